What follows belongs to an exercise in optimizing a design on an open flow for small area and a short achievable clock period; a production flow would make more cautious choices.
Where RTL was checked, it was by simulation tests only, not by an equivalence proof against the original.
Order is by start time. A run may have started before the one above it ended, and the first run may already hold edits.
Some runs may be left out. An edit can pass the tests and still lose a function that they never use.
No functional check of the RTL was part of runs 5 to 8, 16, 19, 21 and 25.

==> flow/design.v <==
module Chevychev_highpass (
    data_in, data_out, clk, rst
);
  output[17:0] data_out;
    input[7:0] data_in;
    input clk, rst;
    parameter b0 = 8'b10000001;
    parameter b1 = 8'b01110110;
    parameter b2 = 8'b10100100;
    parameter b3 = 8'b00101011;
    parameter b4 = 8'b11111111;
    parameter b5 = 8'b00000000;
    parameter b6 = 8'b11010100;
    parameter b7 = 8'b01011011;
    parameter b8 = 8'b10001001;
    parameter b9 = 8'b01111110;
    parameter a1 = 8'b00000000;
    parameter a2 = 8'b11111111;
    parameter a3 = 8'b00010010;
    parameter a4 = 8'b10111110;
    parameter a5 = 8'b01011101;
    parameter a6 = 8'b01110011;
    parameter a7 = 8'b01100100;
    parameter a8 = 8'b01010101;
    parameter a9 = 8'b01010101;
    wire[17:0] data_feedforward;
    wire[17:0] data_feedback;
    reg[17:0] ff_data[1:9];
    reg[17:0] fb_data[1:9];
    assign data_feedforward = b0*data_in+b1*ff_data[1]+b2*ff_data[2]+b3*ff_data[3]+b4*ff_data[4]+b5*ff_data[5]+b6*ff_data[6]+b7*ff_data[7]+b8*ff_data[8]+b9*ff_data[9];
    assign data_feedback = a1*fb_data[1]+a2*fb_data[2]+a3*fb_data[3]+a4*fb_data[4]+a5*fb_data[5]+a6*fb_data[6]+a7*fb_data[7]+a8*fb_data[8]+a9*fb_data[9];
    assign data_out = (data_feedforward - data_feedback);
    integer k;
    always @ (posedge clk)
        if (rst==1)
        begin
            for (k=1;k<=9;k=k+1)
            begin
                ff_data[k]<=0;
                fb_data[k]<=0;
            end
        end
        else
        begin
            ff_data[1]<=data_in;
            fb_data[1]<=data_out;
            for (k=2;k<=9;k=k+1)
            begin
                ff_data[k]<=ff_data[k-1];
                fb_data[k]<=fb_data[k-1];
            end
        end
endmodule
==> flow/run.sh <==
#!/bin/bash
# synth_recipe.tcl (not shown) runs the flow's synth.tcl, then flattens the netlist and writes it again
# the make line also repeats each setting of config.mk as NAME=value (left out here)
make -C /OpenROAD-flow-scripts/flow DESIGN_CONFIG=/design/flow/config.mk WORK_HOME=/design/flow/orfs CLKGATE_MAP_FILE= SYNTH_SCRIPT=/design/flow/synth_recipe.tcl finish
==> flow/config.mk <==
export PLATFORM = sky130hd
export DESIGN_NAME = Chevychev_highpass
export DESIGN_NICKNAME = Chevychev_highpass
export VERILOG_FILES = /design/flow/design.v
export SDC_FILE = /design/flow/constraint.sdc
export NUM_CORES = 4
export LEC_CHECK = 0
export CAP_MARGIN = 20
export CORE_MARGIN = 2
export CORE_UTILIZATION = 40
export SLEW_MARGIN = 20
==> flow/constraint.sdc <==
create_clock -name core_clock -period 16.0 [get_ports {clk}]
set_input_delay 3.2000 -clock core_clock [delete_from_list [all_inputs] [get_ports {clk}]]
set_output_delay 3.2000 -clock core_clock [all_outputs]
set_load 0.01 [all_outputs]
==> results.sh, run 1 <==
export IMPL_status="complete, no violations"
export IMPL_fp_row_count=104
export IMPL_ios=28
export IMPL_end_kind="output port"
export IMPL_cp_arrival_ps=12180
export IMPL_die_width_microns=289
export IMPL_fp_coreArea_sq_um=80500
export IMPL_slew_viol_final=0
export IMPL_grt_pass1_wl_microns=120000
export IMPL_synth_top_area_share=0.410
export IMPL_dp_hpwl_microns=64400
export IMPL_first_pass_iters=5
export IMPL_slowest_delay_ps=550
export IMPL_cp_slowest_cell="fa_1"
export IMPL_finClkSkew_ps=37.3
export IMPL_cts_buffers=34
export IMPL_fin_crit_ps=15380
export IMPL_crit_top_cell="fa_1"
export IMPL_rsz0062_at_grt="no"
export IMPL_cts_root_buffer="clkbuf_16"
export IMPL_post_route_drc_count=0
export IMPL_min_period_over_period=0.962
export IMPL_grt_max_degree=94
export IMPL_use_met3=0.0206
export IMPL_start_util=0.404
export IMPL_n_fill_cell=7705
export IMPL_antenna_found_initial=7
export IMPL_seqCellArea_sq_um=4690
export IMPL_synth_edf_count=0
export IMPL_overflow=0
export IMPL_grt_use_met2=0.311
export IMPL_h_tree_depth=2
export IMPL_ys_flop_type="dfxtp_1"
export IMPL_placed_cell_area_sq_um=34100
export IMPL_cap_violations=0
export IMPL_dr_first_iter_drc_count=956
export IMPL_design_area_sq_um=35400
export IMPL_critPathKind="flop to output port"
export IMPL_postRouteAntennaNets=0
export IMPL_synth_cell_types=38
export IMPL_hp_class="flop to flop"
export IMPL_yosys_warnings=3
export IMPL_cts_buffer_depth=3
export IMPL_routedWlPerCell_microns=17.4
export IMPL_via_per_inst=4.46
export IMPL_gp_congestion=0.878
export IMPL_use_met1=0.274
export IMPL_crit_fanout=4
export IMPL_path_clk_slew_ps=50
export IMPL_fin_util=0.439
export IMPL_cts_num_sinks=234
export IMPL_setup_viol_count_final=0
export IMPL_grt_pass1_vias=20994
export IMPL_area_growth_pct=8.68
export IMPL_grt_most_used_layer="met2"
export IMPL_synthCells=3057
export IMPL_max_slew_margin=0.370
export IMPL_fmax_mhz=65.0
export IMPL_seq_area_frac_synth=0.144
export IMPL_num_antenna_cells=0
export IMPL_grt_total_usage=0.192
export IMPL_io_buffer_count=27
export IMPL_holdWs_ps=431
export IMPL_cts_tree="yes"
export IMPL_dieArea_sq_um=83600
export IMPL_tightest_slew_ps=939
export IMPL_dieHeight_microns=289
export IMPL_postCtsSetupBuffers=0
export IMPL_synth_area_sq_um=32500
export IMPL_required_ps=12800
export IMPL_syn_avg_cell_area_sq_um=10.6
export IMPL_holdBufCountCts=0
export IMPL_final_layout_size_suffix_gt1_frac=0.0237
export IMPL_yosys_area_top_type="fa_1"
export IMPL_vias=18673
export IMPL_totalWireLength_microns=72900
export IMPL_ys_ff_latch=234
export IMPL_async_flop_share=0
export IMPL_clk_latency_ps=570
export IMPL_multiInputGateArea_sq_um=24100
export IMPL_critPathLaunchType="flop"
export IMPL_finalHoldViolCount=0
export IMPL_synth_most_common_cell="inv_1"
export IMPL_yosys_top_cells_area="fa_1 (41%), ha_1 (21%), dfxtp_1 (14%), inv_1 (11%), xnor2_1 (3.5%)"
export IMPL_setup_tns_ps=0
export IMPL_final_nets=4316
export IMPL_synth_commonest_cells="inv_1 (981), fa_1 (667), ha_1 (542)"
sequential cells by signal, summed over array words and instances, names as in the netlist:
| name | cells |
|---|---|
| fb_data | 162 |
| ff_data | 72 |
critical path: cells and delay by family (launching register included):
family	cells	cell delay, ps
fa+ha+maj	15	6700
xor+xnor	11	2170
compound gates	7	1200
buf+inv	7	720
simple gates	1	450
flops	1	420
placed cells by master (no fill, tap or decap), drive strengths merged, types with 2 or more instances in the layout:
cell / n
clkinvlp: 3
o21a: 6
o41a: 2
inv: 983
nor2b: 175
clkdlybuf4s50: 25
dfxtp: 234
nor2: 88
a21oi: 59
xor2: 30
o21bai: 24
o2111ai: 2
bufinv: 8
a21boi: 2
ha: 542
a21o: 13
nand2b: 10
fa: 667
xnor2: 130
buf: 4
nand2: 17
nand3: 5
nor3: 5
clkbuf: 41
or2: 2
clkinv: 9
o21ai: 24
path summary, 6_finish.rpt:
path	to	depth (start not counted)	slack [ps]	startpoint
setup / recovery	data_out[17]	41	620	fb_data[4][2]
hold / removal	fb_data[2][9]	1	430	fb_data[1][9]
setup reg to reg	fb_data[1][17]	41	4350	fb_data[4][2]
hold reg to reg	fb_data[2][9]	1	430	fb_data[1][9]
per-stage QoR:
step / instances / worst slack (ps)
after CTS: 4183 / 57.4
after global placement: 4121 / 697
after floorplan: 3057 / 2080
after global routing: 4183 / 30.9
after detailed placement: 4121 / 570
final: 4183 / 615
final cells by class:
cell class,instances,area share
Sequential cell,234,0.133
Inverter,981,0.104
Tap cell,1060,0.0375
Timing Repair Buffer,31,0.00867
Clock buffer,40,0.0258
Multi-Input combinational cell,1815,0.681
Clock inverter,22,0.0105
cells by family (layout without fill, tap and decap cells):
logic type      Yosys count  count (layout)  synth area share
fa+ha+maj              1209            1209             0.619
buf+inv                1008            1074             0.116
simple gates            305             305            0.0502
flops                   234             234             0.144
xor+xnor                161             161            0.0440
compound gates          140             140            0.0265
layer usage:
metal,routed length [microns],up-vias
met5,0,-
met4,2140,0
met3,2040,74
met2,33800,214
met1,34900,9356
li1,-,9029
timing repair:
action,4_1_cts,5_1_grt
gates resized for setup,3,2
endpoints found under the hold margin,0,0
endpoints found under the setup margin,1,1
Power of run 1 is not shown: default switching activity piles up to over one toggle a cycle in this logic, so the estimate is an artifact.
==> inputs of run 2 (changes only) <==
==> flow/design.v (replaced) <==
module Chevychev_highpass (
    data_in, data_out, clk, rst
);
    output [17:0] data_out;
    input  [7:0]  data_in;
    input         clk, rst;
    reg  [7:0]  X;
    reg  [17:0] Y;
    reg  [17:0] w1, w2, w3, w4, w5, w6, w7, w8;
    wire [17:0] x18 = {10'd0, data_in};
    wire [17:0] X18 = {10'd0, X};
    assign data_out = 18'd129 * x18 + 18'd118 * X18 + w1;
    always @(posedge clk) begin
        if (rst) begin
            X <= 0; Y <= 0;
            w1 <= 0; w2 <= 0; w3 <= 0; w4 <= 0;
            w5 <= 0; w6 <= 0; w7 <= 0; w8 <= 0;
        end else begin
            X  <= data_in;
            Y  <= data_out;
            w1 <= 18'd164 * X18 - 18'd255 * Y + w2;
            w2 <= 18'd43  * X18 - 18'd18  * Y + w3;
            w3 <= 18'd255 * X18 - 18'd190 * Y + w4;
            w4 <=                 - 18'd93  * Y + w5;
            w5 <= 18'd212 * X18 - 18'd115 * Y + w6;
            w6 <= 18'd91  * X18 - 18'd100 * Y + w7;
            w7 <= 18'd137 * X18 - 18'd85  * Y + w8;
            w8 <= 18'd126 * X18 - 18'd85  * Y;
        end
    end
endmodule
==> results.sh, run 2 <==
export IMPL_fmax_mhz=86.2
export IMPL_synth_top_area_share=0.298
export IMPL_vias=21717
export IMPL_critPathKind="input port to output port"
export IMPL_start_util=0.402
export IMPL_crit_fanout=3
export IMPL_gp_congestion=0.925
export IMPL_synthCells=3289
export IMPL_syn_avg_cell_area_sq_um=9.42
export IMPL_cts_buffers=17
export IMPL_status="complete, no violations"
export IMPL_use_met3=0.0334
export IMPL_synth_cell_types=71
export IMPL_grt_max_degree=107
export IMPL_ctsResizeCount=0
export IMPL_setup_tns_ps=0
export IMPL_dieArea_sq_um=79700
export IMPL_critPathLaunchType="input port"
export IMPL_synth_simple_area_share=0.0848
export IMPL_seq_area_frac_synth=0.110
export IMPL_totalWireLength_microns=84500
export IMPL_dp_hpwl_microns=70700
export IMPL_max_slew_margin=0.233
export IMPL_tightest_slew_ps=1140
export IMPL_cts_num_sinks=170
export IMPL_yosys_mux_area_fraction=0.00343
export IMPL_end_kind="output port"
export IMPL_use_met1=0.306
export IMPL_postRouteAntennaNets=0
export IMPL_postCtsSetupBuffers=0
export IMPL_mostFrequentLayoutCells="inv_1 (856), ha_1 (618), fa_1 (461)"
export IMPL_post_route_drc_count=0
export IMPL_cts_root_buffer="clkbuf_16"
export IMPL_antenna_found_initial=1
export IMPL_dr_first_iter_drc_count=1209
export IMPL_synth_top_family_by_area="adder cells"
export IMPL_dieHeight_microns=282
export IMPL_seqCellArea_sq_um=3400
export IMPL_overflow=0
export IMPL_synth_xor_area_frac=0.0666
export IMPL_clk_latency_ps=510
export IMPL_synth_edf_count=0
export IMPL_cap_violations=0
export IMPL_fp_row_count=102
export IMPL_yosys_warnings=1
export IMPL_grt_most_used_layer="met2"
export IMPL_synth_compound_area_frac=0.0818
export IMPL_finClkSkew_ps=15.5
export IMPL_required_ps=12800
export IMPL_h_tree_depth=4
export IMPL_holdBufCountCts=0
export IMPL_pre_cts_slack_ps=4360
export IMPL_hp_class="flop to flop"
export IMPL_yosys_area_top_type="fa_1"
export IMPL_final_nets=4438
export IMPL_grt_use_met2=0.368
export IMPL_first_pass_iters=5
export IMPL_ys_flop_type="dfxtp_1"
export IMPL_min_period_over_period=0.725
export IMPL_layout_setup_ws_ps=4400
export IMPL_ios=28
export IMPL_synth_commonest_cells="inv_1 (856), ha_1 (618), fa_1 (461)"
export IMPL_area_growth_pct=7.56
export IMPL_finalHoldViolCount=0
export IMPL_holdWs_ps=538
export IMPL_cts_tree="yes"
export IMPL_final_layout_size_suffix_gt1_frac=0.0259
export IMPL_n_fill_cell=7691
export IMPL_io_buffer_count=27
export IMPL_slew_viol_final=0
export IMPL_yosys_top_cells_area="fa_1 (30%), ha_1 (25%), dfxtp_1 (11%), inv_1 (10%), xnor2_1 (4.1%)"
export IMPL_fin_crit_ps=11600
export IMPL_setup_viol_count_final=0
export IMPL_layout_commonest_cell="inv_1"
export IMPL_rsz0062_at_grt="no"
export IMPL_cts_buffer_depth=2
export IMPL_via_per_inst=4.93
export IMPL_routedWlPerCell_microns=19.2
export IMPL_synth_adder_area_share=0.547
export IMPL_grt_pass1_wl_microns=132000
export IMPL_grt_total_usage=0.224
export IMPL_multiInputGateArea_sq_um=24300
export IMPL_die_width_microns=282
export IMPL_ys_ff_latch=170
export IMPL_path_clk_slew_ps=80
export IMPL_grt_pass1_vias=22535
export IMPL_synth_most_common_cell="inv_1"
export IMPL_fp_coreArea_sq_um=77100
export IMPL_synth_area_sq_um=31000
export IMPL_async_flop_share=0
export IMPL_cp_arrival_ps=8400
run 2: cell types whose count changed after synthesis, moves of 51 or more:
cell,change
dfxtp_1,-64
nor2_1,+100
xor2_1,+52
a21oi_1,+51
fa_1,-206
inv_1,-125
nor2b_1,-121
o21ai_0,+56
nor3_1,+55
ha_1,+76
nand2_1,+55
run 2: cell families (layout without fill, tap and decap cells):
group,after synthesis,in the layout
fa+ha+maj,1079,1079
buf+inv,875,947
simple gates,537,537
compound gates,387,387
xor+xnor,231,231
flops,170,170
mux,10,10
other cells,0,1
run 2: path summary, 6_finish.rpt:
| check | startpoint | endpoint | slack [ps] | cells past startpoint |
|---|---|---|---|---|
| max | data_in[1] | data_out[16] | 4400 | 17 |
| min | w6[0] | w5[0] | 540 | 3 |
| max reg2reg | Y[1] | w3[16] | 7020 | 27 |
| min reg2reg | w6[0] | w5[0] | 540 | 3 |
run 2: metrics by stage:
stage / std cells / util / area, sq um
final: 4402 / 0.432 / 33300
after global routing: 4401 / 0.432 / 33300
after CTS: 4401 / 0.432 / 33300
after detailed placement: 4370 / 0.425 / 32700
after global placement: 4370 / 0.425 / 32700
after floorplan: 3289 / - / 31000
run 2: cell type report:
class	instances	share of cell area
diodes	1	0.0000751
clock buffers	17	0.0128
clock inverters	14	0.00458
inverters	856	0.0964
multi-input cells	2244	0.729
flip-flops and latches	170	0.102
well taps	1040	0.0390
repair buffers	60	0.0160
run 2: per-layer routing:
metal / vias up / wire, microns
met2: 444 / 39700
met4: 0 / 2170
met1: 10698 / 38100
li1: 10499 / -
met5: - / 0
met3: 76 / 4490
run 2: worst max-delay path: stages:
cell and delay, ps:
clkdlybuf4s50_1 480, ha_1 220, ha_1 290, ha_1 170, inv_1 70, fa_1 430, fa_1 490, inv_1 60
fa_1 400, a21o_1 200, a21oi_1 290, o21a_1 190, o31ai_1 120, o41ai_1 490, o21ai_1 170, xor2_1 480
clkdlybuf4s50_1 640
Power of run 2 is left out for the same reason.
==> inputs of run 3 (changes only) <==
==> flow/design.v (replaced) <==
module Chevychev_highpass (
    data_in, data_out, clk, rst
);
    output [17:0] data_out;
    input  [7:0]  data_in;
    input         clk, rst;
    reg [7:0]  X;
    reg [17:0] Y;
    reg [17:0] w1, w2, w3, w4, w5, w6, w7, w8;
    wire n_1 = ~Y[0];
    wire n_2 = ~Y[1];
    wire n_3 = ~Y[2];
    wire n_4 = ~Y[3];
    wire n_5 = ~Y[4];
    wire n_6 = ~Y[5];
    wire n_7 = ~Y[6];
    wire n_8 = ~Y[7];
    wire n_9 = ~Y[8];
    wire n_10 = ~Y[9];
    wire n_11 = ~Y[10];
    wire n_12 = ~Y[11];
    wire n_13 = ~Y[12];
    wire n_14 = ~Y[13];
    wire n_15 = ~Y[14];
    wire n_16 = ~Y[15];
    wire n_17 = ~Y[16];
    wire n_18 = ~Y[17];
    wire s_19, c_20;
    iir_ha us_19 (.a(n_3), .b(n_1), .s(s_19), .co(c_20));
    wire s_21, c_22;
    iir_fa us_21 (.a(n_4), .b(n_2), .c(c_20), .s(s_21), .co(c_22));
    wire s_23, c_24;
    iir_fa us_23 (.a(n_5), .b(n_3), .c(c_22), .s(s_23), .co(c_24));
    wire s_25, c_26;
    iir_fa us_25 (.a(n_6), .b(n_4), .c(c_24), .s(s_25), .co(c_26));
    wire s_27, c_28;
    iir_fa us_27 (.a(n_7), .b(n_5), .c(c_26), .s(s_27), .co(c_28));
    wire s_29, c_30;
    iir_fa us_29 (.a(n_8), .b(n_6), .c(c_28), .s(s_29), .co(c_30));
    wire s_31, c_32;
    iir_fa us_31 (.a(n_9), .b(n_7), .c(c_30), .s(s_31), .co(c_32));
    wire s_33, c_34;
    iir_fa us_33 (.a(n_10), .b(n_8), .c(c_32), .s(s_33), .co(c_34));
    wire s_35, c_36;
    iir_fa us_35 (.a(n_11), .b(n_9), .c(c_34), .s(s_35), .co(c_36));
    wire s_37, c_38;
    iir_fa us_37 (.a(n_12), .b(n_10), .c(c_36), .s(s_37), .co(c_38));
    wire s_39, c_40;
    iir_fa us_39 (.a(n_13), .b(n_11), .c(c_38), .s(s_39), .co(c_40));
    wire s_41, c_42;
    iir_fa us_41 (.a(n_14), .b(n_12), .c(c_40), .s(s_41), .co(c_42));
    wire s_43, c_44;
    iir_fa us_43 (.a(n_15), .b(n_13), .c(c_42), .s(s_43), .co(c_44));
    wire s_45, c_46;
    iir_fa us_45 (.a(n_16), .b(n_14), .c(c_44), .s(s_45), .co(c_46));
    wire s_47, c_48;
    iir_fa us_47 (.a(n_17), .b(n_15), .c(c_46), .s(s_47), .co(c_48));
    wire s_49 = n_18 ^ n_16;
    wire s_50 = s_49 ^ c_48;
    wire s_51, c_52;
    iir_ha us_51 (.a(n_1), .b(s_23), .s(s_51), .co(c_52));
    wire s_53, c_54;
    iir_fa us_53 (.a(n_2), .b(c_52), .c(s_25), .s(s_53), .co(c_54));
    wire s_55, c_56;
    iir_fa us_55 (.a(s_19), .b(s_27), .c(c_54), .s(s_55), .co(c_56));
    wire s_57, c_58;
    iir_fa us_57 (.a(s_21), .b(s_29), .c(c_56), .s(s_57), .co(c_58));
    wire s_59, c_60;
    iir_fa us_59 (.a(s_23), .b(s_31), .c(c_58), .s(s_59), .co(c_60));
    wire s_61, c_62;
    iir_fa us_61 (.a(s_25), .b(s_33), .c(c_60), .s(s_61), .co(c_62));
    wire s_63, c_64;
    iir_fa us_63 (.a(s_27), .b(s_35), .c(c_62), .s(s_63), .co(c_64));
    wire s_65, c_66;
    iir_fa us_65 (.a(s_29), .b(s_37), .c(c_64), .s(s_65), .co(c_66));
    wire s_67, c_68;
    iir_fa us_67 (.a(s_31), .b(s_39), .c(c_66), .s(s_67), .co(c_68));
    wire s_69, c_70;
    iir_fa us_69 (.a(s_33), .b(c_68), .c(s_41), .s(s_69), .co(c_70));
    wire s_71, c_72;
    iir_fa us_71 (.a(s_35), .b(s_43), .c(c_70), .s(s_71), .co(c_72));
    wire s_73, c_74;
    iir_fa us_73 (.a(s_37), .b(s_45), .c(c_72), .s(s_73), .co(c_74));
    wire s_75, c_76;
    iir_fa us_75 (.a(s_39), .b(s_47), .c(c_74), .s(s_75), .co(c_76));
    wire s_77 = s_41 ^ s_50;
    wire s_78 = c_76 ^ s_77;
    wire s_79, c_80;
    iir_ha us_79 (.a(X[1]), .b(X[0]), .s(s_79), .co(c_80));
    wire s_81, c_82;
    iir_fa us_81 (.a(X[2]), .b(X[1]), .c(c_80), .s(s_81), .co(c_82));
    wire s_83, c_84;
    iir_fa us_83 (.a(X[3]), .b(X[2]), .c(c_82), .s(s_83), .co(c_84));
    wire s_85, c_86;
    iir_fa us_85 (.a(X[4]), .b(X[3]), .c(c_84), .s(s_85), .co(c_86));
    wire s_87, c_88;
    iir_fa us_87 (.a(X[5]), .b(X[4]), .c(c_86), .s(s_87), .co(c_88));
    wire s_89, c_90;
    iir_fa us_89 (.a(X[6]), .b(X[5]), .c(c_88), .s(s_89), .co(c_90));
    wire s_91, c_92;
    iir_fa us_91 (.a(X[7]), .b(X[6]), .c(c_90), .s(s_91), .co(c_92));
    wire s_93, c_94;
    iir_ha us_93 (.a(X[7]), .b(c_92), .s(s_93), .co(c_94));
    wire s_95, c_96;
    iir_ha us_95 (.a(X[2]), .b(X[0]), .s(s_95), .co(c_96));
    wire s_97, c_98;
    iir_fa us_97 (.a(X[3]), .b(X[1]), .c(c_96), .s(s_97), .co(c_98));
    wire s_99, c_100;
    iir_fa us_99 (.a(X[4]), .b(X[2]), .c(c_98), .s(s_99), .co(c_100));
    wire s_101, c_102;
    iir_fa us_101 (.a(X[5]), .b(X[3]), .c(c_100), .s(s_101), .co(c_102));
    wire s_103, c_104;
    iir_fa us_103 (.a(X[6]), .b(X[4]), .c(c_102), .s(s_103), .co(c_104));
    wire s_105, c_106;
    iir_fa us_105 (.a(X[7]), .b(X[5]), .c(c_104), .s(s_105), .co(c_106));
    wire s_107, c_108;
    iir_ha us_107 (.a(X[6]), .b(c_106), .s(s_107), .co(c_108));
    wire s_109, c_110;
    iir_ha us_109 (.a(X[7]), .b(c_108), .s(s_109), .co(c_110));
    wire n_111 = ~X[0];
    wire n_112 = ~X[1];
    wire n_113 = ~X[2];
    wire n_114 = ~X[3];
    wire n_115 = ~X[4];
    wire n_116 = ~X[5];
    wire n_117 = ~X[6];
    wire n_118 = ~X[7];
    wire s_119, c_120;
    iir_ha us_119 (.a(n_111), .b(n_2), .s(s_119), .co(c_120));
    wire s_121, c_122;
    iir_fa us_121 (.a(n_112), .b(c_120), .c(s_19), .s(s_121), .co(c_122));
    wire s_123, c_124;
    iir_fa us_123 (.a(n_113), .b(c_122), .c(s_21), .s(s_123), .co(c_124));
    wire s_125, c_126;
    iir_fa us_125 (.a(n_114), .b(c_124), .c(s_51), .s(s_125), .co(c_126));
    wire s_127, c_128;
    iir_fa us_127 (.a(n_115), .b(c_126), .c(s_53), .s(s_127), .co(c_128));
    wire s_129, c_130;
    iir_fa us_129 (.a(n_116), .b(s_55), .c(c_128), .s(s_129), .co(c_130));
    wire s_131, c_132;
    iir_fa us_131 (.a(X[0]), .b(n_117), .c(s_57), .s(s_131), .co(c_132));
    wire s_133, c_134;
    iir_ha us_133 (.a(c_130), .b(s_131), .s(s_133), .co(c_134));
    wire s_135, c_136;
    iir_fa us_135 (.a(X[1]), .b(n_118), .c(s_59), .s(s_135), .co(c_136));
    wire s_137, c_138;
    iir_fa us_137 (.a(c_132), .b(c_134), .c(s_135), .s(s_137), .co(c_138));
    wire s_139, c_140;
    iir_fa us_139 (.a(X[2]), .b(s_61), .c(c_136), .s(s_139), .co(c_140));
    wire s_141, c_142;
    iir_ha us_141 (.a(c_138), .b(s_139), .s(s_141), .co(c_142));
    wire s_143, c_144;
    iir_fa us_143 (.a(X[3]), .b(s_63), .c(c_140), .s(s_143), .co(c_144));
    wire s_145, c_146;
    iir_ha us_145 (.a(c_142), .b(s_143), .s(s_145), .co(c_146));
    wire s_147, c_148;
    iir_fa us_147 (.a(X[4]), .b(s_65), .c(c_144), .s(s_147), .co(c_148));
    wire s_149, c_150;
    iir_ha us_149 (.a(c_146), .b(s_147), .s(s_149), .co(c_150));
    wire s_151, c_152;
    iir_fa us_151 (.a(X[5]), .b(c_148), .c(s_67), .s(s_151), .co(c_152));
    wire s_153, c_154;
    iir_ha us_153 (.a(c_150), .b(s_151), .s(s_153), .co(c_154));
    wire s_155, c_156;
    iir_fa us_155 (.a(X[6]), .b(c_152), .c(s_69), .s(s_155), .co(c_156));
    wire s_157, c_158;
    iir_ha us_157 (.a(c_154), .b(s_155), .s(s_157), .co(c_158));
    wire s_159, c_160;
    iir_fa us_159 (.a(X[7]), .b(s_71), .c(c_156), .s(s_159), .co(c_160));
    wire s_161, c_162;
    iir_ha us_161 (.a(c_158), .b(s_159), .s(s_161), .co(c_162));
    wire s_163, c_164;
    iir_fa us_163 (.a(s_73), .b(c_160), .c(c_162), .s(s_163), .co(c_164));
    wire s_165, c_166;
    iir_ha us_165 (.a(s_75), .b(c_164), .s(s_165), .co(c_166));
    wire s_167 = s_78 ^ c_166;
    wire [17:0] wn8 = {s_167,s_165,s_163,s_161,s_157,s_153,s_149,s_145,s_141,s_137,s_133,s_129,s_127,s_125,s_123,s_121,s_119,n_1};
    wire s_168, c_169;
    iir_fa us_168 (.a(X[0]), .b(w8[0]), .c(n_1), .s(s_168), .co(c_169));
    wire s_170, c_171;
    iir_fa us_170 (.a(X[1]), .b(w8[1]), .c(n_2), .s(s_170), .co(c_171));
    wire s_172, c_173;
    iir_ha us_172 (.a(c_169), .b(s_170), .s(s_172), .co(c_173));
    wire s_174, c_175;
    iir_fa us_174 (.a(X[2]), .b(w8[2]), .c(s_19), .s(s_174), .co(c_175));
    wire s_176, c_177;
    iir_fa us_176 (.a(c_171), .b(c_173), .c(s_174), .s(s_176), .co(c_177));
    wire s_178, c_179;
    iir_fa us_178 (.a(X[0]), .b(X[3]), .c(w8[3]), .s(s_178), .co(c_179));
    wire s_180, c_181;
    iir_fa us_180 (.a(s_178), .b(c_175), .c(s_21), .s(s_180), .co(c_181));
    wire s_182, c_183;
    iir_ha us_182 (.a(c_177), .b(s_180), .s(s_182), .co(c_183));
    wire s_184, c_185;
    iir_fa us_184 (.a(X[1]), .b(X[4]), .c(w8[4]), .s(s_184), .co(c_185));
    wire s_186, c_187;
    iir_fa us_186 (.a(c_179), .b(s_184), .c(c_181), .s(s_186), .co(c_187));
    wire s_188, c_189;
    iir_fa us_188 (.a(c_183), .b(s_51), .c(s_186), .s(s_188), .co(c_189));
    wire s_190, c_191;
    iir_fa us_190 (.a(X[2]), .b(X[5]), .c(w8[5]), .s(s_190), .co(c_191));
    wire s_192, c_193;
    iir_fa us_192 (.a(c_185), .b(s_190), .c(c_187), .s(s_192), .co(c_193));
    wire s_194, c_195;
    iir_fa us_194 (.a(s_53), .b(c_189), .c(s_192), .s(s_194), .co(c_195));
    wire s_196, c_197;
    iir_fa us_196 (.a(X[3]), .b(X[6]), .c(w8[6]), .s(s_196), .co(c_197));
    wire s_198, c_199;
    iir_fa us_198 (.a(c_191), .b(s_196), .c(c_193), .s(s_198), .co(c_199));
    wire s_200, c_201;
    iir_fa us_200 (.a(s_55), .b(c_195), .c(s_198), .s(s_200), .co(c_201));
    wire s_202, c_203;
    iir_fa us_202 (.a(X[0]), .b(X[4]), .c(X[7]), .s(s_202), .co(c_203));
    wire s_204, c_205;
    iir_fa us_204 (.a(w8[7]), .b(c_197), .c(s_202), .s(s_204), .co(c_205));
    wire s_206, c_207;
    iir_fa us_206 (.a(s_204), .b(c_199), .c(s_57), .s(s_206), .co(c_207));
    wire s_208, c_209;
    iir_ha us_208 (.a(c_201), .b(s_206), .s(s_208), .co(c_209));
    wire s_210, c_211;
    iir_fa us_210 (.a(X[1]), .b(X[5]), .c(w8[8]), .s(s_210), .co(c_211));
    wire s_212, c_213;
    iir_fa us_212 (.a(c_203), .b(s_210), .c(c_205), .s(s_212), .co(c_213));
    wire s_214, c_215;
    iir_fa us_214 (.a(s_212), .b(s_59), .c(c_207), .s(s_214), .co(c_215));
    wire s_216, c_217;
    iir_ha us_216 (.a(c_209), .b(s_214), .s(s_216), .co(c_217));
    wire s_218, c_219;
    iir_fa us_218 (.a(X[2]), .b(X[6]), .c(w8[9]), .s(s_218), .co(c_219));
    wire s_220, c_221;
    iir_fa us_220 (.a(c_211), .b(s_218), .c(c_213), .s(s_220), .co(c_221));
    wire s_222, c_223;
    iir_fa us_222 (.a(s_220), .b(s_61), .c(c_215), .s(s_222), .co(c_223));
    wire s_224, c_225;
    iir_ha us_224 (.a(c_217), .b(s_222), .s(s_224), .co(c_225));
    wire s_226, c_227;
    iir_fa us_226 (.a(X[3]), .b(X[7]), .c(w8[10]), .s(s_226), .co(c_227));
    wire s_228, c_229;
    iir_fa us_228 (.a(c_219), .b(s_226), .c(c_221), .s(s_228), .co(c_229));
    wire s_230, c_231;
    iir_fa us_230 (.a(s_228), .b(s_63), .c(c_223), .s(s_230), .co(c_231));
    wire s_232, c_233;
    iir_ha us_232 (.a(c_225), .b(s_230), .s(s_232), .co(c_233));
    wire s_234, c_235;
    iir_fa us_234 (.a(X[4]), .b(w8[11]), .c(c_227), .s(s_234), .co(c_235));
    wire s_236, c_237;
    iir_fa us_236 (.a(s_234), .b(c_229), .c(s_65), .s(s_236), .co(c_237));
    wire s_238, c_239;
    iir_fa us_238 (.a(c_231), .b(c_233), .c(s_236), .s(s_238), .co(c_239));
    wire s_240, c_241;
    iir_fa us_240 (.a(X[5]), .b(w8[12]), .c(c_235), .s(s_240), .co(c_241));
    wire s_242, c_243;
    iir_fa us_242 (.a(s_240), .b(c_237), .c(s_67), .s(s_242), .co(c_243));
    wire s_244, c_245;
    iir_ha us_244 (.a(c_239), .b(s_242), .s(s_244), .co(c_245));
    wire s_246, c_247;
    iir_fa us_246 (.a(X[6]), .b(w8[13]), .c(c_241), .s(s_246), .co(c_247));
    wire s_248, c_249;
    iir_fa us_248 (.a(s_246), .b(c_243), .c(s_69), .s(s_248), .co(c_249));
    wire s_250, c_251;
    iir_ha us_250 (.a(c_245), .b(s_248), .s(s_250), .co(c_251));
    wire s_252, c_253;
    iir_fa us_252 (.a(X[7]), .b(w8[14]), .c(c_247), .s(s_252), .co(c_253));
    wire s_254, c_255;
    iir_fa us_254 (.a(s_252), .b(s_71), .c(c_249), .s(s_254), .co(c_255));
    wire s_256, c_257;
    iir_ha us_256 (.a(c_251), .b(s_254), .s(s_256), .co(c_257));
    wire s_258, c_259;
    iir_fa us_258 (.a(w8[15]), .b(c_253), .c(s_73), .s(s_258), .co(c_259));
    wire s_260, c_261;
    iir_fa us_260 (.a(c_255), .b(c_257), .c(s_258), .s(s_260), .co(c_261));
    wire s_262, c_263;
    iir_fa us_262 (.a(w8[16]), .b(s_75), .c(c_259), .s(s_262), .co(c_263));
    wire s_264, c_265;
    iir_ha us_264 (.a(c_261), .b(s_262), .s(s_264), .co(c_265));
    wire s_266 = w8[17] ^ s_78;
    wire s_267 = c_263 ^ s_266;
    wire s_268 = c_265 ^ s_267;
    wire [17:0] wn7 = {s_268,s_264,s_260,s_256,s_250,s_244,s_238,s_232,s_224,s_216,s_208,s_200,s_194,s_188,s_182,s_176,s_172,s_168};
    wire n_269 = ~X[0];
    wire n_270 = ~X[1];
    wire n_271 = ~s_95;
    wire n_272 = ~s_97;
    wire n_273 = ~s_99;
    wire n_274 = ~s_101;
    wire n_275 = ~s_103;
    wire n_276 = ~s_105;
    wire n_277 = ~s_107;
    wire n_278 = ~s_109;
    wire n_279 = ~c_110;
    wire s_280, c_281;
    iir_ha us_280 (.a(w7[0]), .b(n_269), .s(s_280), .co(c_281));
    wire s_282, c_283;
    iir_fa us_282 (.a(w7[1]), .b(n_270), .c(c_281), .s(s_282), .co(c_283));
    wire s_284, c_285;
    iir_fa us_284 (.a(w7[2]), .b(n_1), .c(n_271), .s(s_284), .co(c_285));
    wire s_286, c_287;
    iir_ha us_286 (.a(c_283), .b(s_284), .s(s_286), .co(c_287));
    wire s_288, c_289;
    iir_fa us_288 (.a(w7[3]), .b(n_2), .c(n_272), .s(s_288), .co(c_289));
    wire s_290, c_291;
    iir_fa us_290 (.a(c_285), .b(c_287), .c(s_288), .s(s_290), .co(c_291));
    wire s_292, c_293;
    iir_fa us_292 (.a(w7[4]), .b(n_1), .c(s_19), .s(s_292), .co(c_293));
    wire s_294, c_295;
    iir_fa us_294 (.a(s_292), .b(n_273), .c(c_289), .s(s_294), .co(c_295));
    wire s_296, c_297;
    iir_ha us_296 (.a(c_291), .b(s_294), .s(s_296), .co(c_297));
    wire s_298, c_299;
    iir_fa us_298 (.a(X[0]), .b(w7[5]), .c(n_2), .s(s_298), .co(c_299));
    wire s_300, c_301;
    iir_fa us_300 (.a(s_298), .b(c_293), .c(s_21), .s(s_300), .co(c_301));
    wire s_302, c_303;
    iir_fa us_302 (.a(s_300), .b(n_274), .c(c_295), .s(s_302), .co(c_303));
    wire s_304, c_305;
    iir_ha us_304 (.a(c_297), .b(s_302), .s(s_304), .co(c_305));
    wire s_306, c_307;
    iir_fa us_306 (.a(w7[6]), .b(s_79), .c(s_19), .s(s_306), .co(c_307));
    wire s_308, c_309;
    iir_fa us_308 (.a(c_299), .b(s_306), .c(s_23), .s(s_308), .co(c_309));
    wire s_310, c_311;
    iir_fa us_310 (.a(c_301), .b(s_308), .c(n_275), .s(s_310), .co(c_311));
    wire s_312, c_313;
    iir_fa us_312 (.a(c_303), .b(c_305), .c(s_310), .s(s_312), .co(c_313));
    wire s_314, c_315;
    iir_fa us_314 (.a(w7[7]), .b(s_81), .c(c_307), .s(s_314), .co(c_315));
    wire s_316, c_317;
    iir_fa us_316 (.a(s_21), .b(s_314), .c(s_25), .s(s_316), .co(c_317));
    wire s_318, c_319;
    iir_fa us_318 (.a(c_309), .b(s_316), .c(n_276), .s(s_318), .co(c_319));
    wire s_320, c_321;
    iir_fa us_320 (.a(c_311), .b(c_313), .c(s_318), .s(s_320), .co(c_321));
    wire s_322, c_323;
    iir_fa us_322 (.a(w7[8]), .b(s_83), .c(c_315), .s(s_322), .co(c_323));
    wire s_324, c_325;
    iir_fa us_324 (.a(s_23), .b(s_322), .c(s_27), .s(s_324), .co(c_325));
    wire s_326, c_327;
    iir_fa us_326 (.a(c_317), .b(s_324), .c(n_277), .s(s_326), .co(c_327));
    wire s_328, c_329;
    iir_fa us_328 (.a(c_319), .b(s_326), .c(c_321), .s(s_328), .co(c_329));
    wire s_330, c_331;
    iir_fa us_330 (.a(w7[9]), .b(s_85), .c(s_25), .s(s_330), .co(c_331));
    wire s_332, c_333;
    iir_fa us_332 (.a(c_323), .b(s_330), .c(s_29), .s(s_332), .co(c_333));
    wire s_334, c_335;
    iir_fa us_334 (.a(c_325), .b(s_332), .c(n_278), .s(s_334), .co(c_335));
    wire s_336, c_337;
    iir_fa us_336 (.a(c_327), .b(s_334), .c(c_329), .s(s_336), .co(c_337));
    wire s_338, c_339;
    iir_fa us_338 (.a(w7[10]), .b(s_87), .c(s_27), .s(s_338), .co(c_339));
    wire s_340, c_341;
    iir_fa us_340 (.a(c_331), .b(s_338), .c(s_31), .s(s_340), .co(c_341));
    wire s_342, c_343;
    iir_fa us_342 (.a(c_333), .b(n_279), .c(s_340), .s(s_342), .co(c_343));
    wire s_344, c_345;
    iir_fa us_344 (.a(c_335), .b(s_342), .c(c_337), .s(s_344), .co(c_345));
    wire s_346, c_347;
    iir_fa us_346 (.a(w7[11]), .b(s_89), .c(s_29), .s(s_346), .co(c_347));
    wire s_348, c_349;
    iir_fa us_348 (.a(c_339), .b(s_346), .c(s_33), .s(s_348), .co(c_349));
    wire s_350, c_351;
    iir_fa us_350 (.a(c_341), .b(c_343), .c(s_348), .s(s_350), .co(c_351));
    wire s_352, c_353;
    iir_ha us_352 (.a(s_350), .b(c_345), .s(s_352), .co(c_353));
    wire s_354, c_355;
    iir_fa us_354 (.a(w7[12]), .b(s_91), .c(s_31), .s(s_354), .co(c_355));
    wire s_356, c_357;
    iir_fa us_356 (.a(c_347), .b(s_354), .c(s_35), .s(s_356), .co(c_357));
    wire s_358, c_359;
    iir_fa us_358 (.a(c_349), .b(c_351), .c(s_356), .s(s_358), .co(c_359));
    wire s_360, c_361;
    iir_ha us_360 (.a(s_358), .b(c_353), .s(s_360), .co(c_361));
    wire s_362, c_363;
    iir_fa us_362 (.a(w7[13]), .b(s_93), .c(s_33), .s(s_362), .co(c_363));
    wire s_364, c_365;
    iir_fa us_364 (.a(c_355), .b(s_362), .c(s_37), .s(s_364), .co(c_365));
    wire s_366, c_367;
    iir_fa us_366 (.a(c_357), .b(c_359), .c(s_364), .s(s_366), .co(c_367));
    wire s_368, c_369;
    iir_ha us_368 (.a(c_361), .b(s_366), .s(s_368), .co(c_369));
    wire s_370, c_371;
    iir_fa us_370 (.a(w7[14]), .b(c_94), .c(s_35), .s(s_370), .co(c_371));
    wire s_372, c_373;
    iir_fa us_372 (.a(c_363), .b(s_370), .c(s_39), .s(s_372), .co(c_373));
    wire s_374, c_375;
    iir_fa us_374 (.a(c_365), .b(c_367), .c(s_372), .s(s_374), .co(c_375));
    wire s_376, c_377;
    iir_ha us_376 (.a(c_369), .b(s_374), .s(s_376), .co(c_377));
    wire s_378, c_379;
    iir_fa us_378 (.a(w7[15]), .b(s_37), .c(c_371), .s(s_378), .co(c_379));
    wire s_380, c_381;
    iir_fa us_380 (.a(s_378), .b(c_373), .c(s_41), .s(s_380), .co(c_381));
    wire s_382, c_383;
    iir_fa us_382 (.a(c_375), .b(s_380), .c(c_377), .s(s_382), .co(c_383));
    wire s_384, c_385;
    iir_fa us_384 (.a(w7[16]), .b(s_39), .c(c_379), .s(s_384), .co(c_385));
    wire s_386, c_387;
    iir_fa us_386 (.a(s_384), .b(s_43), .c(c_381), .s(s_386), .co(c_387));
    wire s_388, c_389;
    iir_ha us_388 (.a(s_386), .b(c_383), .s(s_388), .co(c_389));
    wire s_390 = w7[17] ^ c_385;
    wire s_391 = s_41 ^ s_390;
    wire s_392 = s_391 ^ s_45;
    wire s_393 = c_387 ^ s_392;
    wire s_394 = s_393 ^ c_389;
    wire [17:0] wn6 = {s_394,s_388,s_382,s_376,s_368,s_360,s_352,s_344,s_336,s_328,s_320,s_312,s_304,s_296,s_290,s_286,s_282,s_280};
    wire n_395 = ~n_1;
    wire n_396 = ~n_2;
    wire n_397 = ~s_19;
    wire n_398 = ~s_21;
    wire n_399 = ~s_23;
    wire n_400 = ~s_25;
    wire n_401 = ~s_27;
    wire n_402 = ~s_29;
    wire n_403 = ~s_31;
    wire n_404 = ~s_33;
    wire n_405 = ~s_35;
    wire n_406 = ~s_37;
    wire n_407 = ~s_39;
    wire n_408 = ~s_41;
    wire n_409 = ~s_43;
    wire n_410 = ~s_45;
    wire n_411 = ~s_47;
    wire n_412 = ~s_50;
    wire s_413, c_414;
    iir_ha us_413 (.a(w6[0]), .b(n_395), .s(s_413), .co(c_414));
    wire s_415, c_416;
    iir_fa us_415 (.a(w6[1]), .b(n_396), .c(c_414), .s(s_415), .co(c_416));
    wire s_417, c_418;
    iir_fa us_417 (.a(X[0]), .b(w6[2]), .c(n_397), .s(s_417), .co(c_418));
    wire s_419, c_420;
    iir_ha us_419 (.a(c_416), .b(s_417), .s(s_419), .co(c_420));
    wire s_421, c_422;
    iir_fa us_421 (.a(X[1]), .b(Y[0]), .c(w6[3]), .s(s_421), .co(c_422));
    wire s_423, c_424;
    iir_fa us_423 (.a(s_421), .b(c_418), .c(n_398), .s(s_423), .co(c_424));
    wire s_425, c_426;
    iir_ha us_425 (.a(c_420), .b(s_423), .s(s_425), .co(c_426));
    wire s_427, c_428;
    iir_fa us_427 (.a(Y[1]), .b(w6[4]), .c(s_95), .s(s_427), .co(c_428));
    wire s_429, c_430;
    iir_fa us_429 (.a(c_422), .b(s_427), .c(c_424), .s(s_429), .co(c_430));
    wire s_431, c_432;
    iir_fa us_431 (.a(n_399), .b(c_426), .c(s_429), .s(s_431), .co(c_432));
    wire s_433, c_434;
    iir_fa us_433 (.a(Y[2]), .b(w6[5]), .c(c_428), .s(s_433), .co(c_434));
    wire s_435, c_436;
    iir_fa us_435 (.a(s_97), .b(s_433), .c(n_400), .s(s_435), .co(c_436));
    wire s_437, c_438;
    iir_fa us_437 (.a(c_430), .b(c_432), .c(s_435), .s(s_437), .co(c_438));
    wire s_439, c_440;
    iir_fa us_439 (.a(X[0]), .b(Y[3]), .c(w6[6]), .s(s_439), .co(c_440));
    wire s_441, c_442;
    iir_fa us_441 (.a(s_439), .b(c_434), .c(s_99), .s(s_441), .co(c_442));
    wire s_443, c_444;
    iir_fa us_443 (.a(s_441), .b(n_401), .c(c_436), .s(s_443), .co(c_444));
    wire s_445, c_446;
    iir_ha us_445 (.a(s_443), .b(c_438), .s(s_445), .co(c_446));
    wire s_447, c_448;
    iir_fa us_447 (.a(Y[4]), .b(w6[7]), .c(n_1), .s(s_447), .co(c_448));
    wire s_449, c_450;
    iir_fa us_449 (.a(s_79), .b(c_440), .c(s_447), .s(s_449), .co(c_450));
    wire s_451, c_452;
    iir_fa us_451 (.a(s_449), .b(s_101), .c(c_442), .s(s_451), .co(c_452));
    wire s_453, c_454;
    iir_fa us_453 (.a(s_451), .b(n_402), .c(c_444), .s(s_453), .co(c_454));
    wire s_455, c_456;
    iir_ha us_455 (.a(c_446), .b(s_453), .s(s_455), .co(c_456));
    wire s_457, c_458;
    iir_fa us_457 (.a(Y[5]), .b(w6[8]), .c(n_2), .s(s_457), .co(c_458));
    wire s_459, c_460;
    iir_fa us_459 (.a(c_448), .b(s_457), .c(s_81), .s(s_459), .co(c_460));
    wire s_461, c_462;
    iir_fa us_461 (.a(c_450), .b(s_459), .c(s_103), .s(s_461), .co(c_462));
    wire s_463, c_464;
    iir_fa us_463 (.a(c_452), .b(s_461), .c(n_403), .s(s_463), .co(c_464));
    wire s_465, c_466;
    iir_fa us_465 (.a(c_454), .b(c_456), .c(s_463), .s(s_465), .co(c_466));
    wire s_467, c_468;
    iir_fa us_467 (.a(Y[6]), .b(w6[9]), .c(n_3), .s(s_467), .co(c_468));
    wire s_469, c_470;
    iir_fa us_469 (.a(c_458), .b(s_467), .c(s_83), .s(s_469), .co(c_470));
    wire s_471, c_472;
    iir_fa us_471 (.a(c_460), .b(s_469), .c(s_105), .s(s_471), .co(c_472));
    wire s_473, c_474;
    iir_fa us_473 (.a(c_462), .b(s_471), .c(n_404), .s(s_473), .co(c_474));
    wire s_475, c_476;
    iir_fa us_475 (.a(c_464), .b(c_466), .c(s_473), .s(s_475), .co(c_476));
    wire s_477, c_478;
    iir_fa us_477 (.a(Y[7]), .b(w6[10]), .c(n_4), .s(s_477), .co(c_478));
    wire s_479, c_480;
    iir_fa us_479 (.a(c_468), .b(s_477), .c(s_85), .s(s_479), .co(c_480));
    wire s_481, c_482;
    iir_fa us_481 (.a(c_470), .b(s_479), .c(s_107), .s(s_481), .co(c_482));
    wire s_483, c_484;
    iir_fa us_483 (.a(c_472), .b(s_481), .c(n_405), .s(s_483), .co(c_484));
    wire s_485, c_486;
    iir_fa us_485 (.a(c_474), .b(c_476), .c(s_483), .s(s_485), .co(c_486));
    wire s_487, c_488;
    iir_fa us_487 (.a(Y[8]), .b(w6[11]), .c(n_5), .s(s_487), .co(c_488));
    wire s_489, c_490;
    iir_fa us_489 (.a(c_478), .b(s_487), .c(s_87), .s(s_489), .co(c_490));
    wire s_491, c_492;
    iir_fa us_491 (.a(c_480), .b(s_489), .c(s_109), .s(s_491), .co(c_492));
    wire s_493, c_494;
    iir_fa us_493 (.a(c_482), .b(s_491), .c(n_406), .s(s_493), .co(c_494));
    wire s_495, c_496;
    iir_fa us_495 (.a(c_484), .b(c_486), .c(s_493), .s(s_495), .co(c_496));
    wire s_497, c_498;
    iir_fa us_497 (.a(Y[9]), .b(w6[12]), .c(n_6), .s(s_497), .co(c_498));
    wire s_499, c_500;
    iir_fa us_499 (.a(c_488), .b(s_497), .c(s_89), .s(s_499), .co(c_500));
    wire s_501, c_502;
    iir_fa us_501 (.a(c_490), .b(c_110), .c(s_499), .s(s_501), .co(c_502));
    wire s_503, c_504;
    iir_fa us_503 (.a(c_492), .b(s_501), .c(n_407), .s(s_503), .co(c_504));
    wire s_505, c_506;
    iir_fa us_505 (.a(c_494), .b(c_496), .c(s_503), .s(s_505), .co(c_506));
    wire s_507, c_508;
    iir_fa us_507 (.a(Y[10]), .b(w6[13]), .c(n_7), .s(s_507), .co(c_508));
    wire s_509, c_510;
    iir_fa us_509 (.a(c_498), .b(s_507), .c(s_91), .s(s_509), .co(c_510));
    wire s_511, c_512;
    iir_fa us_511 (.a(c_500), .b(c_502), .c(s_509), .s(s_511), .co(c_512));
    wire s_513, c_514;
    iir_fa us_513 (.a(s_511), .b(c_504), .c(n_408), .s(s_513), .co(c_514));
    wire s_515, c_516;
    iir_ha us_515 (.a(c_506), .b(s_513), .s(s_515), .co(c_516));
    wire s_517, c_518;
    iir_fa us_517 (.a(Y[11]), .b(w6[14]), .c(n_8), .s(s_517), .co(c_518));
    wire s_519, c_520;
    iir_fa us_519 (.a(c_508), .b(s_517), .c(s_93), .s(s_519), .co(c_520));
    wire s_521, c_522;
    iir_fa us_521 (.a(c_510), .b(s_519), .c(c_512), .s(s_521), .co(c_522));
    wire s_523, c_524;
    iir_fa us_523 (.a(s_521), .b(n_409), .c(c_514), .s(s_523), .co(c_524));
    wire s_525, c_526;
    iir_ha us_525 (.a(c_516), .b(s_523), .s(s_525), .co(c_526));
    wire s_527, c_528;
    iir_fa us_527 (.a(Y[12]), .b(w6[15]), .c(n_9), .s(s_527), .co(c_528));
    wire s_529, c_530;
    iir_fa us_529 (.a(c_518), .b(s_527), .c(c_94), .s(s_529), .co(c_530));
    wire s_531, c_532;
    iir_fa us_531 (.a(c_520), .b(s_529), .c(c_522), .s(s_531), .co(c_532));
    wire s_533, c_534;
    iir_fa us_533 (.a(s_531), .b(n_410), .c(c_524), .s(s_533), .co(c_534));
    wire s_535, c_536;
    iir_ha us_535 (.a(c_526), .b(s_533), .s(s_535), .co(c_536));
    wire s_537, c_538;
    iir_fa us_537 (.a(Y[13]), .b(w6[16]), .c(n_10), .s(s_537), .co(c_538));
    wire s_539, c_540;
    iir_fa us_539 (.a(c_528), .b(s_537), .c(c_530), .s(s_539), .co(c_540));
    wire s_541, c_542;
    iir_fa us_541 (.a(s_539), .b(c_532), .c(n_411), .s(s_541), .co(c_542));
    wire s_543, c_544;
    iir_fa us_543 (.a(c_534), .b(c_536), .c(s_541), .s(s_543), .co(c_544));
    wire s_545 = Y[14] ^ w6[17];
    wire s_546 = n_11 ^ s_545;
    wire s_547 = c_538 ^ s_546;
    wire s_548 = s_547 ^ c_540;
    wire s_549 = s_548 ^ n_412;
    wire s_550 = c_542 ^ s_549;
    wire s_551 = s_550 ^ c_544;
    wire [17:0] wn5 = {s_551,s_543,s_535,s_525,s_515,s_505,s_495,s_485,s_475,s_465,s_455,s_445,s_437,s_431,s_425,s_419,s_415,s_413};
    wire s_552, c_553;
    iir_ha us_552 (.a(w5[0]), .b(n_1), .s(s_552), .co(c_553));
    wire s_554, c_555;
    iir_fa us_554 (.a(w5[1]), .b(n_2), .c(c_553), .s(s_554), .co(c_555));
    wire s_556, c_557;
    iir_fa us_556 (.a(w5[2]), .b(s_19), .c(c_555), .s(s_556), .co(c_557));
    wire s_558, c_559;
    iir_fa us_558 (.a(w5[3]), .b(n_1), .c(s_21), .s(s_558), .co(c_559));
    wire s_560, c_561;
    iir_ha us_560 (.a(c_557), .b(s_558), .s(s_560), .co(c_561));
    wire s_562, c_563;
    iir_fa us_562 (.a(w5[4]), .b(n_2), .c(c_559), .s(s_562), .co(c_563));
    wire s_564, c_565;
    iir_fa us_564 (.a(c_561), .b(s_51), .c(s_562), .s(s_564), .co(c_565));
    wire s_566, c_567;
    iir_fa us_566 (.a(w5[5]), .b(n_3), .c(c_563), .s(s_566), .co(c_567));
    wire s_568, c_569;
    iir_fa us_568 (.a(s_53), .b(c_565), .c(s_566), .s(s_568), .co(c_569));
    wire s_570, c_571;
    iir_fa us_570 (.a(w5[6]), .b(n_4), .c(c_567), .s(s_570), .co(c_571));
    wire s_572, c_573;
    iir_fa us_572 (.a(s_55), .b(c_569), .c(s_570), .s(s_572), .co(c_573));
    wire s_574, c_575;
    iir_fa us_574 (.a(w5[7]), .b(n_5), .c(c_571), .s(s_574), .co(c_575));
    wire s_576, c_577;
    iir_fa us_576 (.a(s_57), .b(c_573), .c(s_574), .s(s_576), .co(c_577));
    wire s_578, c_579;
    iir_fa us_578 (.a(w5[8]), .b(n_6), .c(c_575), .s(s_578), .co(c_579));
    wire s_580, c_581;
    iir_fa us_580 (.a(s_59), .b(c_577), .c(s_578), .s(s_580), .co(c_581));
    wire s_582, c_583;
    iir_fa us_582 (.a(w5[9]), .b(n_7), .c(c_579), .s(s_582), .co(c_583));
    wire s_584, c_585;
    iir_fa us_584 (.a(s_61), .b(c_581), .c(s_582), .s(s_584), .co(c_585));
    wire s_586, c_587;
    iir_fa us_586 (.a(w5[10]), .b(n_8), .c(c_583), .s(s_586), .co(c_587));
    wire s_588, c_589;
    iir_fa us_588 (.a(s_63), .b(c_585), .c(s_586), .s(s_588), .co(c_589));
    wire s_590, c_591;
    iir_fa us_590 (.a(w5[11]), .b(n_9), .c(c_587), .s(s_590), .co(c_591));
    wire s_592, c_593;
    iir_fa us_592 (.a(s_65), .b(c_589), .c(s_590), .s(s_592), .co(c_593));
    wire s_594, c_595;
    iir_fa us_594 (.a(w5[12]), .b(n_10), .c(c_591), .s(s_594), .co(c_595));
    wire s_596, c_597;
    iir_fa us_596 (.a(s_67), .b(c_593), .c(s_594), .s(s_596), .co(c_597));
    wire s_598, c_599;
    iir_fa us_598 (.a(w5[13]), .b(n_11), .c(c_595), .s(s_598), .co(c_599));
    wire s_600, c_601;
    iir_fa us_600 (.a(c_597), .b(s_598), .c(s_69), .s(s_600), .co(c_601));
    wire s_602, c_603;
    iir_fa us_602 (.a(w5[14]), .b(n_12), .c(c_599), .s(s_602), .co(c_603));
    wire s_604, c_605;
    iir_fa us_604 (.a(s_602), .b(s_71), .c(c_601), .s(s_604), .co(c_605));
    wire s_606, c_607;
    iir_fa us_606 (.a(w5[15]), .b(n_13), .c(c_603), .s(s_606), .co(c_607));
    wire s_608, c_609;
    iir_fa us_608 (.a(s_606), .b(s_73), .c(c_605), .s(s_608), .co(c_609));
    wire s_610, c_611;
    iir_fa us_610 (.a(w5[16]), .b(n_14), .c(c_607), .s(s_610), .co(c_611));
    wire s_612, c_613;
    iir_fa us_612 (.a(s_610), .b(s_75), .c(c_609), .s(s_612), .co(c_613));
    wire s_614 = w5[17] ^ n_15;
    wire s_615 = s_614 ^ c_611;
    wire s_616 = s_615 ^ s_78;
    wire s_617 = c_613 ^ s_616;
    wire [17:0] wn4 = {s_617,s_612,s_608,s_604,s_600,s_596,s_592,s_588,s_584,s_580,s_576,s_572,s_568,s_564,s_560,s_556,s_554,s_552};
    wire s_618, c_619;
    iir_ha us_618 (.a(w4[0]), .b(n_111), .s(s_618), .co(c_619));
    wire s_620, c_621;
    iir_fa us_620 (.a(w4[1]), .b(n_112), .c(n_1), .s(s_620), .co(c_621));
    wire s_622, c_623;
    iir_ha us_622 (.a(c_619), .b(s_620), .s(s_622), .co(c_623));
    wire s_624, c_625;
    iir_fa us_624 (.a(w4[2]), .b(n_113), .c(n_2), .s(s_624), .co(c_625));
    wire s_626, c_627;
    iir_fa us_626 (.a(n_1), .b(c_621), .c(s_624), .s(s_626), .co(c_627));
    wire s_628, c_629;
    iir_ha us_628 (.a(c_623), .b(s_626), .s(s_628), .co(c_629));
    wire s_630, c_631;
    iir_fa us_630 (.a(w4[3]), .b(n_114), .c(n_2), .s(s_630), .co(c_631));
    wire s_632, c_633;
    iir_fa us_632 (.a(s_19), .b(c_625), .c(s_630), .s(s_632), .co(c_633));
    wire s_634, c_635;
    iir_fa us_634 (.a(c_627), .b(s_632), .c(c_629), .s(s_634), .co(c_635));
    wire s_636, c_637;
    iir_fa us_636 (.a(w4[4]), .b(n_115), .c(s_19), .s(s_636), .co(c_637));
    wire s_638, c_639;
    iir_fa us_638 (.a(c_631), .b(s_21), .c(s_636), .s(s_638), .co(c_639));
    wire s_640, c_641;
    iir_fa us_640 (.a(c_633), .b(s_638), .c(c_635), .s(s_640), .co(c_641));
    wire s_642, c_643;
    iir_fa us_642 (.a(w4[5]), .b(n_116), .c(c_637), .s(s_642), .co(c_643));
    wire s_644, c_645;
    iir_fa us_644 (.a(s_21), .b(c_639), .c(s_642), .s(s_644), .co(c_645));
    wire s_646, c_647;
    iir_fa us_646 (.a(s_51), .b(s_644), .c(c_641), .s(s_646), .co(c_647));
    wire s_648, c_649;
    iir_fa us_648 (.a(w4[6]), .b(n_117), .c(c_643), .s(s_648), .co(c_649));
    wire s_650, c_651;
    iir_fa us_650 (.a(s_23), .b(c_645), .c(s_648), .s(s_650), .co(c_651));
    wire s_652, c_653;
    iir_fa us_652 (.a(s_53), .b(s_650), .c(c_647), .s(s_652), .co(c_653));
    wire s_654, c_655;
    iir_fa us_654 (.a(w4[7]), .b(n_118), .c(s_25), .s(s_654), .co(c_655));
    wire s_656, c_657;
    iir_fa us_656 (.a(c_649), .b(s_654), .c(c_651), .s(s_656), .co(c_657));
    wire s_658, c_659;
    iir_fa us_658 (.a(s_55), .b(s_656), .c(c_653), .s(s_658), .co(c_659));
    wire s_660, c_661;
    iir_fa us_660 (.a(X[0]), .b(w4[8]), .c(s_27), .s(s_660), .co(c_661));
    wire s_662, c_663;
    iir_fa us_662 (.a(c_655), .b(s_660), .c(c_657), .s(s_662), .co(c_663));
    wire s_664, c_665;
    iir_fa us_664 (.a(s_57), .b(s_662), .c(c_659), .s(s_664), .co(c_665));
    wire s_666, c_667;
    iir_fa us_666 (.a(X[1]), .b(w4[9]), .c(s_29), .s(s_666), .co(c_667));
    wire s_668, c_669;
    iir_fa us_668 (.a(c_661), .b(s_666), .c(c_663), .s(s_668), .co(c_669));
    wire s_670, c_671;
    iir_fa us_670 (.a(s_59), .b(s_668), .c(c_665), .s(s_670), .co(c_671));
    wire s_672, c_673;
    iir_fa us_672 (.a(X[2]), .b(w4[10]), .c(s_31), .s(s_672), .co(c_673));
    wire s_674, c_675;
    iir_fa us_674 (.a(c_667), .b(s_672), .c(c_669), .s(s_674), .co(c_675));
    wire s_676, c_677;
    iir_fa us_676 (.a(s_61), .b(s_674), .c(c_671), .s(s_676), .co(c_677));
    wire s_678, c_679;
    iir_fa us_678 (.a(X[3]), .b(w4[11]), .c(s_33), .s(s_678), .co(c_679));
    wire s_680, c_681;
    iir_fa us_680 (.a(c_673), .b(s_678), .c(c_675), .s(s_680), .co(c_681));
    wire s_682, c_683;
    iir_fa us_682 (.a(s_63), .b(s_680), .c(c_677), .s(s_682), .co(c_683));
    wire s_684, c_685;
    iir_fa us_684 (.a(X[4]), .b(w4[12]), .c(s_35), .s(s_684), .co(c_685));
    wire s_686, c_687;
    iir_fa us_686 (.a(c_679), .b(s_684), .c(c_681), .s(s_686), .co(c_687));
    wire s_688, c_689;
    iir_fa us_688 (.a(s_65), .b(s_686), .c(c_683), .s(s_688), .co(c_689));
    wire s_690, c_691;
    iir_fa us_690 (.a(X[5]), .b(w4[13]), .c(s_37), .s(s_690), .co(c_691));
    wire s_692, c_693;
    iir_fa us_692 (.a(c_685), .b(c_687), .c(s_690), .s(s_692), .co(c_693));
    wire s_694, c_695;
    iir_fa us_694 (.a(s_67), .b(s_692), .c(c_689), .s(s_694), .co(c_695));
    wire s_696, c_697;
    iir_fa us_696 (.a(X[6]), .b(w4[14]), .c(s_39), .s(s_696), .co(c_697));
    wire s_698, c_699;
    iir_fa us_698 (.a(c_691), .b(c_693), .c(s_696), .s(s_698), .co(c_699));
    wire s_700, c_701;
    iir_fa us_700 (.a(s_69), .b(s_698), .c(c_695), .s(s_700), .co(c_701));
    wire s_702, c_703;
    iir_fa us_702 (.a(X[7]), .b(w4[15]), .c(c_697), .s(s_702), .co(c_703));
    wire s_704, c_705;
    iir_fa us_704 (.a(s_41), .b(c_699), .c(s_702), .s(s_704), .co(c_705));
    wire s_706, c_707;
    iir_fa us_706 (.a(s_71), .b(s_704), .c(c_701), .s(s_706), .co(c_707));
    wire s_708, c_709;
    iir_fa us_708 (.a(w4[16]), .b(c_703), .c(s_43), .s(s_708), .co(c_709));
    wire s_710, c_711;
    iir_fa us_710 (.a(c_705), .b(s_708), .c(s_73), .s(s_710), .co(c_711));
    wire s_712, c_713;
    iir_ha us_712 (.a(c_707), .b(s_710), .s(s_712), .co(c_713));
    wire s_714 = w4[17] ^ s_45;
    wire s_715 = c_709 ^ s_714;
    wire s_716 = s_715 ^ s_75;
    wire s_717 = c_711 ^ s_716;
    wire s_718 = c_713 ^ s_717;
    wire [17:0] wn3 = {s_718,s_712,s_706,s_700,s_694,s_688,s_682,s_676,s_670,s_664,s_658,s_652,s_646,s_640,s_634,s_628,s_622,s_618};
    wire s_719, c_720;
    iir_ha us_719 (.a(X[0]), .b(w3[0]), .s(s_719), .co(c_720));
    wire s_721, c_722;
    iir_fa us_721 (.a(w3[1]), .b(n_1), .c(c_720), .s(s_721), .co(c_722));
    wire s_723, c_724;
    iir_ha us_723 (.a(s_79), .b(s_721), .s(s_723), .co(c_724));
    wire s_725, c_726;
    iir_fa us_725 (.a(w3[2]), .b(n_2), .c(c_722), .s(s_725), .co(c_726));
    wire s_727, c_728;
    iir_fa us_727 (.a(s_81), .b(c_724), .c(s_725), .s(s_727), .co(c_728));
    wire s_729, c_730;
    iir_fa us_729 (.a(X[0]), .b(w3[3]), .c(n_3), .s(s_729), .co(c_730));
    wire s_731, c_732;
    iir_fa us_731 (.a(s_729), .b(c_726), .c(s_83), .s(s_731), .co(c_732));
    wire s_733, c_734;
    iir_ha us_733 (.a(c_728), .b(s_731), .s(s_733), .co(c_734));
    wire s_735, c_736;
    iir_fa us_735 (.a(X[1]), .b(w3[4]), .c(n_1), .s(s_735), .co(c_736));
    wire s_737, c_738;
    iir_fa us_737 (.a(n_4), .b(c_730), .c(s_735), .s(s_737), .co(c_738));
    wire s_739, c_740;
    iir_fa us_739 (.a(s_737), .b(s_85), .c(c_732), .s(s_739), .co(c_740));
    wire s_741, c_742;
    iir_ha us_741 (.a(c_734), .b(s_739), .s(s_741), .co(c_742));
    wire s_743, c_744;
    iir_fa us_743 (.a(w3[5]), .b(n_2), .c(n_5), .s(s_743), .co(c_744));
    wire s_745, c_746;
    iir_fa us_745 (.a(s_95), .b(c_736), .c(s_743), .s(s_745), .co(c_746));
    wire s_747, c_748;
    iir_fa us_747 (.a(c_738), .b(s_745), .c(s_87), .s(s_747), .co(c_748));
    wire s_749, c_750;
    iir_fa us_749 (.a(c_740), .b(c_742), .c(s_747), .s(s_749), .co(c_750));
    wire s_751, c_752;
    iir_fa us_751 (.a(w3[6]), .b(n_3), .c(n_6), .s(s_751), .co(c_752));
    wire s_753, c_754;
    iir_fa us_753 (.a(c_744), .b(s_751), .c(s_97), .s(s_753), .co(c_754));
    wire s_755, c_756;
    iir_fa us_755 (.a(c_746), .b(s_753), .c(s_89), .s(s_755), .co(c_756));
    wire s_757, c_758;
    iir_fa us_757 (.a(c_748), .b(c_750), .c(s_755), .s(s_757), .co(c_758));
    wire s_759, c_760;
    iir_fa us_759 (.a(w3[7]), .b(n_4), .c(n_7), .s(s_759), .co(c_760));
    wire s_761, c_762;
    iir_fa us_761 (.a(c_752), .b(s_759), .c(s_99), .s(s_761), .co(c_762));
    wire s_763, c_764;
    iir_fa us_763 (.a(c_754), .b(s_761), .c(s_91), .s(s_763), .co(c_764));
    wire s_765, c_766;
    iir_fa us_765 (.a(c_756), .b(c_758), .c(s_763), .s(s_765), .co(c_766));
    wire s_767, c_768;
    iir_fa us_767 (.a(w3[8]), .b(n_5), .c(n_8), .s(s_767), .co(c_768));
    wire s_769, c_770;
    iir_fa us_769 (.a(c_760), .b(s_767), .c(s_101), .s(s_769), .co(c_770));
    wire s_771, c_772;
    iir_fa us_771 (.a(c_762), .b(s_769), .c(s_93), .s(s_771), .co(c_772));
    wire s_773, c_774;
    iir_fa us_773 (.a(c_764), .b(s_771), .c(c_766), .s(s_773), .co(c_774));
    wire s_775, c_776;
    iir_fa us_775 (.a(w3[9]), .b(n_6), .c(n_9), .s(s_775), .co(c_776));
    wire s_777, c_778;
    iir_fa us_777 (.a(c_768), .b(s_775), .c(s_103), .s(s_777), .co(c_778));
    wire s_779, c_780;
    iir_fa us_779 (.a(c_770), .b(s_777), .c(c_94), .s(s_779), .co(c_780));
    wire s_781, c_782;
    iir_fa us_781 (.a(c_772), .b(s_779), .c(c_774), .s(s_781), .co(c_782));
    wire s_783, c_784;
    iir_fa us_783 (.a(w3[10]), .b(n_7), .c(n_10), .s(s_783), .co(c_784));
    wire s_785, c_786;
    iir_fa us_785 (.a(c_776), .b(s_783), .c(s_105), .s(s_785), .co(c_786));
    wire s_787, c_788;
    iir_fa us_787 (.a(c_778), .b(s_785), .c(c_780), .s(s_787), .co(c_788));
    wire s_789, c_790;
    iir_ha us_789 (.a(s_787), .b(c_782), .s(s_789), .co(c_790));
    wire s_791, c_792;
    iir_fa us_791 (.a(w3[11]), .b(n_8), .c(n_11), .s(s_791), .co(c_792));
    wire s_793, c_794;
    iir_fa us_793 (.a(c_784), .b(s_791), .c(s_107), .s(s_793), .co(c_794));
    wire s_795, c_796;
    iir_fa us_795 (.a(c_786), .b(s_793), .c(c_788), .s(s_795), .co(c_796));
    wire s_797, c_798;
    iir_ha us_797 (.a(s_795), .b(c_790), .s(s_797), .co(c_798));
    wire s_799, c_800;
    iir_fa us_799 (.a(w3[12]), .b(n_9), .c(n_12), .s(s_799), .co(c_800));
    wire s_801, c_802;
    iir_fa us_801 (.a(c_792), .b(s_799), .c(s_109), .s(s_801), .co(c_802));
    wire s_803, c_804;
    iir_fa us_803 (.a(c_794), .b(s_801), .c(c_796), .s(s_803), .co(c_804));
    wire s_805, c_806;
    iir_ha us_805 (.a(s_803), .b(c_798), .s(s_805), .co(c_806));
    wire s_807, c_808;
    iir_fa us_807 (.a(w3[13]), .b(n_10), .c(n_13), .s(s_807), .co(c_808));
    wire s_809, c_810;
    iir_fa us_809 (.a(c_800), .b(s_807), .c(c_110), .s(s_809), .co(c_810));
    wire s_811, c_812;
    iir_fa us_811 (.a(c_802), .b(s_809), .c(c_804), .s(s_811), .co(c_812));
    wire s_813, c_814;
    iir_ha us_813 (.a(s_811), .b(c_806), .s(s_813), .co(c_814));
    wire s_815, c_816;
    iir_fa us_815 (.a(w3[14]), .b(n_11), .c(n_14), .s(s_815), .co(c_816));
    wire s_817, c_818;
    iir_fa us_817 (.a(c_808), .b(s_815), .c(c_810), .s(s_817), .co(c_818));
    wire s_819, c_820;
    iir_fa us_819 (.a(s_817), .b(c_812), .c(c_814), .s(s_819), .co(c_820));
    wire s_821, c_822;
    iir_fa us_821 (.a(w3[15]), .b(n_12), .c(n_15), .s(s_821), .co(c_822));
    wire s_823, c_824;
    iir_fa us_823 (.a(c_816), .b(s_821), .c(c_818), .s(s_823), .co(c_824));
    wire s_825, c_826;
    iir_ha us_825 (.a(s_823), .b(c_820), .s(s_825), .co(c_826));
    wire s_827, c_828;
    iir_fa us_827 (.a(w3[16]), .b(n_13), .c(n_16), .s(s_827), .co(c_828));
    wire s_829, c_830;
    iir_fa us_829 (.a(c_822), .b(s_827), .c(c_824), .s(s_829), .co(c_830));
    wire s_831, c_832;
    iir_ha us_831 (.a(s_829), .b(c_826), .s(s_831), .co(c_832));
    wire s_833 = w3[17] ^ n_14;
    wire s_834 = n_17 ^ s_833;
    wire s_835 = c_828 ^ s_834;
    wire s_836 = s_835 ^ c_830;
    wire s_837 = s_836 ^ c_832;
    wire [17:0] wn2 = {s_837,s_831,s_825,s_819,s_813,s_805,s_797,s_789,s_781,s_773,s_765,s_757,s_749,s_741,s_733,s_727,s_723,s_719};
    wire s_838, c_839;
    iir_ha us_838 (.a(Y[0]), .b(w2[0]), .s(s_838), .co(c_839));
    wire s_840, c_841;
    iir_fa us_840 (.a(Y[1]), .b(w2[1]), .c(c_839), .s(s_840), .co(c_841));
    wire s_842, c_843;
    iir_fa us_842 (.a(X[0]), .b(Y[2]), .c(w2[2]), .s(s_842), .co(c_843));
    wire s_844, c_845;
    iir_ha us_844 (.a(s_842), .b(c_841), .s(s_844), .co(c_845));
    wire s_846, c_847;
    iir_fa us_846 (.a(X[1]), .b(Y[3]), .c(w2[3]), .s(s_846), .co(c_847));
    wire s_848, c_849;
    iir_fa us_848 (.a(c_843), .b(s_846), .c(c_845), .s(s_848), .co(c_849));
    wire s_850, c_851;
    iir_fa us_850 (.a(X[2]), .b(Y[4]), .c(w2[4]), .s(s_850), .co(c_851));
    wire s_852, c_853;
    iir_fa us_852 (.a(c_847), .b(s_850), .c(c_849), .s(s_852), .co(c_853));
    wire s_854, c_855;
    iir_fa us_854 (.a(X[0]), .b(X[3]), .c(Y[5]), .s(s_854), .co(c_855));
    wire s_856, c_857;
    iir_fa us_856 (.a(w2[5]), .b(c_851), .c(s_854), .s(s_856), .co(c_857));
    wire s_858, c_859;
    iir_ha us_858 (.a(s_856), .b(c_853), .s(s_858), .co(c_859));
    wire s_860, c_861;
    iir_fa us_860 (.a(X[1]), .b(X[4]), .c(Y[6]), .s(s_860), .co(c_861));
    wire s_862, c_863;
    iir_fa us_862 (.a(w2[6]), .b(c_855), .c(s_860), .s(s_862), .co(c_863));
    wire s_864, c_865;
    iir_fa us_864 (.a(c_857), .b(s_862), .c(c_859), .s(s_864), .co(c_865));
    wire s_866, c_867;
    iir_fa us_866 (.a(X[5]), .b(Y[7]), .c(w2[7]), .s(s_866), .co(c_867));
    wire s_868, c_869;
    iir_fa us_868 (.a(s_95), .b(c_861), .c(s_866), .s(s_868), .co(c_869));
    wire s_870, c_871;
    iir_fa us_870 (.a(c_863), .b(s_868), .c(c_865), .s(s_870), .co(c_871));
    wire s_872, c_873;
    iir_fa us_872 (.a(X[6]), .b(Y[8]), .c(w2[8]), .s(s_872), .co(c_873));
    wire s_874, c_875;
    iir_fa us_874 (.a(n_1), .b(c_867), .c(s_872), .s(s_874), .co(c_875));
    wire s_876, c_877;
    iir_fa us_876 (.a(s_97), .b(c_869), .c(s_874), .s(s_876), .co(c_877));
    wire s_878, c_879;
    iir_ha us_878 (.a(s_876), .b(c_871), .s(s_878), .co(c_879));
    wire s_880, c_881;
    iir_fa us_880 (.a(X[7]), .b(Y[9]), .c(w2[9]), .s(s_880), .co(c_881));
    wire s_882, c_883;
    iir_fa us_882 (.a(n_2), .b(c_873), .c(s_880), .s(s_882), .co(c_883));
    wire s_884, c_885;
    iir_fa us_884 (.a(c_875), .b(s_882), .c(s_99), .s(s_884), .co(c_885));
    wire s_886, c_887;
    iir_fa us_886 (.a(c_877), .b(s_884), .c(c_879), .s(s_886), .co(c_887));
    wire s_888, c_889;
    iir_fa us_888 (.a(Y[10]), .b(w2[10]), .c(n_3), .s(s_888), .co(c_889));
    wire s_890, c_891;
    iir_fa us_890 (.a(c_881), .b(s_888), .c(c_883), .s(s_890), .co(c_891));
    wire s_892, c_893;
    iir_fa us_892 (.a(s_890), .b(s_101), .c(c_885), .s(s_892), .co(c_893));
    wire s_894, c_895;
    iir_ha us_894 (.a(s_892), .b(c_887), .s(s_894), .co(c_895));
    wire s_896, c_897;
    iir_fa us_896 (.a(Y[11]), .b(w2[11]), .c(n_4), .s(s_896), .co(c_897));
    wire s_898, c_899;
    iir_fa us_898 (.a(c_889), .b(s_896), .c(c_891), .s(s_898), .co(c_899));
    wire s_900, c_901;
    iir_fa us_900 (.a(s_898), .b(s_103), .c(c_893), .s(s_900), .co(c_901));
    wire s_902, c_903;
    iir_ha us_902 (.a(s_900), .b(c_895), .s(s_902), .co(c_903));
    wire s_904, c_905;
    iir_fa us_904 (.a(Y[12]), .b(w2[12]), .c(n_5), .s(s_904), .co(c_905));
    wire s_906, c_907;
    iir_fa us_906 (.a(c_897), .b(s_904), .c(c_899), .s(s_906), .co(c_907));
    wire s_908, c_909;
    iir_fa us_908 (.a(s_906), .b(s_105), .c(c_901), .s(s_908), .co(c_909));
    wire s_910, c_911;
    iir_ha us_910 (.a(s_908), .b(c_903), .s(s_910), .co(c_911));
    wire s_912, c_913;
    iir_fa us_912 (.a(Y[13]), .b(w2[13]), .c(n_6), .s(s_912), .co(c_913));
    wire s_914, c_915;
    iir_fa us_914 (.a(c_905), .b(s_912), .c(c_907), .s(s_914), .co(c_915));
    wire s_916, c_917;
    iir_fa us_916 (.a(s_107), .b(s_914), .c(c_909), .s(s_916), .co(c_917));
    wire s_918, c_919;
    iir_ha us_918 (.a(s_916), .b(c_911), .s(s_918), .co(c_919));
    wire s_920, c_921;
    iir_fa us_920 (.a(Y[14]), .b(w2[14]), .c(n_7), .s(s_920), .co(c_921));
    wire s_922, c_923;
    iir_fa us_922 (.a(c_913), .b(s_920), .c(c_915), .s(s_922), .co(c_923));
    wire s_924, c_925;
    iir_fa us_924 (.a(s_109), .b(s_922), .c(c_917), .s(s_924), .co(c_925));
    wire s_926, c_927;
    iir_ha us_926 (.a(s_924), .b(c_919), .s(s_926), .co(c_927));
    wire s_928, c_929;
    iir_fa us_928 (.a(Y[15]), .b(w2[15]), .c(n_8), .s(s_928), .co(c_929));
    wire s_930, c_931;
    iir_fa us_930 (.a(c_921), .b(s_928), .c(c_110), .s(s_930), .co(c_931));
    wire s_932, c_933;
    iir_fa us_932 (.a(c_923), .b(s_930), .c(c_925), .s(s_932), .co(c_933));
    wire s_934, c_935;
    iir_ha us_934 (.a(s_932), .b(c_927), .s(s_934), .co(c_935));
    wire s_936, c_937;
    iir_fa us_936 (.a(Y[16]), .b(w2[16]), .c(n_9), .s(s_936), .co(c_937));
    wire s_938, c_939;
    iir_fa us_938 (.a(c_929), .b(s_936), .c(c_931), .s(s_938), .co(c_939));
    wire s_940, c_941;
    iir_fa us_940 (.a(s_938), .b(c_933), .c(c_935), .s(s_940), .co(c_941));
    wire s_942 = Y[17] ^ w2[17];
    wire s_943 = n_10 ^ s_942;
    wire s_944 = c_937 ^ s_943;
    wire s_945 = s_944 ^ c_939;
    wire s_946 = s_945 ^ c_941;
    wire [17:0] wn1 = {s_946,s_940,s_934,s_926,s_918,s_910,s_902,s_894,s_886,s_878,s_870,s_864,s_858,s_852,s_848,s_844,s_840,s_838};
    wire s_947, c_948;
    iir_fa us_947 (.a(1'b1), .b(w1[0]), .c(data_in[0]), .s(s_947), .co(c_948));
    wire s_949, c_950;
    iir_fa us_949 (.a(w1[1]), .b(n_111), .c(data_in[1]), .s(s_949), .co(c_950));
    wire s_951, c_952;
    iir_fa us_951 (.a(1'b1), .b(w1[2]), .c(n_112), .s(s_951), .co(c_952));
    wire s_953, c_954;
    iir_fa us_953 (.a(s_951), .b(data_in[2]), .c(c_950), .s(s_953), .co(c_954));
    wire s_955, c_956;
    iir_fa us_955 (.a(w1[3]), .b(n_111), .c(n_113), .s(s_955), .co(c_956));
    wire s_957, c_958;
    iir_fa us_957 (.a(c_952), .b(s_955), .c(data_in[3]), .s(s_957), .co(c_958));
    wire s_959, c_960;
    iir_fa us_959 (.a(w1[4]), .b(n_112), .c(n_114), .s(s_959), .co(c_960));
    wire s_961, c_962;
    iir_fa us_961 (.a(c_956), .b(s_959), .c(data_in[4]), .s(s_961), .co(c_962));
    wire s_963, c_964;
    iir_fa us_963 (.a(w1[5]), .b(n_113), .c(n_115), .s(s_963), .co(c_964));
    wire s_965, c_966;
    iir_fa us_965 (.a(c_960), .b(s_963), .c(data_in[5]), .s(s_965), .co(c_966));
    wire s_967, c_968;
    iir_fa us_967 (.a(1'b1), .b(w1[6]), .c(n_114), .s(s_967), .co(c_968));
    wire s_969, c_970;
    iir_fa us_969 (.a(n_116), .b(c_964), .c(s_967), .s(s_969), .co(c_970));
    wire s_971, c_972;
    iir_fa us_971 (.a(s_969), .b(data_in[6]), .c(c_966), .s(s_971), .co(c_972));
    wire s_973, c_974;
    iir_fa us_973 (.a(1'b1), .b(X[0]), .c(w1[7]), .s(s_973), .co(c_974));
    wire s_975, c_976;
    iir_fa us_975 (.a(n_115), .b(n_117), .c(c_968), .s(s_975), .co(c_976));
    wire s_977, c_978;
    iir_fa us_977 (.a(s_973), .b(c_970), .c(s_975), .s(s_977), .co(c_978));
    wire s_979, c_980;
    iir_fa us_979 (.a(s_977), .b(data_in[7]), .c(data_in[0]), .s(s_979), .co(c_980));
    wire s_981, c_982;
    iir_fa us_981 (.a(X[1]), .b(w1[8]), .c(n_116), .s(s_981), .co(c_982));
    wire s_983, c_984;
    iir_fa us_983 (.a(n_118), .b(c_974), .c(s_981), .s(s_983), .co(c_984));
    wire s_985, c_986;
    iir_fa us_985 (.a(c_976), .b(s_983), .c(c_978), .s(s_985), .co(c_986));
    wire s_987, c_988;
    iir_fa us_987 (.a(s_985), .b(data_in[1]), .c(c_980), .s(s_987), .co(c_988));
    wire s_989, c_990;
    iir_fa us_989 (.a(1'b1), .b(X[2]), .c(w1[9]), .s(s_989), .co(c_990));
    wire s_991, c_992;
    iir_fa us_991 (.a(n_117), .b(c_982), .c(s_989), .s(s_991), .co(c_992));
    wire s_993, c_994;
    iir_fa us_993 (.a(c_984), .b(s_991), .c(c_986), .s(s_993), .co(c_994));
    wire s_995, c_996;
    iir_fa us_995 (.a(s_993), .b(data_in[2]), .c(c_988), .s(s_995), .co(c_996));
    wire s_997, c_998;
    iir_fa us_997 (.a(1'b1), .b(X[3]), .c(w1[10]), .s(s_997), .co(c_998));
    wire s_999, c_1000;
    iir_fa us_999 (.a(n_118), .b(c_990), .c(s_997), .s(s_999), .co(c_1000));
    wire s_1001, c_1002;
    iir_fa us_1001 (.a(c_992), .b(s_999), .c(c_994), .s(s_1001), .co(c_1002));
    wire s_1003, c_1004;
    iir_fa us_1003 (.a(s_1001), .b(data_in[3]), .c(c_996), .s(s_1003), .co(c_1004));
    wire s_1005, c_1006;
    iir_fa us_1005 (.a(1'b1), .b(X[4]), .c(w1[11]), .s(s_1005), .co(c_1006));
    wire s_1007, c_1008;
    iir_fa us_1007 (.a(c_998), .b(s_1005), .c(c_1000), .s(s_1007), .co(c_1008));
    wire s_1009, c_1010;
    iir_fa us_1009 (.a(s_1007), .b(c_1002), .c(data_in[4]), .s(s_1009), .co(c_1010));
    wire s_1011, c_1012;
    iir_fa us_1011 (.a(X[5]), .b(w1[12]), .c(c_1006), .s(s_1011), .co(c_1012));
    wire s_1013, c_1014;
    iir_fa us_1013 (.a(s_1011), .b(c_1008), .c(data_in[5]), .s(s_1013), .co(c_1014));
    wire s_1015, c_1016;
    iir_fa us_1015 (.a(1'b1), .b(X[6]), .c(w1[13]), .s(s_1015), .co(c_1016));
    wire s_1017, c_1018;
    iir_fa us_1017 (.a(s_1015), .b(c_1012), .c(data_in[6]), .s(s_1017), .co(c_1018));
    wire s_1019, c_1020;
    iir_fa us_1019 (.a(1'b1), .b(X[7]), .c(w1[14]), .s(s_1019), .co(c_1020));
    wire s_1021, c_1022;
    iir_fa us_1021 (.a(c_1016), .b(s_1019), .c(data_in[7]), .s(s_1021), .co(c_1022));
    wire s_1023, c_1024;
    iir_fa us_1023 (.a(1'b1), .b(w1[15]), .c(c_1020), .s(s_1023), .co(c_1024));
    wire s_1025, c_1026;
    iir_fa us_1025 (.a(1'b1), .b(w1[16]), .c(c_1024), .s(s_1025), .co(c_1026));
    wire s_1027 = 1'b1 ^ w1[17];
    assign data_out = {s_1027,s_1025,s_1023,c_1018,c_1014,c_1010,s_1009,s_1003,s_995,s_987,s_979,s_971,c_962,c_958,s_957,s_953,c_948,s_947} + {c_1026,1'b0,c_1022,s_1021,s_1017,s_1013,c_1004,1'b0,1'b0,1'b0,c_972,1'b0,s_965,s_961,c_954,1'b0,s_949,1'b0};
    always @(posedge clk) begin
        if (rst) begin
            X <= 8'd0;
            Y <= 18'd0;
            w1 <= 18'd1861;
            w2 <= 18'd2117;
            w3 <= 18'd2135;
            w4 <= 18'd2070;
            w5 <= 18'd2163;
            w6 <= 18'd2287;
            w7 <= 18'd340;
            w8 <= 18'd425;
        end else begin
            X <= data_in;
            Y <= data_out;
            w1 <= wn1;
            w2 <= wn2;
            w3 <= wn3;
            w4 <= wn4;
            w5 <= wn5;
            w6 <= wn6;
            w7 <= wn7;
            w8 <= wn8;
        end
    end
endmodule
module iir_fa (input a, input b, input c, output s, output co);
    assign s  = a ^ b ^ c;
    assign co = (a & b) | (a & c) | (b & c);
endmodule
module iir_ha (input a, input b, output s, output co);
    assign s  = a ^ b;
    assign co = a & b;
endmodule
--- a/flow/config.mk
+++ b/flow/config.mk
@@ -9,3 +9,5 @@
 export CORE_MARGIN = 2
 export CORE_UTILIZATION = 40
 export SLEW_MARGIN = 20
+export SYNTH_HIERARCHICAL = 1
+export SYNTH_MINIMUM_KEEP_SIZE = 0
==> results.sh, run 3 <==
export IMPL_status="complete, no violations"
export IMPL_cts_buffers=17
export IMPL_min_period_over_period=0.648
export IMPL_crit_top_cell="fa_1"
export IMPL_r2r_end="w4[17]"
export IMPL_antenna_found_initial=0
export IMPL_rr_worst_depth=22
export IMPL_synthCells=1004
export IMPL_finClkSkew_ps=10.6
export IMPL_slowest_delay_ps=550
export IMPL_grt_pass1_wl_microns=50800
export IMPL_final_nets=1538
export IMPL_min_to="w1[0]"
export IMPL_r2r_setup_slack_ps=6890
export IMPL_cap_violations=0
export IMPL_via_per_inst=4.72
export IMPL_yosys_top_cells_area="fa_1 (54%), dfxtp_1 (23%), ha_1 (6.9%), nor2b_1 (5.0%), xnor2_1 (2.8%)"
export IMPL_seq_area_frac_synth=0.233
export IMPL_grt_pass1_vias=8488
export IMPL_finalHoldViolCount=0
export IMPL_slew_viol_final=0
export IMPL_ys_ff_latch=170
export IMPL_die_width_microns=195
export IMPL_hp_class="flop to flop"
export IMPL_async_flop_share=0
export IMPL_setup_viol_count_final=0
export IMPL_ctsResizeCount=0
export IMPL_syn_avg_cell_area_sq_um=14.5
export IMPL_hold_path_startpoint="w2[0]"
export IMPL_cts_root_buffer="clkbuf_16"
export IMPL_crit_fanout=4
export IMPL_holdBufCountCts=0
export IMPL_path_delay_family="adder cells"
export IMPL_holdWs_ps=534
export IMPL_critPathLaunchType="input port"
export IMPL_crit_buf_inv=2
export IMPL_dp_hpwl_microns=24100
export IMPL_post_route_drc_count=0
export IMPL_final_layout_size_suffix_gt1_frac=0.0930
export IMPL_path_cells="clkdlybuf4s50_1, fa_1, fa_1, fa_1, fa_1, ha_1, and4_1, nand3_1, o21ai_2, o21ai_1, xnor2_1, clkdlybuf4s50_1"
export IMPL_overflow=0
export IMPL_synth_top_area_share=0.544
export IMPL_dr_first_iter_drc_count=320
export IMPL_gp_congestion=0.794
export IMPL_cts_tree="yes"
export IMPL_totalWireLength_microns=29900
export IMPL_fin_crit_ps=10370
export IMPL_end_kind="output port"
export IMPL_grt_total_usage=0.180
export IMPL_synth_edf_count=0
export IMPL_fmax_mhz=96.4
export IMPL_synth_commonest_cells="fa_1 (397), dfxtp_1 (170), nor2b_1 (117)"
export IMPL_postRouteAntennaNets=0
export IMPL_holdPathStages=2
export IMPL_grt_max_degree=91
export IMPL_cp_arrival_ps=7170
export IMPL_tightest_slew_ps=972
export IMPL_routedWlPerCell_microns=19.6
export IMPL_yosys_area_top_type="fa_1"
export IMPL_rsz0062_at_grt="no"
export IMPL_critPathKind="input port to output port"
export IMPL_vias=7203
export IMPL_area_growth_pct=10.1
export IMPL_ys_flop_type="dfxtp_1"
export IMPL_cts_num_sinks=170
export IMPL_clk_latency_ps=440
export IMPL_h_tree_depth=4
export IMPL_r2r_start="Y[2]"
export IMPL_dieArea_sq_um=38100
export IMPL_start_util=0.409
export IMPL_setup_tns_ps=0
export IMPL_io_buffer_count=27
export IMPL_yosys_warnings=7
export IMPL_num_antenna_cells=0
export IMPL_layout_commonest_cell="fa_1"
export IMPL_ios=28
export IMPL_mostFrequentLayoutCells="fa_1 (397), dfxtp_1 (170), nor2b_1 (117)"
export IMPL_path_clk_slew_ps=60
export IMPL_dieHeight_microns=195
export IMPL_synth_most_common_cell="fa_1"
export IMPL_max_slew_margin=0.352
export IMPL_synth_area_sq_um=14600
export IMPL_postCtsSetupBuffers=0
export IMPL_cts_buffer_depth=2
export IMPL_first_pass_iters=4
export IMPL_cp_slowest_cell="clkdlybuf4s50_1"
export IMPL_synth_cell_types=39
export IMPL_fp_row_count=69
export IMPL_fp_coreArea_sq_um=35700
export IMPL_required_ps=12800
run 3: layer usage:
metal,GRT usage,routed length (microns),part of all wire,up-vias
met5,0,0,0,-
met4,0.0280,179,0.0060,0
met3,0.0307,876,0.029,8
met2,0.294,15300,0.51,69
met1,0.257,13500,0.45,3932
li1,-,-,-,3194
run 3: layout make-up:
type | count | area, sq um
inverter | 50 | 188
sequential | 170 | 3400
clock inverter | 9 | 114
multi-input combinational | 774 | 11000
tap | 461 | 577
timing repair buffer | 38 | 350
fill | 3228 | 19700
clock buffer | 23 | 478
run 3: worst register-to-register path, cell delays in order (launching register included):
cell and delay (ps):
dfxtp_1 430, inv_1 290, ha_1 320, fa_1 370, fa_1 400, fa_1 780
fa_1 630, fa_1 510, fa_1 450, fa_1 430, fa_1 430, fa_1 440
fa_1 430, fa_1 430, fa_1 430, fa_1 460, fa_1 400, fa_1 390
fa_1 380, xnor2_1 210, xnor2_1 160, xnor2_1 140, nor2_1 50
run 3: cells by family (layout without fill, tap and decap cells):
kind of cell | count (synthesis) | after routing | share of synthesized area
fa+ha+maj | 477 | 477 | 0.613
simple gates | 200 | 200 | 0.0814
flops | 170 | 170 | 0.233
buf+inv | 70 | 120 | 0.0182
xor+xnor | 54 | 54 | 0.0324
compound gates | 26 | 26 | 0.0170
mux | 6 | 6 | 0.00488
other cells | 1 | 11 | 0.000257
run 3: stage by stage:
stage               instances  setup slack, ps  utilization  area (sq um)
floorplan                1014             6860            -         14600
global placement         1493             5690        0.433         15500
detailed placement       1493             5630        0.433         15500
CTS                      1525             5630        0.450         16100
global route             1525             5440        0.450         16100
finish                   1525             5630        0.450         16100
run 3: Yosys stat by module (local to each module, per instance):
module              area [sq um]  times used
iir_ha                      12.5          69
Chevychev_highpass          5790           1
iir_fa                      20.0         397
run 3: how the worst max path moves through the flow:
stage / startpoint / end / depth (start not counted)
finish: data_in[7] / data_out[17] / 12
global placement: data_in[7] / data_out[14] / 11
floorplan: data_in[7] / data_out[14] / 9
detailed placement: data_in[7] / data_out[14] / 11
CTS: data_in[7] / data_out[14] / 11
global route: data_in[7] / data_out[17] / 12
Power of run 3 is left out for the same reason.
==> inputs of run 4 (changes only) <==
==> flow/design.v (replaced) <==
module Chevychev_highpass (
    data_in, data_out, clk, rst
);
    output [17:0] data_out;
    input  [7:0]  data_in;
    input         clk, rst;
    reg [7:0]  XN;    
    reg [17:0] YN;    
    reg [17:0] RS;
    reg [17:0] R3;
    reg [0:0] R3c;    
    reg [17:0] R4;
    reg [0:0] R4c;    
    reg [17:0] R5;
    reg [0:0] R5c;    
    reg [17:0] R6;
    reg [0:0] R6c;    
    reg [17:0] R7;
    reg [0:0] R7c;    
    reg [17:0] R8;
    reg [0:0] R8c;    
    reg [17:0] R9;
    reg [0:0] R9c;    
    wire n_1 = ~XN[0];
    wire n_2 = ~XN[1];
    wire n_3 = ~XN[2];
    wire n_4 = ~XN[3];
    wire n_5 = ~XN[4];
    wire n_6 = ~XN[5];
    wire n_7 = ~XN[6];
    wire n_8 = ~XN[7];
    wire n_9 = ~YN[0];
    wire n_10 = ~YN[1];
    wire n_11 = ~YN[2];
    wire n_12 = ~YN[3];
    wire n_13 = ~YN[4];
    wire n_14 = ~YN[5];
    wire n_15 = ~YN[6];
    wire n_16 = ~YN[7];
    wire n_17 = ~YN[8];
    wire n_18 = ~YN[9];
    wire n_19 = ~YN[10];
    wire n_20 = ~YN[11];
    wire n_21 = ~YN[12];
    wire n_22 = ~YN[13];
    wire n_23 = ~YN[14];
    wire n_24 = ~YN[15];
    wire n_25 = ~YN[16];
    wire n_26 = ~YN[17];
    wire s_27, c_28;
    iir_ha us_27 (.a(n_3), .b(n_1), .s(s_27), .co(c_28));
    wire s_29, c_30;
    iir_fa us_29 (.a(n_4), .b(n_2), .c(c_28), .s(s_29), .co(c_30));
    wire s_31, c_32;
    iir_fa us_31 (.a(n_5), .b(n_3), .c(c_30), .s(s_31), .co(c_32));
    wire s_33, c_34;
    iir_fa us_33 (.a(n_6), .b(n_4), .c(c_32), .s(s_33), .co(c_34));
    wire s_35, c_36;
    iir_fa us_35 (.a(n_7), .b(n_5), .c(c_34), .s(s_35), .co(c_36));
    wire s_37, c_38;
    iir_fa us_37 (.a(n_8), .b(n_6), .c(c_36), .s(s_37), .co(c_38));
    wire s_39, c_40;
    iir_ha us_39 (.a(n_7), .b(c_38), .s(s_39), .co(c_40));
    wire s_41, c_42;
    iir_ha us_41 (.a(n_8), .b(c_40), .s(s_41), .co(c_42));
    wire n_43 = ~data_in[0];
    wire n_44 = ~data_in[1];
    wire n_45 = ~data_in[2];
    wire n_46 = ~data_in[3];
    wire n_47 = ~data_in[4];
    wire n_48 = ~data_in[5];
    wire n_49 = ~data_in[6];
    wire n_50 = ~data_in[7];
    wire n_51 = ~n_1;
    wire n_52 = ~n_2;
    wire n_53 = ~s_27;
    wire n_54 = ~s_29;
    wire n_55 = ~s_31;
    wire n_56 = ~s_33;
    wire n_57 = ~s_35;
    wire n_58 = ~s_37;
    wire n_59 = ~s_39;
    wire n_60 = ~s_41;
    wire n_61 = ~c_42;
    wire s_62, c_63;
    iir_fa us_62 (.a(YN[1]), .b(R3[1]), .c(data_in[0]), .s(s_62), .co(c_63));
    wire s_64, c_65;
    iir_fa us_64 (.a(XN[0]), .b(YN[2]), .c(R3[2]), .s(s_64), .co(c_65));
    wire s_66, c_67;
    iir_fa us_66 (.a(s_64), .b(data_in[1]), .c(c_63), .s(s_66), .co(c_67));
    wire s_68, c_69;
    iir_fa us_68 (.a(XN[1]), .b(YN[3]), .c(R3[3]), .s(s_68), .co(c_69));
    wire s_70, c_71;
    iir_fa us_70 (.a(c_65), .b(s_68), .c(data_in[0]), .s(s_70), .co(c_71));
    wire s_72, c_73;
    iir_fa us_72 (.a(data_in[2]), .b(s_70), .c(c_67), .s(s_72), .co(c_73));
    wire s_74, c_75;
    iir_fa us_74 (.a(XN[2]), .b(YN[4]), .c(R3[4]), .s(s_74), .co(c_75));
    wire s_76, c_77;
    iir_fa us_76 (.a(c_69), .b(s_74), .c(data_in[1]), .s(s_76), .co(c_77));
    wire s_78, c_79;
    iir_fa us_78 (.a(data_in[3]), .b(c_71), .c(s_76), .s(s_78), .co(c_79));
    wire s_80, c_81;
    iir_fa us_80 (.a(XN[3]), .b(YN[5]), .c(R3[5]), .s(s_80), .co(c_81));
    wire s_82, c_83;
    iir_fa us_82 (.a(c_75), .b(n_51), .c(s_80), .s(s_82), .co(c_83));
    wire s_84, c_85;
    iir_fa us_84 (.a(s_82), .b(data_in[2]), .c(data_in[4]), .s(s_84), .co(c_85));
    wire s_86, c_87;
    iir_fa us_86 (.a(c_77), .b(s_84), .c(c_79), .s(s_86), .co(c_87));
    wire s_88, c_89;
    iir_fa us_88 (.a(XN[4]), .b(YN[6]), .c(R3[6]), .s(s_88), .co(c_89));
    wire s_90, c_91;
    iir_fa us_90 (.a(c_81), .b(n_52), .c(s_88), .s(s_90), .co(c_91));
    wire s_92, c_93;
    iir_fa us_92 (.a(c_83), .b(s_90), .c(data_in[3]), .s(s_92), .co(c_93));
    wire s_94, c_95;
    iir_fa us_94 (.a(data_in[5]), .b(c_85), .c(s_92), .s(s_94), .co(c_95));
    wire s_96, c_97;
    iir_fa us_96 (.a(XN[5]), .b(YN[7]), .c(R3[7]), .s(s_96), .co(c_97));
    wire s_98, c_99;
    iir_fa us_98 (.a(c_89), .b(s_96), .c(n_53), .s(s_98), .co(c_99));
    wire s_100, c_101;
    iir_fa us_100 (.a(c_91), .b(s_98), .c(data_in[4]), .s(s_100), .co(c_101));
    wire s_102, c_103;
    iir_fa us_102 (.a(data_in[6]), .b(n_43), .c(c_93), .s(s_102), .co(c_103));
    wire s_104, c_105;
    iir_fa us_104 (.a(s_100), .b(s_102), .c(c_95), .s(s_104), .co(c_105));
    wire s_106, c_107;
    iir_fa us_106 (.a(XN[6]), .b(YN[8]), .c(R3[8]), .s(s_106), .co(c_107));
    wire s_108, c_109;
    iir_fa us_108 (.a(n_9), .b(c_97), .c(s_106), .s(s_108), .co(c_109));
    wire s_110, c_111;
    iir_fa us_110 (.a(s_108), .b(c_99), .c(n_54), .s(s_110), .co(c_111));
    wire s_112, c_113;
    iir_fa us_112 (.a(s_110), .b(data_in[5]), .c(data_in[7]), .s(s_112), .co(c_113));
    wire s_114, c_115;
    iir_fa us_114 (.a(n_44), .b(c_101), .c(s_112), .s(s_114), .co(c_115));
    wire s_116, c_117;
    iir_fa us_116 (.a(c_103), .b(s_114), .c(c_105), .s(s_116), .co(c_117));
    wire s_118, c_119;
    iir_fa us_118 (.a(XN[7]), .b(YN[9]), .c(R3[9]), .s(s_118), .co(c_119));
    wire s_120, c_121;
    iir_fa us_120 (.a(R3c[0]), .b(n_10), .c(c_107), .s(s_120), .co(c_121));
    wire s_122, c_123;
    iir_fa us_122 (.a(s_118), .b(s_120), .c(c_109), .s(s_122), .co(c_123));
    wire s_124, c_125;
    iir_fa us_124 (.a(s_122), .b(n_55), .c(c_111), .s(s_124), .co(c_125));
    wire s_126, c_127;
    iir_fa us_126 (.a(s_124), .b(data_in[6]), .c(n_45), .s(s_126), .co(c_127));
    wire s_128, c_129;
    iir_fa us_128 (.a(c_113), .b(s_126), .c(c_115), .s(s_128), .co(c_129));
    wire s_130, c_131;
    iir_fa us_130 (.a(YN[10]), .b(R3[10]), .c(n_11), .s(s_130), .co(c_131));
    wire s_132, c_133;
    iir_fa us_132 (.a(c_119), .b(c_121), .c(s_130), .s(s_132), .co(c_133));
    wire s_134, c_135;
    iir_fa us_134 (.a(c_123), .b(s_132), .c(c_125), .s(s_134), .co(c_135));
    wire s_136, c_137;
    iir_fa us_136 (.a(n_56), .b(s_134), .c(data_in[7]), .s(s_136), .co(c_137));
    wire s_138, c_139;
    iir_fa us_138 (.a(n_46), .b(s_136), .c(c_127), .s(s_138), .co(c_139));
    wire s_140, c_141;
    iir_fa us_140 (.a(YN[11]), .b(R3[11]), .c(n_12), .s(s_140), .co(c_141));
    wire s_142, c_143;
    iir_fa us_142 (.a(c_131), .b(s_140), .c(c_133), .s(s_142), .co(c_143));
    wire s_144, c_145;
    iir_fa us_144 (.a(s_142), .b(n_57), .c(c_135), .s(s_144), .co(c_145));
    wire s_146, c_147;
    iir_fa us_146 (.a(s_144), .b(n_47), .c(c_137), .s(s_146), .co(c_147));
    wire s_148, c_149;
    iir_fa us_148 (.a(YN[12]), .b(R3[12]), .c(n_13), .s(s_148), .co(c_149));
    wire s_150, c_151;
    iir_fa us_150 (.a(c_141), .b(s_148), .c(c_143), .s(s_150), .co(c_151));
    wire s_152, c_153;
    iir_fa us_152 (.a(s_150), .b(c_145), .c(n_58), .s(s_152), .co(c_153));
    wire s_154, c_155;
    iir_fa us_154 (.a(n_48), .b(s_152), .c(c_147), .s(s_154), .co(c_155));
    wire s_156, c_157;
    iir_fa us_156 (.a(YN[13]), .b(R3[13]), .c(n_14), .s(s_156), .co(c_157));
    wire s_158, c_159;
    iir_fa us_158 (.a(c_149), .b(s_156), .c(c_151), .s(s_158), .co(c_159));
    wire s_160, c_161;
    iir_fa us_160 (.a(s_158), .b(n_59), .c(c_153), .s(s_160), .co(c_161));
    wire s_162, c_163;
    iir_fa us_162 (.a(n_49), .b(s_160), .c(c_155), .s(s_162), .co(c_163));
    wire s_164, c_165;
    iir_fa us_164 (.a(YN[14]), .b(R3[14]), .c(n_15), .s(s_164), .co(c_165));
    wire s_166, c_167;
    iir_fa us_166 (.a(c_157), .b(s_164), .c(c_159), .s(s_166), .co(c_167));
    wire s_168, c_169;
    iir_fa us_168 (.a(s_166), .b(n_60), .c(n_50), .s(s_168), .co(c_169));
    wire s_170, c_171;
    iir_fa us_170 (.a(c_161), .b(s_168), .c(c_163), .s(s_170), .co(c_171));
    wire s_172, c_173;
    iir_fa us_172 (.a(YN[15]), .b(R3[15]), .c(n_16), .s(s_172), .co(c_173));
    wire s_174, c_175;
    iir_fa us_174 (.a(c_165), .b(s_172), .c(c_167), .s(s_174), .co(c_175));
    wire s_176, c_177;
    iir_fa us_176 (.a(n_61), .b(s_174), .c(c_169), .s(s_176), .co(c_177));
    wire s_178, c_179;
    iir_fa us_178 (.a(YN[16]), .b(R3[16]), .c(n_17), .s(s_178), .co(c_179));
    wire s_180, c_181;
    iir_fa us_180 (.a(c_173), .b(s_178), .c(c_175), .s(s_180), .co(c_181));
    wire s_182 = YN[17] ^ R3[17];
    wire s_183 = n_18 ^ s_182;
    wire s_184 = s_183 ^ c_179;
    wire [17:0] VS = {s_184,s_180,s_176,s_170,s_162,s_154,s_146,s_138,s_128,s_116,s_104,s_94,s_86,s_78,s_72,s_66,s_62,YN[0]} + {c_181,c_177,c_171,1'b0,1'b0,1'b0,c_139,c_129,c_117,1'b0,1'b0,c_87,1'b0,c_73,1'b0,1'b0,1'b0,R3[0]};
    wire s_185, c_186;
    iir_ha us_185 (.a(n_2), .b(n_1), .s(s_185), .co(c_186));
    wire s_187, c_188;
    iir_fa us_187 (.a(n_3), .b(n_2), .c(c_186), .s(s_187), .co(c_188));
    wire s_189, c_190;
    iir_fa us_189 (.a(n_4), .b(n_3), .c(c_188), .s(s_189), .co(c_190));
    wire s_191, c_192;
    iir_fa us_191 (.a(n_5), .b(n_4), .c(c_190), .s(s_191), .co(c_192));
    wire s_193, c_194;
    iir_fa us_193 (.a(n_6), .b(n_5), .c(c_192), .s(s_193), .co(c_194));
    wire s_195, c_196;
    iir_fa us_195 (.a(n_7), .b(n_6), .c(c_194), .s(s_195), .co(c_196));
    wire s_197, c_198;
    iir_fa us_197 (.a(n_8), .b(n_7), .c(c_196), .s(s_197), .co(c_198));
    wire s_199, c_200;
    iir_ha us_199 (.a(n_8), .b(c_198), .s(s_199), .co(c_200));
    wire s_201, c_202;
    iir_ha us_201 (.a(R4[0]), .b(n_1), .s(s_201), .co(c_202));
    wire s_203, c_204;
    iir_fa us_203 (.a(YN[0]), .b(R4[1]), .c(c_202), .s(s_203), .co(c_204));
    wire s_205, c_206;
    iir_ha us_205 (.a(s_185), .b(s_203), .s(s_205), .co(c_206));
    wire s_207, c_208;
    iir_fa us_207 (.a(YN[1]), .b(R4[2]), .c(c_204), .s(s_207), .co(c_208));
    wire s_209, c_210;
    iir_fa us_209 (.a(s_187), .b(c_206), .c(s_207), .s(s_209), .co(c_210));
    wire s_211, c_212;
    iir_fa us_211 (.a(YN[2]), .b(R4[3]), .c(n_1), .s(s_211), .co(c_212));
    wire s_213, c_214;
    iir_fa us_213 (.a(s_211), .b(c_208), .c(s_189), .s(s_213), .co(c_214));
    wire s_215, c_216;
    iir_ha us_215 (.a(c_210), .b(s_213), .s(s_215), .co(c_216));
    wire s_217, c_218;
    iir_fa us_217 (.a(YN[0]), .b(YN[3]), .c(R4[4]), .s(s_217), .co(c_218));
    wire s_219, c_220;
    iir_fa us_219 (.a(n_2), .b(s_217), .c(c_212), .s(s_219), .co(c_220));
    wire s_221, c_222;
    iir_fa us_221 (.a(s_219), .b(c_214), .c(s_191), .s(s_221), .co(c_222));
    wire s_223, c_224;
    iir_ha us_223 (.a(c_216), .b(s_221), .s(s_223), .co(c_224));
    wire s_225, c_226;
    iir_fa us_225 (.a(YN[1]), .b(YN[4]), .c(R4[5]), .s(s_225), .co(c_226));
    wire s_227, c_228;
    iir_fa us_227 (.a(c_218), .b(s_27), .c(s_225), .s(s_227), .co(c_228));
    wire s_229, c_230;
    iir_fa us_229 (.a(c_220), .b(s_227), .c(s_193), .s(s_229), .co(c_230));
    wire s_231, c_232;
    iir_fa us_231 (.a(c_222), .b(c_224), .c(s_229), .s(s_231), .co(c_232));
    wire s_233, c_234;
    iir_fa us_233 (.a(YN[2]), .b(YN[5]), .c(R4[6]), .s(s_233), .co(c_234));
    wire s_235, c_236;
    iir_fa us_235 (.a(c_226), .b(s_233), .c(c_228), .s(s_235), .co(c_236));
    wire s_237, c_238;
    iir_fa us_237 (.a(s_29), .b(s_235), .c(c_230), .s(s_237), .co(c_238));
    wire s_239, c_240;
    iir_fa us_239 (.a(s_195), .b(c_232), .c(s_237), .s(s_239), .co(c_240));
    wire s_241, c_242;
    iir_fa us_241 (.a(YN[3]), .b(YN[6]), .c(R4[7]), .s(s_241), .co(c_242));
    wire s_243, c_244;
    iir_fa us_243 (.a(c_234), .b(s_241), .c(c_236), .s(s_243), .co(c_244));
    wire s_245, c_246;
    iir_fa us_245 (.a(s_31), .b(s_243), .c(s_197), .s(s_245), .co(c_246));
    wire s_247, c_248;
    iir_fa us_247 (.a(c_238), .b(s_245), .c(c_240), .s(s_247), .co(c_248));
    wire s_249, c_250;
    iir_fa us_249 (.a(YN[4]), .b(YN[7]), .c(R4[8]), .s(s_249), .co(c_250));
    wire s_251, c_252;
    iir_fa us_251 (.a(c_242), .b(s_249), .c(c_244), .s(s_251), .co(c_252));
    wire s_253, c_254;
    iir_fa us_253 (.a(s_33), .b(s_251), .c(s_199), .s(s_253), .co(c_254));
    wire s_255, c_256;
    iir_fa us_255 (.a(c_246), .b(s_253), .c(c_248), .s(s_255), .co(c_256));
    wire s_257, c_258;
    iir_fa us_257 (.a(YN[5]), .b(YN[8]), .c(R4[9]), .s(s_257), .co(c_258));
    wire s_259, c_260;
    iir_fa us_259 (.a(R4c[0]), .b(c_250), .c(s_257), .s(s_259), .co(c_260));
    wire s_261, c_262;
    iir_fa us_261 (.a(s_259), .b(c_252), .c(s_35), .s(s_261), .co(c_262));
    wire s_263, c_264;
    iir_fa us_263 (.a(s_261), .b(c_200), .c(c_254), .s(s_263), .co(c_264));
    wire s_265, c_266;
    iir_fa us_265 (.a(YN[6]), .b(YN[9]), .c(R4[10]), .s(s_265), .co(c_266));
    wire s_267, c_268;
    iir_fa us_267 (.a(c_258), .b(s_265), .c(c_260), .s(s_267), .co(c_268));
    wire s_269, c_270;
    iir_fa us_269 (.a(s_267), .b(c_262), .c(s_37), .s(s_269), .co(c_270));
    wire s_271, c_272;
    iir_ha us_271 (.a(s_269), .b(c_264), .s(s_271), .co(c_272));
    wire s_273, c_274;
    iir_fa us_273 (.a(YN[7]), .b(YN[10]), .c(R4[11]), .s(s_273), .co(c_274));
    wire s_275, c_276;
    iir_fa us_275 (.a(c_266), .b(s_273), .c(c_268), .s(s_275), .co(c_276));
    wire s_277, c_278;
    iir_fa us_277 (.a(s_275), .b(s_39), .c(c_270), .s(s_277), .co(c_278));
    wire s_279, c_280;
    iir_ha us_279 (.a(s_277), .b(c_272), .s(s_279), .co(c_280));
    wire s_281, c_282;
    iir_fa us_281 (.a(YN[8]), .b(YN[11]), .c(R4[12]), .s(s_281), .co(c_282));
    wire s_283, c_284;
    iir_fa us_283 (.a(c_274), .b(s_281), .c(c_276), .s(s_283), .co(c_284));
    wire s_285, c_286;
    iir_fa us_285 (.a(s_283), .b(s_41), .c(c_278), .s(s_285), .co(c_286));
    wire s_287, c_288;
    iir_ha us_287 (.a(s_285), .b(c_280), .s(s_287), .co(c_288));
    wire s_289, c_290;
    iir_fa us_289 (.a(YN[9]), .b(YN[12]), .c(R4[13]), .s(s_289), .co(c_290));
    wire s_291, c_292;
    iir_fa us_291 (.a(c_282), .b(s_289), .c(c_284), .s(s_291), .co(c_292));
    wire s_293, c_294;
    iir_fa us_293 (.a(s_291), .b(c_42), .c(c_286), .s(s_293), .co(c_294));
    wire s_295, c_296;
    iir_ha us_295 (.a(s_293), .b(c_288), .s(s_295), .co(c_296));
    wire s_297, c_298;
    iir_fa us_297 (.a(YN[10]), .b(YN[13]), .c(R4[14]), .s(s_297), .co(c_298));
    wire s_299, c_300;
    iir_fa us_299 (.a(c_290), .b(s_297), .c(c_292), .s(s_299), .co(c_300));
    wire s_301, c_302;
    iir_fa us_301 (.a(s_299), .b(c_294), .c(c_296), .s(s_301), .co(c_302));
    wire s_303, c_304;
    iir_fa us_303 (.a(YN[11]), .b(YN[14]), .c(R4[15]), .s(s_303), .co(c_304));
    wire s_305, c_306;
    iir_fa us_305 (.a(c_298), .b(s_303), .c(c_300), .s(s_305), .co(c_306));
    wire s_307, c_308;
    iir_ha us_307 (.a(s_305), .b(c_302), .s(s_307), .co(c_308));
    wire s_309, c_310;
    iir_fa us_309 (.a(YN[12]), .b(YN[15]), .c(R4[16]), .s(s_309), .co(c_310));
    wire s_311, c_312;
    iir_fa us_311 (.a(c_304), .b(s_309), .c(c_306), .s(s_311), .co(c_312));
    wire s_313, c_314;
    iir_ha us_313 (.a(s_311), .b(c_308), .s(s_313), .co(c_314));
    wire s_315 = YN[13] ^ YN[16];
    wire s_316 = R4[17] ^ s_315;
    wire s_317 = c_310 ^ s_316;
    wire s_318 = s_317 ^ c_312;
    wire s_319 = s_318 ^ c_314;
    wire [17:0] V3 = {s_319,s_313,s_307,s_301,s_295,s_287,s_279,s_271,s_263,s_255,s_247,s_239,s_231,s_223,s_215,s_209,s_205,s_201};
    wire [0:0] V3c = {c_256};
    wire s_320, c_321;
    iir_ha us_320 (.a(n_11), .b(n_9), .s(s_320), .co(c_321));
    wire s_322, c_323;
    iir_fa us_322 (.a(n_12), .b(n_10), .c(c_321), .s(s_322), .co(c_323));
    wire s_324, c_325;
    iir_fa us_324 (.a(n_13), .b(n_11), .c(c_323), .s(s_324), .co(c_325));
    wire s_326, c_327;
    iir_fa us_326 (.a(n_14), .b(n_12), .c(c_325), .s(s_326), .co(c_327));
    wire s_328, c_329;
    iir_fa us_328 (.a(n_15), .b(n_13), .c(c_327), .s(s_328), .co(c_329));
    wire s_330, c_331;
    iir_fa us_330 (.a(n_16), .b(n_14), .c(c_329), .s(s_330), .co(c_331));
    wire s_332, c_333;
    iir_fa us_332 (.a(n_17), .b(n_15), .c(c_331), .s(s_332), .co(c_333));
    wire s_334, c_335;
    iir_ha us_334 (.a(n_18), .b(n_16), .s(s_334), .co(c_335));
    wire s_336, c_337;
    iir_fa us_336 (.a(n_19), .b(n_17), .c(c_335), .s(s_336), .co(c_337));
    wire s_338, c_339;
    iir_fa us_338 (.a(n_20), .b(n_18), .c(c_337), .s(s_338), .co(c_339));
    wire s_340, c_341;
    iir_fa us_340 (.a(n_21), .b(n_19), .c(c_339), .s(s_340), .co(c_341));
    wire s_342, c_343;
    iir_fa us_342 (.a(n_22), .b(n_20), .c(c_341), .s(s_342), .co(c_343));
    wire s_344, c_345;
    iir_fa us_344 (.a(n_23), .b(n_21), .c(c_343), .s(s_344), .co(c_345));
    wire s_346, c_347;
    iir_fa us_346 (.a(n_24), .b(n_22), .c(c_345), .s(s_346), .co(c_347));
    wire s_348, c_349;
    iir_fa us_348 (.a(n_25), .b(n_23), .c(c_347), .s(s_348), .co(c_349));
    wire s_350 = n_26 ^ n_24;
    wire s_351 = s_350 ^ c_349;
    wire s_352, c_353;
    iir_ha us_352 (.a(n_9), .b(s_324), .s(s_352), .co(c_353));
    wire s_354, c_355;
    iir_fa us_354 (.a(n_10), .b(c_353), .c(s_326), .s(s_354), .co(c_355));
    wire s_356, c_357;
    iir_fa us_356 (.a(s_320), .b(s_328), .c(c_355), .s(s_356), .co(c_357));
    wire s_358, c_359;
    iir_fa us_358 (.a(s_322), .b(s_330), .c(c_357), .s(s_358), .co(c_359));
    wire s_360, c_361;
    iir_fa us_360 (.a(s_324), .b(s_332), .c(c_359), .s(s_360), .co(c_361));
    wire s_362, c_363;
    iir_fa us_362 (.a(s_334), .b(s_326), .c(c_333), .s(s_362), .co(c_363));
    wire s_364, c_365;
    iir_fa us_364 (.a(s_336), .b(s_328), .c(c_363), .s(s_364), .co(c_365));
    wire s_366, c_367;
    iir_fa us_366 (.a(s_338), .b(s_330), .c(c_365), .s(s_366), .co(c_367));
    wire s_368, c_369;
    iir_fa us_368 (.a(s_340), .b(s_332), .c(c_367), .s(s_368), .co(c_369));
    wire s_370, c_371;
    iir_fa us_370 (.a(s_334), .b(s_342), .c(c_333), .s(s_370), .co(c_371));
    wire s_372, c_373;
    iir_ha us_372 (.a(s_370), .b(c_369), .s(s_372), .co(c_373));
    wire s_374, c_375;
    iir_fa us_374 (.a(s_336), .b(s_344), .c(c_371), .s(s_374), .co(c_375));
    wire s_376, c_377;
    iir_ha us_376 (.a(s_374), .b(c_373), .s(s_376), .co(c_377));
    wire s_378, c_379;
    iir_fa us_378 (.a(s_338), .b(s_346), .c(c_375), .s(s_378), .co(c_379));
    wire s_380, c_381;
    iir_ha us_380 (.a(s_378), .b(c_377), .s(s_380), .co(c_381));
    wire s_382, c_383;
    iir_fa us_382 (.a(s_340), .b(s_348), .c(c_379), .s(s_382), .co(c_383));
    wire s_384, c_385;
    iir_ha us_384 (.a(s_382), .b(c_381), .s(s_384), .co(c_385));
    wire s_386 = s_342 ^ s_351;
    wire s_387 = s_386 ^ c_383;
    wire s_388 = s_387 ^ c_385;
    wire s_389, c_390;
    iir_ha us_389 (.a(R5[0]), .b(n_1), .s(s_389), .co(c_390));
    wire s_391, c_392;
    iir_fa us_391 (.a(R5[1]), .b(n_2), .c(n_9), .s(s_391), .co(c_392));
    wire s_393, c_394;
    iir_ha us_393 (.a(c_390), .b(s_391), .s(s_393), .co(c_394));
    wire s_395, c_396;
    iir_fa us_395 (.a(R5[2]), .b(n_3), .c(n_10), .s(s_395), .co(c_396));
    wire s_397, c_398;
    iir_fa us_397 (.a(n_9), .b(c_392), .c(s_395), .s(s_397), .co(c_398));
    wire s_399, c_400;
    iir_ha us_399 (.a(c_394), .b(s_397), .s(s_399), .co(c_400));
    wire s_401, c_402;
    iir_fa us_401 (.a(R5[3]), .b(n_4), .c(n_10), .s(s_401), .co(c_402));
    wire s_403, c_404;
    iir_fa us_403 (.a(s_320), .b(c_396), .c(s_401), .s(s_403), .co(c_404));
    wire s_405, c_406;
    iir_fa us_405 (.a(c_398), .b(s_403), .c(c_400), .s(s_405), .co(c_406));
    wire s_407, c_408;
    iir_fa us_407 (.a(R5[4]), .b(n_5), .c(s_320), .s(s_407), .co(c_408));
    wire s_409, c_410;
    iir_fa us_409 (.a(c_402), .b(s_322), .c(s_407), .s(s_409), .co(c_410));
    wire s_411, c_412;
    iir_fa us_411 (.a(c_404), .b(s_409), .c(c_406), .s(s_411), .co(c_412));
    wire s_413, c_414;
    iir_fa us_413 (.a(R5[5]), .b(n_6), .c(c_408), .s(s_413), .co(c_414));
    wire s_415, c_416;
    iir_fa us_415 (.a(s_322), .b(c_410), .c(s_413), .s(s_415), .co(c_416));
    wire s_417, c_418;
    iir_fa us_417 (.a(s_352), .b(s_415), .c(c_412), .s(s_417), .co(c_418));
    wire s_419, c_420;
    iir_fa us_419 (.a(R5[6]), .b(n_7), .c(c_414), .s(s_419), .co(c_420));
    wire s_421, c_422;
    iir_fa us_421 (.a(s_324), .b(c_416), .c(s_419), .s(s_421), .co(c_422));
    wire s_423, c_424;
    iir_fa us_423 (.a(s_354), .b(s_421), .c(c_418), .s(s_423), .co(c_424));
    wire s_425, c_426;
    iir_fa us_425 (.a(R5[7]), .b(n_8), .c(c_420), .s(s_425), .co(c_426));
    wire s_427, c_428;
    iir_fa us_427 (.a(s_326), .b(s_425), .c(c_422), .s(s_427), .co(c_428));
    wire s_429, c_430;
    iir_fa us_429 (.a(s_356), .b(s_427), .c(c_424), .s(s_429), .co(c_430));
    wire s_431, c_432;
    iir_fa us_431 (.a(XN[0]), .b(R5[8]), .c(c_426), .s(s_431), .co(c_432));
    wire s_433, c_434;
    iir_fa us_433 (.a(s_328), .b(c_428), .c(s_431), .s(s_433), .co(c_434));
    wire s_435, c_436;
    iir_fa us_435 (.a(s_358), .b(s_433), .c(c_430), .s(s_435), .co(c_436));
    wire s_437, c_438;
    iir_fa us_437 (.a(XN[1]), .b(R5[9]), .c(R5c[0]), .s(s_437), .co(c_438));
    wire s_439, c_440;
    iir_fa us_439 (.a(s_437), .b(c_432), .c(s_330), .s(s_439), .co(c_440));
    wire s_441, c_442;
    iir_fa us_441 (.a(c_434), .b(s_439), .c(s_360), .s(s_441), .co(c_442));
    wire s_443, c_444;
    iir_fa us_443 (.a(XN[2]), .b(R5[10]), .c(c_438), .s(s_443), .co(c_444));
    wire s_445, c_446;
    iir_fa us_445 (.a(s_443), .b(s_332), .c(c_440), .s(s_445), .co(c_446));
    wire s_447, c_448;
    iir_fa us_447 (.a(s_362), .b(c_361), .c(s_445), .s(s_447), .co(c_448));
    wire s_449, c_450;
    iir_ha us_449 (.a(c_442), .b(s_447), .s(s_449), .co(c_450));
    wire s_451, c_452;
    iir_fa us_451 (.a(XN[3]), .b(R5[11]), .c(s_334), .s(s_451), .co(c_452));
    wire s_453, c_454;
    iir_fa us_453 (.a(c_444), .b(s_451), .c(c_333), .s(s_453), .co(c_454));
    wire s_455, c_456;
    iir_fa us_455 (.a(c_446), .b(s_453), .c(s_364), .s(s_455), .co(c_456));
    wire s_457, c_458;
    iir_fa us_457 (.a(c_448), .b(c_450), .c(s_455), .s(s_457), .co(c_458));
    wire s_459, c_460;
    iir_fa us_459 (.a(XN[4]), .b(R5[12]), .c(c_452), .s(s_459), .co(c_460));
    wire s_461, c_462;
    iir_fa us_461 (.a(s_336), .b(s_459), .c(c_454), .s(s_461), .co(c_462));
    wire s_463, c_464;
    iir_fa us_463 (.a(s_461), .b(s_366), .c(c_456), .s(s_463), .co(c_464));
    wire s_465, c_466;
    iir_ha us_465 (.a(c_458), .b(s_463), .s(s_465), .co(c_466));
    wire s_467, c_468;
    iir_fa us_467 (.a(XN[5]), .b(R5[13]), .c(c_460), .s(s_467), .co(c_468));
    wire s_469, c_470;
    iir_fa us_469 (.a(s_338), .b(s_467), .c(c_462), .s(s_469), .co(c_470));
    wire s_471, c_472;
    iir_fa us_471 (.a(s_469), .b(s_368), .c(c_464), .s(s_471), .co(c_472));
    wire s_473, c_474;
    iir_ha us_473 (.a(c_466), .b(s_471), .s(s_473), .co(c_474));
    wire s_475, c_476;
    iir_fa us_475 (.a(XN[6]), .b(R5[14]), .c(c_468), .s(s_475), .co(c_476));
    wire s_477, c_478;
    iir_fa us_477 (.a(s_340), .b(s_475), .c(c_470), .s(s_477), .co(c_478));
    wire s_479, c_480;
    iir_fa us_479 (.a(s_477), .b(s_372), .c(c_472), .s(s_479), .co(c_480));
    wire s_481, c_482;
    iir_ha us_481 (.a(c_474), .b(s_479), .s(s_481), .co(c_482));
    wire s_483, c_484;
    iir_fa us_483 (.a(XN[7]), .b(R5[15]), .c(c_476), .s(s_483), .co(c_484));
    wire s_485, c_486;
    iir_fa us_485 (.a(s_342), .b(s_483), .c(c_478), .s(s_485), .co(c_486));
    wire s_487, c_488;
    iir_fa us_487 (.a(s_376), .b(s_485), .c(c_480), .s(s_487), .co(c_488));
    wire s_489, c_490;
    iir_ha us_489 (.a(c_482), .b(s_487), .s(s_489), .co(c_490));
    wire s_491, c_492;
    iir_fa us_491 (.a(R5[16]), .b(c_484), .c(s_344), .s(s_491), .co(c_492));
    wire s_493, c_494;
    iir_fa us_493 (.a(s_491), .b(c_486), .c(s_380), .s(s_493), .co(c_494));
    wire s_495, c_496;
    iir_fa us_495 (.a(s_493), .b(c_488), .c(c_490), .s(s_495), .co(c_496));
    wire s_497 = R5[17] ^ s_346;
    wire s_498 = c_492 ^ s_497;
    wire s_499 = s_498 ^ s_384;
    wire s_500 = c_494 ^ s_499;
    wire s_501 = s_500 ^ c_496;
    wire [17:0] V4 = {s_501,s_495,s_489,s_481,s_473,s_465,s_457,s_449,s_441,s_435,s_429,s_423,s_417,s_411,s_405,s_399,s_393,s_389};
    wire [0:0] V4c = {c_436};
    wire s_502, c_503;
    iir_ha us_502 (.a(YN[2]), .b(YN[0]), .s(s_502), .co(c_503));
    wire s_504, c_505;
    iir_fa us_504 (.a(YN[3]), .b(YN[1]), .c(c_503), .s(s_504), .co(c_505));
    wire s_506, c_507;
    iir_fa us_506 (.a(YN[4]), .b(YN[2]), .c(c_505), .s(s_506), .co(c_507));
    wire s_508, c_509;
    iir_fa us_508 (.a(YN[5]), .b(YN[3]), .c(c_507), .s(s_508), .co(c_509));
    wire s_510, c_511;
    iir_fa us_510 (.a(YN[6]), .b(YN[4]), .c(c_509), .s(s_510), .co(c_511));
    wire s_512, c_513;
    iir_fa us_512 (.a(YN[7]), .b(YN[5]), .c(c_511), .s(s_512), .co(c_513));
    wire s_514, c_515;
    iir_fa us_514 (.a(YN[8]), .b(YN[6]), .c(c_513), .s(s_514), .co(c_515));
    wire s_516, c_517;
    iir_ha us_516 (.a(YN[9]), .b(YN[7]), .s(s_516), .co(c_517));
    wire s_518, c_519;
    iir_fa us_518 (.a(YN[10]), .b(YN[8]), .c(c_517), .s(s_518), .co(c_519));
    wire s_520, c_521;
    iir_fa us_520 (.a(YN[11]), .b(YN[9]), .c(c_519), .s(s_520), .co(c_521));
    wire s_522, c_523;
    iir_fa us_522 (.a(YN[12]), .b(YN[10]), .c(c_521), .s(s_522), .co(c_523));
    wire s_524, c_525;
    iir_fa us_524 (.a(YN[13]), .b(YN[11]), .c(c_523), .s(s_524), .co(c_525));
    wire s_526, c_527;
    iir_fa us_526 (.a(YN[14]), .b(YN[12]), .c(c_525), .s(s_526), .co(c_527));
    wire s_528, c_529;
    iir_fa us_528 (.a(YN[15]), .b(YN[13]), .c(c_527), .s(s_528), .co(c_529));
    wire s_530, c_531;
    iir_fa us_530 (.a(YN[16]), .b(YN[14]), .c(c_529), .s(s_530), .co(c_531));
    wire s_532 = YN[17] ^ YN[15];
    wire s_533 = s_532 ^ c_531;
    wire s_534, c_535;
    iir_ha us_534 (.a(YN[0]), .b(s_506), .s(s_534), .co(c_535));
    wire s_536, c_537;
    iir_fa us_536 (.a(YN[1]), .b(c_535), .c(s_508), .s(s_536), .co(c_537));
    wire s_538, c_539;
    iir_fa us_538 (.a(s_502), .b(s_510), .c(c_537), .s(s_538), .co(c_539));
    wire s_540, c_541;
    iir_fa us_540 (.a(s_504), .b(s_512), .c(c_539), .s(s_540), .co(c_541));
    wire s_542, c_543;
    iir_fa us_542 (.a(s_506), .b(s_514), .c(c_541), .s(s_542), .co(c_543));
    wire s_544, c_545;
    iir_fa us_544 (.a(s_516), .b(s_508), .c(c_515), .s(s_544), .co(c_545));
    wire s_546, c_547;
    iir_fa us_546 (.a(s_518), .b(s_510), .c(c_545), .s(s_546), .co(c_547));
    wire s_548, c_549;
    iir_fa us_548 (.a(s_520), .b(s_512), .c(c_547), .s(s_548), .co(c_549));
    wire s_550, c_551;
    iir_fa us_550 (.a(s_522), .b(s_514), .c(c_549), .s(s_550), .co(c_551));
    wire s_552, c_553;
    iir_fa us_552 (.a(s_516), .b(s_524), .c(c_515), .s(s_552), .co(c_553));
    wire s_554, c_555;
    iir_ha us_554 (.a(s_552), .b(c_551), .s(s_554), .co(c_555));
    wire s_556, c_557;
    iir_fa us_556 (.a(s_518), .b(s_526), .c(c_553), .s(s_556), .co(c_557));
    wire s_558, c_559;
    iir_ha us_558 (.a(s_556), .b(c_555), .s(s_558), .co(c_559));
    wire s_560, c_561;
    iir_fa us_560 (.a(s_520), .b(s_528), .c(c_557), .s(s_560), .co(c_561));
    wire s_562, c_563;
    iir_ha us_562 (.a(s_560), .b(c_559), .s(s_562), .co(c_563));
    wire s_564, c_565;
    iir_fa us_564 (.a(s_522), .b(s_530), .c(c_561), .s(s_564), .co(c_565));
    wire s_566, c_567;
    iir_ha us_566 (.a(s_564), .b(c_563), .s(s_566), .co(c_567));
    wire s_568 = s_524 ^ s_533;
    wire s_569 = s_568 ^ c_565;
    wire s_570 = s_569 ^ c_567;
    wire s_571, c_572;
    iir_ha us_571 (.a(YN[0]), .b(R6[0]), .s(s_571), .co(c_572));
    wire s_573, c_574;
    iir_fa us_573 (.a(YN[1]), .b(R6[1]), .c(c_572), .s(s_573), .co(c_574));
    wire s_575, c_576;
    iir_fa us_575 (.a(R6[2]), .b(s_502), .c(c_574), .s(s_575), .co(c_576));
    wire s_577, c_578;
    iir_fa us_577 (.a(YN[0]), .b(R6[3]), .c(s_504), .s(s_577), .co(c_578));
    wire s_579, c_580;
    iir_ha us_579 (.a(c_576), .b(s_577), .s(s_579), .co(c_580));
    wire s_581, c_582;
    iir_fa us_581 (.a(YN[1]), .b(R6[4]), .c(c_578), .s(s_581), .co(c_582));
    wire s_583, c_584;
    iir_fa us_583 (.a(s_534), .b(c_580), .c(s_581), .s(s_583), .co(c_584));
    wire s_585, c_586;
    iir_fa us_585 (.a(YN[2]), .b(R6[5]), .c(c_582), .s(s_585), .co(c_586));
    wire s_587, c_588;
    iir_fa us_587 (.a(c_584), .b(s_536), .c(s_585), .s(s_587), .co(c_588));
    wire s_589, c_590;
    iir_fa us_589 (.a(YN[3]), .b(R6[6]), .c(c_586), .s(s_589), .co(c_590));
    wire s_591, c_592;
    iir_fa us_591 (.a(s_589), .b(c_588), .c(s_538), .s(s_591), .co(c_592));
    wire s_593, c_594;
    iir_fa us_593 (.a(YN[4]), .b(R6[7]), .c(c_590), .s(s_593), .co(c_594));
    wire s_595, c_596;
    iir_fa us_595 (.a(s_540), .b(s_593), .c(c_592), .s(s_595), .co(c_596));
    wire s_597, c_598;
    iir_fa us_597 (.a(YN[5]), .b(R6[8]), .c(c_594), .s(s_597), .co(c_598));
    wire s_599, c_600;
    iir_fa us_599 (.a(s_597), .b(s_542), .c(c_596), .s(s_599), .co(c_600));
    wire s_601, c_602;
    iir_fa us_601 (.a(YN[6]), .b(R6[9]), .c(R6c[0]), .s(s_601), .co(c_602));
    wire s_603, c_604;
    iir_fa us_603 (.a(s_601), .b(c_598), .c(s_544), .s(s_603), .co(c_604));
    wire s_605, c_606;
    iir_ha us_605 (.a(c_543), .b(s_603), .s(s_605), .co(c_606));
    wire s_607, c_608;
    iir_fa us_607 (.a(YN[7]), .b(R6[10]), .c(c_602), .s(s_607), .co(c_608));
    wire s_609, c_610;
    iir_fa us_609 (.a(s_607), .b(s_546), .c(c_604), .s(s_609), .co(c_610));
    wire s_611, c_612;
    iir_ha us_611 (.a(c_606), .b(s_609), .s(s_611), .co(c_612));
    wire s_613, c_614;
    iir_fa us_613 (.a(YN[8]), .b(R6[11]), .c(c_608), .s(s_613), .co(c_614));
    wire s_615, c_616;
    iir_fa us_615 (.a(s_613), .b(s_548), .c(c_610), .s(s_615), .co(c_616));
    wire s_617, c_618;
    iir_ha us_617 (.a(c_612), .b(s_615), .s(s_617), .co(c_618));
    wire s_619, c_620;
    iir_fa us_619 (.a(YN[9]), .b(R6[12]), .c(c_614), .s(s_619), .co(c_620));
    wire s_621, c_622;
    iir_fa us_621 (.a(s_619), .b(s_550), .c(c_616), .s(s_621), .co(c_622));
    wire s_623, c_624;
    iir_ha us_623 (.a(c_618), .b(s_621), .s(s_623), .co(c_624));
    wire s_625, c_626;
    iir_fa us_625 (.a(YN[10]), .b(R6[13]), .c(c_620), .s(s_625), .co(c_626));
    wire s_627, c_628;
    iir_fa us_627 (.a(s_625), .b(s_554), .c(c_622), .s(s_627), .co(c_628));
    wire s_629, c_630;
    iir_ha us_629 (.a(c_624), .b(s_627), .s(s_629), .co(c_630));
    wire s_631, c_632;
    iir_fa us_631 (.a(YN[11]), .b(R6[14]), .c(c_626), .s(s_631), .co(c_632));
    wire s_633, c_634;
    iir_fa us_633 (.a(s_631), .b(s_558), .c(c_628), .s(s_633), .co(c_634));
    wire s_635, c_636;
    iir_ha us_635 (.a(c_630), .b(s_633), .s(s_635), .co(c_636));
    wire s_637, c_638;
    iir_fa us_637 (.a(YN[12]), .b(R6[15]), .c(c_632), .s(s_637), .co(c_638));
    wire s_639, c_640;
    iir_fa us_639 (.a(s_637), .b(s_562), .c(c_634), .s(s_639), .co(c_640));
    wire s_641, c_642;
    iir_ha us_641 (.a(c_636), .b(s_639), .s(s_641), .co(c_642));
    wire s_643, c_644;
    iir_fa us_643 (.a(YN[13]), .b(R6[16]), .c(c_638), .s(s_643), .co(c_644));
    wire s_645, c_646;
    iir_fa us_645 (.a(s_643), .b(s_566), .c(c_640), .s(s_645), .co(c_646));
    wire s_647, c_648;
    iir_ha us_647 (.a(c_642), .b(s_645), .s(s_647), .co(c_648));
    wire s_649 = YN[14] ^ R6[17];
    wire s_650 = s_649 ^ c_644;
    wire s_651 = s_650 ^ s_570;
    wire s_652 = s_651 ^ c_646;
    wire s_653 = s_652 ^ c_648;
    wire [17:0] V5 = {s_653,s_647,s_641,s_635,s_629,s_623,s_617,s_611,s_605,s_599,s_595,s_591,s_587,s_583,s_579,s_575,s_573,s_571};
    wire [0:0] V5c = {c_600};
    wire n_654 = ~n_1;
    wire n_655 = ~s_185;
    wire n_656 = ~s_187;
    wire n_657 = ~s_189;
    wire n_658 = ~s_191;
    wire n_659 = ~s_193;
    wire n_660 = ~s_195;
    wire n_661 = ~s_197;
    wire n_662 = ~s_199;
    wire n_663 = ~c_200;
    wire s_664, c_665;
    iir_ha us_664 (.a(YN[0]), .b(R7[0]), .s(s_664), .co(c_665));
    wire s_666, c_667;
    iir_fa us_666 (.a(YN[1]), .b(R7[1]), .c(c_665), .s(s_666), .co(c_667));
    wire s_668, c_669;
    iir_fa us_668 (.a(R7[2]), .b(s_502), .c(n_51), .s(s_668), .co(c_669));
    wire s_670, c_671;
    iir_ha us_670 (.a(c_667), .b(s_668), .s(s_670), .co(c_671));
    wire s_672, c_673;
    iir_fa us_672 (.a(YN[0]), .b(R7[3]), .c(n_52), .s(s_672), .co(c_673));
    wire s_674, c_675;
    iir_fa us_674 (.a(s_504), .b(c_669), .c(s_672), .s(s_674), .co(c_675));
    wire s_676, c_677;
    iir_ha us_676 (.a(c_671), .b(s_674), .s(s_676), .co(c_677));
    wire s_678, c_679;
    iir_fa us_678 (.a(YN[1]), .b(R7[4]), .c(n_53), .s(s_678), .co(c_679));
    wire s_680, c_681;
    iir_fa us_680 (.a(c_673), .b(s_506), .c(s_678), .s(s_680), .co(c_681));
    wire s_682, c_683;
    iir_fa us_682 (.a(c_675), .b(c_677), .c(s_680), .s(s_682), .co(c_683));
    wire s_684, c_685;
    iir_fa us_684 (.a(YN[2]), .b(R7[5]), .c(c_679), .s(s_684), .co(c_685));
    wire s_686, c_687;
    iir_fa us_686 (.a(n_54), .b(s_508), .c(c_681), .s(s_686), .co(c_687));
    wire s_688, c_689;
    iir_fa us_688 (.a(s_684), .b(s_686), .c(c_683), .s(s_688), .co(c_689));
    wire s_690, c_691;
    iir_fa us_690 (.a(YN[3]), .b(R7[6]), .c(n_654), .s(s_690), .co(c_691));
    wire s_692, c_693;
    iir_fa us_692 (.a(s_690), .b(c_685), .c(n_55), .s(s_692), .co(c_693));
    wire s_694, c_695;
    iir_fa us_694 (.a(s_510), .b(c_687), .c(s_692), .s(s_694), .co(c_695));
    wire s_696, c_697;
    iir_ha us_696 (.a(c_689), .b(s_694), .s(s_696), .co(c_697));
    wire s_698, c_699;
    iir_fa us_698 (.a(YN[4]), .b(R7[7]), .c(n_9), .s(s_698), .co(c_699));
    wire s_700, c_701;
    iir_fa us_700 (.a(n_655), .b(s_698), .c(c_691), .s(s_700), .co(c_701));
    wire s_702, c_703;
    iir_fa us_702 (.a(s_700), .b(c_693), .c(n_56), .s(s_702), .co(c_703));
    wire s_704, c_705;
    iir_fa us_704 (.a(s_512), .b(c_695), .c(s_702), .s(s_704), .co(c_705));
    wire s_706, c_707;
    iir_ha us_706 (.a(c_697), .b(s_704), .s(s_706), .co(c_707));
    wire s_708, c_709;
    iir_fa us_708 (.a(YN[5]), .b(R7[8]), .c(n_10), .s(s_708), .co(c_709));
    wire s_710, c_711;
    iir_fa us_710 (.a(c_699), .b(s_708), .c(n_656), .s(s_710), .co(c_711));
    wire s_712, c_713;
    iir_fa us_712 (.a(c_701), .b(s_710), .c(n_57), .s(s_712), .co(c_713));
    wire s_714, c_715;
    iir_fa us_714 (.a(c_703), .b(s_514), .c(s_712), .s(s_714), .co(c_715));
    wire s_716, c_717;
    iir_fa us_716 (.a(c_705), .b(c_707), .c(s_714), .s(s_716), .co(c_717));
    wire s_718, c_719;
    iir_fa us_718 (.a(YN[6]), .b(R7[9]), .c(R7c[0]), .s(s_718), .co(c_719));
    wire s_720, c_721;
    iir_fa us_720 (.a(n_11), .b(s_516), .c(s_718), .s(s_720), .co(c_721));
    wire s_722, c_723;
    iir_fa us_722 (.a(c_709), .b(s_720), .c(n_657), .s(s_722), .co(c_723));
    wire s_724, c_725;
    iir_fa us_724 (.a(c_711), .b(s_722), .c(c_515), .s(s_724), .co(c_725));
    wire s_726, c_727;
    iir_fa us_726 (.a(c_713), .b(n_58), .c(s_724), .s(s_726), .co(c_727));
    wire s_728, c_729;
    iir_ha us_728 (.a(c_715), .b(s_726), .s(s_728), .co(c_729));
    wire s_730, c_731;
    iir_fa us_730 (.a(YN[7]), .b(R7[10]), .c(n_12), .s(s_730), .co(c_731));
    wire s_732, c_733;
    iir_fa us_732 (.a(c_719), .b(s_518), .c(s_730), .s(s_732), .co(c_733));
    wire s_734, c_735;
    iir_fa us_734 (.a(c_721), .b(s_732), .c(c_723), .s(s_734), .co(c_735));
    wire s_736, c_737;
    iir_fa us_736 (.a(n_658), .b(s_734), .c(n_59), .s(s_736), .co(c_737));
    wire s_738, c_739;
    iir_fa us_738 (.a(c_725), .b(s_736), .c(c_727), .s(s_738), .co(c_739));
    wire s_740, c_741;
    iir_ha us_740 (.a(c_729), .b(s_738), .s(s_740), .co(c_741));
    wire s_742, c_743;
    iir_fa us_742 (.a(YN[8]), .b(R7[11]), .c(n_13), .s(s_742), .co(c_743));
    wire s_744, c_745;
    iir_fa us_744 (.a(c_731), .b(s_742), .c(s_520), .s(s_744), .co(c_745));
    wire s_746, c_747;
    iir_fa us_746 (.a(c_733), .b(s_744), .c(n_659), .s(s_746), .co(c_747));
    wire s_748, c_749;
    iir_fa us_748 (.a(c_735), .b(s_746), .c(n_60), .s(s_748), .co(c_749));
    wire s_750, c_751;
    iir_fa us_750 (.a(c_737), .b(s_748), .c(c_739), .s(s_750), .co(c_751));
    wire s_752, c_753;
    iir_ha us_752 (.a(c_741), .b(s_750), .s(s_752), .co(c_753));
    wire s_754, c_755;
    iir_fa us_754 (.a(YN[9]), .b(R7[12]), .c(n_14), .s(s_754), .co(c_755));
    wire s_756, c_757;
    iir_fa us_756 (.a(c_743), .b(s_754), .c(s_522), .s(s_756), .co(c_757));
    wire s_758, c_759;
    iir_fa us_758 (.a(c_745), .b(s_756), .c(c_747), .s(s_758), .co(c_759));
    wire s_760, c_761;
    iir_fa us_760 (.a(n_660), .b(n_61), .c(s_758), .s(s_760), .co(c_761));
    wire s_762, c_763;
    iir_fa us_762 (.a(c_749), .b(s_760), .c(c_751), .s(s_762), .co(c_763));
    wire s_764, c_765;
    iir_ha us_764 (.a(c_753), .b(s_762), .s(s_764), .co(c_765));
    wire s_766, c_767;
    iir_fa us_766 (.a(YN[10]), .b(R7[13]), .c(n_15), .s(s_766), .co(c_767));
    wire s_768, c_769;
    iir_fa us_768 (.a(c_755), .b(s_766), .c(s_524), .s(s_768), .co(c_769));
    wire s_770, c_771;
    iir_fa us_770 (.a(c_757), .b(s_768), .c(n_661), .s(s_770), .co(c_771));
    wire s_772, c_773;
    iir_fa us_772 (.a(c_759), .b(s_770), .c(c_761), .s(s_772), .co(c_773));
    wire s_774, c_775;
    iir_fa us_774 (.a(s_772), .b(c_763), .c(c_765), .s(s_774), .co(c_775));
    wire s_776, c_777;
    iir_fa us_776 (.a(YN[11]), .b(R7[14]), .c(n_16), .s(s_776), .co(c_777));
    wire s_778, c_779;
    iir_fa us_778 (.a(c_767), .b(s_776), .c(c_769), .s(s_778), .co(c_779));
    wire s_780, c_781;
    iir_fa us_780 (.a(s_526), .b(s_778), .c(n_662), .s(s_780), .co(c_781));
    wire s_782, c_783;
    iir_fa us_782 (.a(c_771), .b(s_780), .c(c_773), .s(s_782), .co(c_783));
    wire s_784, c_785;
    iir_ha us_784 (.a(s_782), .b(c_775), .s(s_784), .co(c_785));
    wire s_786, c_787;
    iir_fa us_786 (.a(YN[12]), .b(R7[15]), .c(n_17), .s(s_786), .co(c_787));
    wire s_788, c_789;
    iir_fa us_788 (.a(c_777), .b(s_786), .c(s_528), .s(s_788), .co(c_789));
    wire s_790, c_791;
    iir_fa us_790 (.a(c_779), .b(s_788), .c(n_663), .s(s_790), .co(c_791));
    wire s_792, c_793;
    iir_fa us_792 (.a(c_781), .b(s_790), .c(c_783), .s(s_792), .co(c_793));
    wire s_794, c_795;
    iir_ha us_794 (.a(s_792), .b(c_785), .s(s_794), .co(c_795));
    wire s_796, c_797;
    iir_fa us_796 (.a(YN[13]), .b(R7[16]), .c(n_18), .s(s_796), .co(c_797));
    wire s_798, c_799;
    iir_fa us_798 (.a(c_787), .b(s_796), .c(c_789), .s(s_798), .co(c_799));
    wire s_800, c_801;
    iir_fa us_800 (.a(s_530), .b(s_798), .c(c_791), .s(s_800), .co(c_801));
    wire s_802, c_803;
    iir_fa us_802 (.a(s_800), .b(c_793), .c(c_795), .s(s_802), .co(c_803));
    wire s_804 = YN[14] ^ R7[17];
    wire s_805 = n_19 ^ s_804;
    wire s_806 = s_805 ^ c_797;
    wire s_807 = s_806 ^ s_533;
    wire s_808 = c_799 ^ s_807;
    wire s_809 = s_808 ^ c_801;
    wire s_810 = s_809 ^ c_803;
    wire [17:0] V6 = {s_810,s_802,s_794,s_784,s_774,s_764,s_752,s_740,s_728,s_716,s_706,s_696,s_688,s_682,s_676,s_670,s_666,s_664};
    wire [0:0] V6c = {c_717};
    wire s_811, c_812;
    iir_ha us_811 (.a(R8[0]), .b(n_51), .s(s_811), .co(c_812));
    wire s_813, c_814;
    iir_fa us_813 (.a(R8[1]), .b(n_52), .c(c_812), .s(s_813), .co(c_814));
    wire s_815, c_816;
    iir_fa us_815 (.a(YN[0]), .b(R8[2]), .c(n_53), .s(s_815), .co(c_816));
    wire s_817, c_818;
    iir_ha us_817 (.a(c_814), .b(s_815), .s(s_817), .co(c_818));
    wire s_819, c_820;
    iir_fa us_819 (.a(YN[1]), .b(R8[3]), .c(c_816), .s(s_819), .co(c_820));
    wire s_821, c_822;
    iir_fa us_821 (.a(n_54), .b(c_818), .c(s_819), .s(s_821), .co(c_822));
    wire s_823, c_824;
    iir_fa us_823 (.a(YN[0]), .b(R8[4]), .c(s_502), .s(s_823), .co(c_824));
    wire s_825, c_826;
    iir_fa us_825 (.a(s_823), .b(c_820), .c(n_55), .s(s_825), .co(c_826));
    wire s_827, c_828;
    iir_ha us_827 (.a(c_822), .b(s_825), .s(s_827), .co(c_828));
    wire s_829, c_830;
    iir_fa us_829 (.a(YN[1]), .b(R8[5]), .c(n_1), .s(s_829), .co(c_830));
    wire s_831, c_832;
    iir_fa us_831 (.a(c_824), .b(s_504), .c(s_829), .s(s_831), .co(c_832));
    wire s_833, c_834;
    iir_fa us_833 (.a(s_831), .b(c_826), .c(n_56), .s(s_833), .co(c_834));
    wire s_835, c_836;
    iir_ha us_835 (.a(c_828), .b(s_833), .s(s_835), .co(c_836));
    wire s_837, c_838;
    iir_fa us_837 (.a(R8[6]), .b(s_502), .c(s_185), .s(s_837), .co(c_838));
    wire s_839, c_840;
    iir_fa us_839 (.a(c_830), .b(s_837), .c(s_506), .s(s_839), .co(c_840));
    wire s_841, c_842;
    iir_fa us_841 (.a(c_832), .b(s_839), .c(n_57), .s(s_841), .co(c_842));
    wire s_843, c_844;
    iir_fa us_843 (.a(c_834), .b(c_836), .c(s_841), .s(s_843), .co(c_844));
    wire s_845, c_846;
    iir_fa us_845 (.a(R8[7]), .b(s_504), .c(c_838), .s(s_845), .co(c_846));
    wire s_847, c_848;
    iir_fa us_847 (.a(s_187), .b(s_845), .c(s_508), .s(s_847), .co(c_848));
    wire s_849, c_850;
    iir_fa us_849 (.a(c_840), .b(s_847), .c(c_842), .s(s_849), .co(c_850));
    wire s_851, c_852;
    iir_fa us_851 (.a(n_58), .b(c_844), .c(s_849), .s(s_851), .co(c_852));
    wire s_853, c_854;
    iir_fa us_853 (.a(R8[8]), .b(s_506), .c(c_846), .s(s_853), .co(c_854));
    wire s_855, c_856;
    iir_fa us_855 (.a(s_189), .b(s_853), .c(s_510), .s(s_855), .co(c_856));
    wire s_857, c_858;
    iir_fa us_857 (.a(c_848), .b(s_855), .c(n_59), .s(s_857), .co(c_858));
    wire s_859, c_860;
    iir_fa us_859 (.a(c_850), .b(s_857), .c(c_852), .s(s_859), .co(c_860));
    wire s_861, c_862;
    iir_fa us_861 (.a(R8[9]), .b(R8c[0]), .c(s_508), .s(s_861), .co(c_862));
    wire s_863, c_864;
    iir_fa us_863 (.a(c_854), .b(s_191), .c(s_861), .s(s_863), .co(c_864));
    wire s_865, c_866;
    iir_fa us_865 (.a(c_856), .b(s_512), .c(s_863), .s(s_865), .co(c_866));
    wire s_867, c_868;
    iir_fa us_867 (.a(s_865), .b(n_60), .c(c_858), .s(s_867), .co(c_868));
    wire s_869, c_870;
    iir_fa us_869 (.a(R8[10]), .b(s_510), .c(c_862), .s(s_869), .co(c_870));
    wire s_871, c_872;
    iir_fa us_871 (.a(s_193), .b(c_864), .c(s_869), .s(s_871), .co(c_872));
    wire s_873, c_874;
    iir_fa us_873 (.a(s_514), .b(c_866), .c(s_871), .s(s_873), .co(c_874));
    wire s_875, c_876;
    iir_fa us_875 (.a(n_61), .b(s_873), .c(c_868), .s(s_875), .co(c_876));
    wire s_877, c_878;
    iir_fa us_877 (.a(R8[11]), .b(s_516), .c(s_512), .s(s_877), .co(c_878));
    wire s_879, c_880;
    iir_fa us_879 (.a(c_870), .b(c_515), .c(s_195), .s(s_879), .co(c_880));
    wire s_881, c_882;
    iir_fa us_881 (.a(s_877), .b(c_872), .c(s_879), .s(s_881), .co(c_882));
    wire s_883, c_884;
    iir_fa us_883 (.a(c_874), .b(s_881), .c(c_876), .s(s_883), .co(c_884));
    wire s_885, c_886;
    iir_fa us_885 (.a(R8[12]), .b(s_518), .c(s_514), .s(s_885), .co(c_886));
    wire s_887, c_888;
    iir_fa us_887 (.a(c_878), .b(s_197), .c(c_880), .s(s_887), .co(c_888));
    wire s_889, c_890;
    iir_fa us_889 (.a(s_885), .b(c_882), .c(s_887), .s(s_889), .co(c_890));
    wire s_891, c_892;
    iir_ha us_891 (.a(s_889), .b(c_884), .s(s_891), .co(c_892));
    wire s_893, c_894;
    iir_fa us_893 (.a(R8[13]), .b(s_516), .c(s_520), .s(s_893), .co(c_894));
    wire s_895, c_896;
    iir_fa us_895 (.a(s_893), .b(c_515), .c(s_199), .s(s_895), .co(c_896));
    wire s_897, c_898;
    iir_fa us_897 (.a(c_886), .b(c_888), .c(s_895), .s(s_897), .co(c_898));
    wire s_899, c_900;
    iir_fa us_899 (.a(c_890), .b(s_897), .c(c_892), .s(s_899), .co(c_900));
    wire s_901, c_902;
    iir_fa us_901 (.a(R8[14]), .b(s_518), .c(s_522), .s(s_901), .co(c_902));
    wire s_903, c_904;
    iir_fa us_903 (.a(c_894), .b(s_901), .c(c_200), .s(s_903), .co(c_904));
    wire s_905, c_906;
    iir_fa us_905 (.a(c_896), .b(s_903), .c(c_898), .s(s_905), .co(c_906));
    wire s_907, c_908;
    iir_ha us_907 (.a(s_905), .b(c_900), .s(s_907), .co(c_908));
    wire s_909, c_910;
    iir_fa us_909 (.a(R8[15]), .b(s_520), .c(s_524), .s(s_909), .co(c_910));
    wire s_911, c_912;
    iir_fa us_911 (.a(c_902), .b(s_909), .c(c_904), .s(s_911), .co(c_912));
    wire s_913, c_914;
    iir_fa us_913 (.a(s_911), .b(c_906), .c(c_908), .s(s_913), .co(c_914));
    wire s_915, c_916;
    iir_fa us_915 (.a(R8[16]), .b(s_522), .c(c_910), .s(s_915), .co(c_916));
    wire s_917, c_918;
    iir_fa us_917 (.a(s_526), .b(s_915), .c(c_912), .s(s_917), .co(c_918));
    wire s_919, c_920;
    iir_ha us_919 (.a(s_917), .b(c_914), .s(s_919), .co(c_920));
    wire s_921 = R8[17] ^ s_524;
    wire s_922 = s_921 ^ s_528;
    wire s_923 = c_916 ^ s_922;
    wire s_924 = s_923 ^ c_918;
    wire s_925 = s_924 ^ c_920;
    wire [17:0] V7 = {s_925,s_919,s_913,s_907,s_899,s_891,s_883,s_875,s_867,s_859,s_851,s_843,s_835,s_827,s_821,s_817,s_813,s_811};
    wire [0:0] V7c = {c_860};
    wire s_926, c_927;
    iir_fa us_926 (.a(XN[0]), .b(R9[0]), .c(n_9), .s(s_926), .co(c_927));
    wire s_928, c_929;
    iir_fa us_928 (.a(XN[1]), .b(R9[1]), .c(n_10), .s(s_928), .co(c_929));
    wire s_930, c_931;
    iir_ha us_930 (.a(c_927), .b(s_928), .s(s_930), .co(c_931));
    wire s_932, c_933;
    iir_fa us_932 (.a(XN[2]), .b(R9[2]), .c(s_320), .s(s_932), .co(c_933));
    wire s_934, c_935;
    iir_fa us_934 (.a(c_929), .b(c_931), .c(s_932), .s(s_934), .co(c_935));
    wire s_936, c_937;
    iir_fa us_936 (.a(XN[0]), .b(XN[3]), .c(R9[3]), .s(s_936), .co(c_937));
    wire s_938, c_939;
    iir_fa us_938 (.a(s_936), .b(c_933), .c(s_322), .s(s_938), .co(c_939));
    wire s_940, c_941;
    iir_ha us_940 (.a(c_935), .b(s_938), .s(s_940), .co(c_941));
    wire s_942, c_943;
    iir_fa us_942 (.a(XN[1]), .b(XN[4]), .c(R9[4]), .s(s_942), .co(c_943));
    wire s_944, c_945;
    iir_fa us_944 (.a(c_937), .b(s_942), .c(c_939), .s(s_944), .co(c_945));
    wire s_946, c_947;
    iir_fa us_946 (.a(s_352), .b(c_941), .c(s_944), .s(s_946), .co(c_947));
    wire s_948, c_949;
    iir_fa us_948 (.a(XN[2]), .b(XN[5]), .c(R9[5]), .s(s_948), .co(c_949));
    wire s_950, c_951;
    iir_fa us_950 (.a(c_943), .b(s_948), .c(c_945), .s(s_950), .co(c_951));
    wire s_952, c_953;
    iir_fa us_952 (.a(c_947), .b(s_354), .c(s_950), .s(s_952), .co(c_953));
    wire s_954, c_955;
    iir_fa us_954 (.a(XN[3]), .b(XN[6]), .c(R9[6]), .s(s_954), .co(c_955));
    wire s_956, c_957;
    iir_fa us_956 (.a(c_949), .b(s_954), .c(c_951), .s(s_956), .co(c_957));
    wire s_958, c_959;
    iir_fa us_958 (.a(s_956), .b(c_953), .c(s_356), .s(s_958), .co(c_959));
    wire s_960, c_961;
    iir_fa us_960 (.a(XN[0]), .b(XN[4]), .c(XN[7]), .s(s_960), .co(c_961));
    wire s_962, c_963;
    iir_fa us_962 (.a(R9[7]), .b(c_955), .c(s_960), .s(s_962), .co(c_963));
    wire s_964, c_965;
    iir_fa us_964 (.a(s_962), .b(c_957), .c(s_358), .s(s_964), .co(c_965));
    wire s_966, c_967;
    iir_ha us_966 (.a(c_959), .b(s_964), .s(s_966), .co(c_967));
    wire s_968, c_969;
    iir_fa us_968 (.a(XN[1]), .b(XN[5]), .c(R9[8]), .s(s_968), .co(c_969));
    wire s_970, c_971;
    iir_fa us_970 (.a(c_961), .b(s_968), .c(c_963), .s(s_970), .co(c_971));
    wire s_972, c_973;
    iir_fa us_972 (.a(s_970), .b(s_360), .c(c_965), .s(s_972), .co(c_973));
    wire s_974, c_975;
    iir_ha us_974 (.a(c_967), .b(s_972), .s(s_974), .co(c_975));
    wire s_976, c_977;
    iir_fa us_976 (.a(XN[2]), .b(XN[6]), .c(R9[9]), .s(s_976), .co(c_977));
    wire s_978, c_979;
    iir_fa us_978 (.a(R9c[0]), .b(c_969), .c(s_976), .s(s_978), .co(c_979));
    wire s_980, c_981;
    iir_fa us_980 (.a(s_978), .b(c_971), .c(s_362), .s(s_980), .co(c_981));
    wire s_982, c_983;
    iir_fa us_982 (.a(c_361), .b(s_980), .c(c_973), .s(s_982), .co(c_983));
    wire s_984, c_985;
    iir_fa us_984 (.a(XN[3]), .b(XN[7]), .c(R9[10]), .s(s_984), .co(c_985));
    wire s_986, c_987;
    iir_fa us_986 (.a(c_977), .b(s_984), .c(c_979), .s(s_986), .co(c_987));
    wire s_988, c_989;
    iir_fa us_988 (.a(s_986), .b(s_364), .c(c_981), .s(s_988), .co(c_989));
    wire s_990, c_991;
    iir_ha us_990 (.a(s_988), .b(c_983), .s(s_990), .co(c_991));
    wire s_992, c_993;
    iir_fa us_992 (.a(XN[4]), .b(R9[11]), .c(c_985), .s(s_992), .co(c_993));
    wire s_994, c_995;
    iir_fa us_994 (.a(s_992), .b(c_987), .c(s_366), .s(s_994), .co(c_995));
    wire s_996, c_997;
    iir_fa us_996 (.a(c_989), .b(c_991), .c(s_994), .s(s_996), .co(c_997));
    wire s_998, c_999;
    iir_fa us_998 (.a(XN[5]), .b(R9[12]), .c(c_993), .s(s_998), .co(c_999));
    wire s_1000, c_1001;
    iir_fa us_1000 (.a(s_998), .b(s_368), .c(c_995), .s(s_1000), .co(c_1001));
    wire s_1002, c_1003;
    iir_ha us_1002 (.a(c_997), .b(s_1000), .s(s_1002), .co(c_1003));
    wire s_1004, c_1005;
    iir_fa us_1004 (.a(XN[6]), .b(R9[13]), .c(c_999), .s(s_1004), .co(c_1005));
    wire s_1006, c_1007;
    iir_fa us_1006 (.a(s_1004), .b(s_372), .c(c_1001), .s(s_1006), .co(c_1007));
    wire s_1008, c_1009;
    iir_ha us_1008 (.a(c_1003), .b(s_1006), .s(s_1008), .co(c_1009));
    wire s_1010, c_1011;
    iir_fa us_1010 (.a(XN[7]), .b(R9[14]), .c(c_1005), .s(s_1010), .co(c_1011));
    wire s_1012, c_1013;
    iir_fa us_1012 (.a(s_1010), .b(s_376), .c(c_1007), .s(s_1012), .co(c_1013));
    wire s_1014, c_1015;
    iir_ha us_1014 (.a(c_1009), .b(s_1012), .s(s_1014), .co(c_1015));
    wire s_1016, c_1017;
    iir_fa us_1016 (.a(R9[15]), .b(c_1011), .c(s_380), .s(s_1016), .co(c_1017));
    wire s_1018, c_1019;
    iir_fa us_1018 (.a(s_1016), .b(c_1013), .c(c_1015), .s(s_1018), .co(c_1019));
    wire s_1020, c_1021;
    iir_fa us_1020 (.a(R9[16]), .b(s_384), .c(c_1017), .s(s_1020), .co(c_1021));
    wire s_1022, c_1023;
    iir_ha us_1022 (.a(s_1020), .b(c_1019), .s(s_1022), .co(c_1023));
    wire s_1024 = R9[17] ^ s_388;
    wire s_1025 = s_1024 ^ c_1021;
    wire s_1026 = s_1025 ^ c_1023;
    wire [17:0] V8 = {s_1026,s_1022,s_1018,s_1014,s_1008,s_1002,s_996,s_990,s_982,s_974,s_966,s_958,s_952,s_946,s_940,s_934,s_930,s_926};
    wire [0:0] V8c = {c_975};
    wire s_1027, c_1028;
    iir_ha us_1027 (.a(XN[0]), .b(YN[1]), .s(s_1027), .co(c_1028));
    wire s_1029, c_1030;
    iir_fa us_1029 (.a(1'b1), .b(XN[1]), .c(c_1028), .s(s_1029), .co(c_1030));
    wire s_1031, c_1032;
    iir_ha us_1031 (.a(s_502), .b(s_1029), .s(s_1031), .co(c_1032));
    wire s_1033, c_1034;
    iir_fa us_1033 (.a(1'b1), .b(XN[2]), .c(c_1030), .s(s_1033), .co(c_1034));
    wire s_1035, c_1036;
    iir_fa us_1035 (.a(s_504), .b(c_1032), .c(s_1033), .s(s_1035), .co(c_1036));
    wire s_1037, c_1038;
    iir_fa us_1037 (.a(XN[3]), .b(c_1034), .c(s_534), .s(s_1037), .co(c_1038));
    wire s_1039, c_1040;
    iir_ha us_1039 (.a(c_1036), .b(s_1037), .s(s_1039), .co(c_1040));
    wire s_1041, c_1042;
    iir_fa us_1041 (.a(1'b1), .b(XN[4]), .c(c_1038), .s(s_1041), .co(c_1042));
    wire s_1043, c_1044;
    iir_fa us_1043 (.a(s_536), .b(c_1040), .c(s_1041), .s(s_1043), .co(c_1044));
    wire s_1045, c_1046;
    iir_fa us_1045 (.a(XN[5]), .b(c_1042), .c(s_538), .s(s_1045), .co(c_1046));
    wire s_1047, c_1048;
    iir_ha us_1047 (.a(c_1044), .b(s_1045), .s(s_1047), .co(c_1048));
    wire s_1049, c_1050;
    iir_fa us_1049 (.a(1'b1), .b(XN[6]), .c(n_1), .s(s_1049), .co(c_1050));
    wire s_1051, c_1052;
    iir_fa us_1051 (.a(s_1049), .b(s_540), .c(c_1046), .s(s_1051), .co(c_1052));
    wire s_1053, c_1054;
    iir_ha us_1053 (.a(c_1048), .b(s_1051), .s(s_1053), .co(c_1054));
    wire s_1055, c_1056;
    iir_fa us_1055 (.a(1'b1), .b(XN[7]), .c(n_2), .s(s_1055), .co(c_1056));
    wire s_1057, c_1058;
    iir_fa us_1057 (.a(c_1050), .b(s_1055), .c(s_542), .s(s_1057), .co(c_1058));
    wire s_1059, c_1060;
    iir_fa us_1059 (.a(c_1052), .b(c_1054), .c(s_1057), .s(s_1059), .co(c_1060));
    wire s_1061, c_1062;
    iir_fa us_1061 (.a(1'b1), .b(n_3), .c(c_1056), .s(s_1061), .co(c_1062));
    wire s_1063, c_1064;
    iir_fa us_1063 (.a(s_1061), .b(s_544), .c(c_543), .s(s_1063), .co(c_1064));
    wire s_1065, c_1066;
    iir_ha us_1065 (.a(s_1063), .b(c_1058), .s(s_1065), .co(c_1066));
    wire s_1067, c_1068;
    iir_fa us_1067 (.a(n_4), .b(c_1062), .c(s_546), .s(s_1067), .co(c_1068));
    wire s_1069, c_1070;
    iir_fa us_1069 (.a(c_1064), .b(c_1066), .c(s_1067), .s(s_1069), .co(c_1070));
    wire s_1071, c_1072;
    iir_fa us_1071 (.a(n_5), .b(s_548), .c(c_1068), .s(s_1071), .co(c_1072));
    wire s_1073, c_1074;
    iir_ha us_1073 (.a(c_1070), .b(s_1071), .s(s_1073), .co(c_1074));
    wire s_1075, c_1076;
    iir_fa us_1075 (.a(n_6), .b(s_550), .c(c_1072), .s(s_1075), .co(c_1076));
    wire s_1077, c_1078;
    iir_ha us_1077 (.a(c_1074), .b(s_1075), .s(s_1077), .co(c_1078));
    wire s_1079, c_1080;
    iir_fa us_1079 (.a(1'b1), .b(n_7), .c(s_554), .s(s_1079), .co(c_1080));
    wire s_1081, c_1082;
    iir_fa us_1081 (.a(c_1076), .b(s_1079), .c(c_1078), .s(s_1081), .co(c_1082));
    wire s_1083, c_1084;
    iir_fa us_1083 (.a(n_8), .b(s_558), .c(c_1080), .s(s_1083), .co(c_1084));
    wire s_1085, c_1086;
    iir_ha us_1085 (.a(s_1083), .b(c_1082), .s(s_1085), .co(c_1086));
    wire s_1087, c_1088;
    iir_fa us_1087 (.a(s_562), .b(c_1084), .c(c_1086), .s(s_1087), .co(c_1088));
    wire s_1089, c_1090;
    iir_ha us_1089 (.a(s_566), .b(c_1088), .s(s_1089), .co(c_1090));
    wire s_1091 = s_570 ^ c_1090;
    wire [17:0] V9 = {s_1091,s_1089,s_1087,s_1085,s_1081,s_1077,s_1073,s_1069,s_1065,s_1059,s_1053,s_1047,s_1043,s_1039,s_1035,s_1031,s_1027,YN[0]};
    wire [0:0] V9c = {c_1060};
    assign data_out = RS + {3'b000, data_in, 7'b0000000} + {10'd0, data_in};
    always @(posedge clk) begin
        if (rst) begin
            XN <= 8'hff;
            YN <= 18'h3ffff;
            RS <= 18'd0;
            R3 <= 18'd162980;
            R3c <= 1'd0;
            R4 <= 18'd99693;
            R4c <= 1'd0;
            R5 <= 18'd97682;
            R5c <= 1'd0;
            R6 <= 18'd165066;
            R6c <= 1'd0;
            R7 <= 18'd23942;
            R7c <= 1'd0;
            R8 <= 18'd236766;
            R8c <= 1'd0;
            R9 <= 18'd253098;
            R9c <= 1'd0;
        end else begin
            XN <= ~data_in;
            YN <= ~data_out;
            RS <= ~VS;
            R3 <= ~V3;
            R3c <= ~V3c;
            R4 <= ~V4;
            R4c <= ~V4c;
            R5 <= ~V5;
            R5c <= ~V5c;
            R6 <= ~V6;
            R6c <= ~V6c;
            R7 <= ~V7;
            R7c <= ~V7c;
            R8 <= ~V8;
            R8c <= ~V8c;
            R9 <= ~V9;
            R9c <= ~V9c;
        end
    end
endmodule
module iir_fa (input a, input b, input c, output s, output co);
    assign s  = a ^ b ^ c;
    assign co = (a & b) | (a & c) | (b & c);
endmodule
module iir_ha (input a, input b, output s, output co);
    assign s  = a ^ b;
    assign co = a & b;
endmodule
==> results.sh, run 4 <==
export IMPL_synth_commonest_cells="fa_1 (414), dfxtp_1 (177), ha_1 (122)"
export IMPL_clk_latency_ps=460
export IMPL_synth_cell_types=47
export IMPL_yosys_warnings=7
export IMPL_cap_violations=0
export IMPL_grt_total_usage=0.190
export IMPL_fp_coreArea_sq_um=38600
export IMPL_area_growth_pct=9.72
export IMPL_critPathKind="input port to output port"
export IMPL_postCtsSetupBuffers=0
export IMPL_min_period_over_period=0.617
export IMPL_antenna_found_initial=0
export IMPL_via_per_inst=4.90
export IMPL_vias=8489
export IMPL_h_tree_depth=4
export IMPL_ios=28
export IMPL_seq_area_frac_synth=0.226
export IMPL_cts_tree="yes"
export IMPL_die_width_microns=202
export IMPL_io_buffer_count=27
export IMPL_cts_buffers=17
export IMPL_setup_tns_ps=0
export IMPL_ctsResizeCount=0
export IMPL_syn_avg_cell_area_sq_um=13.6
export IMPL_final_nets=1747
export IMPL_rsz0062_at_grt="no"
export IMPL_fp_row_count=72
export IMPL_max_slew_margin=0.349
export IMPL_num_antenna_cells=0
export IMPL_end_kind="output port"
export IMPL_dieArea_sq_um=40800
export IMPL_tightest_slew_ps=977
export IMPL_fmax_mhz=101
export IMPL_yosys_top_cells_area="fa_1 (53%), dfxtp_1 (23%), ha_1 (9.7%), xnor2_1 (2.9%), nand2_1 (2.3%)"
export IMPL_cts_buffer_depth=2
export IMPL_synth_top_area_share=0.529
export IMPL_start_util=0.405
export IMPL_status="complete, no violations"
export IMPL_dieHeight_microns=202
export IMPL_slew_viol_final=0
export IMPL_ys_ff_latch=177
export IMPL_async_flop_share=0
export IMPL_layout_commonest_cell="fa_1"
export IMPL_overflow=0
export IMPL_fin_crit_ps=9880
export IMPL_critPathLaunch="data_in[1]"
export IMPL_crit_fanout=6
export IMPL_dr_first_iter_drc_count=426
export IMPL_post_route_drc_count=0
export IMPL_holdBufCountCts=0
export IMPL_mostFrequentLayoutCells="fa_1 (414), dfxtp_1 (177), ha_1 (122)"
export IMPL_finClkSkew_ps=13.3
export IMPL_final_layout_size_suffix_gt1_frac=0.0453
export IMPL_cts_num_sinks=177
export IMPL_finalHoldViolCount=0
export IMPL_first_pass_iters=4
export IMPL_postRouteAntennaNets=0
export IMPL_gp_congestion=0.849
export IMPL_hold_path_startpoint="R6[0]"
export IMPL_ys_flop_type="dfxtp_1"
export IMPL_grt_pass1_wl_microns=56700
export IMPL_dp_hpwl_microns=28500
export IMPL_grt_pass1_vias=9463
export IMPL_required_ps=12800
export IMPL_cp_arrival_ps=6680
export IMPL_holdWs_ps=510
export IMPL_synth_edf_count=0
export IMPL_r2r_start="YN[2]"
export IMPL_setup_viol_count_final=0
export IMPL_critPathLaunchType="input port"
export IMPL_yosys_area_top_type="fa_1"
export IMPL_routedWlPerCell_microns=20.1
export IMPL_cts_root_buffer="clkbuf_16"
export IMPL_grt_max_degree=77
export IMPL_synth_most_common_cell="fa_1"
export IMPL_synth_area_sq_um=15700
export IMPL_synthCells=1156
export IMPL_totalWireLength_microns=34900
export IMPL_path_clk_slew_ps=70
export IMPL_hp_class="flop to flop"
==> run 4: logic make-up (layout without fill, tap and decap cells) <==
logic type	count (synthesis)	after routing	share of synthesized area
compound gates	63	63	0.0281
xor+xnor	64	64	0.0358
fa+ha+maj	536	536	0.626
buf+inv	85	137	0.0208
flops	177	177	0.226
mux	3	3	0.00192
other cells	1	7	0.000239
simple gates	227	227	0.0605
==> run 4: routing by layer <==
metal | global-route usage | vias to the layer above | part of all wire | wire (microns)
met5 | 0 | - | 0 | 0
met4 | 0.0436 | 0 | 0.017 | 587
met3 | 0.0431 | 24 | 0.052 | 1810
met2 | 0.296 | 198 | 0.48 | 16800
met1 | 0.271 | 4507 | 0.45 | 15600
li1 | - | 3760 | - | -
==> run 4: modules after synthesis (local to each module, per instance) <==
module              flip-flops and latches  cells
Chevychev_highpass                     177    660
iir_fa                                   0      1
iir_ha                                   0      1
==> run 4: worst paths after layout <==
| kind | end | depth (start not counted) | slack (ps) |
|---|---|---|---|
| max | data_out[17] | 12 | 6120 |
| min | R5[0] | 2 | 510 |
| max reg2reg | R8[17] | 23 | 7280 |
| min reg2reg | R5[0] | 2 | 510 |
==> run 4: cell type report <==
type	count	area, sq um
clock buffer	19	443
clock inverter	13	126
fill	3530	21500
inverter	65	244
multi-input combinational	900	11800
sequential	177	3540
tap	518	648
timing repair buffer	40	365
==> run 4: through the flow <==
step	cell area, sq um	setup WS [ps]	utilization	cells
floorplan	15700	7500	-	1162
global placement	16600	6160	0.430	1700
detailed placement	16600	6130	0.430	1700
CTS	17200	6120	0.445	1732
global route	17200	5890	0.445	1732
finish	17200	6120	0.445	1732
==> run 4: worst max-delay path, cell delays in order <==
cell and delay [ps]:
clkdlybuf4s50_1 610, ha_1 410, ha_1 180, inv_1 60, fa_1 390, nand2b_1 190
a21oi_1 240, o21ba_4 230, a41oi_2 190, a31oi_2 270, xor2_1 160, clkdlybuf4s50_1 550
Power of run 4 is left out for the same reason.
--- run 5: outline of the changes from run 4 ---
flow/design.v: 1178 -> 1403 lines; modules unchanged: 2
  Chevychev_highpass: edited, 1170 -> 1395 lines, shown in part
==> module Chevychev_highpass, changes in run 5, first 34 of 2192 lines <==
@@ -83,1051 +83,1276 @@
     wire n_60 = ~s_41;
     wire n_61 = ~c_42;
     wire s_62, c_63;
-    iir_fa us_62 (.a(YN[1]), .b(R3[1]), .c(data_in[0]), .s(s_62), .co(c_63));
+    iir_ha us_62 (.a(XN[5]), .b(YN[7]), .s(s_62), .co(c_63));
     wire s_64, c_65;
-    iir_fa us_64 (.a(XN[0]), .b(YN[2]), .c(R3[2]), .s(s_64), .co(c_65));
+    iir_fa us_64 (.a(XN[6]), .b(YN[8]), .c(R3[8]), .s(s_64), .co(c_65));
     wire s_66, c_67;
-    iir_fa us_66 (.a(s_64), .b(data_in[1]), .c(c_63), .s(s_66), .co(c_67));
+    iir_ha us_66 (.a(n_9), .b(n_54), .s(s_66), .co(c_67));
     wire s_68, c_69;
-    iir_fa us_68 (.a(XN[1]), .b(YN[3]), .c(R3[3]), .s(s_68), .co(c_69));
+    iir_fa us_68 (.a(XN[7]), .b(YN[9]), .c(R3[9]), .s(s_68), .co(c_69));
     wire s_70, c_71;
-    iir_fa us_70 (.a(c_65), .b(s_68), .c(data_in[0]), .s(s_70), .co(c_71));
+    iir_fa us_70 (.a(R3c[0]), .b(n_10), .c(n_55), .s(s_70), .co(c_71));
     wire s_72, c_73;
-    iir_fa us_72 (.a(data_in[2]), .b(s_70), .c(c_67), .s(s_72), .co(c_73));
+    iir_fa us_72 (.a(YN[10]), .b(R3[10]), .c(n_11), .s(s_72), .co(c_73));
     wire s_74, c_75;
-    iir_fa us_74 (.a(XN[2]), .b(YN[4]), .c(R3[4]), .s(s_74), .co(c_75));
+    iir_ha us_74 (.a(XN[1]), .b(YN[3]), .s(s_74), .co(c_75));
     wire s_76, c_77;
-    iir_fa us_76 (.a(c_69), .b(s_74), .c(data_in[1]), .s(s_76), .co(c_77));
+    iir_fa us_76 (.a(XN[2]), .b(YN[4]), .c(R3[4]), .s(s_76), .co(c_77));
     wire s_78, c_79;
-    iir_fa us_78 (.a(data_in[3]), .b(c_71), .c(s_76), .s(s_78), .co(c_79));
+    iir_fa us_78 (.a(XN[3]), .b(YN[5]), .c(R3[5]), .s(s_78), .co(c_79));
     wire s_80, c_81;
-    iir_fa us_80 (.a(XN[3]), .b(YN[5]), .c(R3[5]), .s(s_80), .co(c_81));
+    iir_ha us_80 (.a(n_51), .b(data_in[2]), .s(s_80), .co(c_81));
     wire s_82, c_83;
removed: flow/run.sh
==> flow/flow/run.sh (new file) <==
#!/bin/bash
# Standard layout, with stronger port buffers and timing repair aimed past the clock period.
set -euo pipefail
bash standard.sh "BUFFER_PORTS_ARGS=-buffer_cell sky130_fd_sc_hd__buf_4" SETUP_SLACK_MARGIN=7 finish > standard_sh.log 2>&1
==> flow/standard.sh (new file) <==
#!/bin/bash
# synth_recipe.tcl (not shown) runs the flow's synth.tcl, then flattens the netlist and writes it again
# the make line also repeats each setting of config.mk as NAME=value (left out here)
make -C /OpenROAD-flow-scripts/flow DESIGN_CONFIG=/design/flow/config.mk WORK_HOME=/design/flow/orfs CLKGATE_MAP_FILE= SYNTH_SCRIPT=/design/flow/synth_recipe.tcl "${@:-finish}"
==> results.sh, run 5 <==
export IMPL_status="complete, no violations"
export IMPL_end_kind="output port"
export IMPL_io_buffer_count=27
export IMPL_synth_area_sq_um=15800
export IMPL_postRouteAntennaNets=0
export IMPL_min_period_over_period=0.550
export IMPL_fp_coreArea_sq_um=38700
export IMPL_grt_pass1_vias=9486
export IMPL_via_per_inst=4.76
export IMPL_mostFrequentLayoutCells="fa_1 (403), dfxtp_1 (176), ha_1 (151)"
export IMPL_start_util=0.407
export IMPL_routedWlPerCell_microns=19.9
export IMPL_gp_congestion=0.861
export IMPL_yosys_area_top_type="fa_1"
export IMPL_clk_latency_ps=460
export IMPL_critPathKind="input port to output port"
export IMPL_setup_tns_ps=0
export IMPL_finalHoldViolCount=0
export IMPL_ys_flop_type="dfxtp_1"
export IMPL_synth_edf_count=0
export IMPL_post_route_drc_count=0
export IMPL_hp_class="flop to flop"
export IMPL_required_ps=12800
export IMPL_synth_top_area_share=0.512
export IMPL_area_growth_pct=8.54
export IMPL_fin_crit_ps=8800
export IMPL_overflow=0
export IMPL_n_fill_cell=3585
export IMPL_die_width_microns=202
export IMPL_postCtsSetupBuffers=0
export IMPL_totalWireLength_microns=33600
export IMPL_slew_viol_final=0
export IMPL_cp_arrival_ps=5600
export IMPL_cap_violations=0
export IMPL_layout_commonest_cell="fa_1"
export IMPL_synthCells=1131
export IMPL_path_delay_family="adder cells"
export IMPL_ys_ff_latch=177
export IMPL_finClkSkew_ps=10.1
export IMPL_antenna_found_initial=0
export IMPL_vias=8036
export IMPL_seq_area_frac_synth=0.225
export IMPL_max_slew_margin=0.357
export IMPL_synth_xor_area_frac=0.0309
export IMPL_crit_buf_inv=2
export IMPL_dp_hpwl_microns=27900
export IMPL_dieArea_sq_um=41000
export IMPL_dieHeight_microns=202
export IMPL_grt_total_usage=0.187
export IMPL_crit_fanout=6
export IMPL_h_tree_depth=4
export IMPL_grt_max_degree=92
export IMPL_cp_slowest_cell="or2_2"
export IMPL_cts_buffer_depth=2
export IMPL_cts_buffers=17
export IMPL_synth_commonest_cells="fa_1 (403), dfxtp_1 (177), ha_1 (152)"
export IMPL_synth_adder_area_share=0.633
export IMPL_final_layout_size_suffix_gt1_frac=0.0684
export IMPL_seqCellArea_sq_um=3540
export IMPL_async_flop_share=0
export IMPL_multiInputGateArea_sq_um=11900
export IMPL_num_antenna_cells=0
export IMPL_synth_top_family_by_area="adder cells"
export IMPL_first_pass_iters=5
export IMPL_synth_cell_types=31
export IMPL_cts_num_sinks=177
export IMPL_cts_root_buffer="clkbuf_16"
export IMPL_synth_most_common_cell="fa_1"
export IMPL_tightest_slew_ps=964
export IMPL_path_clk_slew_ps=60
export IMPL_rsz0062_at_grt="no"
export IMPL_ios=28
export IMPL_setup_viol_count_final=0
export IMPL_path_cells="buf_4, ha_1, ha_2, a21oi_1, nand3_1, or2_2, a31oi_4, o41ai_2, ha_1, xor2_1, buf_4"
export IMPL_syn_avg_cell_area_sq_um=13.9
export IMPL_dr_first_iter_drc_count=323
export IMPL_fmax_mhz=114
export IMPL_synth_compound_area_frac=0.0194
export IMPL_slowest_delay_ps=340
export IMPL_yosys_top_cells_area="fa_1 (51%), dfxtp_1 (22%), ha_1 (12%), nand2b_1 (3.7%), xnor2_1 (2.3%)"
export IMPL_fp_row_count=72
export IMPL_yosys_warnings=7
export IMPL_yosys_mux_area_fraction=0
export IMPL_grt_pass1_wl_microns=56500
export IMPL_critPathLaunchType="input port"
export IMPL_cts_tree="yes"
export IMPL_synth_simple_area_share=0.0662
export IMPL_final_nets=1721
==> run 5: cell type report <==
class,count,share of cell area
Timing Repair Buffer,37,0.0162
Clock buffer,19,0.0259
Inverter,53,0.0116
Multi-Input combinational cell,870,0.693
Tap cell,518,0.0379
Sequential cell,177,0.207
Clock inverter,13,0.00797
==> run 5: cells by family (layout without fill, tap and decap cells) <==
| logic type | Yosys count | in the layout |
|---|---|---|
| buf+inv | 90 | 122 |
| compound gates | 49 | 49 |
| flops | 177 | 177 |
| xor+xnor | 53 | 53 |
| simple gates | 206 | 206 |
| other cells | 1 | 7 |
| fa+ha+maj | 555 | 555 |
==> run 5: routing by layer <==
layer,share of wire,wire length (microns),up-vias,track usage
li1,-,-,3605,-
met1,0.46,15300,4311,0.266
met2,0.51,17100,99,0.304
met3,0.026,859,21,0.0303
met4,0.011,361,0,0.0388
met5,0,0,-,0
==> run 5: modules after synthesis, one instance, submodules excluded <==
module	cell area (sq um)	times used
iir_ha	12.5	134
iir_fa	20.0	403
Chevychev_highpass	6010	1
==> run 5: path summary, 6_finish.rpt <==
check	start	end	slack, ps	cells past startpoint
max	data_in[0]	data_out[17]	7200	11
min	R7[0]	R6[0]	500	2
max reg2reg	YN[2]	R8[17]	7510	23
min reg2reg	R7[0]	R6[0]	500	2
==> run 5: what timing repair did <==
| item | 4_1_cts | 5_1_grt |
|---|---|---|
| pin swaps | 0 | 1 |
| gates resized for setup | 1 | 4 |
| hold buffers | 0 | 0 |
| setup endpoints to repair | 2 | 4 |
| hold endpoints to repair | 0 | 0 |
==> run 5: worst reg2reg max path: stages (launching register included) <==
cell	delay (ps)
dfxtp_1	740
inv_1	370
ha_1	320
fa_1	380
fa_1	390
fa_1	400
fa_1	400
fa_1	390
fa_1	460
fa_1	410
fa_1	410
fa_1	400
fa_1	510
fa_1	440
fa_1	390
fa_1	450
ha_1	210
fa_1	400
ha_1	210
xnor2_1	170
xnor2_1	150
xnor2_1	160
xnor2_1	140
nand2b_1	70
==> run 5: through the flow <==
| stage | cells | hold WS (ps) | util | setup slack [ps] | area, sq um |
|---|---|---|---|---|---|
| finish | 1687 | 495 | 0.442 | 7200 | 17100 |
| detailed placement | 1655 | 493 | 0.426 | 6930 | 16500 |
| floorplan | 1137 | 454 | - | 7570 | 15800 |
| global route | 1687 | 520 | 0.442 | 7040 | 17100 |
| global placement | 1655 | 489 | 0.426 | 6960 | 16500 |
| CTS | 1687 | 502 | 0.441 | 7010 | 17100 |
Power of run 5 is left out for the same reason.
==> inputs of run 6 (changes only) <==
==> flow/flow/run.sh (replaced) <==
#!/bin/bash
# Standard layout, with stronger port buffers and timing repair aimed past the clock period.
set -euo pipefail
bash standard.sh "BUFFER_PORTS_ARGS=-buffer_cell sky130_fd_sc_hd__buf_4" finish > standard_sh.log 2>&1
==> results.sh, run 6 <==
export IMPL_status="complete, no violations"
export IMPL_postCtsSetupBuffers=0
export IMPL_dr_first_iter_drc_count=346
export IMPL_yosys_warnings=7
export IMPL_fin_crit_ps=9060
export IMPL_io_buffer_count=27
export IMPL_ys_flop_type="dfxtp_1"
export IMPL_routedWlPerCell_microns=19.9
export IMPL_start_util=0.407
export IMPL_ys_ff_latch=177
export IMPL_crit_buf_inv=2
export IMPL_r2r_start="YN[0]"
export IMPL_fp_row_count=72
export IMPL_grt_max_degree=92
export IMPL_synth_cell_types=31
export IMPL_crit_top_cell="ha_1"
export IMPL_grt_total_usage=0.186
export IMPL_cp_slowest_cell="a31oi_1"
export IMPL_gp_congestion=0.861
export IMPL_synth_top_area_share=0.512
export IMPL_post_route_drc_count=0
export IMPL_cp_arrival_ps=5860
export IMPL_rsz0062_at_grt="no"
export IMPL_via_per_inst=4.79
export IMPL_hold_path_startpoint="R7[0]"
export IMPL_cts_root_buffer="clkbuf_16"
export IMPL_ios=28
export IMPL_setup_viol_count_final=0
export IMPL_postRouteAntennaNets=0
export IMPL_critPathLaunchType="input port"
export IMPL_cts_tree="yes"
export IMPL_synth_commonest_cells="fa_1 (403), dfxtp_1 (177), ha_1 (152)"
export IMPL_final_nets=1721
export IMPL_yosys_top_cells_area="fa_1 (51%), dfxtp_1 (22%), ha_1 (12%), nand2b_1 (3.7%), xnor2_1 (2.3%)"
export IMPL_tightest_slew_ps=964
export IMPL_slew_viol_final=0
export IMPL_hp_class="flop to flop"
export IMPL_synthCells=1131
export IMPL_ctsResizeCount=0
export IMPL_n_fill_cell=3587
export IMPL_layout_commonest_cell="fa_1"
export IMPL_setup_tns_ps=0
export IMPL_path_delay_family="adder cells"
export IMPL_vias=8085
export IMPL_cts_num_sinks=177
export IMPL_synth_most_common_cell="fa_1"
export IMPL_grt_pass1_vias=9472
export IMPL_totalWireLength_microns=33600
export IMPL_min_period_over_period=0.567
export IMPL_holdBufCountCts=0
export IMPL_critPathKind="input port to output port"
export IMPL_slowest_delay_ps=420
export IMPL_required_ps=12800
export IMPL_mostFrequentLayoutCells="fa_1 (403), dfxtp_1 (177), ha_1 (152)"
export IMPL_async_flop_share=0
export IMPL_max_slew_margin=0.357
export IMPL_clk_latency_ps=460
export IMPL_fin_util=0.441
export IMPL_path_cells="buf_4, ha_1, ha_1, a21oi_1, nand3_1, or2_2, a31oi_1, o41ai_1, ha_1, xor2_1, buf_4"
export IMPL_h_tree_depth=4
export IMPL_critPathLaunch="data_in[0]"
export IMPL_synth_edf_count=0
export IMPL_grt_pass1_wl_microns=56400
export IMPL_syn_avg_cell_area_sq_um=13.9
export IMPL_antenna_found_initial=0
export IMPL_fp_coreArea_sq_um=38700
export IMPL_cts_buffer_depth=2
export IMPL_num_antenna_cells=0
export IMPL_overflow=0
export IMPL_fmax_mhz=110
export IMPL_seq_area_frac_synth=0.225
export IMPL_cts_buffers=17
export IMPL_cap_violations=0
export IMPL_dieHeight_microns=202
export IMPL_dp_hpwl_microns=27900
export IMPL_final_layout_size_suffix_gt1_frac=0.0650
export IMPL_yosys_area_top_type="fa_1"
export IMPL_crit_fanout=6
export IMPL_die_width_microns=202
export IMPL_first_pass_iters=4
export IMPL_synth_area_sq_um=15800
export IMPL_path_clk_slew_ps=70
export IMPL_finClkSkew_ps=9.63
export IMPL_finalHoldViolCount=0
export IMPL_end_kind="output port"
export IMPL_area_growth_pct=8.38
export IMPL_dieArea_sq_um=41000
[run 6: cell types whose count changed in the layout (fill, tap and decap cells not counted)]
| cell | previous run | this run |
|---|---|---|
| a31oi_4 | 1 | 0 |
| ha_1 | 151 | 152 |
| ha_2 | 1 | 0 |
| a31oi_1 | 0 | 1 |
| o41ai_1 | 0 | 1 |
| o41ai_2 | 1 | 0 |
| dfxtp_2 | 1 | 0 |
| dfxtp_1 | 176 | 177 |
[run 6: worst register-to-register path, stage by stage (launching register included)]
cell      delay [ps]
dfxtp_1          830
inv_1            480
ha_1             350
fa_1             380
fa_1             390
fa_1             400
fa_1             400
fa_1             390
fa_1             460
fa_1             410
fa_1             410
fa_1             400
fa_1             510
fa_1             440
fa_1             390
fa_1             450
ha_1             210
fa_1             400
ha_1             210
xnor2_1          170
xnor2_1          150
xnor2_1          160
xnor2_1          140
nand2b_1          70
[run 6: Yosys stat by module (local to each module, per instance)]
module	cells	flops+latches
Chevychev_highpass	594	177
iir_fa	1	0
iir_ha	1	0
[run 6: logic make-up (layout without fill, tap and decap cells)]
family,Yosys count,after routing,synth area share
AOI/OAI and AO/OA,49,49,0.0194
xor gates and xnor gates,53,53,0.0309
adders and majority gates,555,555,0.633
buffers and inverters,90,122,0.0258
DFF,177,177,0.225
other,1,7,0.000238
and+or+nand+nor,206,206,0.0662
[run 6: final cells by class]
cell class	instances	area [sq um]	area share
Clock buffer	19	443	0.0259
Clock inverter	13	136	0.00799
Inverter	53	199	0.0116
Multi-Input combinational cell	870	11800	0.693
Sequential cell	177	3540	0.207
Tap cell	518	648	0.0379
Timing Repair Buffer	37	278	0.0163
[run 6: final timing paths]
path	to	slack, ps	cells past startpoint
max	data_out[17]	6940	11
min	R6[0]	500	2
max reg2reg	R8[17]	7290	23
min reg2reg	R6[0]	500	2
[run 6: through the flow]
step	cells	hold WS (ps)	area [sq um]	worst slack, ps
after floorplan	1137	454	15800	7570
after global placement	1655	489	16500	6960
after detailed placement	1655	493	16500	6930
after CTS	1687	502	17100	6890
after global routing	1687	520	17100	6730
final	1687	495	17100	6940
[run 6: routing by layer]
layer | wire length (microns) | track usage | part of all wire
met1 | 15200 | 0.265 | 0.45
met5 | 0 | 0 | 0
met4 | 361 | 0.0388 | 0.011
met3 | 987 | 0.0303 | 0.029
met2 | 17100 | 0.304 | 0.51
Power of run 6 is left out for the same reason.
==> inputs of run 7 (changes only) <==
==> flow/flow/run.sh (replaced) <==
#!/bin/bash
# Standard layout, with stronger port buffers and timing repair aimed past the clock period.
set -euo pipefail
bash standard.sh "BUFFER_PORTS_ARGS=-buffer_cell sky130_fd_sc_hd__buf_4" SETUP_SLACK_MARGIN=7 finish > standard_sh.log 2>&1
--- a/flow/config.mk
+++ b/flow/config.mk
@@ -8,6 +8,9 @@
 export CAP_MARGIN = 20
 export CORE_MARGIN = 2
 export CORE_UTILIZATION = 40
+export CTS_BUF_LIST = sky130_fd_sc_hd__clkbuf_8
+export CTS_CLUSTER_DIAMETER = 60
+export CTS_CLUSTER_SIZE = 20
 export SLEW_MARGIN = 20
 export SYNTH_HIERARCHICAL = 1
 export SYNTH_MINIMUM_KEEP_SIZE = 0
==> results.sh, run 7 <==
export IMPL_status="complete, no violations"
export IMPL_path_clk_slew_ps=90
export IMPL_vias=8029
export IMPL_grt_use_met2=0.303
export IMPL_setup_viol_count_final=0
export IMPL_use_met1=0.264
export IMPL_first_pass_iters=4
export IMPL_num_antenna_cells=0
export IMPL_start_util=0.407
export IMPL_hp_class="flop to flop"
export IMPL_yosys_warnings=7
export IMPL_h_tree_depth=4
export IMPL_via_per_inst=4.76
export IMPL_mostFrequentLayoutCells="fa_1 (403), dfxtp_1 (176), ha_1 (151)"
export IMPL_fp_coreArea_sq_um=38700
export IMPL_slew_viol_final=0
export IMPL_post_route_drc_count=0
export IMPL_final_nets=1721
export IMPL_io_buffer_count=27
export IMPL_cp_arrival_ps=5600
export IMPL_cts_buffers=17
export IMPL_setup_tns_ps=0
export IMPL_synth_area_sq_um=15800
export IMPL_cts_tree="yes"
export IMPL_grt_total_usage=0.186
export IMPL_synthCells=1131
export IMPL_cts_num_sinks=177
export IMPL_use_met3=0.0310
export IMPL_ys_ff_latch=177
export IMPL_synth_top_area_share=0.512
export IMPL_die_width_microns=202
export IMPL_max_slew_margin=0.374
export IMPL_tightest_slew_ps=939
export IMPL_min_period_over_period=0.550
export IMPL_cts_buffer_depth=2
export IMPL_layout_commonest_cell="fa_1"
export IMPL_finalHoldViolCount=0
export IMPL_yosys_top_cells_area="fa_1 (51%), dfxtp_1 (22%), ha_1 (12%), nand2b_1 (3.7%), xnor2_1 (2.3%)"
export IMPL_rsz0062_at_grt="no"
export IMPL_routedWlPerCell_microns=19.8
export IMPL_synth_commonest_cells="fa_1 (403), dfxtp_1 (177), ha_1 (152)"
export IMPL_postCtsSetupBuffers=0
export IMPL_dieHeight_microns=202
export IMPL_syn_avg_cell_area_sq_um=13.9
export IMPL_fin_crit_ps=8800
export IMPL_critPathLaunchType="input port"
export IMPL_overflow=0
export IMPL_grt_pass1_wl_microns=56400
export IMPL_async_flop_share=0
export IMPL_postRouteAntennaNets=0
export IMPL_grt_pass1_vias=9484
export IMPL_end_kind="output port"
export IMPL_ios=28
export IMPL_dr_first_iter_drc_count=324
export IMPL_grt_most_used_layer="met2"
export IMPL_critPathKind="input port to output port"
export IMPL_synth_cell_types=31
export IMPL_cts_root_buffer="clkbuf_8"
export IMPL_dp_hpwl_microns=27900
export IMPL_area_growth_pct=7.33
export IMPL_seq_area_frac_synth=0.225
export IMPL_antenna_found_initial=0
export IMPL_holdBufCountCts=0
export IMPL_ys_flop_type="dfxtp_1"
export IMPL_totalWireLength_microns=33400
export IMPL_cap_violations=0
export IMPL_fp_row_count=72
export IMPL_grt_max_degree=92
export IMPL_finClkSkew_ps=15.6
export IMPL_crit_fanout=6
export IMPL_dieArea_sq_um=41000
export IMPL_yosys_area_top_type="fa_1"
export IMPL_synth_edf_count=0
export IMPL_fmax_mhz=114
export IMPL_gp_congestion=0.861
export IMPL_required_ps=12800
export IMPL_synth_most_common_cell="fa_1"
export IMPL_clk_latency_ps=510
export IMPL_final_layout_size_suffix_gt1_frac=0.0684
## run 7: cell counts after synthesis
No cell type changed its count.
## run 7: worst max-delay path, cell delays in order
cell and delay (ps):
buf_4 150, ha_1 290, ha_2 370, nand4_1 80, a21oi_1 120, or2_2 190, a31oi_4 140, o41ai_2 380
ha_1 260, xor2_1 240, buf_4 170
## run 7: final cells by class
cell class	instances	area, sq um
Multi-Input combinational cell	870	11900
Fill cell	3610	21800
Tap cell	518	648
Timing Repair Buffer	37	278
Sequential cell	177	3540
Clock buffer	18	248
Inverter	53	199
Clock inverter	14	140
## run 7: through the flow
stage          hold WS [ps]  std cells  utilization  area, sq um  worst slack [ps]
3_5_place_dp            493       1655        0.426        16500              6930
4_1_cts                 506       1687        0.436        16900              7010
6_report                499       1687        0.437        16900              7200
3_3_place_gp            489       1655        0.426        16500              6960
5_1_grt                 524       1687        0.437        16900              7040
2_1_floorplan           454       1137            -        15800              7570
## run 7: per-module statistics from Yosys, one instance, submodules excluded
module	flip-flops and latches	copies in the design	area, sq um
Chevychev_highpass	177	1	6010
iir_ha	0	134	12.5
iir_fa	0	403	20.0
## run 7: cells by family (layout without fill, tap and decap cells)
kind of cell    Yosys count  count (layout)  share of synthesized area
xor+xnor                 53              53                     0.0309
flops                   177             177                      0.225
buf+inv                  90             122                     0.0258
simple gates            206             206                     0.0662
other cells               1               7                   0.000238
fa+ha+maj               555             555                      0.633
compound gates           49              49                     0.0194
## run 7: path summary, 6_finish.rpt
path	from	slack [ps]	endpoint	cells past startpoint
setup / recovery	data_in[0]	7200	data_out[17]	11
hold / removal	R7[0]	500	R6[0]	2
setup reg to reg	YN[2]	7510	R8[17]	23
hold reg to reg	R7[0]	500	R6[0]	2
## run 7: metal layers
layer / routed length, microns / vias up
li1: - / 3606
met2: 17100 / 95
met4: 361 / 0
met5: 0 / -
met1: 15000 / 4307
met3: 975 / 21
## run 7: timing repair
| action | CTS | global route |
|---|---|---|
| gates resized for setup | 1 | 4 |
| pin swaps | 0 | 1 |
| setup endpoints to repair | 2 | 4 |
| gates cloned | 0 | 0 |
Power of run 7 is left out for the same reason.
==> inputs of run 8 (changes only) <==
==> flow/flow/run.sh (replaced) <==
#!/bin/bash
# Standard layout, with stronger port buffers and timing repair aimed past the clock period.
set -euo pipefail
bash standard.sh "BUFFER_PORTS_ARGS=-buffer_cell sky130_fd_sc_hd__buf_4" SETUP_SLACK_MARGIN=8.5 finish > standard_sh.log 2>&1
--- a/flow/config.mk
+++ b/flow/config.mk
@@ -8,9 +8,6 @@
 export CAP_MARGIN = 20
 export CORE_MARGIN = 2
 export CORE_UTILIZATION = 40
-export CTS_BUF_LIST = sky130_fd_sc_hd__clkbuf_8
-export CTS_CLUSTER_DIAMETER = 60
-export CTS_CLUSTER_SIZE = 20
 export SLEW_MARGIN = 20
 export SYNTH_HIERARCHICAL = 1
 export SYNTH_MINIMUM_KEEP_SIZE = 0
==> results.sh, run 8 <==
export IMPL_status="complete, no violations"
export IMPL_layout_commonest_cell="fa_1"
export IMPL_dieArea_sq_um=41000
export IMPL_antenna_found_initial=0
export IMPL_tightest_slew_ps=793
export IMPL_fin_util=0.469
export IMPL_end_kind="output port"
export IMPL_num_antenna_cells=0
export IMPL_via_per_inst=4.76
export IMPL_dp_hpwl_microns=28500
export IMPL_area_growth_pct=15.3
export IMPL_dr_first_iter_drc_count=302
export IMPL_final_layout_size_suffix_gt1_frac=0.184
export IMPL_postRouteAntennaNets=0
export IMPL_synth_top_area_share=0.512
export IMPL_seq_area_frac_synth=0.225
export IMPL_grt_pass1_wl_microns=57900
export IMPL_grt_pass1_vias=9786
export IMPL_start_util=0.407
export IMPL_max_slew_margin=0.471
export IMPL_routedWlPerCell_microns=20.2
export IMPL_fmax_mhz=117
export IMPL_cp_arrival_ps=5320
export IMPL_cts_buffers=17
export IMPL_holdBufCountCts=0
export IMPL_finClkSkew_ps=11.5
export IMPL_fp_row_count=72
export IMPL_gp_congestion=0.847
export IMPL_cts_buffer_depth=2
export IMPL_hp_class="flop to flop"
export IMPL_critPathLaunchType="input port"
export IMPL_ys_ff_latch=177
export IMPL_yosys_warnings=7
export IMPL_h_tree_depth=4
export IMPL_totalWireLength_microns=35300
export IMPL_post_route_drc_count=0
export IMPL_synth_area_sq_um=15800
export IMPL_cap_violations=0
export IMPL_overflow=0
export IMPL_synth_edf_count=0
export IMPL_dieHeight_microns=202
export IMPL_ys_flop_type="dfxtp_1"
export IMPL_fp_coreArea_sq_um=38700
export IMPL_cts_root_buffer="clkbuf_16"
export IMPL_grt_max_degree=66
export IMPL_slew_viol_final=0
export IMPL_path_clk_slew_ps=60
export IMPL_synth_cell_types=31
export IMPL_syn_avg_cell_area_sq_um=13.9
export IMPL_min_period_over_period=0.532
export IMPL_synth_most_common_cell="fa_1"
export IMPL_grt_total_usage=0.193
export IMPL_mostFrequentLayoutCells="fa_1 (370), dfxtp_1 (171), ha_1 (132)"
export IMPL_async_flop_share=0
export IMPL_vias=8305
export IMPL_finalHoldViolCount=0
export IMPL_required_ps=12800
export IMPL_final_nets=1777
export IMPL_setup_viol_count_final=0
export IMPL_rsz0062_at_grt="yes"
export IMPL_cts_num_sinks=177
export IMPL_setup_tns_ps=0
export IMPL_die_width_microns=202
export IMPL_synth_commonest_cells="fa_1 (403), dfxtp_1 (177), ha_1 (152)"
export IMPL_cts_tree="yes"
export IMPL_first_pass_iters=5
export IMPL_synthCells=1131
export IMPL_io_buffer_count=27
export IMPL_fin_crit_ps=8520
export IMPL_ios=28
export IMPL_crit_fanout=2
export IMPL_clk_latency_ps=460
export IMPL_critPathKind="input port to output port"
export IMPL_yosys_area_top_type="fa_1"
export IMPL_yosys_top_cells_area="fa_1 (51%), dfxtp_1 (22%), ha_1 (12%), nand2b_1 (3.7%), xnor2_1 (2.3%)"
==> run 8: worst max-delay path: stages <==
cell      delay (ps)
buf_12           100
ha_4             230
ha_4             150
o211ai_1         260
a21oi_1          120
or2_4            270
buf_6            120
a21o_1           150
a21o_1           180
ha_4             160
nor2_4            90
xnor2_2          120
buf_4            150
==> run 8: layout make-up <==
class	count	area, sq um
sequential	177	3560
fill	3532	20600
tap	518	648
clock buffer	20	437
multi-input combinational	870	12400
clock inverter	12	159
timing repair buffer	93	781
inverter	53	229
==> run 8: final timing paths <==
check	endpoint	from	cells past startpoint	slack (ps)
worst max-delay path	data_out[11]	data_in[1]	13	7480
worst min-delay path	R6[0]	R7[0]	2	500
worst max register to register	R8[17]	YN[2]	24	8660
worst min register to register	R6[0]	R7[0]	2	500
==> run 8: logic make-up after synthesis <==
logic type	count (synthesis)	share of synthesized area
adders and majority gates	555	0.633
xor gates and xnor gates	53	0.0309
DFF	177	0.225
other	1	0.000238
AOI/OAI and AO/OA	49	0.0194
and+or+nand+nor	206	0.0662
buffers and inverters	90	0.0258
==> run 8: what timing repair did <==
| action | CTS | global route |
|---|---|---|
| endpoints found under the setup margin | 24 | 20 |
| endpoints found under the hold margin | 0 | 0 |
| pin swaps | 36 | 39 |
| resized for setup | 54 | 48 |
| buffers inserted | 33 | 22 |
==> run 8: per-module statistics from Yosys (local to each module, per instance) <==
module              flip-flops and latches  cells  cell area [sq um]
Chevychev_highpass                     177    594               6010
iir_fa                                   0      1               20.0
iir_ha                                   0      1               12.5
==> run 8: metrics by stage <==
step	std cells	setup slack (ps)	hold WS, ps	area (sq um)
after floorplan	1137	7870	454	16000
after global placement	1656	7460	491	16700
after detailed placement	1656	7430	491	16700
after CTS	1721	7460	501	17800
after global routing	1743	7400	518	18200
final	1743	7480	498	18200
==> run 8: layer usage <==
metal | up-vias | track usage | wire length (microns)
met5 | - | 0 | 0
met4 | 0 | 0.0519 | 575
met3 | 31 | 0.0403 | 1430
met2 | 146 | 0.313 | 17800
met1 | 4405 | 0.264 | 15400
li1 | 3723 | - | -
Power of run 8 is left out for the same reason.
## Run 9: large edit since run 8, in outline
flow/design.v: 1403 -> 1370 lines; modules unchanged: 2
  Chevychev_highpass: edited, 1395 -> 1362 lines, shown in part
==> module Chevychev_highpass, changes in run 9, first 31 of 1613 lines <==
@@ -450,41 +450,41 @@
     wire [17:0] V3 = {s_425,s_419,s_413,s_407,s_401,s_393,s_385,s_377,s_369,s_361,s_353,s_345,s_337,s_329,s_321,s_315,s_311,s_307};
     wire [0:0] V3c = {c_362};
     wire s_426, c_427;
-    iir_ha us_426 (.a(n_11), .b(n_9), .s(s_426), .co(c_427));
+    iir_ha us_426 (.a(YN[2]), .b(YN[0]), .s(s_426), .co(c_427));
     wire s_428, c_429;
-    iir_fa us_428 (.a(n_12), .b(n_10), .c(c_427), .s(s_428), .co(c_429));
+    iir_fa us_428 (.a(YN[3]), .b(YN[1]), .c(c_427), .s(s_428), .co(c_429));
     wire s_430, c_431;
-    iir_fa us_430 (.a(n_13), .b(n_11), .c(c_429), .s(s_430), .co(c_431));
+    iir_fa us_430 (.a(YN[4]), .b(YN[2]), .c(c_429), .s(s_430), .co(c_431));
     wire s_432, c_433;
-    iir_fa us_432 (.a(n_14), .b(n_12), .c(c_431), .s(s_432), .co(c_433));
+    iir_fa us_432 (.a(YN[5]), .b(YN[3]), .c(c_431), .s(s_432), .co(c_433));
     wire s_434, c_435;
-    iir_fa us_434 (.a(n_15), .b(n_13), .c(c_433), .s(s_434), .co(c_435));
+    iir_fa us_434 (.a(YN[6]), .b(YN[4]), .c(c_433), .s(s_434), .co(c_435));
     wire s_436, c_437;
-    iir_fa us_436 (.a(n_16), .b(n_14), .c(c_435), .s(s_436), .co(c_437));
+    iir_fa us_436 (.a(YN[7]), .b(YN[5]), .c(c_435), .s(s_436), .co(c_437));
     wire s_438, c_439;
-    iir_fa us_438 (.a(n_17), .b(n_15), .c(c_437), .s(s_438), .co(c_439));
+    iir_fa us_438 (.a(YN[8]), .b(YN[6]), .c(c_437), .s(s_438), .co(c_439));
     wire s_440, c_441;
-    iir_ha us_440 (.a(n_18), .b(n_16), .s(s_440), .co(c_441));
+    iir_ha us_440 (.a(YN[9]), .b(YN[7]), .s(s_440), .co(c_441));
     wire s_442, c_443;
-    iir_fa us_442 (.a(n_19), .b(n_17), .c(c_441), .s(s_442), .co(c_443));
+    iir_fa us_442 (.a(YN[10]), .b(YN[8]), .c(c_441), .s(s_442), .co(c_443));
     wire s_444, c_445;
==> flow/flow/run.sh (replaced) <==
#!/bin/bash
# The standard layout (standard.sh), with three changes to how it is made:
#  - port buffers are buf_4 instead of the default (a slow delay buffer),
#  - timing repair aims for 7 ns of setup slack (the design runs well below
#    the 16 ns clock, so the default repair would never act),
#  - clock tree: clkbuf_8 buffers, sinks clustered by 20 within 60 um, no
#    dummy loads.
# The full make output goes to standard_sh.log; ORFS keeps per-step logs in orfs/logs.
set -euo pipefail
bash standard.sh \
  "BUFFER_PORTS_ARGS=-buffer_cell sky130_fd_sc_hd__buf_4" \
  SETUP_SLACK_MARGIN=7 \
  "CTS_ARGS=-sink_clustering_enable -repair_clock_nets -dont_use_dummy_load -sink_clustering_size 20 -sink_clustering_max_diameter 60 -buf_list sky130_fd_sc_hd__clkbuf_8" \
  finish > standard_sh.log 2>&1
==> results.sh, run 9 <==
export IMPL_start_util=0.405
export IMPL_synth_xor_area_frac=0.0292
export IMPL_required_ps=12800
export IMPL_via_per_inst=4.72
export IMPL_grt_pass1_wl_microns=52000
export IMPL_routedWlPerCell_microns=18.5
export IMPL_postCtsSetupBuffers=0
export IMPL_synth_simple_area_share=0.0681
export IMPL_yosys_area_top_type="fa_1"
export IMPL_ys_flop_type="dfxtp_1"
export IMPL_hp_class="flop to flop"
export IMPL_antenna_found_initial=0
export IMPL_pre_cts_slack_ps=6990
export IMPL_syn_avg_cell_area_sq_um=13.6
export IMPL_die_width_microns=199
export IMPL_seq_area_frac_synth=0.233
export IMPL_final_nets=1676
export IMPL_cp_arrival_ps=5630
export IMPL_critPathLaunchType="input port"
export IMPL_fp_coreArea_sq_um=37600
export IMPL_layout_commonest_cell="fa_1"
export IMPL_first_pass_iters=6
export IMPL_yosys_top_cells_area="fa_1 (50%), dfxtp_1 (23%), ha_1 (12%), nand2b_1 (3.6%), nor2_1 (2.3%)"
export IMPL_grt_pass1_vias=9199
export IMPL_layout_setup_ws_ps=7170
export IMPL_yosys_warnings=7
export IMPL_overflow=0
export IMPL_cts_root_buffer="clkbuf_8"
export IMPL_postRouteAntennaNets=0
export IMPL_multiInputGateArea_sq_um=11200
export IMPL_synth_compound_area_frac=0.0211
export IMPL_finalHoldViolCount=0
export IMPL_io_buffer_count=27
export IMPL_finClkSkew_ps=16.8
export IMPL_totalWireLength_microns=30600
export IMPL_vias=7795
export IMPL_dieHeight_microns=199
export IMPL_cts_buffer_depth=2
export IMPL_ios=28
export IMPL_h_tree_depth=4
export IMPL_synth_most_common_cell="fa_1"
export IMPL_fin_crit_ps=8830
export IMPL_crit_fanout=6
export IMPL_dp_hpwl_microns=25600
export IMPL_cap_violations=0
export IMPL_dieArea_sq_um=39600
export IMPL_ys_ff_latch=177
export IMPL_clk_latency_ps=490
export IMPL_setup_tns_ps=0
export IMPL_cts_num_sinks=177
export IMPL_max_slew_margin=0.315
export IMPL_slew_viol_final=0
export IMPL_area_growth_pct=6.65
export IMPL_synth_area_sq_um=15200
export IMPL_holdPathStages=2
export IMPL_cts_buffers=17
export IMPL_r2r_setup_slack_ps=7660
export IMPL_post_route_drc_count=0
export IMPL_critPathKind="input port to output port"
export IMPL_grt_max_degree=102
export IMPL_dr_first_iter_drc_count=272
export IMPL_synth_cell_types=32
export IMPL_synthCells=1115
export IMPL_synth_top_area_share=0.498
export IMPL_mostFrequentLayoutCells="fa_1 (378), dfxtp_1 (177), ha_1 (144)"
export IMPL_synth_adder_area_share=0.616
export IMPL_cts_tree="yes"
export IMPL_num_antenna_cells=0
export IMPL_rr_worst_depth=22
export IMPL_fp_row_count=71
export IMPL_setup_viol_count_final=0
export IMPL_min_period_over_period=0.552
export IMPL_n_fill_cell=3558
export IMPL_seqCellArea_sq_um=3540
export IMPL_holdBufCountCts=0
export IMPL_synth_edf_count=0
export IMPL_status="complete, no violations"
export IMPL_end_kind="output port"
export IMPL_async_flop_share=0
export IMPL_gp_congestion=0.848
export IMPL_fmax_mhz=113
export IMPL_grt_total_usage=0.179
export IMPL_ctsResizeCount=1
export IMPL_synth_top_family_by_area="adder cells"
export IMPL_final_layout_size_suffix_gt1_frac=0.0595
export IMPL_rsz0062_at_grt="no"
export IMPL_synth_commonest_cells="fa_1 (378), dfxtp_1 (177), ha_1 (144)"
export IMPL_path_clk_slew_ps=80
export IMPL_tightest_slew_ps=1030
export IMPL_yosys_mux_area_fraction=0
==> run 9: cell count changes in the layout (fill, tap and decap cells not counted), sizes merged <==
cell,previous run,this run
buf,93,41
xnor2,44,39
bufinv,3,0
inv,47,74
nor2,89,93
fa,403,378
clkbuf,20,17
ha,152,144
clkinvlp,13,0
nand2b,92,88
clkinv,2,0
xor2,9,10
==> run 9: path summary, 6_finish.rpt <==
kind,to,startpoint
worst min register to register,R6[0],R7[0]
worst min-delay path,R6[0],R7[0]
worst max-delay path,data_out[17],data_in[0]
worst max register to register,R5[17],YN[2]
==> run 9: logic make-up (layout without fill, tap and decap cells) <==
group / after synthesis / after routing
other: 1 / 7
flip-flops: 177 / 177
AND/OR/NAND/NOR: 206 / 206
AO/OA/AOI/OAI: 49 / 49
XOR/XNOR: 49 / 49
adder cells (fa/ha/maj): 522 / 522
buffers and inverters: 111 / 132
==> run 9: Yosys stat by module, one instance, submodules excluded <==
module / times used / flip-flops and latches / cell area (sq um)
iir_ha: 126 / 0 / 12.5
Chevychev_highpass: 1 / 177 / 6060
iir_fa: 378 / 0 / 20.0
==> run 9: critical path, stage by stage <==
cell,delay [ps]
buf_4,150
ha_1,280
ha_1,380
nand4_1,110
a21oi_1,140
or2_4,170
a31oi_4,120
o41ai_2,420
ha_1,270
xor2_2,220
buf_4,160
==> run 9: layout make-up <==
cell class                      instances  area share
Tap cell                              511      0.0394
Sequential cell                       177       0.219
Clock buffer                           17      0.0144
Multi-Input combinational cell        833       0.691
Timing Repair Buffer                   41      0.0190
Inverter                               74      0.0171
==> run 9: per-stage QoR <==
stage	cell area, sq um	util	hold slack [ps]	std cells
2_1_floorplan	15200	-	454	1121
3_3_place_gp	16000	0.425	492	1636
3_5_place_dp	16000	0.425	497	1636
4_1_cts	16200	0.431	506	1653
5_1_grt	16200	0.431	523	1653
6_report	16200	0.431	503	1653
==> run 9: layer usage <==
metal,vias up,part of all wire,GRT usage
li1,3521,-,-
met1,4161,0.45,0.249
met2,92,0.50,0.294
met3,21,0.038,0.0353
met4,0,0.012,0.0379
met5,-,0,0
Power of run 9 is left out for the same reason.
==> inputs of run 10 (changes only) <==
--- a/flow/flow/run.sh
+++ b/flow/flow/run.sh
@@ -9,6 +9,6 @@
 set -euo pipefail
 bash standard.sh \
   "BUFFER_PORTS_ARGS=-buffer_cell sky130_fd_sc_hd__buf_4" \
-  SETUP_SLACK_MARGIN=7 \
+  SETUP_SLACK_MARGIN=7.5 \
   "CTS_ARGS=-sink_clustering_enable -repair_clock_nets -dont_use_dummy_load -sink_clustering_size 20 -sink_clustering_max_diameter 60 -buf_list sky130_fd_sc_hd__clkbuf_8" \
   finish > standard_sh.log 2>&1
==> results.sh, run 10 <==
export IMPL_status="complete, no violations"
export IMPL_cap_violations=0
export IMPL_via_per_inst=4.72
export IMPL_end_kind="output port"
export IMPL_mostFrequentLayoutCells="fa_1 (378), dfxtp_1 (176), ha_1 (134)"
export IMPL_max_slew_margin=0.312
export IMPL_dieArea_sq_um=39600
export IMPL_io_buffer_count=27
export IMPL_first_pass_iters=4
export IMPL_routedWlPerCell_microns=18.7
export IMPL_yosys_area_top_type="fa_1"
export IMPL_hp_class="flop to flop"
export IMPL_critPathKind="input port to output port"
export IMPL_cp_arrival_ps=5250
export IMPL_yosys_warnings=7
export IMPL_grt_pass1_wl_microns=52100
export IMPL_rr_worst_depth=23
export IMPL_synth_edf_count=0
export IMPL_slew_viol_final=0
export IMPL_n_fill_cell=3546
export IMPL_synth_commonest_cells="fa_1 (378), dfxtp_1 (177), ha_1 (144)"
export IMPL_r2r_setup_slack_ps=7750
export IMPL_grt_pass1_vias=9228
export IMPL_start_util=0.405
export IMPL_cp_slowest_cell="or2_4"
export IMPL_required_ps=12800
export IMPL_yosys_top_cells_area="fa_1 (50%), dfxtp_1 (23%), ha_1 (12%), nand2b_1 (3.6%), nor2_1 (2.3%)"
export IMPL_cp_depth=12
export IMPL_path_cells="buf_6, ha_4, ha_4, o211ai_1, a21oi_2, or2_4, a31oi_4, o31ai_2, ha_2, nor2_4, xnor2_2, buf_4"
export IMPL_fin_crit_ps=8450
export IMPL_ys_ff_latch=177
export IMPL_min_period_over_period=0.528
export IMPL_fp_coreArea_sq_um=37600
export IMPL_crit_top_cell="ha_4"
export IMPL_dieHeight_microns=199
export IMPL_cts_root_buffer="clkbuf_8"
export IMPL_gp_congestion=0.848
export IMPL_h_tree_depth=4
export IMPL_holdPathStages=2
export IMPL_cts_buffers=17
export IMPL_overflow=0
export IMPL_num_antenna_cells=0
export IMPL_ys_flop_type="dfxtp_1"
export IMPL_cts_tree="yes"
export IMPL_clk_latency_ps=490
export IMPL_totalWireLength_microns=30900
export IMPL_finalHoldViolCount=0
export IMPL_final_nets=1678
export IMPL_synth_most_common_cell="fa_1"
export IMPL_critPathLaunch="data_in[1]"
export IMPL_setup_tns_ps=0
export IMPL_vias=7817
export IMPL_seq_area_frac_synth=0.233
export IMPL_r2r_start="YN[0]"
export IMPL_finalNonFillerCells=1655
export IMPL_hold_path_startpoint="R7[0]"
export IMPL_synthCells=1115
export IMPL_rsz0062_at_grt="yes"
export IMPL_setup_viol_count_final=0
export IMPL_finClkSkew_ps=17.1
export IMPL_critPathLaunchType="input port"
export IMPL_design_area_sq_um=16400
export IMPL_layout_commonest_cell="fa_1"
export IMPL_cts_num_sinks=177
export IMPL_placed_cell_area_sq_um=16000
export IMPL_path_delay_family="compound AO/OA/AOI/OAI gates"
export IMPL_crit_buf_inv=2
export IMPL_path_clk_slew_ps=80
export IMPL_dp_cells=1636
export IMPL_synth_cell_types=32
export IMPL_synth_top_area_share=0.498
export IMPL_dp_hpwl_microns=25600
export IMPL_multiInputGateArea_sq_um=11400
export IMPL_syn_avg_cell_area_sq_um=13.6
export IMPL_seqCellArea_sq_um=3540
export IMPL_synth_area_sq_um=15200
export IMPL_final_layout_size_suffix_gt1_frac=0.0822
export IMPL_tightest_slew_ps=1030
export IMPL_fp_row_count=71
export IMPL_post_route_drc_count=0
export IMPL_cts_buffer_depth=2
export IMPL_fmax_mhz=118
export IMPL_ios=28
export IMPL_dr_first_iter_drc_count=273
export IMPL_async_flop_share=0
export IMPL_holdWs_ps=502
export IMPL_slowest_delay_ps=280
export IMPL_antenna_found_initial=0
export IMPL_grt_total_usage=0.180
export IMPL_grt_max_degree=102
export IMPL_crit_fanout=6
export IMPL_postRouteAntennaNets=0
export IMPL_area_growth_pct=8.01
export IMPL_die_width_microns=199
[run 10: changes by cell type in the layout (fill, tap and decap cells not counted), moves of 4 or more]
cell     delta
ha_4        +5
ha_2        +5
ha_1       -10
nor2_1      -4
a21oi_1     -4
a21oi_2     +4
[run 10: timing repair]
item                                    4_1_cts  5_1_grt
gates resized for setup                      17       21
hold buffers                                  0        0
endpoints found under the setup margin        7        5
pin swaps                                    11       13
buffers inserted                              1        1
[run 10: worst paths after layout]
path                                      to
worst max-delay path            data_out[15]
worst min-delay path                   R6[0]
worst max register to register        R5[17]
worst min register to register         R6[0]
[run 10: logic make-up after synthesis]
logic type,after synthesis,synth area share
adder cells (fa/ha/maj),522,0.616
AND/OR/NAND/NOR,206,0.0681
flip-flops,177,0.233
buffers and inverters,111,0.0319
AO/OA/AOI/OAI,49,0.0211
XOR/XNOR,49,0.0292
other,1,0.000247
[run 10: routing by layer]
| metal | routed length (microns) | track usage | vias up |
|---|---|---|---|
| li1 | - | - | 3524 |
| met1 | 13900 | 0.249 | 4197 |
| met2 | 15600 | 0.295 | 75 |
| met3 | 1070 | 0.0353 | 21 |
| met4 | 353 | 0.0376 | 0 |
| met5 | 0 | 0 | - |
[run 10: per-stage QoR]
step | setup slack, ps | util
4_1_cts | 7510 | 0.434
3_5_place_dp | 6990 | 0.425
6_report | 7550 | 0.437
2_1_floorplan | 7630 | -
5_1_grt | 7440 | 0.437
3_3_place_gp | 7050 | 0.425
[run 10: tightest hold or removal path: cells and delay by family, from the launching register on]
kind                     cells  cell delay [ps]
adder cells (fa/ha/maj)      1              110
AND/OR/NAND/NOR              1               40
flip-flops                   1              320
[run 10: layout make-up]
type,count,share of cell area
timing repair buffer,43,0.0209
sequential,177,0.216
inverter,74,0.0169
tap,511,0.0389
multi-input combinational,833,0.693
clock buffer,17,0.0142
[run 10: Yosys stat by module, one instance, submodules excluded]
| module | cell area, sq um | cells inside | times used |
|---|---|---|---|
| Chevychev_highpass | 6060 | 611 | 1 |
| iir_fa | 20.0 | 1 | 378 |
| iir_ha | 12.5 | 1 | 126 |
Power of run 10 is left out for the same reason.
==> inputs of run 11 (changes only) <==
--- a/flow/flow/run.sh
+++ b/flow/flow/run.sh
@@ -9,6 +9,6 @@
 set -euo pipefail
 bash standard.sh \
   "BUFFER_PORTS_ARGS=-buffer_cell sky130_fd_sc_hd__buf_4" \
-  SETUP_SLACK_MARGIN=7.5 \
+  SETUP_SLACK_MARGIN=8 \
   "CTS_ARGS=-sink_clustering_enable -repair_clock_nets -dont_use_dummy_load -sink_clustering_size 20 -sink_clustering_max_diameter 60 -buf_list sky130_fd_sc_hd__clkbuf_8" \
   finish > standard_sh.log 2>&1
==> results.sh, run 11 <==
export IMPL_status="complete, no violations"
export IMPL_h_tree_depth=4
export IMPL_max_slew_margin=0.277
export IMPL_slew_viol_final=0
export IMPL_totalWireLength_microns=31200
export IMPL_grt_pass1_vias=9214
export IMPL_synth_top_area_share=0.498
export IMPL_synth_area_sq_um=15200
export IMPL_first_pass_iters=4
export IMPL_synth_edf_count=0
export IMPL_finClkSkew_ps=22.3
export IMPL_cts_buffers=17
export IMPL_design_area_sq_um=16900
export IMPL_routedWlPerCell_microns=18.6
export IMPL_end_kind="output port"
export IMPL_hold_path_startpoint="R6[0]"
export IMPL_area_growth_pct=10.9
export IMPL_critPathKind="input port to output port"
export IMPL_setup_tns_ps=0
export IMPL_placed_cell_area_sq_um=16100
export IMPL_min_period_over_period=0.531
export IMPL_ys_ff_latch=177
export IMPL_cts_root_buffer="clkbuf_8"
export IMPL_crit_fanout=2
export IMPL_post_route_drc_count=0
export IMPL_final_nets=1703
export IMPL_grt_max_degree=107
export IMPL_overflow=0
export IMPL_cp_arrival_ps=5300
export IMPL_setup_viol_count_final=0
export IMPL_clk_latency_ps=490
export IMPL_cts_tree="yes"
export IMPL_antenna_found_initial=0
export IMPL_min_to="R5[0]"
export IMPL_yosys_warnings=7
export IMPL_dieArea_sq_um=39600
export IMPL_io_buffer_count=27
export IMPL_cts_num_sinks=177
export IMPL_yosys_top_cells_area="fa_1 (50%), dfxtp_1 (23%), ha_1 (12%), nand2b_1 (3.6%), nor2_1 (2.3%)"
export IMPL_postRouteAntennaNets=0
export IMPL_holdBufCountCts=0
export IMPL_fin_crit_ps=8500
export IMPL_ys_flop_type="dfxtp_1"
export IMPL_grt_pass1_wl_microns=52500
export IMPL_fp_coreArea_sq_um=37600
export IMPL_pre_cts_slack_ps=7380
export IMPL_die_width_microns=199
export IMPL_via_per_inst=4.67
export IMPL_synth_most_common_cell="fa_1"
export IMPL_layout_setup_ws_ps=7500
export IMPL_fmax_mhz=118
export IMPL_async_flop_share=0
export IMPL_r2r_end="R5[17]"
export IMPL_tightest_slew_ps=1080
export IMPL_dp_hpwl_microns=25500
export IMPL_mostFrequentLayoutCells="fa_1 (374), dfxtp_1 (174), ha_1 (126)"
export IMPL_syn_avg_cell_area_sq_um=13.6
export IMPL_final_layout_size_suffix_gt1_frac=0.120
export IMPL_path_clk_slew_ps=80
export IMPL_dr_first_iter_drc_count=243
export IMPL_r2r_start="YN[2]"
export IMPL_r2r_setup_slack_ps=8290
export IMPL_yosys_area_top_type="fa_1"
export IMPL_rr_worst_depth=22
export IMPL_synth_cell_types=32
export IMPL_num_antenna_cells=0
export IMPL_vias=7846
export IMPL_fp_row_count=71
export IMPL_finalHoldViolCount=0
export IMPL_synthCells=1115
export IMPL_rsz0062_at_grt="yes"
export IMPL_ios=28
export IMPL_grt_total_usage=0.181
export IMPL_layout_commonest_cell="fa_1"
export IMPL_cts_buffer_depth=2
export IMPL_required_ps=12800
export IMPL_cap_violations=0
export IMPL_hp_class="flop to flop"
export IMPL_critPathLaunchType="input port"
export IMPL_gp_congestion=0.819
export IMPL_start_util=0.405
export IMPL_holdPathStages=2
export IMPL_dieHeight_microns=199
export IMPL_seq_area_frac_synth=0.233
export IMPL_synth_commonest_cells="fa_1 (378), dfxtp_1 (177), ha_1 (144)"
-- run 11: cell types whose count changed in the layout (fill, tap and decap cells not counted), sizes merged --
cell,before,now
clkinvlp,0,1
buf,43,68
inv,74,73
-- run 11: Yosys stat by module (local to each module, per instance) --
module              times used  flops+latches  area [sq um]  cells
iir_ha                     126              0          12.5      1
Chevychev_highpass           1            177          6060    611
iir_fa                     378              0          20.0      1
-- run 11: metal layers --
metal / up-vias / global-route usage / part of all wire
met5: - / 0 / 0
li1: 3569 / - / -
met1: 4178 / 0.251 / 0.45
met4: 0 / 0.0282 / 0.0093
met2: 83 / 0.296 / 0.50
met3: 16 / 0.0400 / 0.037
-- run 11: worst max-delay path by stage --
stage	from	endpoint	slack [ps]	depth (start not counted)
finish	data_in[1]	data_out[11]	7500	13
global route	data_in[1]	data_out[15]	7420	12
CTS	data_in[1]	data_out[11]	7490	13
detailed placement	data_in[0]	data_out[17]	7380	11
global placement	data_in[0]	data_out[17]	7400	11
floorplan	data_in[0]	data_out[11]	7870	11
-- run 11: cell type report --
type	instances	area, sq um
sequential	177	3550
tap	511	639
inverter	74	282
fill	3451	20700
multi-input combinational	833	11600
clock buffer	17	234
timing repair buffer	68	573
-- run 11: what timing repair did --
item | CTS | global route
setup endpoints to repair | 17 | 16
setup buffers | 10 | 16
resized for setup | 42 | 25
pin swaps | 24 | 22
-- run 11: through the flow --
stage | hold WS (ps) | instances | utilization
final | 505 | 1680 | 0.449
after global routing | 544 | 1680 | 0.449
after CTS | 507 | 1664 | 0.442
after detailed placement | 495 | 1637 | 0.427
after global placement | 498 | 1637 | 0.427
after floorplan | 454 | 1121 | -
-- run 11: cell families after synthesis --
family                     Yosys count  synth area share
DFF                                177             0.233
buffers and inverters              111            0.0319
and+or+nand+nor                    206            0.0681
xor gates and xnor gates            49            0.0292
adders and majority gates          522             0.616
other                                1          0.000247
AOI/OAI and AO/OA                   49            0.0211
-- run 11: critical path, stage by stage --
cell,delay [ps]
buf_12,100
ha_4,230
ha_4,150
o211ai_1,260
a21oi_1,110
or2_4,260
buf_6,120
a21o_1,140
a21o_1,180
ha_4,170
nor2_4,90
xnor2_2,130
buf_4,150
Power of run 11 is left out for the same reason.
==> inputs of run 12 (changes only) <==
--- a/flow/flow/run.sh
+++ b/flow/flow/run.sh
@@ -9,6 +9,6 @@
 set -euo pipefail
 bash standard.sh \
   "BUFFER_PORTS_ARGS=-buffer_cell sky130_fd_sc_hd__buf_4" \
-  SETUP_SLACK_MARGIN=8 \
+  SETUP_SLACK_MARGIN=7.5 \
   "CTS_ARGS=-sink_clustering_enable -repair_clock_nets -dont_use_dummy_load -sink_clustering_size 20 -sink_clustering_max_diameter 60 -buf_list sky130_fd_sc_hd__clkbuf_8" \
   finish > standard_sh.log 2>&1
--- a/flow/config.mk
+++ b/flow/config.mk
@@ -7,7 +7,7 @@
 export LEC_CHECK = 0
 export CAP_MARGIN = 20
 export CORE_MARGIN = 2
-export CORE_UTILIZATION = 40
+export CORE_UTILIZATION = 60
 export SLEW_MARGIN = 20
 export SYNTH_HIERARCHICAL = 1
 export SYNTH_MINIMUM_KEEP_SIZE = 0
==> results.sh, run 12 <==
export IMPL_status="complete, no violations"
export IMPL_n_fill_cell=1943
export IMPL_setup_viol_count_final=0
export IMPL_holdWs_ps=497
export IMPL_synth_top_family_by_area="adder cells"
export IMPL_crit_fanout=4
export IMPL_path_delay_family="compound AO/OA/AOI/OAI gates"
export IMPL_grt_total_usage=0.269
export IMPL_post_route_drc_count=0
export IMPL_min_period_over_period=0.529
export IMPL_totalWireLength_microns=30800
export IMPL_rr_worst_depth=23
export IMPL_critPathLaunch="data_in[1]"
export IMPL_synth_compound_area_frac=0.0211
export IMPL_cts_num_sinks=177
export IMPL_ios=28
export IMPL_layout_commonest_cell="fa_1"
export IMPL_start_util=0.607
export IMPL_cp_arrival_ps=5260
export IMPL_grt_pass1_vias=9235
export IMPL_r2r_setup_slack_ps=7750
export IMPL_tightest_slew_ps=978
export IMPL_synth_edf_count=0
export IMPL_layout_setup_ws_ps=7540
export IMPL_synth_adder_area_share=0.616
export IMPL_yosys_mux_area_fraction=0
export IMPL_final_layout_size_suffix_gt1_frac=0.0836
export IMPL_fp_row_count=58
export IMPL_num_antenna_cells=0
export IMPL_crit_buf_inv=2
export IMPL_area_growth_pct=6.58
export IMPL_dieArea_sq_um=26600
export IMPL_path_cells="buf_12, ha_4, ha_4, o211ai_1, a21oi_2, or2_4, a31oi_4, o31ai_2, ha_2, nor2_4, xnor2_2, buf_4"
export IMPL_routedWlPerCell_microns=20.9
export IMPL_vias=7824
export IMPL_cts_buffers=17
export IMPL_critical_path_endpoint="data_out[15]"
export IMPL_yosys_area_top_type="fa_1"
export IMPL_cts_buffer_depth=2
export IMPL_slew_viol_final=0
export IMPL_finClkSkew_ps=43.4
export IMPL_max_slew_margin=0.348
export IMPL_cp_depth=12
export IMPL_synth_most_common_cell="fa_1"
export IMPL_gp_congestion=0.807
export IMPL_async_flop_share=0
export IMPL_die_width_microns=163
export IMPL_cts_tree="yes"
export IMPL_yosys_warnings=7
export IMPL_synth_area_sq_um=15200
export IMPL_clk_latency_ps=470
export IMPL_slowest_delay_ps=290
export IMPL_end_kind="output port"
export IMPL_path_clk_slew_ps=110
export IMPL_synth_top_area_share=0.498
export IMPL_grt_max_degree=100
export IMPL_ys_ff_latch=177
export IMPL_yosys_top_cells_area="fa_1 (50%), dfxtp_1 (23%), ha_1 (12%), nand2b_1 (3.6%), nor2_1 (2.3%)"
export IMPL_setup_tns_ps=0
export IMPL_synth_commonest_cells="fa_1 (378), dfxtp_1 (177), ha_1 (144)"
export IMPL_seq_area_frac_synth=0.233
export IMPL_hp_class="flop to flop"
export IMPL_dp_hpwl_microns=25200
export IMPL_synth_simple_area_share=0.0681
export IMPL_crit_top_cell="ha_4"
export IMPL_postRouteAntennaNets=0
export IMPL_cp_slowest_cell="or2_4"
export IMPL_holdBufCountCts=0
export IMPL_required_ps=12800
export IMPL_synthCells=1115
export IMPL_antenna_found_initial=0
export IMPL_finalHoldViolCount=0
export IMPL_rsz0062_at_grt="yes"
export IMPL_first_pass_iters=4
export IMPL_h_tree_depth=4
export IMPL_synth_cell_types=32
export IMPL_r2r_end="R5[17]"
export IMPL_mostFrequentLayoutCells="fa_1 (378), dfxtp_1 (176), ha_1 (134)"
export IMPL_final_nets=1683
export IMPL_syn_avg_cell_area_sq_um=13.6
export IMPL_dr_first_iter_drc_count=383
export IMPL_via_per_inst=5.29
export IMPL_cap_violations=0
export IMPL_overflow=0
export IMPL_grt_pass1_wl_microns=51900
export IMPL_critPathKind="input port to output port"
export IMPL_dieHeight_microns=163
export IMPL_fp_coreArea_sq_um=25000
export IMPL_critPathLaunchType="input port"
export IMPL_io_buffer_count=27
export IMPL_ys_flop_type="dfxtp_1"
export IMPL_r2r_start="YN[0]"
export IMPL_pre_cts_slack_ps=7250
export IMPL_synth_xor_area_frac=0.0292
export IMPL_fin_crit_ps=8460
export IMPL_fmax_mhz=118
export IMPL_cts_root_buffer="clkbuf_8"
[run 12: cell counts after synthesis]
No cell type changed its count.
[run 12: cells by family (layout without fill, tap and decap cells)]
logic type      count (synthesis)  count (layout)
fa+ha+maj                     522             522
flops                         177             177
other cells                     1               7
xor+xnor                       49              49
simple gates                  206             206
compound gates                 49              49
buf+inv                       111             139
[run 12: worst min-delay path by stage]
stage | startpoint | to | slack [ps] | cells after the start
finish | R5[0] | R4[0] | 500 | 2
global route | R5[0] | R4[0] | 520 | 2
CTS | R5[0] | R4[0] | 500 | 2
detailed placement | RS[17] | YN[17] | 480 | 2
global placement | RS[17] | YN[17] | 490 | 2
floorplan | RS[17] | YN[17] | 450 | 2
[run 12: routing by layer]
metal | track usage | share of wire
met5 | 0 | 0
met4 | 0.0623 | 0.020
met3 | 0.0455 | 0.035
met2 | 0.451 | 0.52
met1 | 0.373 | 0.42
[run 12: stage by stage]
step	std cells	util	area, sq um
after CTS	1477	0.643	16100
after floorplan	1121	-	15200
after global routing	1479	0.647	16200
after global placement	1455	0.629	15700
final	1479	0.647	16200
after detailed placement	1455	0.629	15700
[run 12: worst min-delay path: cells and delay by family, from the launching register on]
family	cells	cell delay, ps
AND/OR/NAND/NOR	1	50
adder cells (fa/ha/maj)	1	130
flip-flops	1	320
[run 12: what timing repair did]
action,CTS,global route
endpoints found under the setup margin,6,5
pin swaps,8,18
gates resized for setup,11,21
setup buffers,5,2
[run 12: cell type report]
| class | count | area (sq um) | share of cell area |
|---|---|---|---|
| repair buffers | 48 | 377 | 0.0232 |
| multi-input cells | 833 | 11400 | 0.701 |
| inverters | 74 | 278 | 0.0171 |
| well taps | 330 | 413 | 0.0255 |
| clock buffers | 17 | 234 | 0.0144 |
| flip-flops and latches | 177 | 3540 | 0.219 |
[run 12: Yosys stat by module, one instance, submodules excluded]
module              flops+latches  cell area (sq um)  cells  copies in the design
Chevychev_highpass            177               6060    611                     1
iir_ha                          0               12.5      1                   126
iir_fa                          0               20.0      1                   378
Power of run 12 is left out for the same reason.
==> inputs of run 13 (changes only) <==
--- a/flow/config.mk
+++ b/flow/config.mk
@@ -7,7 +7,8 @@
 export LEC_CHECK = 0
 export CAP_MARGIN = 20
 export CORE_MARGIN = 2
-export CORE_UTILIZATION = 60
+export CORE_UTILIZATION = 70
+export PLACE_DENSITY = 0.75
 export SLEW_MARGIN = 20
 export SYNTH_HIERARCHICAL = 1
 export SYNTH_MINIMUM_KEEP_SIZE = 0
==> results.sh, run 13 <==
export IMPL_mostFrequentLayoutCells="fa_1 (378), dfxtp_1 (176), ha_1 (134)"
export IMPL_cts_buffer_depth=2
export IMPL_status="complete, no violations"
export IMPL_cts_root_buffer="clkbuf_8"
export IMPL_holdPathStages=2
export IMPL_yosys_warnings=7
export IMPL_hp_class="flop to flop"
export IMPL_synth_commonest_cells="fa_1 (378), dfxtp_1 (177), ha_1 (144)"
export IMPL_grt_total_usage=0.302
export IMPL_ys_ff_latch=177
export IMPL_yosys_area_top_type="fa_1"
export IMPL_via_per_inst=5.60
export IMPL_fp_row_count=53
export IMPL_cts_tree="yes"
export IMPL_ios=28
export IMPL_dieArea_sq_um=22900
export IMPL_synth_edf_count=0
export IMPL_fin_crit_ps=8480
export IMPL_dp_hpwl_microns=24300
export IMPL_setup_viol_count_final=0
export IMPL_rsz0062_at_grt="yes"
export IMPL_routedWlPerCell_microns=21.0
export IMPL_cts_buffers=17
export IMPL_layout_commonest_cell="fa_1"
export IMPL_vias=7983
export IMPL_finClkSkew_ps=36.0
export IMPL_grt_pass1_wl_microns=49700
export IMPL_area_growth_pct=6.19
export IMPL_gp_congestion=0.865
export IMPL_holdBufCountCts=0
export IMPL_cp_arrival_ps=5280
export IMPL_clk_latency_ps=490
export IMPL_syn_avg_cell_area_sq_um=13.6
export IMPL_fmax_mhz=118
export IMPL_first_pass_iters=6
export IMPL_synthCells=1115
export IMPL_grt_max_degree=106
export IMPL_num_antenna_cells=0
export IMPL_max_slew_margin=0.328
export IMPL_end_kind="output port"
export IMPL_cts_num_sinks=177
export IMPL_synth_top_area_share=0.498
export IMPL_fp_coreArea_sq_um=21200
export IMPL_antenna_found_initial=0
export IMPL_overflow=0
export IMPL_start_util=0.719
export IMPL_dr_first_iter_drc_count=240
export IMPL_cap_violations=0
export IMPL_dieHeight_microns=151
export IMPL_crit_fanout=5
export IMPL_finalHoldViolCount=0
export IMPL_slew_viol_final=0
export IMPL_yosys_top_cells_area="fa_1 (50%), dfxtp_1 (23%), ha_1 (12%), nand2b_1 (3.6%), nor2_1 (2.3%)"
export IMPL_critPathLaunchType="input port"
export IMPL_tightest_slew_ps=1010
export IMPL_critPathKind="input port to output port"
export IMPL_die_width_microns=151
export IMPL_setup_tns_ps=0
export IMPL_ys_flop_type="dfxtp_1"
export IMPL_totalWireLength_microns=29900
export IMPL_synth_cell_types=32
export IMPL_postRouteAntennaNets=0
export IMPL_post_route_drc_count=0
export IMPL_h_tree_depth=4
export IMPL_required_ps=12800
export IMPL_io_buffer_count=27
export IMPL_path_clk_slew_ps=110
export IMPL_final_nets=1685
export IMPL_final_layout_size_suffix_gt1_frac=0.0851
export IMPL_rr_worst_depth=23
export IMPL_seq_area_frac_synth=0.233
export IMPL_min_period_over_period=0.530
export IMPL_async_flop_share=0
export IMPL_synth_area_sq_um=15200
export IMPL_grt_pass1_vias=9311
export IMPL_synth_most_common_cell="fa_1"
-- run 13: cells by family (layout without fill, tap and decap cells) --
| logic type | count (synthesis) | in the layout | synth area share |
|---|---|---|---|
| AOI/OAI and AO/OA | 49 | 49 | 0.0211 |
| xor gates and xnor gates | 49 | 49 | 0.0292 |
| adders and majority gates | 522 | 522 | 0.616 |
| buffers and inverters | 111 | 141 | 0.0319 |
| DFF | 177 | 177 | 0.233 |
| other | 1 | 7 | 0.000247 |
| and+or+nand+nor | 206 | 206 | 0.0681 |
-- run 13: timing repair --
item                                    in CTS  in global routing
pin swaps                                   13                 16
hold endpoints to repair                     0                  0
buffers inserted                             6                  4
endpoints found under the setup margin       6                  5
gates resized for setup                     11                 21
-- run 13: metrics by stage --
step,hold slack (ps),cells,cell area (sq um),setup WS (ps),util
detailed placement,481,1399,15700,7240,0.740
finish,497,1426,16100,7520,0.763
global route,521,1426,16100,7410,0.763
floorplan,454,1121,15200,7630,-
CTS,499,1422,16000,7500,0.757
global placement,479,1399,15700,7280,0.740
-- run 13: modules after synthesis (local to each module, per instance) --
| module | area (sq um) | copies in the design | cells | flops+latches |
|---|---|---|---|---|
| Chevychev_highpass | 6060 | 1 | 611 | 177 |
| iir_ha | 12.5 | 126 | 1 | 0 |
| iir_fa | 20.0 | 378 | 1 | 0 |
-- run 13: path summary, 6_finish.rpt --
path,end,slack [ps],startpoint
max reg2reg,R5[17],7860,YN[0]
min reg2reg,RS[0],500,R3[0]
min,RS[0],500,R3[0]
max,data_out[13],7520,data_in[1]
-- run 13: critical path, cell delays in order --
cell      delay (ps)
buf_12           110
ha_4             210
ha_4             150
o211ai_1         260
a21oi_2           90
or2_4            280
a31oi_4          240
nor2_1            80
ha_2             190
nor2_2           120
xnor2_1          160
buf_4            160
-- run 13: cell type report --
| class | instances | area [sq um] |
|---|---|---|
| repair buffers | 50 | 400 |
| inverters | 74 | 278 |
| multi-input cells | 833 | 11300 |
| clock buffers | 17 | 234 |
| well taps | 275 | 344 |
| fillers | 1353 | 5010 |
| flip-flops and latches | 177 | 3540 |
-- run 13: routing by layer --
layer  track usage  vias to the layer above  part of all wire
met5             0                        -                 0
met4        0.0991                        0             0.034
met3        0.0524                       49             0.031
met2         0.509                      124              0.52
met1         0.404                     4272              0.41
li1              -                     3538                 -
Power of run 13 is left out for the same reason.
==> inputs of run 14 (changes only) <==
--- a/flow/flow/run.sh
+++ b/flow/flow/run.sh
@@ -10,5 +10,5 @@
 bash standard.sh \
   "BUFFER_PORTS_ARGS=-buffer_cell sky130_fd_sc_hd__buf_4" \
   SETUP_SLACK_MARGIN=7.5 \
-  "CTS_ARGS=-sink_clustering_enable -repair_clock_nets -dont_use_dummy_load -sink_clustering_size 20 -sink_clustering_max_diameter 60 -buf_list sky130_fd_sc_hd__clkbuf_8" \
+  "CTS_ARGS=-sink_clustering_enable -repair_clock_nets -dont_use_dummy_load -sink_clustering_size 30 -sink_clustering_max_diameter 100 -buf_list sky130_fd_sc_hd__clkbuf_8" \
   finish > standard_sh.log 2>&1
--- a/flow/config.mk
+++ b/flow/config.mk
@@ -7,8 +7,7 @@
 export LEC_CHECK = 0
 export CAP_MARGIN = 20
 export CORE_MARGIN = 2
-export CORE_UTILIZATION = 70
-export PLACE_DENSITY = 0.75
+export CORE_UTILIZATION = 40
 export SLEW_MARGIN = 20
 export SYNTH_HIERARCHICAL = 1
 export SYNTH_MINIMUM_KEEP_SIZE = 0
==> results.sh, run 14 <==
export IMPL_fmax_mhz=118
export IMPL_crit_fanout=6
export IMPL_ios=28
export IMPL_cts_buffer_depth=2
export IMPL_n_fill_cell=3546
export IMPL_crit_buf_inv=2
export IMPL_via_per_inst=4.72
export IMPL_seq_area_frac_synth=0.233
export IMPL_slowest_delay_ps=280
export IMPL_cts_root_buffer="clkbuf_8"
export IMPL_yosys_warnings=7
export IMPL_critPathKind="input port to output port"
export IMPL_syn_avg_cell_area_sq_um=13.6
export IMPL_r2r_setup_slack_ps=7750
export IMPL_r2r_start="YN[0]"
export IMPL_seqCellArea_sq_um=3540
export IMPL_die_width_microns=199
export IMPL_yosys_area_top_type="fa_1"
export IMPL_start_util=0.405
export IMPL_crit_top_cell="ha_4"
export IMPL_hp_class="flop to flop"
export IMPL_vias=7817
export IMPL_grt_use_met2=0.295
export IMPL_holdBufCountCts=0
export IMPL_grt_total_usage=0.180
export IMPL_postRouteAntennaNets=0
export IMPL_tightest_slew_ps=1030
export IMPL_clk_latency_ps=490
export IMPL_grt_max_degree=102
export IMPL_ys_ff_latch=177
export IMPL_area_growth_pct=8.01
export IMPL_ys_flop_type="dfxtp_1"
export IMPL_synth_top_area_share=0.498
export IMPL_overflow=0
export IMPL_cts_tree="yes"
export IMPL_synthCells=1115
export IMPL_layout_commonest_cell="fa_1"
export IMPL_slew_viol_final=0
export IMPL_cap_violations=0
export IMPL_min_period_over_period=0.528
export IMPL_async_flop_share=0
export IMPL_antenna_found_initial=0
export IMPL_multiInputGateArea_sq_um=11400
export IMPL_critPathLaunch="data_in[1]"
export IMPL_dieHeight_microns=199
export IMPL_grt_pass1_wl_microns=52100
export IMPL_rsz0062_at_grt="yes"
export IMPL_setup_tns_ps=0
export IMPL_fin_crit_ps=8450
export IMPL_synth_area_sq_um=15200
export IMPL_max_slew_margin=0.312
export IMPL_fp_row_count=71
export IMPL_io_buffer_count=27
export IMPL_first_pass_iters=4
export IMPL_status="complete, no violations"
export IMPL_cts_buffers=17
export IMPL_rr_worst_depth=23
export IMPL_critPathLaunchType="input port"
export IMPL_mostFrequentLayoutCells="fa_1 (378), dfxtp_1 (176), ha_1 (134)"
export IMPL_final_layout_size_suffix_gt1_frac=0.0822
export IMPL_cp_arrival_ps=5250
export IMPL_gp_congestion=0.848
export IMPL_end_kind="output port"
export IMPL_synth_cell_types=32
export IMPL_use_met1=0.249
export IMPL_path_clk_slew_ps=80
export IMPL_post_route_drc_count=0
export IMPL_synth_edf_count=0
export IMPL_dr_first_iter_drc_count=273
export IMPL_required_ps=12800
export IMPL_r2r_end="R5[17]"
export IMPL_synth_most_common_cell="fa_1"
export IMPL_final_nets=1678
export IMPL_synth_commonest_cells="fa_1 (378), dfxtp_1 (177), ha_1 (144)"
export IMPL_grt_pass1_vias=9228
export IMPL_cp_slowest_cell="or2_4"
export IMPL_fp_coreArea_sq_um=37600
export IMPL_h_tree_depth=4
export IMPL_cp_depth=12
export IMPL_cts_num_sinks=177
export IMPL_yosys_top_cells_area="fa_1 (50%), dfxtp_1 (23%), ha_1 (12%), nand2b_1 (3.6%), nor2_1 (2.3%)"
export IMPL_dieArea_sq_um=39600
export IMPL_path_delay_family="compound AO/OA/AOI/OAI gates"
export IMPL_use_met3=0.0353
export IMPL_path_cells="buf_6, ha_4, ha_4, o211ai_1, a21oi_2, or2_4, a31oi_4, o31ai_2, ha_2, nor2_4, xnor2_2, buf_4"
export IMPL_critical_path_endpoint="data_out[15]"
export IMPL_routedWlPerCell_microns=18.7
export IMPL_finalHoldViolCount=0
export IMPL_setup_viol_count_final=0
export IMPL_dp_hpwl_microns=25600
export IMPL_totalWireLength_microns=30900
export IMPL_num_antenna_cells=0
export IMPL_finClkSkew_ps=17.1
export IMPL_grt_most_used_layer="met2"
export IMPL_hold_path_startpoint="R7[0]"
-- run 14: cell count changes in the layout (fill, tap and decap cells not counted), sizes merged --
cell  change
buf       -7
-- run 14: what timing repair did --
item,CTS,global route
buffers inserted,1,1
resized for setup,17,21
endpoints found under the setup margin,7,5
pin swaps,11,13
-- run 14: layout make-up --
type / instances / area share
repair buffers: 43 / 0.0209
well taps: 511 / 0.0389
flip-flops and latches: 177 / 0.216
inverters: 74 / 0.0169
multi-input cells: 833 / 0.693
clock buffers: 17 / 0.0142
-- run 14: through the flow --
| step | hold slack [ps] | instances | util | area [sq um] | worst slack, ps |
|---|---|---|---|---|---|
| after floorplan | 454 | 1121 | - | 15200 | 7630 |
| after global placement | 492 | 1636 | 0.425 | 16000 | 7050 |
| after detailed placement | 497 | 1636 | 0.425 | 16000 | 6990 |
| after CTS | 506 | 1654 | 0.434 | 16300 | 7510 |
| after global routing | 523 | 1655 | 0.437 | 16400 | 7440 |
| final | 502 | 1655 | 0.437 | 16400 | 7550 |
-- run 14: modules after synthesis, one instance, submodules excluded --
module | copies in the design | cells | flops+latches | cell area (sq um)
Chevychev_highpass | 1 | 611 | 177 | 6060
iir_fa | 378 | 1 | 0 | 20.0
iir_ha | 126 | 1 | 0 | 12.5
-- run 14: per-layer routing --
metal | vias to the layer above | share of wire
met5 | - | 0
met4 | 0 | 0.011
met3 | 21 | 0.035
met2 | 75 | 0.50
met1 | 4197 | 0.45
li1 | 3524 | -
-- run 14: how the worst min path moves through the flow --
stage,end,slack (ps),cells after the start
global placement,R6[0],490,2
global route,R6[0],520,2
floorplan,YN[17],450,2
detailed placement,R6[0],500,2
finish,R6[0],500,2
CTS,R6[0],510,2
-- run 14: worst min-delay path, cell delays in order, from the launching register on --
cell	delay [ps]
dfxtp_1	320
ha_1	110
nor2_1	40
-- run 14: cells by family after synthesis --
kind of cell,count (synthesis),share of synthesized area
flip-flops,177,0.233
buffers and inverters,111,0.0319
XOR/XNOR,49,0.0292
adder cells (fa/ha/maj),522,0.616
AO/OA/AOI/OAI,49,0.0211
AND/OR/NAND/NOR,206,0.0681
other,1,0.000247
Power of run 14 is left out for the same reason.
--- run 15: outline of the changes from run 14 ---
flow/design.v: 1370 -> 1320 lines; modules unchanged: 2
  Chevychev_highpass: edited, 1362 -> 1312 lines, shown in part
==> module Chevychev_highpass, changes in run 15, first 34 of 1519 lines <==
@@ -464,7 +464,7 @@
     wire s_438, c_439;
     iir_fa us_438 (.a(YN[8]), .b(YN[6]), .c(c_437), .s(s_438), .co(c_439));
     wire s_440, c_441;
-    iir_ha us_440 (.a(YN[9]), .b(YN[7]), .s(s_440), .co(c_441));
+    iir_fa us_440 (.a(YN[9]), .b(YN[7]), .c(c_439), .s(s_440), .co(c_441));
     wire s_442, c_443;
     iir_fa us_442 (.a(YN[10]), .b(YN[8]), .c(c_441), .s(s_442), .co(c_443));
     wire s_444, c_445;
@@ -492,834 +492,784 @@
     wire s_466, c_467;
     iir_fa us_466 (.a(s_430), .b(s_438), .c(c_465), .s(s_466), .co(c_467));
     wire s_468, c_469;
-    iir_fa us_468 (.a(s_440), .b(s_432), .c(c_439), .s(s_468), .co(c_469));
+    iir_fa us_468 (.a(s_432), .b(s_440), .c(c_467), .s(s_468), .co(c_469));
     wire s_470, c_471;
-    iir_fa us_470 (.a(s_442), .b(s_434), .c(c_469), .s(s_470), .co(c_471));
+    iir_fa us_470 (.a(s_434), .b(s_442), .c(c_469), .s(s_470), .co(c_471));
     wire s_472, c_473;
-    iir_fa us_472 (.a(s_444), .b(s_436), .c(c_471), .s(s_472), .co(c_473));
+    iir_fa us_472 (.a(s_436), .b(s_444), .c(c_471), .s(s_472), .co(c_473));
     wire s_474, c_475;
-    iir_fa us_474 (.a(s_446), .b(s_438), .c(c_473), .s(s_474), .co(c_475));
+    iir_fa us_474 (.a(s_438), .b(s_446), .c(c_473), .s(s_474), .co(c_475));
     wire s_476, c_477;
-    iir_fa us_476 (.a(s_440), .b(s_448), .c(c_439), .s(s_476), .co(c_477));
+    iir_fa us_476 (.a(s_440), .b(s_448), .c(c_475), .s(s_476), .co(c_477));
     wire s_478, c_479;
-    iir_ha us_478 (.a(s_476), .b(c_475), .s(s_478), .co(c_479));
+    iir_fa us_478 (.a(s_442), .b(s_450), .c(c_477), .s(s_478), .co(c_479));
     wire s_480, c_481;
-    iir_fa us_480 (.a(s_442), .b(s_450), .c(c_477), .s(s_480), .co(c_481));
+    iir_fa us_480 (.a(s_444), .b(s_452), .c(c_479), .s(s_480), .co(c_481));
     wire s_482, c_483;
--- a/flow/flow/run.sh
+++ b/flow/flow/run.sh
@@ -10,5 +10,5 @@
 bash standard.sh \
   "BUFFER_PORTS_ARGS=-buffer_cell sky130_fd_sc_hd__buf_4" \
   SETUP_SLACK_MARGIN=7.5 \
-  "CTS_ARGS=-sink_clustering_enable -repair_clock_nets -dont_use_dummy_load -sink_clustering_size 30 -sink_clustering_max_diameter 100 -buf_list sky130_fd_sc_hd__clkbuf_8" \
+  "CTS_ARGS=-sink_clustering_enable -repair_clock_nets -dont_use_dummy_load -sink_clustering_size 20 -sink_clustering_max_diameter 60 -buf_list sky130_fd_sc_hd__clkbuf_8" \
   finish > standard_sh.log 2>&1
==> results.sh, run 15 <==
export IMPL_dieHeight_microns=197
export IMPL_placed_cell_area_sq_um=15500
export IMPL_cap_violations=0
export IMPL_cts_num_sinks=177
export IMPL_mostFrequentLayoutCells="fa_1 (364), dfxtp_1 (174), ha_1 (109)"
export IMPL_holdBufCountCts=0
export IMPL_fp_row_count=70
export IMPL_gp_congestion=0.848
export IMPL_yosys_warnings=7
export IMPL_fp_coreArea_sq_um=36600
export IMPL_postRouteAntennaNets=0
export IMPL_grt_max_degree=70
export IMPL_min_period_over_period=0.528
export IMPL_final_layout_size_suffix_gt1_frac=0.0994
export IMPL_start_util=0.406
export IMPL_fmax_mhz=118
export IMPL_antenna_found_initial=0
export IMPL_hp_class="flop to flop"
export IMPL_critPathLaunch="data_in[1]"
export IMPL_yosys_area_top_type="fa_1"
export IMPL_fin_util=0.442
export IMPL_grt_pass1_vias=8821
export IMPL_via_per_inst=4.79
export IMPL_status="complete, no violations"
export IMPL_h_tree_depth=4
export IMPL_routedWlPerCell_microns=18.9
export IMPL_seq_area_frac_synth=0.239
export IMPL_seqCellArea_sq_um=3550
export IMPL_vias=7585
export IMPL_finalHoldViolCount=0
export IMPL_synth_area_sq_um=14800
export IMPL_yosys_top_cells_area="fa_1 (50%), dfxtp_1 (24%), ha_1 (11%), nand2b_1 (4.0%), nor2_1 (2.2%)"
export IMPL_area_growth_pct=8.97
export IMPL_slew_viol_final=0
export IMPL_fin_crit_ps=8450
export IMPL_io_buffer_count=27
export IMPL_cp_arrival_ps=5250
export IMPL_critPathKind="input port to output port"
export IMPL_cts_tree="yes"
export IMPL_grt_total_usage=0.175
export IMPL_ys_flop_type="dfxtp_1"
export IMPL_ys_ff_latch=177
export IMPL_dp_hpwl_microns=25000
export IMPL_tightest_slew_ps=806
export IMPL_dr_first_iter_drc_count=304
export IMPL_design_area_sq_um=16200
export IMPL_ios=28
export IMPL_finClkSkew_ps=37.0
export IMPL_syn_avg_cell_area_sq_um=13.6
export IMPL_dieArea_sq_um=38700
export IMPL_path_clk_slew_ps=80
export IMPL_setup_viol_count_final=0
export IMPL_n_fill_cell=3332
export IMPL_overflow=0
export IMPL_synth_commonest_cells="fa_1 (371), dfxtp_1 (177), ha_1 (128)"
export IMPL_synth_cell_types=30
export IMPL_end_kind="output port"
export IMPL_critPathLaunchType="input port"
export IMPL_max_slew_margin=0.462
export IMPL_num_antenna_cells=0
export IMPL_grt_pass1_wl_microns=50200
export IMPL_synth_most_common_cell="fa_1"
export IMPL_async_flop_share=0
export IMPL_die_width_microns=197
export IMPL_crit_fanout=6
export IMPL_hold_path_startpoint="R4[0]"
export IMPL_first_pass_iters=6
export IMPL_synthCells=1090
export IMPL_r2r_start="YN[2]"
export IMPL_final_nets=1628
export IMPL_totalWireLength_microns=29900
export IMPL_setup_tns_ps=0
export IMPL_cts_root_buffer="clkbuf_8"
export IMPL_synth_edf_count=0
export IMPL_rsz0062_at_grt="yes"
export IMPL_clk_latency_ps=490
export IMPL_multiInputGateArea_sq_um=11200
export IMPL_post_route_drc_count=0
export IMPL_synth_top_area_share=0.500
export IMPL_cts_buffer_depth=2
export IMPL_layout_commonest_cell="fa_1"
export IMPL_cts_buffers=17
export IMPL_required_ps=12800
-- run 15: changes by cell type in the layout (fill, tap and decap cells not counted), sizes merged, moves of 3 or more --
cell / before / now
nand3: 4 / 0
nor3: 0 / 5
inv: 74 / 70
nor2: 93 / 88
ha: 144 / 128
fa: 378 / 371
nand4: 4 / 1
a31o: 2 / 6
nand2b: 88 / 95
o21ai: 9 / 12
-- run 15: per-layer routing --
metal | wire length, microns | up-vias | part of all wire | global-route usage
li1 | - | 3430 | - | -
met1 | 13600 | 4063 | 0.45 | 0.249
met2 | 15000 | 76 | 0.50 | 0.284
met3 | 994 | 16 | 0.033 | 0.0346
met4 | 310 | 0 | 0.010 | 0.0331
met5 | 0 | - | 0 | 0
-- run 15: kinds of logic (layout without fill, tap and decap cells) --
group           Yosys count  after routing  synth area share
fa+ha+maj               499            499             0.608
other cells               1              6          0.000253
xor+xnor                 47             47            0.0282
buf+inv                 107            129            0.0319
simple gates            208            208            0.0710
compound gates           51             51            0.0219
flops                   177            177             0.239
-- run 15: worst paths after layout --
check	slack [ps]	cells past startpoint	end
setup / recovery	7550	11	data_out[17]
hold / removal	500	2	R3[0]
setup reg to reg	7670	23	R8[17]
hold reg to reg	500	2	R3[0]
-- run 15: final cells by class --
type | count | area share
sequential | 177 | 0.219
tap | 468 | 0.0362
multi-input combinational | 811 | 0.693
clock buffer | 17 | 0.0145
timing repair buffer | 42 | 0.0209
inverter | 70 | 0.0162
-- run 15: stage by stage --
step           setup slack (ps)  hold WS (ps)  cells
2_1_floorplan              7650           454   1095
3_3_place_gp               7170           489   1564
3_5_place_dp               7150           489   1564
4_1_cts                    7430           501   1584
5_1_grt                    7370           519   1585
6_report                   7550           495   1585
-- run 15: what timing repair did --
| action | in CTS | in global routing |
|---|---|---|
| pin swaps | 9 | 16 |
| setup buffers | 3 | 1 |
| resized for setup | 27 | 37 |
| setup endpoints to repair | 8 | 7 |
-- run 15: critical path, stage by stage --
cell	delay, ps
buf_8	120
ha_1	280
ha_1	310
nand2_2	100
o21ai_2	90
o21a_1	180
a31o_4	220
a31o_1	230
ha_4	190
xor2_4	190
buf_6	130
-- run 15: modules after synthesis, one instance, submodules excluded --
| module | copies in the design | cells inside |
|---|---|---|
| Chevychev_highpass | 1 | 609 |
| iir_ha | 110 | 1 |
| iir_fa | 371 | 1 |
Power of run 15 is left out for the same reason.
==> run 16: too many edits to list; what changed since run 15 <==
flow/design.v: 1320 -> 1344 lines; modules unchanged: 2
  Chevychev_highpass: edited, 1312 -> 1336 lines, shown in part
==> module Chevychev_highpass as of run 16, first 64 of 1336 lines <==
module Chevychev_highpass (
    data_in, data_out, clk, rst
);
    output [17:0] data_out;
    input  [7:0]  data_in;
    input         clk, rst;
    reg [7:0]  XN;    
    reg [17:0] YN;    
    reg [17:0] RS;
    reg [17:0] R3;
    reg [0:0] R3c;    
    reg [17:0] R4;
    reg [0:0] R4c;    
    reg [17:0] R5;
    reg [0:0] R5c;    
    reg [17:0] R6;
    reg [0:0] R6c;    
    reg [17:0] R7;
    reg [0:0] R7c;    
    reg [17:0] R8;
    reg [0:0] R8c;    
    reg [17:0] R9;
    reg [0:0] R9c;    
    wire n_1 = ~XN[0];
    wire n_2 = ~XN[1];
    wire n_3 = ~XN[2];
    wire n_4 = ~XN[3];
    wire n_5 = ~XN[4];
    wire n_6 = ~XN[5];
    wire n_7 = ~XN[6];
    wire n_8 = ~XN[7];
    wire n_9 = ~YN[0];
    wire n_10 = ~YN[1];
    wire n_11 = ~YN[2];
    wire n_12 = ~YN[3];
    wire n_13 = ~YN[4];
    wire n_14 = ~YN[5];
    wire n_15 = ~YN[6];
    wire n_16 = ~YN[7];
    wire n_17 = ~YN[8];
    wire n_18 = ~YN[9];
    wire n_19 = ~YN[10];
    wire n_20 = ~YN[11];
    wire n_21 = ~YN[12];
    wire n_22 = ~YN[13];
    wire n_23 = ~YN[14];
    wire n_24 = ~YN[15];
    wire n_25 = ~YN[16];
    wire n_26 = ~YN[17];
    wire s_27, c_28;
    iir_ha us_27 (.a(n_3), .b(n_1), .s(s_27), .co(c_28));
    wire s_29, c_30;
    iir_fa us_29 (.a(n_4), .b(n_2), .c(c_28), .s(s_29), .co(c_30));
    wire s_31, c_32;
    iir_fa us_31 (.a(n_5), .b(n_3), .c(c_30), .s(s_31), .co(c_32));
    wire s_33, c_34;
    iir_fa us_33 (.a(n_6), .b(n_4), .c(c_32), .s(s_33), .co(c_34));
    wire s_35, c_36;
    iir_fa us_35 (.a(n_7), .b(n_5), .c(c_34), .s(s_35), .co(c_36));
    wire s_37, c_38;
    iir_fa us_37 (.a(n_8), .b(n_6), .c(c_36), .s(s_37), .co(c_38));
    wire s_39, c_40;
    iir_ha us_39 (.a(n_7), .b(c_38), .s(s_39), .co(c_40));
    wire s_41, c_42;
==> results.sh, run 16 <==
export IMPL_status="complete, no violations"
export IMPL_dp_cells=1583
export IMPL_required_ps=12800
export IMPL_vias=7849
export IMPL_hold_path_startpoint="R4[0]"
export IMPL_finalNonFillerCells=1642
export IMPL_clk_latency_ps=480
export IMPL_yosys_area_top_type="fa_1"
export IMPL_grt_max_degree=73
export IMPL_io_buffer_count=27
export IMPL_routedWlPerCell_microns=19.0
export IMPL_synth_edf_count=0
export IMPL_num_antenna_cells=0
export IMPL_syn_avg_cell_area_sq_um=13.3
export IMPL_die_width_microns=196
export IMPL_synth_simple_area_share=0.0601
export IMPL_dieHeight_microns=196
export IMPL_cp_arrival_ps=5350
export IMPL_dr_first_iter_drc_count=267
export IMPL_overflow=0
export IMPL_finClkSkew_ps=31.5
export IMPL_cts_buffers=17
export IMPL_cts_root_buffer="clkbuf_8"
export IMPL_synth_most_common_cell="fa_1"
export IMPL_cap_violations=0
export IMPL_dieArea_sq_um=38300
export IMPL_synth_cell_types=48
export IMPL_grt_pass1_wl_microns=52200
export IMPL_via_per_inst=4.78
export IMPL_ys_flop_type="dfxtp_1"
export IMPL_holdWs_ps=507
export IMPL_holdPathStages=2
export IMPL_rsz0062_at_grt="yes"
export IMPL_max_slew_margin=0.406
export IMPL_synth_area_sq_um=14700
export IMPL_critPathLaunchType="input port"
export IMPL_grt_total_usage=0.182
export IMPL_antenna_found_initial=0
export IMPL_yosys_top_cells_area="fa_1 (50%), dfxtp_1 (24%), ha_1 (10%), nand2_1 (2.5%), nor2_1 (2.2%)"
export IMPL_min_period_over_period=0.534
export IMPL_ys_ff_latch=177
export IMPL_r2r_setup_slack_ps=7680
export IMPL_setup_tns_ps=0
export IMPL_hp_class="flop to flop"
export IMPL_area_growth_pct=10.2
export IMPL_path_clk_slew_ps=100
export IMPL_seq_area_frac_synth=0.241
export IMPL_fin_crit_ps=8550
export IMPL_yosys_mux_area_fraction=0.00366
export IMPL_yosys_warnings=7
export IMPL_fp_coreArea_sq_um=36400
export IMPL_finalHoldViolCount=0
export IMPL_synth_top_area_share=0.505
export IMPL_first_pass_iters=4
export IMPL_cts_num_sinks=177
export IMPL_path_cells="buf_4, ha_4, ha_4, a21oi_2, nor2_1, a21oi_2, nand3b_1, a41o_1, a21o_1, ha_4, xor2_2, buf_4"
export IMPL_slew_viol_final=0
export IMPL_post_route_drc_count=0
export IMPL_r2r_end="R8[17]"
export IMPL_fmax_mhz=117
export IMPL_mostFrequentLayoutCells="fa_1 (356), dfxtp_1 (175), ha_1 (109)"
export IMPL_fp_row_count=70
export IMPL_synth_compound_area_frac=0.0231
export IMPL_gp_congestion=0.838
export IMPL_ios=28
export IMPL_holdBufCountCts=0
export IMPL_start_util=0.404
export IMPL_synth_commonest_cells="fa_1 (371), dfxtp_1 (177), ha_1 (120)"
export IMPL_h_tree_depth=4
export IMPL_crit_fanout=6
export IMPL_rr_worst_depth=23
export IMPL_totalWireLength_microns=31100
export IMPL_slowest_delay_ps=280
export IMPL_grt_pass1_vias=9141
export IMPL_synth_adder_area_share=0.607
export IMPL_end_kind="output port"
export IMPL_final_nets=1677
export IMPL_crit_top_cell="ha_4"
export IMPL_critPathKind="input port to output port"
export IMPL_cts_tree="yes"
export IMPL_synth_top_family_by_area="adder cells"
export IMPL_min_to="R3[0]"
export IMPL_setup_viol_count_final=0
export IMPL_layout_commonest_cell="fa_1"
export IMPL_r2r_start="YN[2]"
export IMPL_final_layout_size_suffix_gt1_frac=0.127
export IMPL_dp_hpwl_microns=25200
export IMPL_postRouteAntennaNets=0
export IMPL_tightest_slew_ps=892
export IMPL_fin_util=0.445
export IMPL_cp_slowest_cell="ha_4"
export IMPL_async_flop_share=0
export IMPL_synthCells=1106
export IMPL_cts_buffer_depth=2
export IMPL_synth_xor_area_frac=0.0309
export IMPL_n_fill_cell=3350
[run 16: worst max path at each step]
| stage | from | end | slack (ps) | depth (start not counted) |
|---|---|---|---|---|
| floorplan | data_in[2] | data_out[17] | 7520 | 11 |
| global placement | data_in[0] | data_out[17] | 7090 | 12 |
| detailed placement | data_in[0] | data_out[17] | 7060 | 12 |
| CTS | data_in[1] | data_out[17] | 7500 | 12 |
| global route | YN[2] | R8[17] | 7350 | 23 |
| finish | data_in[2] | data_out[17] | 7450 | 12 |
[run 16: logic make-up (layout without fill, tap and decap cells)]
| family | after synthesis | in the layout |
|---|---|---|
| multiplexers | 5 | 5 |
| other | 1 | 6 |
| XOR/XNOR | 52 | 52 |
| flip-flops | 177 | 177 |
| adder cells (fa/ha/maj) | 491 | 491 |
| AO/OA/AOI/OAI | 51 | 51 |
| buffers and inverters | 113 | 176 |
| AND/OR/NAND/NOR | 216 | 216 |
[run 16: per-module statistics from Yosys, one instance, submodules excluded]
| module | copies in the design | cells inside | flops+latches |
|---|---|---|---|
| Chevychev_highpass | 1 | 625 | 177 |
| iir_fa | 371 | 1 | 0 |
| iir_ha | 110 | 1 | 0 |
[run 16: layout make-up]
cell class | instances | area, sq um | area share
Clock buffer | 17 | 234 | 0.0144
Inverter | 75 | 283 | 0.0174
Multi-Input combinational cell | 821 | 10900 | 0.673
Sequential cell | 177 | 3550 | 0.219
Tap cell | 468 | 586 | 0.0361
Timing Repair Buffer | 84 | 658 | 0.0406
[run 16: worst max-delay path, delay by kind of cell]
kind	cells	cell delay [ps]
simple gates	2	230
fa+ha+maj	3	660
buf+inv	2	300
compound gates	4	790
xor+xnor	1	170
[run 16: what timing repair did]
| item | in CTS | in global routing |
|---|---|---|
| endpoints found under the setup margin | 4 | 9 |
| cloned | 0 | 0 |
| pin swaps | 18 | 17 |
| resized for setup | 24 | 28 |
| endpoints found under the hold margin | 0 | 0 |
| buffers inserted | 22 | 20 |
[run 16: per-layer routing]
layer / vias to the layer above / track usage / wire, microns
met3: 17 / 0.0254 / 1210
met1: 4167 / 0.257 / 13700
met5: - / 0 / 0
met2: 95 / 0.304 / 15900
met4: 0 / 0.0365 / 345
li1: 3570 / - / -
[run 16: per-stage QoR]
stage / instance area (sq um) / setup slack, ps
floorplan: 14700 / 7520
global placement: 15400 / 7090
detailed placement: 15400 / 7060
CTS: 15900 / 7500
global route: 16200 / 7350
finish: 16200 / 7450
Power of run 16 is left out for the same reason.
==> inputs of run 17 (changes only) <==
==> flow/design.v: back to that of run 15 <==
==> flow/flow/run.sh (replaced) <==
#!/bin/bash
# The standard layout (standard.sh), with three changes to how it is made:
#  - port buffers are buf_2 instead of the default (a slow delay buffer),
#  - timing repair aims for 7 ns of setup slack (the design runs well below
#    the 16 ns clock, so the default repair would never act),
#  - clock tree: clkbuf_8 buffers, sinks clustered by 20 within 60 um, no
#    dummy loads.
# The full make output goes to standard_sh.log; ORFS keeps per-step logs in orfs/logs.
set -euo pipefail
bash standard.sh \
  "BUFFER_PORTS_ARGS=-buffer_cell sky130_fd_sc_hd__buf_2" \
  SETUP_SLACK_MARGIN=7.5 \
  "CTS_ARGS=-sink_clustering_enable -repair_clock_nets -dont_use_dummy_load -sink_clustering_size 20 -sink_clustering_max_diameter 60 -buf_list sky130_fd_sc_hd__clkbuf_8" \
  finish > standard_sh.log 2>&1
==> results.sh, run 17 <==
export IMPL_status="complete, no violations"
export IMPL_ys_ff_latch=177
export IMPL_dieHeight_microns=197
export IMPL_gp_congestion=0.837
export IMPL_area_growth_pct=10.2
export IMPL_synth_area_sq_um=14800
export IMPL_dieArea_sq_um=38700
export IMPL_n_fill_cell=3363
export IMPL_crit_top_cell="ha_4"
export IMPL_ys_flop_type="dfxtp_1"
export IMPL_synth_edf_count=0
export IMPL_clk_latency_ps=500
export IMPL_routedWlPerCell_microns=18.8
export IMPL_cap_violations=0
export IMPL_dr_first_iter_drc_count=275
export IMPL_post_route_drc_count=0
export IMPL_yosys_warnings=7
export IMPL_rsz0062_at_grt="yes"
export IMPL_start_util=0.406
export IMPL_dp_hpwl_microns=25200
export IMPL_antenna_found_initial=0
export IMPL_fmax_mhz=118
export IMPL_cts_root_buffer="clkbuf_8"
export IMPL_r2r_setup_slack_ps=7640
export IMPL_die_width_microns=197
export IMPL_ios=28
export IMPL_max_slew_margin=0.355
export IMPL_mostFrequentLayoutCells="fa_1 (357), dfxtp_1 (174), ha_1 (110)"
export IMPL_async_flop_share=0
export IMPL_path_delay_family="compound AO/OA/AOI/OAI gates"
export IMPL_overflow=0
export IMPL_grt_pass1_vias=8998
export IMPL_r2r_end="R8[17]"
export IMPL_cts_buffers=17
export IMPL_layout_commonest_cell="fa_1"
export IMPL_finalHoldViolCount=0
export IMPL_min_period_over_period=0.531
export IMPL_io_buffer_count=27
export IMPL_path_cells="buf_12, ha_4, ha_4, o211ai_1, nand2_1, a31o_4, a21o_2, a31o_2, ha_1, nor2_2, xnor2_2, buf_2"
export IMPL_crit_buf_inv=2
export IMPL_setup_tns_ps=0
export IMPL_pre_cts_slack_ps=7140
export IMPL_cts_buffer_depth=2
export IMPL_setup_viol_count_final=0
export IMPL_synth_commonest_cells="fa_1 (371), dfxtp_1 (177), ha_1 (128)"
export IMPL_num_antenna_cells=0
export IMPL_path_clk_slew_ps=80
export IMPL_final_nets=1658
export IMPL_required_ps=12800
export IMPL_first_pass_iters=4
export IMPL_holdBufCountCts=0
export IMPL_fp_coreArea_sq_um=36600
export IMPL_crit_fanout=4
export IMPL_grt_pass1_wl_microns=50800
export IMPL_final_layout_size_suffix_gt1_frac=0.128
export IMPL_syn_avg_cell_area_sq_um=13.6
export IMPL_fin_crit_ps=8500
export IMPL_tightest_slew_ps=968
export IMPL_vias=7667
export IMPL_h_tree_depth=4
export IMPL_finClkSkew_ps=35.3
export IMPL_layout_setup_ws_ps=7500
export IMPL_hold_path_startpoint="R7[0]"
export IMPL_yosys_top_cells_area="fa_1 (50%), dfxtp_1 (24%), ha_1 (11%), nand2b_1 (4.0%), nor2_1 (2.2%)"
export IMPL_slowest_delay_ps=270
export IMPL_critPathKind="input port to output port"
export IMPL_synthCells=1090
export IMPL_cp_slowest_cell="a31o_4"
export IMPL_synth_cell_types=30
export IMPL_slew_viol_final=0
export IMPL_cts_num_sinks=177
export IMPL_hp_class="flop to flop"
export IMPL_min_to="R6[0]"
export IMPL_rr_worst_depth=23
export IMPL_via_per_inst=4.75
export IMPL_grt_max_degree=96
export IMPL_cp_arrival_ps=5300
export IMPL_end_kind="output port"
export IMPL_critPathLaunchType="input port"
export IMPL_holdPathStages=2
export IMPL_yosys_area_top_type="fa_1"
export IMPL_seq_area_frac_synth=0.239
export IMPL_postRouteAntennaNets=0
export IMPL_cts_tree="yes"
export IMPL_grt_total_usage=0.178
export IMPL_synth_top_area_share=0.500
export IMPL_fp_row_count=70
export IMPL_r2r_start="YN[0]"
export IMPL_totalWireLength_microns=30400
export IMPL_synth_most_common_cell="fa_1"
## run 17: area by class of cell
| type | count | area [sq um] | share of cell area |
|---|---|---|---|
| Sequential cell | 177 | 3550 | 0.217 |
| Inverter | 70 | 263 | 0.0161 |
| Clock buffer | 17 | 234 | 0.0143 |
| Multi-Input combinational cell | 811 | 11200 | 0.685 |
| Tap cell | 468 | 586 | 0.0358 |
| Timing Repair Buffer | 72 | 523 | 0.0320 |
## run 17: modules after synthesis (local to each module, per instance)
| module | cells inside | cell area, sq um | flip-flops and latches |
|---|---|---|---|
| iir_ha | 1 | 12.5 | 0 |
| iir_fa | 1 | 20.0 | 0 |
| Chevychev_highpass | 609 | 6040 | 177 |
## run 17: worst max-delay path by stage
stage,startpoint,end,cells past startpoint
after CTS,data_in[2],data_out[17],11
after global routing,YN[0],R8[17],23
final,data_in[1],data_out[13],12
after detailed placement,data_in[0],data_out[17],11
after global placement,data_in[0],data_out[17],11
after floorplan,data_in[6],data_out[17],10
## run 17: cell families after synthesis
kind of cell | Yosys count | share of synthesized area
XOR/XNOR | 47 | 0.0282
other | 1 | 0.000253
flip-flops | 177 | 0.239
adder cells (fa/ha/maj) | 499 | 0.608
AND/OR/NAND/NOR | 208 | 0.0710
AO/OA/AOI/OAI | 51 | 0.0219
buffers and inverters | 107 | 0.0319
## run 17: repair_timing
item,CTS,global route
resized for setup,38,40
pin swaps,11,29
setup endpoints to repair,10,7
setup buffers,6,28
## run 17: metrics by stage
| step | hold WS, ps | instance area (sq um) | util | cells |
|---|---|---|---|---|
| 5_1_grt | 505 | 16400 | 0.447 | 1615 |
| 2_1_floorplan | 454 | 14900 | - | 1095 |
| 3_5_place_dp | 487 | 15500 | 0.422 | 1564 |
| 3_3_place_gp | 490 | 15500 | 0.422 | 1564 |
| 6_report | 470 | 16400 | 0.447 | 1615 |
| 4_1_cts | 475 | 16000 | 0.436 | 1587 |
## run 17: worst reg2reg max path: stages, from the launching register on
cell,delay [ps]
dfxtp_4,430
ha_1,220
fa_1,380
fa_2,380
fa_2,410
fa_2,380
fa_2,380
fa_2,410
fa_2,410
fa_2,400
fa_2,390
fa_2,420
fa_2,530
fa_1,420
fa_1,410
fa_2,620
inv_1,80
fa_1,450
fa_1,390
ha_1,220
xor2_1,170
xnor2_1,150
xnor2_1,140
nand2b_1,60
## run 17: routing by layer
metal	global-route usage	vias to the layer above	part of all wire
met2	0.294	83	0.50
met4	0.0398	0	0.016
met5	0	-	0
met3	0.0371	21	0.032
met1	0.243	4065	0.45
li1	-	3498	-
Power of run 17 is left out for the same reason.
==> inputs of run 18 (changes only) <==
==> flow/flow/run.sh (replaced) <==
#!/bin/bash
# The standard layout (standard.sh), with three changes to how it is made:
#  - port buffers are buf_4 instead of the default (a slow delay buffer),
#  - timing repair aims for 7 ns of setup slack (the design runs well below
#    the 16 ns clock, so the default repair would never act),
#  - clock tree: clkbuf_8 buffers, sinks clustered by 20 within 60 um, no
#    dummy loads.
# The full make output goes to standard_sh.log; ORFS keeps per-step logs in orfs/logs.
set -euo pipefail
bash standard.sh \
  "BUFFER_PORTS_ARGS=-buffer_cell sky130_fd_sc_hd__buf_4" \
  SETUP_SLACK_MARGIN=7.75 \
  "CTS_ARGS=-sink_clustering_enable -repair_clock_nets -dont_use_dummy_load -sink_clustering_size 20 -sink_clustering_max_diameter 60 -buf_list sky130_fd_sc_hd__clkbuf_8" \
  finish > standard_sh.log 2>&1
==> results.sh, run 18 <==
export IMPL_h_tree_depth=4
export IMPL_num_antenna_cells=0
export IMPL_gp_congestion=0.847
export IMPL_grt_pass1_wl_microns=51300
export IMPL_yosys_warnings=7
export IMPL_status="complete, no violations"
export IMPL_critPathLaunchType="input port"
export IMPL_cts_buffers=17
export IMPL_synth_cell_types=30
export IMPL_dieHeight_microns=197
export IMPL_setup_viol_count_final=0
export IMPL_cap_violations=0
export IMPL_r2r_setup_slack_ps=7980
export IMPL_cts_tree="yes"
export IMPL_syn_avg_cell_area_sq_um=13.6
export IMPL_fp_coreArea_sq_um=36600
export IMPL_hold_path_startpoint="R4[0]"
export IMPL_finalNonFillerCells=1616
export IMPL_finClkSkew_ps=28.9
export IMPL_grt_pass1_vias=8983
export IMPL_grt_total_usage=0.181
export IMPL_max_slew_margin=0.484
export IMPL_critPathKind="input port to output port"
export IMPL_holdPathStages=2
export IMPL_slew_viol_final=0
export IMPL_ys_ff_latch=177
export IMPL_cts_buffer_depth=2
export IMPL_final_layout_size_suffix_gt1_frac=0.147
export IMPL_synth_top_area_share=0.500
export IMPL_ys_flop_type="dfxtp_1"
export IMPL_finalHoldViolCount=0
export IMPL_clk_latency_ps=510
export IMPL_mostFrequentLayoutCells="fa_1 (347), dfxtp_1 (174), ha_1 (107)"
export IMPL_fp_row_count=70
export IMPL_setup_tns_ps=0
export IMPL_end_kind="output port"
export IMPL_cts_num_sinks=177
export IMPL_via_per_inst=4.82
export IMPL_synthCells=1090
export IMPL_final_nets=1659
export IMPL_seq_area_frac_synth=0.239
export IMPL_min_to="R3[0]"
export IMPL_dp_hpwl_microns=25200
export IMPL_synth_commonest_cells="fa_1 (371), dfxtp_1 (177), ha_1 (128)"
export IMPL_area_growth_pct=11.6
export IMPL_layout_commonest_cell="fa_1"
export IMPL_ios=28
export IMPL_start_util=0.406
export IMPL_dieArea_sq_um=38700
export IMPL_io_buffer_count=27
export IMPL_path_clk_slew_ps=90
export IMPL_r2r_start="YN[2]"
export IMPL_rr_worst_depth=23
export IMPL_antenna_found_initial=0
export IMPL_dr_first_iter_drc_count=321
export IMPL_crit_fanout=6
export IMPL_fin_crit_ps=8440
export IMPL_first_pass_iters=4
export IMPL_synth_area_sq_um=14800
export IMPL_totalWireLength_microns=30900
export IMPL_rsz0062_at_grt="yes"
export IMPL_hp_class="flop to flop"
export IMPL_overflow=0
export IMPL_async_flop_share=0
export IMPL_dp_cells=1568
export IMPL_tightest_slew_ps=773
export IMPL_yosys_area_top_type="fa_1"
export IMPL_routedWlPerCell_microns=19.1
export IMPL_layout_setup_ws_ps=7560
export IMPL_required_ps=12800
export IMPL_fmax_mhz=119
export IMPL_synth_edf_count=0
export IMPL_post_route_drc_count=0
export IMPL_cp_arrival_ps=5240
export IMPL_vias=7790
export IMPL_holdWs_ps=499
export IMPL_cts_root_buffer="clkbuf_8"
export IMPL_pre_cts_slack_ps=7220
export IMPL_postRouteAntennaNets=0
export IMPL_grt_max_degree=66
export IMPL_die_width_microns=197
export IMPL_synth_most_common_cell="fa_1"
export IMPL_min_period_over_period=0.527
export IMPL_r2r_end="R8[17]"
export IMPL_yosys_top_cells_area="fa_1 (50%), dfxtp_1 (24%), ha_1 (11%), nand2b_1 (4.0%), nor2_1 (2.2%)"
export IMPL_holdBufCountCts=0
[run 18: cell types whose count changed in the layout (fill, tap and decap cells not counted), moves of 4 or more]
cell,change
buf_2,-18
ha_4,+5
buf_4,+14
fa_2,+10
buf_6,+4
fa_1,-10
[run 18: stage by stage]
step	util	cell area, sq um
2_1_floorplan	-	14900
3_3_place_gp	0.427	15600
3_5_place_dp	0.427	15600
4_1_cts	0.447	16400
5_1_grt	0.453	16600
6_report	0.453	16600
[run 18: Yosys stat by module (local to each module, per instance)]
module	copies in the design	cells	flops+latches
iir_ha	110	1	0
iir_fa	371	1	0
Chevychev_highpass	1	609	177
[run 18: worst max-delay path, cell delays in order]
cell	delay, ps
buf_4	180
ha_4	230
ha_4	290
o21ai_2	60
a211oi_2	260
buf_4	160
a31o_4	170
a31o_1	190
ha_4	170
xor2_4	180
buf_6	120
[run 18: worst max-delay path by stage]
stage | start | cells after the start | end
floorplan | data_in[2] | 10 | data_out[17]
global placement | data_in[2] | 11 | data_out[17]
detailed placement | data_in[2] | 11 | data_out[17]
CTS | data_in[1] | 11 | data_out[17]
global route | data_in[3] | 11 | data_out[17]
finish | data_in[3] | 11 | data_out[17]
[run 18: area by class of cell]
type | count | area (sq um)
Fill cell | 3318 | 20000
Sequential cell | 177 | 3550
Multi-Input combinational cell | 811 | 11300
Tap cell | 468 | 586
Inverter | 70 | 267
Timing Repair Buffer | 73 | 598
Clock buffer | 17 | 234
[run 18: repair_timing]
action                                  4_1_cts  5_1_grt
resized for setup                            66       26
setup buffers                                20       11
pin swaps                                    37       25
endpoints found under the setup margin       15       13
[run 18: kinds of logic (layout without fill, tap and decap cells)]
logic type | Yosys count | in the layout | share of synthesized area
fa+ha+maj | 499 | 499 | 0.608
simple gates | 208 | 208 | 0.0710
flops | 177 | 177 | 0.239
buf+inv | 107 | 160 | 0.0319
compound gates | 51 | 51 | 0.0219
xor+xnor | 47 | 47 | 0.0282
other cells | 1 | 6 | 0.000253
[run 18: per-layer routing]
| metal | GRT usage | vias up | wire [microns] | part of all wire |
|---|---|---|---|---|
| met2 | 0.292 | 85 | 15400 | 0.50 |
| met5 | 0 | - | 0 | 0 |
| met3 | 0.0260 | 34 | 846 | 0.027 |
| met1 | 0.253 | 4173 | 14000 | 0.45 |
| met4 | 0.0576 | 0 | 713 | 0.023 |
| li1 | - | 3498 | - | - |
Power of run 18 is left out for the same reason.
==> inputs of run 19 (changes only) <==
--- a/flow/design.v
+++ b/flow/design.v
@@ -8,19 +8,12 @@
     reg [17:0] YN;    
     reg [17:0] RS;
     reg [17:0] R3;
-    reg [0:0] R3c;    
     reg [17:0] R4;
-    reg [0:0] R4c;    
     reg [17:0] R5;
-    reg [0:0] R5c;    
     reg [17:0] R6;
-    reg [0:0] R6c;    
     reg [17:0] R7;
-    reg [0:0] R7c;    
     reg [17:0] R8;
-    reg [0:0] R8c;    
     reg [17:0] R9;
-    reg [0:0] R9c;    
     wire n_1 = ~XN[0];
     wire n_2 = ~XN[1];
     wire n_3 = ~XN[2];
@@ -91,7 +84,7 @@
     wire s_68, c_69;
     iir_fa us_68 (.a(XN[7]), .b(YN[9]), .c(R3[9]), .s(s_68), .co(c_69));
     wire s_70, c_71;
-    iir_fa us_70 (.a(R3c[0]), .b(n_10), .c(n_55), .s(s_70), .co(c_71));
+    iir_ha us_70 (.a(n_10), .b(n_55), .s(s_70), .co(c_71));
     wire s_72, c_73;
     iir_fa us_72 (.a(YN[10]), .b(R3[10]), .c(n_11), .s(s_72), .co(c_73));
     wire s_74, c_75;
@@ -387,41 +380,41 @@
     wire s_363, c_364;
     iir_fa us_363 (.a(YN[5]), .b(YN[8]), .c(R4[9]), .s(s_363), .co(c_364));
     wire s_365, c_366;
-    iir_fa us_365 (.a(R4c[0]), .b(c_356), .c(s_363), .s(s_365), .co(c_366));
+    iir_fa us_365 (.a(c_356), .b(s_363), .c(c_358), .s(s_365), .co(c_366));
     wire s_367, c_368;
-    iir_fa us_367 (.a(s_365), .b(c_358), .c(s_35), .s(s_367), .co(c_368));
+    iir_fa us_367 (.a(s_35), .b(s_365), .c(c_306), .s(s_367), .co(c_368));
     wire s_369, c_370;
-    iir_fa us_369 (.a(s_367), .b(c_306), .c(c_360), .s(s_369), .co(c_370));
+    iir_fa us_369 (.a(c_360), .b(s_367), .c(c_362), .s(s_369), .co(c_370));
     wire s_371, c_372;
     iir_fa us_371 (.a(YN[6]), .b(YN[9]), .c(R4[10]), .s(s_371), .co(c_372));
     wire s_373, c_374;
     iir_fa us_373 (.a(c_364), .b(s_371), .c(c_366), .s(s_373), .co(c_374));
     wire s_375, c_376;
-    iir_fa us_375 (.a(s_373), .b(c_368), .c(s_37), .s(s_375), .co(c_376));
+    iir_fa us_375 (.a(s_37), .b(s_373), .c(c_368), .s(s_375), .co(c_376));
     wire s_377, c_378;
     iir_ha us_377 (.a(s_375), .b(c_370), .s(s_377), .co(c_378));
     wire s_379, c_380;
     iir_fa us_379 (.a(YN[7]), .b(YN[10]), .c(R4[11]), .s(s_379), .co(c_380));
     wire s_381, c_382;
-    iir_fa us_381 (.a(c_372), .b(s_379), .c(c_374), .s(s_381), .co(c_382));
+    iir_fa us_381 (.a(c_372), .b(s_379), .c(s_39), .s(s_381), .co(c_382));
     wire s_383, c_384;
-    iir_fa us_383 (.a(s_381), .b(s_39), .c(c_376), .s(s_383), .co(c_384));
+    iir_fa us_383 (.a(c_374), .b(s_381), .c(c_376), .s(s_383), .co(c_384));
     wire s_385, c_386;
     iir_ha us_385 (.a(s_383), .b(c_378), .s(s_385), .co(c_386));
     wire s_387, c_388;
     iir_fa us_387 (.a(YN[8]), .b(YN[11]), .c(R4[12]), .s(s_387), .co(c_388));
     wire s_389, c_390;
-    iir_fa us_389 (.a(c_380), .b(s_387), .c(c_382), .s(s_389), .co(c_390));
+    iir_fa us_389 (.a(c_380), .b(s_387), .c(s_41), .s(s_389), .co(c_390));
     wire s_391, c_392;
-    iir_fa us_391 (.a(s_389), .b(s_41), .c(c_384), .s(s_391), .co(c_392));
+    iir_fa us_391 (.a(c_382), .b(s_389), .c(c_384), .s(s_391), .co(c_392));
     wire s_393, c_394;
     iir_ha us_393 (.a(s_391), .b(c_386), .s(s_393), .co(c_394));
     wire s_395, c_396;
     iir_fa us_395 (.a(YN[9]), .b(YN[12]), .c(R4[13]), .s(s_395), .co(c_396));
     wire s_397, c_398;
-    iir_fa us_397 (.a(c_388), .b(s_395), .c(c_390), .s(s_397), .co(c_398));
+    iir_fa us_397 (.a(c_388), .b(s_395), .c(c_42), .s(s_397), .co(c_398));
     wire s_399, c_400;
-    iir_fa us_399 (.a(s_397), .b(c_42), .c(c_392), .s(s_399), .co(c_400));
+    iir_fa us_399 (.a(c_390), .b(s_397), .c(c_392), .s(s_399), .co(c_400));
     wire s_401, c_402;
     iir_ha us_401 (.a(s_399), .b(c_394), .s(s_401), .co(c_402));
     wire s_403, c_404;
@@ -448,7 +441,6 @@
     wire s_424 = s_423 ^ c_418;
     wire s_425 = s_424 ^ c_420;
     wire [17:0] V3 = {s_425,s_419,s_413,s_407,s_401,s_393,s_385,s_377,s_369,s_361,s_353,s_345,s_337,s_329,s_321,s_315,s_311,s_307};
-    wire [0:0] V3c = {c_362};
     wire s_426, c_427;
     iir_ha us_426 (.a(YN[2]), .b(YN[0]), .s(s_426), .co(c_427));
     wire s_428, c_429;
@@ -594,47 +586,47 @@
     wire s_568, c_569;
     iir_fa us_568 (.a(n_493), .b(s_566), .c(c_563), .s(s_568), .co(c_569));
     wire s_570, c_571;
-    iir_fa us_570 (.a(XN[1]), .b(R5[9]), .c(R5c[0]), .s(s_570), .co(c_571));
+    iir_fa us_570 (.a(XN[1]), .b(R5[9]), .c(c_565), .s(s_570), .co(c_571));
     wire s_572, c_573;
-    iir_fa us_572 (.a(s_570), .b(c_565), .c(n_511), .s(s_572), .co(c_573));
+    iir_fa us_572 (.a(n_511), .b(s_570), .c(c_567), .s(s_572), .co(c_573));
     wire s_574, c_575;
-    iir_fa us_574 (.a(c_567), .b(s_572), .c(n_494), .s(s_574), .co(c_575));
+    iir_fa us_574 (.a(n_494), .b(s_572), .c(c_569), .s(s_574), .co(c_575));
     wire s_576, c_577;
     iir_fa us_576 (.a(XN[2]), .b(R5[10]), .c(c_571), .s(s_576), .co(c_577));
     wire s_578, c_579;
-    iir_fa us_578 (.a(s_576), .b(n_512), .c(c_573), .s(s_578), .co(c_579));
+    iir_fa us_578 (.a(n_512), .b(c_573), .c(s_576), .s(s_578), .co(c_579));
     wire s_580, c_581;
-    iir_fa us_580 (.a(s_578), .b(n_495), .c(c_575), .s(s_580), .co(c_581));
+    iir_fa us_580 (.a(n_495), .b(s_578), .c(c_575), .s(s_580), .co(c_581));
     wire s_582, c_583;
     iir_fa us_582 (.a(XN[3]), .b(R5[11]), .c(c_577), .s(s_582), .co(c_583));
     wire s_584, c_585;
-    iir_fa us_584 (.a(s_582), .b(n_513), .c(c_579), .s(s_584), .co(c_585));
+    iir_fa us_584 (.a(n_513), .b(s_582), .c(c_579), .s(s_584), .co(c_585));
     wire s_586, c_587;
-    iir_fa us_586 (.a(s_584), .b(n_496), .c(c_581), .s(s_586), .co(c_587));
+    iir_fa us_586 (.a(n_496), .b(s_584), .c(c_581), .s(s_586), .co(c_587));
     wire s_588, c_589;
     iir_fa us_588 (.a(XN[4]), .b(R5[12]), .c(c_583), .s(s_588), .co(c_589));
     wire s_590, c_591;
-    iir_fa us_590 (.a(s_588), .b(n_514), .c(c_585), .s(s_590), .co(c_591));
+    iir_fa us_590 (.a(n_514), .b(s_588), .c(c_585), .s(s_590), .co(c_591));
     wire s_592, c_593;
-    iir_fa us_592 (.a(s_590), .b(n_497), .c(c_587), .s(s_592), .co(c_593));
+    iir_fa us_592 (.a(n_497), .b(s_590), .c(c_587), .s(s_592), .co(c_593));
     wire s_594, c_595;
     iir_fa us_594 (.a(XN[5]), .b(R5[13]), .c(c_589), .s(s_594), .co(c_595));
     wire s_596, c_597;
-    iir_fa us_596 (.a(s_594), .b(n_515), .c(c_591), .s(s_596), .co(c_597));
+    iir_fa us_596 (.a(n_515), .b(s_594), .c(c_591), .s(s_596), .co(c_597));
     wire s_598, c_599;
-    iir_fa us_598 (.a(s_596), .b(n_498), .c(c_593), .s(s_598), .co(c_599));
+    iir_fa us_598 (.a(n_498), .b(s_596), .c(c_593), .s(s_598), .co(c_599));
     wire s_600, c_601;
     iir_fa us_600 (.a(XN[6]), .b(R5[14]), .c(c_595), .s(s_600), .co(c_601));
     wire s_602, c_603;
-    iir_fa us_602 (.a(s_600), .b(n_516), .c(c_597), .s(s_602), .co(c_603));
+    iir_fa us_602 (.a(n_516), .b(s_600), .c(c_597), .s(s_602), .co(c_603));
     wire s_604, c_605;
-    iir_fa us_604 (.a(s_602), .b(n_499), .c(c_599), .s(s_604), .co(c_605));
+    iir_fa us_604 (.a(n_499), .b(s_602), .c(c_599), .s(s_604), .co(c_605));
     wire s_606, c_607;
     iir_fa us_606 (.a(XN[7]), .b(R5[15]), .c(c_601), .s(s_606), .co(c_607));
     wire s_608, c_609;
-    iir_fa us_608 (.a(s_606), .b(n_517), .c(c_603), .s(s_608), .co(c_609));
+    iir_fa us_608 (.a(n_517), .b(s_606), .c(c_603), .s(s_608), .co(c_609));
     wire s_610, c_611;
-    iir_fa us_610 (.a(s_608), .b(n_500), .c(c_605), .s(s_610), .co(c_611));
+    iir_fa us_610 (.a(n_500), .b(s_608), .c(c_605), .s(s_610), .co(c_611));
     wire s_612, c_613;
     iir_fa us_612 (.a(R5[16]), .b(c_607), .c(n_518), .s(s_612), .co(c_613));
     wire s_614, c_615;
@@ -647,7 +639,6 @@
     wire s_621 = c_615 ^ s_620;
     wire s_622 = c_617 ^ s_621;
     wire [17:0] V4 = {s_622,s_616,s_610,s_604,s_598,s_592,s_586,s_580,s_574,s_568,s_562,s_556,s_550,s_544,s_538,s_532,s_526,s_522};
-    wire [0:0] V4c = {c_569};
     wire s_623, c_624;
     iir_ha us_623 (.a(YN[0]), .b(R6[0]), .s(s_623), .co(c_624));
     wire s_625, c_626;
@@ -679,9 +670,9 @@
     wire s_651, c_652;
     iir_fa us_651 (.a(s_649), .b(s_466), .c(c_648), .s(s_651), .co(c_652));
     wire s_653, c_654;
-    iir_fa us_653 (.a(YN[6]), .b(R6[9]), .c(R6c[0]), .s(s_653), .co(c_654));
+    iir_fa us_653 (.a(YN[6]), .b(R6[9]), .c(c_650), .s(s_653), .co(c_654));
     wire s_655, c_656;
-    iir_fa us_655 (.a(s_653), .b(c_650), .c(s_468), .s(s_655), .co(c_656));
+    iir_fa us_655 (.a(s_468), .b(s_653), .c(c_652), .s(s_655), .co(c_656));
     wire s_657, c_658;
     iir_fa us_657 (.a(YN[7]), .b(R6[10]), .c(c_654), .s(s_657), .co(c_658));
     wire s_659, c_660;
@@ -715,7 +706,6 @@
     wire s_687 = s_686 ^ s_485;
     wire s_688 = c_684 ^ s_687;
     wire [17:0] V5 = {s_688,s_683,s_679,s_675,s_671,s_667,s_663,s_659,s_655,s_651,s_647,s_643,s_639,s_635,s_631,s_627,s_625,s_623};
-    wire [0:0] V5c = {c_652};
     wire n_689 = ~n_1;
     wire n_690 = ~s_291;
     wire n_691 = ~s_293;
@@ -781,71 +771,71 @@
     wire s_751, c_752;
     iir_fa us_751 (.a(c_740), .b(c_742), .c(s_749), .s(s_751), .co(c_752));
     wire s_753, c_754;
-    iir_fa us_753 (.a(YN[6]), .b(R7[9]), .c(R7c[0]), .s(s_753), .co(c_754));
+    iir_fa us_753 (.a(YN[6]), .b(R7[9]), .c(n_11), .s(s_753), .co(c_754));
     wire s_755, c_756;
-    iir_fa us_755 (.a(n_11), .b(s_753), .c(c_744), .s(s_755), .co(c_756));
+    iir_fa us_755 (.a(c_744), .b(s_753), .c(n_692), .s(s_755), .co(c_756));
     wire s_757, c_758;
-    iir_fa us_757 (.a(s_755), .b(n_692), .c(c_746), .s(s_757), .co(c_758));
+    iir_fa us_757 (.a(c_746), .b(s_755), .c(c_748), .s(s_757), .co(c_758));
     wire s_759, c_760;
-    iir_fa us_759 (.a(s_757), .b(c_748), .c(n_58), .s(s_759), .co(c_760));
+    iir_fa us_759 (.a(n_58), .b(s_440), .c(c_750), .s(s_759), .co(c_760));
     wire s_761, c_762;
-    iir_fa us_761 (.a(s_440), .b(c_750), .c(s_759), .s(s_761), .co(c_762));
+    iir_fa us_761 (.a(s_757), .b(c_752), .c(s_759), .s(s_761), .co(c_762));
     wire s_763, c_764;
     iir_fa us_763 (.a(YN[7]), .b(R7[10]), .c(n_12), .s(s_763), .co(c_764));
     wire s_765, c_766;
     iir_fa us_765 (.a(c_754), .b(s_763), .c(c_756), .s(s_765), .co(c_766));
     wire s_767, c_768;
-    iir_fa us_767 (.a(s_765), .b(c_758), .c(n_693), .s(s_767), .co(c_768));
+    iir_fa us_767 (.a(n_693), .b(s_765), .c(n_59), .s(s_767), .co(c_768));
     wire s_769, c_770;
-    iir_fa us_769 (.a(s_767), .b(n_59), .c(c_760), .s(s_769), .co(c_770));
+    iir_fa us_769 (.a(c_758), .b(s_442), .c(s_767), .s(s_769), .co(c_770));
     wire s_771, c_772;
-    iir_fa us_771 (.a(s_442), .b(c_762), .c(s_769), .s(s_771), .co(c_772));
+    iir_fa us_771 (.a(c_760), .b(s_769), .c(c_762), .s(s_771), .co(c_772));
     wire s_773, c_774;
     iir_fa us_773 (.a(YN[8]), .b(R7[11]), .c(n_13), .s(s_773), .co(c_774));
     wire s_775, c_776;
-    iir_fa us_775 (.a(c_764), .b(s_773), .c(c_766), .s(s_775), .co(c_776));
+    iir_fa us_775 (.a(c_764), .b(s_773), .c(n_694), .s(s_775), .co(c_776));
     wire s_777, c_778;
-    iir_fa us_777 (.a(s_775), .b(n_694), .c(c_768), .s(s_777), .co(c_778));
+    iir_fa us_777 (.a(c_766), .b(s_775), .c(n_60), .s(s_777), .co(c_778));
     wire s_779, c_780;
-    iir_fa us_779 (.a(s_777), .b(n_60), .c(c_770), .s(s_779), .co(c_780));
+    iir_fa us_779 (.a(c_768), .b(s_777), .c(s_444), .s(s_779), .co(c_780));
     wire s_781, c_782;
-    iir_fa us_781 (.a(s_444), .b(c_772), .c(s_779), .s(s_781), .co(c_782));
+    iir_fa us_781 (.a(c_770), .b(s_779), .c(c_772), .s(s_781), .co(c_782));
     wire s_783, c_784;
     iir_fa us_783 (.a(YN[9]), .b(R7[12]), .c(n_14), .s(s_783), .co(c_784));
     wire s_785, c_786;
     iir_fa us_785 (.a(c_774), .b(s_783), .c(c_776), .s(s_785), .co(c_786));
     wire s_787, c_788;
-    iir_fa us_787 (.a(s_785), .b(n_695), .c(c_778), .s(s_787), .co(c_788));
+    iir_fa us_787 (.a(n_695), .b(n_61), .c(s_785), .s(s_787), .co(c_788));
     wire s_789, c_790;
-    iir_fa us_789 (.a(n_61), .b(s_787), .c(c_780), .s(s_789), .co(c_790));
+    iir_fa us_789 (.a(c_778), .b(s_787), .c(s_446), .s(s_789), .co(c_790));
     wire s_791, c_792;
-    iir_fa us_791 (.a(s_446), .b(c_782), .c(s_789), .s(s_791), .co(c_792));
+    iir_fa us_791 (.a(c_780), .b(s_789), .c(c_782), .s(s_791), .co(c_792));
     wire s_793, c_794;
     iir_fa us_793 (.a(YN[10]), .b(R7[13]), .c(n_15), .s(s_793), .co(c_794));
     wire s_795, c_796;
-    iir_fa us_795 (.a(c_784), .b(s_793), .c(c_786), .s(s_795), .co(c_796));
+    iir_fa us_795 (.a(c_784), .b(s_793), .c(n_696), .s(s_795), .co(c_796));
     wire s_797, c_798;
-    iir_fa us_797 (.a(s_795), .b(n_696), .c(c_788), .s(s_797), .co(c_798));
+    iir_fa us_797 (.a(c_786), .b(s_795), .c(c_788), .s(s_797), .co(c_798));
     wire s_799, c_800;
-    iir_fa us_799 (.a(s_797), .b(c_790), .c(s_448), .s(s_799), .co(c_800));
+    iir_fa us_799 (.a(s_797), .b(s_448), .c(c_790), .s(s_799), .co(c_800));
     wire s_801, c_802;
-    iir_ha us_801 (.a(c_792), .b(s_799), .s(s_801), .co(c_802));
+    iir_ha us_801 (.a(s_799), .b(c_792), .s(s_801), .co(c_802));
     wire s_803, c_804;
     iir_fa us_803 (.a(YN[11]), .b(R7[14]), .c(n_16), .s(s_803), .co(c_804));
     wire s_805, c_806;
-    iir_fa us_805 (.a(c_794), .b(s_803), .c(c_796), .s(s_805), .co(c_806));
+    iir_fa us_805 (.a(c_794), .b(s_803), .c(n_697), .s(s_805), .co(c_806));
     wire s_807, c_808;
-    iir_fa us_807 (.a(s_805), .b(n_697), .c(c_798), .s(s_807), .co(c_808));
+    iir_fa us_807 (.a(c_796), .b(s_805), .c(c_798), .s(s_807), .co(c_808));
     wire s_809, c_810;
     iir_fa us_809 (.a(s_807), .b(s_450), .c(c_800), .s(s_809), .co(c_810));
     wire s_811, c_812;
-    iir_ha us_811 (.a(c_802), .b(s_809), .s(s_811), .co(c_812));
+    iir_ha us_811 (.a(s_809), .b(c_802), .s(s_811), .co(c_812));
     wire s_813, c_814;
     iir_fa us_813 (.a(YN[12]), .b(R7[15]), .c(n_17), .s(s_813), .co(c_814));
     wire s_815, c_816;
-    iir_fa us_815 (.a(c_804), .b(s_813), .c(c_806), .s(s_815), .co(c_816));
+    iir_fa us_815 (.a(c_804), .b(s_813), .c(n_698), .s(s_815), .co(c_816));
     wire s_817, c_818;
-    iir_fa us_817 (.a(n_698), .b(s_815), .c(c_808), .s(s_817), .co(c_818));
+    iir_fa us_817 (.a(c_806), .b(s_815), .c(c_808), .s(s_817), .co(c_818));
     wire s_819, c_820;
     iir_fa us_819 (.a(s_817), .b(s_452), .c(c_810), .s(s_819), .co(c_820));
     wire s_821, c_822;
@@ -866,7 +856,6 @@
     wire s_836 = c_828 ^ s_835;
     wire s_837 = s_836 ^ c_830;
     wire [17:0] V6 = {s_837,s_829,s_821,s_811,s_801,s_791,s_781,s_771,s_761,s_751,s_741,s_731,s_723,s_717,s_711,s_705,s_701,s_699};
-    wire [0:0] V6c = {c_752};
     wire s_838, c_839;
     iir_ha us_838 (.a(R8[0]), .b(n_51), .s(s_838), .co(c_839));
     wire s_840, c_841;
@@ -918,21 +907,21 @@
     wire s_886, c_887;
     iir_fa us_886 (.a(c_877), .b(s_884), .c(c_879), .s(s_886), .co(c_887));
     wire s_888, c_889;
-    iir_fa us_888 (.a(R8[9]), .b(R8c[0]), .c(s_432), .s(s_888), .co(c_889));
+    iir_fa us_888 (.a(R8[9]), .b(s_432), .c(c_881), .s(s_888), .co(c_889));
     wire s_890, c_891;
-    iir_fa us_890 (.a(c_881), .b(s_297), .c(s_888), .s(s_890), .co(c_891));
+    iir_fa us_890 (.a(s_297), .b(s_888), .c(c_883), .s(s_890), .co(c_891));
     wire s_892, c_893;
-    iir_fa us_892 (.a(c_883), .b(s_436), .c(s_890), .s(s_892), .co(c_893));
+    iir_fa us_892 (.a(s_436), .b(s_890), .c(n_60), .s(s_892), .co(c_893));
     wire s_894, c_895;
-    iir_fa us_894 (.a(s_892), .b(n_60), .c(c_885), .s(s_894), .co(c_895));
+    iir_fa us_894 (.a(c_885), .b(s_892), .c(c_887), .s(s_894), .co(c_895));
     wire s_896, c_897;
     iir_fa us_896 (.a(R8[10]), .b(s_434), .c(c_889), .s(s_896), .co(c_897));
     wire s_898, c_899;
-    iir_fa us_898 (.a(s_299), .b(c_891), .c(s_896), .s(s_898), .co(c_899));
+    iir_fa us_898 (.a(s_299), .b(s_896), .c(s_438), .s(s_898), .co(c_899));
     wire s_900, c_901;
-    iir_fa us_900 (.a(s_438), .b(c_893), .c(s_898), .s(s_900), .co(c_901));
+    iir_fa us_900 (.a(c_891), .b(n_61), .c(s_898), .s(s_900), .co(c_901));
     wire s_902, c_903;
-    iir_fa us_902 (.a(n_61), .b(s_900), .c(c_895), .s(s_902), .co(c_903));
+    iir_fa us_902 (.a(c_893), .b(s_900), .c(c_895), .s(s_902), .co(c_903));
     wire s_904, c_905;
     iir_fa us_904 (.a(R8[11]), .b(s_436), .c(c_897), .s(s_904), .co(c_905));
     wire s_906, c_907;
@@ -944,33 +933,33 @@
     wire s_912, c_913;
     iir_fa us_912 (.a(R8[12]), .b(s_438), .c(c_905), .s(s_912), .co(c_913));
     wire s_914, c_915;
-    iir_fa us_914 (.a(s_303), .b(c_907), .c(s_912), .s(s_914), .co(c_915));
+    iir_fa us_914 (.a(s_303), .b(s_912), .c(s_442), .s(s_914), .co(c_915));
     wire s_916, c_917;
-    iir_fa us_916 (.a(s_442), .b(s_914), .c(c_909), .s(s_916), .co(c_917));
+    iir_fa us_916 (.a(c_907), .b(s_914), .c(c_909), .s(s_916), .co(c_917));
     wire s_918, c_919;
     iir_ha us_918 (.a(s_916), .b(c_911), .s(s_918), .co(c_919));
     wire s_920, c_921;
     iir_fa us_920 (.a(R8[13]), .b(s_305), .c(s_440), .s(s_920), .co(c_921));
     wire s_922, c_923;
-    iir_fa us_922 (.a(c_913), .b(s_920), .c(c_915), .s(s_922), .co(c_923));
+    iir_fa us_922 (.a(c_913), .b(s_920), .c(s_444), .s(s_922), .co(c_923));
     wire s_924, c_925;
-    iir_fa us_924 (.a(s_444), .b(s_922), .c(c_917), .s(s_924), .co(c_925));
+    iir_fa us_924 (.a(c_915), .b(s_922), .c(c_917), .s(s_924), .co(c_925));
     wire s_926, c_927;
-    iir_ha us_926 (.a(c_919), .b(s_924), .s(s_926), .co(c_927));
+    iir_ha us_926 (.a(s_924), .b(c_919), .s(s_926), .co(c_927));
     wire s_928, c_929;
     iir_fa us_928 (.a(R8[14]), .b(c_306), .c(s_442), .s(s_928), .co(c_929));
     wire s_930, c_931;
-    iir_fa us_930 (.a(c_921), .b(s_928), .c(c_923), .s(s_930), .co(c_931));
+    iir_fa us_930 (.a(c_921), .b(s_928), .c(s_446), .s(s_930), .co(c_931));
     wire s_932, c_933;
-    iir_fa us_932 (.a(s_446), .b(s_930), .c(c_925), .s(s_932), .co(c_933));
+    iir_fa us_932 (.a(c_923), .b(s_930), .c(c_925), .s(s_932), .co(c_933));
     wire s_934, c_935;
-    iir_ha us_934 (.a(c_927), .b(s_932), .s(s_934), .co(c_935));
+    iir_ha us_934 (.a(s_932), .b(c_927), .s(s_934), .co(c_935));
     wire s_936, c_937;
     iir_fa us_936 (.a(R8[15]), .b(s_444), .c(c_929), .s(s_936), .co(c_937));
     wire s_938, c_939;
-    iir_fa us_938 (.a(s_936), .b(c_931), .c(s_448), .s(s_938), .co(c_939));
+    iir_fa us_938 (.a(s_936), .b(s_448), .c(c_931), .s(s_938), .co(c_939));
     wire s_940, c_941;
-    iir_fa us_940 (.a(c_933), .b(s_938), .c(c_935), .s(s_940), .co(c_941));
+    iir_fa us_940 (.a(s_938), .b(c_933), .c(c_935), .s(s_940), .co(c_941));
     wire s_942, c_943;
     iir_fa us_942 (.a(R8[16]), .b(s_446), .c(c_937), .s(s_942), .co(c_943));
     wire s_944, c_945;
@@ -981,9 +970,8 @@
     wire s_949 = c_943 ^ s_948;
     wire s_950 = s_949 ^ s_452;
     wire s_951 = c_945 ^ s_950;
-    wire s_952 = c_947 ^ s_951;
+    wire s_952 = s_951 ^ c_947;
     wire [17:0] V7 = {s_952,s_946,s_940,s_934,s_926,s_918,s_910,s_902,s_894,s_886,s_878,s_870,s_862,s_854,s_848,s_844,s_840,s_838};
-    wire [0:0] V7c = {c_887};
     wire s_953, c_954;
     iir_fa us_953 (.a(XN[0]), .b(R9[0]), .c(n_486), .s(s_953), .co(c_954));
     wire s_955, c_956;
@@ -1037,11 +1025,11 @@
     wire s_1003, c_1004;
     iir_fa us_1003 (.a(XN[2]), .b(XN[6]), .c(R9[9]), .s(s_1003), .co(c_1004));
     wire s_1005, c_1006;
-    iir_fa us_1005 (.a(R9c[0]), .b(c_996), .c(s_1003), .s(s_1005), .co(c_1006));
+    iir_fa us_1005 (.a(c_996), .b(s_1003), .c(c_998), .s(s_1005), .co(c_1006));
     wire s_1007, c_1008;
-    iir_fa us_1007 (.a(s_1005), .b(c_998), .c(n_495), .s(s_1007), .co(c_1008));
+    iir_fa us_1007 (.a(s_1005), .b(n_495), .c(c_1000), .s(s_1007), .co(c_1008));
     wire s_1009, c_1010;
-    iir_ha us_1009 (.a(c_1000), .b(s_1007), .s(s_1009), .co(c_1010));
+    iir_ha us_1009 (.a(c_1002), .b(s_1007), .s(s_1009), .co(c_1010));
     wire s_1011, c_1012;
     iir_fa us_1011 (.a(XN[3]), .b(XN[7]), .c(R9[10]), .s(s_1011), .co(c_1012));
     wire s_1013, c_1014;
@@ -1086,7 +1074,6 @@
     wire s_1052 = c_1048 ^ s_1051;
     wire s_1053 = c_1050 ^ s_1052;
     wire [17:0] V8 = {s_1053,s_1049,s_1045,s_1041,s_1035,s_1029,s_1023,s_1017,s_1009,s_1001,s_993,s_985,s_979,s_973,s_967,s_961,s_957,s_953};
-    wire [0:0] V8c = {c_1002};
     wire s_1054, c_1055;
     iir_ha us_1054 (.a(XN[0]), .b(YN[1]), .s(s_1054), .co(c_1055));
     wire s_1056, c_1057;
@@ -1120,70 +1107,69 @@
     wire s_1084, c_1085;
     iir_ha us_1084 (.a(c_1079), .b(s_1082), .s(s_1084), .co(c_1085));
     wire s_1086, c_1087;
-    iir_fa us_1086 (.a(n_3), .b(c_1081), .c(s_468), .s(s_1086), .co(c_1087));
+    iir_fa us_1086 (.a(1'b1), .b(n_3), .c(c_1081), .s(s_1086), .co(c_1087));
     wire s_1088, c_1089;
-    iir_ha us_1088 (.a(c_1083), .b(s_1086), .s(s_1088), .co(c_1089));
+    iir_fa us_1088 (.a(s_1086), .b(s_468), .c(c_1083), .s(s_1088), .co(c_1089));
     wire s_1090, c_1091;
-    iir_fa us_1090 (.a(1'b1), .b(n_4), .c(s_470), .s(s_1090), .co(c_1091));
+    iir_ha us_1090 (.a(c_1085), .b(s_1088), .s(s_1090), .co(c_1091));
     wire s_1092, c_1093;
-    iir_fa us_1092 (.a(c_1087), .b(c_1089), .c(s_1090), .s(s_1092), .co(c_1093));
+    iir_fa us_1092 (.a(n_4), .b(c_1087), .c(s_470), .s(s_1092), .co(c_1093));
     wire s_1094, c_1095;
-    iir_fa us_1094 (.a(n_5), .b(s_472), .c(c_1091), .s(s_1094), .co(c_1095));
+    iir_fa us_1094 (.a(c_1089), .b(c_1091), .c(s_1092), .s(s_1094), .co(c_1095));
     wire s_1096, c_1097;
-    iir_ha us_1096 (.a(c_1093), .b(s_1094), .s(s_1096), .co(c_1097));
+    iir_fa us_1096 (.a(n_5), .b(s_472), .c(c_1093), .s(s_1096), .co(c_1097));
     wire s_1098, c_1099;
-    iir_fa us_1098 (.a(n_6), .b(s_474), .c(c_1095), .s(s_1098), .co(c_1099));
+    iir_ha us_1098 (.a(c_1095), .b(s_1096), .s(s_1098), .co(c_1099));
     wire s_1100, c_1101;
-    iir_ha us_1100 (.a(c_1097), .b(s_1098), .s(s_1100), .co(c_1101));
+    iir_fa us_1100 (.a(n_6), .b(s_474), .c(c_1097), .s(s_1100), .co(c_1101));
     wire s_1102, c_1103;
-    iir_fa us_1102 (.a(1'b1), .b(n_7), .c(s_476), .s(s_1102), .co(c_1103));
+    iir_ha us_1102 (.a(c_1099), .b(s_1100), .s(s_1102), .co(c_1103));
     wire s_1104, c_1105;
-    iir_fa us_1104 (.a(c_1099), .b(c_1101), .c(s_1102), .s(s_1104), .co(c_1105));
+    iir_fa us_1104 (.a(1'b1), .b(n_7), .c(s_476), .s(s_1104), .co(c_1105));
     wire s_1106, c_1107;
-    iir_fa us_1106 (.a(n_8), .b(s_478), .c(c_1103), .s(s_1106), .co(c_1107));
+    iir_fa us_1106 (.a(c_1101), .b(c_1103), .c(s_1104), .s(s_1106), .co(c_1107));
     wire s_1108, c_1109;
-    iir_ha us_1108 (.a(c_1105), .b(s_1106), .s(s_1108), .co(c_1109));
+    iir_fa us_1108 (.a(n_8), .b(s_478), .c(c_1105), .s(s_1108), .co(c_1109));
     wire s_1110, c_1111;
-    iir_fa us_1110 (.a(s_480), .b(c_1107), .c(c_1109), .s(s_1110), .co(c_1111));
+    iir_ha us_1110 (.a(c_1107), .b(s_1108), .s(s_1110), .co(c_1111));
     wire s_1112, c_1113;
-    iir_ha us_1112 (.a(s_482), .b(c_1111), .s(s_1112), .co(c_1113));
-    wire s_1114 = s_485 ^ c_1113;
-    wire [17:0] V9 = {s_1114,s_1112,s_1110,s_1108,s_1104,s_1100,s_1096,s_1092,s_1088,s_1084,s_1078,s_1072,s_1068,s_1064,s_1060,s_1056,s_1054,YN[0]};
-    wire [0:0] V9c = {c_1085};
-    wire s_1115, c_1116;
-    iir_ha us_1115 (.a(RS[7]), .b(data_in[0]), .s(s_1115), .co(c_1116));
+    iir_fa us_1112 (.a(s_480), .b(c_1109), .c(c_1111), .s(s_1112), .co(c_1113));
+    wire s_1114, c_1115;
+    iir_ha us_1114 (.a(s_482), .b(c_1113), .s(s_1114), .co(c_1115));
+    wire s_1116 = s_485 ^ c_1115;
+    wire [17:0] V9 = {s_1116,s_1114,s_1112,s_1110,s_1106,s_1102,s_1098,s_1094,s_1090,s_1084,s_1078,s_1072,s_1068,s_1064,s_1060,s_1056,s_1054,YN[0]};
     wire s_1117, c_1118;
-    iir_ha us_1117 (.a(RS[8]), .b(data_in[1]), .s(s_1117), .co(c_1118));
+    iir_ha us_1117 (.a(RS[7]), .b(data_in[0]), .s(s_1117), .co(c_1118));
     wire s_1119, c_1120;
-    iir_ha us_1119 (.a(RS[9]), .b(data_in[2]), .s(s_1119), .co(c_1120));
+    iir_ha us_1119 (.a(RS[8]), .b(data_in[1]), .s(s_1119), .co(c_1120));
     wire s_1121, c_1122;
-    iir_ha us_1121 (.a(RS[10]), .b(data_in[3]), .s(s_1121), .co(c_1122));
+    iir_ha us_1121 (.a(RS[9]), .b(data_in[2]), .s(s_1121), .co(c_1122));
     wire s_1123, c_1124;
-    iir_ha us_1123 (.a(RS[11]), .b(data_in[4]), .s(s_1123), .co(c_1124));
+    iir_ha us_1123 (.a(RS[10]), .b(data_in[3]), .s(s_1123), .co(c_1124));
     wire s_1125, c_1126;
-    iir_ha us_1125 (.a(RS[12]), .b(data_in[5]), .s(s_1125), .co(c_1126));
+    iir_ha us_1125 (.a(RS[11]), .b(data_in[4]), .s(s_1125), .co(c_1126));
     wire s_1127, c_1128;
-    iir_ha us_1127 (.a(RS[13]), .b(data_in[6]), .s(s_1127), .co(c_1128));
+    iir_ha us_1127 (.a(RS[12]), .b(data_in[5]), .s(s_1127), .co(c_1128));
     wire s_1129, c_1130;
-    iir_ha us_1129 (.a(RS[14]), .b(data_in[7]), .s(s_1129), .co(c_1130));
+    iir_ha us_1129 (.a(RS[13]), .b(data_in[6]), .s(s_1129), .co(c_1130));
     wire s_1131, c_1132;
-    iir_ha us_1131 (.a(RS[0]), .b(data_in[0]), .s(s_1131), .co(c_1132));
+    iir_ha us_1131 (.a(RS[14]), .b(data_in[7]), .s(s_1131), .co(c_1132));
     wire s_1133, c_1134;
-    iir_ha us_1133 (.a(RS[1]), .b(data_in[1]), .s(s_1133), .co(c_1134));
+    iir_ha us_1133 (.a(RS[0]), .b(data_in[0]), .s(s_1133), .co(c_1134));
     wire s_1135, c_1136;
-    iir_ha us_1135 (.a(RS[2]), .b(data_in[2]), .s(s_1135), .co(c_1136));
+    iir_ha us_1135 (.a(RS[1]), .b(data_in[1]), .s(s_1135), .co(c_1136));
     wire s_1137, c_1138;
-    iir_ha us_1137 (.a(RS[3]), .b(data_in[3]), .s(s_1137), .co(c_1138));
+    iir_ha us_1137 (.a(RS[2]), .b(data_in[2]), .s(s_1137), .co(c_1138));
     wire s_1139, c_1140;
-    iir_ha us_1139 (.a(RS[4]), .b(data_in[4]), .s(s_1139), .co(c_1140));
+    iir_ha us_1139 (.a(RS[3]), .b(data_in[3]), .s(s_1139), .co(c_1140));
     wire s_1141, c_1142;
-    iir_ha us_1141 (.a(RS[5]), .b(data_in[5]), .s(s_1141), .co(c_1142));
+    iir_ha us_1141 (.a(RS[4]), .b(data_in[4]), .s(s_1141), .co(c_1142));
     wire s_1143, c_1144;
-    iir_ha us_1143 (.a(RS[6]), .b(data_in[6]), .s(s_1143), .co(c_1144));
+    iir_ha us_1143 (.a(RS[5]), .b(data_in[5]), .s(s_1143), .co(c_1144));
     wire s_1145, c_1146;
-    iir_ha us_1145 (.a(s_1115), .b(data_in[7]), .s(s_1145), .co(c_1146));
+    iir_ha us_1145 (.a(RS[6]), .b(data_in[6]), .s(s_1145), .co(c_1146));
     wire s_1147, c_1148;
-    iir_ha us_1147 (.a(c_1116), .b(s_1117), .s(s_1147), .co(c_1148));
+    iir_ha us_1147 (.a(s_1117), .b(data_in[7]), .s(s_1147), .co(c_1148));
     wire s_1149, c_1150;
     iir_ha us_1149 (.a(c_1118), .b(s_1119), .s(s_1149), .co(c_1150));
     wire s_1151, c_1152;
@@ -1197,116 +1183,104 @@
     wire s_1159, c_1160;
     iir_ha us_1159 (.a(c_1128), .b(s_1129), .s(s_1159), .co(c_1160));
     wire s_1161, c_1162;
-    iir_ha us_1161 (.a(c_1130), .b(RS[15]), .s(s_1161), .co(c_1162));
-    wire p_1163 = c_1134 | (s_1133 & c_1132);
-    wire p_1164 = s_1133 & s_1131;
-    wire p_1165 = c_1138 | (s_1137 & c_1136);
-    wire p_1166 = s_1137 & s_1135;
-    wire p_1167 = c_1142 | (s_1141 & c_1140);
-    wire p_1168 = s_1141 & s_1139;
-    wire p_1169 = c_1146 | (s_1145 & c_1144);
-    wire p_1170 = s_1145 & s_1143;
-    wire p_1171 = c_1150 | (s_1149 & c_1148);
-    wire p_1172 = s_1149 & s_1147;
-    wire p_1173 = c_1154 | (s_1153 & c_1152);
-    wire p_1174 = s_1153 & s_1151;
-    wire p_1175 = c_1158 | (s_1157 & c_1156);
-    wire p_1176 = s_1157 & s_1155;
-    wire p_1177 = c_1162 | (s_1161 & c_1160);
-    wire p_1178 = s_1161 & s_1159;
-    wire p_1179 = p_1165 | (p_1166 & p_1163);
-    wire p_1180 = p_1166 & p_1164;
-    wire p_1181 = p_1169 | (p_1170 & p_1167);
-    wire p_1182 = p_1170 & p_1168;
-    wire p_1183 = p_1173 | (p_1174 & p_1171);
-    wire p_1184 = p_1174 & p_1172;
-    wire p_1185 = p_1177 | (p_1178 & p_1175);
-    wire p_1186 = p_1178 & p_1176;
-    wire p_1187 = p_1181 | (p_1182 & p_1179);
-    wire p_1188 = p_1182 & p_1180;
-    wire p_1189 = p_1185 | (p_1186 & p_1183);
-    wire p_1190 = p_1186 & p_1184;
-    wire p_1191 = p_1189 | (p_1190 & p_1187);
-    wire p_1192 = p_1190 & p_1188;
-    wire p_1193 = p_1183 | (p_1184 & p_1187);
-    wire p_1194 = p_1184 & p_1188;
-    wire p_1195 = p_1167 | (p_1168 & p_1179);
-    wire p_1196 = p_1168 & p_1180;
-    wire p_1197 = p_1171 | (p_1172 & p_1187);
-    wire p_1198 = p_1172 & p_1188;
-    wire p_1199 = p_1175 | (p_1176 & p_1193);
-    wire p_1200 = p_1176 & p_1194;
-    wire p_1201 = c_1136 | (s_1135 & p_1163);
-    wire p_1202 = s_1135 & p_1164;
-    wire p_1203 = c_1140 | (s_1139 & p_1179);
-    wire p_1204 = s_1139 & p_1180;
-    wire p_1205 = c_1144 | (s_1143 & p_1195);
-    wire p_1206 = s_1143 & p_1196;
-    wire p_1207 = c_1148 | (s_1147 & p_1187);
-    wire p_1208 = s_1147 & p_1188;
-    wire p_1209 = c_1152 | (s_1151 & p_1197);
-    wire p_1210 = s_1151 & p_1198;
-    wire p_1211 = c_1156 | (s_1155 & p_1193);
-    wire p_1212 = s_1155 & p_1194;
-    wire p_1213 = c_1160 | (s_1159 & p_1199);
-    wire p_1214 = s_1159 & p_1200;
-    wire p_1215 = RS[16] & p_1191;
-    wire p_1216 = RS[16] & p_1192;
-    wire s_1217 = s_1133 ^ c_1132;
-    wire s_1218 = s_1135 ^ p_1163;
-    wire s_1219 = s_1137 ^ p_1201;
-    wire s_1220 = s_1139 ^ p_1179;
-    wire s_1221 = s_1141 ^ p_1203;
-    wire s_1222 = s_1143 ^ p_1195;
-    wire s_1223 = s_1145 ^ p_1205;
-    wire s_1224 = s_1147 ^ p_1187;
-    wire s_1225 = s_1149 ^ p_1207;
-    wire s_1226 = s_1151 ^ p_1197;
-    wire s_1227 = s_1153 ^ p_1209;
-    wire s_1228 = s_1155 ^ p_1193;
-    wire s_1229 = s_1157 ^ p_1211;
-    wire s_1230 = s_1159 ^ p_1199;
-    wire s_1231 = s_1161 ^ p_1213;
-    wire s_1232 = RS[16] ^ p_1191;
-    wire s_1233 = RS[17] ^ p_1215;
-    assign data_out = {s_1233,s_1232,s_1231,s_1230,s_1229,s_1228,s_1227,s_1226,s_1225,s_1224,s_1223,s_1222,s_1221,s_1220,s_1219,s_1218,s_1217,s_1131};
+    iir_ha us_1161 (.a(c_1130), .b(s_1131), .s(s_1161), .co(c_1162));
+    wire s_1163, c_1164;
+    iir_ha us_1163 (.a(c_1132), .b(RS[15]), .s(s_1163), .co(c_1164));
+    wire p_1165 = c_1136 | (s_1135 & c_1134);
+    wire p_1166 = s_1135 & s_1133;
+    wire p_1167 = c_1140 | (s_1139 & c_1138);
+    wire p_1168 = s_1139 & s_1137;
+    wire p_1169 = c_1144 | (s_1143 & c_1142);
+    wire p_1170 = s_1143 & s_1141;
+    wire p_1171 = c_1148 | (s_1147 & c_1146);
+    wire p_1172 = s_1147 & s_1145;
+    wire p_1173 = c_1152 | (s_1151 & c_1150);
+    wire p_1174 = s_1151 & s_1149;
+    wire p_1175 = c_1156 | (s_1155 & c_1154);
+    wire p_1176 = s_1155 & s_1153;
+    wire p_1177 = c_1160 | (s_1159 & c_1158);
+    wire p_1178 = s_1159 & s_1157;
+    wire p_1179 = c_1164 | (s_1163 & c_1162);
+    wire p_1180 = s_1163 & s_1161;
+    wire p_1181 = p_1167 | (p_1168 & p_1165);
+    wire p_1182 = p_1168 & p_1166;
+    wire p_1183 = p_1171 | (p_1172 & p_1169);
+    wire p_1184 = p_1172 & p_1170;
+    wire p_1185 = p_1175 | (p_1176 & p_1173);
+    wire p_1186 = p_1176 & p_1174;
+    wire p_1187 = p_1179 | (p_1180 & p_1177);
+    wire p_1188 = p_1180 & p_1178;
+    wire p_1189 = p_1183 | (p_1184 & p_1181);
+    wire p_1190 = p_1184 & p_1182;
+    wire p_1191 = p_1187 | (p_1188 & p_1185);
+    wire p_1192 = p_1188 & p_1186;
+    wire p_1193 = p_1191 | (p_1192 & p_1189);
+    wire p_1194 = p_1192 & p_1190;
+    wire p_1195 = p_1185 | (p_1186 & p_1189);
+    wire p_1196 = p_1186 & p_1190;
+    wire p_1197 = p_1169 | (p_1170 & p_1181);
+    wire p_1198 = p_1170 & p_1182;
+    wire p_1199 = p_1173 | (p_1174 & p_1189);
+    wire p_1200 = p_1174 & p_1190;
+    wire p_1201 = p_1177 | (p_1178 & p_1195);
+    wire p_1202 = p_1178 & p_1196;
+    wire p_1203 = c_1138 | (s_1137 & p_1165);
+    wire p_1204 = s_1137 & p_1166;
+    wire p_1205 = c_1142 | (s_1141 & p_1181);
+    wire p_1206 = s_1141 & p_1182;
+    wire p_1207 = c_1146 | (s_1145 & p_1197);
+    wire p_1208 = s_1145 & p_1198;
+    wire p_1209 = c_1150 | (s_1149 & p_1189);
+    wire p_1210 = s_1149 & p_1190;
+    wire p_1211 = c_1154 | (s_1153 & p_1199);
+    wire p_1212 = s_1153 & p_1200;
+    wire p_1213 = c_1158 | (s_1157 & p_1195);
+    wire p_1214 = s_1157 & p_1196;
+    wire p_1215 = c_1162 | (s_1161 & p_1201);
+    wire p_1216 = s_1161 & p_1202;
+    wire p_1217 = RS[16] & p_1193;
+    wire p_1218 = RS[16] & p_1194;
+    wire s_1219 = s_1135 ^ c_1134;
+    wire s_1220 = s_1137 ^ p_1165;
+    wire s_1221 = s_1139 ^ p_1203;
+    wire s_1222 = s_1141 ^ p_1181;
+    wire s_1223 = s_1143 ^ p_1205;
+    wire s_1224 = s_1145 ^ p_1197;
+    wire s_1225 = s_1147 ^ p_1207;
+    wire s_1226 = s_1149 ^ p_1189;
+    wire s_1227 = s_1151 ^ p_1209;
+    wire s_1228 = s_1153 ^ p_1199;
+    wire s_1229 = s_1155 ^ p_1211;
+    wire s_1230 = s_1157 ^ p_1195;
+    wire s_1231 = s_1159 ^ p_1213;
+    wire s_1232 = s_1161 ^ p_1201;
+    wire s_1233 = s_1163 ^ p_1215;
+    wire s_1234 = RS[16] ^ p_1193;
+    wire s_1235 = RS[17] ^ p_1217;
+    assign data_out = {s_1235,s_1234,s_1233,s_1232,s_1231,s_1230,s_1229,s_1228,s_1227,s_1226,s_1225,s_1224,s_1223,s_1222,s_1221,s_1220,s_1219,s_1133};
     always @(posedge clk) begin
         if (rst) begin
             XN <= 8'hff;
             YN <= 18'h3ffff;
             RS <= 18'd0;
             R3 <= 18'd162980;
-            R3c <= 1'd0;
-            R4 <= 18'd99693;
-            R4c <= 1'd0;
+            R4 <= 18'd99181;
             R5 <= 18'd97498;
-            R5c <= 1'd0;
-            R6 <= 18'd165250;
-            R6c <= 1'd0;
+            R6 <= 18'd164738;
             R7 <= 18'd23758;
-            R7c <= 1'd0;
-            R8 <= 18'd236950;
-            R8c <= 1'd0;
+            R8 <= 18'd236438;
             R9 <= 18'd252830;
-            R9c <= 1'd0;
         end else begin
             XN <= ~data_in;
             YN <= ~data_out;
             RS <= ~VS;
             R3 <= ~V3;
-            R3c <= ~V3c;
             R4 <= ~V4;
-            R4c <= ~V4c;
             R5 <= ~V5;
-            R5c <= ~V5c;
             R6 <= ~V6;
-            R6c <= ~V6c;
             R7 <= ~V7;
-            R7c <= ~V7c;
             R8 <= ~V8;
-            R8c <= ~V8c;
             R9 <= ~V9;
-            R9c <= ~V9c;
         end
     end
 endmodule
--- a/flow/flow/run.sh
+++ b/flow/flow/run.sh
@@ -9,6 +9,6 @@
 set -euo pipefail
 bash standard.sh \
   "BUFFER_PORTS_ARGS=-buffer_cell sky130_fd_sc_hd__buf_4" \
-  SETUP_SLACK_MARGIN=7.75 \
+  SETUP_SLACK_MARGIN=7.5 \
   "CTS_ARGS=-sink_clustering_enable -repair_clock_nets -dont_use_dummy_load -sink_clustering_size 20 -sink_clustering_max_diameter 60 -buf_list sky130_fd_sc_hd__clkbuf_8" \
   finish > standard_sh.log 2>&1
==> results.sh, run 19 <==
export IMPL_status="complete, no violations"
export IMPL_seq_area_frac_synth=0.232
export IMPL_layout_commonest_cell="fa_1"
export IMPL_fin_crit_ps=8520
export IMPL_cp_arrival_ps=5320
export IMPL_design_area_sq_um=16300
export IMPL_vias=7609
export IMPL_start_util=0.404
export IMPL_postRouteAntennaNets=0
export IMPL_fmax_mhz=117
export IMPL_dp_hpwl_microns=24900
export IMPL_fp_row_count=70
export IMPL_r2r_setup_slack_ps=7760
export IMPL_tightest_slew_ps=926
export IMPL_yosys_top_cells_area="fa_1 (51%), dfxtp_1 (23%), ha_1 (11%), nand2b_1 (4.0%), xnor2_1 (2.2%)"
export IMPL_hold_path_startpoint="R6[0]"
export IMPL_slowest_delay_ps=290
export IMPL_via_per_inst=4.76
export IMPL_syn_avg_cell_area_sq_um=13.6
export IMPL_seqCellArea_sq_um=3410
export IMPL_ys_flop_type="dfxtp_1"
export IMPL_grt_pass1_wl_microns=50700
export IMPL_final_layout_size_suffix_gt1_frac=0.134
export IMPL_synth_commonest_cells="fa_1 (371), dfxtp_1 (170), ha_1 (129)"
export IMPL_h_tree_depth=4
export IMPL_cap_violations=0
export IMPL_required_ps=12800
export IMPL_area_growth_pct=10.7
export IMPL_path_cells="buf_12, ha_4, ha_4, o211ai_1, nand2_1, a31o_4, a21o_4, buf_4, ha_1, nor2_1, xnor2_1, buf_4"
export IMPL_holdPathStages=2
export IMPL_rr_worst_depth=24
export IMPL_hp_class="flop to flop"
export IMPL_synthCells=1077
export IMPL_overflow=0
export IMPL_grt_total_usage=0.178
export IMPL_num_antenna_cells=0
export IMPL_finalHoldViolCount=0
export IMPL_ys_ff_latch=170
export IMPL_async_flop_share=0
export IMPL_clk_latency_ps=480
export IMPL_cts_buffers=17
export IMPL_end_kind="output port"
export IMPL_r2r_start="YN[0]"
export IMPL_synth_edf_count=0
export IMPL_critPathKind="input port to output port"
export IMPL_synth_cell_types=29
export IMPL_setup_viol_count_final=0
export IMPL_routedWlPerCell_microns=19.0
export IMPL_io_buffer_count=27
export IMPL_final_nets=1643
export IMPL_dieArea_sq_um=38300
export IMPL_yosys_warnings=7
export IMPL_min_period_over_period=0.533
export IMPL_cts_num_sinks=170
export IMPL_gp_congestion=0.842
export IMPL_first_pass_iters=4
export IMPL_n_fill_cell=3292
export IMPL_synth_area_sq_um=14700
export IMPL_critPathLaunchType="input port"
export IMPL_yosys_area_top_type="fa_1"
export IMPL_crit_fanout=4
export IMPL_cts_buffer_depth=2
export IMPL_synth_most_common_cell="fa_1"
export IMPL_cp_slowest_cell="a31o_4"
export IMPL_rsz0062_at_grt="yes"
export IMPL_antenna_found_initial=0
export IMPL_min_to="R5[0]"
export IMPL_layout_setup_ws_ps=7480
export IMPL_totalWireLength_microns=30400
export IMPL_post_route_drc_count=0
export IMPL_multiInputGateArea_sq_um=11200
export IMPL_dr_first_iter_drc_count=275
export IMPL_path_clk_slew_ps=80
export IMPL_pre_cts_slack_ps=7110
export IMPL_placed_cell_area_sq_um=15400
export IMPL_grt_pass1_vias=8915
export IMPL_r2r_end="R8[17]"
export IMPL_die_width_microns=196
export IMPL_holdBufCountCts=0
export IMPL_finClkSkew_ps=25.8
export IMPL_mostFrequentLayoutCells="fa_1 (354), dfxtp_1 (165), ha_1 (109)"
export IMPL_cts_root_buffer="clkbuf_8"
export IMPL_max_slew_margin=0.383
export IMPL_slew_viol_final=0
export IMPL_fp_coreArea_sq_um=36300
export IMPL_cts_tree="yes"
export IMPL_ios=28
export IMPL_dieHeight_microns=196
export IMPL_grt_max_degree=92
export IMPL_setup_tns_ps=0
export IMPL_synth_top_area_share=0.506
export IMPL_fin_util=0.447
run 19: area by class of cell:
class / count / area share
clock buffers: 17 / 0.0144
multi-input cells: 805 / 0.689
well taps: 468 / 0.0360
flip-flops and latches: 170 / 0.210
inverters: 70 / 0.0162
repair buffers: 69 / 0.0346
run 19: worst max-delay path by stage:
stage               start  slack, ps           end
2_1_floorplan  data_in[6]       7650  data_out[17]
3_3_place_gp   data_in[0]       7140  data_out[17]
3_5_place_dp        YN[2]       7110        R8[17]
4_1_cts        data_in[6]       7470  data_out[17]
5_1_grt        data_in[1]       7420  data_out[11]
6_report       data_in[1]       7480  data_out[11]
run 19: critical path, delay by kind of cell:
family,cells,cell delay (ps)
compound gates,3,660
simple gates,2,270
fa+ha+maj,3,540
buf+inv,3,420
xor+xnor,1,220
run 19: per-module statistics from Yosys (local to each module, per instance):
module	times used	area, sq um	cells	flip-flops and latches
Chevychev_highpass	1	5880	595	170
iir_fa	371	20.0	1	0
iir_ha	111	12.5	1	0
run 19: through the flow:
step | hold slack (ps) | std cells
final | 507 | 1599
after global routing | 543 | 1599
after CTS | 513 | 1587
after detailed placement | 498 | 1553
after global placement | 491 | 1553
after floorplan | 454 | 1082
run 19: routing by layer:
| layer | GRT usage | share of wire | vias up | wire (microns) |
|---|---|---|---|---|
| met3 | 0.0278 | 0.033 | 14 | 1010 |
| met5 | 0 | 0 | - | 0 |
| met4 | 0.0359 | 0.010 | 0 | 305 |
| met1 | 0.248 | 0.44 | 4059 | 13500 |
| met2 | 0.298 | 0.51 | 88 | 15600 |
| li1 | - | - | 3448 | - |
run 19: what timing repair did:
item	in CTS	in global routing
buffers inserted	17	12
gates cloned	0	0
endpoints found under the setup margin	10	9
pin swaps	25	27
resized for setup	53	27
run 19: cell families (layout without fill, tap and decap cells):
logic type	count (synthesis)	after routing	share of synthesized area
adder cells (fa/ha/maj)	500	500	0.615
XOR/XNOR	47	47	0.0285
AO/OA/AOI/OAI	51	51	0.0221
buffers and inverters	107	156	0.0320
flip-flops	170	170	0.232
other	1	6	0.000255
AND/OR/NAND/NOR	201	201	0.0700
Power of run 19 is left out for the same reason.
==> inputs of run 20 (changes only) <==
==> flow/design.v: back to that of run 15 <==
--- a/flow/flow/run.sh
+++ b/flow/flow/run.sh
@@ -1,7 +1,7 @@
 #!/bin/bash
 # The standard layout (standard.sh), with three changes to how it is made:
 #  - port buffers are buf_4 instead of the default (a slow delay buffer),
-#  - timing repair aims for 7 ns of setup slack (the design runs well below
+#  - timing repair aims for 7.5 ns of setup slack (the design runs well below
 #    the 16 ns clock, so the default repair would never act),
 #  - clock tree: clkbuf_8 buffers, sinks clustered by 20 within 60 um, no
 #    dummy loads.
==> results.sh, run 20 <==
export IMPL_dieHeight_microns=197
export IMPL_fin_crit_ps=8450
export IMPL_cts_num_sinks=177
export IMPL_finClkSkew_ps=37.0
export IMPL_start_util=0.406
export IMPL_synth_xor_area_frac=0.0282
export IMPL_hold_path_startpoint="R4[0]"
export IMPL_synth_top_family_by_area="adder cells"
export IMPL_fmax_mhz=118
export IMPL_placed_cell_area_sq_um=15500
export IMPL_critPathLaunchType="input port"
export IMPL_grt_pass1_vias=8821
export IMPL_max_slew_margin=0.462
export IMPL_min_period_over_period=0.528
export IMPL_rr_worst_depth=23
export IMPL_slowest_delay_ps=310
export IMPL_routedWlPerCell_microns=18.9
export IMPL_fp_coreArea_sq_um=36600
export IMPL_synth_top_area_share=0.500
export IMPL_fp_row_count=70
export IMPL_yosys_mux_area_fraction=0
export IMPL_finalNonFillerCells=1585
export IMPL_via_per_inst=4.79
export IMPL_yosys_area_top_type="fa_1"
export IMPL_grt_total_usage=0.175
export IMPL_syn_avg_cell_area_sq_um=13.6
export IMPL_cp_arrival_ps=5250
export IMPL_cts_root_buffer="clkbuf_8"
export IMPL_totalWireLength_microns=29900
export IMPL_ys_flop_type="dfxtp_1"
export IMPL_final_layout_size_suffix_gt1_frac=0.0994
export IMPL_yosys_warnings=7
export IMPL_synth_edf_count=0
export IMPL_design_area_sq_um=16200
export IMPL_postRouteAntennaNets=0
export IMPL_min_to="R3[0]"
export IMPL_crit_fanout=6
export IMPL_cts_tree="yes"
export IMPL_first_pass_iters=6
export IMPL_antenna_found_initial=0
export IMPL_hp_class="flop to flop"
export IMPL_synth_most_common_cell="fa_1"
export IMPL_cp_slowest_cell="ha_1"
export IMPL_mostFrequentLayoutCells="fa_1 (364), dfxtp_1 (174), ha_1 (109)"
export IMPL_dieArea_sq_um=38700
export IMPL_grt_max_degree=70
export IMPL_finalHoldViolCount=0
export IMPL_area_growth_pct=8.97
export IMPL_num_antenna_cells=0
export IMPL_dp_cells=1564
export IMPL_synth_simple_area_share=0.0710
export IMPL_cts_buffer_depth=2
export IMPL_overflow=0
export IMPL_setup_tns_ps=0
export IMPL_critPathKind="input port to output port"
export IMPL_seq_area_frac_synth=0.239
export IMPL_r2r_setup_slack_ps=7670
export IMPL_h_tree_depth=4
export IMPL_setup_viol_count_final=0
export IMPL_grt_pass1_wl_microns=50200
export IMPL_yosys_top_cells_area="fa_1 (50%), dfxtp_1 (24%), ha_1 (11%), nand2b_1 (4.0%), nor2_1 (2.2%)"
export IMPL_dr_first_iter_drc_count=304
export IMPL_synth_area_sq_um=14800
export IMPL_required_ps=12800
export IMPL_crit_top_cell="ha_1"
export IMPL_n_fill_cell=3332
export IMPL_tightest_slew_ps=806
export IMPL_end_kind="output port"
export IMPL_synth_commonest_cells="fa_1 (371), dfxtp_1 (177), ha_1 (128)"
export IMPL_ios=28
export IMPL_clk_latency_ps=490
export IMPL_synthCells=1090
export IMPL_path_cells="buf_8, ha_1, ha_1, nand2_2, o21ai_2, o21a_1, a31o_4, a31o_1, ha_4, xor2_4, buf_6"
export IMPL_synth_cell_types=30
export IMPL_vias=7585
export IMPL_io_buffer_count=27
export IMPL_synth_adder_area_share=0.608
export IMPL_status="complete, no violations"
export IMPL_final_nets=1628
export IMPL_dp_hpwl_microns=25000
export IMPL_r2r_end="R8[17]"
export IMPL_gp_congestion=0.848
export IMPL_cts_buffers=17
export IMPL_die_width_microns=197
export IMPL_layout_commonest_cell="fa_1"
export IMPL_r2r_start="YN[2]"
export IMPL_ys_ff_latch=177
export IMPL_slew_viol_final=0
export IMPL_synth_compound_area_frac=0.0219
export IMPL_async_flop_share=0
export IMPL_cap_violations=0
export IMPL_holdPathStages=2
export IMPL_path_clk_slew_ps=80
export IMPL_rsz0062_at_grt="yes"
export IMPL_post_route_drc_count=0
## run 20: cell count changes after synthesis, sizes merged
cell,before,now
dfxtp,170,177
clkbuf,18,13
buf,19,24
nor2,81,88
ha,129,128
## run 20: worst max-delay path, delay by kind of cell
kind	cells	cell delay, ps
compound gates	4	720
buf+inv	2	250
simple gates	1	100
fa+ha+maj	3	780
xor+xnor	1	190
## run 20: worst max path at each step
stage	startpoint	cells after the start	end	slack [ps]
after floorplan	data_in[6]	10	data_out[17]	7650
after global placement	data_in[0]	11	data_out[17]	7170
after detailed placement	data_in[0]	11	data_out[17]	7150
after CTS	data_in[0]	11	data_out[17]	7430
after global routing	YN[2]	23	R8[17]	7370
final	data_in[1]	11	data_out[17]	7550
## run 20: cells by family after synthesis
kind of cell	count (synthesis)
flops	177
buf+inv	107
fa+ha+maj	499
simple gates	208
xor+xnor	47
compound gates	51
other cells	1
## run 20: per-stage QoR
stage               hold slack [ps]  utilization  setup WS, ps
floorplan                       454            -          7650
finish                          495        0.442          7550
global placement                489        0.424          7170
global route                    519        0.442          7370
CTS                             501        0.436          7430
detailed placement              489        0.424          7150
## run 20: per-module statistics from Yosys, one instance, submodules excluded
module | copies in the design | flip-flops and latches | area (sq um) | cells
iir_fa | 371 | 0 | 20.0 | 1
Chevychev_highpass | 1 | 177 | 6040 | 609
iir_ha | 110 | 0 | 12.5 | 1
## run 20: repair_timing
item                                    in CTS  in global routing
resized for setup                           27                 37
endpoints found under the setup margin       8                  7
hold buffers                                 0                  0
buffers inserted                             3                  1
gates cloned                                 0                  0
pin swaps                                    9                 16
## run 20: area by class of cell
cell class,count,area (sq um),area share
inverters,70,263,0.0162
well taps,468,586,0.0362
clock buffers,17,234,0.0145
flip-flops and latches,177,3550,0.219
multi-input cells,811,11200,0.693
repair buffers,42,338,0.0209
## run 20: per-layer routing
layer	up-vias	part of all wire	GRT usage
li1	3430	-	-
met1	4063	0.45	0.249
met2	76	0.50	0.284
met3	16	0.033	0.0346
met4	0	0.010	0.0331
met5	-	0	0
Power of run 20 is left out for the same reason.
==> run 21: too many edits to list; what changed since run 20 <==
flow/design.v: 1320 -> 1324 lines; modules unchanged: 2
  Chevychev_highpass: edited, 1312 -> 1316 lines, shown in part
==> module Chevychev_highpass, changes in run 21, first 51 of 1911 lines <==
@@ -8,19 +8,19 @@
     reg [17:0] YN;    
     reg [17:0] RS;
     reg [17:0] R3;
-    reg [0:0] R3c;    
+    reg [1:0] R3c;    
     reg [17:0] R4;
-    reg [0:0] R4c;    
+    reg [1:0] R4c;    
     reg [17:0] R5;
-    reg [0:0] R5c;    
+    reg [1:0] R5c;    
     reg [17:0] R6;
-    reg [0:0] R6c;    
+    reg [1:0] R6c;    
     reg [17:0] R7;
-    reg [0:0] R7c;    
+    reg [1:0] R7c;    
     reg [17:0] R8;
-    reg [0:0] R8c;    
+    reg [1:0] R8c;    
     reg [17:0] R9;
-    reg [0:0] R9c;    
+    reg [1:0] R9c;    
     wire n_1 = ~XN[0];
     wire n_2 = ~XN[1];
     wire n_3 = ~XN[2];
@@ -83,134 +83,134 @@
     wire n_60 = ~s_41;
     wire n_61 = ~c_42;
     wire s_62, c_63;
-    iir_ha us_62 (.a(XN[5]), .b(YN[7]), .s(s_62), .co(c_63));
+    iir_ha us_62 (.a(XN[4]), .b(YN[6]), .s(s_62), .co(c_63));
     wire s_64, c_65;
-    iir_fa us_64 (.a(XN[6]), .b(YN[8]), .c(R3[8]), .s(s_64), .co(c_65));
+    iir_fa us_64 (.a(XN[5]), .b(YN[7]), .c(R3[7]), .s(s_64), .co(c_65));
     wire s_66, c_67;
-    iir_ha us_66 (.a(n_9), .b(n_54), .s(s_66), .co(c_67));
+    iir_fa us_66 (.a(XN[6]), .b(YN[8]), .c(R3[8]), .s(s_66), .co(c_67));
     wire s_68, c_69;
-    iir_fa us_68 (.a(XN[7]), .b(YN[9]), .c(R3[9]), .s(s_68), .co(c_69));
+    iir_ha us_68 (.a(n_9), .b(n_54), .s(s_68), .co(c_69));
     wire s_70, c_71;
-    iir_fa us_70 (.a(R3c[0]), .b(n_10), .c(n_55), .s(s_70), .co(c_71));
+    iir_fa us_70 (.a(XN[7]), .b(YN[9]), .c(R3[9]), .s(s_70), .co(c_71));
     wire s_72, c_73;
-    iir_fa us_72 (.a(YN[10]), .b(R3[10]), .c(n_11), .s(s_72), .co(c_73));
+    iir_ha us_72 (.a(n_10), .b(n_55), .s(s_72), .co(c_73));
     wire s_74, c_75;
-    iir_ha us_74 (.a(XN[1]), .b(YN[3]), .s(s_74), .co(c_75));
+    iir_fa us_74 (.a(YN[10]), .b(R3[10]), .c(n_11), .s(s_74), .co(c_75));
==> results.sh, run 21 <==
export IMPL_status="complete, no violations"
export IMPL_grt_total_usage=0.178
export IMPL_routedWlPerCell_microns=18.5
export IMPL_dr_first_iter_drc_count=280
export IMPL_area_growth_pct=11.3
export IMPL_async_flop_share=0
export IMPL_fin_crit_ps=8490
export IMPL_grt_pass1_vias=9076
export IMPL_grt_pass1_wl_microns=51000
export IMPL_tightest_slew_ps=929
export IMPL_num_antenna_cells=0
export IMPL_ys_ff_latch=184
export IMPL_synth_compound_area_frac=0.0216
export IMPL_totalWireLength_microns=31100
export IMPL_finClkSkew_ps=36.0
export IMPL_critPathLaunchType="input port"
export IMPL_synth_area_sq_um=15100
export IMPL_start_util=0.403
export IMPL_cts_buffer_depth=2
export IMPL_synth_most_common_cell="fa_1"
export IMPL_slew_viol_final=0
export IMPL_cp_slowest_cell="a31o_4"
export IMPL_synthCells=1107
export IMPL_setup_viol_count_final=0
export IMPL_yosys_area_top_type="fa_1"
export IMPL_rsz0062_at_grt="yes"
export IMPL_mostFrequentLayoutCells="fa_1 (357), dfxtp_1 (183), ha_1 (107)"
export IMPL_critPathKind="input port to output port"
export IMPL_dieArea_sq_um=39200
export IMPL_cts_root_buffer="clkbuf_8"
export IMPL_max_slew_margin=0.380
export IMPL_cp_arrival_ps=5290
export IMPL_seqCellArea_sq_um=3690
export IMPL_end_kind="output port"
export IMPL_fp_coreArea_sq_um=37400
export IMPL_dieHeight_microns=198
export IMPL_cts_tree="yes"
export IMPL_vias=7836
export IMPL_die_width_microns=198
export IMPL_yosys_mux_area_fraction=0
export IMPL_synth_xor_area_frac=0.0278
export IMPL_n_fill_cell=3442
export IMPL_final_layout_size_suffix_gt1_frac=0.137
export IMPL_h_tree_depth=4
export IMPL_clk_latency_ps=500
export IMPL_synth_top_area_share=0.496
export IMPL_min_period_over_period=0.531
export IMPL_crit_fanout=4
export IMPL_yosys_top_cells_area="fa_1 (50%), dfxtp_1 (24%), ha_1 (11%), nand2b_1 (4.1%), nor2_1 (2.3%)"
export IMPL_gp_congestion=0.807
export IMPL_fp_row_count=71
export IMPL_via_per_inst=4.66
export IMPL_slowest_delay_ps=290
export IMPL_seq_area_frac_synth=0.245
export IMPL_ios=28
export IMPL_multiInputGateArea_sq_um=11300
export IMPL_synth_commonest_cells="fa_1 (373), dfxtp_1 (184), ha_1 (128)"
export IMPL_required_ps=12800
export IMPL_dp_hpwl_microns=25400
export IMPL_ys_flop_type="dfxtp_1"
export IMPL_layout_commonest_cell="fa_1"
export IMPL_finalHoldViolCount=0
export IMPL_layout_setup_ws_ps=7510
export IMPL_path_clk_slew_ps=100
export IMPL_io_buffer_count=27
export IMPL_cap_violations=0
export IMPL_synth_top_family_by_area="adder cells"
export IMPL_post_route_drc_count=0
export IMPL_syn_avg_cell_area_sq_um=13.6
export IMPL_postRouteAntennaNets=0
export IMPL_synth_adder_area_share=0.602
export IMPL_path_cells="buf_12, ha_4, ha_4, o211ai_1, nand2_1, a31o_4, a21o_4, buf_4, ha_1, nor2_1, xnor2_1, buf_4"
export IMPL_cts_num_sinks=184
export IMPL_final_nets=1685
export IMPL_first_pass_iters=4
export IMPL_synth_cell_types=28
export IMPL_grt_max_degree=95
export IMPL_synth_simple_area_share=0.0724
export IMPL_fmax_mhz=118
export IMPL_hp_class="flop to flop"
export IMPL_pre_cts_slack_ps=7100
export IMPL_yosys_warnings=7
export IMPL_synth_edf_count=0
export IMPL_cts_buffers=17
export IMPL_antenna_found_initial=0
export IMPL_setup_tns_ps=0
export IMPL_overflow=0
==> run 21: changes by cell type after synthesis, sizes merged <==
cell    before  now
nand2b      95   99
buf         24   18
nor2        88   91
clkbuf      13   20
dfxtp      177  184
fa         371  373
==> run 21: worst max-delay path: cells and delay by family <==
kind	cells	cell delay (ps)
buffers and inverters	3	420
AND/OR/NAND/NOR	2	260
XOR/XNOR	1	210
AO/OA/AOI/OAI	3	650
adder cells (fa/ha/maj)	3	540
==> run 21: final timing paths <==
check              from      endpoint  slack [ps]  cells past startpoint
max          data_in[1]  data_out[11]        7510                     12
min               R5[0]         R4[0]         510                      2
max reg2reg       YN[2]        R8[17]        7740                     23
min reg2reg       R5[0]         R4[0]         510                      2
==> run 21: Yosys stat by module, one instance, submodules excluded <==
module | cell area, sq um | cells inside | times used | flops+latches
Chevychev_highpass | 6220 | 624 | 1 | 184
iir_fa | 20.0 | 1 | 373 | 0
iir_ha | 12.5 | 1 | 110 | 0
==> run 21: logic make-up (layout without fill, tap and decap cells) <==
logic type	count (synthesis)	in the layout
AOI/OAI and AO/OA	51	51
other	1	8
adders and majority gates	501	501
and+or+nand+nor	215	215
xor gates and xnor gates	47	47
buffers and inverters	108	166
DFF	184	184
==> run 21: metal layers <==
metal / up-vias / global-route usage / share of wire
li1: 3562 / - / -
met1: 4173 / 0.242 / 0.45
met2: 80 / 0.291 / 0.50
met3: 21 / 0.0385 / 0.036
met4: 0 / 0.0420 / 0.016
met5: - / 0 / 0
==> run 21: layout make-up <==
class / count / area share
Clock buffer: 17 / 0.0140
Inverter: 70 / 0.0157
Multi-Input combinational cell: 822 / 0.675
Sequential cell: 184 / 0.220
Tap cell: 511 / 0.0381
Timing Repair Buffer: 79 / 0.0370
==> run 21: metrics by stage <==
stage	hold slack (ps)	utilization	area (sq um)	std cells
after floorplan	454	-	15100	1114
after global placement	496	0.424	15800	1630
after detailed placement	501	0.424	15800	1630
after CTS	514	0.434	16200	1652
after global routing	533	0.448	16800	1683
final	506	0.448	16800	1683
==> run 21: what timing repair did <==
item | CTS | global route
hold buffers | 0 | 0
resized for setup | 22 | 53
setup endpoints to repair | 8 | 7
buffers inserted | 5 | 31
pin swaps | 9 | 34
Power of run 21 is left out for the same reason.
--- run 22: outline of the changes from run 21 ---
flow/design.v: 1324 -> 1395 lines; modules unchanged: 2
  Chevychev_highpass: edited, 1316 -> 1384 lines, shown in part
  iir_xor: new, 3 lines
==> module Chevychev_highpass, changes in run 22, first 51 of 1985 lines <==
@@ -8,19 +8,19 @@
     reg [17:0] YN;    
     reg [17:0] RS;
     reg [17:0] R3;
-    reg [1:0] R3c;    
+    reg [0:0] R3c;    
     reg [17:0] R4;
-    reg [1:0] R4c;    
+    reg [0:0] R4c;    
     reg [17:0] R5;
-    reg [1:0] R5c;    
+    reg [0:0] R5c;    
     reg [17:0] R6;
-    reg [1:0] R6c;    
+    reg [0:0] R6c;    
     reg [17:0] R7;
-    reg [1:0] R7c;    
+    reg [0:0] R7c;    
     reg [17:0] R8;
-    reg [1:0] R8c;    
+    reg [0:0] R8c;    
     reg [17:0] R9;
-    reg [1:0] R9c;    
+    reg [0:0] R9c;    
     wire n_1 = ~XN[0];
     wire n_2 = ~XN[1];
     wire n_3 = ~XN[2];
@@ -83,134 +83,137 @@
     wire n_60 = ~s_41;
     wire n_61 = ~c_42;
     wire s_62, c_63;
-    iir_ha us_62 (.a(XN[4]), .b(YN[6]), .s(s_62), .co(c_63));
+    iir_ha us_62 (.a(XN[5]), .b(YN[7]), .s(s_62), .co(c_63));
     wire s_64, c_65;
-    iir_fa us_64 (.a(XN[5]), .b(YN[7]), .c(R3[7]), .s(s_64), .co(c_65));
+    iir_fa us_64 (.a(XN[6]), .b(YN[8]), .c(R3[8]), .s(s_64), .co(c_65));
     wire s_66, c_67;
-    iir_fa us_66 (.a(XN[6]), .b(YN[8]), .c(R3[8]), .s(s_66), .co(c_67));
+    iir_ha us_66 (.a(n_9), .b(n_54), .s(s_66), .co(c_67));
     wire s_68, c_69;
-    iir_ha us_68 (.a(n_9), .b(n_54), .s(s_68), .co(c_69));
+    iir_fa us_68 (.a(XN[7]), .b(YN[9]), .c(R3[9]), .s(s_68), .co(c_69));
     wire s_70, c_71;
-    iir_fa us_70 (.a(XN[7]), .b(YN[9]), .c(R3[9]), .s(s_70), .co(c_71));
+    iir_fa us_70 (.a(R3c[0]), .b(n_10), .c(n_55), .s(s_70), .co(c_71));
     wire s_72, c_73;
-    iir_ha us_72 (.a(n_10), .b(n_55), .s(s_72), .co(c_73));
+    iir_fa us_72 (.a(YN[10]), .b(R3[10]), .c(n_11), .s(s_72), .co(c_73));
     wire s_74, c_75;
-    iir_fa us_74 (.a(YN[10]), .b(R3[10]), .c(n_11), .s(s_74), .co(c_75));
+    iir_ha us_74 (.a(XN[1]), .b(YN[3]), .s(s_74), .co(c_75));
==> module iir_xor as of run 22 <==
module iir_xor (input a, input b, output s);
    assign s = a ^ b;
endmodule
==> flow/flow/run.sh (replaced) <==
#!/bin/bash
# The standard layout (standard.sh), with three changes to how it is made:
#  - port buffers are buf_4 instead of the default (a slow delay buffer),
#  - timing repair aims for 7.75 ns of setup slack (the design runs well below
#    the 16 ns clock, so the default repair would never act),
#  - clock tree: clkbuf_8 buffers, sinks clustered by 20 within 60 um, no
#    dummy loads.
# The full make output goes to standard_sh.log; ORFS keeps per-step logs in orfs/logs.
set -euo pipefail
bash standard.sh \
  "BUFFER_PORTS_ARGS=-buffer_cell sky130_fd_sc_hd__buf_4" \
  SETUP_SLACK_MARGIN=7.75 \
  "CTS_ARGS=-sink_clustering_enable -repair_clock_nets -dont_use_dummy_load -sink_clustering_size 20 -sink_clustering_max_diameter 60 -buf_list sky130_fd_sc_hd__clkbuf_8" \
  finish > standard_sh.log 2>&1
==> results.sh, run 22 <==
export IMPL_totalWireLength_microns=30200
export IMPL_cts_root_buffer="clkbuf_8"
export IMPL_die_width_microns=197
export IMPL_ys_ff_latch=177
export IMPL_holdBufCountCts=0
export IMPL_tightest_slew_ps=1000
export IMPL_critPathKind="input port to output port"
export IMPL_postRouteAntennaNets=0
export IMPL_overflow=0
export IMPL_ys_flop_type="dfxtp_1"
export IMPL_first_pass_iters=4
export IMPL_synth_top_area_share=0.499
export IMPL_critPathLaunchType="input port"
export IMPL_required_ps=12800
export IMPL_r2r_setup_slack_ps=8030
export IMPL_io_buffer_count=27
export IMPL_rr_worst_depth=22
export IMPL_grt_pass1_vias=8837
export IMPL_dieHeight_microns=197
export IMPL_mostFrequentLayoutCells="fa_1 (353), dfxtp_1 (175), nand2b_1 (95), ha_1 (95), buf_4 (88)"
export IMPL_cp_arrival_ps=5240
export IMPL_setup_tns_ps=0
export IMPL_antenna_found_initial=0
export IMPL_path_cells="buf_12, ha_4, ha_4, and3_4, o21ai_2, o211ai_1, buf_4, o211ai_1, a21boi_1, xor2_1, buf_4"
export IMPL_fmax_mhz=118
export IMPL_fp_coreArea_sq_um=36600
export IMPL_cts_buffers=17
export IMPL_status="complete, no violations"
export IMPL_async_flop_share=0
export IMPL_post_route_drc_count=0
export IMPL_slowest_delay_ps=280
export IMPL_grt_pass1_wl_microns=50100
export IMPL_path_clk_slew_ps=80
export IMPL_layout_commonest_cell="fa_1"
export IMPL_n_fill_cell=3354
export IMPL_synthCells=1099
export IMPL_cts_buffer_depth=2
export IMPL_placed_cell_area_sq_um=15500
export IMPL_routedWlPerCell_microns=18.3
export IMPL_yosys_warnings=7
export IMPL_design_area_sq_um=16600
export IMPL_synth_most_common_cell="fa_1"
export IMPL_hp_class="flop to flop"
export IMPL_end_kind="output port"
export IMPL_num_antenna_cells=0
export IMPL_r2r_start="YN[0]"
export IMPL_cap_violations=0
export IMPL_fin_crit_ps=8440
export IMPL_cp_slowest_cell="o211ai_1"
export IMPL_start_util=0.406
export IMPL_seq_area_frac_synth=0.238
export IMPL_dp_hpwl_microns=24400
export IMPL_pre_cts_slack_ps=7350
export IMPL_min_period_over_period=0.528
export IMPL_synth_commonest_cells="fa_1 (371), dfxtp_1 (177), ha_1 (110)"
export IMPL_gp_congestion=0.828
export IMPL_cts_tree="yes"
export IMPL_seqCellArea_sq_um=3550
export IMPL_cts_num_sinks=177
export IMPL_holdPathStages=2
export IMPL_fp_row_count=70
export IMPL_h_tree_depth=4
export IMPL_area_growth_pct=11.5
export IMPL_final_layout_size_suffix_gt1_frac=0.140
export IMPL_dr_first_iter_drc_count=250
export IMPL_synth_area_sq_um=14900
export IMPL_r2r_end="R8[17]"
export IMPL_clk_latency_ps=510
export IMPL_yosys_area_top_type="fa_1"
export IMPL_multiInputGateArea_sq_um=11200
export IMPL_dieArea_sq_um=38700
export IMPL_crit_fanout=4
export IMPL_finClkSkew_ps=35.7
export IMPL_slew_viol_final=0
export IMPL_final_nets=1671
export IMPL_max_slew_margin=0.331
export IMPL_ios=28
export IMPL_yosys_top_cells_area="fa_1 (50%), dfxtp_1 (24%), ha_1 (9.3%), xor2_1 (4.2%), nand2b_1 (4.0%)"
export IMPL_rsz0062_at_grt="yes"
export IMPL_synth_edf_count=0
export IMPL_grt_total_usage=0.175
export IMPL_min_to="R5[0]"
export IMPL_syn_avg_cell_area_sq_um=13.5
export IMPL_synth_cell_types=34
export IMPL_setup_viol_count_final=0
export IMPL_grt_max_degree=103
export IMPL_layout_setup_ws_ps=7560
export IMPL_vias=7740
export IMPL_finalHoldViolCount=0
export IMPL_via_per_inst=4.70
export IMPL_hold_path_startpoint="R6[0]"
## run 22: changes by cell type after synthesis, moves of 7 or more
cell | before | now
xor2_1 | 9 | 72
xnor2_1 | 37 | 0
ha_1 | 128 | 110
a21o_1 | 8 | 21
o21ai_0 | 12 | 1
dfxtp_1 | 184 | 177
or3_1 | 7 | 0
## run 22: per-layer routing
metal | GRT usage | share of wire | wire [microns]
met3 | 0.0371 | 0.038 | 1160
met4 | 0.0507 | 0.017 | 517
met1 | 0.239 | 0.45 | 13600
met5 | 0 | 0 | 0
met2 | 0.283 | 0.49 | 14900
## run 22: final cells by class
cell class,count,area share
multi-input combinational,813,0.673
tap,468,0.0353
timing repair buffer,94,0.0460
clock buffer,17,0.0141
inverter,77,0.0174
sequential,177,0.214
## run 22: critical path: cells and delay by family
kind            cells  cell delay, ps
xor+xnor            1             280
simple gates        1             180
fa+ha+maj           2             490
buf+inv             3             440
compound gates      4             640
## run 22: cell families (layout without fill, tap and decap cells)
family | after synthesis | after routing | share of synthesized area
fa+ha+maj | 481 | 481 | 0.592
simple gates | 202 | 202 | 0.0687
flops | 177 | 177 | 0.238
buf+inv | 114 | 188 | 0.0335
xor+xnor | 72 | 72 | 0.0424
compound gates | 52 | 52 | 0.0248
other cells | 1 | 6 | 0.000252
## run 22: how the worst max path moves through the flow
stage                     from  slack (ps)  depth (start not counted)      endpoint
global placement    data_in[0]        7340                         10  data_out[17]
finish              data_in[3]        7560                         11  data_out[17]
detailed placement  data_in[0]        7350                         10  data_out[17]
floorplan           data_in[0]        7890                          9  data_out[11]
global route        data_in[3]        7470                         11  data_out[17]
CTS                 data_in[4]        7580                         10  data_out[17]
## run 22: what timing repair did
action                                  in CTS  in global routing
pin swaps                                   17                 37
buffers inserted                            15                 42
endpoints found under the setup margin      12                 13
resized for setup                           33                 36
## run 22: Yosys stat by module, one instance, submodules excluded
module,times used,cell area [sq um]
iir_fa,371,20.0
Chevychev_highpass,1,5440
iir_xor,72,8.76
iir_ha,110,12.5
## run 22: stage by stage
step	utilization	hold slack, ps	std cells
floorplan	-	454	1104
detailed placement	0.425	491	1572
global route	0.453	517	1646
global placement	0.425	491	1572
finish	0.453	497	1646
CTS	0.440	503	1604
Power of run 22 is left out for the same reason.
==> inputs of run 23 (changes only) <==
==> flow/flow/run.sh (replaced) <==
#!/bin/bash
# The standard layout (standard.sh), with three changes to how it is made:
#  - port buffers are buf_4 instead of the default (a slow delay buffer),
#  - timing repair aims for 7.5 ns of setup slack (the design runs well below
#    the 16 ns clock, so the default repair would never act),
#  - clock tree: clkbuf_8 buffers, sinks clustered by 20 within 60 um, no
#    dummy loads.
# The full make output goes to standard_sh.log; ORFS keeps per-step logs in orfs/logs.
set -euo pipefail
bash standard.sh \
  "BUFFER_PORTS_ARGS=-buffer_cell sky130_fd_sc_hd__buf_4" \
  SETUP_SLACK_MARGIN=7.5 \
  "CTS_ARGS=-sink_clustering_enable -repair_clock_nets -dont_use_dummy_load -sink_clustering_size 20 -sink_clustering_max_diameter 60 -buf_list sky130_fd_sc_hd__clkbuf_8" \
  finish > standard_sh.log 2>&1
==> results.sh, run 23 <==
export IMPL_num_antenna_cells=0
export IMPL_dp_hpwl_microns=24400
export IMPL_synth_most_common_cell="fa_1"
export IMPL_die_width_microns=197
export IMPL_post_route_drc_count=0
export IMPL_dr_first_iter_drc_count=213
export IMPL_critPathLaunchType="input port"
export IMPL_yosys_area_top_type="fa_1"
export IMPL_grt_total_usage=0.174
export IMPL_grt_pass1_wl_microns=49600
export IMPL_overflow=0
export IMPL_grt_pass1_vias=8685
export IMPL_synth_top_area_share=0.499
export IMPL_fmax_mhz=118
export IMPL_hp_class="flop to flop"
export IMPL_end_kind="output port"
export IMPL_finClkSkew_ps=35.6
export IMPL_yosys_top_cells_area="fa_1 (50%), dfxtp_1 (24%), ha_1 (9.3%), xor2_1 (4.2%), nand2b_1 (4.0%)"
export IMPL_fp_coreArea_sq_um=36600
export IMPL_slew_viol_final=0
export IMPL_yosys_warnings=7
export IMPL_pre_cts_slack_ps=7350
export IMPL_rsz0062_at_grt="yes"
export IMPL_via_per_inst=4.74
export IMPL_routedWlPerCell_microns=18.5
export IMPL_final_layout_size_suffix_gt1_frac=0.0719
export IMPL_postRouteAntennaNets=0
export IMPL_cts_num_sinks=177
export IMPL_layout_setup_ws_ps=7530
export IMPL_required_ps=12800
export IMPL_totalWireLength_microns=29600
export IMPL_path_clk_slew_ps=80
export IMPL_status="complete, no violations"
export IMPL_io_buffer_count=27
export IMPL_synth_commonest_cells="fa_1 (371), dfxtp_1 (177), ha_1 (110)"
export IMPL_final_nets=1620
export IMPL_setup_viol_count_final=0
export IMPL_fp_row_count=70
export IMPL_ys_ff_latch=177
export IMPL_synthCells=1099
export IMPL_min_period_over_period=0.530
export IMPL_first_pass_iters=4
export IMPL_mostFrequentLayoutCells="fa_1 (368), dfxtp_1 (177), ha_1 (99)"
export IMPL_vias=7554
export IMPL_setup_tns_ps=0
export IMPL_cts_buffer_depth=2
export IMPL_syn_avg_cell_area_sq_um=13.5
export IMPL_clk_latency_ps=500
export IMPL_synth_cell_types=34
export IMPL_dieArea_sq_um=38700
export IMPL_cts_tree="yes"
export IMPL_h_tree_depth=4
export IMPL_seq_area_frac_synth=0.238
export IMPL_cap_violations=0
export IMPL_async_flop_share=0
export IMPL_area_growth_pct=7.73
export IMPL_start_util=0.406
export IMPL_cts_root_buffer="clkbuf_8"
export IMPL_max_slew_margin=0.353
export IMPL_n_fill_cell=3414
export IMPL_layout_commonest_cell="fa_1"
export IMPL_ys_flop_type="dfxtp_1"
export IMPL_crit_fanout=6
export IMPL_dieHeight_microns=197
export IMPL_r2r_setup_slack_ps=7790
export IMPL_cp_arrival_ps=5270
export IMPL_grt_max_degree=103
export IMPL_antenna_found_initial=0
export IMPL_synth_area_sq_um=14900
export IMPL_ios=28
export IMPL_synth_edf_count=0
export IMPL_finalHoldViolCount=0
export IMPL_gp_congestion=0.828
export IMPL_tightest_slew_ps=971
export IMPL_holdBufCountCts=0
export IMPL_fin_crit_ps=8470
export IMPL_critPathKind="input port to output port"
export IMPL_cts_buffers=17
==> run 23: final timing paths <==
kind / startpoint / end / depth (start not counted)
worst min-delay path: R6[0] / R5[0] / 2
worst max register to register: YN[2] / R8[17] / 21
worst min register to register: R6[0] / R5[0] / 2
worst max-delay path: data_in[2] / data_out[17] / 11
==> run 23: kinds of logic (layout without fill, tap and decap cells) <==
family / count (synthesis) / count (layout) / synth area share
fa+ha+maj: 481 / 481 / 0.592
xor+xnor: 72 / 72 / 0.0424
other cells: 1 / 6 / 0.000252
simple gates: 202 / 202 / 0.0687
buf+inv: 114 / 137 / 0.0335
compound gates: 52 / 52 / 0.0248
flops: 177 / 177 / 0.238
==> run 23: stage by stage <==
step                std cells  hold slack, ps  instance area (sq um)   util
finish                   1595             498                  16000  0.438
floorplan                1104             454                  14900      -
detailed placement       1572             491                  15500  0.425
CTS                      1589             503                  15900  0.435
global placement         1572             491                  15500  0.425
global route             1595             517                  16000  0.438
==> run 23: layout make-up <==
| class | instances | area (sq um) | share of cell area |
|---|---|---|---|
| multi-input combinational | 813 | 11000 | 0.687 |
| timing repair buffer | 43 | 359 | 0.0224 |
| clock buffer | 17 | 234 | 0.0146 |
| inverter | 77 | 289 | 0.0180 |
| tap | 468 | 586 | 0.0366 |
| sequential | 177 | 3540 | 0.221 |
==> run 23: worst max-delay path: stages <==
cell	delay (ps)
buf_6	130
ha_4	250
ha_4	240
and3_1	190
o21ai_1	120
o211ai_1	110
buf_4	160
o211ai_1	280
a21boi_1	130
xor2_1	280
buf_4	180
==> run 23: Yosys stat by module, one instance, submodules excluded <==
module / times used / cell area (sq um) / flip-flops and latches / cells
Chevychev_highpass: 1 / 5440 / 177 / 546
iir_fa: 371 / 20.0 / 0 / 1
iir_ha: 110 / 12.5 / 0 / 1
iir_xor: 72 / 8.76 / 0 / 1
==> run 23: routing by layer <==
layer	share of wire	track usage	vias up
li1	-	-	3433
met1	0.45	0.240	4023
met2	0.49	0.281	73
met3	0.037	0.0351	25
met4	0.015	0.0476	0
met5	0	0	-
==> run 23: repair_timing <==
item                       in CTS  in global routing
setup buffers                   0                  6
cloned                          0                  0
setup endpoints to repair       5                  5
pin swaps                       5                 13
gates resized for setup        12                 12
Power of run 23 is left out for the same reason.
==> inputs of run 24 (changes only) <==
--- a/flow/design.v
+++ b/flow/design.v
@@ -1342,46 +1342,48 @@
     wire s_1233;
     iir_xor us_1233 (.a(RS[17]), .b(p_1215), .s(s_1233));
     assign data_out = {s_1233,s_1232,s_1231,s_1230,s_1229,s_1228,s_1227,s_1226,s_1225,s_1224,s_1223,s_1222,s_1221,s_1220,s_1219,s_1218,s_1217,s_1131};
+    wire rstn;
+    iir_inv u_rstn (.a(rst), .y(rstn));
+    wire [7:0] DXN = {~(data_in[7] & rstn), ~(data_in[6] & rstn), ~(data_in[5] & rstn), ~(data_in[4] & rstn), ~(data_in[3] & rstn), ~(data_in[2] & rstn), ~(data_in[1] & rstn), ~(data_in[0] & rstn)};
+    wire [17:0] DYN = {~(data_out[17] & rstn), ~(data_out[16] & rstn), ~(data_out[15] & rstn), ~(data_out[14] & rstn), ~(data_out[13] & rstn), ~(data_out[12] & rstn), ~(data_out[11] & rstn), ~(data_out[10] & rstn), ~(data_out[9] & rstn), ~(data_out[8] & rstn), ~(data_out[7] & rstn), ~(data_out[6] & rstn), ~(data_out[5] & rstn), ~(data_out[4] & rstn), ~(data_out[3] & rstn), ~(data_out[2] & rstn), ~(data_out[1] & rstn), ~(data_out[0] & rstn)};
+    wire [17:0] DRS = {~(VS[17] | rst), ~(VS[16] | rst), ~(VS[15] | rst), ~(VS[14] | rst), ~(VS[13] | rst), ~(VS[12] | rst), ~(VS[11] | rst), ~(VS[10] | rst), ~(VS[9] | rst), ~(VS[8] | rst), ~(VS[7] | rst), ~(VS[6] | rst), ~(VS[5] | rst), ~(VS[4] | rst), ~(VS[3] | rst), ~(VS[2] | rst), ~(VS[1] | rst), ~(VS[0] | rst)};
+    wire [17:0] DR3 = {~(V3[17] & rstn), ~(V3[16] | rst), ~(V3[15] | rst), ~(V3[14] & rstn), ~(V3[13] & rstn), ~(V3[12] & rstn), ~(V3[11] & rstn), ~(V3[10] & rstn), ~(V3[9] | rst), ~(V3[8] | rst), ~(V3[7] & rstn), ~(V3[6] | rst), ~(V3[5] & rstn), ~(V3[4] | rst), ~(V3[3] | rst), ~(V3[2] & rstn), ~(V3[1] | rst), ~(V3[0] | rst)};
+    wire [0:0] DR3c = {~(V3c[0] | rst)};
+    wire [17:0] DR4 = {~(V4[17] | rst), ~(V4[16] & rstn), ~(V4[15] & rstn), ~(V4[14] | rst), ~(V4[13] | rst), ~(V4[12] | rst), ~(V4[11] | rst), ~(V4[10] & rstn), ~(V4[9] | rst), ~(V4[8] & rstn), ~(V4[7] | rst), ~(V4[6] & rstn), ~(V4[5] & rstn), ~(V4[4] | rst), ~(V4[3] & rstn), ~(V4[2] & rstn), ~(V4[1] | rst), ~(V4[0] & rstn)};
+    wire [0:0] DR4c = {~(V4c[0] | rst)};
+    wire [17:0] DR5 = {~(V5[17] | rst), ~(V5[16] & rstn), ~(V5[15] | rst), ~(V5[14] & rstn), ~(V5[13] & rstn), ~(V5[12] & rstn), ~(V5[11] & rstn), ~(V5[10] & rstn), ~(V5[9] | rst), ~(V5[8] | rst), ~(V5[7] & rstn), ~(V5[6] & rstn), ~(V5[5] | rst), ~(V5[4] & rstn), ~(V5[3] & rstn), ~(V5[2] | rst), ~(V5[1] & rstn), ~(V5[0] | rst)};
+    wire [0:0] DR5c = {~(V5c[0] | rst)};
+    wire [17:0] DR6 = {~(V6[17] & rstn), ~(V6[16] | rst), ~(V6[15] & rstn), ~(V6[14] | rst), ~(V6[13] | rst), ~(V6[12] | rst), ~(V6[11] | rst), ~(V6[10] & rstn), ~(V6[9] | rst), ~(V6[8] & rstn), ~(V6[7] & rstn), ~(V6[6] | rst), ~(V6[5] | rst), ~(V6[4] | rst), ~(V6[3] | rst), ~(V6[2] | rst), ~(V6[1] & rstn), ~(V6[0] | rst)};
+    wire [0:0] DR6c = {~(V6c[0] | rst)};
+    wire [17:0] DR7 = {~(V7[17] | rst), ~(V7[16] | rst), ~(V7[15] | rst), ~(V7[14] & rstn), ~(V7[13] | rst), ~(V7[12] & rstn), ~(V7[11] & rstn), ~(V7[10] & rstn), ~(V7[9] | rst), ~(V7[8] | rst), ~(V7[7] & rstn), ~(V7[6] & rstn), ~(V7[5] | rst), ~(V7[4] | rst), ~(V7[3] & rstn), ~(V7[2] & rstn), ~(V7[1] & rstn), ~(V7[0] | rst)};
+    wire [0:0] DR7c = {~(V7c[0] | rst)};
+    wire [17:0] DR8 = {~(V8[17] & rstn), ~(V8[16] & rstn), ~(V8[15] & rstn), ~(V8[14] | rst), ~(V8[13] | rst), ~(V8[12] & rstn), ~(V8[11] & rstn), ~(V8[10] & rstn), ~(V8[9] | rst), ~(V8[8] & rstn), ~(V8[7] & rstn), ~(V8[6] | rst), ~(V8[5] | rst), ~(V8[4] & rstn), ~(V8[3] | rst), ~(V8[2] & rstn), ~(V8[1] & rstn), ~(V8[0] | rst)};
+    wire [0:0] DR8c = {~(V8c[0] | rst)};
+    wire [17:0] DR9 = {~(V9[17] & rstn), ~(V9[16] & rstn), ~(V9[15] & rstn), ~(V9[14] & rstn), ~(V9[13] | rst), ~(V9[12] & rstn), ~(V9[11] & rstn), ~(V9[10] | rst), ~(V9[9] & rstn), ~(V9[8] & rstn), ~(V9[7] & rstn), ~(V9[6] | rst), ~(V9[5] | rst), ~(V9[4] & rstn), ~(V9[3] & rstn), ~(V9[2] & rstn), ~(V9[1] & rstn), ~(V9[0] | rst)};
+    wire [0:0] DR9c = {~(V9c[0] | rst)};
     always @(posedge clk) begin
-        if (rst) begin
-            XN <= 8'hff;
-            YN <= 18'h3ffff;
-            RS <= 18'd0;
-            R3 <= 18'd162980;
-            R3c <= 1'd0;
-            R4 <= 18'd99693;
-            R4c <= 1'd0;
-            R5 <= 18'd97498;
-            R5c <= 1'd0;
-            R6 <= 18'd165250;
-            R6c <= 1'd0;
-            R7 <= 18'd23758;
-            R7c <= 1'd0;
-            R8 <= 18'd236950;
-            R8c <= 1'd0;
-            R9 <= 18'd252830;
-            R9c <= 1'd0;
-        end else begin
-            XN <= ~data_in;
-            YN <= ~data_out;
-            RS <= ~VS;
-            R3 <= ~V3;
-            R3c <= ~V3c;
-            R4 <= ~V4;
-            R4c <= ~V4c;
-            R5 <= ~V5;
-            R5c <= ~V5c;
-            R6 <= ~V6;
-            R6c <= ~V6c;
-            R7 <= ~V7;
-            R7c <= ~V7c;
-            R8 <= ~V8;
-            R8c <= ~V8c;
-            R9 <= ~V9;
-            R9c <= ~V9c;
-        end
+        XN <= DXN;
+        YN <= DYN;
+        RS <= DRS;
+        R3 <= DR3;
+        R4 <= DR4;
+        R5 <= DR5;
+        R6 <= DR6;
+        R7 <= DR7;
+        R8 <= DR8;
+        R9 <= DR9;
+        R3c <= DR3c;
+        R4c <= DR4c;
+        R5c <= DR5c;
+        R6c <= DR6c;
+        R7c <= DR7c;
+        R8c <= DR8c;
+        R9c <= DR9c;
     end
 endmodule
+module iir_inv (input a, output y);
+    assign y = ~a;
+endmodule
 module iir_fa (input a, input b, input c, output s, output co);
     assign s  = a ^ b ^ c;
     assign co = (a & b) | (a & c) | (b & c);
==> results.sh, run 24 <==
export IMPL_ys_flop_type="dfxtp_1"
export IMPL_ios=28
export IMPL_clk_latency_ps=470
export IMPL_dr_first_iter_drc_count=281
export IMPL_layout_commonest_cell="fa_1"
export IMPL_cts_buffers=17
export IMPL_syn_avg_cell_area_sq_um=13.3
export IMPL_totalWireLength_microns=29700
export IMPL_path_clk_slew_ps=90
export IMPL_cts_root_buffer="clkbuf_8"
export IMPL_cap_violations=0
export IMPL_hp_class="flop to flop"
export IMPL_rr_worst_depth=22
export IMPL_design_area_sq_um=15700
export IMPL_r2r_end="R8[17]"
export IMPL_die_width_microns=195
export IMPL_fmax_mhz=119
export IMPL_synth_cell_types=32
export IMPL_m1WireLength_microns=13500
export IMPL_h_tree_depth=4
export IMPL_routed_wl_met3_microns=831
export IMPL_overflow=0
export IMPL_cts_tree="yes"
export IMPL_gp_congestion=0.822
export IMPL_first_pass_iters=5
export IMPL_slew_viol_final=0
export IMPL_fp_coreArea_sq_um=36300
export IMPL_setup_viol_count_final=0
export IMPL_seqCellArea_sq_um=3540
export IMPL_cp_arrival_ps=5230
export IMPL_dieHeight_microns=195
export IMPL_antenna_found_initial=0
export IMPL_tightest_slew_ps=1050
export IMPL_yosys_warnings=7
export IMPL_end_kind="output port"
export IMPL_setup_tns_ps=0
export IMPL_min_to="R6[0]"
export IMPL_critPathKind="input port to output port"
export IMPL_final_layout_size_suffix_gt1_frac=0.0689
export IMPL_synth_commonest_cells="fa_1 (371), dfxtp_1 (177), ha_1 (110)"
export IMPL_holdPathStages=2
export IMPL_critPathLaunchType="input port"
export IMPL_yosys_area_top_type="fa_1"
export IMPL_final_nets=1625
export IMPL_mostFrequentLayoutCells="fa_1 (368), dfxtp_1 (176), ha_1 (107)"
export IMPL_grt_total_usage=0.176
export IMPL_seq_area_frac_synth=0.242
export IMPL_num_antenna_cells=0
export IMPL_finalHoldViolCount=0
export IMPL_routedWlPerCell_microns=18.6
export IMPL_synth_top_area_share=0.507
export IMPL_min_period_over_period=0.527
export IMPL_area_growth_pct=7.30
export IMPL_finClkSkew_ps=32.3
export IMPL_dp_hpwl_microns=24600
export IMPL_max_slew_margin=0.300
export IMPL_post_route_drc_count=0
export IMPL_yosys_top_cells_area="fa_1 (51%), dfxtp_1 (24%), ha_1 (9.4%), xor2_1 (4.3%), nand2_1 (2.7%)"
export IMPL_grt_pass1_wl_microns=49900
export IMPL_r2r_start="YN[0]"
export IMPL_grt_pass1_vias=8879
export IMPL_via_per_inst=4.73
export IMPL_async_flop_share=0
export IMPL_grt_max_degree=84
export IMPL_cts_num_sinks=177
export IMPL_fp_row_count=70
export IMPL_start_util=0.403
export IMPL_placed_cell_area_sq_um=15400
export IMPL_multiInputGateArea_sq_um=10700
export IMPL_fin_crit_ps=8430
export IMPL_synthCells=1100
export IMPL_status="complete, no violations"
export IMPL_synth_edf_count=0
export IMPL_synth_most_common_cell="fa_1"
export IMPL_crit_fanout=6
export IMPL_r2r_setup_slack_ps=7820
export IMPL_required_ps=12800
export IMPL_postRouteAntennaNets=0
export IMPL_ys_ff_latch=177
export IMPL_vias=7570
export IMPL_synth_area_sq_um=14600
export IMPL_n_fill_cell=3423
export IMPL_dr_max_layer_used="met4"
export IMPL_rsz0062_at_grt="yes"
export IMPL_cts_buffer_depth=2
export IMPL_hold_path_startpoint="R7[0]"
export IMPL_io_buffer_count=27
export IMPL_wl_met2_microns=14900
export IMPL_dieArea_sq_um=38100
## run 24: repair_timing
item / 4_1_cts / 5_1_grt
endpoints found under the hold margin: 0 / 0
hold buffers: 0 / 0
setup endpoints to repair: 4 / 8
gates resized for setup: 4 / 6
setup buffers: 7 / 0
pin swaps: 4 / 4
## run 24: final cells by class
type | count | share of cell area
multi-input cells | 813 | 0.680
flip-flops and latches | 177 | 0.226
well taps | 468 | 0.0373
repair buffers | 47 | 0.0237
inverters | 78 | 0.0187
clock buffers | 17 | 0.0149
## run 24: worst max-delay path by stage
stage	from	to	slack, ps	depth (start not counted)
6_report	data_in[0]	data_out[17]	7570	9
5_1_grt	data_in[0]	data_out[17]	7480	9
4_1_cts	YN[2]	R8[17]	7510	21
3_5_place_dp	data_in[2]	data_out[17]	7410	9
3_3_place_gp	data_in[0]	data_out[17]	7510	10
2_1_floorplan	data_in[0]	data_out[11]	7900	9
## run 24: through the flow
stage	instances	util	worst slack, ps	hold slack (ps)
6_report	1600	0.432	7570	493
3_3_place_gp	1575	0.422	7510	490
4_1_cts	1600	0.431	7510	501
3_5_place_dp	1576	0.422	7410	482
5_1_grt	1600	0.432	7480	509
2_1_floorplan	1105	-	7900	451
## run 24: layer usage
| layer | up-vias | GRT usage |
|---|---|---|
| met4 | 0 | 0.0393 |
| met5 | - | 0 |
| met2 | 78 | 0.291 |
| li1 | 3439 | - |
| met3 | 17 | 0.0256 |
| met1 | 4036 | 0.246 |
## run 24: worst max-delay path: stages
cell and delay [ps]:
buf_4 150, ha_1 320, ha_4 290, nand4_1 130
nor3_2 370, o211ai_1 220, a21boi_1 200, xor2_1 200
buf_4 150
## run 24: cells by family after synthesis
kind of cell    after synthesis  synth area share
other cells                   1          0.000256
xor+xnor                     72            0.0431
flops                       177             0.242
compound gates               52            0.0252
fa+ha+maj                   481             0.602
buf+inv                     115            0.0341
simple gates                202            0.0537
## run 24: per-module statistics from Yosys, one instance, submodules excluded
module,cells,copies in the design,flops+latches,area (sq um)
iir_inv,1,1,0,3.75
iir_xor,1,72,0,8.76
iir_fa,1,371,0,20.0
iir_ha,1,110,0,12.5
Chevychev_highpass,546,1,177,5200
Power of run 24 is left out for the same reason.
==> run 25: too many edits to list; what changed since run 24 <==
flow/design.v: 1397 -> 1391 lines; modules unchanged: 4
  Chevychev_highpass: edited, 1383 -> 1377 lines, shown in part
==> module Chevychev_highpass, changes in run 25, first 44 of 1526 lines <==
@@ -8,15 +8,12 @@
     reg [17:0] YN;    
     reg [17:0] RS;
     reg [17:0] R3;
-    reg [0:0] R3c;    
     reg [17:0] R4;
     reg [0:0] R4c;    
     reg [17:0] R5;
     reg [0:0] R5c;    
     reg [17:0] R6;
-    reg [0:0] R6c;    
     reg [17:0] R7;
-    reg [0:0] R7c;    
     reg [17:0] R8;
     reg [0:0] R8c;    
     reg [17:0] R9;
@@ -91,7 +88,7 @@
     wire s_68, c_69;
     iir_fa us_68 (.a(XN[7]), .b(YN[9]), .c(R3[9]), .s(s_68), .co(c_69));
     wire s_70, c_71;
-    iir_fa us_70 (.a(R3c[0]), .b(n_10), .c(n_55), .s(s_70), .co(c_71));
+    iir_ha us_70 (.a(n_10), .b(n_55), .s(s_70), .co(c_71));
     wire s_72, c_73;
     iir_fa us_72 (.a(YN[10]), .b(R3[10]), .c(n_11), .s(s_72), .co(c_73));
     wire s_74, c_75;
@@ -414,107 +411,106 @@
     wire s_369, c_370;
     iir_fa us_369 (.a(s_367), .b(c_306), .c(c_360), .s(s_369), .co(c_370));
     wire s_371, c_372;
-    iir_fa us_371 (.a(YN[6]), .b(YN[9]), .c(R4[10]), .s(s_371), .co(c_372));
+    iir_ha us_371 (.a(s_369), .b(c_362), .s(s_371), .co(c_372));
     wire s_373, c_374;
-    iir_fa us_373 (.a(c_364), .b(s_371), .c(c_366), .s(s_373), .co(c_374));
+    iir_fa us_373 (.a(YN[6]), .b(YN[9]), .c(R4[10]), .s(s_373), .co(c_374));
     wire s_375, c_376;
-    iir_fa us_375 (.a(s_373), .b(c_368), .c(s_37), .s(s_375), .co(c_376));
+    iir_fa us_375 (.a(c_364), .b(s_373), .c(c_366), .s(s_375), .co(c_376));
     wire s_377, c_378;
-    iir_ha us_377 (.a(s_375), .b(c_370), .s(s_377), .co(c_378));
+    iir_fa us_377 (.a(s_375), .b(c_368), .c(s_37), .s(s_377), .co(c_378));
     wire s_379, c_380;
-    iir_fa us_379 (.a(YN[7]), .b(YN[10]), .c(R4[11]), .s(s_379), .co(c_380));
+    iir_fa us_379 (.a(s_377), .b(c_370), .c(c_372), .s(s_379), .co(c_380));
     wire s_381, c_382;
==> results.sh, run 25 <==
export IMPL_setup_tns_ps=0
export IMPL_min_period_over_period=0.525
export IMPL_yosys_warnings=7
export IMPL_overflow=0
export IMPL_crit_fanout=6
export IMPL_syn_avg_cell_area_sq_um=13.3
export IMPL_final_layout_size_suffix_gt1_frac=0.0801
export IMPL_io_buffer_count=27
export IMPL_slowest_delay_ps=330
export IMPL_finalHoldViolCount=0
export IMPL_fp_coreArea_sq_um=35700
export IMPL_seq_area_frac_synth=0.238
export IMPL_area_growth_pct=7.86
export IMPL_design_area_sq_um=15800
export IMPL_post_route_drc_count=0
export IMPL_postRouteAntennaNets=0
export IMPL_die_width_microns=195
export IMPL_synth_most_common_cell="fa_1"
export IMPL_ys_flop_type="dfxtp_1"
export IMPL_cts_root_buffer="clkbuf_8"
export IMPL_slew_viol_final=0
export IMPL_first_pass_iters=4
export IMPL_cts_buffer_depth=2
export IMPL_fp_row_count=69
export IMPL_hp_class="flop to flop"
export IMPL_start_util=0.409
export IMPL_dieArea_sq_um=38100
export IMPL_h_tree_depth=4
export IMPL_layout_commonest_cell="fa_1"
export IMPL_async_flop_share=0
export IMPL_dr_first_iter_drc_count=284
export IMPL_holdBufCountCts=0
export IMPL_gp_congestion=0.844
export IMPL_end_kind="output port"
export IMPL_totalWireLength_microns=30200
export IMPL_dieHeight_microns=195
export IMPL_vias=7612
export IMPL_crit_top_cell="buf_4"
export IMPL_yosys_area_top_type="fa_1"
export IMPL_setup_viol_count_final=0
export IMPL_dp_hpwl_microns=24800
export IMPL_critPathLaunchType="input port"
export IMPL_grt_total_usage=0.182
export IMPL_cp_slowest_cell="ha_1"
export IMPL_fmax_mhz=119
export IMPL_required_ps=12800
export IMPL_synth_cell_types=33
export IMPL_antenna_found_initial=0
export IMPL_fin_crit_ps=8400
export IMPL_synthCells=1098
export IMPL_synth_commonest_cells="fa_1 (371), dfxtp_1 (174), ha_1 (113)"
export IMPL_synth_edf_count=0
export IMPL_synth_area_sq_um=14600
export IMPL_cts_buffers=17
export IMPL_path_cells="buf_4, ha_1, ha_4, nand4_1, nor3_2, o211ai_1, a21boi_1, xor2_1, buf_4"
export IMPL_grt_max_degree=64
export IMPL_finClkSkew_ps=30.9
export IMPL_synth_top_area_share=0.509
export IMPL_cp_arrival_ps=5200
export IMPL_ios=28
export IMPL_yosys_top_cells_area="fa_1 (51%), dfxtp_1 (24%), ha_1 (9.7%), xor2_1 (4.3%), nand2_1 (2.7%)"
export IMPL_mostFrequentLayoutCells="fa_1 (366), dfxtp_1 (173), nand2_1 (105), ha_1 (105), nor2_1 (82)"
export IMPL_cts_num_sinks=174
export IMPL_routedWlPerCell_microns=18.9
export IMPL_clk_latency_ps=490
export IMPL_grt_pass1_wl_microns=51800
export IMPL_cts_tree="yes"
export IMPL_rsz0062_at_grt="yes"
export IMPL_final_nets=1632
export IMPL_status="complete, no violations"
export IMPL_grt_pass1_vias=8949
export IMPL_path_clk_slew_ps=80
export IMPL_cap_violations=0
export IMPL_ys_ff_latch=174
export IMPL_tightest_slew_ps=750
export IMPL_max_slew_margin=0.500
export IMPL_via_per_inst=4.77
export IMPL_num_antenna_cells=0
export IMPL_critPathKind="input port to output port"
export IMPL_placed_cell_area_sq_um=15300
## run 25: cell count changes in the layout (fill, tap and decap cells not counted), moves of 2 or more
cell / previous run / this run
nor2_1: 86 / 82
fa_1: 368 / 366
ha_4: 3 / 8
fa_2: 3 / 5
buf_4: 46 / 54
dfxtp_1: 176 / 173
ha_1: 107 / 105
## run 25: layout make-up
type	instances	area, sq um
Fill cell	3300	20000
Multi-Input combinational cell	813	10800
Sequential cell	174	3480
Tap cell	461	577
Timing Repair Buffer	54	405
Inverter	78	294
Clock buffer	17	234
## run 25: cell families (layout without fill, tap and decap cells)
logic type | after synthesis | after routing | synth area share
compound gates | 52 | 52 | 0.0253
xor+xnor | 72 | 72 | 0.0432
fa+ha+maj | 484 | 484 | 0.605
buf+inv | 116 | 149 | 0.0344
flops | 174 | 174 | 0.238
other cells | 1 | 6 | 0.000257
simple gates | 199 | 199 | 0.0530
## run 25: final timing paths
path | from | end | slack (ps) | cells after the start
setup / recovery | data_in[4] | data_out[17] | 7600 | 9
hold / removal | R6[0] | R5[0] | 490 | 2
setup reg to reg | YN[0] | R8[17] | 7850 | 22
hold reg to reg | R6[0] | R5[0] | 490 | 2
## run 25: worst max-delay path: cells and delay by family
family                   cells  cell delay [ps]
adder cells (fa/ha/maj)      2              630
AND/OR/NAND/NOR              2              440
AO/OA/AOI/OAI                2              410
buffers and inverters        2              320
XOR/XNOR                     1              210
## run 25: what timing repair did
action                     in CTS  in global routing
setup endpoints to repair       4                  8
setup buffers                   6                  3
hold endpoints to repair        0                  0
resized for setup               8                  8
pin swaps                       4                  5
## run 25: Yosys stat by module, one instance, submodules excluded
module / flops+latches / cells inside
iir_fa: 0 / 1
iir_xor: 0 / 1
Chevychev_highpass: 174 / 541
iir_inv: 0 / 1
iir_ha: 0 / 1
## run 25: metal layers
layer,up-vias,track usage,share of wire,wire length (microns)
li1,3452,-,-,-
met1,4049,0.262,0.47,14000
met2,91,0.290,0.49,14800
met3,20,0.0328,0.032,968
met4,0,0.0370,0.011,338
met5,-,0,0,0
## run 25: per-stage QoR
stage | setup slack [ps] | instances | utilization | hold WS [ps]
finish | 7600 | 1597 | 0.441 | 492
detailed placement | 7440 | 1571 | 0.429 | 486
global route | 7480 | 1597 | 0.441 | 518
floorplan | 7900 | 1103 | - | 451
global placement | 7510 | 1571 | 0.429 | 483
CTS | 7520 | 1594 | 0.438 | 498
Power of run 25 is left out for the same reason.
==> run 26: too many edits to list; what changed since run 25 <==
flow/design.v: 1391 -> 1505 lines; modules unchanged: 4
  Chevychev_highpass: edited, 1377 -> 1485 lines, shown in part
  iir_ao: new, 3 lines
  iir_and: new, 3 lines
==> module Chevychev_highpass, changes in run 26, first 44 of 1655 lines <==
@@ -8,12 +8,15 @@
     reg [17:0] YN;    
     reg [17:0] RS;
     reg [17:0] R3;
+    reg [0:0] R3c;    
     reg [17:0] R4;
     reg [0:0] R4c;    
     reg [17:0] R5;
     reg [0:0] R5c;    
     reg [17:0] R6;
+    reg [0:0] R6c;    
     reg [17:0] R7;
+    reg [0:0] R7c;    
     reg [17:0] R8;
     reg [0:0] R8c;    
     reg [17:0] R9;
@@ -88,7 +91,7 @@
     wire s_68, c_69;
     iir_fa us_68 (.a(XN[7]), .b(YN[9]), .c(R3[9]), .s(s_68), .co(c_69));
     wire s_70, c_71;
-    iir_ha us_70 (.a(n_10), .b(n_55), .s(s_70), .co(c_71));
+    iir_fa us_70 (.a(R3c[0]), .b(n_10), .c(n_55), .s(s_70), .co(c_71));
     wire s_72, c_73;
     iir_fa us_72 (.a(YN[10]), .b(R3[10]), .c(n_11), .s(s_72), .co(c_73));
     wire s_74, c_75;
@@ -411,106 +414,107 @@
     wire s_369, c_370;
     iir_fa us_369 (.a(s_367), .b(c_306), .c(c_360), .s(s_369), .co(c_370));
     wire s_371, c_372;
-    iir_ha us_371 (.a(s_369), .b(c_362), .s(s_371), .co(c_372));
+    iir_fa us_371 (.a(YN[6]), .b(YN[9]), .c(R4[10]), .s(s_371), .co(c_372));
     wire s_373, c_374;
-    iir_fa us_373 (.a(YN[6]), .b(YN[9]), .c(R4[10]), .s(s_373), .co(c_374));
+    iir_fa us_373 (.a(c_364), .b(s_371), .c(c_366), .s(s_373), .co(c_374));
     wire s_375, c_376;
-    iir_fa us_375 (.a(c_364), .b(s_373), .c(c_366), .s(s_375), .co(c_376));
+    iir_fa us_375 (.a(s_373), .b(c_368), .c(s_37), .s(s_375), .co(c_376));
     wire s_377, c_378;
-    iir_fa us_377 (.a(s_375), .b(c_368), .c(s_37), .s(s_377), .co(c_378));
+    iir_ha us_377 (.a(s_375), .b(c_370), .s(s_377), .co(c_378));
     wire s_379, c_380;
-    iir_fa us_379 (.a(s_377), .b(c_370), .c(c_372), .s(s_379), .co(c_380));
+    iir_fa us_379 (.a(YN[7]), .b(YN[10]), .c(R4[11]), .s(s_379), .co(c_380));
     wire s_381, c_382;
==> module iir_ao as of run 26 <==
module iir_ao (input a, input b, input c, output y);
    assign y = a | (b & c);
endmodule
==> module iir_and as of run 26 <==
module iir_and (input a, input b, output y);
    assign y = a & b;
endmodule
==> flow/flow/run.sh (replaced) <==
#!/bin/bash
# The standard layout (standard.sh), with three changes to how it is made:
#  - port buffers are buf_4 instead of the default (a slow delay buffer),
#  - timing repair aims for 7.7 ns of setup slack (the design runs well below
#    the 16 ns clock, so the default repair would never act),
#  - clock tree: clkbuf_8 buffers, sinks clustered by 20 within 60 um, no
#    dummy loads.
# The full make output goes to standard_sh.log; ORFS keeps per-step logs in orfs/logs.
set -euo pipefail
bash standard.sh \
  "BUFFER_PORTS_ARGS=-buffer_cell sky130_fd_sc_hd__buf_4" \
  SETUP_SLACK_MARGIN=7.7 \
  "CTS_ARGS=-sink_clustering_enable -repair_clock_nets -dont_use_dummy_load -sink_clustering_size 20 -sink_clustering_max_diameter 60 -buf_list sky130_fd_sc_hd__clkbuf_8" \
  finish > standard_sh.log 2>&1
==> results.sh, run 26 <==
export IMPL_post_route_drc_count=0
export IMPL_dieHeight_microns=197
export IMPL_path_clk_slew_ps=90
export IMPL_r2r_setup_slack_ps=7940
export IMPL_overflow=0
export IMPL_layout_commonest_cell="fa_1"
export IMPL_ys_ff_latch=177
export IMPL_tightest_slew_ps=877
export IMPL_synth_cell_types=32
export IMPL_antenna_found_initial=0
export IMPL_end_kind="output port"
export IMPL_pre_cts_slack_ps=7560
export IMPL_fin_crit_ps=8240
export IMPL_grt_max_degree=70
export IMPL_start_util=0.406
export IMPL_crit_fanout=9
export IMPL_yosys_warnings=7
export IMPL_grt_pass1_wl_microns=51500
export IMPL_r2r_start="YN[0]"
export IMPL_syn_avg_cell_area_sq_um=13.0
export IMPL_path_cells="buf_6, xor2_2, xor2_2, a21o_1, a21o_1, a21o_4, a21o_1, and2_4, xor2_1, buf_4"
export IMPL_setup_viol_count_final=0
export IMPL_cap_violations=0
export IMPL_dp_cells=1621
export IMPL_synth_top_area_share=0.500
export IMPL_critPathLaunchType="input port"
export IMPL_max_slew_margin=0.416
export IMPL_cts_num_sinks=177
export IMPL_mostFrequentLayoutCells="fa_1 (353), dfxtp_1 (175), nand2_1 (95)"
export IMPL_finClkSkew_ps=30.3
export IMPL_via_per_inst=4.76
export IMPL_yosys_area_top_type="fa_1"
export IMPL_n_fill_cell=3413
export IMPL_clk_latency_ps=480
export IMPL_postRouteAntennaNets=0
export IMPL_critPathKind="input port to output port"
export IMPL_hp_class="flop to flop"
export IMPL_seq_area_frac_synth=0.238
export IMPL_synth_most_common_cell="fa_1"
export IMPL_fp_row_count=70
export IMPL_fmax_mhz=121
export IMPL_io_buffer_count=27
export IMPL_final_layout_size_suffix_gt1_frac=0.121
export IMPL_area_growth_pct=9.84
export IMPL_vias=7987
export IMPL_finalHoldViolCount=0
export IMPL_r2r_end="R8[17]"
export IMPL_finalNonFillerCells=1678
export IMPL_critPathLaunch="data_in[0]"
export IMPL_synthCells=1146
export IMPL_dieArea_sq_um=38700
export IMPL_die_width_microns=197
export IMPL_min_period_over_period=0.515
export IMPL_routedWlPerCell_microns=18.9
export IMPL_status="complete, no violations"
export IMPL_cp_arrival_ps=5040
export IMPL_slowest_delay_ps=230
export IMPL_layout_setup_ws_ps=7760
export IMPL_slew_viol_final=0
export IMPL_fp_coreArea_sq_um=36600
export IMPL_cp_slowest_cell="a21o_4"
export IMPL_setup_tns_ps=0
export IMPL_synth_edf_count=0
export IMPL_synth_area_sq_um=14900
export IMPL_ios=28
export IMPL_fin_util=0.446
export IMPL_required_ps=12800
export IMPL_ys_flop_type="dfxtp_1"
export IMPL_dr_first_iter_drc_count=263
export IMPL_cts_tree="yes"
export IMPL_final_nets=1679
export IMPL_synth_commonest_cells="fa_1 (371), dfxtp_1 (177), xor2_1 (96)"
export IMPL_crit_top_cell="a21o_1"
export IMPL_dp_hpwl_microns=25600
export IMPL_cts_buffer_depth=2
export IMPL_grt_total_usage=0.180
export IMPL_critical_path_endpoint="data_out[17]"
export IMPL_yosys_top_cells_area="fa_1 (50%), dfxtp_1 (24%), ha_1 (7.2%), xor2_1 (5.7%), nand2_1 (2.4%)"
export IMPL_async_flop_share=0
export IMPL_first_pass_iters=4
export IMPL_num_antenna_cells=0
export IMPL_gp_congestion=0.818
export IMPL_rsz0062_at_grt="yes"
export IMPL_cts_buffers=17
export IMPL_h_tree_depth=4
export IMPL_grt_pass1_vias=8999
export IMPL_totalWireLength_microns=31800
export IMPL_cts_root_buffer="clkbuf_8"
export IMPL_rr_worst_depth=22
-- run 26: layer usage --
metal | wire [microns] | up-vias | track usage
li1 | - | 3627 | -
met1 | 14400 | 4259 | 0.252
met2 | 15900 | 76 | 0.294
met3 | 885 | 25 | 0.0287
met4 | 531 | 0 | 0.0451
met5 | 0 | - | 0
-- run 26: critical path: cells and delay by family --
kind	cells	cell delay (ps)
AOI/OAI and AO/OA	4	840
xor gates and xnor gates	3	560
buffers and inverters	2	280
and+or+nand+nor	1	150
-- run 26: area by class of cell --
type | count | area, sq um | share of cell area
inverters | 77 | 290 | 0.0178
repair buffers | 78 | 613 | 0.0376
multi-input cells | 861 | 11000 | 0.677
well taps | 468 | 586 | 0.0359
flip-flops and latches | 177 | 3550 | 0.217
clock buffers | 17 | 234 | 0.0143
-- run 26: worst min-delay path by stage --
| stage | depth (start not counted) | start | slack (ps) | end |
|---|---|---|---|---|
| floorplan | 2 | RS[17] | 450 | YN[17] |
| global placement | 2 | R6[0] | 480 | R5[0] |
| detailed placement | 2 | R6[0] | 490 | R5[0] |
| CTS | 2 | R8[0] | 490 | R7[0] |
| global route | 2 | R6[0] | 510 | R5[0] |
| finish | 2 | R8[0] | 490 | R7[0] |
-- run 26: timing repair --
item / CTS / global route
hold buffers: 0 / 0
buffers inserted: 1 / 38
gates resized for setup: 5 / 50
pin swaps: 1 / 32
cloned: 0 / 1
setup endpoints to repair: 3 / 12
-- run 26: Yosys stat by module, one instance, submodules excluded --
| module | cell area, sq um | copies in the design |
|---|---|---|
| iir_ao | 7.51 | 32 |
| Chevychev_highpass | 5160 | 1 |
| iir_and | 6.26 | 18 |
| iir_ha | 12.5 | 86 |
| iir_xor | 8.76 | 96 |
| iir_inv | 3.75 | 1 |
| iir_fa | 20.0 | 371 |
-- run 26: logic make-up after synthesis --
kind of cell / after synthesis / share of synthesized area
and+or+nand+nor: 242 / 0.0699
other: 1 / 0.000252
adders and majority gates: 457 / 0.572
AOI/OAI and AO/OA: 59 / 0.0292
xor gates and xnor gates: 96 / 0.0566
DFF: 177 / 0.238
buffers and inverters: 114 / 0.0333
-- run 26: stage by stage --
step                area [sq um]  hold WS, ps
floorplan                  14900          451
global placement           15600          482
detailed placement         15600          486
CTS                        15800          492
global route               16300          514
finish                     16300          494
Power of run 26 is left out for the same reason.
==> inputs of run 27 (changes only) <==
==> flow/flow/run.sh (replaced) <==
#!/bin/bash
# The standard layout (standard.sh), with three changes to how it is made:
#  - port buffers are buf_4 instead of the default (a slow delay buffer),
#  - timing repair aims for 7.85 ns of setup slack (the design runs well below
#    the 16 ns clock, so the default repair would never act),
#  - clock tree: clkbuf_8 buffers, sinks clustered by 20 within 60 um, no
#    dummy loads.
# The full make output goes to standard_sh.log; ORFS keeps per-step logs in orfs/logs.
set -euo pipefail
bash standard.sh \
  "BUFFER_PORTS_ARGS=-buffer_cell sky130_fd_sc_hd__buf_4" \
  SETUP_SLACK_MARGIN=7.85 \
  "CTS_ARGS=-sink_clustering_enable -repair_clock_nets -dont_use_dummy_load -sink_clustering_size 20 -sink_clustering_max_diameter 60 -buf_list sky130_fd_sc_hd__clkbuf_8" \
  finish > standard_sh.log 2>&1
==> results.sh, run 27 <==
export IMPL_r2r_setup_slack_ps=8100
export IMPL_crit_fanout=5
export IMPL_clk_latency_ps=480
export IMPL_path_delay_family="compound AO/OA/AOI/OAI gates"
export IMPL_cts_buffers=17
export IMPL_ios=28
export IMPL_cts_root_buffer="clkbuf_8"
export IMPL_synth_most_common_cell="fa_1"
export IMPL_critPathLaunch="data_in[2]"
export IMPL_cts_tree="yes"
export IMPL_synth_commonest_cells="fa_1 (371), dfxtp_1 (177), xor2_1 (96)"
export IMPL_setup_viol_count_final=0
export IMPL_holdWs_ps=491
export IMPL_first_pass_iters=5
export IMPL_fp_coreArea_sq_um=36600
export IMPL_tightest_slew_ps=863
export IMPL_async_flop_share=0
export IMPL_cp_slowest_cell="a21o_4"
export IMPL_dr_first_iter_drc_count=302
export IMPL_min_period_over_period=0.510
export IMPL_io_buffer_count=27
export IMPL_ys_flop_type="dfxtp_1"
export IMPL_path_clk_slew_ps=90
export IMPL_start_util=0.406
export IMPL_cts_num_sinks=177
export IMPL_finalHoldViolCount=0
export IMPL_cap_violations=0
export IMPL_multiInputGateArea_sq_um=11100
export IMPL_post_route_drc_count=0
export IMPL_crit_top_cell="a21o_1"
export IMPL_synthCells=1146
export IMPL_overflow=0
export IMPL_layout_commonest_cell="fa_1"
export IMPL_antenna_found_initial=0
export IMPL_yosys_warnings=7
export IMPL_hold_path_startpoint="R8[0]"
export IMPL_slew_viol_final=0
export IMPL_fp_row_count=70
export IMPL_via_per_inst=4.78
export IMPL_seqCellArea_sq_um=3540
export IMPL_cp_arrival_ps=4960
export IMPL_synth_area_sq_um=14900
export IMPL_synth_cell_types=32
export IMPL_yosys_top_cells_area="fa_1 (50%), dfxtp_1 (24%), ha_1 (7.2%), xor2_1 (5.7%), nand2_1 (2.4%)"
export IMPL_dp_hpwl_microns=25600
export IMPL_vias=7981
export IMPL_fmax_mhz=123
export IMPL_totalWireLength_microns=31700
export IMPL_ys_ff_latch=177
export IMPL_grt_max_degree=70
export IMPL_gp_congestion=0.818
export IMPL_seq_area_frac_synth=0.238
export IMPL_mostFrequentLayoutCells="fa_1 (352), dfxtp_1 (176), nand2_1 (95)"
export IMPL_path_cells="buf_12, xor2_4, xor2_2, a21o_1, a21o_4, a21o_1, a21o_1, and2_4, xor2_2, buf_4"
export IMPL_dieHeight_microns=197
export IMPL_slowest_delay_ps=230
export IMPL_required_ps=12800
export IMPL_final_layout_size_suffix_gt1_frac=0.122
export IMPL_synth_edf_count=0
export IMPL_status="complete, no violations"
export IMPL_die_width_microns=197
export IMPL_area_growth_pct=10.1
export IMPL_end_kind="output port"
export IMPL_num_antenna_cells=0
export IMPL_cts_buffer_depth=2
export IMPL_fin_util=0.447
export IMPL_n_fill_cell=3395
export IMPL_syn_avg_cell_area_sq_um=13.0
export IMPL_fin_crit_ps=8160
export IMPL_synth_top_area_share=0.500
export IMPL_grt_pass1_vias=9237
export IMPL_max_slew_margin=0.425
export IMPL_h_tree_depth=4
export IMPL_routedWlPerCell_microns=19.0
export IMPL_rsz0062_at_grt="yes"
export IMPL_grt_pass1_wl_microns=52500
export IMPL_postRouteAntennaNets=0
export IMPL_critPathKind="input port to output port"
export IMPL_setup_tns_ps=0
export IMPL_grt_total_usage=0.183
export IMPL_dieArea_sq_um=38700
export IMPL_hp_class="flop to flop"
export IMPL_critPathLaunchType="input port"
export IMPL_crit_buf_inv=2
export IMPL_final_nets=1670
export IMPL_yosys_area_top_type="fa_1"
export IMPL_r2r_start="YN[0]"
export IMPL_finClkSkew_ps=31.9
-- run 27: path summary, 6_finish.rpt --
kind / end / depth (start not counted)
hold / removal: R7[0] / 2
setup reg to reg: R8[17] / 22
setup / recovery: data_out[17] / 10
hold reg to reg: R7[0] / 2
-- run 27: tightest hold or removal path, stage by stage (launching register included) --
cell     delay (ps)
dfxtp_1         320
ha_1            130
nor2_1           30
-- run 27: cells by family (layout without fill, tap and decap cells) --
family,count (synthesis),after routing,share of synthesized area
and+or+nand+nor,242,242,0.0699
other,1,6,0.000252
DFF,177,177,0.238
buffers and inverters,114,164,0.0333
AOI/OAI and AO/OA,59,59,0.0292
adders and majority gates,457,457,0.572
xor gates and xnor gates,96,96,0.0566
-- run 27: Yosys stat by module, one instance, submodules excluded --
module	cell area [sq um]	times used	flops+latches
Chevychev_highpass	5160	1	177
iir_and	6.26	18	0
iir_ao	7.51	32	0
iir_fa	20.0	371	0
iir_ha	12.5	86	0
iir_inv	3.75	1	0
iir_xor	8.76	96	0
-- run 27: cell type report --
type	count	area share
multi-input cells	860	0.679
flip-flops and latches	177	0.217
repair buffers	70	0.0362
well taps	468	0.0358
inverters	77	0.0177
clock buffers	17	0.0143
-- run 27: through the flow --
stage | cell area (sq um) | setup slack [ps] | std cells
2_1_floorplan | 14900 | 8020 | 1151
3_3_place_gp | 15600 | 7690 | 1621
3_5_place_dp | 15600 | 7560 | 1621
4_1_cts | 16100 | 7850 | 1662
5_1_grt | 16400 | 7780 | 1669
6_report | 16400 | 7840 | 1669
-- run 27: what timing repair did --
action | CTS | global route
endpoints found under the setup margin | 14 | 12
setup buffers | 24 | 7
hold buffers | 0 | 0
resized for setup | 39 | 33
pin swaps | 31 | 22
-- run 27: routing by layer --
metal	part of all wire	GRT usage	up-vias	routed length, microns
met1	0.45	0.255	4278	14300
li1	-	-	3594	-
met3	0.025	0.0305	25	784
met5	0	0	-	0
met2	0.51	0.300	84	16000
met4	0.018	0.0490	0	564
Power of run 27 is left out for the same reason.
==> inputs of run 28 (changes only) <==
==> flow/flow/run.sh (replaced) <==
#!/bin/bash
# The standard layout (standard.sh), with three changes to how it is made:
#  - port buffers are buf_4 instead of the default (a slow delay buffer),
#  - timing repair aims for 7.5 ns of setup slack (the design runs well below
#    the 16 ns clock, so the default repair would never act),
#  - clock tree: clkbuf_8 buffers, sinks clustered by 20 within 60 um, no
#    dummy loads.
# The full make output goes to standard_sh.log; ORFS keeps per-step logs in orfs/logs.
set -euo pipefail
bash standard.sh \
  "BUFFER_PORTS_ARGS=-buffer_cell sky130_fd_sc_hd__buf_4" \
  SETUP_SLACK_MARGIN=7.5 \
  "CTS_ARGS=-sink_clustering_enable -repair_clock_nets -dont_use_dummy_load -sink_clustering_size 20 -sink_clustering_max_diameter 60 -buf_list sky130_fd_sc_hd__clkbuf_8" \
  finish > standard_sh.log 2>&1
==> results.sh, run 28 <==
export IMPL_status="complete, no violations"
export IMPL_m1WireLength_microns=14000
export IMPL_postCtsSetupBuffers=0
export IMPL_ys_flop_type="dfxtp_1"
export IMPL_synth_edf_count=0
export IMPL_area_growth_pct=6.37
export IMPL_slew_viol_final=0
export IMPL_num_antenna_cells=0
export IMPL_critPathLaunchType="input port"
export IMPL_routed_wl_met3_microns=993
export IMPL_h_tree_depth=4
export IMPL_synth_most_common_cell="fa_1"
export IMPL_dieArea_sq_um=38700
export IMPL_rsz0062_at_grt="yes"
export IMPL_cp_slowest_cell="xor2_1"
export IMPL_path_cells="buf_4, xor2_1, xor2_1, and2_1, and2_1, and2_1, a21o_1, and2_1, xor2_1, buf_4"
export IMPL_antenna_found_initial=0
export IMPL_end_kind="output port"
export IMPL_totalWireLength_microns=30800
export IMPL_dr_max_layer_used="met4"
export IMPL_ios=28
export IMPL_postRouteAntennaNets=0
export IMPL_grt_pass1_vias=8992
export IMPL_fmax_mhz=120
export IMPL_vias=7817
export IMPL_grt_pass1_wl_microns=51500
export IMPL_yosys_top_cells_area="fa_1 (50%), dfxtp_1 (24%), ha_1 (7.2%), xor2_1 (5.7%), nand2_1 (2.4%)"
export IMPL_cap_violations=0
export IMPL_start_util=0.406
export IMPL_synth_area_sq_um=14900
export IMPL_synthCells=1146
export IMPL_routedWlPerCell_microns=18.8
export IMPL_slowest_delay_ps=290
export IMPL_holdBufCountCts=0
export IMPL_grt_total_usage=0.180
export IMPL_fin_crit_ps=8320
export IMPL_cts_root_buffer="clkbuf_8"
export IMPL_crit_buf_inv=2
export IMPL_cts_buffers=17
export IMPL_via_per_inst=4.77
export IMPL_fp_row_count=70
export IMPL_finClkSkew_ps=30.6
export IMPL_setup_tns_ps=0
export IMPL_die_width_microns=197
export IMPL_path_delay_family="simple AND/OR/NAND/NOR gates"
export IMPL_gp_congestion=0.818
export IMPL_final_nets=1639
export IMPL_finalHoldViolCount=0
export IMPL_async_flop_share=0
export IMPL_fp_coreArea_sq_um=36600
export IMPL_mostFrequentLayoutCells="fa_1 (364), dfxtp_1 (176), xor2_1 (96)"
export IMPL_pre_cts_slack_ps=7560
export IMPL_crit_fanout=9
export IMPL_finalNonFillerCells=1638
export IMPL_dp_hpwl_microns=25600
export IMPL_synth_commonest_cells="fa_1 (371), dfxtp_1 (177), xor2_1 (96)"
export IMPL_yosys_warnings=7
export IMPL_io_buffer_count=27
export IMPL_hp_class="flop to flop"
export IMPL_required_ps=12800
export IMPL_yosys_area_top_type="fa_1"
export IMPL_max_slew_margin=0.417
export IMPL_grt_max_degree=70
export IMPL_crit_top_cell="and2_1"
export IMPL_min_period_over_period=0.520
export IMPL_dr_first_iter_drc_count=301
export IMPL_ctsResizeCount=0
export IMPL_first_pass_iters=4
export IMPL_path_clk_slew_ps=90
export IMPL_dp_cells=1621
export IMPL_critPathKind="input port to output port"
export IMPL_layout_setup_ws_ps=7680
export IMPL_synth_cell_types=32
export IMPL_final_layout_size_suffix_gt1_frac=0.0615
export IMPL_seq_area_frac_synth=0.238
export IMPL_cts_num_sinks=177
export IMPL_post_route_drc_count=0
export IMPL_cp_arrival_ps=5120
export IMPL_tightest_slew_ps=875
export IMPL_layout_commonest_cell="fa_1"
export IMPL_cts_tree="yes"
export IMPL_syn_avg_cell_area_sq_um=13.0
export IMPL_ys_ff_latch=177
export IMPL_setup_viol_count_final=0
export IMPL_overflow=0
export IMPL_wl_met2_microns=15300
export IMPL_synth_top_area_share=0.500
export IMPL_dieHeight_microns=197
export IMPL_cts_buffer_depth=2
export IMPL_clk_latency_ps=480
run 28: final cells by class:
type,instances,area (sq um)
repair buffers,39,293
flip-flops and latches,177,3540
fillers,3448,20800
well taps,468,586
inverters,77,290
clock buffers,17,234
multi-input cells,860,10900
run 28: per-module statistics from Yosys, one instance, submodules excluded:
module | cell area [sq um] | cells inside | times used
Chevychev_highpass | 5160 | 542 | 1
iir_and | 6.26 | 1 | 18
iir_ao | 7.51 | 1 | 32
iir_fa | 20.0 | 1 | 371
iir_ha | 12.5 | 1 | 86
iir_inv | 3.75 | 1 | 1
iir_xor | 8.76 | 1 | 96
run 28: stage by stage:
stage          hold slack (ps)  utilization  area [sq um]
2_1_floorplan              451            -         14900
3_3_place_gp               482        0.425         15600
3_5_place_dp               486        0.425         15600
4_1_cts                    492        0.431         15800
5_1_grt                    514        0.432         15800
6_report                   491        0.432         15800
run 28: tightest hold or removal path, stage by stage (launching register included):
cell and delay [ps]:
dfxtp_1 320, ha_1 130, nor2_1 30
run 28: routing by layer:
| layer | vias up | global-route usage |
|---|---|---|
| li1 | 3551 | - |
| met1 | 4157 | 0.251 |
| met2 | 86 | 0.293 |
| met3 | 23 | 0.0299 |
| met4 | 0 | 0.0451 |
| met5 | - | 0 |
run 28: cell families after synthesis:
family          count (synthesis)  share of synthesized area
compound gates                 59                     0.0292
xor+xnor                       96                     0.0566
fa+ha+maj                     457                      0.572
buf+inv                       114                     0.0333
flops                         177                      0.238
other cells                     1                   0.000252
simple gates                  242                     0.0699
run 28: path summary, 6_finish.rpt:
kind / slack [ps] / cells after the start / to / start
min reg2reg: 490 / 2 / R7[0] / R8[0]
max: 7680 / 10 / data_out[17] / data_in[3]
min: 490 / 2 / R7[0] / R8[0]
max reg2reg: 7850 / 22 / R8[17] / YN[0]
Power of run 28 is left out for the same reason.
==> inputs of run 29 (changes only) <==
--- a/flow/flow/run.sh
+++ b/flow/flow/run.sh
@@ -10,5 +10,5 @@
 bash standard.sh \
   "BUFFER_PORTS_ARGS=-buffer_cell sky130_fd_sc_hd__buf_4" \
   SETUP_SLACK_MARGIN=7.5 \
-  "CTS_ARGS=-sink_clustering_enable -repair_clock_nets -dont_use_dummy_load -sink_clustering_size 20 -sink_clustering_max_diameter 60 -buf_list sky130_fd_sc_hd__clkbuf_8" \
+  "CTS_ARGS=-sink_clustering_enable -repair_clock_nets -dont_use_dummy_load -sink_clustering_size 40 -sink_clustering_max_diameter 200 -sink_clustering_levels 1 -buf_list sky130_fd_sc_hd__clkbuf_8" \
   finish > standard_sh.log 2>&1
==> results.sh, run 29 <==
export IMPL_status="complete, no violations"
export IMPL_gp_congestion=0.818
export IMPL_grt_max_degree=70
export IMPL_yosys_area_top_type="fa_1"
export IMPL_start_util=0.406
export IMPL_slowest_delay_ps=290
export IMPL_critPathLaunchType="input port"
export IMPL_ctsResizeCount=0
export IMPL_cp_slowest_cell="xor2_1"
export IMPL_routedWlPerCell_microns=18.8
export IMPL_critPathLaunch="data_in[3]"
export IMPL_final_nets=1639
export IMPL_r2r_start="YN[0]"
export IMPL_crit_fanout=9
export IMPL_fmax_mhz=120
export IMPL_fp_row_count=70
export IMPL_min_period_over_period=0.520
export IMPL_cts_root_buffer="clkbuf_8"
export IMPL_rsz0062_at_grt="yes"
export IMPL_synth_area_sq_um=14900
export IMPL_cp_arrival_ps=5120
export IMPL_first_pass_iters=4
export IMPL_synth_most_common_cell="fa_1"
export IMPL_holdBufCountCts=0
export IMPL_dr_first_iter_drc_count=301
export IMPL_setup_tns_ps=0
export IMPL_yosys_top_cells_area="fa_1 (50%), dfxtp_1 (24%), ha_1 (7.2%), xor2_1 (5.7%), nand2_1 (2.4%)"
export IMPL_cap_violations=0
export IMPL_antenna_found_initial=0
export IMPL_path_cells="buf_4, xor2_1, xor2_1, and2_1, and2_1, and2_1, a21o_1, and2_1, xor2_1, buf_4"
export IMPL_seq_area_frac_synth=0.238
export IMPL_synth_commonest_cells="fa_1 (371), dfxtp_1 (177), xor2_1 (96)"
export IMPL_grt_pass1_wl_microns=51500
export IMPL_max_slew_margin=0.417
export IMPL_die_width_microns=197
export IMPL_fp_coreArea_sq_um=36600
export IMPL_end_kind="output port"
export IMPL_crit_top_cell="and2_1"
export IMPL_cts_num_sinks=177
export IMPL_postCtsSetupBuffers=0
export IMPL_area_growth_pct=6.37
export IMPL_synth_top_area_share=0.500
export IMPL_cp_depth=10
export IMPL_slew_viol_final=0
export IMPL_hp_class="flop to flop"
export IMPL_h_tree_depth=4
export IMPL_setup_viol_count_final=0
export IMPL_critPathKind="input port to output port"
export IMPL_cts_buffer_depth=2
export IMPL_synth_edf_count=0
export IMPL_grt_total_usage=0.180
export IMPL_layout_commonest_cell="fa_1"
export IMPL_totalWireLength_microns=30800
export IMPL_finClkSkew_ps=30.6
export IMPL_num_antenna_cells=0
export IMPL_path_delay_family="simple AND/OR/NAND/NOR gates"
export IMPL_n_fill_cell=3448
export IMPL_routed_wl_met3_microns=993
export IMPL_required_ps=12800
export IMPL_postRouteAntennaNets=0
export IMPL_via_per_inst=4.77
export IMPL_finalHoldViolCount=0
export IMPL_yosys_warnings=7
export IMPL_ys_flop_type="dfxtp_1"
export IMPL_mostFrequentLayoutCells="fa_1 (364), dfxtp_1 (176), xor2_1 (96)"
export IMPL_synth_cell_types=32
export IMPL_async_flop_share=0
export IMPL_dp_hpwl_microns=25600
export IMPL_final_layout_size_suffix_gt1_frac=0.0615
export IMPL_rr_worst_depth=22
export IMPL_cts_buffers=17
export IMPL_path_clk_slew_ps=90
export IMPL_grt_pass1_vias=8992
export IMPL_wl_met2_microns=15300
export IMPL_ys_ff_latch=177
export IMPL_r2r_setup_slack_ps=7850
export IMPL_r2r_end="R8[17]"
export IMPL_fin_crit_ps=8320
export IMPL_dieArea_sq_um=38700
export IMPL_synthCells=1146
export IMPL_overflow=0
export IMPL_clk_latency_ps=480
export IMPL_syn_avg_cell_area_sq_um=13.0
export IMPL_vias=7817
export IMPL_m1WireLength_microns=14000
export IMPL_tightest_slew_ps=875
export IMPL_crit_buf_inv=2
export IMPL_io_buffer_count=27
export IMPL_post_route_drc_count=0
export IMPL_ios=28
export IMPL_dr_max_layer_used="met4"
export IMPL_critical_path_endpoint="data_out[17]"
export IMPL_cts_tree="yes"
export IMPL_dieHeight_microns=197
[run 29: cell counts after synthesis]
No cell type changed its count.
[run 29: cell type report]
cell class              count  area [sq um]  share of cell area
multi-input cells         860         10900               0.687
inverters                  77           290              0.0184
clock buffers              17           234              0.0148
flip-flops and latches    177          3540               0.224
repair buffers             39           293              0.0185
well taps                 468           586              0.0370
[run 29: tightest hold or removal path, cell delays in order, from the launching register on]
cell and delay, ps:
dfxtp_1 320, ha_1 130, nor2_1 30
[run 29: logic make-up after synthesis]
group                    count (synthesis)  synth area share
AO/OA/AOI/OAI                           59            0.0292
XOR/XNOR                                96            0.0566
adder cells (fa/ha/maj)                457             0.572
buffers and inverters                  114            0.0333
flip-flops                             177             0.238
other                                    1          0.000252
AND/OR/NAND/NOR                        242            0.0699
[run 29: metal layers]
metal | vias to the layer above | track usage
li1 | 3551 | -
met1 | 4157 | 0.251
met2 | 86 | 0.293
met3 | 23 | 0.0299
met4 | 0 | 0.0451
met5 | - | 0
[run 29: Yosys stat by module (local to each module, per instance)]
module,cell area [sq um],flops+latches,copies in the design
iir_fa,20.0,0,371
Chevychev_highpass,5160,177,1
iir_ha,12.5,0,86
iir_and,6.26,0,18
iir_ao,7.51,0,32
iir_xor,8.76,0,96
iir_inv,3.75,0,1
[run 29: worst min path at each step]
stage | depth (start not counted) | from | slack (ps) | end
CTS | 2 | R8[0] | 490 | R7[0]
global route | 2 | R6[0] | 510 | R5[0]
global placement | 2 | R6[0] | 480 | R5[0]
finish | 2 | R8[0] | 490 | R7[0]
detailed placement | 2 | R6[0] | 490 | R5[0]
floorplan | 2 | RS[17] | 450 | YN[17]
[run 29: per-stage QoR]
step / cells / setup WS [ps] / hold WS, ps / utilization / instance area [sq um]
final: 1638 / 7680 / 491 / 0.432 / 15800
after global routing: 1638 / 7490 / 514 / 0.432 / 15800
after CTS: 1638 / 7520 / 492 / 0.431 / 15800
after detailed placement: 1621 / 7560 / 486 / 0.425 / 15600
after floorplan: 1151 / 8020 / 451 / - / 14900
after global placement: 1621 / 7690 / 482 / 0.425 / 15600
Power of run 29 is left out for the same reason.
==> inputs of run 30 (changes only) <==
==> flow/flow/run.sh (replaced) <==
#!/bin/bash
# The standard layout (standard.sh), with three changes to how it is made:
#  - port buffers are buf_4 instead of the default (a slow delay buffer),
#  - timing repair aims for 7.6 ns of setup slack (the design runs well below
#    the 16 ns clock, so the default repair would never act),
#  - clock tree: clkbuf_8 buffers, sinks clustered by 20 within 60 um, no
#    dummy loads.
# The full make output goes to standard_sh.log; ORFS keeps per-step logs in orfs/logs.
set -euo pipefail
bash standard.sh \
  "BUFFER_PORTS_ARGS=-buffer_cell sky130_fd_sc_hd__buf_4" \
  SETUP_SLACK_MARGIN=7.6 \
  "CTS_ARGS=-sink_clustering_enable -repair_clock_nets -dont_use_dummy_load -sink_clustering_size 20 -sink_clustering_max_diameter 60 -buf_list sky130_fd_sc_hd__clkbuf_8" \
  finish > standard_sh.log 2>&1
==> results.sh, run 30 <==
export IMPL_status="complete, no violations"
export IMPL_dp_cells=1621
export IMPL_seqCellArea_sq_um=3550
export IMPL_dieArea_sq_um=38700
export IMPL_required_ps=12800
export IMPL_fp_coreArea_sq_um=36600
export IMPL_yosys_area_top_type="fa_1"
export IMPL_cap_violations=0
export IMPL_fp_row_count=70
export IMPL_critPathKind="input port to output port"
export IMPL_die_width_microns=197
export IMPL_layout_commonest_cell="fa_1"
export IMPL_clk_latency_ps=480
export IMPL_hp_class="flop to flop"
export IMPL_finalHoldViolCount=0
export IMPL_end_kind="output port"
export IMPL_dr_first_iter_drc_count=280
export IMPL_totalWireLength_microns=31400
export IMPL_path_clk_slew_ps=90
export IMPL_grt_pass1_wl_microns=51500
export IMPL_yosys_warnings=7
export IMPL_area_growth_pct=8.86
export IMPL_rr_worst_depth=22
export IMPL_first_pass_iters=4
export IMPL_multiInputGateArea_sq_um=10900
export IMPL_final_nets=1675
export IMPL_min_period_over_period=0.519
export IMPL_slew_viol_final=0
export IMPL_antenna_found_initial=0
export IMPL_cts_buffer_depth=2
export IMPL_ios=28
export IMPL_crit_fanout=9
export IMPL_cp_arrival_ps=5100
export IMPL_holdBufCountCts=0
export IMPL_critPathLaunchType="input port"
export IMPL_cts_tree="yes"
export IMPL_dp_hpwl_microns=25600
export IMPL_max_slew_margin=0.413
export IMPL_seq_area_frac_synth=0.238
export IMPL_synth_cell_types=32
export IMPL_cts_buffers=17
export IMPL_synthCells=1146
export IMPL_synth_commonest_cells="fa_1 (371), dfxtp_1 (177), xor2_1 (96)"
export IMPL_io_buffer_count=27
export IMPL_postRouteAntennaNets=0
export IMPL_ys_ff_latch=177
export IMPL_setup_viol_count_final=0
export IMPL_synth_edf_count=0
export IMPL_finalNonFillerCells=1674
export IMPL_holdPathStages=2
export IMPL_rsz0062_at_grt="no"
export IMPL_cts_root_buffer="clkbuf_8"
export IMPL_gp_congestion=0.818
export IMPL_synth_top_area_share=0.500
export IMPL_dieHeight_microns=197
export IMPL_fin_crit_ps=8300
export IMPL_finClkSkew_ps=30.3
export IMPL_async_flop_share=0
export IMPL_grt_total_usage=0.180
export IMPL_vias=7956
export IMPL_synth_area_sq_um=14900
export IMPL_tightest_slew_ps=881
export IMPL_h_tree_depth=4
export IMPL_n_fill_cell=3426
export IMPL_grt_max_degree=70
export IMPL_ys_flop_type="dfxtp_1"
export IMPL_setup_tns_ps=0
export IMPL_cts_num_sinks=177
export IMPL_start_util=0.406
export IMPL_routedWlPerCell_microns=18.8
export IMPL_synth_most_common_cell="fa_1"
export IMPL_via_per_inst=4.75
export IMPL_overflow=0
export IMPL_grt_pass1_vias=8996
export IMPL_syn_avg_cell_area_sq_um=13.0
export IMPL_yosys_top_cells_area="fa_1 (50%), dfxtp_1 (24%), ha_1 (7.2%), xor2_1 (5.7%), nand2_1 (2.4%)"
export IMPL_post_route_drc_count=0
export IMPL_fmax_mhz=121
export IMPL_num_antenna_cells=0
export IMPL_final_layout_size_suffix_gt1_frac=0.105
export IMPL_mostFrequentLayoutCells="fa_1 (354), dfxtp_1 (175), nand2_1 (95)"
run 30: final timing paths:
path | from | to | slack [ps]
hold reg to reg | R6[0] | R5[0] | 490
setup reg to reg | YN[0] | R8[17] | 7910
setup / recovery | data_in[3] | data_out[17] | 7700
hold / removal | R6[0] | R5[0] | 490
run 30: cell families after synthesis:
kind of cell / after synthesis / synth area share
adder cells (fa/ha/maj): 457 / 0.572
AND/OR/NAND/NOR: 242 / 0.0699
flip-flops: 177 / 0.238
buffers and inverters: 114 / 0.0333
XOR/XNOR: 96 / 0.0566
AO/OA/AOI/OAI: 59 / 0.0292
other: 1 / 0.000252
run 30: routing by layer:
| layer | global-route usage | routed length, microns | vias to the layer above |
|---|---|---|---|
| li1 | - | - | 3618 |
| met1 | 0.252 | 14400 | 4237 |
| met2 | 0.294 | 15800 | 75 |
| met3 | 0.0287 | 709 | 26 |
| met4 | 0.0451 | 531 | 0 |
| met5 | 0 | 0 | - |
run 30: per-module statistics from Yosys (local to each module, per instance):
| module | area, sq um | cells inside | flops+latches | copies in the design |
|---|---|---|---|---|
| iir_and | 6.26 | 1 | 0 | 18 |
| iir_fa | 20.0 | 1 | 0 | 371 |
| iir_inv | 3.75 | 1 | 0 | 1 |
| iir_ha | 12.5 | 1 | 0 | 86 |
| iir_ao | 7.51 | 1 | 0 | 32 |
| iir_xor | 8.76 | 1 | 0 | 96 |
| Chevychev_highpass | 5160 | 542 | 177 | 1 |
run 30: critical path, stage by stage:
cell and delay [ps]:
buf_4 200, xor2_2 180, xor2_1 290, and2_1 190
and2_1 220, and2_1 150, a21o_1 170, and2_1 160
xor2_1 180, buf_4 150
run 30: layout make-up:
class / count / share of cell area
clock buffer: 17 / 0.0145
inverter: 77 / 0.0179
multi-input combinational: 860 / 0.676
sequential: 177 / 0.219
tap: 468 / 0.0362
timing repair buffer: 75 / 0.0356
run 30: per-stage QoR:
step | util | setup WS (ps) | hold WS (ps) | cell area [sq um]
4_1_cts | 0.431 | 7610 | 492 | 15800
5_1_grt | 0.442 | 7610 | 514 | 16200
3_5_place_dp | 0.425 | 7560 | 486 | 15600
2_1_floorplan | - | 8020 | 451 | 14900
6_report | 0.442 | 7700 | 494 | 16200
3_3_place_gp | 0.425 | 7690 | 482 | 15600
run 30: repair_timing:
item / in CTS / in global routing
setup buffers: 0 / 36
resized for setup: 4 / 30
pin swaps: 0 / 22
setup endpoints to repair: 1 / 11
Power of run 30 is left out for the same reason.
==> inputs of run 31 (changes only) <==
==> flow/flow/run.sh (replaced) <==
#!/bin/bash
# The standard layout (standard.sh), with three changes to how it is made:
#  - port buffers are buf_4 instead of the default (a slow delay buffer),
#  - timing repair aims for 7.55 ns of setup slack (the design runs well below
#    the 16 ns clock, so the default repair would never act),
#  - clock tree: clkbuf_8 buffers, sinks clustered by 20 within 60 um, no
#    dummy loads.
# The full make output goes to standard_sh.log; ORFS keeps per-step logs in orfs/logs.
set -euo pipefail
bash standard.sh \
  "BUFFER_PORTS_ARGS=-buffer_cell sky130_fd_sc_hd__buf_4" \
  SETUP_SLACK_MARGIN=7.55 \
  "CTS_ARGS=-sink_clustering_enable -repair_clock_nets -dont_use_dummy_load -sink_clustering_size 20 -sink_clustering_max_diameter 60 -buf_list sky130_fd_sc_hd__clkbuf_8" \
  finish > standard_sh.log 2>&1
==> results.sh, run 31 <==
export IMPL_layout_commonest_cell="fa_1"
export IMPL_yosys_top_cells_area="fa_1 (50%), dfxtp_1 (24%), ha_1 (7.2%), xor2_1 (5.7%), nand2_1 (2.4%)"
export IMPL_cts_num_sinks=177
export IMPL_synth_top_family_by_area="adder cells"
export IMPL_cts_tree="yes"
export IMPL_yosys_mux_area_fraction=0
export IMPL_post_route_drc_count=0
export IMPL_critPathLaunchType="input port"
export IMPL_r2r_end="R8[17]"
export IMPL_holdPathStages=2
export IMPL_overflow=0
export IMPL_area_growth_pct=7.92
export IMPL_async_flop_share=0
export IMPL_grt_total_usage=0.180
export IMPL_cp_arrival_ps=5130
export IMPL_slowest_delay_ps=280
export IMPL_totalWireLength_microns=31300
export IMPL_vias=7950
export IMPL_slew_viol_final=0
export IMPL_postRouteAntennaNets=0
export IMPL_critPathLaunch="data_in[1]"
export IMPL_num_antenna_cells=0
export IMPL_r2r_setup_slack_ps=7870
export IMPL_grt_max_degree=70
export IMPL_required_ps=12800
export IMPL_rr_worst_depth=22
export IMPL_synth_edf_count=0
export IMPL_synth_commonest_cells="fa_1 (371), dfxtp_1 (177), xor2_1 (96)"
export IMPL_dp_cells=1621
export IMPL_hold_path_startpoint="R8[0]"
export IMPL_min_to="R7[0]"
export IMPL_seq_area_frac_synth=0.238
export IMPL_min_period_over_period=0.521
export IMPL_dr_first_iter_drc_count=315
export IMPL_synth_simple_area_share=0.0699
export IMPL_yosys_warnings=7
export IMPL_start_util=0.406
export IMPL_design_area_sq_um=16000
export IMPL_fmax_mhz=120
export IMPL_clk_latency_ps=480
export IMPL_io_buffer_count=27
export IMPL_fp_row_count=70
export IMPL_crit_fanout=9
export IMPL_h_tree_depth=4
export IMPL_antenna_found_initial=0
export IMPL_gp_congestion=0.818
export IMPL_cp_slowest_cell="xor2_1"
export IMPL_holdBufCountCts=0
export IMPL_grt_pass1_wl_microns=51500
export IMPL_final_layout_size_suffix_gt1_frac=0.0902
export IMPL_max_slew_margin=0.414
export IMPL_hp_class="flop to flop"
export IMPL_finalHoldViolCount=0
export IMPL_synth_top_area_share=0.500
export IMPL_synth_adder_area_share=0.572
export IMPL_ys_ff_latch=177
export IMPL_grt_pass1_vias=8996
export IMPL_dieHeight_microns=197
export IMPL_synth_xor_area_frac=0.0566
export IMPL_fin_util=0.438
export IMPL_ios=28
export IMPL_finalNonFillerCells=1665
export IMPL_dieArea_sq_um=38700
export IMPL_r2r_start="YN[0]"
export IMPL_cts_buffer_depth=2
export IMPL_placed_cell_area_sq_um=15600
export IMPL_ys_flop_type="dfxtp_1"
export IMPL_first_pass_iters=4
export IMPL_syn_avg_cell_area_sq_um=13.0
export IMPL_end_kind="output port"
export IMPL_yosys_area_top_type="fa_1"
export IMPL_final_nets=1666
export IMPL_synth_most_common_cell="fa_1"
export IMPL_setup_viol_count_final=0
export IMPL_rsz0062_at_grt="yes"
export IMPL_synthCells=1146
export IMPL_cts_buffers=17
export IMPL_die_width_microns=197
export IMPL_cts_root_buffer="clkbuf_8"
export IMPL_crit_top_cell="and2_1"
export IMPL_routedWlPerCell_microns=18.8
export IMPL_fin_crit_ps=8330
export IMPL_synth_compound_area_frac=0.0292
export IMPL_fp_coreArea_sq_um=36600
export IMPL_synth_cell_types=32
export IMPL_via_per_inst=4.77
export IMPL_critPathKind="input port to output port"
export IMPL_mostFrequentLayoutCells="fa_1 (356), dfxtp_1 (176), nand2_1 (95), xor2_1 (95), nor2_1 (94)"
export IMPL_cap_violations=0
export IMPL_setup_tns_ps=0
export IMPL_tightest_slew_ps=880
export IMPL_path_clk_slew_ps=90
export IMPL_dp_hpwl_microns=25600
export IMPL_status="complete, no violations"
export IMPL_finClkSkew_ps=31.2
export IMPL_synth_area_sq_um=14900
export IMPL_path_cells="buf_4, xor2_1, xor2_1, and2_1, and2_1, and2_1, a21o_1, and2_1, xor2_1, buf_4"
## run 31: worst max-delay path: cells and delay by family
kind                   cells  cell delay [ps]
buffers and inverters      2              320
AO/OA/AOI/OAI              1              170
AND/OR/NAND/NOR            4              750
XOR/XNOR                   3              670
## run 31: logic make-up after synthesis
logic type / Yosys count
other: 1
DFF: 177
AOI/OAI and AO/OA: 59
buffers and inverters: 114
and+or+nand+nor: 242
xor gates and xnor gates: 96
adders and majority gates: 457
## run 31: layout make-up
class | count | area [sq um]
clock buffer | 17 | 234
fill | 3440 | 20600
inverter | 77 | 290
multi-input combinational | 860 | 10900
sequential | 177 | 3540
tap | 468 | 586
timing repair buffer | 66 | 495
## run 31: what timing repair did
item                                   4_1_cts  5_1_grt
buffers inserted                             0       27
setup endpoints to repair                    1        6
pin swaps                                    0       14
resized for setup                            2       16
endpoints found under the hold margin        0        0
## run 31: worst max path at each step
stage / to / slack, ps / cells after the start
final: data_out[17] / 7670 / 10
after global routing: R8[17] / 7540 / 22
after CTS: R8[17] / 7560 / 21
after detailed placement: R8[17] / 7560 / 21
after global placement: R8[17] / 7690 / 21
after floorplan: R8[17] / 8020 / 21
## run 31: routing by layer
layer,vias up,part of all wire,track usage,routed length [microns]
li1,3609,-,-,-
met1,4217,0.45,0.252,14200
met2,99,0.50,0.294,15600
met3,25,0.031,0.0287,970
met4,0,0.016,0.0451,513
met5,-,0,0,0
## run 31: Yosys stat by module, one instance, submodules excluded
module              cells  flops+latches
iir_ha                  1              0
Chevychev_highpass    542            177
iir_ao                  1              0
iir_inv                 1              0
iir_fa                  1              0
iir_xor                 1              0
iir_and                 1              0
## run 31: per-stage QoR
stage	hold slack, ps	setup slack, ps
final	491	7670
after global routing	514	7540
after CTS	492	7560
after detailed placement	486	7560
after global placement	482	7690
after floorplan	451	8020
Power of run 31 is left out for the same reason.
==> inputs of run 32 (changes only) <==
==> flow/flow/run.sh (replaced) <==
#!/bin/bash
# The standard layout (standard.sh), with three changes to how it is made:
#  - port buffers are buf_4 instead of the default (a slow delay buffer),
#  - timing repair aims for 7.4 ns of setup slack (the design runs well below
#    the 16 ns clock, so the default repair would never act),
#  - clock tree: clkbuf_8 buffers, sinks clustered by 20 within 60 um, no
#    dummy loads.
# The full make output goes to standard_sh.log; ORFS keeps per-step logs in orfs/logs.
set -euo pipefail
bash standard.sh \
  "BUFFER_PORTS_ARGS=-buffer_cell sky130_fd_sc_hd__buf_4" \
  SETUP_SLACK_MARGIN=7.4 \
  "CTS_ARGS=-sink_clustering_enable -repair_clock_nets -dont_use_dummy_load -sink_clustering_size 20 -sink_clustering_max_diameter 60 -buf_list sky130_fd_sc_hd__clkbuf_8" \
  finish > standard_sh.log 2>&1
==> results.sh, run 32 <==
export IMPL_status="complete, no violations"
export IMPL_cp_arrival_ps=5210
export IMPL_vias=7818
export IMPL_antenna_found_initial=0
export IMPL_die_width_microns=197
export IMPL_critPathLaunchType="input port"
export IMPL_dp_hpwl_microns=25600
export IMPL_grt_pass1_wl_microns=51500
export IMPL_yosys_top_cells_area="fa_1 (50%), dfxtp_1 (24%), ha_1 (7.2%), xor2_1 (5.7%), nand2_1 (2.4%)"
export IMPL_min_period_over_period=0.526
export IMPL_hp_class="flop to flop"
export IMPL_dr_first_iter_drc_count=302
export IMPL_crit_buf_inv=2
export IMPL_r2r_start="YN[2]"
export IMPL_path_cells="buf_4, xor2_1, xor2_1, and2_1, and2_1, a21o_1, a21o_1, and2_1, xor2_1, buf_4"
export IMPL_grt_total_usage=0.180
export IMPL_end_kind="output port"
export IMPL_area_growth_pct=6.35
export IMPL_mostFrequentLayoutCells="fa_1 (364), dfxtp_1 (177), xor2_1 (96)"
export IMPL_h_tree_depth=4
export IMPL_fp_coreArea_sq_um=36600
export IMPL_fmax_mhz=119
export IMPL_cts_num_sinks=177
export IMPL_setup_tns_ps=0
export IMPL_grt_pass1_vias=8992
export IMPL_dieHeight_microns=197
export IMPL_max_slew_margin=0.417
export IMPL_synth_commonest_cells="fa_1 (371), dfxtp_1 (177), xor2_1 (96)"
export IMPL_clk_latency_ps=480
export IMPL_crit_fanout=9
export IMPL_synth_edf_count=0
export IMPL_finalHoldViolCount=0
export IMPL_synth_top_area_share=0.500
export IMPL_post_route_drc_count=0
export IMPL_critical_path_endpoint="data_out[17]"
export IMPL_num_antenna_cells=0
export IMPL_critPathKind="input port to output port"
export IMPL_yosys_warnings=7
export IMPL_required_ps=12800
export IMPL_rsz0062_at_grt="no"
export IMPL_finClkSkew_ps=30.6
export IMPL_fp_row_count=70
export IMPL_ios=28
export IMPL_cts_root_buffer="clkbuf_8"
export IMPL_start_util=0.406
export IMPL_final_nets=1639
export IMPL_cap_violations=0
export IMPL_critPathLaunch="data_in[0]"
export IMPL_holdPathStages=2
export IMPL_final_layout_size_suffix_gt1_frac=0.0598
export IMPL_setup_viol_count_final=0
export IMPL_cts_tree="yes"
export IMPL_layout_commonest_cell="fa_1"
export IMPL_tightest_slew_ps=875
export IMPL_grt_max_degree=70
export IMPL_synth_area_sq_um=14900
export IMPL_slew_viol_final=0
export IMPL_dieArea_sq_um=38700
export IMPL_rr_worst_depth=21
export IMPL_path_clk_slew_ps=90
export IMPL_syn_avg_cell_area_sq_um=13.0
export IMPL_synthCells=1146
export IMPL_async_flop_share=0
export IMPL_r2r_setup_slack_ps=7780
export IMPL_cts_buffer_depth=2
export IMPL_routedWlPerCell_microns=18.8
export IMPL_totalWireLength_microns=30800
export IMPL_via_per_inst=4.77
export IMPL_path_delay_family="XOR/XNOR gates"
export IMPL_first_pass_iters=4
export IMPL_overflow=0
export IMPL_r2r_end="R8[17]"
export IMPL_fin_crit_ps=8410
export IMPL_seq_area_frac_synth=0.238
export IMPL_cp_depth=10
export IMPL_postRouteAntennaNets=0
export IMPL_cts_buffers=17
export IMPL_yosys_area_top_type="fa_1"
export IMPL_synth_cell_types=32
export IMPL_slowest_delay_ps=340
export IMPL_gp_congestion=0.818
export IMPL_synth_most_common_cell="fa_1"
export IMPL_ys_ff_latch=177
export IMPL_cp_slowest_cell="a21o_1"
export IMPL_holdBufCountCts=0
export IMPL_io_buffer_count=27
export IMPL_ys_flop_type="dfxtp_1"
==> run 32: cell count changes in the layout (fill, tap and decap cells not counted) <==
cell / previous run / this run
buf_4: 66 / 39
fa_1: 356 / 364
xor2_2: 1 / 0
xor2_1: 95 / 96
dfxtp_2: 1 / 0
a21o_2: 3 / 2
dfxtp_1: 176 / 177
a21o_1: 37 / 38
fa_2: 15 / 7
==> run 32: final cells by class <==
class,instances,area (sq um)
sequential,177,3540
multi-input combinational,860,10900
clock buffer,17,234
timing repair buffer,39,293
inverter,77,290
fill,3450,20800
tap,468,586
==> run 32: cell families after synthesis <==
group,count (synthesis),share of synthesized area
compound gates,59,0.0292
flops,177,0.238
simple gates,242,0.0699
xor+xnor,96,0.0566
other cells,1,0.000252
buf+inv,114,0.0333
fa+ha+maj,457,0.572
==> run 32: modules after synthesis (local to each module, per instance) <==
module,copies in the design,cells inside,cell area (sq um)
Chevychev_highpass,1,542,5160
iir_and,18,1,6.26
iir_ao,32,1,7.51
iir_fa,371,1,20.0
iir_ha,86,1,12.5
iir_inv,1,1,3.75
iir_xor,96,1,8.76
==> run 32: per-layer routing <==
metal | track usage | part of all wire | up-vias
met5 | 0 | 0 | -
met4 | 0.0451 | 0.016 | 0
met3 | 0.0299 | 0.033 | 23
met2 | 0.293 | 0.50 | 88
met1 | 0.251 | 0.45 | 4155
li1 | - | - | 3552
==> run 32: worst min-delay path by stage <==
stage                start  endpoint  slack, ps
floorplan           RS[17]    YN[17]        450
global placement     R6[0]     R5[0]        480
detailed placement   R6[0]     R5[0]        490
CTS                  R8[0]     R7[0]        490
global route         R6[0]     R5[0]        510
finish               R8[0]     R7[0]        490
==> run 32: through the flow <==
stage | util | hold slack [ps] | setup WS (ps) | cells | cell area (sq um)
after detailed placement | 0.425 | 486 | 7560 | 1621 | 15600
after CTS | 0.431 | 492 | 7520 | 1638 | 15800
after global routing | 0.432 | 514 | 7420 | 1638 | 15800
after floorplan | - | 451 | 8020 | 1151 | 14900
final | 0.432 | 491 | 7590 | 1638 | 15800
after global placement | 0.425 | 482 | 7690 | 1621 | 15600
==> run 32: repair_timing <==
action                     4_1_cts  5_1_grt
resized for setup                0        7
buffers inserted                 0        0
setup endpoints to repair        0        3
==> run 32: worst register-to-register path, cell delays in order (launching register included) <==
cell and delay [ps]:
dfxtp_1 490, ha_1 320, fa_1 390, fa_1 430, fa_2 550, fa_1 430, fa_1 390, fa_1 390
fa_1 390, fa_1 390, fa_1 390, fa_1 390, fa_1 390, fa_1 380, fa_1 380, fa_1 600
inv_1 110, fa_1 390, fa_1 500, ha_1 160, xor2_1 150, nand2_1 60
Power of run 32 is left out for the same reason.

## what the ideal ports hide
In the flow no input, the clock included, has a driving cell. The finished layouts below were timed again as built, in two steps.
Step 1 assumes that a clkbuf_16 drives the clock port and a buf_2 every other input.
Step 2 adds t to the input delays and takes it off the output delays; t is the mean of the earliest and latest rising clock arrival at the registers after step 1. Input paths then give back, and output paths get back, about the clock's delay inside the block.
a / b / c = ideal ports / drivers / drivers and shift; a / b = the first two.
| run | t, ns | slack for setup (ns) | clock arrival spread, ns |
|---|---|---|---|
| run 1 | 0.621 | 0.615 / 0.548 / 1.082 | 0.039 / 0.039 |
| run 2 | 0.573 | 4.404 / 4.382 / 4.382 | 0.018 / 0.017 |
| run 3 | 0.480 | 5.628 / 5.608 / 5.608 | 0.011 / 0.011 |
| run 4 | 0.505 | 6.121 / 6.100 / 6.100 | 0.014 / 0.014 |
| run 5 | 0.510 | 7.204 / 7.179 / 7.179 | 0.011 / 0.010 |
| run 6 | 0.510 | 6.935 / 6.910 / 6.910 | 0.009 / 0.009 |
| run 7 | 0.553 | 7.205 / 7.179 / 7.179 | 0.017 / 0.016 |
| run 8 | 0.508 | 7.484 / 7.438 / 7.438 | 0.013 / 0.013 |
| run 9 | 0.530 | 7.169 / 7.148 / 7.148 | 0.017 / 0.017 |
| run 10 | 0.534 | 7.551 / 7.520 / 7.520 | 0.017 / 0.017 |
| run 11 | 0.532 | 7.500 / 7.451 / 7.451 | 0.022 / 0.023 |
| run 12 | 0.498 | 7.543 / 7.498 / 7.498 | 0.043 / 0.044 |
| run 13 | 0.518 | 7.523 / 7.476 / 7.476 | 0.036 / 0.036 |
| run 14 | 0.534 | 7.551 / 7.520 / 7.520 | 0.017 / 0.017 |
| run 15 | 0.524 | 7.554 / 7.511 / 7.511 | 0.038 / 0.037 |
| run 16 | 0.516 | 7.451 / 7.427 / 7.427 | 0.033 / 0.033 |
| run 17 | 0.530 | 7.501 / 7.456 / 7.456 | 0.037 / 0.037 |
| run 18 | 0.538 | 7.564 / 7.537 / 7.537 | 0.029 / 0.030 |
| run 19 | 0.512 | 7.480 / 7.429 / 7.429 | 0.026 / 0.025 |
| run 20 | 0.524 | 7.554 / 7.511 / 7.511 | 0.038 / 0.037 |
| run 21 | 0.536 | 7.507 / 7.461 / 7.461 | 0.037 / 0.037 |
| run 22 | 0.535 | 7.557 / 7.508 / 7.508 | 0.037 / 0.036 |
| run 23 | 0.533 | 7.525 / 7.481 / 7.481 | 0.036 / 0.036 |
| run 24 | 0.499 | 7.569 / 7.547 / 7.547 | 0.034 / 0.033 |
| run 25 | 0.522 | 7.601 / 7.580 / 7.580 | 0.031 / 0.031 |
| run 26 | 0.512 | 7.760 / 7.729 / 7.729 | 0.030 / 0.031 |
| run 27 | 0.510 | 7.845 / 7.795 / 7.795 | 0.032 / 0.031 |
| run 28 | 0.512 | 7.683 / 7.660 / 7.660 | 0.031 / 0.031 |
| run 29 | 0.512 | 7.683 / 7.660 / 7.660 | 0.031 / 0.031 |
| run 30 | 0.511 | 7.702 / 7.679 / 7.679 | 0.030 / 0.030 |
| run 31 | 0.510 | 7.669 / 7.640 / 7.640 | 0.031 / 0.031 |
| run 32 | 0.512 | 7.587 / 7.564 / 7.564 | 0.031 / 0.031 |
After both steps setup and hold are still met in every run listed. The setup slack of run 19, which loses most, moves by -0.051 ns with the drivers and by -0.051 ns with both steps.
